Source: an optimization exercise on an open RTL-to-GDS flow (aim: small area, a short achievable clock period and few clock cycles per item). Production flows keep margins and buffers that such runs may drop.
Where RTL was checked, it was by simulation tests only, not by an equivalence proof against the original.
The runs stand in the order in which they began. Some may have run side by side, so a run need not build on the results above it, and the first need not be the original design.
The series may have gaps, and a smaller design here may also do less where the tests do not look.
For runs 1 to 6, 30, 41 and 42, only the layout was checked, not whether the RTL still works.
The flow treats the clock pin as an ideal source, which a real chip does not have.

===== flow/config.mk =====
export PLATFORM = sky130hd
export DESIGN_NAME = Divider_Modulo
export DESIGN_NICKNAME = Divider_Modulo
export VERILOG_FILES = /design/flow/design.v
export SDC_FILE = /design/flow/constraint.sdc
export NUM_CORES = 4
export LEC_CHECK = 0
export CAP_MARGIN = 20
export CORE_MARGIN = 2
export CORE_UTILIZATION = 40
export SLEW_MARGIN = 20

===== flow/constraint.sdc =====
create_clock -name core_clock -period 25.0 [get_ports {clk}]
set_input_delay 5.0000 -clock core_clock [delete_from_list [all_inputs] [get_ports {clk}]]
set_output_delay 5.0000 -clock core_clock [all_outputs]
set_load 0.01 [all_outputs]

===== flow/design.v =====
module cas (divisor, dividend, quotient, cin, cout, remainder);
input wire divisor, dividend, quotient, cin;
output wire cout, remainder;
assign remainder = (quotient ^ divisor) ^ dividend ^ cin;
assign cout = ((quotient ^ divisor)&dividend) | ((quotient ^ divisor)&cin) | (cin&dividend);
endmodule
module Divider_row(divisor, p_in, bit_in, p_out, q_out);
input  [14:0] divisor;
input  [14:0] p_in;
input         bit_in;
output [14:0] p_out;
output        q_out;
wire [15:0] shifted = {p_in, bit_in};
wire [16:0] diff    = {1'b0, shifted} - {2'b0, divisor};
assign q_out = ~diff[16];
assign p_out = q_out ? diff[14:0] : shifted[14:0];
endmodule
module Divider_Modulo (clk , reset, mode, valid_in, divisor, dividend, result, valid_out);
input wire clk, reset, mode, valid_in;
input wire [31:0] dividend;
input wire [15:0] divisor;
output reg valid_out;
output wire [31:0] result;
localparam [16:0] CUT = 17'b0_0100_1001_0010_0100;
reg        v_in;
reg        m_in;
reg [31:0] dd_in;
reg [14:0] dv_in;
always @(posedge clk or posedge reset)
	if (reset) v_in <= 1'b0;
	else       v_in <= valid_in;
always @(posedge clk) begin
	m_in  <= mode;
	dd_in <= dividend;
	dv_in <= divisor[14:0];
end
wire [14:0] p   [0:17];
wire [16:0] s   [0:17];
wire [14:0] d   [0:17];
wire        m   [0:17];
wire        v   [0:17];
assign p[0] = dd_in[31:17];
assign s[0] = dd_in[16:0];
assign d[0] = dv_in;
assign m[0] = m_in;
assign v[0] = v_in;
genvar i;
generate for (i = 0; i < 17; i = i + 1) begin : row
	wire [14:0] p_n;
	wire        q_n;
	Divider_row r (
		.divisor (d[i]),
		.p_in    (p[i]),
		.bit_in  (s[i][16]),
		.p_out   (p_n),
		.q_out   (q_n)
	);
	if (CUT[i]) begin : cut
		reg [14:0] p_r;
		reg [16:0] s_r;
		reg [14:0] d_r;
		reg        m_r;
		reg        v_r;
		always @(posedge clk or posedge reset)
			if (reset) v_r <= 1'b0;
			else       v_r <= v[i];
		always @(posedge clk) begin
			p_r <= p_n;
			s_r <= {s[i][15:0], q_n};
			d_r <= d[i];
			m_r <= m[i];
		end
		assign p[i+1] = p_r;
		assign s[i+1] = s_r;
		assign d[i+1] = d_r;
		assign m[i+1] = m_r;
		assign v[i+1] = v_r;
	end else begin : nocut
		assign p[i+1] = p_n;
		assign s[i+1] = {s[i][15:0], q_n};
		assign d[i+1] = d[i];
		assign m[i+1] = m[i];
		assign v[i+1] = v[i];
	end
end endgenerate
reg [16:0] res_r;
always @(posedge clk or posedge reset)
	if (reset) valid_out <= 1'b0;
	else       valid_out <= v[17];
always @(posedge clk)
	res_r <= m[17] ? {2'b0, p[17]} : s[17];
assign result = {15'b0, res_r};
endmodule

===== flow/run.sh =====
#!/bin/bash
# synth_recipe.tcl (not shown) runs the flow's synth.tcl, then flattens the netlist and writes it again
# the make line also repeats each setting of config.mk as NAME=value (left out here)
make -C /OpenROAD-flow-scripts/flow DESIGN_CONFIG=/design/flow/config.mk WORK_HOME=/design/flow/orfs CLKGATE_MAP_FILE= SYNTH_SCRIPT=/design/flow/synth_recipe.tcl finish

==> results.ini, run 1 <==
[status]
status=finished clean

[clock_tree]
ctsHtreeMaxLevel=2
cts_tree=yes
post-cts-setup-buffers=0
cts_buffers=35
cts_hold_buffers=0
cts-root-buf=clkbuf_16
clk_latency_ps=550
clkTransAtPathRegs_ps=60
clock-sinks=312
clockBufferDepth=3
post_cts_resize_count=0

[logic_synthesis]
yosys.area.top_type=dfxtp_1
yosysMostFrequentCell=dfxtp_1
synthArstFlopShare_pct=2.244
synth_edf_count=0
ys_top_cells_by_count=dfxtp_1, ha_1, nor2_1
yosysWarnings=1
synth_seq_cells=312
syn_area_mm2=0.02077
synth_area_leaders=dfxtp_1, ha_1, mux2_2
avgSynthCellArea_um2=9.035
synth_top_area_share_pct=29.39
yosysUniqueCellTypes=93
yosysSeqAreaShare_pct=30.24
syn_inst=2299
synthFlopType=dfxtp_1

[finish]
fillers=4945
drive_above_1_share_pct=10.23
multi_input_area_mm2=0.01361
area_growth_syn_to_layout_pct=12.25
regArea_mm2=0.006281
num_antenna_cells=0
nets=2704

[route]
drtIter0Drc=764
totalWireLength_mm=47.75
num_vias=16340
drc=0
drt_first_pass_iters=5
ant_nets=0
wl_per_cell_um=15.48
via_per_inst=5.297

[timing]
final-setup-viol-count=0
rsz0062_at_grt=no
min_period_ps=9574
fmax_mhz=104.5
fin_worst_skew_ps=34.86
slew_headroom_pct=35.65
tightest_slew_ps=965.2
fin_setup_tns_ps=0
hold_violations=0
slew_violations=0
fin_crit_sh_pct=38.30

[global_routing]
grt_max_degree=30
grt_util_all_layers_pct=17.68
grt_pass1_wl_mm=78.10
grt_pass1_vias=15940
overflow=0
antenna_found_initial=1

[setup_path]
critPathSlowestCell=a311oi_4
ff2ff_setup_slack_ps=15430
worstPathMaxFanout=22
critPathMaxStageDelay_ps=900
worstSetupEndpointType=flip-flop
r2r_end=row[14].cut.p_r[5]
reg2reg_from=row[11].cut.d_r[0]
required_ps=25410
crit_type=reg2reg
worst_setup_path_start_kind=flip-flop
reg2reg_depth=28
worstPathArrival_ps=9980

[die]
dieArea_mm2=0.05377
fp.dieH_um=231.9
core_mm2=0.05130
ios=85
start_util_pct=40.49
dieWidth_um=231.9
rows=83

[worst_hold_path]
holdPathStages=0
holdCritPathClass=reg2reg
hp-start=row[8].cut.s_r[1]
min_to=row[11].cut.s_r[4]

[flow_run]
drv_cap=0

[placed_design]
io_buffers=68
place_congestion=0.8681
dp_hpwl_mm=38.72

## critical path, delay by kind of cell (launching register included)
kind / cells / cell delay [ps]
AO/OA/AOI/OAI: 17 / 5950
adder cells (fa/ha/maj): 4 / 1230
buffers and inverters: 3 / 850
flip-flops: 1 / 410
multiplexers: 1 / 420
AND/OR/NAND/NOR: 3 / 560
## area by class of cell
cell class,instances,area share [%]
Multi-Input combinational cell,1772,58.35
Timing Repair Buffer,79,3.273
Tap cell,680,3.649
Sequential cell,312,26.94
Inverter,180,2.908
Clock buffer,41,3.982
Clock inverter,21,0.9015
## through the flow
step / setup WS, ps / util (%) / instance area (µm²) / instances / hold WS (ps)
finish: 15430 / 45.45 / 23320 / 3085 / 323.4
floorplan: 17340 / - / 20830 / 2313 / 309.6
CTS: 15490 / 45.45 / 23320 / 3085 / 325.8
global placement: 15650 / 43.23 / 22180 / 3023 / 309.6
global route: 14560 / 45.45 / 23320 / 3085 / 327.7
detailed placement: 15590 / 43.23 / 22180 / 3023 / 312.1
## placed cells by master (no fill, tap or decap), types with 8 or more instances in the layout
cell / count
nor3_1: 54
nor2b_1: 42
a21o_1: 34
or3_1: 17
clkinv_2: 8
nor2_1: 193
nand2_1: 118
a211oi_1: 23
mux2_2: 128
a31oi_1: 13
or2_2: 12
mux2_4: 8
inv_1: 177
fa_1: 17
o21ai_0: 115
a21oi_1: 163
clkbuf_16: 35
o21a_1: 60
o2111ai_1: 9
ha_1: 255
o31ai_1: 14
xor2_1: 46
clkdlybuf4s50_1: 68
o211ai_1: 11
buf_4: 11
conb_1: 15
nor4_1: 15
a211o_1: 8
and3_1: 22
o31a_1: 15
nand2b_1: 21
dfxtp_1: 305
mux2i_1: 38
o21bai_1: 13
nand3_1: 38
xnor2_1: 121
## per-layer routing
metal | wire [µm] | track usage (%)
met1 | 22000 | 22.45
met2 | 22920 | 31.20
met3 | 1639 | 2.149
met4 | 1197 | 5.248
met5 | 0 | 0
## how the worst max path moves through the flow
stage / startpoint / end / slack [ps] / cells past startpoint
finish: row[11].cut.d_r[0] / row[14].cut.p_r[5] / 15430 / 28
global route: row[11].cut.d_r[0] / row[14].cut.p_r[5] / 14560 / 28
detailed placement: row[11].cut.d_r[0] / row[14].cut.p_r[5] / 15590 / 27
floorplan: row[2].cut.d_r[0] / row[5].cut.p_r[10] / 17340 / 31
global placement: row[11].cut.d_r[0] / row[14].cut.p_r[14] / 15650 / 27
CTS: row[11].cut.d_r[0] / row[14].cut.p_r[5] / 15490 / 27
## cell families (layout without fill, tap and decap cells)
family	count (synthesis)	after routing	synth area share (%)
simple gates	572	572	13.18
compound gates	565	565	18.17
flops	312	312	30.24
fa+ha+maj	272	272	17.00
buf+inv	229	321	4.620
mux	181	181	9.740
xor+xnor	167	167	7.041
other cells	1	15	0.01805
## sequential cells by signal, summed over array words and instances (netlist names)
signal and cells:
dd_in 32, dv_in 15, m_in 1, res_r 17
row.cut.d_r 75, row.cut.m_r 5, row.cut.p_r 75, row.cut.s_r 85
row.cut.v_r 5, v_in 1, valid_out 1
Power of run 1 is left out: the tool's default activity adds up to more than one toggle a clock period on the data nets, which glitch-free logic cannot reach.
==> run 2, diff against run 1 <==
--- a/flow/design.v
+++ b/flow/design.v
@@ -21,7 +21,7 @@
 input wire [15:0] divisor;
 output reg valid_out;
 output wire [31:0] result;
-localparam [16:0] CUT = 17'b0_0100_1001_0010_0100;
+localparam [16:0] CUT = 17'b0_1010_1010_1010_1010;
 reg        v_in;
 reg        m_in;
 reg [31:0] dd_in;
==> run 2 against run 1 <==
  * Cell count increased by 8.9%
  * Still clean on timing, DRC and antenna
  * Core utilization increased by 0.45 points
  * Critical path type is now reg2out
  * Sequential share of layout area increased by 7.8 points
  * Wire length increased by 0.80%
  * Largest cell class unchanged
  * Highest routed layer unchanged
  * Count of clock-buffer cells in the layout increased by 27
  * Fmax increased by 49%
==> results.ini, run 2 <==
[die]
fp.dieH_um=246.3
rows=88
dieArea_mm2=0.06064
dieWidth_um=246.3
start_util_pct=40.54
core_mm2=0.05792
ios=85

[timing]
setup_ws_ps=18560
rsz0062_at_grt=no
fmax_mhz=155.2
slew_violations=0
fin_worst_skew_ps=20.94
fin_setup_tns_ps=0
final-setup-viol-count=0
tightest_slew_ps=1004
min_period_ps=6445
slew_headroom_pct=33.07
hold_violations=0
fin_crit_sh_pct=25.78

[setup_path]
endpoint=result[1]
required_ps=20000
reg2reg_from=row[1].cut.d_r[6]
r2r_end=row[3].cut.p_r[2]
cp.depth=1
critPathMaxStageDelay_ps=540
worst_setup_path_start_kind=flip-flop
worstPathMaxFanout=1
startpoint=res_r[1]
ff2ff_setup_slack_ps=18580
reg2reg_depth=20
crit_type=reg2out
worstSetupEndpointType=primary output
worstPathArrival_ps=1440
timing.critical_path.buf_inv=1
critPathTopFamily=buffers and inverters
critPathSlowestCell=clkdlybuf4s50_1
crit_chain=clkdlybuf4s50_1

[finish]
drive_above_1_share_pct=9.214
num_antenna_cells=0
final_common_cell=dfxtp_1
postLayoutCellArea_mm2=0.02659
nets=2879
largest_reg_flops=136
final_cell_mix=dfxtp_1, ha_1, inv_1
reg_top3=row.cut.s_r x136, row.cut.d_r x120, row.cut.p_r x120
largest_register=row.cut.s_r
area_growth_syn_to_layout_pct=13.25

[logic_synthesis]
syn_area_mm2=0.02348
yosysUniqueCellTypes=88
synthArstFlopShare_pct=2.179
yosysSeqAreaShare_pct=39.35
ys_top_cells_by_count=dfxtp_1, ha_1, inv_1
avgSynthCellArea_um2=9.532
synth_top_area_share_pct=38.29
syn_inst=2463
synthFlopType=dfxtp_1
synth_area_leaders=dfxtp_1, ha_1, mux2_2
yosysMostFrequentCell=dfxtp_1
yosysWarnings=1
synth_seq_cells=459
synth_edf_count=0
yosys.area.top_type=dfxtp_1

[clock_tree]
post_cts_resize_count=0
ctsHtreeMaxLevel=2
clock-sinks=459
cts_buffers=50
clk_latency_ps=590
cts-root-buf=clkbuf_16
clockBufferDepth=3
clkTransAtPathRegs_ps=60
post-cts-setup-buffers=0
cts_tree=yes
cts_hold_buffers=0

[route]
drt_first_pass_iters=5
drc=0
num_vias=17180
ant_nets=0
drtIter0Drc=664
totalWireLength_mm=48.13
via_per_inst=5.115
wl_per_cell_um=14.33

[global_routing]
overflow=0
grt_pass1_vias=17320
grt_pass1_wl_mm=80.67
antenna_found_initial=0
grt_util_all_layers_pct=15.82
grt_max_degree=33

[status]
status=finished clean

[worst_hold_path]
holdCritPathClass=reg2reg

[placed_design]
place_congestion=0.8759
dp_hpwl_mm=37.85
io_buffers=68
place_ws_ps=18620
placed_cell_area_mm2=0.02492

[flow_run]
drv_cap=0

run 2: cell types whose count changed after synthesis, moves of 12 or more:
cell	before	now
nor2b_1	42	54
o21ai_0	116	147
nor4_1	15	3
mux2_2	128	111
inv_1	177	200
nand2b_1	21	34
mux2i_1	38	18
dfxtp_1	305	449
xnor2_1	121	103
nor2_1	193	178
run 2: worst min-delay path by stage:
stage / startpoint / to / cells after the start
6_report: row[7].cut.s_r[14] / row[9].cut.s_r[16] / 0
5_1_grt: row[13].cut.m_r / row[15].cut.m_r / 0
4_1_cts: row[13].cut.m_r / row[15].cut.m_r / 0
3_5_place_dp: row[9].cut.s_r[5] / row[11].cut.s_r[7] / 0
3_3_place_gp: row[13].cut.s_r[13] / row[15].cut.s_r[15] / 0
2_1_floorplan: row[9].cut.m_r / row[11].cut.m_r / 0
run 2: metrics by stage:
| step | util [%] | hold WS, ps | cells |
|---|---|---|---|
| 2_1_floorplan | - | 309.6 | 2477 |
| 5_1_grt | 45.91 | 312.5 | 3359 |
| 6_report | 45.91 | 313.7 | 3359 |
| 4_1_cts | 45.91 | 304.5 | 3359 |
| 3_3_place_gp | 43.03 | 310.5 | 3268 |
| 3_5_place_dp | 43.03 | 312.1 | 3268 |
run 2: cells by family (layout without fill, tap and decap cells):
logic type / count (synthesis) / count (layout) / share of synthesized area [%]
AOI/OAI and AO/OA: 603 / 603 / 16.59
xor gates and xnor gates: 151 / 151 / 5.633
adders and majority gates: 272 / 272 / 15.04
buffers and inverters: 251 / 368 / 4.557
DFF: 459 / 459 / 39.35
muxes: 138 / 138 / 6.539
other: 1 / 15 / 0.01597
and+or+nand+nor: 588 / 588 / 12.27
run 2: metal layers:
| metal | track usage (%) | vias up | share of wire, % |
|---|---|---|---|
| met4 | 5.138 | 0 | 2.5 |
| met3 | 2.723 | 94 | 3.7 |
| met5 | 0 | - | 0 |
| met1 | 19.20 | 7980 | 45 |
| met2 | 28.24 | 263 | 49 |
| li1 | - | 8843 | - |
run 2: final cells by class:
cell class | count | area, µm²
tap | 765 | 957.2
multi-input combinational | 1767 | 13230
timing repair buffer | 76 | 740.7
fill | 5451 | 31330
sequential | 459 | 9239
clock buffer | 68 | 1420
inverter | 201 | 754.5
clock inverter | 23 | 244.0
Power of run 2 is not shown: the default activity estimate is doubtful for this run.
==> run 3, diff against run 2 <==
--- a/flow/design.v
+++ b/flow/design.v
@@ -21,7 +21,7 @@
 input wire [15:0] divisor;
 output reg valid_out;
 output wire [31:0] result;
-localparam [16:0] CUT = 17'b0_1010_1010_1010_1010;
+localparam [16:0] CUT = 17'b0_0100_1001_0010_0100;
 reg        v_in;
 reg        m_in;
 reg [31:0] dd_in;
--- a/flow/config.mk
+++ b/flow/config.mk
@@ -5,6 +5,7 @@
 export SDC_FILE = /design/flow/constraint.sdc
 export NUM_CORES = 4
 export LEC_CHECK = 0
+export ABC_AREA = 1
 export CAP_MARGIN = 20
 export CORE_MARGIN = 2
 export CORE_UTILIZATION = 40
==> run 3 against run 2 <==
  * Fmax shrank 12%
  * Flip-flop and latch count fell by 147
  * Global-route usage rose by 4.6 points
  * Count of clock-buffer cells in the layout fell by 28
  * Die area decreased by 0.50%
  * Clock skew grew 13 ps
  * Still clean on timing, DRC and antenna
  * Via count increased by 22%
==> results.ini, run 3 <==
[clock_tree]
cts-root-buf=clkbuf_16
cts_buffers=37
clk_latency_ps=570
ctsHtreeMaxLevel=2
post_cts_resize_count=0
clock-sinks=312
post-cts-setup-buffers=0
clkTransAtPathRegs_ps=60
clockBufferDepth=3
cts_hold_buffers=0
cts_tree=yes

[die]
rows=88
start_util_pct=40.48
fp.dieH_um=245.6
dieWidth_um=245.6
dieArea_mm2=0.06034
core_mm2=0.05770
ios=85

[timing]
rsz0062_at_grt=no
fin_setup_tns_ps=0
fin_crit_sh_pct=29.22
slew_headroom_pct=40.81
min_period_ps=7306
fmax_mhz=136.9
slew_violations=0
tightest_slew_ps=887.8
hold_violations=0
fin_worst_skew_ps=34.35
final-setup-viol-count=0
setup_ws_ps=17690

[setup_path]
crit_type=reg2reg
timing.critical_path.buf_inv=3
worstPathMaxFanout=19
critPathMaxStageDelay_ps=730
r2r_end=row[5].cut.p_r[6]
critPathTopFamily=simple AND/OR/NAND/NOR gates
worstPathArrival_ps=7720
reg2reg_from=row[2].cut.d_r[0]
required_ps=25410
ff2ff_setup_slack_ps=17690
cpMostUsedCell=nand2_1
critPathSlowestCell=a21oi_2
reg2reg_depth=33
worst_setup_path_start_kind=flip-flop
worstSetupEndpointType=flip-flop

[logic_synthesis]
yosysUniqueCellTypes=49
synth_top_area_share_pct=26.14
yosysMostFrequentCell=nand2_1
ys_top_cells_by_count=nand2_1, inv_1, dfxtp_1
synth_edf_count=0
yosys.area.top_type=dfxtp_1
syn_area_mm2=0.02336
synth_area_leaders=dfxtp_1, nand2_1, ha_1
synth_seq_cells=312
synthFlopType=dfxtp_1
syn_inst=3449
yosysWarnings=1
yosysSeqAreaShare_pct=26.89
synthArstFlopShare_pct=2.244
avgSynthCellArea_um2=6.772

[finish]
regArea_mm2=0.006281
largest_reg_flops=85
multi_input_area_mm2=0.01491
fillers=6031
final_common_cell=nand2_1
post_layout_nonfiller_instances=4305
final_util_pct=44.91
final_cell_mix=nand2_1, inv_1, dfxtp_1
num_antenna_cells=0
reg_top3=row.cut.s_r x85, row.cut.d_r x75, row.cut.p_r x75
nets=3838
largest_register=row.cut.s_r
area_growth_syn_to_layout_pct=10.94
drive_above_1_share_pct=5.282

[route]
via_per_inst=4.857
totalWireLength_mm=61.72
wl_per_cell_um=14.34
drc=0
ant_nets=0
drt_first_pass_iters=5
num_vias=20910
drtIter0Drc=1217

[worst_hold_path]
hp-start=row[11].cut.s_r[6]
min_to=row[14].cut.s_r[9]
holdPathStages=0
holdCritPathClass=reg2reg

[placed_design]
place_inst=4240
dp_hpwl_mm=50.41
place_ws_ps=17830
io_buffers=68
place_congestion=0.9141

[global_routing]
grt_pass1_wl_mm=99.59
antenna_found_initial=0
grt_util_all_layers_pct=20.46
grt_max_degree=24
grt_pass1_vias=19910
overflow=0

[status]
status=finished clean

[flow_run]
drv_cap=0

[run 3: cell type report]
type / count / area share, %
timing repair buffer: 70 / 2.685
clock buffer: 40 / 3.694
tap: 765 / 3.694
sequential: 312 / 24.24
clock inverter: 25 / 1.255
multi-input combinational: 2619 / 57.55
inverter: 474 / 6.876
[run 3: kinds of logic (layout without fill, tap and decap cells)]
family,count (synthesis),count (layout),synth area share (%)
AO/OA/AOI/OAI,434,434,10.43
XOR/XNOR,152,152,5.700
adder cells (fa/ha/maj),272,272,15.12
buffers and inverters,532,609,9.482
flip-flops,312,312,26.89
other,1,15,0.01606
AND/OR/NAND/NOR,1746,1746,32.36
[run 3: worst max-delay path by stage]
stage | cells past startpoint | slack [ps] | end | start
global route | 33 | 17040 | row[5].cut.p_r[6] | row[2].cut.d_r[0]
detailed placement | 33 | 17830 | row[5].cut.p_r[6] | row[2].cut.d_r[0]
finish | 33 | 17690 | row[5].cut.p_r[6] | row[2].cut.d_r[0]
global placement | 33 | 17820 | row[5].cut.p_r[6] | row[2].cut.d_r[0]
CTS | 33 | 17780 | row[5].cut.p_r[6] | row[2].cut.d_r[0]
floorplan | 0 | 19620 | valid_out | valid_out
[run 3: worst reg2reg max path, delay by kind of cell (launching register included)]
family,cells,cell delay (ps)
AOI/OAI and AO/OA,6,1810
adders and majority gates,4,1400
buffers and inverters,3,850
and+or+nand+nor,20,2540
DFF,1,580
[run 3: stage by stage]
step,cell area [µm²],hold WS [ps]
CTS,25910,322.1
global placement,24630,310.0
global route,25910,319.4
finish,25910,313.1
detailed placement,24630,312.1
floorplan,23410,309.6
[run 3: routing by layer]
| metal | share of wire (%) | routed length (µm) | vias to the layer above | global-route usage, % |
|---|---|---|---|---|
| li1 | - | - | 11220 | - |
| met1 | 46 | 28480 | 9173 | 26.04 |
| met2 | 46 | 28540 | 392 | 35.05 |
| met3 | 3.7 | 2272 | 121 | 2.434 |
| met4 | 3.9 | 2423 | 0 | 8.271 |
| met5 | 0 | 0 | - | 0 |
Power of run 3 is left out: the tool's default activity adds up to more than one toggle a clock period on the data nets, which glitch-free logic cannot reach.
==> run 4, diff against run 3 <==
--- a/flow/design.v
+++ b/flow/design.v
@@ -21,7 +21,7 @@
 input wire [15:0] divisor;
 output reg valid_out;
 output wire [31:0] result;
-localparam [16:0] CUT = 17'b0_0100_1001_0010_0100;
+localparam [16:0] CUT = 17'b0_1010_1010_1010_1010;
 reg        v_in;
 reg        m_in;
 reg [31:0] dd_in;
==> run 4 against run 3 <==
  * Final area increased by 18%
  * Die area increased by 17%
  * Via count increased by 10%
  * Worst hold slack got worse by 9.5 ps
  * Core utilization increased by 0.58 points
  * Worst setup slack improved by 860 ps
  * Critical path depth decreased by 32
==> results.ini, run 4 <==
[route]
num_vias=23040
totalWireLength_mm=68.29
ant_nets=0
wl_per_cell_um=14.07
drt_first_pass_iters=6
drtIter0Drc=1461
drc=0
via_per_inst=4.745

[timing]
slew_headroom_pct=35.79
final-setup-viol-count=0
fin_worst_skew_ps=34.32
min_period_ps=6446
hold_violations=0
fmax_mhz=155.1
fin_setup_tns_ps=0
tightest_slew_ps=961.8
fin_crit_sh_pct=25.78
slew_violations=0
rsz0062_at_grt=no

[logic_synthesis]
synthFlopType=dfxtp_1
ys_top_cells_by_count=nand2_1, inv_1, dfxtp_1
syn_area_mm2=0.02730
yosysSeqAreaShare_pct=33.85
synthArstFlopShare_pct=2.179
synth_top_family_by_area=simple AND/OR/NAND/NOR gates
synth-simple-area-share_pct=30.67
synth_seq_cells=459
yosysUniqueCellTypes=47
yosysMostFrequentCell=nand2_1
synth_area_leaders=dfxtp_1, nand2_1, ha_1
avgSynthCellArea_um2=7.095
syn_inst=3847
yosysWarnings=1
synth_edf_count=0
synthMuxAreaShare_pct=0
yosys.area.top_type=dfxtp_1
synth_top_area_share_pct=32.93
synth_compound_area_share_pct=8.003
yosys.area_share.xor_xnor_pct=4.781
synth-adder-area-share_pct=12.94

[setup_path]
critPathSlowestCell=clkdlybuf4s50_1
worstSetupEndpointType=primary output
reg2reg_from=row[1].cut.d_r[0]
cp.depth=1
worstPathArrival_ps=1450
worst_setup_path_start_kind=flip-flop
required_ps=20000
timing.critical_path.buf_inv=1
crit_type=reg2out
worstPathMaxFanout=1
r2r_end=row[3].cut.p_r[1]
reg2reg_depth=23
critPathMaxStageDelay_ps=520
crit_chain=clkdlybuf4s50_1
critPathTopFamily=buffers and inverters
ff2ff_setup_slack_ps=20500
endpoint=result[16]
startpoint=res_r[16]

[global_routing]
grtUsageMet3_pct=2.203
grt_max_degree=25
antenna_found_initial=0
gr-usage-met1_pct=25.39
grt_use_met2_pct=33.11
grt_pass1_vias=21330
grt_pass1_wl_mm=109.7
grt_util_all_layers_pct=19.31
overflow=0
grt_busiest_layer=met2

[finish]
area_growth_syn_to_layout_pct=12.32
final_common_cell=nand2_1
nets=4263
fillers=6921
final_cell_mix=nand2_1, inv_1, dfxtp_1
postLayoutCellArea_mm2=0.03066
drive_above_1_share_pct=5.148
reg_top3=row.cut.s_r x136, row.cut.d_r x120, row.cut.p_r x120
final_util_pct=45.49
multi_input_area_mm2=0.01545
largest_reg_flops=136
regArea_mm2=0.009239
largest_register=row.cut.s_r
num_antenna_cells=0
post_layout_nonfiller_instances=4855

[status]
status=finished clean

[clock_tree]
post-cts-setup-buffers=0
cts-root-buf=clkbuf_16
cts_hold_buffers=0
cts_tree=yes
clockBufferDepth=3
post_cts_resize_count=0
clk_latency_ps=620
clkTransAtPathRegs_ps=60
ctsHtreeMaxLevel=2
cts_buffers=53
clock-sinks=459

[die]
rows=95
ios=85
core_mm2=0.06740
dieArea_mm2=0.07035
dieWidth_um=265.2
fp.dieH_um=265.2
start_util_pct=40.50

[placed_design]
place_congestion=0.9328
dp_hpwl_mm=55.61
placed_cell_area_mm2=0.02875
io_buffers=68
place_inst=4757

[worst_hold_path]
holdCritPathClass=reg2reg

[flow_run]
drv_cap=0

run 4: cell count changes after synthesis, sizes merged, moves of 8 or more:
cell,previous run,this run
buf,55,42
o21ai,142,127
or2,39,18
inv,473,603
o31ai,13,1
nor2,162,179
o21a,17,5
o21bai,9,17
nand4,41,81
nand2,1148,1335
nor3,26,15
nand3,293,254
dfxtp,305,449
run 4: worst min path at each step:
stage / start / end / depth (start not counted)
2_1_floorplan: row[9].cut.m_r / row[11].cut.m_r / 0
3_3_place_gp: row[1].cut.s_r[0] / row[3].cut.s_r[2] / 0
3_5_place_dp: row[11].cut.s_r[9] / row[13].cut.s_r[11] / 0
4_1_cts: row[11].cut.s_r[2] / row[13].cut.s_r[4] / 0
5_1_grt: row[11].cut.s_r[6] / row[13].cut.s_r[8] / 0
6_report: row[11].cut.s_r[2] / row[13].cut.s_r[4] / 0
run 4: metal layers:
metal	routed length, µm	vias up	share of wire [%]
met3	2862	112	4.2
met5	0	-	0
met4	1907	0	2.8
li1	-	12370	-
met1	31920	10120	47
met2	31600	436	46
run 4: cell type report:
class | count | area share, %
clock buffer | 68 | 4.909
clock inverter | 30 | 1.330
inverter | 607 | 7.460
multi-input combinational | 2750 | 50.38
sequential | 459 | 30.13
tap | 873 | 3.563
timing repair buffer | 68 | 2.220
run 4: kinds of logic (layout without fill, tap and decap cells):
logic type      count (synthesis)  in the layout
xor+xnor                      149            149
compound gates                393            393
other cells                     1             15
simple gates                 1921           1921
flops                         459            459
buf+inv                       652            773
fa+ha+maj                     272            272
run 4: stage by stage:
| step | setup WS [ps] | hold slack (ps) |
|---|---|---|
| detailed placement | 19170 | 312.1 |
| floorplan | 19620 | 309.6 |
| finish | 18550 | 303.6 |
| global route | 18490 | 323.8 |
| global placement | 19170 | 310.0 |
| CTS | 18500 | 317.2 |
Power of run 4 is not shown: the default activity estimate is doubtful for this run.
==> run 5, diff against run 4 <==
--- a/flow/config.mk
+++ b/flow/config.mk
@@ -5,7 +5,7 @@
 export SDC_FILE = /design/flow/constraint.sdc
 export NUM_CORES = 4
 export LEC_CHECK = 0
-export ABC_AREA = 1
+export ABC_CLOCK_PERIOD_IN_PS = 5500
 export CAP_MARGIN = 20
 export CORE_MARGIN = 2
 export CORE_UTILIZATION = 40
==> run 5 against run 4 <==
  * Sequential share of layout area grew 4.6 points
  * First-iteration DRC count fell by 55%
  * Non-clock buffer count increased by 8
  * Register-to-register slack worse by 1900 ps
  * Critical path type unchanged
  * Largest cell class unchanged
  * Highest routed layer unchanged
==> results.ini, run 5 <==
[timing]
rsz0062_at_grt=no
tightest_slew_ps=1004
fmax_mhz=155.2
slew_headroom_pct=33.07
slew_violations=0
final-setup-viol-count=0
min_period_ps=6445
fin_setup_tns_ps=0
fin_worst_skew_ps=20.94
hold_violations=0
fin_crit_sh_pct=25.78
whs_ps=313.7

[finish]
fillers=5451
postLayoutCellArea_mm2=0.02659
num_antenna_cells=0
post_layout_nonfiller_instances=3359
final_common_cell=dfxtp_1
reg_top3=row.cut.s_r x136, row.cut.d_r x120, row.cut.p_r x120
final_cell_mix=dfxtp_1, ha_1, inv_1
largest_reg_flops=136
nets=2879
largest_register=row.cut.s_r
drive_above_1_share_pct=9.214
area_growth_syn_to_layout_pct=13.25

[logic_synthesis]
syn_area_mm2=0.02348
synth_edf_count=0
synth_area_leaders=dfxtp_1, ha_1, mux2_2
syn_inst=2463
synthFlopType=dfxtp_1
synth_top_area_share_pct=38.29
yosysMostFrequentCell=dfxtp_1
yosysSeqAreaShare_pct=39.35
yosys.area.top_type=dfxtp_1
avgSynthCellArea_um2=9.532
yosysWarnings=1
synthArstFlopShare_pct=2.179
ys_top_cells_by_count=dfxtp_1, ha_1, inv_1
yosysUniqueCellTypes=88
synth_seq_cells=459

[route]
drc=0
totalWireLength_mm=48.13
drtIter0Drc=664
via_per_inst=5.115
num_vias=17180
ant_nets=0
wl_per_cell_um=14.33
drt_first_pass_iters=5

[die]
rows=88
start_util_pct=40.54
dieArea_mm2=0.06064
fp.dieH_um=246.3
ios=85
core_mm2=0.05792
dieWidth_um=246.3

[clock_tree]
post_cts_resize_count=0
post-cts-setup-buffers=0
cts_buffers=50
cts-root-buf=clkbuf_16
clock-sinks=459
cts_tree=yes
clk_latency_ps=590
clockBufferDepth=3
cts_hold_buffers=0
clkTransAtPathRegs_ps=60
ctsHtreeMaxLevel=2

[setup_path]
critPathMaxStageDelay_ps=540
crit_type=reg2out
crit_chain=clkdlybuf4s50_1
timing.critical_path.buf_inv=1
critPathTopFamily=buffers and inverters
worstPathMaxFanout=1
worstSetupEndpointType=primary output
worst_setup_path_start_kind=flip-flop
worstPathArrival_ps=1440
critPathSlowestCell=clkdlybuf4s50_1
required_ps=20000

[flow_run]
drv_cap=0

[global_routing]
grt_pass1_vias=17320
grt_util_all_layers_pct=15.82
grt_max_degree=33
grt_pass1_wl_mm=80.67
overflow=0
antenna_found_initial=0

[placed_design]
place_inst=3268
io_buffers=68
place_congestion=0.8759
dp_hpwl_mm=37.85
placed_cell_area_mm2=0.02492

[status]
status=finished clean

[worst_hold_path]
holdCritPathClass=reg2reg

[run 5: cell count changes after synthesis, sizes merged, moves of 25 or more]
| cell | previous run | this run |
|---|---|---|
| nand2 | 1335 | 129 |
| inv | 603 | 201 |
| nand3 | 254 | 42 |
| mux2 | 0 | 120 |
| nand4 | 81 | 4 |
| nor2b | 0 | 55 |
| o21a | 5 | 59 |
| a21oi | 215 | 174 |
| nor3 | 15 | 49 |
| nand2b | 1 | 34 |
| xnor2 | 77 | 103 |
| o21ai | 127 | 152 |
[run 5: area by class of cell]
type	instances	area [µm²]	share of cell area, %
clock buffer	68	1420	5.341
timing repair buffer	76	740.7	2.786
tap	765	957.2	3.600
inverter	201	754.5	2.838
multi-input combinational	1767	13230	49.77
sequential	459	9239	34.75
clock inverter	23	244.0	0.9177
[run 5: metrics by stage]
step / setup WS, ps / util (%)
after global routing: 17720 / 45.91
final: 18560 / 45.91
after CTS: 18500 / 45.91
after global placement: 18700 / 43.03
after detailed placement: 18620 / 43.03
after floorplan: 19620 / -
[run 5: logic make-up after synthesis]
| logic type | synth area share [%] |
|---|---|
| compound gates | 16.59 |
| other cells | 0.01597 |
| simple gates | 12.27 |
| buf+inv | 4.557 |
| flops | 39.35 |
| xor+xnor | 5.633 |
| mux | 6.539 |
| fa+ha+maj | 15.04 |
[run 5: worst paths after layout]
check	endpoint	slack [ps]	startpoint	cells past startpoint
worst max-delay path	result[1]	18560	res_r[1]	1
worst min-delay path	row[9].cut.s_r[16]	310	row[7].cut.s_r[14]	0
worst max register to register	row[3].cut.p_r[2]	18580	row[1].cut.d_r[6]	20
worst min register to register	row[9].cut.s_r[16]	310	row[7].cut.s_r[14]	0
max in group asynchronous	row[9].cut.v_r	20070	reset	2
min in group asynchronous	row[3].cut.v_r	4680	reset	2
[run 5: per-layer routing]
metal  GRT usage, %  up-vias  part of all wire (%)
met5              0        -                     0
li1               -     8843                     -
met2          28.24      263                    49
met4          5.138        0                   2.5
met3          2.723       94                   3.7
met1          19.20     7980                    45
Power of run 5 is not shown: the default activity estimate is doubtful for this run.
==> run 6, diff against run 5 <==
--- a/flow/design.v
+++ b/flow/design.v
@@ -21,7 +21,7 @@
 input wire [15:0] divisor;
 output reg valid_out;
 output wire [31:0] result;
-localparam [16:0] CUT = 17'b0_1010_1010_1010_1010;
+localparam [16:0] CUT = 17'b0_0100_1001_0010_0100;
 reg        v_in;
 reg        m_in;
 reg [31:0] dd_in;
==> run 6 against run 5 <==
  * Critical path type is now reg2reg
  * Final area shrank 12%
  * Fmax fell by 33%
  * Cell count down 8.2%
  * Global-route usage up 1.9 points
  * Still clean
==> results.ini, run 6 <==
[status]
status=finished clean

[timing]
hold_violations=0
rsz0062_at_grt=no
tightest_slew_ps=965.2
slew_violations=0
final-setup-viol-count=0
slew_headroom_pct=35.65
fin_setup_tns_ps=0
min_period_ps=9574
fmax_mhz=104.5
fin_crit_sh_pct=38.30
fin_worst_skew_ps=34.86

[route]
num_vias=16340
via_per_inst=5.297
drt_first_pass_iters=5
drtIter0Drc=764
drc=0
ant_nets=0
totalWireLength_mm=47.75
wl_per_cell_um=15.48

[placed_design]
dp_hpwl_mm=38.72
place_congestion=0.8681
io_buffers=68

[die]
dieWidth_um=231.9
dieArea_mm2=0.05377
core_mm2=0.05130
rows=83
ios=85
fp.dieH_um=231.9
start_util_pct=40.49

[logic_synthesis]
ys_top_cells_by_count=dfxtp_1, ha_1, nor2_1
yosysUniqueCellTypes=93
avgSynthCellArea_um2=9.035
synth_top_area_share_pct=29.39
synth_area_leaders=dfxtp_1, ha_1, mux2_2
yosys.area.top_type=dfxtp_1
yosysWarnings=1
yosysMostFrequentCell=dfxtp_1
synthArstFlopShare_pct=2.244
syn_inst=2299
yosysSeqAreaShare_pct=30.24
synth_seq_cells=312
syn_area_mm2=0.02077
synthFlopType=dfxtp_1
synth_edf_count=0

[setup_path]
required_ps=25410
ff2ff_setup_slack_ps=15430
critPathSlowestCell=a311oi_4
worst_setup_path_start_kind=flip-flop
startpoint=row[11].cut.d_r[0]
crit_type=reg2reg
worstPathArrival_ps=9980
worstSetupEndpointType=flip-flop
endpoint=row[14].cut.p_r[5]
r2r_end=row[14].cut.p_r[5]
reg2reg_depth=28
worstPathMaxFanout=22
critPathMaxStageDelay_ps=900
reg2reg_from=row[11].cut.d_r[0]

[global_routing]
overflow=0
grt_util_all_layers_pct=17.68
antenna_found_initial=1
grt_max_degree=30
grt_pass1_vias=15940
grt_pass1_wl_mm=78.10

[clock_tree]
cts_hold_buffers=0
clk_latency_ps=550
cts_buffers=35
post-cts-setup-buffers=0
clockBufferDepth=3
ctsHtreeMaxLevel=2
cts_tree=yes
post_cts_resize_count=0
cts-root-buf=clkbuf_16
clkTransAtPathRegs_ps=60
clock-sinks=312

[finish]
num_antenna_cells=0
largest_reg_flops=85
area_growth_syn_to_layout_pct=12.25
fillers=4945
nets=2704
final_common_cell=dfxtp_1
drive_above_1_share_pct=10.23
reg_top3=row.cut.s_r x85, row.cut.d_r x75, row.cut.p_r x75
largest_register=row.cut.s_r
final_cell_mix=dfxtp_1, ha_1, nor2_1

[worst_hold_path]
holdCritPathClass=reg2reg

[flow_run]
drv_cap=0

run 6: logic make-up after synthesis:
| family | after synthesis | share of synthesized area, % |
|---|---|---|
| simple gates | 572 | 13.18 |
| compound gates | 565 | 18.17 |
| flops | 312 | 30.24 |
| fa+ha+maj | 272 | 17.00 |
| buf+inv | 229 | 4.620 |
| mux | 181 | 9.740 |
| xor+xnor | 167 | 7.041 |
| other cells | 1 | 0.01805 |
run 6: routing by layer:
layer | vias to the layer above | GRT usage, % | routed length, µm
li1 | 8406 | - | -
met1 | 7603 | 22.45 | 22000
met2 | 266 | 31.20 | 22920
met3 | 65 | 2.149 | 1639
met4 | 0 | 5.248 | 1197
met5 | - | 0 | 0
run 6: cell type report:
| class | count | area [µm²] | area share [%] |
|---|---|---|---|
| multi-input combinational | 1772 | 13610 | 58.35 |
| sequential | 312 | 6281 | 26.94 |
| clock buffer | 41 | 928.4 | 3.982 |
| tap | 680 | 850.8 | 3.649 |
| timing repair buffer | 79 | 763.2 | 3.273 |
| inverter | 180 | 678.2 | 2.908 |
| clock inverter | 21 | 210.2 | 0.9015 |
run 6: through the flow:
step	util, %	worst slack [ps]	instances	hold slack [ps]	area, µm²
after floorplan	-	17340	2313	309.6	20830
after detailed placement	43.23	15590	3023	312.1	22180
after global placement	43.23	15650	3023	309.6	22180
after CTS	45.45	15490	3085	325.8	23320
after global routing	45.45	14560	3085	327.7	23320
final	45.45	15430	3085	323.4	23320
run 6: critical path, delay by kind of cell (launching register included):
family / cells / cell delay, ps
buffers and inverters: 3 / 850
flip-flops: 1 / 410
AO/OA/AOI/OAI: 17 / 5950
adder cells (fa/ha/maj): 4 / 1230
multiplexers: 1 / 420
AND/OR/NAND/NOR: 3 / 560
run 6: worst min-delay path by stage:
stage / start / endpoint / slack, ps / cells after the start
6_report: row[8].cut.s_r[1] / row[11].cut.s_r[4] / 320 / 0
2_1_floorplan: row[8].cut.m_r / row[11].cut.m_r / 310 / 0
4_1_cts: row[8].cut.s_r[1] / row[11].cut.s_r[4] / 330 / 0
5_1_grt: row[11].cut.m_r / row[14].cut.m_r / 330 / 0
3_3_place_gp: row[8].cut.m_r / row[11].cut.m_r / 310 / 0
3_5_place_dp: row[8].cut.s_r[9] / row[11].cut.s_r[12] / 310 / 0
Power of run 6 is not shown: default switching activity piles up to over one toggle a cycle in this logic, so the estimate is an artifact.
==> run 7, diff against run 6 <==
--- a/flow/design.v
+++ b/flow/design.v
@@ -5,15 +5,718 @@
 assign cout = ((quotient ^ divisor)&dividend) | ((quotient ^ divisor)&cin) | (cin&dividend);
 endmodule
 module Divider_row(divisor, p_in, bit_in, p_out, q_out);
+parameter ROWV = 7;
 input  [14:0] divisor;
 input  [14:0] p_in;
 input         bit_in;
 output [14:0] p_out;
 output        q_out;
-wire [15:0] shifted = {p_in, bit_in};
-wire [16:0] diff    = {1'b0, shifted} - {2'b0, divisor};
-assign q_out = ~diff[16];
-assign p_out = q_out ? diff[14:0] : shifted[14:0];
+wire [15:0] x = {p_in, bit_in};
+generate
+if (ROWV == 0) begin : v0
+	wire [16:0] diff = {1'b0, x} - {2'b0, divisor};
+	assign q_out = ~diff[16];
+	assign p_out = q_out ? diff[14:0] : x[14:0];
+end else if (ROWV == 1) begin : v1
+	wire [15:0] nd = ~{1'b0, divisor};
+	wire [16:0] c;
+	wire [15:0] s;
+	assign c[0] = 1'b1;
+	genvar j;
+	for (j = 0; j < 16; j = j + 1) begin : b
+		assign s[j]   = x[j] ^ nd[j] ^ c[j];
+		assign c[j+1] = (x[j] & nd[j]) | (x[j] & c[j]) | (nd[j] & c[j]);
+	end
+	assign q_out = c[16];
+	assign p_out = q_out ? s[14:0] : x[14:0];
+end else if (ROWV == 2) begin : v2
+	wire [15:0] nd = ~{1'b0, divisor};
+	wire [4:0] bc;
+	wire [15:0] s;
+	assign bc[0] = 1'b1;
+	genvar k;
+	for (k = 0; k < 4; k = k + 1) begin : blk
+		wire [4:0] s0 = {1'b0, x[4*k+3:4*k]} + {1'b0, nd[4*k+3:4*k]};
+		wire [4:0] s1 = {1'b0, x[4*k+3:4*k]} + {1'b0, nd[4*k+3:4*k]} + 5'd1;
+		assign s[4*k+3:4*k] = bc[k] ? s1[3:0] : s0[3:0];
+		assign bc[k+1] = bc[k] ? s1[4] : s0[4];
+	end
+	assign q_out = bc[4];
+	assign p_out = q_out ? s[14:0] : x[14:0];
+end else if (ROWV == 3) begin : v3
+	wire ge = x >= {1'b0, divisor};
+	wire [15:0] diff = x - {1'b0, divisor};
+	assign q_out = ge;
+	assign p_out = ge ? diff[14:0] : x[14:0];
+end else if (ROWV == 4) begin : v4
+	wire [15:0] nd = ~{1'b0, divisor};
+	wire [15:0] g0 = x & nd;
+	wire [15:0] p0 = x ^ nd;
+	wire [15:0] gg0 = {g0[15:1], g0[0] | p0[0]};
+	wire [15:0] pp0 = p0;
+	wire [15:0] gg1, pp1;
+	assign gg1[0] = gg0[0];
+	assign pp1[0] = pp0[0];
+	assign gg1[1] = gg0[1] | (pp0[1] & gg0[0]);
+	assign pp1[1] = pp0[1] & pp0[0];
+	assign gg1[2] = gg0[2];
+	assign pp1[2] = pp0[2];
+	assign gg1[3] = gg0[3] | (pp0[3] & gg0[2]);
+	assign pp1[3] = pp0[3] & pp0[2];
+	assign gg1[4] = gg0[4];
+	assign pp1[4] = pp0[4];
+	assign gg1[5] = gg0[5] | (pp0[5] & gg0[4]);
+	assign pp1[5] = pp0[5] & pp0[4];
+	assign gg1[6] = gg0[6];
+	assign pp1[6] = pp0[6];
+	assign gg1[7] = gg0[7] | (pp0[7] & gg0[6]);
+	assign pp1[7] = pp0[7] & pp0[6];
+	assign gg1[8] = gg0[8];
+	assign pp1[8] = pp0[8];
+	assign gg1[9] = gg0[9] | (pp0[9] & gg0[8]);
+	assign pp1[9] = pp0[9] & pp0[8];
+	assign gg1[10] = gg0[10];
+	assign pp1[10] = pp0[10];
+	assign gg1[11] = gg0[11] | (pp0[11] & gg0[10]);
+	assign pp1[11] = pp0[11] & pp0[10];
+	assign gg1[12] = gg0[12];
+	assign pp1[12] = pp0[12];
+	assign gg1[13] = gg0[13] | (pp0[13] & gg0[12]);
+	assign pp1[13] = pp0[13] & pp0[12];
+	assign gg1[14] = gg0[14];
+	assign pp1[14] = pp0[14];
+	assign gg1[15] = gg0[15] | (pp0[15] & gg0[14]);
+	assign pp1[15] = pp0[15] & pp0[14];
+	wire [15:0] gg2, pp2;
+	assign gg2[0] = gg1[0];
+	assign pp2[0] = pp1[0];
+	assign gg2[1] = gg1[1];
+	assign pp2[1] = pp1[1];
+	assign gg2[2] = gg1[2];
+	assign pp2[2] = pp1[2];
+	assign gg2[3] = gg1[3] | (pp1[3] & gg1[1]);
+	assign pp2[3] = pp1[3] & pp1[1];
+	assign gg2[4] = gg1[4];
+	assign pp2[4] = pp1[4];
+	assign gg2[5] = gg1[5];
+	assign pp2[5] = pp1[5];
+	assign gg2[6] = gg1[6];
+	assign pp2[6] = pp1[6];
+	assign gg2[7] = gg1[7] | (pp1[7] & gg1[5]);
+	assign pp2[7] = pp1[7] & pp1[5];
+	assign gg2[8] = gg1[8];
+	assign pp2[8] = pp1[8];
+	assign gg2[9] = gg1[9];
+	assign pp2[9] = pp1[9];
+	assign gg2[10] = gg1[10];
+	assign pp2[10] = pp1[10];
+	assign gg2[11] = gg1[11] | (pp1[11] & gg1[9]);
+	assign pp2[11] = pp1[11] & pp1[9];
+	assign gg2[12] = gg1[12];
+	assign pp2[12] = pp1[12];
+	assign gg2[13] = gg1[13];
+	assign pp2[13] = pp1[13];
+	assign gg2[14] = gg1[14];
+	assign pp2[14] = pp1[14];
+	assign gg2[15] = gg1[15] | (pp1[15] & gg1[13]);
+	assign pp2[15] = pp1[15] & pp1[13];
+	wire [15:0] gg3, pp3;
+	assign gg3[0] = gg2[0];
+	assign pp3[0] = pp2[0];
+	assign gg3[1] = gg2[1];
+	assign pp3[1] = pp2[1];
+	assign gg3[2] = gg2[2];
+	assign pp3[2] = pp2[2];
+	assign gg3[3] = gg2[3];
+	assign pp3[3] = pp2[3];
+	assign gg3[4] = gg2[4];
+	assign pp3[4] = pp2[4];
+	assign gg3[5] = gg2[5];
+	assign pp3[5] = pp2[5];
+	assign gg3[6] = gg2[6];
+	assign pp3[6] = pp2[6];
+	assign gg3[7] = gg2[7] | (pp2[7] & gg2[3]);
+	assign pp3[7] = pp2[7] & pp2[3];
+	assign gg3[8] = gg2[8];
+	assign pp3[8] = pp2[8];
+	assign gg3[9] = gg2[9];
+	assign pp3[9] = pp2[9];
+	assign gg3[10] = gg2[10];
+	assign pp3[10] = pp2[10];
+	assign gg3[11] = gg2[11];
+	assign pp3[11] = pp2[11];
+	assign gg3[12] = gg2[12];
+	assign pp3[12] = pp2[12];
+	assign gg3[13] = gg2[13];
+	assign pp3[13] = pp2[13];
+	assign gg3[14] = gg2[14];
+	assign pp3[14] = pp2[14];
+	assign gg3[15] = gg2[15] | (pp2[15] & gg2[11]);
+	assign pp3[15] = pp2[15] & pp2[11];
+	wire [15:0] gg4, pp4;
+	assign gg4[0] = gg3[0];
+	assign pp4[0] = pp3[0];
+	assign gg4[1] = gg3[1];
+	assign pp4[1] = pp3[1];
+	assign gg4[2] = gg3[2];
+	assign pp4[2] = pp3[2];
+	assign gg4[3] = gg3[3];
+	assign pp4[3] = pp3[3];
+	assign gg4[4] = gg3[4];
+	assign pp4[4] = pp3[4];
+	assign gg4[5] = gg3[5];
+	assign pp4[5] = pp3[5];
+	assign gg4[6] = gg3[6];
+	assign pp4[6] = pp3[6];
+	assign gg4[7] = gg3[7];
+	assign pp4[7] = pp3[7];
+	assign gg4[8] = gg3[8];
+	assign pp4[8] = pp3[8];
+	assign gg4[9] = gg3[9];
+	assign pp4[9] = pp3[9];
+	assign gg4[10] = gg3[10];
+	assign pp4[10] = pp3[10];
+	assign gg4[11] = gg3[11];
+	assign pp4[11] = pp3[11];
+	assign gg4[12] = gg3[12];
+	assign pp4[12] = pp3[12];
+	assign gg4[13] = gg3[13];
+	assign pp4[13] = pp3[13];
+	assign gg4[14] = gg3[14];
+	assign pp4[14] = pp3[14];
+	assign gg4[15] = gg3[15] | (pp3[15] & gg3[7]);
+	assign pp4[15] = pp3[15] & pp3[7];
+	wire [15:0] gg5, pp5;
+	assign gg5[0] = gg4[0];
+	assign pp5[0] = pp4[0];
+	assign gg5[1] = gg4[1];
+	assign pp5[1] = pp4[1];
+	assign gg5[2] = gg4[2];
+	assign pp5[2] = pp4[2];
+	assign gg5[3] = gg4[3];
+	assign pp5[3] = pp4[3];
+	assign gg5[4] = gg4[4];
+	assign pp5[4] = pp4[4];
+	assign gg5[5] = gg4[5];
+	assign pp5[5] = pp4[5];
+	assign gg5[6] = gg4[6];
+	assign pp5[6] = pp4[6];
+	assign gg5[7] = gg4[7];
+	assign pp5[7] = pp4[7];
+	assign gg5[8] = gg4[8];
+	assign pp5[8] = pp4[8];
+	assign gg5[9] = gg4[9];
+	assign pp5[9] = pp4[9];
+	assign gg5[10] = gg4[10];
+	assign pp5[10] = pp4[10];
+	assign gg5[11] = gg4[11] | (pp4[11] & gg4[7]);
+	assign pp5[11] = pp4[11] & pp4[7];
+	assign gg5[12] = gg4[12];
+	assign pp5[12] = pp4[12];
+	assign gg5[13] = gg4[13];
+	assign pp5[13] = pp4[13];
+	assign gg5[14] = gg4[14];
+	assign pp5[14] = pp4[14];
+	assign gg5[15] = gg4[15];
+	assign pp5[15] = pp4[15];
+	wire [15:0] gg6, pp6;
+	assign gg6[0] = gg5[0];
+	assign pp6[0] = pp5[0];
+	assign gg6[1] = gg5[1];
+	assign pp6[1] = pp5[1];
+	assign gg6[2] = gg5[2];
+	assign pp6[2] = pp5[2];
+	assign gg6[3] = gg5[3];
+	assign pp6[3] = pp5[3];
+	assign gg6[4] = gg5[4];
+	assign pp6[4] = pp5[4];
+	assign gg6[5] = gg5[5] | (pp5[5] & gg5[3]);
+	assign pp6[5] = pp5[5] & pp5[3];
+	assign gg6[6] = gg5[6];
+	assign pp6[6] = pp5[6];
+	assign gg6[7] = gg5[7];
+	assign pp6[7] = pp5[7];
+	assign gg6[8] = gg5[8];
+	assign pp6[8] = pp5[8];
+	assign gg6[9] = gg5[9] | (pp5[9] & gg5[7]);
+	assign pp6[9] = pp5[9] & pp5[7];
+	assign gg6[10] = gg5[10];
+	assign pp6[10] = pp5[10];
+	assign gg6[11] = gg5[11];
+	assign pp6[11] = pp5[11];
+	assign gg6[12] = gg5[12];
+	assign pp6[12] = pp5[12];
+	assign gg6[13] = gg5[13] | (pp5[13] & gg5[11]);
+	assign pp6[13] = pp5[13] & pp5[11];
+	assign gg6[14] = gg5[14];
+	assign pp6[14] = pp5[14];
+	assign gg6[15] = gg5[15];
+	assign pp6[15] = pp5[15];
+	wire [15:0] gg7, pp7;
+	assign gg7[0] = gg6[0];
+	assign pp7[0] = pp6[0];
+	assign gg7[1] = gg6[1];
+	assign pp7[1] = pp6[1];
+	assign gg7[2] = gg6[2] | (pp6[2] & gg6[1]);
+	assign pp7[2] = pp6[2] & pp6[1];
+	assign gg7[3] = gg6[3];
+	assign pp7[3] = pp6[3];
+	assign gg7[4] = gg6[4] | (pp6[4] & gg6[3]);
+	assign pp7[4] = pp6[4] & pp6[3];
+	assign gg7[5] = gg6[5];
+	assign pp7[5] = pp6[5];
+	assign gg7[6] = gg6[6] | (pp6[6] & gg6[5]);
+	assign pp7[6] = pp6[6] & pp6[5];
+	assign gg7[7] = gg6[7];
+	assign pp7[7] = pp6[7];
+	assign gg7[8] = gg6[8] | (pp6[8] & gg6[7]);
+	assign pp7[8] = pp6[8] & pp6[7];
+	assign gg7[9] = gg6[9];
+	assign pp7[9] = pp6[9];
+	assign gg7[10] = gg6[10] | (pp6[10] & gg6[9]);
+	assign pp7[10] = pp6[10] & pp6[9];
+	assign gg7[11] = gg6[11];
+	assign pp7[11] = pp6[11];
+	assign gg7[12] = gg6[12] | (pp6[12] & gg6[11]);
+	assign pp7[12] = pp6[12] & pp6[11];
+	assign gg7[13] = gg6[13];
+	assign pp7[13] = pp6[13];
+	assign gg7[14] = gg6[14] | (pp6[14] & gg6[13]);
+	assign pp7[14] = pp6[14] & pp6[13];
+	assign gg7[15] = gg6[15];
+	assign pp7[15] = pp6[15];
+	wire [16:0] c = {gg7, 1'b1};
+	wire [15:0] s = p0 ^ c[15:0];
+	assign q_out = c[16];
+	assign p_out = q_out ? s[14:0] : x[14:0];
+end else if (ROWV == 5) begin : v5
+	wire [15:0] nd = ~{1'b0, divisor};
+	wire [15:0] g0 = x & nd;
+	wire [15:0] p0 = x ^ nd;
+	wire [15:0] gg0 = {g0[15:1], g0[0] | p0[0]};
+	wire [15:0] pp0 = p0;
+	wire [15:0] gg1, pp1;
+	assign gg1[0] = gg0[0];
+	assign pp1[0] = pp0[0];
+	assign gg1[1] = gg0[1] | (pp0[1] & gg0[0]);
+	assign pp1[1] = pp0[1] & pp0[0];
+	assign gg1[2] = gg0[2];
+	assign pp1[2] = pp0[2];
+	assign gg1[3] = gg0[3] | (pp0[3] & gg0[2]);
+	assign pp1[3] = pp0[3] & pp0[2];
+	assign gg1[4] = gg0[4];
+	assign pp1[4] = pp0[4];
+	assign gg1[5] = gg0[5] | (pp0[5] & gg0[4]);
+	assign pp1[5] = pp0[5] & pp0[4];
+	assign gg1[6] = gg0[6];
+	assign pp1[6] = pp0[6];
+	assign gg1[7] = gg0[7] | (pp0[7] & gg0[6]);
+	assign pp1[7] = pp0[7] & pp0[6];
+	assign gg1[8] = gg0[8];
+	assign pp1[8] = pp0[8];
+	assign gg1[9] = gg0[9] | (pp0[9] & gg0[8]);
+	assign pp1[9] = pp0[9] & pp0[8];
+	assign gg1[10] = gg0[10];
+	assign pp1[10] = pp0[10];
+	assign gg1[11] = gg0[11] | (pp0[11] & gg0[10]);
+	assign pp1[11] = pp0[11] & pp0[10];
+	assign gg1[12] = gg0[12];
+	assign pp1[12] = pp0[12];
+	assign gg1[13] = gg0[13] | (pp0[13] & gg0[12]);
+	assign pp1[13] = pp0[13] & pp0[12];
+	assign gg1[14] = gg0[14];
+	assign pp1[14] = pp0[14];
+	assign gg1[15] = gg0[15] | (pp0[15] & gg0[14]);
+	assign pp1[15] = pp0[15] & pp0[14];
+	wire [15:0] gg2, pp2;
+	assign gg2[0] = gg1[0];
+	assign pp2[0] = pp1[0];
+	assign gg2[1] = gg1[1];
+	assign pp2[1] = pp1[1];
+	assign gg2[2] = gg1[2] | (pp1[2] & gg1[1]);
+	assign pp2[2] = pp1[2] & pp1[1];
+	assign gg2[3] = gg1[3] | (pp1[3] & gg1[1]);
+	assign pp2[3] = pp1[3] & pp1[1];
+	assign gg2[4] = gg1[4];
+	assign pp2[4] = pp1[4];
+	assign gg2[5] = gg1[5];
+	assign pp2[5] = pp1[5];
+	assign gg2[6] = gg1[6] | (pp1[6] & gg1[5]);
+	assign pp2[6] = pp1[6] & pp1[5];
+	assign gg2[7] = gg1[7] | (pp1[7] & gg1[5]);
+	assign pp2[7] = pp1[7] & pp1[5];
+	assign gg2[8] = gg1[8];
+	assign pp2[8] = pp1[8];
+	assign gg2[9] = gg1[9];
+	assign pp2[9] = pp1[9];
+	assign gg2[10] = gg1[10] | (pp1[10] & gg1[9]);
+	assign pp2[10] = pp1[10] & pp1[9];
+	assign gg2[11] = gg1[11] | (pp1[11] & gg1[9]);
+	assign pp2[11] = pp1[11] & pp1[9];
+	assign gg2[12] = gg1[12];
+	assign pp2[12] = pp1[12];
+	assign gg2[13] = gg1[13];
+	assign pp2[13] = pp1[13];
+	assign gg2[14] = gg1[14] | (pp1[14] & gg1[13]);
+	assign pp2[14] = pp1[14] & pp1[13];
+	assign gg2[15] = gg1[15] | (pp1[15] & gg1[13]);
+	assign pp2[15] = pp1[15] & pp1[13];
+	wire [15:0] gg3, pp3;
+	assign gg3[0] = gg2[0];
+	assign pp3[0] = pp2[0];
+	assign gg3[1] = gg2[1];
+	assign pp3[1] = pp2[1];
+	assign gg3[2] = gg2[2];
+	assign pp3[2] = pp2[2];
+	assign gg3[3] = gg2[3];
+	assign pp3[3] = pp2[3];
+	assign gg3[4] = gg2[4] | (pp2[4] & gg2[3]);
+	assign pp3[4] = pp2[4] & pp2[3];
+	assign gg3[5] = gg2[5] | (pp2[5] & gg2[3]);
+	assign pp3[5] = pp2[5] & pp2[3];
+	assign gg3[6] = gg2[6] | (pp2[6] & gg2[3]);
+	assign pp3[6] = pp2[6] & pp2[3];
+	assign gg3[7] = gg2[7] | (pp2[7] & gg2[3]);
+	assign pp3[7] = pp2[7] & pp2[3];
+	assign gg3[8] = gg2[8];
+	assign pp3[8] = pp2[8];
+	assign gg3[9] = gg2[9];
+	assign pp3[9] = pp2[9];
+	assign gg3[10] = gg2[10];
+	assign pp3[10] = pp2[10];
+	assign gg3[11] = gg2[11];
+	assign pp3[11] = pp2[11];
+	assign gg3[12] = gg2[12] | (pp2[12] & gg2[11]);
+	assign pp3[12] = pp2[12] & pp2[11];
+	assign gg3[13] = gg2[13] | (pp2[13] & gg2[11]);
+	assign pp3[13] = pp2[13] & pp2[11];
+	assign gg3[14] = gg2[14] | (pp2[14] & gg2[11]);
+	assign pp3[14] = pp2[14] & pp2[11];
+	assign gg3[15] = gg2[15] | (pp2[15] & gg2[11]);
+	assign pp3[15] = pp2[15] & pp2[11];
+	wire [15:0] gg4, pp4;
+	assign gg4[0] = gg3[0];
+	assign pp4[0] = pp3[0];
+	assign gg4[1] = gg3[1];
+	assign pp4[1] = pp3[1];
+	assign gg4[2] = gg3[2];
+	assign pp4[2] = pp3[2];
+	assign gg4[3] = gg3[3];
+	assign pp4[3] = pp3[3];
+	assign gg4[4] = gg3[4];
+	assign pp4[4] = pp3[4];
+	assign gg4[5] = gg3[5];
+	assign pp4[5] = pp3[5];
+	assign gg4[6] = gg3[6];
+	assign pp4[6] = pp3[6];
+	assign gg4[7] = gg3[7];
+	assign pp4[7] = pp3[7];
+	assign gg4[8] = gg3[8] | (pp3[8] & gg3[7]);
+	assign pp4[8] = pp3[8] & pp3[7];
+	assign gg4[9] = gg3[9] | (pp3[9] & gg3[7]);
+	assign pp4[9] = pp3[9] & pp3[7];
+	assign gg4[10] = gg3[10] | (pp3[10] & gg3[7]);
+	assign pp4[10] = pp3[10] & pp3[7];
+	assign gg4[11] = gg3[11] | (pp3[11] & gg3[7]);
+	assign pp4[11] = pp3[11] & pp3[7];
+	assign gg4[12] = gg3[12] | (pp3[12] & gg3[7]);
+	assign pp4[12] = pp3[12] & pp3[7];
+	assign gg4[13] = gg3[13] | (pp3[13] & gg3[7]);
+	assign pp4[13] = pp3[13] & pp3[7];
+	assign gg4[14] = gg3[14] | (pp3[14] & gg3[7]);
+	assign pp4[14] = pp3[14] & pp3[7];
+	assign gg4[15] = gg3[15] | (pp3[15] & gg3[7]);
+	assign pp4[15] = pp3[15] & pp3[7];
+	wire [16:0] c = {gg4, 1'b1};
+	wire [15:0] s = p0 ^ c[15:0];
+	assign q_out = c[16];
+	assign p_out = q_out ? s[14:0] : x[14:0];
+end else if (ROWV == 6) begin : v6
+	wire [15:0] nd = ~{1'b0, divisor};
+	wire [15:0] g0 = x & nd;
+	wire [15:0] p0 = x ^ nd;
+	wire [15:0] gg0 = {g0[15:1], g0[0] | p0[0]};
+	wire [15:0] pp0 = p0;
+	wire [15:0] gg1, pp1;
+	assign gg1[0] = gg0[0];
+	assign pp1[0] = pp0[0];
+	assign gg1[1] = gg0[1] | (pp0[1] & gg0[0]);
+	assign pp1[1] = pp0[1] & pp0[0];
+	assign gg1[2] = gg0[2] | (pp0[2] & gg0[1]);
+	assign pp1[2] = pp0[2] & pp0[1];
+	assign gg1[3] = gg0[3] | (pp0[3] & gg0[2]);
+	assign pp1[3] = pp0[3] & pp0[2];
+	assign gg1[4] = gg0[4] | (pp0[4] & gg0[3]);
+	assign pp1[4] = pp0[4] & pp0[3];
+	assign gg1[5] = gg0[5] | (pp0[5] & gg0[4]);
+	assign pp1[5] = pp0[5] & pp0[4];
+	assign gg1[6] = gg0[6] | (pp0[6] & gg0[5]);
+	assign pp1[6] = pp0[6] & pp0[5];
+	assign gg1[7] = gg0[7] | (pp0[7] & gg0[6]);
+	assign pp1[7] = pp0[7] & pp0[6];
+	assign gg1[8] = gg0[8] | (pp0[8] & gg0[7]);
+	assign pp1[8] = pp0[8] & pp0[7];
+	assign gg1[9] = gg0[9] | (pp0[9] & gg0[8]);
+	assign pp1[9] = pp0[9] & pp0[8];
+	assign gg1[10] = gg0[10] | (pp0[10] & gg0[9]);
+	assign pp1[10] = pp0[10] & pp0[9];
+	assign gg1[11] = gg0[11] | (pp0[11] & gg0[10]);
+	assign pp1[11] = pp0[11] & pp0[10];
+	assign gg1[12] = gg0[12] | (pp0[12] & gg0[11]);
+	assign pp1[12] = pp0[12] & pp0[11];
+	assign gg1[13] = gg0[13] | (pp0[13] & gg0[12]);
+	assign pp1[13] = pp0[13] & pp0[12];
+	assign gg1[14] = gg0[14] | (pp0[14] & gg0[13]);
+	assign pp1[14] = pp0[14] & pp0[13];
+	assign gg1[15] = gg0[15] | (pp0[15] & gg0[14]);
+	assign pp1[15] = pp0[15] & pp0[14];
+	wire [15:0] gg2, pp2;
+	assign gg2[0] = gg1[0];
+	assign pp2[0] = pp1[0];
+	assign gg2[1] = gg1[1];
+	assign pp2[1] = pp1[1];
+	assign gg2[2] = gg1[2] | (pp1[2] & gg1[0]);
+	assign pp2[2] = pp1[2] & pp1[0];
+	assign gg2[3] = gg1[3] | (pp1[3] & gg1[1]);
+	assign pp2[3] = pp1[3] & pp1[1];
+	assign gg2[4] = gg1[4] | (pp1[4] & gg1[2]);
+	assign pp2[4] = pp1[4] & pp1[2];
+	assign gg2[5] = gg1[5] | (pp1[5] & gg1[3]);
+	assign pp2[5] = pp1[5] & pp1[3];
+	assign gg2[6] = gg1[6] | (pp1[6] & gg1[4]);
+	assign pp2[6] = pp1[6] & pp1[4];
+	assign gg2[7] = gg1[7] | (pp1[7] & gg1[5]);
+	assign pp2[7] = pp1[7] & pp1[5];
+	assign gg2[8] = gg1[8] | (pp1[8] & gg1[6]);
+	assign pp2[8] = pp1[8] & pp1[6];
+	assign gg2[9] = gg1[9] | (pp1[9] & gg1[7]);
+	assign pp2[9] = pp1[9] & pp1[7];
+	assign gg2[10] = gg1[10] | (pp1[10] & gg1[8]);
+	assign pp2[10] = pp1[10] & pp1[8];
+	assign gg2[11] = gg1[11] | (pp1[11] & gg1[9]);
+	assign pp2[11] = pp1[11] & pp1[9];
+	assign gg2[12] = gg1[12] | (pp1[12] & gg1[10]);
+	assign pp2[12] = pp1[12] & pp1[10];
+	assign gg2[13] = gg1[13] | (pp1[13] & gg1[11]);
+	assign pp2[13] = pp1[13] & pp1[11];
+	assign gg2[14] = gg1[14] | (pp1[14] & gg1[12]);
+	assign pp2[14] = pp1[14] & pp1[12];
+	assign gg2[15] = gg1[15] | (pp1[15] & gg1[13]);
+	assign pp2[15] = pp1[15] & pp1[13];
+	wire [15:0] gg3, pp3;
+	assign gg3[0] = gg2[0];
+	assign pp3[0] = pp2[0];
+	assign gg3[1] = gg2[1];
+	assign pp3[1] = pp2[1];
+	assign gg3[2] = gg2[2];
+	assign pp3[2] = pp2[2];
+	assign gg3[3] = gg2[3];
+	assign pp3[3] = pp2[3];
+	assign gg3[4] = gg2[4] | (pp2[4] & gg2[0]);
+	assign pp3[4] = pp2[4] & pp2[0];
+	assign gg3[5] = gg2[5] | (pp2[5] & gg2[1]);
+	assign pp3[5] = pp2[5] & pp2[1];
+	assign gg3[6] = gg2[6] | (pp2[6] & gg2[2]);
+	assign pp3[6] = pp2[6] & pp2[2];
+	assign gg3[7] = gg2[7] | (pp2[7] & gg2[3]);
+	assign pp3[7] = pp2[7] & pp2[3];
+	assign gg3[8] = gg2[8] | (pp2[8] & gg2[4]);
+	assign pp3[8] = pp2[8] & pp2[4];
+	assign gg3[9] = gg2[9] | (pp2[9] & gg2[5]);
+	assign pp3[9] = pp2[9] & pp2[5];
+	assign gg3[10] = gg2[10] | (pp2[10] & gg2[6]);
+	assign pp3[10] = pp2[10] & pp2[6];
+	assign gg3[11] = gg2[11] | (pp2[11] & gg2[7]);
+	assign pp3[11] = pp2[11] & pp2[7];
+	assign gg3[12] = gg2[12] | (pp2[12] & gg2[8]);
+	assign pp3[12] = pp2[12] & pp2[8];
+	assign gg3[13] = gg2[13] | (pp2[13] & gg2[9]);
+	assign pp3[13] = pp2[13] & pp2[9];
+	assign gg3[14] = gg2[14] | (pp2[14] & gg2[10]);
+	assign pp3[14] = pp2[14] & pp2[10];
+	assign gg3[15] = gg2[15] | (pp2[15] & gg2[11]);
+	assign pp3[15] = pp2[15] & pp2[11];
+	wire [15:0] gg4, pp4;
+	assign gg4[0] = gg3[0];
+	assign pp4[0] = pp3[0];
+	assign gg4[1] = gg3[1];
+	assign pp4[1] = pp3[1];
+	assign gg4[2] = gg3[2];
+	assign pp4[2] = pp3[2];
+	assign gg4[3] = gg3[3];
+	assign pp4[3] = pp3[3];
+	assign gg4[4] = gg3[4];
+	assign pp4[4] = pp3[4];
+	assign gg4[5] = gg3[5];
+	assign pp4[5] = pp3[5];
+	assign gg4[6] = gg3[6];
+	assign pp4[6] = pp3[6];
+	assign gg4[7] = gg3[7];
+	assign pp4[7] = pp3[7];
+	assign gg4[8] = gg3[8] | (pp3[8] & gg3[0]);
+	assign pp4[8] = pp3[8] & pp3[0];
+	assign gg4[9] = gg3[9] | (pp3[9] & gg3[1]);
+	assign pp4[9] = pp3[9] & pp3[1];
+	assign gg4[10] = gg3[10] | (pp3[10] & gg3[2]);
+	assign pp4[10] = pp3[10] & pp3[2];
+	assign gg4[11] = gg3[11] | (pp3[11] & gg3[3]);
+	assign pp4[11] = pp3[11] & pp3[3];
+	assign gg4[12] = gg3[12] | (pp3[12] & gg3[4]);
+	assign pp4[12] = pp3[12] & pp3[4];
+	assign gg4[13] = gg3[13] | (pp3[13] & gg3[5]);
+	assign pp4[13] = pp3[13] & pp3[5];
+	assign gg4[14] = gg3[14] | (pp3[14] & gg3[6]);
+	assign pp4[14] = pp3[14] & pp3[6];
+	assign gg4[15] = gg3[15] | (pp3[15] & gg3[7]);
+	assign pp4[15] = pp3[15] & pp3[7];
+	wire [16:0] c = {gg4, 1'b1};
+	wire [15:0] s = p0 ^ c[15:0];
+	assign q_out = c[16];
+	assign p_out = q_out ? s[14:0] : x[14:0];
+end else if (ROWV == 7) begin : v7
+	wire [15:0] nd = {1'b1, divisor};
+	wire [15:0] g0 = x & nd;
+	wire [15:0] p0 = x ^ nd;
+	wire [15:0] gg0 = {g0[15:1], g0[0] | p0[0]};
+	wire [15:0] pp0 = p0;
+	wire [15:0] gg1, pp1;
+	assign gg1[0] = gg0[0];
+	assign pp1[0] = pp0[0];
+	assign gg1[1] = gg0[1] | (pp0[1] & gg0[0]);
+	assign pp1[1] = pp0[1] & pp0[0];
+	assign gg1[2] = gg0[2];
+	assign pp1[2] = pp0[2];
+	assign gg1[3] = gg0[3] | (pp0[3] & gg0[2]);
+	assign pp1[3] = pp0[3] & pp0[2];
+	assign gg1[4] = gg0[4];
+	assign pp1[4] = pp0[4];
+	assign gg1[5] = gg0[5] | (pp0[5] & gg0[4]);
+	assign pp1[5] = pp0[5] & pp0[4];
+	assign gg1[6] = gg0[6];
+	assign pp1[6] = pp0[6];
+	assign gg1[7] = gg0[7] | (pp0[7] & gg0[6]);
+	assign pp1[7] = pp0[7] & pp0[6];
+	assign gg1[8] = gg0[8];
+	assign pp1[8] = pp0[8];
+	assign gg1[9] = gg0[9] | (pp0[9] & gg0[8]);
+	assign pp1[9] = pp0[9] & pp0[8];
+	assign gg1[10] = gg0[10];
+	assign pp1[10] = pp0[10];
+	assign gg1[11] = gg0[11] | (pp0[11] & gg0[10]);
+	assign pp1[11] = pp0[11] & pp0[10];
+	assign gg1[12] = gg0[12];
+	assign pp1[12] = pp0[12];
+	assign gg1[13] = gg0[13] | (pp0[13] & gg0[12]);
+	assign pp1[13] = pp0[13] & pp0[12];
+	assign gg1[14] = gg0[14];
+	assign pp1[14] = pp0[14];
+	assign gg1[15] = gg0[15] | (pp0[15] & gg0[14]);
+	assign pp1[15] = pp0[15] & pp0[14];
+	wire [15:0] gg2, pp2;
+	assign gg2[0] = gg1[0];
+	assign pp2[0] = pp1[0];
+	assign gg2[1] = gg1[1];
+	assign pp2[1] = pp1[1];
+	assign gg2[2] = gg1[2] | (pp1[2] & gg1[1]);
+	assign pp2[2] = pp1[2] & pp1[1];
+	assign gg2[3] = gg1[3] | (pp1[3] & gg1[1]);
+	assign pp2[3] = pp1[3] & pp1[1];
+	assign gg2[4] = gg1[4];
+	assign pp2[4] = pp1[4];
+	assign gg2[5] = gg1[5];
+	assign pp2[5] = pp1[5];
+	assign gg2[6] = gg1[6] | (pp1[6] & gg1[5]);
+	assign pp2[6] = pp1[6] & pp1[5];
+	assign gg2[7] = gg1[7] | (pp1[7] & gg1[5]);
+	assign pp2[7] = pp1[7] & pp1[5];
+	assign gg2[8] = gg1[8];
+	assign pp2[8] = pp1[8];
+	assign gg2[9] = gg1[9];
+	assign pp2[9] = pp1[9];
+	assign gg2[10] = gg1[10] | (pp1[10] & gg1[9]);
+	assign pp2[10] = pp1[10] & pp1[9];
+	assign gg2[11] = gg1[11] | (pp1[11] & gg1[9]);
+	assign pp2[11] = pp1[11] & pp1[9];
+	assign gg2[12] = gg1[12];
+	assign pp2[12] = pp1[12];
+	assign gg2[13] = gg1[13];
+	assign pp2[13] = pp1[13];
+	assign gg2[14] = gg1[14] | (pp1[14] & gg1[13]);
+	assign pp2[14] = pp1[14] & pp1[13];
+	assign gg2[15] = gg1[15] | (pp1[15] & gg1[13]);
+	assign pp2[15] = pp1[15] & pp1[13];
+	wire [15:0] gg3, pp3;
+	assign gg3[0] = gg2[0];
+	assign pp3[0] = pp2[0];
+	assign gg3[1] = gg2[1];
+	assign pp3[1] = pp2[1];
+	assign gg3[2] = gg2[2];
+	assign pp3[2] = pp2[2];
+	assign gg3[3] = gg2[3];
+	assign pp3[3] = pp2[3];
+	assign gg3[4] = gg2[4] | (pp2[4] & gg2[3]);
+	assign pp3[4] = pp2[4] & pp2[3];
+	assign gg3[5] = gg2[5] | (pp2[5] & gg2[3]);
+	assign pp3[5] = pp2[5] & pp2[3];
+	assign gg3[6] = gg2[6] | (pp2[6] & gg2[3]);
+	assign pp3[6] = pp2[6] & pp2[3];
+	assign gg3[7] = gg2[7] | (pp2[7] & gg2[3]);
+	assign pp3[7] = pp2[7] & pp2[3];
+	assign gg3[8] = gg2[8];
+	assign pp3[8] = pp2[8];
+	assign gg3[9] = gg2[9];
+	assign pp3[9] = pp2[9];
+	assign gg3[10] = gg2[10];
+	assign pp3[10] = pp2[10];
+	assign gg3[11] = gg2[11];
+	assign pp3[11] = pp2[11];
+	assign gg3[12] = gg2[12] | (pp2[12] & gg2[11]);
+	assign pp3[12] = pp2[12] & pp2[11];
+	assign gg3[13] = gg2[13] | (pp2[13] & gg2[11]);
+	assign pp3[13] = pp2[13] & pp2[11];
+	assign gg3[14] = gg2[14] | (pp2[14] & gg2[11]);
+	assign pp3[14] = pp2[14] & pp2[11];
+	assign gg3[15] = gg2[15] | (pp2[15] & gg2[11]);
+	assign pp3[15] = pp2[15] & pp2[11];
+	wire [15:0] gg4, pp4;
+	assign gg4[0] = gg3[0];
+	assign pp4[0] = pp3[0];
+	assign gg4[1] = gg3[1];
+	assign pp4[1] = pp3[1];
+	assign gg4[2] = gg3[2];
+	assign pp4[2] = pp3[2];
+	assign gg4[3] = gg3[3];
+	assign pp4[3] = pp3[3];
+	assign gg4[4] = gg3[4];
+	assign pp4[4] = pp3[4];
+	assign gg4[5] = gg3[5];
+	assign pp4[5] = pp3[5];
+	assign gg4[6] = gg3[6];
+	assign pp4[6] = pp3[6];
+	assign gg4[7] = gg3[7];
+	assign pp4[7] = pp3[7];
+	assign gg4[8] = gg3[8] | (pp3[8] & gg3[7]);
+	assign pp4[8] = pp3[8] & pp3[7];
+	assign gg4[9] = gg3[9] | (pp3[9] & gg3[7]);
+	assign pp4[9] = pp3[9] & pp3[7];
+	assign gg4[10] = gg3[10] | (pp3[10] & gg3[7]);
+	assign pp4[10] = pp3[10] & pp3[7];
+	assign gg4[11] = gg3[11] | (pp3[11] & gg3[7]);
+	assign pp4[11] = pp3[11] & pp3[7];
+	assign gg4[12] = gg3[12] | (pp3[12] & gg3[7]);
+	assign pp4[12] = pp3[12] & pp3[7];
+	assign gg4[13] = gg3[13] | (pp3[13] & gg3[7]);
+	assign pp4[13] = pp3[13] & pp3[7];
+	assign gg4[14] = gg3[14] | (pp3[14] & gg3[7]);
+	assign pp4[14] = pp3[14] & pp3[7];
+	assign gg4[15] = gg3[15] | (pp3[15] & gg3[7]);
+	assign pp4[15] = pp3[15] & pp3[7];
+	wire [16:0] c = {gg4, 1'b1};
+	wire [15:0] s = p0 ^ c[15:0];
+	assign q_out = c[16];
+	assign p_out = q_out ? s[14:0] : x[14:0];
+end
+endgenerate
 endmodule
 module Divider_Modulo (clk , reset, mode, valid_in, divisor, dividend, result, valid_out);
 input wire clk, reset, mode, valid_in;
@@ -21,7 +724,7 @@
 input wire [15:0] divisor;
 output reg valid_out;
 output wire [31:0] result;
-localparam [16:0] CUT = 17'b0_0100_1001_0010_0100;
+localparam [16:0] CUT = 17'b0_1010_1010_1010_1010;
 reg        v_in;
 reg        m_in;
 reg [31:0] dd_in;
@@ -32,7 +735,7 @@
 always @(posedge clk) begin
 	m_in  <= mode;
 	dd_in <= dividend;
-	dv_in <= divisor[14:0];
+	dv_in <= ~divisor[14:0];
 end
 wire [14:0] p   [0:17];
 wire [16:0] s   [0:17];
--- a/flow/config.mk
+++ b/flow/config.mk
@@ -5,7 +5,6 @@
 export SDC_FILE = /design/flow/constraint.sdc
 export NUM_CORES = 4
 export LEC_CHECK = 0
-export ABC_CLOCK_PERIOD_IN_PS = 5500
 export CAP_MARGIN = 20
 export CORE_MARGIN = 2
 export CORE_UTILIZATION = 40
==> run 7 against run 6 <==
  * Wire length down 19%
  * Fmax up 48%
  * Register-to-register slack improved by 3600 ps
  * Flip-flop and latch count rose by 147
  * Die area is 5.3% higher
  * Critical path depth decreased by 27
  * Worst setup slack better by 3100 ps
  * Core utilization up 0.99 points
  * Count of clock-buffer cells in the layout is 21 higher
==> results.ini, run 7 <==
[die]
start_util_pct=40.59
fp.dieH_um=237.9
dieArea_mm2=0.05661
rows=85
dieWidth_um=237.9
ios=85
core_mm2=0.05392

[logic_synthesis]
yosys.area_share.xor_xnor_pct=5.642
synth-simple-area-share_pct=8.580
synthMuxAreaShare_pct=8.014
synth_area_leaders=dfxtp_1, ha_1, fa_1
synthFlopType=dfxtp_1
syn_inst=2050
avgSynthCellArea_um2=10.68
yosysUniqueCellTypes=76
ys_top_cells_by_count=dfxtp_1, ha_1, inv_1
synth_top_family_by_area=adder cells
yosysSeqAreaShare_pct=42.21
synth_seq_cells=459
yosysWarnings=1
synth_top_area_share_pct=41.07
synth_edf_count=0
synthArstFlopShare_pct=2.179
synth_compound_area_share_pct=11.87
yosys.area.top_type=dfxtp_1
yosysMostFrequentCell=dfxtp_1
synth-adder-area-share_pct=19.82
syn_area_mm2=0.02189

[timing]
setup_ws_ps=18540
fin_setup_tns_ps=0
fin_worst_skew_ps=21.89
min_period_ps=6459
fmax_mhz=154.8
hold_violations=0
whs_ps=305.3
slew_headroom_pct=30.04
final-setup-viol-count=0
rsz0062_at_grt=no
slew_violations=0
fin_crit_sh_pct=25.84
tightest_slew_ps=1049

[global_routing]
grt_max_degree=34
grt_util_all_layers_pct=14.19
antenna_found_initial=0
grt_pass1_vias=14660
grt_pass1_wl_mm=67.94
overflow=0

[flow_run]
drv_cap=0

[finish]
final_common_cell=dfxtp_1
area_growth_syn_to_layout_pct=14.40
largest_reg_flops=136
nets=2503
drive_above_1_share_pct=10.02
num_antenna_cells=0
largest_register=row.cut.s_r
final_cell_mix=dfxtp_1, ha_1, inv_1
reg_top3=row.cut.s_r x136, row.cut.d_r x120, row.cut.p_r x120

[placed_design]
place_ws_ps=18890
place_congestion=0.8001
dp_hpwl_mm=30.33
io_buffers=68

[clock_tree]
post_cts_resize_count=0
post-cts-setup-buffers=0
ctsHtreeMaxLevel=2
cts-root-buf=clkbuf_16
cts_tree=yes
clockBufferDepth=3
clk_latency_ps=600
clock-sinks=459
clkTransAtPathRegs_ps=60
cts_hold_buffers=0
cts_buffers=51

[route]
highest_layer=met4
drc=0
num_vias=14110
ant_nets=0
met2WireLength_mm=18.05
via_per_inst=4.898
wl_per_cell_um=13.42
drt_first_pass_iters=5
wl_met3_mm=1.284
totalWireLength_mm=38.67
met1_length_mm=18.43
drtIter0Drc=460

[setup_path]
worstPathArrival_ps=1460
critPathTopFamily=buffers and inverters
crit_type=reg2out
required_ps=20000
critPathSlowestCell=clkdlybuf4s50_1
timing.critical_path.buf_inv=1
worstSetupEndpointType=primary output
worst_setup_path_start_kind=flip-flop
critPathMaxStageDelay_ps=530
worstPathMaxFanout=1
crit_chain=clkdlybuf4s50_1

[worst_hold_path]
holdCritPathClass=reg2reg

[status]
status=finished clean

## run 7: cell types whose count changed in the layout (fill, tap and decap cells not counted), moves of 36 or more
cell     previous run  this run
o21ai_0           115        67
dfxtp_1           305       449
nor2_1            193       130
nand2_1           118        82
xnor2_1           121        73
fa_1               17        68
## run 7: per-layer routing
metal	global-route usage, %	vias to the layer above
met5	0	-
li1	-	7321
met4	4.441	0
met1	17.86	6580
met3	2.649	73
met2	24.57	138
## run 7: path summary, 6_finish.rpt
path	from	end	slack, ps	depth (start not counted)
max in group asynchronous	reset	row[7].cut.v_r	20070	2
hold reg to reg	row[13].cut.s_r[2]	row[15].cut.s_r[4]	310	0
setup reg to reg	row[13].cut.d_r[0]	row[15].cut.p_r[13]	18990	19
hold / removal	row[13].cut.s_r[2]	row[15].cut.s_r[4]	310	0
setup / recovery	valid_out	valid_out	18540	1
min in group asynchronous	reset	row[5].cut.v_r	4680	2
## run 7: metrics by stage
step                instances  utilization, %  instance area (µm²)
global route             2881           46.44                25040
finish                   2881           46.44                25040
CTS                      2881           46.44                25040
global placement         2788           43.17                23280
detailed placement       2788           43.17                23280
floorplan                2064               -                21940
## run 7: area by class of cell
class / instances / area (µm²)
multi-input combinational: 1405 / 11870
timing repair buffer: 72 / 710.7
inverter: 156 / 585.6
clock inverter: 31 / 376.6
clock buffer: 62 / 1388
fill: 4897 / 28880
sequential: 459 / 9239
tap: 696 / 870.8
## run 7: cell families after synthesis
family                     Yosys count
buffers and inverters              200
muxes                              161
and+or+nand+nor                    386
xor gates and xnor gates           141
DFF                                459
other                                1
adders and majority gates          306
AOI/OAI and AO/OA                  396
Testbench counts for the RTL of run 7, summed over its fixed seeds: cycles 16,072, items 16,000.
Power of run 7 is not shown: the default activity estimate is doubtful for this run.
==> run 8, diff against run 7 <==
--- a/flow/config.mk
+++ b/flow/config.mk
@@ -8,4 +8,6 @@
 export CAP_MARGIN = 20
 export CORE_MARGIN = 2
 export CORE_UTILIZATION = 40
+export CTS_BUF_LIST = sky130_fd_sc_hd__clkbuf_4 sky130_fd_sc_hd__clkbuf_8
+export CTS_CLUSTER_SIZE = 30
 export SLEW_MARGIN = 20
==> run 8 against run 7 <==
  * Via count is 1.4% higher
  * Count of clock-buffer cells in the layout up 58
  * Wire length increased by 1.3%
  * First-iteration DRC count fell by 2.0%
  * Global-route usage increased by 0.31 points
  * Cell count is 1.9% higher
  * Worst setup slack worse by 75 ps
  * Final area increased by 0.58%
  * Register-to-register slack got worse by 20 ps
  * Flip-flop and latch count did not move
  * Fmax fell by 1.1%
  * Critical path depth unchanged
  * Critical path type unchanged
==> results.ini, run 8 <==
[status]
status=finished clean

[route]
num_vias=14310
via_per_inst=4.875
drt_first_pass_iters=5
drc=0
totalWireLength_mm=39.17
drtIter0Drc=451
wl_per_cell_um=13.34
ant_nets=0

[logic_synthesis]
yosys.area.top_type=dfxtp_1
synth_area_leaders=dfxtp_1, ha_1, fa_1
synthFlopType=dfxtp_1
yosysWarnings=1
syn_area_mm2=0.02189
synth_edf_count=0
yosysSeqAreaShare_pct=42.21
syn_inst=2050
yosysMostFrequentCell=dfxtp_1
ys_top_cells_by_count=dfxtp_1, ha_1, inv_1
synthArstFlopShare_pct=2.179
yosysUniqueCellTypes=76
synth_seq_cells=459
avgSynthCellArea_um2=10.68
synth_top_area_share_pct=41.07

[clock_tree]
cts-root-buf=clkbuf_8
ctsHtreeMaxLevel=3
post-cts-setup-buffers=0
cts_buffers=81
cts_hold_buffers=0
clkTransAtPathRegs_ps=60
clk_latency_ps=690
clock-sinks=459
post_cts_resize_count=0
clockBufferDepth=3
cts_tree=yes

[finish]
area_growth_syn_to_layout_pct=15.06
reg_top3=row.cut.s_r x136, row.cut.d_r x120, row.cut.p_r x120
drive_above_1_share_pct=12.33
regArea_mm2=0.009239
final_cell_mix=dfxtp_1, ha_1, inv_1
largest_reg_flops=136
fillers=4934
nets=2533
multi_input_area_mm2=0.01187
final_common_cell=dfxtp_1
largest_register=row.cut.s_r

[die]
start_util_pct=40.59
ios=85
fp.dieH_um=237.9
rows=85
core_mm2=0.05392
dieArea_mm2=0.05661
dieWidth_um=237.9

[global_routing]
grt_max_degree=34
grt_pass1_wl_mm=68.67
antenna_found_initial=1
overflow=0
grt_pass1_vias=14880
grt_util_all_layers_pct=14.51

[timing]
fin_crit_sh_pct=26.14
final-setup-viol-count=0
slew_headroom_pct=29.50
min_period_ps=6534
fmax_mhz=153.0
hold_violations=0
slew_violations=0
fin_setup_tns_ps=0
fin_worst_skew_ps=56.11
rsz0062_at_grt=no
tightest_slew_ps=1058

[setup_path]
worstPathArrival_ps=1530
worstPathMaxFanout=1
critPathMaxStageDelay_ps=530
critPathTopFamily=buffers and inverters
crit_chain=clkdlybuf4s50_1
required_ps=20000
crit_type=reg2out
reg2reg_from=row[13].cut.d_r[0]
startpoint=valid_out
timing.critical_path.buf_inv=1
critPathSlowestCell=clkdlybuf4s50_1
worst_setup_path_start_kind=flip-flop
worstSetupEndpointType=primary output

[placed_design]
io_buffers=68
dp_hpwl_mm=30.33
place_congestion=0.8001

[flow_run]
drv_cap=0

[worst_hold_path]
hp-start=row[7].cut.s_r[13]
holdCritPathClass=reg2reg

-- run 8: cell counts after synthesis --
Identical to the previous run, type by type.
-- run 8: path summary, 6_finish.rpt --
kind                                            to  slack, ps  cells past startpoint
min in group asynchronous           row[7].cut.v_r       4600                      2
max in group asynchronous          row[13].cut.v_r      20130                      2
worst min-delay path            row[9].cut.s_r[15]        310                      0
worst max-delay path                     valid_out      18470                      1
worst min register to register  row[9].cut.s_r[15]        310                      0
worst max register to register  row[15].cut.p_r[2]      18970                     19
-- run 8: routing by layer --
metal	vias up	wire, µm	track usage [%]
li1	7399	-	-
met1	6650	18420	17.78
met2	185	18260	24.59
met3	80	1521	3.089
met4	0	977	6.289
met5	-	0	0
-- run 8: worst reg2reg max path: stages, from the launching register on --
cell      delay, ps
dfxtp_1         340
inv_1            70
ha_1            210
fa_1            410
nand2b_1        200
a21o_1          190
a31oi_1         400
a21bo_2         220
o21ai_0         200
nand2_1         590
mux2_2          440
fa_1            400
nor2b_1         180
o31a_1          200
o21ai_1         120
o21ai_0         390
and4_1          310
o31ai_1         110
nand2_1         540
mux2_2          420
-- run 8: cells by family after synthesis --
logic type | synth area share (%)
other | 0.01713
muxes | 8.014
adders and majority gates | 19.82
AOI/OAI and AO/OA | 11.87
xor gates and xnor gates | 5.642
buffers and inverters | 3.847
DFF | 42.21
and+or+nand+nor | 8.580
-- run 8: area by class of cell --
type                       instances  share of cell area, %
tap                              696                  3.458
antenna                            2                0.01987
inverter                         156                  2.325
clock buffer                     120                  6.061
multi-input combinational       1405                  47.13
sequential                       459                  36.68
timing repair buffer              72                  2.822
clock inverter                    26                  1.500
-- run 8: stage by stage --
step                      setup slack [ps]  util, %  instance area (µm²)  cells  hold slack [ps]
after floorplan                      19620        -                21940   2064            309.6
after global placement               18960    43.17                23280   2788            309.7
after detailed placement             18890    43.17                23280   2788            312.1
after CTS                            18380    46.70                25180   2934            297.2
after global routing                 18400    46.71                25190   2936            308.1
final                                18470    46.71                25190   2936            305.5
Power of run 8 is not shown: the default activity estimate is doubtful for this run.
==> run 9, diff against run 8 <==
--- a/flow/config.mk
+++ b/flow/config.mk
@@ -8,6 +8,6 @@
 export CAP_MARGIN = 20
 export CORE_MARGIN = 2
 export CORE_UTILIZATION = 40
-export CTS_BUF_LIST = sky130_fd_sc_hd__clkbuf_4 sky130_fd_sc_hd__clkbuf_8
-export CTS_CLUSTER_SIZE = 30
+export CTS_CLUSTER_DIAMETER = 60
+export CTS_CLUSTER_SIZE = 20
 export SLEW_MARGIN = 20
==> run 9 against run 8 <==
  * Area after synthesis did not move
  * Die area unchanged
  * Core utilization is 0.87 points lower
  * Count of clock-buffer cells in the layout fell by 69
  * Critical path type unchanged
  * Fmax increased by 1.6%
  * Critical endpoint unchanged
  * Final area is 1.9% lower
==> results.ini, run 9 <==
[finish]
final_cell_mix=dfxtp_1, ha_1, inv_1
largest_register=row.cut.s_r
final_common_cell=dfxtp_1
drive_above_1_share_pct=9.372
num_antenna_cells=0
area_growth_syn_to_layout_pct=12.91
largest_reg_flops=136
nets=2494
reg_top3=row.cut.s_r x136, row.cut.d_r x120, row.cut.p_r x120
postLayoutCellArea_mm2=0.02472

[setup_path]
crit_chain=clkdlybuf4s50_1
startpoint=valid_out
critPathTopFamily=buffers and inverters
worst_setup_path_start_kind=flip-flop
critPathSlowestCell=clkdlybuf4s50_1
worstSetupEndpointType=primary output
critPathMaxStageDelay_ps=530
required_ps=20000
worstPathArrival_ps=1430
crit_type=reg2out
timing.critical_path.buf_inv=1
worstPathMaxFanout=1
reg2reg_from=row[13].cut.d_r[0]

[logic_synthesis]
syn_area_mm2=0.02189
avgSynthCellArea_um2=10.68
synthFlopType=dfxtp_1
yosysWarnings=1
synth_seq_cells=459
syn_inst=2050
yosysUniqueCellTypes=76
synth_top_area_share_pct=41.07
synthArstFlopShare_pct=2.179
synth_edf_count=0
yosys.area.top_type=dfxtp_1
ys_top_cells_by_count=dfxtp_1, ha_1, inv_1
yosysMostFrequentCell=dfxtp_1
yosysSeqAreaShare_pct=42.21
synth_area_leaders=dfxtp_1, ha_1, fa_1

[route]
via_per_inst=4.914
drc=0
num_vias=14060
ant_nets=0
wl_per_cell_um=13.50
drtIter0Drc=474
drt_first_pass_iters=5
totalWireLength_mm=38.65

[timing]
setup_ws_ps=18570
hold_violations=0
fin_worst_skew_ps=16.63
fin_crit_sh_pct=25.72
whs_ps=310.0
min_period_ps=6431
tightest_slew_ps=1073
rsz0062_at_grt=no
fin_setup_tns_ps=0
final-setup-viol-count=0
slew_headroom_pct=28.50
slew_violations=0
fmax_mhz=155.5

[die]
start_util_pct=40.59
core_mm2=0.05392
ios=85
rows=85
dieArea_mm2=0.05661
dieWidth_um=237.9
fp.dieH_um=237.9

[placed_design]
place_ws_ps=18890
dp_hpwl_mm=30.33
place_congestion=0.8001
placed_cell_area_mm2=0.02328
io_buffers=68

[worst_hold_path]
hp-start=row[1].cut.s_r[5]
holdCritPathClass=reg2reg

[clock_tree]
post-cts-setup-buffers=0
clk_latency_ps=570
cts_buffers=42
post_cts_resize_count=0
ctsHtreeMaxLevel=2
clock-sinks=459
cts-root-buf=clkbuf_16
clockBufferDepth=3
cts_tree=yes
cts_hold_buffers=0
clkTransAtPathRegs_ps=70

[global_routing]
grt_pass1_wl_mm=67.56
overflow=0
grt_util_all_layers_pct=14.13
antenna_found_initial=0
grt_pass1_vias=14550
grt_max_degree=34

[status]
status=finished clean

[flow_run]
drv_cap=0

## run 9: area by class of cell
class                   count  area (µm²)
clock buffers              51        1199
repair buffers             72       710.7
clock inverters            23       240.2
fillers                  4947       29210
flip-flops and latches    459        9239
inverters                 156       585.6
well taps                 696       870.8
multi-input cells        1405       11870
## run 9: cells by family after synthesis
family	after synthesis	share of synthesized area, %
DFF	459	42.21
AOI/OAI and AO/OA	396	11.87
and+or+nand+nor	386	8.580
adders and majority gates	306	19.82
buffers and inverters	200	3.847
muxes	161	8.014
xor gates and xnor gates	141	5.642
other	1	0.01713
## run 9: final timing paths
kind | to | cells past startpoint | slack (ps)
setup / recovery | valid_out | 1 | 18570
hold / removal | row[3].cut.s_r[7] | 0 | 310
setup reg to reg | row[15].cut.p_r[13] | 19 | 18960
hold reg to reg | row[3].cut.s_r[7] | 0 | 310
max in group asynchronous | row[7].cut.v_r | 2 | 20040
min in group asynchronous | row[5].cut.v_r | 2 | 4700
## run 9: stage by stage
step,instances,utilization [%]
after floorplan,2064,-
after global placement,2788,43.17
after detailed placement,2788,43.17
after CTS,2862,45.84
after global routing,2862,45.84
final,2862,45.84
## run 9: routing by layer
layer  GRT usage [%]  wire, µm  vias up
li1                -         -     7284
met1           17.86     18370     6564
met2           24.40     18050      149
met3           2.233      1199       66
met4           5.051      1031        0
met5               0         0        -
Power of run 9 is not shown: the default activity estimate is doubtful for this run.
==> run 10, diff against run 9 <==
--- a/flow/config.mk
+++ b/flow/config.mk
@@ -8,6 +8,6 @@
 export CAP_MARGIN = 20
 export CORE_MARGIN = 2
 export CORE_UTILIZATION = 40
-export CTS_CLUSTER_DIAMETER = 60
-export CTS_CLUSTER_SIZE = 20
+export CTS_CLUSTER_DIAMETER = 100
+export CTS_CLUSTER_SIZE = 25
 export SLEW_MARGIN = 20
==> run 10 against run 9 <==
  * Still clean on timing, DRC and antenna
  * First-iteration DRC count shrank 10%
  * Worst hold slack gained 9.5 ps
  * Sequential share of layout area is 1.2 points higher
  * Count of clock-buffer cells in the layout decreased by 26
  * Via count fell by 1.2%
  * Final area is 3.2% lower
  * Die area unchanged
  * Clock skew is 5.2 ps lower
==> results.ini, run 10 <==
[global_routing]
antenna_found_initial=0
overflow=0
grt_pass1_vias=14340
grt_util_all_layers_pct=13.80
grt_pass1_wl_mm=66.74
grt_max_degree=34

[setup_path]
timing.critical_path.buf_inv=1
r2r_end=row[15].cut.p_r[13]
critPathSlowestCell=clkdlybuf4s50_1
crit_type=reg2out
critPathMaxStageDelay_ps=530
reg2reg_depth=19
endpoint=valid_out
worstPathMaxFanout=1
critPathTopFamily=buffers and inverters
startpoint=valid_out
reg2reg_from=row[13].cut.d_r[0]
cp.depth=1
worst_setup_path_start_kind=flip-flop
required_ps=20000
worstPathArrival_ps=1460
ff2ff_setup_slack_ps=18960
crit_chain=clkdlybuf4s50_1
worstSetupEndpointType=primary output

[finish]
nets=2475
post_layout_nonfiller_instances=2819
final_common_cell=dfxtp_1
drive_above_1_share_pct=7.489
reg_top3=row.cut.s_r x136, row.cut.d_r x120, row.cut.p_r x120
num_antenna_cells=0
fillers=5012
largest_reg_flops=136
area_growth_syn_to_layout_pct=9.283
largest_register=row.cut.s_r
final_cell_mix=dfxtp_1, ha_1, inv_1

[route]
via_per_inst=4.929
wl_per_cell_um=13.48
totalWireLength_mm=37.99
ant_nets=0
drtIter0Drc=426
drc=0
num_vias=13900
drt_first_pass_iters=5

[timing]
slew_violations=0
hold_violations=0
fin_crit_sh_pct=25.83
setup_ws_ps=18540
whs_ps=319.6
final-setup-viol-count=0
min_period_ps=6458
slew_headroom_pct=28.66
tightest_slew_ps=1070
fin_worst_skew_ps=11.47
rsz0062_at_grt=no
fmax_mhz=154.8
fin_setup_tns_ps=0

[placed_design]
dp_hpwl_mm=30.33
io_buffers=68
place_congestion=0.8001
place_inst=2788
place_ws_ps=18890

[logic_synthesis]
synthMuxAreaShare_pct=8.014
syn_area_mm2=0.02189
syn_inst=2050
yosysWarnings=1
synth_edf_count=0
yosysUniqueCellTypes=76
synth_area_leaders=dfxtp_1, ha_1, fa_1
yosysSeqAreaShare_pct=42.21
synthArstFlopShare_pct=2.179
synth-simple-area-share_pct=8.580
yosys.area.top_type=dfxtp_1
synth_compound_area_share_pct=11.87
synth_top_area_share_pct=41.07
synth_top_family_by_area=adder cells
yosysMostFrequentCell=dfxtp_1
ys_top_cells_by_count=dfxtp_1, ha_1, inv_1
avgSynthCellArea_um2=10.68
synth_seq_cells=459
yosys.area_share.xor_xnor_pct=5.642
synthFlopType=dfxtp_1
synth-adder-area-share_pct=19.82

[clock_tree]
cts_tree=yes
post-cts-setup-buffers=0
clockBufferDepth=3
ctsHtreeMaxLevel=1
clock-sinks=459
cts_hold_buffers=0
clkTransAtPathRegs_ps=90
cts_buffers=23
cts-root-buf=clkbuf_16
clk_latency_ps=570
post_cts_resize_count=0

[die]
dieArea_mm2=0.05661
ios=85
core_mm2=0.05392
fp.dieH_um=237.9
rows=85
dieWidth_um=237.9
start_util_pct=40.59

[status]
status=finished clean

[worst_hold_path]
holdCritPathClass=reg2reg

[flow_run]
drv_cap=0

run 10: cell count changes in the layout (fill, tap and decap cells not counted), moves of 2 or more:
cell / delta
bufinv_16: -2
inv_8: -2
clkinv_2: -4
clkbuf_8: -5
clkinvlp_4: -2
inv_6: -4
clkbuf_16: -22
clkinv_4: -3
run 10: cell type report:
cell class / count / area (µm²) / area share, %
repair buffers: 72 / 710.7 / 2.971
multi-input cells: 1405 / 11870 / 49.62
well taps: 696 / 870.8 / 3.641
clock inverters: 6 / 61.31 / 0.2563
flip-flops and latches: 459 / 9239 / 38.62
inverters: 156 / 585.6 / 2.448
clock buffers: 25 / 583.1 / 2.437
run 10: layer usage:
layer  up-vias  global-route usage [%]  wire, µm
met5         -                       0         0
met4         0                   3.278       563
met3        42                   1.712      1119
met2       128                   24.41     17950
met1      6508                   17.89     18360
li1       7217                       -         -
run 10: logic make-up (layout without fill, tap and decap cells):
group | Yosys count | after routing
simple gates | 386 | 386
fa+ha+maj | 306 | 306
compound gates | 396 | 396
buf+inv | 200 | 259
other cells | 1 | 15
flops | 459 | 459
xor+xnor | 141 | 141
mux | 161 | 161
run 10: worst min-delay path by stage:
stage / startpoint / end / slack [ps] / cells past startpoint
floorplan: row[9].cut.m_r / row[11].cut.m_r / 310 / 0
global route: row[13].cut.s_r[1] / row[15].cut.s_r[3] / 330 / 0
global placement: row[3].cut.m_r / row[5].cut.m_r / 310 / 0
detailed placement: row[9].cut.s_r[13] / row[11].cut.s_r[15] / 310 / 0
finish: row[11].cut.s_r[13] / row[13].cut.s_r[15] / 320 / 0
CTS: row[11].cut.s_r[13] / row[13].cut.s_r[15] / 320 / 0
run 10: per-stage QoR:
stage	cell area, µm²	utilization (%)
after global routing	23920	44.36
after floorplan	21940	-
after detailed placement	23280	43.17
final	23920	44.36
after global placement	23280	43.17
after CTS	23920	44.36
Power of run 10 is not shown: the default activity estimate is doubtful for this run.
==> run 11, diff against run 10 <==
==> flow/flow/run.sh (new file) <==
#!/bin/bash
# The standard layout (standard.sh, unchanged synthesis and steps),
# with one change: ports are buffered with a fixed buffer cell instead of
# the one buffer_ports picks by default.
set -euo pipefail
bash standard.sh "BUFFER_PORTS_ARGS=-buffer_cell sky130_fd_sc_hd__buf_2" finish > make_finish.log 2>&1
==> flow/standard.sh (new file) <==
#!/bin/bash
# synth_recipe.tcl (not shown) runs the flow's synth.tcl, then flattens the netlist and writes it again
# the make line also repeats each setting of config.mk as NAME=value (left out here)
make -C /OpenROAD-flow-scripts/flow DESIGN_CONFIG=/design/flow/config.mk WORK_HOME=/design/flow/orfs CLKGATE_MAP_FILE= SYNTH_SCRIPT=/design/flow/synth_recipe.tcl "${@:-finish}"
removed: flow/run.sh
==> run 11 against run 10 <==
  * Clock skew up 7.4 ps
  * First-iteration DRC count up 25%
  * Via count up 0.27%
  * Register-to-register slack about the same
  * Count of clock-buffer cells in the layout up 4
  * Non-clock buffer count unchanged
  * Core utilization down 0.41 points
  * Cell count up 0.21%
  * Highest routed layer unchanged
==> results.ini, run 11 <==
[logic_synthesis]
syn_area_mm2=0.02189
yosysWarnings=1
synthArstFlopShare_pct=2.179
synth_area_leaders=dfxtp_1, ha_1, fa_1
ys_top_cells_by_count=dfxtp_1, ha_1, inv_1
synth_edf_count=0
avgSynthCellArea_um2=10.68
yosysUniqueCellTypes=76
yosysSeqAreaShare_pct=42.21
yosys.area.top_type=dfxtp_1
synthFlopType=dfxtp_1
synth_seq_cells=459
synth_top_area_share_pct=41.07
yosysMostFrequentCell=dfxtp_1
syn_inst=2050

[finish]
largest_reg_flops=136
reg_top3=row.cut.s_r x136, row.cut.d_r x120, row.cut.p_r x120
num_antenna_cells=0
post_layout_nonfiller_instances=2825
area_growth_syn_to_layout_pct=8.283
nets=2477
largest_register=row.cut.s_r
drive_above_1_share_pct=10.94
final_cell_mix=dfxtp_1, ha_1, inv_1
final_common_cell=dfxtp_1

[clock_tree]
cts_hold_buffers=0
cts_buffers=25
cts-root-buf=clkbuf_16
clock-sinks=459
post_cts_resize_count=0
clockBufferDepth=3
clkTransAtPathRegs_ps=100
cts_tree=yes
post-cts-setup-buffers=0
ctsHtreeMaxLevel=1
clk_latency_ps=570

[placed_design]
place_congestion=0.8045
dp_hpwl_mm=30.06
place_inst=2788
place_ws_ps=18910
io_buffers=68

[global_routing]
grt_pass1_wl_mm=65.76
overflow=0
antenna_found_initial=0
grt_max_degree=34
grt_pass1_vias=14140
grt_util_all_layers_pct=13.59

[timing]
setup_ws_ps=18940
slew_violations=0
final-setup-viol-count=0
fin_worst_skew_ps=18.85
fin_setup_tns_ps=0
tightest_slew_ps=1071
fin_crit_sh_pct=24.23
hold_violations=0
fmax_mhz=165.1
min_period_ps=6057
rsz0062_at_grt=no
slew_headroom_pct=28.62

[die]
ios=85
core_mm2=0.05392
rows=85
fp.dieH_um=237.9
start_util_pct=40.59
dieWidth_um=237.9
dieArea_mm2=0.05661

[setup_path]
required_ps=20000
critPathSlowestCell=dfrtp_1
timing.critical_path.buf_inv=1
worstPathMaxFanout=1
critPathTopFamily=flip-flops
crit_chain=buf_2
critPathMaxStageDelay_ps=370
worstSetupEndpointType=primary output
worst_setup_path_start_kind=flip-flop
crit_type=reg2out
worstPathArrival_ps=1060

[worst_hold_path]
holdCritPathClass=reg2reg

[route]
drc=0
via_per_inst=4.932
totalWireLength_mm=37.76
num_vias=13930
wl_per_cell_um=13.37
ant_nets=0
drt_first_pass_iters=6
drtIter0Drc=534

[status]
status=finished clean

[flow_run]
drv_cap=0

==> run 11: kinds of logic (layout without fill, tap and decap cells) <==
family / count (synthesis) / in the layout / synth area share [%]
simple gates: 386 / 386 / 8.580
other cells: 1 / 15 / 0.01713
buf+inv: 200 / 265 / 3.847
fa+ha+maj: 306 / 306 / 19.82
flops: 459 / 459 / 42.21
xor+xnor: 141 / 141 / 5.642
mux: 161 / 161 / 8.014
compound gates: 396 / 396 / 11.87
==> run 11: final cells by class <==
cell class              count  area (µm²)
fillers                  4997       30220
well taps                 696       870.8
repair buffers             72       370.4
multi-input cells        1405       11870
clock inverters             8       105.1
flip-flops and latches    459        9239
inverters                 156       585.6
clock buffers              29       660.6
==> run 11: per-layer routing <==
layer  wire length (µm)  vias to the layer above  global-route usage, %
met3               1099                       43                  1.608
met4                626                        0                  3.126
met2              17560                      138                  23.73
met5                  0                        -                      0
met1              18470                     6532                  17.97
li1                   -                     7220                      -
==> run 11: final timing paths <==
| kind | to | depth (start not counted) | start | slack, ps |
|---|---|---|---|---|
| worst max register to register | row[3].cut.p_r[7] | 19 | row[1].cut.d_r[0] | 18970 |
| max in group asynchronous | row[13].cut.v_r | 2 | reset | 20320 |
| worst min-delay path | row[5].cut.s_r[15] | 0 | row[3].cut.s_r[13] | 320 |
| worst max-delay path | valid_out | 1 | valid_out | 18940 |
| worst min register to register | row[5].cut.s_r[15] | 0 | row[3].cut.s_r[13] | 320 |
| min in group asynchronous | row[15].cut.v_r | 2 | reset | 4390 |
==> run 11: metrics by stage <==
step / cell area, µm² / util (%) / hold WS [ps]
finish: 23700 / 43.96 / 318.6
global route: 23700 / 43.96 / 329.2
CTS: 23700 / 43.96 / 320.9
detailed placement: 22940 / 42.54 / 312.1
global placement: 22940 / 42.54 / 309.6
floorplan: 21940 / - / 309.6
Power of run 11 is not shown: the default activity estimate is doubtful for this run.
==> run 12, diff against run 11 <==
==> flow/flow/run.sh (replaced) <==
#!/bin/bash
# The standard layout (standard.sh, unchanged synthesis and steps),
# with one change: ports are buffered with a fixed buffer cell instead of
# the one buffer_ports picks by default.
set -euo pipefail
bash standard.sh "BUFFER_PORTS_ARGS=-buffer_cell sky130_fd_sc_hd__buf_4" finish > make_finish.log 2>&1
==> run 12 against run 11 <==
  * Flip-flop and latch count did not move
  * Worst setup slack improved by 5.8 ps
  * Still clean on timing, DRC and antenna
  * Core utilization rose by 0.081 points
  * Via count fell by 0.79%
  * Clock skew barely moved
  * Area after synthesis did not move
  * Highest routed layer unchanged
  * Global-route usage rose by 0.069 points
  * Synthesized cell count did not move
  * Critical endpoint unchanged
  * Largest cell class unchanged
  * Cell count fell by 0.28%
  * Register-to-register slack barely moved
  * Critical path depth did not move
  * Non-clock buffer count rose by 1
==> results.ini, run 12 <==
[status]
status=finished clean

[timing]
fmax_mhz=165.3
fin_worst_skew_ps=18.70
hold_violations=0
slew_headroom_pct=39.03
fin_crit_sh_pct=24.20
slew_violations=0
min_period_ps=6051
tightest_slew_ps=914.6
fin_setup_tns_ps=0
rsz0062_at_grt=no
final-setup-viol-count=0
whs_ps=326.7

[worst_hold_path]
holdPathStages=0
holdCritPathClass=reg2reg

[logic_synthesis]
synthArstFlopShare_pct=2.179
synth_compound_area_share_pct=11.87
yosysUniqueCellTypes=76
syn_area_mm2=0.02189
yosysMostFrequentCell=dfxtp_1
yosysSeqAreaShare_pct=42.21
synthMuxAreaShare_pct=8.014
yosys.area_share.xor_xnor_pct=5.642
yosys.area.top_type=dfxtp_1
ys_top_cells_by_count=dfxtp_1, ha_1, inv_1
avgSynthCellArea_um2=10.68
synth_top_area_share_pct=41.07
yosysWarnings=1
synthFlopType=dfxtp_1
synth-simple-area-share_pct=8.580
synth-adder-area-share_pct=19.82
synth_edf_count=0
synth_top_family_by_area=adder cells
synth_area_leaders=dfxtp_1, ha_1, fa_1
syn_inst=2050
synth_seq_cells=459

[die]
fp.dieH_um=237.9
start_util_pct=40.59
dieWidth_um=237.9
core_mm2=0.05392
rows=85
ios=85
dieArea_mm2=0.05661

[setup_path]
crit_type=reg2out
worstPathArrival_ps=1050
crit_chain=buf_4
required_ps=20000
reg2reg_depth=18
critPathMaxStageDelay_ps=370
worstSetupEndpointType=primary output
worst_setup_path_start_kind=flip-flop
cp.depth=1
critPathSlowestCell=dfrtp_1
timing.critical_path.buf_inv=1
worstPathMaxFanout=1
critPathTopFamily=flip-flops

[finish]
final_common_cell=dfxtp_1
largest_reg_flops=136
final_cell_mix=dfxtp_1, ha_1, inv_1
reg_top3=row.cut.s_r x136, row.cut.d_r x120, row.cut.p_r x120
area_growth_syn_to_layout_pct=8.483
num_antenna_cells=0
nets=2476
largest_register=row.cut.s_r
drive_above_1_share_pct=10.70

[global_routing]
grt_pass1_vias=13980
antenna_found_initial=0
overflow=0
grt_pass1_wl_mm=65.89
grt_max_degree=34
grt_util_all_layers_pct=13.66

[route]
ant_nets=0
drtIter0Drc=567
drc=0
num_vias=13820
wl_per_cell_um=13.60
via_per_inst=4.907
drt_first_pass_iters=5
totalWireLength_mm=38.31

[clock_tree]
post-cts-setup-buffers=0
cts-root-buf=clkbuf_16
clock-sinks=459
ctsHtreeMaxLevel=1
cts_hold_buffers=0
clkTransAtPathRegs_ps=90
post_cts_resize_count=0
clk_latency_ps=560
cts_tree=yes
cts_buffers=23
clockBufferDepth=3

[placed_design]
place_congestion=0.8103
io_buffers=68
dp_hpwl_mm=30.51

[flow_run]
drv_cap=0

## run 12: worst paths after layout
kind,startpoint,to,slack (ps)
setup / recovery,valid_out,valid_out,18950
hold / removal,row[7].cut.s_r[8],row[9].cut.s_r[10],330
setup reg to reg,row[9].cut.d_r[0],row[11].cut.p_r[5],18960
hold reg to reg,row[7].cut.s_r[8],row[9].cut.s_r[10],330
max in group asynchronous,reset,row[9].cut.v_r,20320
min in group asynchronous,reset,row[3].cut.v_r,4420
## run 12: logic make-up after synthesis
logic type,after synthesis
buffers and inverters,200
multiplexers,161
flip-flops,459
AO/OA/AOI/OAI,396
adder cells (fa/ha/maj),306
other,1
XOR/XNOR,141
AND/OR/NAND/NOR,386
## run 12: final cells by class
| cell class | instances | area [µm²] |
|---|---|---|
| sequential | 459 | 9239 |
| timing repair buffer | 73 | 551.8 |
| fill | 4976 | 30180 |
| inverter | 156 | 585.6 |
| clock inverter | 5 | 52.55 |
| clock buffer | 23 | 575.6 |
| tap | 696 | 870.8 |
| multi-input combinational | 1405 | 11870 |
## run 12: per-layer routing
metal	track usage (%)	vias up	share of wire [%]
li1	-	7217	-
met1	17.86	6455	48
met2	24.10	112	48
met3	1.643	39	2.6
met4	3.087	0	1.6
met5	0	-	0
## run 12: through the flow
step | utilization (%) | std cells | setup WS [ps] | cell area, µm²
6_report | 44.04 | 2817 | 18950 | 23750
2_1_floorplan | - | 2064 | 19620 | 21940
3_5_place_dp | 42.85 | 2788 | 18850 | 23110
3_3_place_gp | 42.85 | 2788 | 18960 | 23110
5_1_grt | 44.04 | 2817 | 18530 | 23750
4_1_cts | 44.02 | 2816 | 18850 | 23730
Power of run 12 is not shown: the default activity estimate is doubtful for this run.
==> run 13, diff against run 12 <==
==> flow/design.v (replaced) <==
module cas (divisor, dividend, quotient, cin, cout, remainder);
input wire divisor, dividend, quotient, cin;
output wire cout, remainder;
assign remainder = (quotient ^ divisor) ^ dividend ^ cin;
assign cout = ((quotient ^ divisor)&dividend) | ((quotient ^ divisor)&cin) | (cin&dividend);
endmodule
module Divider_row(ndivisor, p_in, bit_in, p_out, q_out);
input  [14:0] ndivisor;
input  [14:0] p_in;
input         bit_in;
output [14:0] p_out;
output        q_out;
wire [15:0] x  = {p_in, bit_in};
wire [15:0] nd = {1'b1, ndivisor};
wire [15:0] g0 = x & nd;
wire [15:0] p0 = x ^ nd;
wire [15:0] gl [0:4];
wire [15:0] pl [0:4];
assign gl[0] = {g0[15:1], g0[0] | p0[0]};
assign pl[0] = p0;
genvar l, i;
generate for (l = 0; l < 4; l = l + 1) begin : lvl
	for (i = 0; i < 16; i = i + 1) begin : b
		if ((i >> l) & 1) begin : comb
			localparam integer J = ((i >> (l + 1)) << (l + 1)) + (1 << l) - 1;
			assign gl[l+1][i] = gl[l][i] | (pl[l][i] & gl[l][J]);
			assign pl[l+1][i] = pl[l][i] & pl[l][J];
		end else begin : pass
			assign gl[l+1][i] = gl[l][i];
			assign pl[l+1][i] = pl[l][i];
		end
	end
end endgenerate
wire [16:0] c = {gl[4], 1'b1};
wire [15:0] s = p0 ^ c[15:0];
assign q_out = c[16];
assign p_out = q_out ? s[14:0] : x[14:0];
endmodule
module Divider_Modulo (clk , reset, mode, valid_in, divisor, dividend, result, valid_out);
input wire clk, reset, mode, valid_in;
input wire [31:0] dividend;
input wire [15:0] divisor;
output reg valid_out;
output wire [31:0] result;
localparam [16:0] CUT = 17'b0_1010_1010_1010_1010;
reg        v_in;
reg        m_in;
reg [31:0] dd_in;
reg [14:0] dv_in;    
always @(posedge clk or posedge reset)
	if (reset) v_in <= 1'b0;
	else       v_in <= valid_in;
always @(posedge clk) begin
	m_in  <= mode;
	dd_in <= dividend;
	dv_in <= ~divisor[14:0];
end
wire [14:0] p   [0:17];
wire [16:0] s   [0:17];
wire [14:0] d   [0:17];    
wire        m   [0:17];
wire        v   [0:17];
assign p[0] = dd_in[31:17];
assign s[0] = dd_in[16:0];
assign d[0] = dv_in;
assign m[0] = m_in;
assign v[0] = v_in;
genvar i;
generate for (i = 0; i < 17; i = i + 1) begin : row
	wire [14:0] p_n;
	wire        q_n;
	Divider_row r (
		.ndivisor (d[i]),
		.p_in    (p[i]),
		.bit_in  (s[i][16]),
		.p_out   (p_n),
		.q_out   (q_n)
	);
	if (CUT[i]) begin : cut
		reg [14:0] p_r;
		reg [16:0] s_r;
		reg [14:0] d_r;
		reg        m_r;
		reg        v_r;
		always @(posedge clk or posedge reset)
			if (reset) v_r <= 1'b0;
			else       v_r <= v[i];
		always @(posedge clk) begin
			p_r <= p_n;
			s_r <= {s[i][15:0], q_n};
			d_r <= d[i];
			m_r <= m[i];
		end
		assign p[i+1] = p_r;
		assign s[i+1] = s_r;
		assign d[i+1] = d_r;
		assign m[i+1] = m_r;
		assign v[i+1] = v_r;
	end else begin : nocut
		assign p[i+1] = p_n;
		assign s[i+1] = {s[i][15:0], q_n};
		assign d[i+1] = d[i];
		assign m[i+1] = m[i];
		assign v[i+1] = v[i];
	end
end endgenerate
reg [16:0] res_r;
always @(posedge clk or posedge reset)
	if (reset) valid_out <= 1'b0;
	else       valid_out <= v[17];
always @(posedge clk)
	res_r <= m[17] ? {2'b0, p[17]} : s[17];
assign result = {15'b0, res_r};
endmodule
==> flow/flow/run.sh (replaced) <==
#!/bin/bash
# The standard layout (standard.sh, unchanged synthesis and steps),
# with one change: ports are buffered with a fixed buffer cell instead of
# the one buffer_ports picks by default.
set -euo pipefail
bash standard.sh "BUFFER_PORTS_ARGS=-buffer_cell sky130_fd_sc_hd__buf_2" finish > make_finish.log 2>&1
==> run 13 against run 12 <==
  * Die area is 1.6% higher
  * Flip-flop and latch count stayed put
  * Non-clock buffer count is 6 higher
  * Highest routed layer unchanged
  * Synthesized cell count is 1.2% higher
  * Critical path depth stayed put
  * Register-to-register slack better by 70 ps
  * Area after synthesis is 1.7% higher
  * Critical endpoint unchanged
  * Core utilization is 0.15 points lower
  * Clock skew is 3.1 ps higher
  * Count of clock-buffer cells in the layout is 2 higher
  * Global-route usage is 0.60 points higher
==> results.ini, run 13 <==
[status]
status=finished clean

[setup_path]
worst_setup_path_start_kind=flip-flop
critPathTopFamily=flip-flops
reg2reg_depth=18
crit_type=reg2out
cp.depth=1
worstPathMaxFanout=1
crit_chain=buf_2
reg2reg_from=row[5].cut.d_r[0]
critPathSlowestCell=dfrtp_1
worstPathArrival_ps=1080
worstSetupEndpointType=primary output
ff2ff_setup_slack_ps=19030
timing.critical_path.buf_inv=1
critPathMaxStageDelay_ps=360
required_ps=20000
r2r_end=row[7].cut.p_r[13]

[finish]
num_antenna_cells=0
multi_input_area_mm2=0.01217
largest_register=row.cut.s_r
reg_top3=row.cut.s_r x136, row.cut.d_r x120, row.cut.p_r x120
final_common_cell=dfxtp_1
final_cell_mix=dfxtp_1, ha_1, inv_1
drive_above_1_share_pct=12.19
largest_reg_flops=136
area_growth_syn_to_layout_pct=8.659
final_util_pct=43.89
regArea_mm2=0.009239
fillers=5144
nets=2512

[global_routing]
overflow=0
antenna_found_initial=0
grt_util_all_layers_pct=14.26
grt_pass1_vias=14520
grt_max_degree=27
grt_pass1_wl_mm=68.95

[flow_run]
drv_cap=0

[die]
core_mm2=0.05509
rows=86
start_util_pct=40.39
fp.dieH_um=239.9
ios=85
dieArea_mm2=0.05754
dieWidth_um=239.9

[logic_synthesis]
synthArstFlopShare_pct=2.179
avgSynthCellArea_um2=10.72
synth_top_area_share_pct=40.39
yosysSeqAreaShare_pct=41.52
ys_top_cells_by_count=dfxtp_1, ha_1, inv_1
synth_seq_cells=459
yosysMostFrequentCell=dfxtp_1
synthFlopType=dfxtp_1
yosysUniqueCellTypes=67
synth_area_leaders=dfxtp_1, ha_1, fa_1
synth_edf_count=0
syn_inst=2075
yosys.area.top_type=dfxtp_1
yosysWarnings=2
syn_area_mm2=0.02225

[worst_hold_path]
holdCritPathClass=reg2reg
holdPathStages=0
min_to=row[15].cut.s_r[16]
hp-start=row[13].cut.s_r[14]

[clock_tree]
cts_hold_buffers=0
ctsHtreeMaxLevel=1
clkTransAtPathRegs_ps=90
cts-root-buf=clkbuf_16
clk_latency_ps=590
clock-sinks=459
post_cts_resize_count=0
post-cts-setup-buffers=0
cts_buffers=25
cts_tree=yes
clockBufferDepth=3

[route]
via_per_inst=4.905
num_vias=14290
drt_first_pass_iters=5
drtIter0Drc=500
wl_per_cell_um=13.82
drc=0
totalWireLength_mm=40.28
ant_nets=0

[placed_design]
dp_hpwl_mm=32.30
place_congestion=0.8076
io_buffers=68

[timing]
slew_violations=0
rsz0062_at_grt=no
tightest_slew_ps=1094
fmax_mhz=164.5
fin_worst_skew_ps=21.77
fin_setup_tns_ps=0
slew_headroom_pct=27.06
final-setup-viol-count=0
hold_violations=0
fin_crit_sh_pct=24.32
min_period_ps=6079

[run 13: cell count changes in the layout (fill, tap and decap cells not counted), sizes merged, moves of 17 or more]
cell   previous run  this run
mux2             99       116
xor2             68        51
nand2            82        65
inv             159       180
mux2i            62        83
nor2            130       107
[run 13: area by class of cell]
class                           instances  share of cell area, %
Inverter                              173                  2.686
Clock inverter                         14                 0.5796
Tap cell                              748                  3.871
Clock buffer                           25                  2.587
Multi-Input combinational cell       1416                  50.32
Sequential cell                       459                  38.21
Timing Repair Buffer                   79                  1.749
[run 13: logic make-up (layout without fill, tap and decap cells)]
kind of cell	count (synthesis)	in the layout	share of synthesized area, %
muxes	199	199	9.620
adders and majority gates	306	306	19.50
DFF	459	459	41.52
xor gates and xnor gates	135	135	5.313
buffers and inverters	214	291	4.060
other	1	15	0.01685
and+or+nand+nor	335	335	7.377
AOI/OAI and AO/OA	426	426	12.59
[run 13: worst max-delay path by stage]
| stage | slack (ps) | to | from |
|---|---|---|---|
| after floorplan | 19620 | valid_out | valid_out |
| after global placement | 19060 | row[7].cut.p_r[11] | row[5].cut.d_r[0] |
| after detailed placement | 19060 | row[7].cut.p_r[9] | row[5].cut.d_r[0] |
| after CTS | 18860 | valid_out | valid_out |
| after global routing | 18630 | row[7].cut.p_r[13] | row[5].cut.d_r[0] |
| final | 18920 | valid_out | valid_out |
[run 13: routing by layer]
metal	vias up	global-route usage [%]	wire length (µm)	share of wire, %
met5	-	0	0	0
li1	7395	-	-	-
met3	45	1.894	1300	3.2
met1	6690	18.75	19470	48
met4	0	3.275	649	1.6
met2	163	24.83	18860	47
[run 13: per-stage QoR]
step | cells | setup WS (ps) | hold slack [ps] | cell area [µm²]
3_5_place_dp | 2875 | 19060 | 312.1 | 23410
2_1_floorplan | 2089 | 19620 | 309.6 | 22310
5_1_grt | 2914 | 18630 | 330.0 | 24180
4_1_cts | 2914 | 18860 | 330.2 | 24180
3_3_place_gp | 2875 | 19060 | 309.7 | 23410
6_report | 2914 | 18920 | 325.2 | 24180
Testbench counts for the RTL of run 13, summed over its fixed seeds: cycles 16,072, items 16,000.
Power of run 13 is not shown: the default activity estimate is doubtful for this run.
==> run 14, diff against run 13 <==
--- a/flow/config.mk
+++ b/flow/config.mk
@@ -10,4 +10,5 @@
 export CORE_UTILIZATION = 40
 export CTS_CLUSTER_DIAMETER = 100
 export CTS_CLUSTER_SIZE = 25
+export GPL_TIMING_DRIVEN = 1
 export SLEW_MARGIN = 20
==> run 14 against run 13 <==
  * Synthesized cell count unchanged
  * Global-route usage unchanged
  * Sequential share of layout area unchanged
  * Via count unchanged
  * Core utilization is the same
  * Count of clock-buffer cells in the layout stayed put
  * Worst setup slack unchanged
  * Clock skew is the same
==> results.ini, run 14 <==
[setup_path]
required_ps=20000
critPathMaxStageDelay_ps=360
worst_setup_path_start_kind=flip-flop
crit_chain=buf_2
worstSetupEndpointType=primary output
critPathTopFamily=flip-flops
timing.critical_path.buf_inv=1
crit_type=reg2out
worstPathMaxFanout=1
critPathSlowestCell=dfrtp_1
worstPathArrival_ps=1080

[logic_synthesis]
synthMuxAreaShare_pct=9.620
avgSynthCellArea_um2=10.72
yosysMostFrequentCell=dfxtp_1
synth-simple-area-share_pct=7.377
synth_area_leaders=dfxtp_1, ha_1, fa_1
yosys.area.top_type=dfxtp_1
yosys.area_share.xor_xnor_pct=5.313
synth_edf_count=0
synthArstFlopShare_pct=2.179
synth_top_family_by_area=adder cells
yosysSeqAreaShare_pct=41.52
ys_top_cells_by_count=dfxtp_1, ha_1, inv_1
synth-adder-area-share_pct=19.50
syn_area_mm2=0.02225
synth_top_area_share_pct=40.39
synth_seq_cells=459
yosysWarnings=2
synthFlopType=dfxtp_1
yosysUniqueCellTypes=67
synth_compound_area_share_pct=12.59
syn_inst=2075

[timing]
fin_crit_sh_pct=24.32
fin_setup_tns_ps=0
fin_worst_skew_ps=21.77
fmax_mhz=164.5
slew_headroom_pct=27.06
rsz0062_at_grt=no
final-setup-viol-count=0
tightest_slew_ps=1094
min_period_ps=6079
hold_violations=0
slew_violations=0

[die]
fp.dieH_um=239.9
rows=86
ios=85
core_mm2=0.05509
dieWidth_um=239.9
dieArea_mm2=0.05754
start_util_pct=40.39

[finish]
area_growth_syn_to_layout_pct=8.659
drive_above_1_share_pct=12.19
final_cell_mix=dfxtp_1, ha_1, inv_1
largest_register=row.cut.s_r
final_common_cell=dfxtp_1
reg_top3=row.cut.s_r x136, row.cut.d_r x120, row.cut.p_r x120
largest_reg_flops=136
nets=2512
num_antenna_cells=0

[route]
num_vias=14290
totalWireLength_mm=40.28
wl_per_cell_um=13.82
via_per_inst=4.905
drt_first_pass_iters=5
drc=0
ant_nets=0
drtIter0Drc=500

[clock_tree]
clk_latency_ps=590
clockBufferDepth=3
ctsHtreeMaxLevel=1
cts_buffers=25
post_cts_resize_count=0
cts-root-buf=clkbuf_16
cts_hold_buffers=0
post-cts-setup-buffers=0
clock-sinks=459
clkTransAtPathRegs_ps=90
cts_tree=yes

[placed_design]
io_buffers=68
dp_hpwl_mm=32.30
place_congestion=0.8076

[global_routing]
overflow=0
grt_max_degree=27
grt_util_all_layers_pct=14.26
grt_pass1_wl_mm=68.95
antenna_found_initial=0
grt_pass1_vias=14520

[status]
status=finished clean

[worst_hold_path]
holdCritPathClass=reg2reg

[flow_run]
drv_cap=0

==> run 14: cell counts in the layout (fill, tap and decap cells not counted) <==
Identical to the previous run, type by type.
==> run 14: cell type report <==
class                      count  area [µm²]
fill                        5144       30910
multi-input combinational   1416       12170
sequential                   459        9239
tap                          748       935.9
inverter                     173       649.4
clock buffer                  25       625.6
timing repair buffer          79       422.9
clock inverter                14       140.1
==> run 14: kinds of logic (layout without fill, tap and decap cells) <==
group           count (synthesis)  after routing
compound gates                426            426
xor+xnor                      135            135
fa+ha+maj                     306            306
buf+inv                       214            291
flops                         459            459
mux                           199            199
other cells                     1             15
simple gates                  335            335
==> run 14: path summary, 6_finish.rpt <==
check | slack [ps] | cells past startpoint | end | startpoint
min in group asynchronous | 4360 | 2 | row[1].cut.v_r | reset
setup / recovery | 18920 | 1 | valid_out | valid_out
hold / removal | 330 | 0 | row[15].cut.s_r[16] | row[13].cut.s_r[14]
setup reg to reg | 19030 | 18 | row[7].cut.p_r[13] | row[5].cut.d_r[0]
hold reg to reg | 330 | 0 | row[15].cut.s_r[16] | row[13].cut.s_r[14]
max in group asynchronous | 20380 | 2 | row[11].cut.v_r | reset
==> run 14: metrics by stage <==
step / hold WS [ps] / utilization (%) / cell area, µm² / worst slack (ps) / cells
floorplan: 309.6 / - / 22310 / 19620 / 2089
detailed placement: 312.1 / 42.50 / 23410 / 19060 / 2875
global route: 330.0 / 43.89 / 24180 / 18630 / 2914
finish: 325.2 / 43.89 / 24180 / 18920 / 2914
CTS: 330.2 / 43.89 / 24180 / 18860 / 2914
global placement: 309.7 / 42.50 / 23410 / 19060 / 2875
==> run 14: routing by layer <==
layer  vias to the layer above  global-route usage, %  share of wire (%)
met2                       163                  24.83                 47
met4                         0                  3.275                1.6
met3                        45                  1.894                3.2
met5                         -                      0                  0
li1                       7395                      -                  -
met1                      6690                  18.75                 48
Power of run 14 is not shown: the default activity estimate is doubtful for this run.
==> run 15, diff against run 14 <==
==> flow/flow/run.sh (replaced) <==
#!/bin/bash
# The standard layout (standard.sh) with two changes:
#  - synthesis maps with flow/abc_map.script (see flow/synth_wrap.tcl);
#  - ports are buffered with a fixed buffer cell instead of the one
#    buffer_ports picks by default.
set -euo pipefail
export FLOW_SYNTH_TCL="$PWD/synth_recipe.tcl"
export MY_ABC_SCRIPT="$PWD/flow/abc_map.script"
bash standard.sh "SYNTH_SCRIPT=$PWD/flow/synth_wrap.tcl" \
  "BUFFER_PORTS_ARGS=-buffer_cell sky130_fd_sc_hd__buf_2" finish > make_finish.log 2>&1
==> flow/flow/abc_map.script (new file) <==
strash
dch -f
map -D 4500
topo
buffer -c
upsize -D 4500
dnsize -D 4500
stime -p
==> flow/flow/synth_wrap.tcl (new file) <==
# The standard synthesis (synth_recipe.tcl, sourced unchanged), with one
# change: the ABC technology-mapping call runs flow/abc_map.script instead of
# ORFS's abc_speed.script. Everything else, including register naming,
# flattening and renaming, is the standard synthesis.
proc abc {args} {
  set i [lsearch -exact $args -script]
  if {$i >= 0} { set args [lreplace $args $i [expr {$i + 1}] -script $::env(MY_ABC_SCRIPT)] }
  yosys abc {*}$args
}
source $::env(FLOW_SYNTH_TCL)
--- a/flow/config.mk
+++ b/flow/config.mk
@@ -10,5 +10,4 @@
 export CORE_UTILIZATION = 40
 export CTS_CLUSTER_DIAMETER = 100
 export CTS_CLUSTER_SIZE = 25
-export GPL_TIMING_DRIVEN = 1
 export SLEW_MARGIN = 20
==> run 15 against run 14 <==
  * Non-clock buffer count rose by 5
  * Global-route usage decreased by 0.22 points
  * Worst setup slack gained 12 ps
  * Critical path type unchanged
==> results.ini, run 15 <==
[die]
dieArea_mm2=0.05489
fp.dieH_um=234.3
start_util_pct=40.45
rows=84
ios=85
dieWidth_um=234.3
core_mm2=0.05245

[global_routing]
grt_max_degree=28
antenna_found_initial=0
grt_util_all_layers_pct=14.03
grt_pass1_vias=14470
overflow=0
grt_pass1_wl_mm=65.16

[setup_path]
critPathTopFamily=flip-flops
reg2reg_depth=24
critPathMaxStageDelay_ps=370
crit_chain=buf_2
timing.critical_path.buf_inv=1
critPathSlowestCell=dfrtp_1
worstSetupEndpointType=primary output
crit_type=reg2out
ff2ff_setup_slack_ps=19000
required_ps=20000
worstPathMaxFanout=1
worstPathArrival_ps=1070
worst_setup_path_start_kind=flip-flop
r2r_end=row[7].cut.p_r[1]
reg2reg_from=row[5].cut.d_r[0]

[status]
status=finished clean

[logic_synthesis]
yosysWarnings=2
yosysMostFrequentCell=dfxtp_1
synth_area_leaders=dfxtp_1, ha_1, fa_1
ys_top_cells_by_count=dfxtp_1, nand2_1, inv_1
synth_edf_count=0
synth_top_area_share_pct=42.37
synth_seq_cells=459
yosysSeqAreaShare_pct=43.55
synthArstFlopShare_pct=2.179
avgSynthCellArea_um2=9.117
synthFlopType=dfxtp_1
syn_inst=2327
syn_area_mm2=0.02121
yosysUniqueCellTypes=35
yosys.area.top_type=dfxtp_1

[route]
ant_nets=0
totalWireLength_mm=37.62
num_vias=14630
wl_per_cell_um=12.14
drt_first_pass_iters=5
drtIter0Drc=646
via_per_inst=4.721
drc=0

[worst_hold_path]
hp-start=row[1].cut.s_r[11]
min_to=row[3].cut.s_r[13]
holdPathStages=0
holdCritPathClass=reg2reg

[finish]
regArea_mm2=0.009239
area_growth_syn_to_layout_pct=8.835
largest_register=row.cut.s_r
nets=2758
reg_top3=row.cut.s_r x136, row.cut.d_r x120, row.cut.p_r x120
drive_above_1_share_pct=5.187
multi_input_area_mm2=0.01062
final_cell_mix=dfxtp_1, nand2_1, inv_1
largest_reg_flops=136
fillers=5016
num_antenna_cells=0
final_common_cell=dfxtp_1

[placed_design]
io_buffers=68
place_ws_ps=18960
place_congestion=0.8446
dp_hpwl_mm=30.18

[clock_tree]
clkTransAtPathRegs_ps=90
post_cts_resize_count=0
ctsHtreeMaxLevel=1
clk_latency_ps=580
clockBufferDepth=3
cts-root-buf=clkbuf_16
cts_tree=yes
cts_hold_buffers=0
cts_buffers=24
post-cts-setup-buffers=0
clock-sinks=459

[flow_run]
drv_cap=0

[timing]
slew_headroom_pct=45.74
fin_worst_skew_ps=43.85
final-setup-viol-count=0
fin_crit_sh_pct=24.27
slew_violations=0
setup_ws_ps=18930
fmax_mhz=164.8
tightest_slew_ps=805.4
min_period_ps=6067
rsz0062_at_grt=no
hold_violations=0
fin_setup_tns_ps=0

-- run 15: cell count changes after synthesis, moves of 76 or more --
cell | previous run | this run
nand2_1 | 65 | 306
o21ai_0 | 51 | 203
inv_1 | 172 | 304
mux2_2 | 115 | 2
nor2_1 | 107 | 185
xor2_1 | 51 | 127
-- run 15: logic make-up (layout without fill, tap and decap cells) --
logic type               after synthesis  in the layout  share of synthesized area [%]
AND/OR/NAND/NOR                      581            581                          11.02
AO/OA/AOI/OAI                        462            462                          11.73
flip-flops                           459            459                          43.55
buffers and inverters                360            429                          6.635
adder cells (fa/ha/maj)              306            306                          20.45
XOR/XNOR                             148            148                          6.110
multiplexers                          10             10                         0.4836
other                                  1             15                        0.01768
-- run 15: metal layers --
metal,vias up,GRT usage [%],part of all wire [%]
li1,7690,-,-
met1,6696,17.27,46
met2,176,24.91,48
met3,65,1.958,3.2
met4,0,5.110,3.4
met5,-,0,0
-- run 15: worst reg2reg max path: cells and delay by family, from the launching register on --
kind | cells | cell delay (ps)
buf+inv | 3 | 470
fa+ha+maj | 3 | 960
compound gates | 8 | 2300
mux | 1 | 370
flops | 1 | 490
simple gates | 9 | 1280
-- run 15: stage by stage --
| stage | util [%] | instances | area (µm²) | hold slack [ps] |
|---|---|---|---|---|
| floorplan | - | 2341 | 21270 | 309.6 |
| global placement | 42.60 | 3062 | 22340 | 309.6 |
| detailed placement | 42.60 | 3062 | 22340 | 312.1 |
| CTS | 44.02 | 3098 | 23090 | 295.7 |
| global route | 44.02 | 3098 | 23090 | 288.7 |
| finish | 44.02 | 3098 | 23090 | 291.4 |
-- run 15: worst max path at each step --
stage	start	endpoint	slack, ps	cells after the start
2_1_floorplan	valid_out	valid_out	19620	0
3_3_place_gp	row[5].cut.d_r[0]	row[7].cut.p_r[1]	19110	24
3_5_place_dp	row[5].cut.d_r[0]	row[7].cut.p_r[1]	18960	24
4_1_cts	row[5].cut.d_r[0]	row[7].cut.p_r[1]	18890	24
5_1_grt	row[5].cut.d_r[0]	row[7].cut.p_r[1]	18390	24
6_report	valid_out	valid_out	18930	1
-- run 15: cell type report --
class	instances	share of cell area, %
sequential	459	40.02
inverter	309	5.024
clock inverter	8	0.4877
tap	688	3.728
clock buffer	28	2.753
multi-input combinational	1522	46.00
timing repair buffer	84	1.994
Power of run 15 is not shown: the default activity estimate is doubtful for this run.
==> run 16, diff against run 15 <==
--- a/flow/design.v
+++ b/flow/design.v
@@ -42,7 +42,7 @@
 input wire [15:0] divisor;
 output reg valid_out;
 output wire [31:0] result;
-localparam [16:0] CUT = 17'b0_1010_1010_1010_1010;
+localparam [16:0] CUT = 17'b0_0100_1001_0010_0100;
 reg        v_in;
 reg        m_in;
 reg [31:0] dd_in;
==> flow/flow/run.sh (replaced) <==
#!/bin/bash
# The standard layout (standard.sh) with three changes:
#  - synthesis maps with flow/abc_map.script (see flow/synth_wrap.tcl);
#  - no full/half-adder cell extraction (ADDER_MAP_FILE empty), so ABC maps
#    the adders' logic freely;
#  - ports are buffered with a fixed buffer cell instead of the one
#    buffer_ports picks by default.
set -euo pipefail
export FLOW_SYNTH_TCL="$PWD/synth_recipe.tcl"
export MY_ABC_SCRIPT="$PWD/flow/abc_map.script"
bash standard.sh "SYNTH_SCRIPT=$PWD/flow/synth_wrap.tcl" "ADDER_MAP_FILE=" \
  "BUFFER_PORTS_ARGS=-buffer_cell sky130_fd_sc_hd__buf_2" finish > make_finish.log 2>&1
==> flow/flow/abc_map.script (replaced) <==
strash
dch -f
map -D 3500
topo
buffer -c
upsize -D 3500
dnsize -D 3500
stime -p
==> run 16 against run 15 <==
  * Still clean
  * Count of clock-buffer cells in the layout is 11 lower
  * Flip-flop and latch count down 147
  * Area after synthesis decreased by 8.5%
  * Critical path type is now reg2reg
  * Largest cell class unchanged
==> results.ini, run 16 <==
[logic_synthesis]
avgSynthCellArea_um2=6.552
syn_area_mm2=0.01942
synth-simple-area-share_pct=29.21
yosysUniqueCellTypes=76
synth_top_area_share_pct=31.44
yosysMostFrequentCell=nor2_1
synth_top_family_by_area=simple AND/OR/NAND/NOR gates
synth-adder-area-share_pct=0.1031
synthFlopType=dfxtp_1
synth_area_leaders=dfxtp_1, nor2_1, nand2_1
ys_top_cells_by_count=nor2_1, nand2_1, inv_1
synth_edf_count=0
yosysWarnings=2
yosys.area.top_type=dfxtp_1
synthMuxAreaShare_pct=0.6700
synth_seq_cells=312
synth_compound_area_share_pct=17.57
syn_inst=2964
synthArstFlopShare_pct=2.244
yosysSeqAreaShare_pct=32.34
yosys.area_share.xor_xnor_pct=10.32

[route]
ant_nets=0
met2WireLength_mm=21.97
highest_layer=met4
drt_first_pass_iters=7
totalWireLength_mm=45.18
num_vias=17830
via_per_inst=4.921
drc=0
drtIter0Drc=899
met1_length_mm=20.29
wl_per_cell_um=12.47
wl_met3_mm=1.671

[timing]
hold_violations=0
whs_ps=330.6
slew_violations=0
final-setup-viol-count=0
rsz0062_at_grt=no
fmax_mhz=139.8
fin_worst_skew_ps=32.61
fin_setup_tns_ps=0
slew_headroom_pct=37.85
tightest_slew_ps=931.6
min_period_ps=7155
setup_ws_ps=17850
fin_crit_sh_pct=28.62

[setup_path]
cpMostUsedCell=nand2_1
reg2reg_depth=28
critPathTopFamily=compound AO/OA/AOI/OAI gates
reg2reg_from=row[2].cut.d_r[0]
worstPathMaxFanout=27
r2r_end=row[5].cut.p_r[1]
critPathMaxStageDelay_ps=750
worst_setup_path_start_kind=flip-flop
critPathSlowestCell=o21ai_2
required_ps=25360
worstPathArrival_ps=7510
worstSetupEndpointType=flip-flop
ff2ff_setup_slack_ps=17850
crit_type=reg2reg
timing.critical_path.buf_inv=4

[worst_hold_path]
hp-start=row[8].cut.s_r[12]
holdPathStages=0
holdCritPathClass=reg2reg
min_to=row[11].cut.s_r[15]

[finish]
drive_above_1_share_pct=6.879
nets=3057
largest_reg_flops=85
largest_register=row.cut.s_r
post_layout_nonfiller_instances=3624
final_cell_mix=nor2_1, nand2_1, inv_1
area_growth_syn_to_layout_pct=6.339
final_common_cell=nor2_1
reg_top3=row.cut.s_r x85, row.cut.d_r x75, row.cut.p_r x75
num_antenna_cells=0
fillers=4904

[clock_tree]
cts-root-buf=clkbuf_16
clock-sinks=312
clockBufferDepth=3
clkTransAtPathRegs_ps=90
clk_latency_ps=540
post-cts-setup-buffers=0
cts_hold_buffers=0
post_cts_resize_count=0
ctsHtreeMaxLevel=1
cts_buffers=17
cts_tree=yes

[die]
rows=80
core_mm2=0.04785
dieWidth_um=224.3
fp.dieH_um=224.3
ios=85
start_util_pct=40.59
dieArea_mm2=0.05033

[placed_design]
io_buffers=68
place_ws_ps=17760
place_inst=3601
dp_hpwl_mm=36.72
place_congestion=0.8666

[global_routing]
grt_util_all_layers_pct=17.87
grt_pass1_vias=16680
grt_max_degree=32
antenna_found_initial=1
grt_pass1_wl_mm=76.40
overflow=0

[status]
status=finished clean

[flow_run]
drv_cap=0

-- run 16: final cells by class --
class                      instances  area (µm²)  area share (%)
inverter                         388        1456           7.052
tap                              615       769.5           3.726
clock inverter                     6       56.30          0.2726
sequential                       312        6281           30.41
multi-input combinational       2215       11300           54.72
clock buffer                      17       425.4           2.060
timing repair buffer              71       362.8           1.757
-- run 16: metal layers --
layer | vias up | track usage, %
met1 | 7980 | 21.88
met4 | 0 | 6.003
met3 | 76 | 1.868
met2 | 320 | 32.55
met5 | - | 0
li1 | 9456 | -
-- run 16: per-stage QoR --
step / instance area [µm²] / utilization, %
floorplan: 19470 / -
global placement: 20170 / 42.15
detailed placement: 20170 / 42.15
CTS: 20650 / 43.15
global route: 20650 / 43.16
finish: 20650 / 43.16
-- run 16: worst max-delay path by stage --
stage / end / slack (ps) / start / cells after the start
4_1_cts: row[5].cut.p_r[1] / 17700 / row[2].cut.d_r[0] / 28
6_report: row[5].cut.p_r[1] / 17850 / row[2].cut.d_r[0] / 28
3_5_place_dp: row[5].cut.p_r[1] / 17760 / row[2].cut.d_r[0] / 28
2_1_floorplan: valid_out / 19620 / valid_out / 0
5_1_grt: row[5].cut.p_r[1] / 16920 / row[2].cut.d_r[0] / 28
3_3_place_gp: row[5].cut.p_r[1] / 17970 / row[2].cut.d_r[0] / 28
-- run 16: cells by family after synthesis --
kind of cell	count (synthesis)
AO/OA/AOI/OAI	570
XOR/XNOR	228
adder cells (fa/ha/maj)	2
buffers and inverters	451
flip-flops	312
multiplexers	13
other	1
AND/OR/NAND/NOR	1387
-- run 16: worst register-to-register path: cells and delay by family, from the launching register on --
kind	cells	cell delay [ps]
flops	1	520
buf+inv	4	650
compound gates	11	3900
simple gates	13	1900
Testbench counts for the RTL of run 16, summed over its fixed seeds: cycles 16,048, items 16,000.
Power of run 16 is not shown: default switching activity piles up to over one toggle a cycle in this logic, so the estimate is an artifact.
==> run 17, diff against run 16 <==
==> flow/flow/abc_map.script (replaced) <==
strash
dch -f
map -D 4000
topo
buffer -c
upsize -D 4000
dnsize -D 4000
stime -p
--- a/flow/config.mk
+++ b/flow/config.mk
@@ -5,9 +5,9 @@
 export SDC_FILE = /design/flow/constraint.sdc
 export NUM_CORES = 4
 export LEC_CHECK = 0
-export CAP_MARGIN = 20
+export CAP_MARGIN = 60
 export CORE_MARGIN = 2
 export CORE_UTILIZATION = 40
 export CTS_CLUSTER_DIAMETER = 100
 export CTS_CLUSTER_SIZE = 25
-export SLEW_MARGIN = 20
+export SLEW_MARGIN = 60
==> run 17 against run 16 <==
  * Still clean
  * Clock skew shrank 2.0 ps
  * Count of clock-buffer cells in the layout grew 1
  * Global-route usage shrank 0.54 points
  * Die area grew 1.6%
  * Via count grew 0.27%
==> results.ini, run 17 <==
[status]
status=finished clean

[setup_path]
critPathMaxStageDelay_ps=420
ff2ff_setup_slack_ps=18650
timing.critical_path.buf_inv=7
worstSetupEndpointType=flip-flop
worstPathMaxFanout=26
reg2reg_from=row[2].cut.d_r[1]
reg2reg_depth=35
worst_setup_path_start_kind=flip-flop
r2r_end=row[5].cut.p_r[12]
cp.depth=35
crit_type=reg2reg
critPathTopFamily=simple AND/OR/NAND/NOR gates
worstPathArrival_ps=6780
required_ps=25430
critPathSlowestCell=dfxtp_1

[logic_synthesis]
yosysWarnings=2
avgSynthCellArea_um2=6.553
syn_inst=3012
synth_top_area_share_pct=30.93
ys_top_cells_by_count=nor2_1, nand2_1, inv_1
synth_seq_cells=312
synth_compound_area_share_pct=17.01
yosys.area_share.xor_xnor_pct=9.673
synthFlopType=dfxtp_1
yosys.area.top_type=dfxtp_1
synthArstFlopShare_pct=2.244
synthMuxAreaShare_pct=1.217
synth_area_leaders=dfxtp_1, nor2_1, nand2_1
syn_area_mm2=0.01974
synth_edf_count=0
synth_top_family_by_area=simple AND/OR/NAND/NOR gates
yosysSeqAreaShare_pct=31.82
yosysUniqueCellTypes=64
yosysMostFrequentCell=nor2_1
synth-simple-area-share_pct=29.13
synth-adder-area-share_pct=0

[finish]
area_growth_syn_to_layout_pct=7.100
final_common_cell=nor2_1
final_cell_mix=nor2_1, nand2_1, inv_1
drive_above_1_share_pct=8.377
nets=3115
num_antenna_cells=0
largest_reg_flops=85
reg_top3=row.cut.s_r x85, row.cut.d_r x75, row.cut.p_r x75
final_util_pct=43.28
largest_register=row.cut.s_r

[clock_tree]
ctsHtreeMaxLevel=1
cts_hold_buffers=0
post_cts_resize_count=0
cts_buffers=17
clk_latency_ps=520
clkTransAtPathRegs_ps=90
cts_tree=yes
post-cts-setup-buffers=0
clockBufferDepth=3
cts-root-buf=clkbuf_16
clock-sinks=312

[route]
totalWireLength_mm=43.78
num_vias=17880
via_per_inst=4.791
drt_first_pass_iters=6
wl_per_cell_um=11.73
drtIter0Drc=755
ant_nets=0
drc=0

[die]
fp.dieH_um=226.1
start_util_pct=40.41
ios=85
dieWidth_um=226.1
rows=81
core_mm2=0.04885
dieArea_mm2=0.05114

[timing]
min_period_ps=6351
slew_violations=0
rsz0062_at_grt=no
fin_setup_tns_ps=0
fin_worst_skew_ps=30.65
fmax_mhz=157.5
hold_violations=0
slew_headroom_pct=63.16
final-setup-viol-count=0
setup_ws_ps=18650
tightest_slew_ps=547.5
fin_crit_sh_pct=25.40

[global_routing]
grt_pass1_wl_mm=75.20
overflow=0
grt_pass1_vias=17430
antenna_found_initial=0
grt_max_degree=28
grt_util_all_layers_pct=17.33

[placed_design]
place_congestion=0.8330
place_ws_ps=18570
io_buffers=68
dp_hpwl_mm=36.14

[worst_hold_path]
min_to=row[8].cut.s_r[7]
hp-start=row[5].cut.s_r[4]
holdCritPathClass=reg2reg
holdPathStages=0

[flow_run]
drv_cap=0

[run 17: changes by cell type after synthesis, moves of 15 or more]
| cell | delta |
|---|---|
| a21oi_1 | +36 |
| and2_1 | -19 |
| inv_1 | +60 |
| nand2_1 | -88 |
| nand3_1 | +15 |
| nor2_1 | +116 |
| o21a_1 | -15 |
| o21ai_0 | -41 |
| o21ai_1 | -32 |
| o21ai_2 | +24 |
| or2_2 | -19 |
[run 17: metal layers]
metal / share of wire (%) / GRT usage (%)
met1: 43 / 18.65
met2: 52 / 35.27
met3: 2.1 / 1.652
met4: 2.5 / 4.839
met5: 0 / 0
[run 17: cells by family after synthesis]
family	Yosys count
and+or+nand+nor	1407
DFF	312
AOI/OAI and AO/OA	526
other	1
muxes	24
xor gates and xnor gates	218
buffers and inverters	524
[run 17: worst register-to-register path: cells and delay by family (launching register included)]
kind / cells / cell delay [ps]
DFF: 1 / 420
xor gates and xnor gates: 1 / 140
buffers and inverters: 7 / 940
muxes: 1 / 380
and+or+nand+nor: 18 / 2660
AOI/OAI and AO/OA: 8 / 1750
[run 17: worst max-delay path by stage]
stage                 startpoint                 end  slack (ps)
2_1_floorplan          valid_out           valid_out       19620
3_3_place_gp            dv_in[9]  row[2].cut.p_r[14]       18580
3_5_place_dp   row[2].cut.d_r[1]  row[5].cut.p_r[12]       18570
4_1_cts        row[2].cut.d_r[1]  row[5].cut.p_r[12]       18520
5_1_grt        row[5].cut.d_r[3]  row[8].cut.p_r[11]       17860
6_report       row[2].cut.d_r[1]  row[5].cut.p_r[12]       18650
[run 17: cell type report]
type,instances,area (µm²)
clock buffer,18,429.2
clock inverter,6,108.9
fill,5105,27710
inverter,466,1752
multi-input combinational,2190,11340
sequential,312,6281
tap,664,830.8
timing repair buffer,76,397.9
[run 17: through the flow]
stage                     instance area (µm²)  std cells  hold WS (ps)
after CTS                               21110       3731         327.0
final                                   21140       3732         324.0
after floorplan                         19790       3026         309.6
after global routing                    21140       3732         332.5
after detailed placement                20580       3707         312.1
after global placement                  20550       3704         310.4
Power of run 17 is left out for the same reason.
==> run 18, diff against run 17 <==
--- a/flow/config.mk
+++ b/flow/config.mk
@@ -5,9 +5,9 @@
 export SDC_FILE = /design/flow/constraint.sdc
 export NUM_CORES = 4
 export LEC_CHECK = 0
-export CAP_MARGIN = 60
+export CAP_MARGIN = 80
 export CORE_MARGIN = 2
 export CORE_UTILIZATION = 40
 export CTS_CLUSTER_DIAMETER = 100
 export CTS_CLUSTER_SIZE = 25
-export SLEW_MARGIN = 60
+export SLEW_MARGIN = 80
==> run 18 against run 17 <==
  * First-iteration DRC count decreased by 20%
  * Global-route usage up 0.20 points
  * Core utilization up 2.2 points
  * Via count is 1.5% higher
  * Register-to-register slack got worse by 1200 ps
  * Count of clock-buffer cells in the layout increased by 1
  * Area after synthesis is the same
  * Worst hold slack improved by 5.0 ps
  * Largest cell class unchanged
==> results.ini, run 18 <==
[global_routing]
grt_pass1_wl_mm=75.82
grt_max_degree=28
antenna_found_initial=1
grt_util_all_layers_pct=17.53
overflow=0
grt_pass1_vias=17640

[finish]
multi_input_area_mm2=0.01222
fillers=5030
final_util_pct=45.51
largest_register=row.cut.s_r
reg_top3=row.cut.s_r x85, row.cut.d_r x75, row.cut.p_r x75
area_growth_syn_to_layout_pct=12.63
nets=3151
regArea_mm2=0.006287
drive_above_1_share_pct=13.76
final_common_cell=nor2_1
largest_reg_flops=85
final_cell_mix=nor2_1, nand2_1, inv_1
num_antenna_cells=0

[logic_synthesis]
synthArstFlopShare_pct=2.244
yosysSeqAreaShare_pct=31.82
yosysMostFrequentCell=nor2_1
avgSynthCellArea_um2=6.553
synth_area_leaders=dfxtp_1, nor2_1, nand2_1
synthFlopType=dfxtp_1
synth_seq_cells=312
yosysWarnings=2
yosys.area.top_type=dfxtp_1
syn_area_mm2=0.01974
synth_edf_count=0
yosysUniqueCellTypes=64
synth_top_area_share_pct=30.93
ys_top_cells_by_count=nor2_1, nand2_1, inv_1
syn_inst=3012

[timing]
rsz0062_at_grt=no
fin_worst_skew_ps=28.89
min_period_ps=7518
fin_crit_sh_pct=30.07
whs_ps=329.0
hold_violations=0
fin_setup_tns_ps=0
setup_ws_ps=17480
fmax_mhz=133.0
slew_violations=0
final-setup-viol-count=0

[die]
dieWidth_um=226.1
core_mm2=0.04885
ios=85
start_util_pct=40.41
rows=81
fp.dieH_um=226.1
dieArea_mm2=0.05114

[clock_tree]
clkTransAtPathRegs_ps=90
cts_buffers=17
cts-root-buf=clkbuf_16
clk_latency_ps=540
clock-sinks=312
post-cts-setup-buffers=0
post_cts_resize_count=0
cts_hold_buffers=0
clockBufferDepth=3
cts_tree=yes
ctsHtreeMaxLevel=1

[placed_design]
dp_hpwl_mm=36.79
io_buffers=68
place_congestion=0.8330
place_ws_ps=17450

[route]
drtIter0Drc=607
num_vias=18140
wl_per_cell_um=11.90
drc=0
drt_first_pass_iters=5
ant_nets=0
totalWireLength_mm=44.83
via_per_inst=4.815

[setup_path]
crit_type=reg2reg
worst_setup_path_start_kind=flip-flop
required_ps=25460
worstSetupEndpointType=flip-flop
critPathMaxStageDelay_ps=630
worstPathArrival_ps=7970
cpMostUsedCell=nor2_1
worstPathMaxFanout=27
critPathSlowestCell=clkdlybuf4s50_1

[flow_run]
drv_cap=0

[status]
status=finished clean

[worst_hold_path]
holdCritPathClass=reg2reg

run 18: area by class of cell:
class / instances / share of cell area [%]
Tap cell: 664 / 3.737
Timing Repair Buffer: 112 / 2.797
Inverter: 466 / 7.891
Clock buffer: 19 / 1.947
Sequential cell: 312 / 28.28
Multi-Input combinational cell: 2190 / 54.99
Clock inverter: 5 / 0.3602
run 18: critical path: cells and delay by family, from the launching register on:
kind                   cells  cell delay (ps)
buffers and inverters     10             2740
AND/OR/NAND/NOR           17             2340
AO/OA/AOI/OAI              8             1530
flip-flops                 1              380
multiplexers               1              240
XOR/XNOR                   1              160
run 18: routing by layer:
metal  global-route usage, %  vias to the layer above  wire (µm)
li1                        -                     9624          -
met1                   18.58                     8305      18800
met2                   36.02                      158      24080
met5                       0                        -          0
met3                   1.769                       56       1032
met4                   4.754                        0        915
run 18: cells by family (layout without fill, tap and decap cells):
group | Yosys count | count (layout) | synth area share [%]
simple gates | 1407 | 1407 | 29.13
compound gates | 526 | 526 | 17.01
buf+inv | 524 | 602 | 11.14
flops | 312 | 312 | 31.82
xor+xnor | 218 | 218 | 9.673
mux | 24 | 24 | 1.217
other cells | 1 | 15 | 0.01900
run 18: path summary, 6_finish.rpt:
check / depth (start not counted) / slack [ps] / endpoint / start
max: 37 / 17480 / row[14].cut.p_r[0] / row[11].cut.d_r[9]
max in group asynchronous: 2 / 20500 / row[11].cut.v_r / reset
min: 0 / 330 / row[11].cut.s_r[10] / row[8].cut.s_r[7]
max reg2reg: 37 / 17480 / row[14].cut.p_r[0] / row[11].cut.d_r[9]
min reg2reg: 0 / 330 / row[11].cut.s_r[10] / row[8].cut.s_r[7]
min in group asynchronous: 2 / 4350 / row[2].cut.v_r / reset
run 18: stage by stage:
stage | instance area [µm²] | std cells
3_5_place_dp | 21250 | 3741
4_1_cts | 21760 | 3765
2_1_floorplan | 19790 | 3026
6_report | 22230 | 3768
3_3_place_gp | 20550 | 3704
5_1_grt | 22230 | 3768
Power of run 18 is left out for the same reason.
==> run 19, diff against run 18 <==
--- a/flow/config.mk
+++ b/flow/config.mk
@@ -5,9 +5,9 @@
 export SDC_FILE = /design/flow/constraint.sdc
 export NUM_CORES = 4
 export LEC_CHECK = 0
-export CAP_MARGIN = 80
+export CAP_MARGIN = 20
 export CORE_MARGIN = 2
 export CORE_UTILIZATION = 40
 export CTS_CLUSTER_DIAMETER = 100
 export CTS_CLUSTER_SIZE = 25
-export SLEW_MARGIN = 80
+export SLEW_MARGIN = 20
==> run 19 against run 18 <==
  * Count of clock-buffer cells in the layout unchanged
  * Fmax increased by 18%
  * Worst setup slack improved by 1100 ps
  * Worst hold slack improved by 1.7 ps
  * Clock skew decreased by 11 ps
  * Wire length decreased by 2.7%
  * Area after synthesis unchanged
  * Register-to-register slack improved by 1100 ps
  * Core utilization decreased by 2.4 points
  * Critical path type unchanged
  * Largest cell class unchanged
  * Highest routed layer unchanged
==> results.ini, run 19 <==
[timing]
rsz0062_at_grt=no
slew_violations=0
hold_violations=0
fin_setup_tns_ps=0
fmax_mhz=156.7
final-setup-viol-count=0
fin_worst_skew_ps=18.27
min_period_ps=6380
slew_headroom_pct=48.93
tightest_slew_ps=765.3
fin_crit_sh_pct=25.52

[logic_synthesis]
yosysMostFrequentCell=nor2_1
yosysUniqueCellTypes=64
synth_area_leaders=dfxtp_1, nor2_1, nand2_1
synth_edf_count=0
synth_seq_cells=312
ys_top_cells_by_count=nor2_1, nand2_1, inv_1
synth_top_area_share_pct=30.93
yosys.area.top_type=dfxtp_1
synthFlopType=dfxtp_1
yosysSeqAreaShare_pct=31.82
avgSynthCellArea_um2=6.553
yosysWarnings=2
syn_inst=3012
syn_area_mm2=0.01974
synthArstFlopShare_pct=2.244

[route]
drc=0
wl_per_cell_um=11.70
drtIter0Drc=690
drt_first_pass_iters=5
ant_nets=0
totalWireLength_mm=43.60
via_per_inst=4.795
num_vias=17880

[setup_path]
critPathSlowestCell=o21ai_4
reg2reg_from=row[2].cut.d_r[1]
required_ps=25450
cpMostUsedCell=nor2_1
startpoint=row[2].cut.d_r[1]
worst_setup_path_start_kind=flip-flop
worstPathMaxFanout=27
ff2ff_setup_slack_ps=18620
critPathMaxStageDelay_ps=570
crit_type=reg2reg
worstSetupEndpointType=flip-flop
worstPathArrival_ps=6830

[worst_hold_path]
holdCritPathClass=reg2reg
hp-start=row[2].cut.s_r[9]

[finish]
post_layout_nonfiller_instances=3728
nets=3111
final_cell_mix=nor2_1, nand2_1, inv_1
regArea_mm2=0.006281
reg_top3=row.cut.s_r x85, row.cut.d_r x75, row.cut.p_r x75
largest_reg_flops=85
final_common_cell=nor2_1
drive_above_1_share_pct=8.192
final_util_pct=43.08
fillers=5101
multi_input_area_mm2=0.01132
largest_register=row.cut.s_r
area_growth_syn_to_layout_pct=6.618
num_antenna_cells=0

[clock_tree]
post_cts_resize_count=0
clock-sinks=312
clkTransAtPathRegs_ps=90
cts_tree=yes
cts-root-buf=clkbuf_16
clockBufferDepth=3
post-cts-setup-buffers=0
clk_latency_ps=540
cts_buffers=17
cts_hold_buffers=0
ctsHtreeMaxLevel=1

[global_routing]
grt_pass1_wl_mm=75.18
grt_pass1_vias=17470
grt_util_all_layers_pct=17.34
grt_max_degree=30
antenna_found_initial=0
overflow=0

[die]
start_util_pct=40.41
fp.dieH_um=226.1
ios=85
dieWidth_um=226.1
core_mm2=0.04885
dieArea_mm2=0.05114
rows=81

[placed_design]
place_congestion=0.8330
io_buffers=68
place_inst=3704
dp_hpwl_mm=36.20

[flow_run]
drv_cap=0

[status]
status=finished clean

-- run 19: kinds of logic (layout without fill, tap and decap cells) --
logic type	after synthesis	in the layout	share of synthesized area, %
simple gates	1407	1407	29.13
other cells	1	15	0.01900
mux	24	24	1.217
xor+xnor	218	218	9.673
compound gates	526	526	17.01
flops	312	312	31.82
buf+inv	524	562	11.14
-- run 19: routing by layer --
layer / up-vias / GRT usage (%) / routed length [µm]
met4: 0 / 4.711 / 911
met3: 60 / 1.717 / 960
met5: - / 0 / 0
met1: 8068 / 18.55 / 18650
li1: 9556 / - / -
met2: 193 / 35.44 / 23080
-- run 19: final timing paths --
check                                      to  cells after the start
min reg2reg                row[5].cut.s_r[12]                      0
max reg2reg                row[5].cut.p_r[12]                     33
min                        row[5].cut.s_r[12]                      0
min in group asynchronous           valid_out                      2
max in group asynchronous     row[14].cut.v_r                      2
max                        row[5].cut.p_r[12]                     33
-- run 19: area by class of cell --
| cell class | count | share of cell area (%) |
|---|---|---|
| repair buffers | 72 | 1.760 |
| clock inverters | 5 | 0.2794 |
| flip-flops and latches | 312 | 29.85 |
| multi-input cells | 2190 | 53.79 |
| well taps | 664 | 3.948 |
| inverters | 466 | 8.323 |
| clock buffers | 19 | 2.057 |
-- run 19: critical path, delay by kind of cell, from the launching register on --
| kind | cells | cell delay [ps] |
|---|---|---|
| compound gates | 8 | 2180 |
| xor+xnor | 1 | 140 |
| buf+inv | 5 | 340 |
| flops | 1 | 430 |
| mux | 1 | 370 |
| simple gates | 18 | 2800 |
-- run 19: per-stage QoR --
| step | hold WS [ps] | area, µm² | setup slack (ps) |
|---|---|---|---|
| global placement | 310.4 | 20550 | 18580 |
| floorplan | 309.6 | 19790 | 19620 |
| detailed placement | 312.1 | 20550 | 18410 |
| finish | 330.7 | 21050 | 18620 |
| CTS | 330.2 | 21040 | 18370 |
| global route | 335.7 | 21050 | 17780 |
Power of run 19 is left out for the same reason.
==> run 20, diff against run 19 <==
==> flow/flow/abc_map.script (replaced) <==
strash
dch -f
map -D 4000
topo
buffer -c -N 6
upsize -D 4000
dnsize -D 4000
stime -p
==> run 20 against run 19 <==
  * Final area about the same
  * Worst hold slack got worse by 3.1 ps
  * Flip-flop and latch count unchanged
  * Synthesized cell count increased by 1.7%
  * Sequential share of layout area about the same
  * Critical endpoint is now row[14].cut.p_r[8]
  * Critical path type unchanged
  * Worst setup slack got worse by 800 ps
  * Cell count increased by 0.27%
  * Core utilization decreased by 0.056 points
  * Still clean
  * Clock skew increased by 1.8 ps
  * Non-clock buffer count increased by 5
  * Register-to-register slack got worse by 800 ps
==> results.ini, run 20 <==
[logic_synthesis]
synth_top_area_share_pct=30.82
yosysUniqueCellTypes=64
synth-adder-area-share_pct=0
synthFlopType=dfxtp_1
synthArstFlopShare_pct=2.244
yosysWarnings=2
synth_seq_cells=312
synthMuxAreaShare_pct=1.250
avgSynthCellArea_um2=6.466
syn_inst=3064
synth_top_family_by_area=simple AND/OR/NAND/NOR gates
ys_top_cells_by_count=nor2_1, nand2_1, inv_1
yosysMostFrequentCell=nor2_1
synth-simple-area-share_pct=28.94
yosys.area_share.xor_xnor_pct=9.637
synth_compound_area_share_pct=16.48
synth_edf_count=0
syn_area_mm2=0.01981
synth_area_leaders=dfxtp_1, nor2_1, nand2_1
yosysSeqAreaShare_pct=31.70
yosys.area.top_type=dfxtp_1

[timing]
fmax_mhz=139.3
fin_setup_tns_ps=0
hold_violations=0
fin_crit_sh_pct=28.72
slew_violations=0
min_period_ps=7180
fin_worst_skew_ps=20.09
final-setup-viol-count=0
rsz0062_at_grt=no
slew_headroom_pct=38.93
tightest_slew_ps=906.4

[setup_path]
critPathMaxStageDelay_ps=670
worstPathMaxFanout=24
worstSetupEndpointType=flip-flop
critPathSlowestCell=nor2_2
reg2reg_depth=35
worst_setup_path_start_kind=flip-flop
crit_type=reg2reg
required_ps=25390
cpMostUsedCell=nor2_1
worstPathArrival_ps=7570

[finish]
multi_input_area_mm2=0.01122
regArea_mm2=0.006281
final_cell_mix=nor2_1, nand2_1, inv_1
reg_top3=row.cut.s_r x85, row.cut.d_r x75, row.cut.p_r x75
area_growth_syn_to_layout_pct=6.309
nets=3117
largest_reg_flops=85
largest_register=row.cut.s_r
drive_above_1_share_pct=8.458
fillers=5061
num_antenna_cells=0
final_common_cell=nor2_1

[clock_tree]
clk_latency_ps=540
clockBufferDepth=3
ctsHtreeMaxLevel=1
post_cts_resize_count=0
post-cts-setup-buffers=0
cts_hold_buffers=0
cts_tree=yes
cts_buffers=18
clock-sinks=312
clkTransAtPathRegs_ps=90
cts-root-buf=clkbuf_16

[die]
dieArea_mm2=0.05132
ios=85
rows=81
start_util_pct=40.47
fp.dieH_um=226.6
dieWidth_um=226.6
core_mm2=0.04895

[placed_design]
dp_hpwl_mm=35.31
place_congestion=0.8784
io_buffers=68

[route]
totalWireLength_mm=43.32
drt_first_pass_iters=5
drc=0
wl_per_cell_um=11.59
num_vias=17750
via_per_inst=4.747
ant_nets=0
drtIter0Drc=802

[global_routing]
grt_util_all_layers_pct=17.02
grt_max_degree=29
grt_pass1_vias=17250
grt_pass1_wl_mm=73.97
overflow=0
antenna_found_initial=0

[status]
status=finished clean

[worst_hold_path]
holdPathStages=0
holdCritPathClass=reg2reg

[flow_run]
drv_cap=0

==> run 20: logic make-up after synthesis <==
logic type | Yosys count
buf+inv | 576
compound gates | 526
mux | 24
simple gates | 1407
other cells | 1
xor+xnor | 218
flops | 312
==> run 20: critical path: cells and delay by family (launching register included) <==
| family | cells | cell delay (ps) |
|---|---|---|
| DFF | 1 | 450 |
| AOI/OAI and AO/OA | 10 | 2100 |
| buffers and inverters | 7 | 1320 |
| and+or+nand+nor | 18 | 3130 |
==> run 20: cell type report <==
cell class,count,share of cell area (%)
multi-input combinational,2190,53.27
tap,664,3.945
timing repair buffer,77,1.937
inverter,466,8.305
clock inverter,8,0.3802
clock buffer,21,2.341
sequential,312,29.82
==> run 20: stage by stage <==
| step | hold WS, ps | instance area [µm²] | setup slack (ps) | instances | util [%] |
|---|---|---|---|---|---|
| global route | 333.7 | 21060 | 16900 | 3738 | 43.03 |
| detailed placement | 312.1 | 20490 | 17780 | 3709 | 41.86 |
| CTS | 326.9 | 21060 | 17730 | 3738 | 43.03 |
| finish | 327.6 | 21060 | 17820 | 3738 | 43.03 |
| floorplan | 309.6 | 19860 | 19620 | 3078 | - |
| global placement | 310.2 | 20490 | 17950 | 3709 | 41.86 |
==> run 20: final timing paths <==
path,from,slack (ps),to
hold reg to reg,row[11].cut.s_r[11],330,row[14].cut.s_r[14]
max in group asynchronous,reset,20440,row[11].cut.v_r
hold / removal,row[11].cut.s_r[11],330,row[14].cut.s_r[14]
min in group asynchronous,reset,4360,row[2].cut.v_r
setup reg to reg,row[11].cut.d_r[9],17820,row[14].cut.p_r[8]
setup / recovery,row[11].cut.d_r[9],17820,row[14].cut.p_r[8]
==> run 20: per-layer routing <==
metal | GRT usage, % | up-vias | part of all wire, %
met5 | 0 | - | 0
met4 | 5.242 | 0 | 2.5
met3 | 2.022 | 64 | 2.8
met2 | 34.41 | 203 | 53
met1 | 18.06 | 7901 | 42
li1 | - | 9578 | -
Power of run 20 is left out for the same reason.
==> run 21, diff against run 20 <==
==> flow/flow/run.sh (replaced) <==
#!/bin/bash
# The standard layout (standard.sh) with four changes:
#  - synthesis maps with flow/abc_map.script (see flow/synth_wrap.tcl);
#  - no full/half-adder cell extraction (ADDER_MAP_FILE empty), so ABC maps
#    the adders' logic freely;
#  - ports are buffered with a fixed buffer cell instead of the one
#    buffer_ports picks by default;
#  - after placement repair, flow/upsize.tcl upsizes the drivers of
#    high-fanout nets (before detailed placement legalizes them).
set -euo pipefail
export FLOW_SYNTH_TCL="$PWD/synth_recipe.tcl"
export MY_ABC_SCRIPT="$PWD/flow/abc_map.script"
export UPSIZE_FANOUT=8
bash standard.sh "SYNTH_SCRIPT=$PWD/flow/synth_wrap.tcl" "ADDER_MAP_FILE=" \
  "BUFFER_PORTS_ARGS=-buffer_cell sky130_fd_sc_hd__buf_2" \
  "POST_RESIZE_TCL=$PWD/flow/upsize.tcl" finish > make_finish.log 2>&1
==> flow/flow/abc_map.script (replaced) <==
strash
dch -f
map -D 4000
topo
buffer -c
upsize -D 4000
dnsize -D 4000
stime -p
==> flow/flow/upsize.tcl (new file) <==
# Upsize the drivers of high-fanout signal nets. With the design's long
# clock period the standard repair leaves these gates at minimum size, so
# the wide selects of the divider rows switch slowly. Sizing depends only on
# each net's fanout, not on any timing constraint.
set n_up 0
foreach net [get_nets *] {
  set loads [get_pins -quiet -of_objects $net -filter "direction == input"]
  set fo [llength $loads]
  if {$fo < $::env(UPSIZE_FANOUT)} { continue }
  set drv [get_pins -quiet -of_objects $net -filter "direction == output"]
  if {[llength $drv] != 1} { continue }
  set inst [get_cells -of_objects $drv]
  set cell [get_property $inst ref_name]
  if {![regexp {^(sky130_fd_sc_hd__[a-z0-9]+)_([0-9]+)$} $cell -> base size]} { continue }
  if {[regexp {df|dl|clk|conb|buf} $base]} { continue }
  set want [expr {$fo >= 2 * $::env(UPSIZE_FANOUT) ? 4 : 2}]
  if {$size >= $want} { continue }
  foreach s [list $want 2] {
    if {$s <= $size} { continue }
    set lc [get_lib_cells -quiet */${base}_$s]
    if {[llength $lc] == 1 && ![get_property $lc dont_use]} {
      replace_cell $inst $lc
      incr n_up
      break
    }
  }
}
puts "upsize.tcl: upsized $n_up drivers"
==> run 21 against run 20 <==
  * Cell count down 0.27%
  * Largest cell class unchanged
  * First-iteration DRC count down 16%
  * Final area up 0.10%
  * Area after synthesis down 0.37%
  * Worst setup slack better by 830 ps
==> results.ini, run 21 <==
[status]
status=finished clean

[die]
dieWidth_um=226.1
core_mm2=0.04885
fp.dieH_um=226.1
ios=85
rows=81
dieArea_mm2=0.05114
start_util_pct=40.41

[timing]
min_period_ps=6350
fin_crit_sh_pct=25.40
slew_violations=0
setup_ws_ps=18650
rsz0062_at_grt=no
slew_headroom_pct=51.66
whs_ps=328.8
tightest_slew_ps=722.3
fmax_mhz=157.5
hold_violations=0
fin_setup_tns_ps=0
fin_worst_skew_ps=20.42
final-setup-viol-count=0

[setup_path]
cpMostUsedCell=nor2_1
crit_type=reg2reg
startpoint=row[2].cut.d_r[0]
reg2reg_from=row[2].cut.d_r[0]
worstPathMaxFanout=27
worst_setup_path_start_kind=flip-flop
critPathMaxStageDelay_ps=580
critPathSlowestCell=o21ai_4
required_ps=25440
worstSetupEndpointType=flip-flop
worstPathArrival_ps=6790

[global_routing]
grt_busiest_layer=met2
grtUsageMet3_pct=1.861
overflow=0
grt_pass1_wl_mm=74.96
grt_max_degree=30
grt_pass1_vias=17450
gr-usage-met1_pct=18.60
grt_util_all_layers_pct=17.30
grt_use_met2_pct=35.00
antenna_found_initial=0

[clock_tree]
cts-root-buf=clkbuf_16
post_cts_resize_count=0
clock-sinks=312
post-cts-setup-buffers=0
clk_latency_ps=540
clockBufferDepth=3
clkTransAtPathRegs_ps=90
ctsHtreeMaxLevel=1
cts_tree=yes
cts_buffers=17
cts_hold_buffers=0

[route]
wl_per_cell_um=11.64
num_vias=17840
totalWireLength_mm=43.41
via_per_inst=4.785
drt_first_pass_iters=5
drc=0
ant_nets=0
drtIter0Drc=672

[finish]
reg_top3=row.cut.s_r x85, row.cut.d_r x75, row.cut.p_r x75
fillers=5106
area_growth_syn_to_layout_pct=6.808
largest_reg_flops=85
num_antenna_cells=0
nets=3111
final_common_cell=nor2_1
final_cell_mix=nor2_1, nand2_1, inv_1
final_util_pct=43.16
largest_register=row.cut.s_r
drive_above_1_share_pct=8.290

[logic_synthesis]
yosysWarnings=2
syn_area_mm2=0.01974
yosysUniqueCellTypes=64
synthArstFlopShare_pct=2.244
synthFlopType=dfxtp_1
synth_edf_count=0
yosys.area.top_type=dfxtp_1
synth_area_leaders=dfxtp_1, nor2_1, nand2_1
ys_top_cells_by_count=nor2_1, nand2_1, inv_1
avgSynthCellArea_um2=6.553
synth_top_area_share_pct=30.93
yosysSeqAreaShare_pct=31.82
synth_seq_cells=312
syn_inst=3012
yosysMostFrequentCell=nor2_1

[worst_hold_path]
holdCritPathClass=reg2reg
hp-start=row[11].cut.s_r[1]

[placed_design]
dp_hpwl_mm=36.14
place_congestion=0.8330
place_ws_ps=18650
io_buffers=68

[flow_run]
drv_cap=0

run 21: cell types whose count changed in the layout (fill, tap and decap cells not counted), moves of 5 or more:
cell	delta
inv_2	+5
a21oi_1	+5
nor2_2	-11
a21oi_2	-5
inv_1	-10
buf_4	-5
nor2_1	+9
o21ai_1	-19
nand2_2	-5
o21ai_0	+6
o21ai_2	+12
nand2_4	+7
run 21: area by class of cell:
class,instances,area (µm²),area share (%)
clock inverters,5,58.81,0.2789
clock buffers,19,432.9,2.053
multi-input cells,2190,11350,53.86
inverters,466,1754,8.320
repair buffers,72,370.4,1.757
well taps,664,830.8,3.941
flip-flops and latches,312,6281,29.79
run 21: cell families after synthesis:
| kind of cell | synth area share [%] |
|---|---|
| AOI/OAI and AO/OA | 17.01 |
| xor gates and xnor gates | 9.673 |
| buffers and inverters | 11.14 |
| DFF | 31.82 |
| muxes | 1.217 |
| other | 0.01900 |
| and+or+nand+nor | 29.13 |
run 21: routing by layer:
layer,part of all wire [%],vias to the layer above
met5,0,-
met4,2.5,0
met3,2.0,75
met2,53,161
met1,43,8054
li1,-,9550
run 21: critical path: cells and delay by family, from the launching register on:
kind                      cells  cell delay (ps)
buffers and inverters         4              270
and+or+nand+nor              18             2700
DFF                           1              470
muxes                         1              350
AOI/OAI and AO/OA             8             2280
xor gates and xnor gates      1              140
run 21: final timing paths:
kind,endpoint,slack (ps),depth (start not counted)
setup / recovery,row[5].cut.p_r[12],18650,32
hold / removal,row[14].cut.s_r[4],330,0
setup reg to reg,row[5].cut.p_r[12],18650,32
hold reg to reg,row[14].cut.s_r[4],330,0
max in group asynchronous,row[14].cut.v_r,20430,2
min in group asynchronous,row[5].cut.v_r,4380,2
run 21: stage by stage:
| step | cells | area, µm² |
|---|---|---|
| 2_1_floorplan | 3026 | 19790 |
| 3_3_place_gp | 3704 | 20550 |
| 3_5_place_dp | 3704 | 20590 |
| 4_1_cts | 3728 | 21080 |
| 5_1_grt | 3728 | 21080 |
| 6_report | 3728 | 21080 |
Power of run 21 is left out for the same reason.
==> run 22, diff against run 21 <==
--- a/flow/flow/run.sh
+++ b/flow/flow/run.sh
@@ -10,7 +10,8 @@
 set -euo pipefail
 export FLOW_SYNTH_TCL="$PWD/synth_recipe.tcl"
 export MY_ABC_SCRIPT="$PWD/flow/abc_map.script"
-export UPSIZE_FANOUT=8
+export UPSIZE_FANOUT=6
+export MAX_FANOUT=10
 bash standard.sh "SYNTH_SCRIPT=$PWD/flow/synth_wrap.tcl" "ADDER_MAP_FILE=" \
   "BUFFER_PORTS_ARGS=-buffer_cell sky130_fd_sc_hd__buf_2" \
   "POST_RESIZE_TCL=$PWD/flow/upsize.tcl" finish > make_finish.log 2>&1
--- a/flow/flow/upsize.tcl
+++ b/flow/flow/upsize.tcl
@@ -1,7 +1,10 @@
-# Upsize the drivers of high-fanout signal nets. With the design's long
-# clock period the standard repair leaves these gates at minimum size, so
-# the wide selects of the divider rows switch slowly. Sizing depends only on
-# each net's fanout, not on any timing constraint.
+# Split and strengthen high-fanout signal nets. With the design's long
+# clock period the standard repair leaves them alone, so the wide selects of
+# the divider rows switch slowly. This uses only fanout limits, not any
+# timing constraint: first buffer nets above MAX_FANOUT loads, then upsize
+# the drivers of nets with UPSIZE_FANOUT or more loads.
+set_max_fanout $::env(MAX_FANOUT) [current_design]
+repair_design
 set n_up 0
 foreach net [get_nets *] {
   set loads [get_pins -quiet -of_objects $net -filter "direction == input"]
@@ -12,7 +15,7 @@
   set inst [get_cells -of_objects $drv]
   set cell [get_property $inst ref_name]
   if {![regexp {^(sky130_fd_sc_hd__[a-z0-9]+)_([0-9]+)$} $cell -> base size]} { continue }
-  if {[regexp {df|dl|clk|conb|buf} $base]} { continue }
+  if {[regexp {df|dl|clk|conb} $base]} { continue }
   set want [expr {$fo >= 2 * $::env(UPSIZE_FANOUT) ? 4 : 2}]
   if {$size >= $want} { continue }
   foreach s [list $want 2] {
==> run 22 against run 21 <==
  * Flip-flop and latch count is the same
  * Non-clock buffer count grew 51
  * Area after synthesis unchanged
==> results.ini, run 22 <==
[status]
status=finished clean

[global_routing]
overflow=0
grt_pass1_wl_mm=77.34
grt_pass1_vias=17580
grt_util_all_layers_pct=17.99
grtUsageMet3_pct=1.913
gr-usage-met1_pct=19.46
grt_use_met2_pct=35.96
grt_max_degree=27
grt_busiest_layer=met2
antenna_found_initial=0

[die]
core_mm2=0.04885
ios=85
start_util_pct=40.41
fp.dieH_um=226.1
dieWidth_um=226.1
rows=81
dieArea_mm2=0.05114

[timing]
rsz0062_at_grt=no
slew_headroom_pct=57.36
fin_crit_sh_pct=44.30
fmax_mhz=90.30
tightest_slew_ps=632.9
fin_setup_tns_ps=0
hold_violations=0
min_period_ps=11070
setup_ws_ps=13930
slew_violations=0
final-setup-viol-count=0
fin_worst_skew_ps=21.04

[logic_synthesis]
synth_edf_count=0
synth_area_leaders=dfxtp_1, nor2_1, nand2_1
yosysSeqAreaShare_pct=31.82
synthFlopType=dfxtp_1
yosysWarnings=2
yosysUniqueCellTypes=64
syn_inst=3012
yosys.area.top_type=dfxtp_1
synthArstFlopShare_pct=2.244
synth_top_area_share_pct=30.93
ys_top_cells_by_count=nor2_1, nand2_1, inv_1
synth_seq_cells=312
yosysMostFrequentCell=nor2_1
syn_area_mm2=0.01974
avgSynthCellArea_um2=6.553

[setup_path]
worst_setup_path_start_kind=flip-flop
critPathSlowestCell=clkdlybuf4s50_1
r2r_end=row[5].cut.p_r[12]
reg2reg_from=row[2].cut.d_r[0]
crit_type=reg2reg
worstPathMaxFanout=10
reg2reg_depth=38
critPathMaxStageDelay_ps=860
worstPathArrival_ps=11500
cpMostUsedCell=clkdlybuf4s50_1
endpoint=row[5].cut.p_r[12]
worstSetupEndpointType=flip-flop
startpoint=row[2].cut.d_r[0]
required_ps=25430
ff2ff_setup_slack_ps=13930

[clock_tree]
cts_tree=yes
ctsHtreeMaxLevel=1
clk_latency_ps=520
cts_hold_buffers=0
cts-root-buf=clkbuf_16
clkTransAtPathRegs_ps=90
post-cts-setup-buffers=0
cts_buffers=17
clock-sinks=312
clockBufferDepth=3
post_cts_resize_count=0

[placed_design]
place_congestion=0.8330
place_ws_ps=13920
io_buffers=68
dp_hpwl_mm=37.86

[flow_run]
drv_cap=0

[finish]
reg_top3=row.cut.s_r x85, row.cut.d_r x75, row.cut.p_r x75
drive_above_1_share_pct=8.248
nets=3162
largest_reg_flops=85
final_cell_mix=nor2_1, nand2_1, inv_1
num_antenna_cells=0
area_growth_syn_to_layout_pct=9.179
final_common_cell=nor2_1
largest_register=row.cut.s_r

[worst_hold_path]
holdPathStages=0
holdCritPathClass=reg2reg

[route]
drt_first_pass_iters=5
via_per_inst=4.781
drtIter0Drc=655
wl_per_cell_um=11.98
ant_nets=0
drc=0
num_vias=18070
totalWireLength_mm=45.30

-- run 22: worst min-delay path by stage --
stage | from | endpoint | slack, ps
6_report | row[5].cut.m_r | row[8].cut.m_r | 320
5_1_grt | row[5].cut.s_r[0] | row[8].cut.s_r[3] | 330
4_1_cts | row[8].cut.s_r[0] | row[11].cut.s_r[3] | 330
3_5_place_dp | row[8].cut.s_r[7] | row[11].cut.s_r[10] | 310
3_3_place_gp | row[2].cut.s_r[2] | row[5].cut.s_r[5] | 310
2_1_floorplan | row[8].cut.m_r | row[11].cut.m_r | 310
-- run 22: critical path, delay by kind of cell, from the launching register on --
family          cells  cell delay, ps
compound gates      8            1900
simple gates       18            2430
flops               1             470
buf+inv            12            6140
-- run 22: logic make-up (layout without fill, tap and decap cells) --
family                 count (synthesis)  count (layout)  share of synthesized area (%)
AND/OR/NAND/NOR                     1407            1407                          29.13
AO/OA/AOI/OAI                        526             526                          17.01
buffers and inverters                524             614                          11.14
flip-flops                           312             312                          31.82
XOR/XNOR                             218             218                          9.673
multiplexers                          24              24                          1.217
other                                  1              15                        0.01900
-- run 22: stage by stage --
step | hold slack [ps] | instance area (µm²) | util (%) | instances
finish | 323.3 | 21550 | 44.12 | 3780
global route | 334.3 | 21550 | 44.12 | 3780
CTS | 325.6 | 21550 | 44.12 | 3780
detailed placement | 312.1 | 21060 | 43.10 | 3755
global placement | 310.4 | 20550 | 42.06 | 3704
floorplan | 309.6 | 19790 | - | 3026
-- run 22: cell type report --
| cell class | instances | area (µm²) |
|---|---|---|
| sequential | 312 | 6281 |
| clock buffer | 20 | 436.7 |
| tap | 664 | 830.8 |
| inverter | 466 | 1752 |
| fill | 5024 | 27300 |
| clock inverter | 5 | 57.56 |
| timing repair buffer | 123 | 880.8 |
| multi-input combinational | 2190 | 11310 |
-- run 22: metal layers --
metal  wire length (µm)  vias up
li1                   -     9663
met1              19440     8148
met2              23540      183
met3                987       79
met4               1336        0
met5                  0        -
Power of run 22 is left out for the same reason.
==> run 23, diff against run 22 <==
--- a/flow/flow/run.sh
+++ b/flow/flow/run.sh
@@ -10,8 +10,7 @@
 set -euo pipefail
 export FLOW_SYNTH_TCL="$PWD/synth_recipe.tcl"
 export MY_ABC_SCRIPT="$PWD/flow/abc_map.script"
-export UPSIZE_FANOUT=6
-export MAX_FANOUT=10
+export UPSIZE_FANOUT=8
 bash standard.sh "SYNTH_SCRIPT=$PWD/flow/synth_wrap.tcl" "ADDER_MAP_FILE=" \
   "BUFFER_PORTS_ARGS=-buffer_cell sky130_fd_sc_hd__buf_2" \
   "POST_RESIZE_TCL=$PWD/flow/upsize.tcl" finish > make_finish.log 2>&1
==> flow/flow/upsize.tcl (replaced) <==
# Upsize the drivers of high-fanout signal nets. With the design's long
# clock period the standard repair leaves these gates at minimum size, so
# the wide selects of the divider rows switch slowly. Sizing depends only on
# each net's fanout, not on any timing constraint.
set n_up 0
foreach net [get_nets *] {
  set loads [get_pins -quiet -of_objects $net -filter "direction == input"]
  set fo [llength $loads]
  if {$fo < $::env(UPSIZE_FANOUT)} { continue }
  set drv [get_pins -quiet -of_objects $net -filter "direction == output"]
  if {[llength $drv] != 1} { continue }
  set inst [get_cells -of_objects $drv]
  set cell [get_property $inst ref_name]
  if {![regexp {^(sky130_fd_sc_hd__[a-z0-9]+)_([0-9]+)$} $cell -> base size]} { continue }
  if {[regexp {df|dl|clk|conb|buf} $base]} { continue }
  set want [expr {$fo >= 2 * $::env(UPSIZE_FANOUT) ? 4 : 2}]
  if {$size >= $want} { continue }
  foreach s [list $want 2] {
    if {$s <= $size} { continue }
    set lc [get_lib_cells -quiet */${base}_$s]
    if {[llength $lc] == 1 && ![get_property $lc dont_use]} {
      replace_cell $inst $lc
      incr n_up
      break
    }
  }
}
puts "upsize.tcl: upsized $n_up drivers"
--- a/flow/config.mk
+++ b/flow/config.mk
@@ -7,7 +7,8 @@
 export LEC_CHECK = 0
 export CAP_MARGIN = 20
 export CORE_MARGIN = 2
-export CORE_UTILIZATION = 40
+export CORE_UTILIZATION = 60
 export CTS_CLUSTER_DIAMETER = 100
 export CTS_CLUSTER_SIZE = 25
+export PLACE_DENSITY = 0.7
 export SLEW_MARGIN = 20
==> run 23 against run 22 <==
  * Fmax is 71% higher
  * Critical endpoint unchanged
  * Critical path type unchanged
  * First-iteration DRC count is 39% higher
  * Highest routed layer unchanged
  * Clock skew shrank 4.2 ps
  * Via count decreased by 0.58%
  * Wire length shrank 4.0%
==> results.ini, run 23 <==
[status]
status=finished clean

[clock_tree]
cts_tree=yes
clk_latency_ps=510
cts-root-buf=clkbuf_16
ctsHtreeMaxLevel=1
clock-sinks=312
clockBufferDepth=3
cts_hold_buffers=0
cts_buffers=17
post-cts-setup-buffers=0
post_cts_resize_count=0
clkTransAtPathRegs_ps=90

[route]
drtIter0Drc=912
ant_nets=0
num_vias=17970
drc=0
via_per_inst=5.128
totalWireLength_mm=43.48
wl_per_cell_um=12.41
drt_first_pass_iters=5

[logic_synthesis]
ys_top_cells_by_count=nor2_1, nand2_1, inv_1
avgSynthCellArea_um2=6.553
synth_seq_cells=312
yosysWarnings=2
yosysMostFrequentCell=nor2_1
syn_area_mm2=0.01974
synth_area_leaders=dfxtp_1, nor2_1, nand2_1
synthArstFlopShare_pct=2.244
synth_edf_count=0
yosysSeqAreaShare_pct=31.82
yosysUniqueCellTypes=64
yosys.area.top_type=dfxtp_1
synthFlopType=dfxtp_1
synth_top_area_share_pct=30.93
syn_inst=3012

[timing]
slew_headroom_pct=51.83
fmax_mhz=154.2
rsz0062_at_grt=no
slew_violations=0
final-setup-viol-count=0
hold_violations=0
tightest_slew_ps=719.8
fin_worst_skew_ps=16.83
min_period_ps=6487
fin_setup_tns_ps=0
whs_ps=327.4
fin_crit_sh_pct=25.95

[placed_design]
dp_hpwl_mm=35.35
io_buffers=68
place_congestion=0.8832

[setup_path]
critPathSlowestCell=o21ai_4
cpMostUsedCell=nor2_1
worstPathMaxFanout=27
worst_setup_path_start_kind=flip-flop
worstPathArrival_ps=6930
worstSetupEndpointType=flip-flop
critPathMaxStageDelay_ps=590
required_ps=25440
crit_type=reg2reg

[finish]
largest_register=row.cut.s_r
nets=3109
final_common_cell=nor2_1
final_cell_mix=nor2_1, nand2_1, inv_1
drive_above_1_share_pct=8.263
num_antenna_cells=0
largest_reg_flops=85
reg_top3=row.cut.s_r x85, row.cut.d_r x75, row.cut.p_r x75
area_growth_syn_to_layout_pct=5.394

[global_routing]
grt_util_all_layers_pct=25.64
antenna_found_initial=0
grt_max_degree=30
grt_pass1_vias=17020
overflow=0
grt_pass1_wl_mm=74.25

[die]
dieArea_mm2=0.03437
rows=66
ios=85
start_util_pct=60.82
core_mm2=0.03245
fp.dieH_um=185.4
dieWidth_um=185.4

[worst_hold_path]
holdCritPathClass=reg2reg

[flow_run]
drv_cap=0

-- run 23: cell counts after synthesis --
No cell type changed its count.
-- run 23: area by class of cell --
type	instances	area [µm²]
Multi-Input combinational cell	2190	11370
Timing Repair Buffer	70	355.3
Fill cell	3069	11650
Sequential cell	312	6281
Inverter	466	1754
Tap cell	442	553.0
Clock buffer	19	432.9
Clock inverter	5	57.56
-- run 23: cells by family (layout without fill, tap and decap cells) --
kind of cell	count (synthesis)	in the layout	share of synthesized area [%]
AOI/OAI and AO/OA	526	526	17.01
DFF	312	312	31.82
xor gates and xnor gates	218	218	9.673
buffers and inverters	524	560	11.14
muxes	24	24	1.217
and+or+nand+nor	1407	1407	29.13
other	1	15	0.01900
-- run 23: routing by layer --
| metal | wire length (µm) | global-route usage (%) | up-vias |
|---|---|---|---|
| li1 | - | - | 9552 |
| met1 | 18490 | 28.89 | 8048 |
| met2 | 22420 | 49.99 | 281 |
| met3 | 1120 | 2.241 | 87 |
| met4 | 1443 | 8.730 | 0 |
| met5 | 0 | 0 | - |
-- run 23: worst paths after layout --
check | start | end | slack [ps] | depth (start not counted)
setup / recovery | row[2].cut.d_r[9] | row[5].cut.p_r[12] | 18510 | 31
hold / removal | row[11].cut.s_r[3] | row[14].cut.s_r[6] | 330 | 0
setup reg to reg | row[2].cut.d_r[9] | row[5].cut.p_r[12] | 18510 | 31
hold reg to reg | row[11].cut.s_r[3] | row[14].cut.s_r[6] | 330 | 0
max in group asynchronous | reset | valid_out | 20360 | 2
min in group asynchronous | reset | v_in | 4400 | 2
-- run 23: critical path: cells and delay by family (launching register included) --
kind | cells | cell delay, ps
AOI/OAI and AO/OA | 9 | 2450
and+or+nand+nor | 17 | 2940
buffers and inverters | 5 | 570
DFF | 1 | 430
-- run 23: per-stage QoR --
step	worst slack (ps)	std cells	util, %	instance area [µm²]
final	18510	3504	64.10	20800
after detailed placement	18580	3480	62.59	20310
after global routing	17820	3504	64.10	20800
after global placement	18600	3480	62.41	20250
after CTS	18530	3504	64.10	20800
after floorplan	19620	3026	-	19790
Power of run 23 is left out for the same reason.
==> run 24, diff against run 23 <==
==> flow/flow/run.sh (replaced) <==
#!/bin/bash
# The standard layout (standard.sh) with four changes:
#  - synthesis maps with flow/abc_map.script (see flow/synth_wrap.tcl);
#  - no full/half-adder cell extraction (ADDER_MAP_FILE empty), so ABC maps
#    the adders' logic freely;
#  - ports are buffered with a fixed buffer cell instead of the one
#    buffer_ports picks by default;
#  - after placement repair, flow/size_crit.tcl upsizes the drivers of
#    high-fanout nets (before detailed placement legalizes them).
set -euo pipefail
export FLOW_SYNTH_TCL="$PWD/synth_recipe.tcl"
export MY_ABC_SCRIPT="$PWD/flow/abc_map.script"
export SIZE_MAX_MOVES=400
bash standard.sh "SYNTH_SCRIPT=$PWD/flow/synth_wrap.tcl" "ADDER_MAP_FILE=" \
  "BUFFER_PORTS_ARGS=-buffer_cell sky130_fd_sc_hd__buf_2" \
  "POST_RESIZE_TCL=$PWD/flow/size_crit.tcl" finish > make_finish.log 2>&1
==> flow/flow/size_crit.tcl (new file) <==
# Greedy gate sizing at the design's own constraints. With the design's
# long clock period ORFS's repair_timing sees no violation and leaves every
# gate as synthesis mapped it. This loop repeatedly takes the worst path,
# tries upsizing each gate on it by one step, and keeps the single change
# that most improves the design's worst setup slack; it stops when no
# change helps or after SIZE_MAX_MOVES changes.
estimate_parasitics -placement

proc sc_parse {cell} {
  if {[regexp {^(sky130_fd_sc_hd__[a-z0-9]+)_([0-9]+)$} $cell -> base size]} {
    return [list $base $size]
  }
  return {}
}

# next larger usable size of the same cell family, or ""
proc sc_next {base size} {
  set best ""
  set best_s 1000
  foreach lc [get_lib_cells -quiet */${base}_*] {
    if {[get_property $lc dont_use]} { continue }
    set n [get_name $lc]
    if {![regexp "^${base}_(\[0-9\]+)\$" $n -> s]} { continue }
    if {$s > $size && $s < $best_s} {
      set best $lc
      set best_s $s
    }
  }
  return $best
}

set moves 0
set ws [worst_slack -max]
puts "size_crit: start worst slack $ws"
while {$moves < $::env(SIZE_MAX_MOVES)} {
  set pe [lindex [find_timing_paths -sort_by_slack -group_path_count 1] 0]
  set best_inst ""
  set best_lc ""
  set best_ws $ws
  foreach pt [get_property $pe points] {
    set pin [get_property $pt pin]
    if {[get_property $pin direction] ne "output"} { continue }
    set inst [get_cells -quiet -of_objects $pin]
    if {[llength $inst] != 1} { continue }
    set cell [get_property $inst ref_name]
    set bs [sc_parse $cell]
    if {$bs eq ""} { continue }
    lassign $bs base size
    if {[regexp {clkbuf|conb} $base]} { continue }
    set lc [sc_next $base $size]
    if {$lc eq ""} { continue }
    set old [get_lib_cells */$cell]
    replace_cell $inst $lc
    set nws [worst_slack -max]
    replace_cell $inst $old
    if {$nws > $best_ws + 0.001} {
      set best_ws $nws
      set best_inst $inst
      set best_lc $lc
    }
  }
  if {$best_inst eq ""} { break }
  replace_cell $best_inst $best_lc
  set ws [worst_slack -max]
  incr moves
}
puts "size_crit: $moves moves, worst slack $ws"
--- a/flow/config.mk
+++ b/flow/config.mk
@@ -7,8 +7,7 @@
 export LEC_CHECK = 0
 export CAP_MARGIN = 20
 export CORE_MARGIN = 2
-export CORE_UTILIZATION = 60
+export CORE_UTILIZATION = 40
 export CTS_CLUSTER_DIAMETER = 100
 export CTS_CLUSTER_SIZE = 25
-export PLACE_DENSITY = 0.7
 export SLEW_MARGIN = 20
removed: flow/flow/upsize.tcl
==> run 24 against run 23 <==
  * Still clean on timing, DRC and antenna
  * Critical path depth increased by 1
  * Global-route usage down 8.3 points
  * Non-clock buffer count rose by 2
  * Worst hold slack worse by 1.1 ps
  * Via count decreased by 0.83%
  * Count of clock-buffer cells in the layout rose by 1
  * Synthesized cell count did not move
  * Wire length grew 0.27%
  * Cell count increased by 6.4%
  * Largest cell class unchanged
  * Highest routed layer unchanged
==> results.ini, run 24 <==
[clock_tree]
clock-sinks=312
post_cts_resize_count=0
cts_buffers=17
cts_tree=yes
post-cts-setup-buffers=0
cts-root-buf=clkbuf_16
cts_hold_buffers=0
clkTransAtPathRegs_ps=90
clockBufferDepth=3
clk_latency_ps=540
ctsHtreeMaxLevel=1

[route]
via_per_inst=4.778
ant_nets=0
met1_length_mm=18.63
totalWireLength_mm=43.60
drtIter0Drc=723
highest_layer=met4
drc=0
wl_met3_um=967
drt_first_pass_iters=5
met2WireLength_mm=23.01
num_vias=17820
wl_per_cell_um=11.69

[finish]
final_cell_mix=nor2_1, nand2_1, inv_1
fillers=5084
largest_register=row.cut.s_r
final_common_cell=nor2_1
largest_reg_flops=85
num_antenna_cells=0
nets=3111
final_util_pct=43.15
drive_above_1_share_pct=8.418
area_growth_syn_to_layout_pct=6.776
reg_top3=row.cut.s_r x85, row.cut.d_r x75, row.cut.p_r x75

[setup_path]
worstSetupEndpointType=flip-flop
worstPathMaxFanout=27
r2r_end=row[5].cut.p_r[12]
reg2reg_depth=32
critPathTopFamily=simple AND/OR/NAND/NOR gates
ff2ff_setup_slack_ps=18570
crit_type=reg2reg
reg2reg_from=row[2].cut.d_r[0]
cp.depth=32
critPathSlowestCell=o21ai_4
worstPathArrival_ps=6870
timing.critical_path.buf_inv=4
worst_setup_path_start_kind=flip-flop
cpMostUsedCell=nor2_1
required_ps=25450
critPathMaxStageDelay_ps=570

[logic_synthesis]
yosysUniqueCellTypes=64
ys_top_cells_by_count=nor2_1, nand2_1, inv_1
yosysSeqAreaShare_pct=31.82
syn_area_mm2=0.01974
yosys.area.top_type=dfxtp_1
yosysWarnings=2
synth_edf_count=0
synth_area_leaders=dfxtp_1, nor2_1, nand2_1
yosysMostFrequentCell=nor2_1
syn_inst=3012
synthArstFlopShare_pct=2.244
synthFlopType=dfxtp_1
synth_top_area_share_pct=30.93
synth_seq_cells=312
avgSynthCellArea_um2=6.553

[timing]
fmax_mhz=155.6
final-setup-viol-count=0
whs_ps=326.2
hold_violations=0
fin_crit_sh_pct=25.71
rsz0062_at_grt=no
slew_headroom_pct=47.64
fin_worst_skew_ps=25.56
tightest_slew_ps=784.6
min_period_ps=6427
fin_setup_tns_ps=0
slew_violations=0

[global_routing]
grt_max_degree=30
antenna_found_initial=0
grt_pass1_vias=17380
overflow=0
grt_util_all_layers_pct=17.35
grt_pass1_wl_mm=75.14

[worst_hold_path]
holdPathStages=0
min_to=row[14].cut.s_r[15]
holdCritPathClass=reg2reg
hp-start=row[11].cut.s_r[12]

[die]
ios=85
rows=81
start_util_pct=40.41
dieWidth_um=226.1
fp.dieH_um=226.1
core_mm2=0.04885
dieArea_mm2=0.05114

[placed_design]
io_buffers=68
place_congestion=0.8330
dp_hpwl_mm=36.13

[status]
status=finished clean

[flow_run]
drv_cap=0

## run 24: per-stage QoR
step / worst slack [ps] / cell area (µm²) / instances
global placement: 18580 / 20550 / 3704
floorplan: 19620 / 19790 / 3026
detailed placement: 18540 / 20560 / 3704
CTS: 18500 / 21070 / 3729
global route: 17770 / 21080 / 3729
finish: 18570 / 21080 / 3729
## run 24: logic make-up (layout without fill, tap and decap cells)
kind of cell | after synthesis | in the layout | share of synthesized area [%]
AO/OA/AOI/OAI | 526 | 526 | 17.01
other | 1 | 15 | 0.01900
multiplexers | 24 | 24 | 1.217
AND/OR/NAND/NOR | 1407 | 1407 | 29.13
flip-flops | 312 | 312 | 31.82
buffers and inverters | 524 | 563 | 11.14
XOR/XNOR | 218 | 218 | 9.673
## run 24: worst max path at each step
stage                      startpoint            endpoint
floorplan                   valid_out           valid_out
global placement             dv_in[9]  row[2].cut.p_r[14]
detailed placement           dv_in[0]   row[2].cut.p_r[8]
CTS                 row[2].cut.d_r[0]  row[5].cut.p_r[12]
global route        row[2].cut.d_r[0]  row[5].cut.p_r[12]
finish              row[2].cut.d_r[0]  row[5].cut.p_r[12]
## run 24: layout make-up
| class | count | area [µm²] | area share, % |
|---|---|---|---|
| clock buffers | 20 | 446.7 | 2.119 |
| clock inverters | 5 | 57.56 | 0.2731 |
| inverters | 466 | 1752 | 8.311 |
| multi-input cells | 2190 | 11330 | 53.78 |
| flip-flops and latches | 312 | 6285 | 29.82 |
| well taps | 664 | 830.8 | 3.942 |
| repair buffers | 72 | 370.4 | 1.757 |
## run 24: routing by layer
layer	up-vias	GRT usage [%]
li1	9544	-
met1	8042	18.57
met2	177	35.43
met3	56	1.730
met4	0	4.711
met5	-	0
## run 24: worst register-to-register path: cells and delay by family (launching register included)
family	cells	cell delay, ps
multiplexers	1	380
buffers and inverters	4	250
flip-flops	1	480
AO/OA/AOI/OAI	8	2260
AND/OR/NAND/NOR	18	2810
XOR/XNOR	1	140
Power of run 24 is left out for the same reason.
==> run 25, diff against run 24 <==
==> flow/flow/run.sh (replaced) <==
#!/bin/bash
# The standard layout (standard.sh) with four changes:
#  - synthesis maps with flow/abc_map.script (see flow/synth_wrap.tcl);
#  - no full/half-adder cell extraction (ADDER_MAP_FILE empty), so ABC maps
#    the adders' logic freely;
#  - ports are buffered with a fixed buffer cell instead of the one
#    buffer_ports picks by default;
#  - after placement repair, flow/size_crit.tcl upsizes gates on the worst
#    register-to-register paths (before detailed placement legalizes them).
set -euo pipefail
export FLOW_SYNTH_TCL="$PWD/synth_recipe.tcl"
export MY_ABC_SCRIPT="$PWD/flow/abc_map.script"
export SIZE_MAX_MOVES=400
export SIZE_MIN_GAIN=0.003
bash standard.sh "SYNTH_SCRIPT=$PWD/flow/synth_wrap.tcl" "ADDER_MAP_FILE=" \
  "BUFFER_PORTS_ARGS=-buffer_cell sky130_fd_sc_hd__buf_2" \
  "POST_RESIZE_TCL=$PWD/flow/size_crit.tcl" finish > make_finish.log 2>&1
--- a/flow/flow/size_crit.tcl
+++ b/flow/flow/size_crit.tcl
@@ -1,9 +1,11 @@
 # Greedy gate sizing at the design's own constraints. With the design's
 # long clock period ORFS's repair_timing sees no violation and leaves every
-# gate as synthesis mapped it. This loop repeatedly takes the worst path,
-# tries upsizing each gate on it by one step, and keeps the single change
-# that most improves the design's worst setup slack; it stops when no
-# change helps or after SIZE_MAX_MOVES changes.
+# gate as synthesis mapped it. This loop repeatedly takes the worst
+# register-to-register path, tries upsizing each gate on it by one step, and
+# keeps the single change that most improves that path group's worst setup
+# slack; it stops when no change gains SIZE_MIN_GAIN ns or after
+# SIZE_MAX_MOVES changes. (Paths to and from the ports are left alone: their
+# fixed external delays and port buffers set them.)
 estimate_parasitics -placement
 
 proc sc_parse {cell} {
@@ -29,11 +31,19 @@
   return $best
 }
 
+set regs [all_registers -edge_triggered]
+proc r2r_path {} {
+  return [lindex [find_timing_paths -from $::regs -to $::regs -sort_by_slack -group_path_count 1] 0]
+}
+proc r2r_ws {} {
+  return [get_property [r2r_path] slack]
+}
+
 set moves 0
-set ws [worst_slack -max]
+set ws [r2r_ws]
 puts "size_crit: start worst slack $ws"
 while {$moves < $::env(SIZE_MAX_MOVES)} {
-  set pe [lindex [find_timing_paths -sort_by_slack -group_path_count 1] 0]
+  set pe [r2r_path]
   set best_inst ""
   set best_lc ""
   set best_ws $ws
@@ -51,9 +61,9 @@
     if {$lc eq ""} { continue }
     set old [get_lib_cells */$cell]
     replace_cell $inst $lc
-    set nws [worst_slack -max]
+    set nws [r2r_ws]
     replace_cell $inst $old
-    if {$nws > $best_ws + 0.001} {
+    if {$nws > $best_ws + $::env(SIZE_MIN_GAIN)} {
       set best_ws $nws
       set best_inst $inst
       set best_lc $lc
@@ -61,7 +71,7 @@
   }
   if {$best_inst eq ""} { break }
   replace_cell $best_inst $best_lc
-  set ws [worst_slack -max]
+  set ws [r2r_ws]
   incr moves
 }
 puts "size_crit: $moves moves, worst slack $ws"
==> run 25 against run 24 <==
  * Area after synthesis is the same
  * Synthesized cell count is the same
  * The run now fails in placement repair
==> results.ini, run 25 <==
[status]
status=stopped before the end
haltStage=placement repair
error=Error: resize.tcl, 39 can't read "::regs": no such variable

[logic_synthesis]
synthFlopType=dfxtp_1
yosys.area.top_type=dfxtp_1
synth_top_family_by_area=simple AND/OR/NAND/NOR gates
yosysWarnings=2
ys_top_cells_by_count=nor2_1, nand2_1, inv_1
synthArstFlopShare_pct=2.244
yosysSeqAreaShare_pct=31.82
synth_top_area_share_pct=30.93
yosysUniqueCellTypes=64
syn_inst=3012
synth_seq_cells=312
synth_edf_count=0
yosys.area_share.xor_xnor_pct=9.673
avgSynthCellArea_um2=6.553
yosysMostFrequentCell=nor2_1
synth-simple-area-share_pct=29.13
synth_compound_area_share_pct=17.01
synthMuxAreaShare_pct=1.217
synth-adder-area-share_pct=0
syn_area_mm2=0.01974
synth_area_leaders=dfxtp_1, nor2_1, nand2_1

[placed_design]
place_congestion=0.8330
io_buffers=68

[die]
dieWidth_um=226.1
ios=85
fp.dieH_um=226.1
start_util_pct=40.41
rows=81

run 25: cell counts after synthesis:
No cell type changed its count.
run 25: kinds of logic after synthesis:
logic type	Yosys count
AOI/OAI and AO/OA	526
xor gates and xnor gates	218
buffers and inverters	524
DFF	312
muxes	24
other	1
and+or+nand+nor	1407
run 25: how the worst max path moves through the flow:
stage                   startpoint            endpoint  slack [ps]  cells after the start
after floorplan          valid_out           valid_out       19620                      0
after global placement    dv_in[9]  row[2].cut.p_r[14]       18580                     27
run 25: stage by stage:
step	instance area (µm²)	instances	hold WS, ps	setup slack, ps
3_3_place_gp	20550	3704	310.4	18580
2_1_floorplan	19790	3026	309.6	19620
==> run 26, diff against run 25 <==
--- a/flow/flow/size_crit.tcl
+++ b/flow/flow/size_crit.tcl
@@ -31,7 +31,7 @@
   return $best
 }
 
-set regs [all_registers -edge_triggered]
+set ::regs [all_registers -edge_triggered]
 proc r2r_path {} {
   return [lindex [find_timing_paths -from $::regs -to $::regs -sort_by_slack -group_path_count 1] 0]
 }
@@ -47,11 +47,15 @@
   set best_inst ""
   set best_lc ""
   set best_ws $ws
+  # collect the path's gates first: resizing invalidates the path object
+  set insts {}
   foreach pt [get_property $pe points] {
     set pin [get_property $pt pin]
     if {[get_property $pin direction] ne "output"} { continue }
     set inst [get_cells -quiet -of_objects $pin]
-    if {[llength $inst] != 1} { continue }
+    if {[llength $inst] == 1} { lappend insts $inst }
+  }
+  foreach inst $insts {
     set cell [get_property $inst ref_name]
     set bs [sc_parse $cell]
     if {$bs eq ""} { continue }
==> run 26 against run 25 <==
  * Now clean on timing, DRC and antenna
  * Synthesized cell count unchanged
  * Area after synthesis unchanged
==> results.ini, run 26 <==
[setup_path]
reg2reg_depth=32
endpoint=row[5].cut.p_r[12]
ff2ff_setup_slack_ps=18620
worstSetupEndpointType=flip-flop
cpMostUsedCell=nor2_1
r2r_end=row[5].cut.p_r[12]
worst_setup_path_start_kind=flip-flop
reg2reg_from=row[2].cut.d_r[0]
worstPathMaxFanout=27
crit_type=reg2reg
critPathMaxStageDelay_ps=570
startpoint=row[2].cut.d_r[0]
worstPathArrival_ps=6830
critPathSlowestCell=o21ai_4
required_ps=25450

[finish]
num_antenna_cells=0
nets=3111
area_growth_syn_to_layout_pct=6.795
drive_above_1_share_pct=8.515
largest_reg_flops=85
final_common_cell=nor2_1
reg_top3=row.cut.s_r x85, row.cut.d_r x75, row.cut.p_r x75
final_cell_mix=nor2_1, nand2_1, inv_1
largest_register=row.cut.s_r
post_layout_nonfiller_instances=3729

[timing]
fin_setup_tns_ps=0
slew_headroom_pct=50.42
fin_worst_skew_ps=19.34
min_period_ps=6378
rsz0062_at_grt=no
hold_violations=0
fin_crit_sh_pct=25.51
slew_violations=0
fmax_mhz=156.8
final-setup-viol-count=0
tightest_slew_ps=742.8

[logic_synthesis]
yosysMostFrequentCell=nor2_1
syn_inst=3012
yosysUniqueCellTypes=64
synth_area_leaders=dfxtp_1, nor2_1, nand2_1
yosysWarnings=2
synthArstFlopShare_pct=2.244
synth_seq_cells=312
ys_top_cells_by_count=nor2_1, nand2_1, inv_1
synthFlopType=dfxtp_1
yosysSeqAreaShare_pct=31.82
synth_edf_count=0
avgSynthCellArea_um2=6.553
yosys.area.top_type=dfxtp_1
syn_area_mm2=0.01974
synth_top_area_share_pct=30.93

[die]
dieWidth_um=226.1
dieArea_mm2=0.05114
fp.dieH_um=226.1
start_util_pct=40.41
rows=81
ios=85
core_mm2=0.04885

[clock_tree]
cts_tree=yes
cts_buffers=17
clk_latency_ps=540
ctsHtreeMaxLevel=1
clockBufferDepth=3
cts-root-buf=clkbuf_16
clkTransAtPathRegs_ps=90
post_cts_resize_count=0
clock-sinks=312
post-cts-setup-buffers=0
cts_hold_buffers=0

[route]
totalWireLength_mm=43.48
drc=0
ant_nets=0
wl_per_cell_um=11.66
num_vias=17780
via_per_inst=4.769
drt_first_pass_iters=5
drtIter0Drc=718

[global_routing]
grt_max_degree=30
overflow=0
grt_pass1_wl_mm=75.09
antenna_found_initial=0
grt_util_all_layers_pct=17.35
grt_pass1_vias=17400

[placed_design]
place_inst=3704
io_buffers=68
dp_hpwl_mm=35.93
place_congestion=0.8330

[worst_hold_path]
holdCritPathClass=reg2reg
hp-start=row[11].cut.s_r[1]

[status]
status=finished clean

[flow_run]
drv_cap=0

-- run 26: layer usage --
layer | vias up | track usage [%] | part of all wire [%]
met2 | 175 | 35.05 | 53
met3 | 70 | 1.795 | 2.0
met4 | 0 | 5.051 | 2.4
li1 | 9547 | - | -
met1 | 7992 | 18.73 | 43
met5 | - | 0 | 0
-- run 26: cells by family (layout without fill, tap and decap cells) --
| family | after synthesis | after routing | share of synthesized area [%] |
|---|---|---|---|
| xor gates and xnor gates | 218 | 218 | 9.673 |
| DFF | 312 | 312 | 31.82 |
| and+or+nand+nor | 1407 | 1407 | 29.13 |
| buffers and inverters | 524 | 563 | 11.14 |
| AOI/OAI and AO/OA | 526 | 526 | 17.01 |
| muxes | 24 | 24 | 1.217 |
| other | 1 | 15 | 0.01900 |
-- run 26: area by class of cell --
cell class,count,area (µm²)
fillers,5106,27770
clock inverters,5,57.56
multi-input cells,2190,11350
flip-flops and latches,312,6287
clock buffers,20,436.7
well taps,664,830.8
repair buffers,72,370.4
inverters,466,1752
-- run 26: stage by stage --
step / util [%] / hold WS [ps] / setup WS, ps / instance area, µm²
2_1_floorplan: - / 309.6 / 19620 / 19790
3_3_place_gp: 42.06 / 310.4 / 18580 / 20550
3_5_place_dp: 42.14 / 312.1 / 18590 / 20590
4_1_cts: 43.15 / 330.9 / 18540 / 21080
5_1_grt: 43.15 / 339.3 / 17800 / 21080
6_report: 43.15 / 328.1 / 18620 / 21080
-- run 26: worst min-delay path by stage --
| stage | end | slack (ps) | depth (start not counted) |
|---|---|---|---|
| after detailed placement | row[11].cut.s_r[11] | 310 | 0 |
| after CTS | row[14].cut.s_r[4] | 330 | 0 |
| after floorplan | row[11].cut.m_r | 310 | 0 |
| after global routing | row[2].cut.s_r[14] | 340 | 0 |
| final | row[14].cut.s_r[4] | 330 | 0 |
| after global placement | row[5].cut.s_r[5] | 310 | 0 |
-- run 26: critical path: cells and delay by family, from the launching register on --
kind                      cells  cell delay [ps]
and+or+nand+nor              18             2730
muxes                         1              360
AOI/OAI and AO/OA             8             2280
buffers and inverters         4              270
xor gates and xnor gates      1              140
DFF                           1              470
Power of run 26 is left out for the same reason.
==> run 27, diff against run 26 <==
==> flow/flow/run.sh (replaced) <==
#!/bin/bash
# The standard layout (standard.sh) with three changes:
#  - synthesis maps with flow/abc_map.script (see flow/synth_wrap.tcl);
#  - no full/half-adder cell extraction (ADDER_MAP_FILE empty), so ABC maps
#    the adders' logic freely;
#  - ports are buffered with a fixed buffer cell instead of the one
#    buffer_ports picks by default.
set -euo pipefail
export FLOW_SYNTH_TCL="$PWD/synth_recipe.tcl"
export MY_ABC_SCRIPT="$PWD/flow/abc_map.script"
bash standard.sh "SYNTH_SCRIPT=$PWD/flow/synth_wrap.tcl" "ADDER_MAP_FILE=" \
  "BUFFER_PORTS_ARGS=-buffer_cell sky130_fd_sc_hd__buf_2" finish > make_finish.log 2>&1
--- a/flow/config.mk
+++ b/flow/config.mk
@@ -10,4 +10,5 @@
 export CORE_UTILIZATION = 40
 export CTS_CLUSTER_DIAMETER = 100
 export CTS_CLUSTER_SIZE = 25
+export GPL_TIMING_DRIVEN = 0
 export SLEW_MARGIN = 20
removed: flow/flow/size_crit.tcl
==> run 27 against run 26 <==
  * Critical path type unchanged
  * Critical path depth decreased by 2
  * Critical endpoint is now row[8].cut.p_r[8]
  * Still clean
  * Worst hold slack worse by 22 ps
  * Largest cell class unchanged
  * Via count is 2.8% higher
==> results.ini, run 27 <==
[clock_tree]
cts_hold_buffers=0
cts_tree=yes
clockBufferDepth=3
post-cts-setup-buffers=0
cts-root-buf=clkbuf_16
clk_latency_ps=540
ctsHtreeMaxLevel=1
clock-sinks=312
clkTransAtPathRegs_ps=110
post_cts_resize_count=0
cts_buffers=18

[route]
wl_per_cell_um=12.71
ant_nets=0
totalWireLength_mm=48.11
drtIter0Drc=915
drc=0
num_vias=18270
via_per_inst=4.827
drt_first_pass_iters=5

[timing]
min_period_ps=6041
slew_violations=0
final-setup-viol-count=0
rsz0062_at_grt=no
hold_violations=0
whs_ps=306.5
slew_headroom_pct=51.03
fin_crit_sh_pct=24.16
fin_setup_tns_ps=0
fmax_mhz=165.5
fin_worst_skew_ps=24.29
tightest_slew_ps=729.6

[die]
rows=81
core_mm2=0.04885
dieArea_mm2=0.05114
fp.dieH_um=226.1
ios=85
start_util_pct=40.41
dieWidth_um=226.1

[global_routing]
grt_busiest_layer=met2
overflow=0
grt_use_met2_pct=37.21
grt_util_all_layers_pct=19.04
grt_max_degree=27
grt_pass1_wl_mm=80.62
grt_pass1_vias=17650
grtUsageMet3_pct=1.900
antenna_found_initial=0
gr-usage-met1_pct=21.31

[finish]
drive_above_1_share_pct=9.641
num_antenna_cells=0
final_common_cell=nor2_1
largest_register=row.cut.s_r
reg_top3=row.cut.s_r x85, row.cut.d_r x75, row.cut.p_r x75
fillers=5086
postLayoutCellArea_mm2=0.02155
largest_reg_flops=85
nets=3166
final_cell_mix=nor2_1, nand2_1, inv_1
area_growth_syn_to_layout_pct=9.166

[setup_path]
critPathSlowestCell=dfxtp_1
worstPathMaxFanout=10
worstPathArrival_ps=6440
required_ps=25400
worstSetupEndpointType=flip-flop
worst_setup_path_start_kind=flip-flop
critPathMaxStageDelay_ps=440
cpMostUsedCell=nor2_1
crit_type=reg2reg

[logic_synthesis]
avgSynthCellArea_um2=6.553
synth_area_leaders=dfxtp_1, nor2_1, nand2_1
syn_area_mm2=0.01974
yosysUniqueCellTypes=64
synth_top_area_share_pct=30.93
yosysSeqAreaShare_pct=31.82
yosysWarnings=2
syn_inst=3012
synth_edf_count=0
yosysMostFrequentCell=nor2_1
synth_seq_cells=312
yosys.area.top_type=dfxtp_1
synthArstFlopShare_pct=2.244
ys_top_cells_by_count=nor2_1, nand2_1, inv_1
synthFlopType=dfxtp_1

[placed_design]
place_congestion=0.9144
placed_cell_area_mm2=0.02096
dp_hpwl_mm=40.14
io_buffers=68

[worst_hold_path]
holdCritPathClass=reg2reg

[status]
status=finished clean

[flow_run]
drv_cap=0

[run 27: cell type report]
cell class                      instances  area [µm²]  share of cell area, %
Buffer                                 58       446.7                  2.073
Clock inverter                          6       98.84                 0.4587
Multi-Input combinational cell       2190       11310                  52.50
Clock buffer                           22       486.7                  2.259
Tap cell                              664       830.8                  3.856
Timing Repair Buffer                   68       340.3                  1.579
Sequential cell                       312        6281                  29.15
Inverter                              466        1752                  8.129
[run 27: worst max-delay path, delay by kind of cell, from the launching register on]
kind / cells / cell delay [ps]
DFF: 1 / 440
buffers and inverters: 6 / 1140
and+or+nand+nor: 15 / 1920
AOI/OAI and AO/OA: 9 / 2370
[run 27: logic make-up after synthesis]
logic type	Yosys count	share of synthesized area, %
buf+inv	524	11.14
xor+xnor	218	9.673
compound gates	526	17.01
flops	312	31.82
other cells	1	0.01900
mux	24	1.217
simple gates	1407	29.13
[run 27: through the flow]
stage                     util, %  cells  setup WS, ps
after floorplan                 -   3026         19620
after global placement      42.91   3758         18940
after detailed placement    42.91   3758         18940
after CTS                   44.11   3786         18920
after global routing        44.11   3786         18280
final                       44.11   3786         18960
[run 27: path summary, 6_finish.rpt]
path | start | endpoint | slack [ps] | cells past startpoint
setup / recovery | row[5].cut.d_r[3] | row[8].cut.p_r[8] | 18960 | 30
hold / removal | row[2].cut.s_r[13] | row[5].cut.s_r[16] | 310 | 0
setup reg to reg | row[5].cut.d_r[3] | row[8].cut.p_r[8] | 18960 | 30
hold reg to reg | row[2].cut.s_r[13] | row[5].cut.s_r[16] | 310 | 0
max in group asynchronous | reset | row[11].cut.v_r | 20400 | 2
min in group asynchronous | reset | valid_out | 4380 | 2
[run 27: routing by layer]
metal | vias to the layer above | share of wire (%)
met3 | 78 | 2.5
met1 | 8297 | 43
met4 | 0 | 2.9
met5 | - | 0
li1 | 9668 | -
met2 | 231 | 52
Power of run 27 is left out for the same reason.
==> run 28, diff against run 27 <==
==> flow/flow/run.sh (replaced) <==
#!/bin/bash
# The standard layout (standard.sh) with four changes:
#  - synthesis maps with flow/abc_map.script (see flow/synth_wrap.tcl);
#  - no full/half-adder cell extraction (ADDER_MAP_FILE empty), so ABC maps
#    the adders' logic freely;
#  - ports are buffered with a fixed buffer cell instead of the one
#    buffer_ports picks by default;
#  - after placement repair, flow/upsize.tcl upsizes the drivers of
#    high-fanout nets (before detailed placement legalizes them).
set -euo pipefail
export FLOW_SYNTH_TCL="$PWD/synth_recipe.tcl"
export MY_ABC_SCRIPT="$PWD/flow/abc_map.script"
export UPSIZE_FANOUT=8
bash standard.sh "SYNTH_SCRIPT=$PWD/flow/synth_wrap.tcl" "ADDER_MAP_FILE=" \
  "BUFFER_PORTS_ARGS=-buffer_cell sky130_fd_sc_hd__buf_2" \
  "POST_RESIZE_TCL=$PWD/flow/upsize.tcl" finish > make_finish.log 2>&1
==> flow/flow/upsize.tcl (new file) <==
# Upsize the drivers of high-fanout signal nets. With the design's long
# clock period the standard repair leaves these gates at minimum size, so
# the wide selects of the divider rows switch slowly. Sizing depends only on
# each net's fanout, not on any timing constraint.
set n_up 0
foreach net [get_nets *] {
  set loads [get_pins -quiet -of_objects $net -filter "direction == input"]
  set fo [llength $loads]
  if {$fo < $::env(UPSIZE_FANOUT)} { continue }
  set drv [get_pins -quiet -of_objects $net -filter "direction == output"]
  if {[llength $drv] != 1} { continue }
  set inst [get_cells -of_objects $drv]
  set cell [get_property $inst ref_name]
  if {![regexp {^(sky130_fd_sc_hd__[a-z0-9]+)_([0-9]+)$} $cell -> base size]} { continue }
  if {[regexp {df|dl|clk|conb|buf} $base]} { continue }
  set want [expr {$fo >= 2 * $::env(UPSIZE_FANOUT) ? 4 : 2}]
  if {$size >= $want} { continue }
  foreach s [list $want 2] {
    if {$s <= $size} { continue }
    set lc [get_lib_cells -quiet */${base}_$s]
    if {[llength $lc] == 1 && ![get_property $lc dont_use]} {
      replace_cell $inst $lc
      incr n_up
      break
    }
  }
}
puts "upsize.tcl: upsized $n_up drivers"
==> run 28 against run 27 <==
  * Still clean
  * Worst setup slack better by 34 ps
  * Cell count about the same
  * Synthesized cell count unchanged
  * Register-to-register slack better by 70 ps
  * First-iteration DRC count down 1.9%
  * Die area unchanged
  * Critical endpoint is now valid_out
  * Highest routed layer unchanged
==> results.ini, run 28 <==
[logic_synthesis]
syn_area_mm2=0.01974
synthFlopType=dfxtp_1
synth_edf_count=0
syn_inst=3012
yosysWarnings=2
yosys.area.top_type=dfxtp_1
yosysMostFrequentCell=nor2_1
avgSynthCellArea_um2=6.553
synth_seq_cells=312
synth_area_leaders=dfxtp_1, nor2_1, nand2_1
synthArstFlopShare_pct=2.244
yosysSeqAreaShare_pct=31.82
synth_top_area_share_pct=30.93
ys_top_cells_by_count=nor2_1, nand2_1, inv_1
yosysUniqueCellTypes=64

[clock_tree]
clockBufferDepth=3
post-cts-setup-buffers=0
cts-root-buf=clkbuf_16
cts_tree=yes
clock-sinks=312
post_cts_resize_count=0
cts_buffers=18
cts_hold_buffers=0
clk_latency_ps=530
ctsHtreeMaxLevel=1
clkTransAtPathRegs_ps=100

[finish]
nets=3166
largest_register=row.cut.s_r
reg_top3=row.cut.s_r x85, row.cut.d_r x75, row.cut.p_r x75
final_cell_mix=nor2_1, nand2_1, inv_1
drive_above_1_share_pct=9.708
num_antenna_cells=0
final_common_cell=nor2_1
post_layout_nonfiller_instances=3785
postLayoutCellArea_mm2=0.02155
largest_reg_flops=85
area_growth_syn_to_layout_pct=9.179

[global_routing]
grt_util_all_layers_pct=18.97
overflow=0
grt_max_degree=27
grt_pass1_wl_mm=80.31
grt_pass1_vias=17600
antenna_found_initial=0

[setup_path]
worstPathArrival_ps=1010
ff2ff_setup_slack_ps=19030
critPathSlowestCell=dfrtp_1
worst_setup_path_start_kind=flip-flop
worstPathMaxFanout=1
crit_type=reg2out
worstSetupEndpointType=primary output
crit_chain=buf_2
required_ps=20000
timing.critical_path.buf_inv=1
critPathTopFamily=flip-flops
critPathMaxStageDelay_ps=360
startpoint=valid_out
reg2reg_from=row[5].cut.d_r[3]

[timing]
hold_violations=0
slew_headroom_pct=56.13
setup_ws_ps=18990
slew_violations=0
rsz0062_at_grt=no
tightest_slew_ps=651.2
fin_setup_tns_ps=0
fmax_mhz=166.5
fin_crit_sh_pct=24.03
min_period_ps=6008
fin_worst_skew_ps=18.55
final-setup-viol-count=0

[route]
drt_first_pass_iters=5
wl_per_cell_um=12.71
totalWireLength_mm=48.11
via_per_inst=4.808
ant_nets=0
drtIter0Drc=898
num_vias=18200
drc=0

[die]
fp.dieH_um=226.1
dieWidth_um=226.1
ios=85
rows=81
start_util_pct=40.41
dieArea_mm2=0.05114
core_mm2=0.04885

[placed_design]
place_ws_ps=18950
dp_hpwl_mm=40.09
place_inst=3758
io_buffers=68
placed_cell_area_mm2=0.02097
place_congestion=0.9144

[flow_run]
drv_cap=0

[status]
status=finished clean

[worst_hold_path]
holdCritPathClass=reg2reg
hp-start=row[2].cut.s_r[13]

==> run 28: cell types whose count changed in the layout (fill, tap and decap cells not counted) <==
| cell | delta |
|---|---|
| inv_6 | +1 |
| nand2_2 | +1 |
| o21ai_2 | +1 |
| clkbuf_1 | -1 |
| clkinv_4 | -1 |
| o21ai_1 | -1 |
| nand2_1 | -1 |
==> run 28: per-layer routing <==
layer / part of all wire (%) / vias up / track usage [%]
li1: - / 9659 / -
met1: 43 / 8233 / 21.17
met2: 52 / 234 / 37.52
met3: 2.6 / 74 / 1.821
met4: 2.8 / 0 / 5.645
met5: 0 / - / 0
==> run 28: area by class of cell <==
type	count	area (µm²)
Fill cell	5081	27300
Multi-Input combinational cell	2190	11320
Sequential cell	312	6281
Inverter	466	1752
Tap cell	664	830.8
Clock buffer	21	483.0
Buffer	58	446.7
Timing Repair Buffer	68	340.3
Clock inverter	6	98.84
==> run 28: worst paths after layout <==
kind,endpoint,cells past startpoint
worst max-delay path,valid_out,1
worst min-delay path,row[5].cut.s_r[16],0
worst max register to register,row[8].cut.p_r[8],30
worst min register to register,row[5].cut.s_r[16],0
max in group asynchronous,row[11].cut.v_r,2
min in group asynchronous,v_in,2
==> run 28: cells by family (layout without fill, tap and decap cells) <==
| kind of cell | count (synthesis) | count (layout) | synth area share [%] |
|---|---|---|---|
| simple gates | 1407 | 1407 | 29.13 |
| other cells | 1 | 15 | 0.01900 |
| buf+inv | 524 | 619 | 11.14 |
| xor+xnor | 218 | 218 | 9.673 |
| flops | 312 | 312 | 31.82 |
| compound gates | 526 | 526 | 17.01 |
| mux | 24 | 24 | 1.217 |
==> run 28: metrics by stage <==
| step | util, % | hold slack (ps) |
|---|---|---|
| floorplan | - | 309.6 |
| global placement | 42.91 | 310.0 |
| CTS | 44.12 | 321.0 |
| global route | 44.12 | 325.4 |
| finish | 44.12 | 314.9 |
| detailed placement | 42.93 | 312.1 |
Power of run 28 is left out for the same reason.
==> run 29, diff against run 28 <==
==> flow/flow/run.sh (replaced) <==
#!/bin/bash
# The standard layout (standard.sh) with four changes:
#  - synthesis maps with flow/abc_map.script (see flow/synth_wrap.tcl);
#  - no full/half-adder cell extraction (ADDER_MAP_FILE empty), so ABC maps
#    the adders' logic freely;
#  - ports are buffered with a fixed buffer cell instead of the one
#    buffer_ports picks by default;
#  - after placement repair, flow/size_crit.tcl upsizes gates on the worst
#    register-to-register paths (before detailed placement legalizes them).
set -euo pipefail
export FLOW_SYNTH_TCL="$PWD/synth_recipe.tcl"
export MY_ABC_SCRIPT="$PWD/flow/abc_map.script"
export SIZE_MAX_MOVES=400
export SIZE_MIN_GAIN=0.003
bash standard.sh "SYNTH_SCRIPT=$PWD/flow/synth_wrap.tcl" "ADDER_MAP_FILE=" \
  "BUFFER_PORTS_ARGS=-buffer_cell sky130_fd_sc_hd__buf_2" \
  "POST_RESIZE_TCL=$PWD/flow/size_crit.tcl" finish > make_finish.log 2>&1
==> flow/flow/size_crit.tcl: back to that of run 26 <==
removed: flow/flow/upsize.tcl
==> run 29 against run 28 <==
  * Still clean
  * Wire length rose by 0.14%
  * Fmax down 1.0%
  * Register-to-register slack got worse by 99 ps
  * Worst hold slack worse by 0.57 ps
  * Global-route usage decreased by 0.082 points
  * Count of clock-buffer cells in the layout did not move
  * Via count barely moved
  * Die area unchanged
  * Synthesized cell count unchanged
  * Clock skew increased by 2.6 ps
  * Non-clock buffer count stayed put
==> results.ini, run 29 <==
[route]
num_vias=18190
drc=0
ant_nets=0
drtIter0Drc=815
wl_per_cell_um=12.73
via_per_inst=4.806
drt_first_pass_iters=5
totalWireLength_mm=48.17

[global_routing]
grtUsageMet3_pct=2.017
grt_pass1_vias=17260
grt_max_degree=27
overflow=0
grt_pass1_wl_mm=79.92
grt_util_all_layers_pct=18.89
antenna_found_initial=0
grt_busiest_layer=met2
gr-usage-met1_pct=21.29
grt_use_met2_pct=36.82

[setup_path]
worstPathArrival_ps=6470
ff2ff_setup_slack_ps=18930
reg2reg_from=row[5].cut.d_r[3]
r2r_end=row[8].cut.p_r[8]
worstSetupEndpointType=flip-flop
worst_setup_path_start_kind=flip-flop
worstPathMaxFanout=10
critPathMaxStageDelay_ps=450
crit_type=reg2reg
reg2reg_depth=30
cpMostUsedCell=nor2_1
required_ps=25400
critPathSlowestCell=dfxtp_1
endpoint=row[8].cut.p_r[8]
startpoint=row[5].cut.d_r[3]

[timing]
fin_setup_tns_ps=0
fin_worst_skew_ps=21.11
fin_crit_sh_pct=24.28
slew_headroom_pct=50.31
hold_violations=0
setup_ws_ps=18930
final-setup-viol-count=0
rsz0062_at_grt=no
slew_violations=0
fmax_mhz=164.8
tightest_slew_ps=740.4
min_period_ps=6069

[die]
ios=85
dieArea_mm2=0.05114
core_mm2=0.04885
rows=81
start_util_pct=40.41
dieWidth_um=226.1
fp.dieH_um=226.1

[clock_tree]
clock-sinks=312
post_cts_resize_count=0
post-cts-setup-buffers=0
cts_tree=yes
clockBufferDepth=3
clkTransAtPathRegs_ps=100
cts_hold_buffers=0
cts_buffers=18
ctsHtreeMaxLevel=1
cts-root-buf=clkbuf_16
clk_latency_ps=530

[placed_design]
place_ws_ps=18860
io_buffers=68
place_congestion=0.9144
dp_hpwl_mm=40.07
placed_cell_area_mm2=0.02101

[finish]
nets=3166
area_growth_syn_to_layout_pct=9.394
final_common_cell=nor2_1
drive_above_1_share_pct=10.16
multi_input_area_mm2=0.01134
regArea_mm2=0.006292
largest_reg_flops=85
num_antenna_cells=0
largest_register=row.cut.s_r
postLayoutCellArea_mm2=0.02159
reg_top3=row.cut.s_r x85, row.cut.d_r x75, row.cut.p_r x75
final_cell_mix=nor2_1, nand2_1, inv_1
fillers=5094

[logic_synthesis]
synthArstFlopShare_pct=2.244
yosys.area.top_type=dfxtp_1
avgSynthCellArea_um2=6.553
synth_area_leaders=dfxtp_1, nor2_1, nand2_1
syn_area_mm2=0.01974
synth_edf_count=0
synth_top_area_share_pct=30.93
synthFlopType=dfxtp_1
yosysWarnings=2
yosysUniqueCellTypes=64
yosysMostFrequentCell=nor2_1
yosysSeqAreaShare_pct=31.82
ys_top_cells_by_count=nor2_1, nand2_1, inv_1
synth_seq_cells=312
syn_inst=3012

[flow_run]
drv_cap=0

[worst_hold_path]
holdCritPathClass=reg2reg

[status]
status=finished clean

==> run 29: cell counts after synthesis <==
No cell type changed its count.
==> run 29: cell families (layout without fill, tap and decap cells) <==
group                  after synthesis  in the layout  share of synthesized area, %
AO/OA/AOI/OAI                      526            526                         17.01
XOR/XNOR                           218            218                         9.673
buffers and inverters              524            619                         11.14
flip-flops                         312            312                         31.82
multiplexers                        24             24                         1.217
other                                1             15                       0.01900
AND/OR/NAND/NOR                   1407           1407                         29.13
==> run 29: layout make-up <==
type,count,share of cell area (%)
clock buffer,21,2.237
sequential,312,29.14
clock inverter,6,0.4578
tap,664,3.847
inverter,466,8.124
buffer,58,2.080
multi-input combinational,2190,52.54
timing repair buffer,68,1.576
==> run 29: metal layers <==
layer	part of all wire [%]	vias to the layer above	routed length (µm)
met2	52	245	24940
met4	2.9	0	1389
met1	42	8205	20470
met3	2.9	75	1374
met5	0	-	0
li1	-	9667	-
==> run 29: metrics by stage <==
stage	hold slack, ps	utilization (%)	cells
after floorplan	309.6	-	3026
after global placement	310.0	42.91	3758
after detailed placement	312.1	43.01	3758
after CTS	323.8	44.20	3785
after global routing	327.6	44.20	3785
final	314.3	44.20	3785
==> run 29: how the worst min path moves through the flow <==
stage / startpoint / end / cells after the start
floorplan: row[8].cut.m_r / row[11].cut.m_r / 0
global placement: row[8].cut.s_r[9] / row[11].cut.s_r[12] / 0
detailed placement: row[8].cut.s_r[7] / row[11].cut.s_r[10] / 0
CTS: row[5].cut.s_r[12] / row[8].cut.s_r[15] / 0
global route: dd_in[9] / row[2].cut.s_r[12] / 0
finish: row[2].cut.s_r[13] / row[5].cut.s_r[16] / 0
==> run 29: critical path, delay by kind of cell, from the launching register on <==
kind                   cells  cell delay, ps
buffers and inverters      6            1130
AOI/OAI and AO/OA          9            2420
DFF                        1             450
and+or+nand+nor           15            1930
Power of run 29 is left out for the same reason.
==> run 30, diff against run 29 <==
--- a/flow/design.v
+++ b/flow/design.v
@@ -10,31 +10,100 @@
 input         bit_in;
 output [14:0] p_out;
 output        q_out;
-wire [15:0] x  = {p_in, bit_in};
-wire [15:0] nd = {1'b1, ndivisor};
-wire [15:0] g0 = x & nd;
-wire [15:0] p0 = x ^ nd;
-wire [15:0] gl [0:4];
-wire [15:0] pl [0:4];
-assign gl[0] = {g0[15:1], g0[0] | p0[0]};
-assign pl[0] = p0;
-genvar l, i;
-generate for (l = 0; l < 4; l = l + 1) begin : lvl
-	for (i = 0; i < 16; i = i + 1) begin : b
-		if ((i >> l) & 1) begin : comb
-			localparam integer J = ((i >> (l + 1)) << (l + 1)) + (1 << l) - 1;
-			assign gl[l+1][i] = gl[l][i] | (pl[l][i] & gl[l][J]);
-			assign pl[l+1][i] = pl[l][i] & pl[l][J];
-		end else begin : pass
-			assign gl[l+1][i] = gl[l][i];
-			assign pl[l+1][i] = pl[l][i];
-		end
-	end
-end endgenerate
-wire [16:0] c = {gl[4], 1'b1};
-wire [15:0] s = p0 ^ c[15:0];
-assign q_out = c[16];
-assign p_out = q_out ? s[14:0] : x[14:0];
+wire [15:0] x = {p_in, bit_in};
+	wire [15:0] nd = {1'b1, ndivisor};
+	wire [15:0] g0 = x & nd;
+	wire [15:0] p0 = x ^ nd;
+	wire [16:0] c;
+	assign c[0] = 1'b1;
+	wire [7:0] GG, GP;
+	assign GG[0] = (g0[1] | (p0[1] & (g0[0] | p0[0])));
+	assign GP[0] = (p0[1] & p0[0]);
+	assign GG[1] = (g0[3] | (p0[3] & g0[2]));
+	assign GP[1] = (p0[3] & p0[2]);
+	assign GG[2] = (g0[5] | (p0[5] & g0[4]));
+	assign GP[2] = (p0[5] & p0[4]);
+	assign GG[3] = (g0[7] | (p0[7] & g0[6]));
+	assign GP[3] = (p0[7] & p0[6]);
+	assign GG[4] = (g0[9] | (p0[9] & g0[8]));
+	assign GP[4] = (p0[9] & p0[8]);
+	assign GG[5] = (g0[11] | (p0[11] & g0[10]));
+	assign GP[5] = (p0[11] & p0[10]);
+	assign GG[6] = (g0[13] | (p0[13] & g0[12]));
+	assign GP[6] = (p0[13] & p0[12]);
+	assign GG[7] = (g0[15] | (p0[15] & g0[14]));
+	assign GP[7] = (p0[15] & p0[14]);
+	wire [7:0] G0 = GG, P0 = GP;
+	wire [7:0] G1, P1;
+	assign G1[0] = G0[0];
+	assign P1[0] = P0[0];
+	assign G1[1] = G0[1] | (P0[1] & G0[0]);
+	assign P1[1] = P0[1] & P0[0];
+	assign G1[2] = G0[2];
+	assign P1[2] = P0[2];
+	assign G1[3] = G0[3] | (P0[3] & G0[2]);
+	assign P1[3] = P0[3] & P0[2];
+	assign G1[4] = G0[4];
+	assign P1[4] = P0[4];
+	assign G1[5] = G0[5] | (P0[5] & G0[4]);
+	assign P1[5] = P0[5] & P0[4];
+	assign G1[6] = G0[6];
+	assign P1[6] = P0[6];
+	assign G1[7] = G0[7] | (P0[7] & G0[6]);
+	assign P1[7] = P0[7] & P0[6];
+	wire [7:0] G2, P2;
+	assign G2[0] = G1[0];
+	assign P2[0] = P1[0];
+	assign G2[1] = G1[1];
+	assign P2[1] = P1[1];
+	assign G2[2] = G1[2] | (P1[2] & G1[1]);
+	assign P2[2] = P1[2] & P1[1];
+	assign G2[3] = G1[3] | (P1[3] & G1[1]);
+	assign P2[3] = P1[3] & P1[1];
+	assign G2[4] = G1[4];
+	assign P2[4] = P1[4];
+	assign G2[5] = G1[5];
+	assign P2[5] = P1[5];
+	assign G2[6] = G1[6] | (P1[6] & G1[5]);
+	assign P2[6] = P1[6] & P1[5];
+	assign G2[7] = G1[7] | (P1[7] & G1[5]);
+	assign P2[7] = P1[7] & P1[5];
+	wire [7:0] G3, P3;
+	assign G3[0] = G2[0];
+	assign P3[0] = P2[0];
+	assign G3[1] = G2[1];
+	assign P3[1] = P2[1];
+	assign G3[2] = G2[2];
+	assign P3[2] = P2[2];
+	assign G3[3] = G2[3];
+	assign P3[3] = P2[3];
+	assign G3[4] = G2[4] | (P2[4] & G2[3]);
+	assign P3[4] = P2[4] & P2[3];
+	assign G3[5] = G2[5] | (P2[5] & G2[3]);
+	assign P3[5] = P2[5] & P2[3];
+	assign G3[6] = G2[6] | (P2[6] & G2[3]);
+	assign P3[6] = P2[6] & P2[3];
+	assign G3[7] = G2[7] | (P2[7] & G2[3]);
+	assign P3[7] = P2[7] & P2[3];
+	assign c[1] = g0[0] | (p0[0] & c[0]);
+	assign c[2] = G3[0];
+	assign c[3] = g0[2] | (p0[2] & c[2]);
+	assign c[4] = G3[1];
+	assign c[5] = g0[4] | (p0[4] & c[4]);
+	assign c[6] = G3[2];
+	assign c[7] = g0[6] | (p0[6] & c[6]);
+	assign c[8] = G3[3];
+	assign c[9] = g0[8] | (p0[8] & c[8]);
+	assign c[10] = G3[4];
+	assign c[11] = g0[10] | (p0[10] & c[10]);
+	assign c[12] = G3[5];
+	assign c[13] = g0[12] | (p0[12] & c[12]);
+	assign c[14] = G3[6];
+	assign c[15] = g0[14] | (p0[14] & c[14]);
+	assign c[16] = G3[7];
+	wire [15:0] s = p0 ^ c[15:0];
+	assign q_out = c[16];
+	assign p_out = q_out ? s[14:0] : x[14:0];
 endmodule
 module Divider_Modulo (clk , reset, mode, valid_in, divisor, dividend, result, valid_out);
 input wire clk, reset, mode, valid_in;
==> flow/flow/run.sh (replaced) <==
#!/bin/bash
# The standard layout (standard.sh) with four changes:
#  - synthesis maps with flow/abc_map.script (see flow/synth_wrap.tcl);
#  - no full/half-adder cell extraction (ADDER_MAP_FILE empty), so ABC maps
#    the adders' logic freely;
#  - ports are buffered with a fixed buffer cell instead of the one
#    buffer_ports picks by default;
#  - after placement repair, flow/upsize.tcl upsizes the drivers of
#    high-fanout nets (before detailed placement legalizes them).
set -euo pipefail
export FLOW_SYNTH_TCL="$PWD/synth_recipe.tcl"
export MY_ABC_SCRIPT="$PWD/flow/abc_map.script"
export UPSIZE_FANOUT=8
bash standard.sh "SYNTH_SCRIPT=$PWD/flow/synth_wrap.tcl" "ADDER_MAP_FILE=" \
  "BUFFER_PORTS_ARGS=-buffer_cell sky130_fd_sc_hd__buf_2" \
  "POST_RESIZE_TCL=$PWD/flow/upsize.tcl" finish > make_finish.log 2>&1
==> flow/flow/upsize.tcl (new file) <==
# Upsize the drivers of high-fanout signal nets. With the design's long
# clock period the standard repair leaves these gates at minimum size, so
# the wide selects of the divider rows switch slowly. Sizing depends only on
# each net's fanout, not on any timing constraint.
set n_up 0
foreach net [get_nets *] {
  set loads [get_pins -quiet -of_objects $net -filter "direction == input"]
  set fo [llength $loads]
  if {$fo < $::env(UPSIZE_FANOUT)} { continue }
  set drv [get_pins -quiet -of_objects $net -filter "direction == output"]
  if {[llength $drv] != 1} { continue }
  set inst [get_cells -of_objects $drv]
  set cell [get_property $inst ref_name]
  if {![regexp {^(sky130_fd_sc_hd__[a-z0-9]+)_([0-9]+)$} $cell -> base size]} { continue }
  if {[regexp {df|dl|clk|conb|buf} $base]} { continue }
  set want [expr {$fo >= 2 * $::env(UPSIZE_FANOUT) ? 4 : 2}]
  if {$size >= $want} { continue }
  foreach s [list $want 2] {
    if {$s <= $size} { continue }
    set lc [get_lib_cells -quiet */${base}_$s]
    if {[llength $lc] == 1 && ![get_property $lc dont_use]} {
      replace_cell $inst $lc
      incr n_up
      break
    }
  }
}
puts "upsize.tcl: upsized $n_up drivers"
removed: flow/flow/size_crit.tcl
==> run 30 against run 29 <==
  * Still clean
  * Via count decreased by 2.0%
  * Sequential share of layout area rose by 1.1 points
  * Fmax decreased by 3.3%
  * Final area is 3.8% lower
  * Worst setup slack got worse by 210 ps
  * Critical path type unchanged
  * Largest cell class unchanged
==> results.ini, run 30 <==
[finish]
final_cell_mix=nor2_1, nand2_1, inv_1
num_antenna_cells=0
drive_above_1_share_pct=8.426
final_common_cell=nor2_1
reg_top3=row.cut.s_r x85, row.cut.d_r x75, row.cut.p_r x75
area_growth_syn_to_layout_pct=8.932
nets=3095
largest_reg_flops=85
largest_register=row.cut.s_r

[die]
fp.dieH_um=222.3
start_util_pct=40.27
ios=85
dieArea_mm2=0.04943
core_mm2=0.04735
dieWidth_um=222.3
rows=80

[global_routing]
grt_pass1_wl_mm=77.34
grt_pass1_vias=16950
overflow=0
grt_util_all_layers_pct=18.56
grt_max_degree=27
antenna_found_initial=0

[flow_run]
drv_cap=0

[setup_path]
reg2reg_depth=36
critPathSlowestCell=dfxtp_1
cp.depth=36
worst_setup_path_start_kind=flip-flop
worstPathArrival_ps=6690
critPathTopFamily=simple AND/OR/NAND/NOR gates
timing.critical_path.buf_inv=9
ff2ff_setup_slack_ps=18720
critPathMaxStageDelay_ps=490
worstPathMaxFanout=10
required_ps=25410
crit_type=reg2reg
worstSetupEndpointType=flip-flop

[route]
via_per_inst=4.866
highest_layer=met4
drt_first_pass_iters=5
wl_per_cell_um=12.70
wl_met3_mm=1.372
met2WireLength_mm=24.36
totalWireLength_mm=46.56
drtIter0Drc=928
ant_nets=0
num_vias=17840
drc=0
met1_length_mm=19.23

[timing]
fmax_mhz=159.3
hold_violations=0
fin_worst_skew_ps=13.29
final-setup-viol-count=0
setup_ws_ps=18720
fin_setup_tns_ps=0
fin_crit_sh_pct=25.12
tightest_slew_ps=619.2
slew_headroom_pct=58.18
slew_violations=0
min_period_ps=6279
rsz0062_at_grt=no

[clock_tree]
post_cts_resize_count=0
clk_latency_ps=530
post-cts-setup-buffers=0
clock-sinks=312
cts-root-buf=clkbuf_16
clkTransAtPathRegs_ps=100
clockBufferDepth=3
cts_tree=yes
ctsHtreeMaxLevel=1
cts_hold_buffers=0
cts_buffers=17

[placed_design]
place_congestion=0.8787
io_buffers=68
place_ws_ps=18740
dp_hpwl_mm=38.75

[logic_synthesis]
synth_edf_count=0
syn_inst=2942
synth_area_leaders=dfxtp_1, nor2_1, nand2_1
yosysMostFrequentCell=nor2_1
yosys.area.top_type=dfxtp_1
synth_top_area_share_pct=32.03
synthArstFlopShare_pct=2.244
yosysSeqAreaShare_pct=32.94
avgSynthCellArea_um2=6.481
yosysWarnings=1
synthFlopType=dfxtp_1
ys_top_cells_by_count=nor2_1, nand2_1, inv_1
synth_seq_cells=312
syn_area_mm2=0.01907
yosysUniqueCellTypes=73

[worst_hold_path]
holdCritPathClass=reg2reg
holdPathStages=0

[status]
status=finished clean

-- run 30: metal layers --
layer | GRT usage [%] | vias up
met5 | 0 | -
met4 | 6.364 | 0
met3 | 1.666 | 82
met2 | 37.22 | 270
met1 | 20.05 | 8046
li1 | - | 9437
-- run 30: worst paths after layout --
| kind | startpoint | end |
|---|---|---|
| worst max-delay path | dv_in[7] | row[2].cut.p_r[13] |
| worst min-delay path | row[11].cut.s_r[13] | row[14].cut.s_r[16] |
| worst min register to register | row[11].cut.s_r[13] | row[14].cut.s_r[16] |
| min in group asynchronous | reset | row[11].cut.v_r |
| worst max register to register | dv_in[7] | row[2].cut.p_r[13] |
| max in group asynchronous | reset | v_in |
-- run 30: stage by stage --
stage	instances	utilization (%)	hold WS (ps)	instance area, µm²
5_1_grt	3665	43.87	338.3	20770
3_5_place_dp	3639	42.73	312.1	20230
3_3_place_gp	3639	42.72	309.6	20230
6_report	3665	43.87	325.9	20770
2_1_floorplan	2956	-	309.6	19120
4_1_cts	3665	43.87	325.7	20770
-- run 30: layout make-up --
type | instances | area (µm²)
multi-input cells | 2154 | 10820
repair buffers | 68 | 340.3
fillers | 4934 | 26580
plain buffers | 60 | 409.1
clock buffers | 21 | 460.4
flip-flops and latches | 312 | 6281
inverters | 430 | 1614
well taps | 615 | 769.5
clock inverters | 5 | 77.57
-- run 30: worst reg2reg max path: cells and delay by family (launching register included) --
kind	cells	cell delay, ps
DFF	1	490
and+or+nand+nor	19	2570
AOI/OAI and AO/OA	8	1650
buffers and inverters	9	1450
-- run 30: cells by family after synthesis --
logic type	count (synthesis)	synth area share [%]
AO/OA/AOI/OAI	536	17.17
XOR/XNOR	198	9.096
buffers and inverters	490	10.61
flip-flops	312	32.94
multiplexers	7	0.3872
other	1	0.01967
AND/OR/NAND/NOR	1398	29.77
Power of run 30 is left out for the same reason.
==> run 31, diff against run 30 <==
==> flow/design.v: back to that of run 16 <==
==> flow/flow/run.sh (replaced) <==
#!/bin/bash
# The standard layout (standard.sh, with flow/config.mk's settings)
# with these changes:
#  - no full/half-adder cell extraction (ADDER_MAP_FILE empty), so ABC maps
#    the adders' logic freely;
#  - ports are buffered with buf_2 instead of the buffer buffer_ports picks;
#  - after placement repair, flow/size_crit.tcl upsizes gates on the worst
#    register-to-register path (before detailed placement legalizes them).
# Each step's full log is under orfs/logs/; make's own output goes to
# make_finish.log.
set -euo pipefail
export FLOW_SYNTH_TCL="$PWD/synth_recipe.tcl"
export MY_ABC_SCRIPT="$PWD/flow/abc_map.script"
export SIZE_MAX_MOVES=80
export SIZE_MIN_GAIN=0.005
export SIZE_WINDOW=0.3
export SIZE_PATHS=3
export SIZE_ENDPOINTS=300
bash standard.sh "SYNTH_SCRIPT=$PWD/flow/synth_wrap.tcl" "ADDER_MAP_FILE=" \
  "BUFFER_PORTS_ARGS=-buffer_cell sky130_fd_sc_hd__buf_2" \
  "POST_RESIZE_TCL=$PWD/flow/size_crit.tcl" finish > make_finish.log 2>&1
==> flow/flow/size_crit.tcl (new file) <==
source $::env(PLATFORM_DIR)/setRC.tcl

proc sc_parse {cell} {
  if {[regexp {^(sky130_fd_sc_hd__[a-z0-9]+)_([0-9]+)$} $cell -> base size]} {
    return [list $base $size]
  }
  return {}
}

# next larger usable size of the same cell family, or ""
proc sc_next {base size} {
  set best ""
  set best_s 1000
  foreach lc [get_lib_cells -quiet */${base}_*] {
    if {[get_property $lc dont_use]} { continue }
    set n [get_name $lc]
    if {![regexp "^${base}_(\[0-9\]+)\$" $n -> s]} { continue }
    if {$s > $size && $s < $best_s} {
      set best $lc
      set best_s $s
    }
  }
  return $best
}

set ::regs [all_registers -edge_triggered]

proc r2r_paths {n} {
  return [find_timing_paths -from $::regs -to $::regs -sort_by_slack \
    -group_path_count $n -endpoint_path_count 1]
}

# summed shortfall below target t of the register endpoints (a resized
# gate's nets lose their estimated parasitics, so estimate again first)
proc shortfall {t} {
  estimate_parasitics -placement
  set sum 0.0
  foreach pe [r2r_paths $::env(SIZE_ENDPOINTS)] {
    set s [get_property $pe slack]
    if {$s >= $t} { break }
    set sum [expr {$sum + $t - $s}]
  }
  return $sum
}

set moves 0
estimate_parasitics -placement
puts "size_crit: start worst slack [get_property [lindex [r2r_paths 1] 0] slack]"
while {$moves < $::env(SIZE_MAX_MOVES)} {
  estimate_parasitics -placement
  set worst [r2r_paths $::env(SIZE_PATHS)]
  set t [expr {[get_property [lindex $worst 0] slack] + $::env(SIZE_WINDOW)}]
  # collect the gates first: resizing invalidates the path objects
  set insts {}
  foreach pe $worst {
    foreach pt [get_property $pe points] {
      set pin [get_property $pt pin]
      if {[get_property $pin direction] ne "output"} { continue }
      set inst [get_cells -quiet -of_objects $pin]
      if {[llength $inst] == 1 && [lsearch -exact $insts $inst] < 0} { lappend insts $inst }
    }
  }
  set base_cost [shortfall $t]
  set best_cost [expr {$base_cost - $::env(SIZE_MIN_GAIN)}]
  set best_inst ""
  set best_lc ""
  foreach inst $insts {
    set cell [get_property $inst ref_name]
    set bs [sc_parse $cell]
    if {$bs eq ""} { continue }
    lassign $bs base size
    if {[regexp {clkbuf|conb} $base]} { continue }
    set lc [sc_next $base $size]
    if {$lc eq ""} { continue }
    set old [get_lib_cells */$cell]
    replace_cell $inst $lc
    set cost [shortfall $t]
    replace_cell $inst $old
    if {$cost < $best_cost} {
      set best_cost $cost
      set best_inst $inst
      set best_lc $lc
    }
  }
  if {$best_inst eq ""} { break }
  replace_cell $best_inst $best_lc
  incr moves
}
estimate_parasitics -placement
puts "size_crit: $moves moves, worst slack [get_property [lindex [r2r_paths 1] 0] slack]"
removed: flow/flow/upsize.tcl
==> run 31 against run 30 <==
  * Via count is 2.5% higher
  * Sequential share of layout area down 1.2 points
  * Flip-flop and latch count stayed put
  * First-iteration DRC count fell by 5.7%
  * Non-clock buffer count fell by 2
  * Largest cell class unchanged
==> results.ini, run 31 <==
[clock_tree]
clkTransAtPathRegs_ps=100
post-cts-setup-buffers=0
clock-sinks=312
clockBufferDepth=3
cts_tree=yes
ctsHtreeMaxLevel=1
clk_latency_ps=530
cts_buffers=17
cts_hold_buffers=0
cts-root-buf=clkbuf_16
post_cts_resize_count=0

[timing]
slew_violations=0
fmax_mhz=166.0
min_period_ps=6023
fin_setup_tns_ps=0
hold_violations=0
tightest_slew_ps=627.1
fin_worst_skew_ps=16.91
slew_headroom_pct=58.20
rsz0062_at_grt=no
final-setup-viol-count=0
fin_crit_sh_pct=24.09

[finish]
drive_above_1_share_pct=11.38
final_util_pct=44.44
area_growth_syn_to_layout_pct=9.971
nets=3165
largest_register=row.cut.s_r
largest_reg_flops=85
fillers=5085
reg_top3=row.cut.s_r x85, row.cut.d_r x75, row.cut.p_r x75
final_cell_mix=nor2_1, nand2_1, inv_1
final_common_cell=nor2_1
num_antenna_cells=0

[die]
start_util_pct=40.41
ios=85
fp.dieH_um=226.1
dieArea_mm2=0.05114
rows=81
dieWidth_um=226.1
core_mm2=0.04885

[setup_path]
required_ps=20000
crit_type=reg2out
worstSetupEndpointType=primary output
reg2reg_from=dv_in[10]
worstPathArrival_ps=1020
timing.critical_path.buf_inv=1
critPathSlowestCell=dfrtp_1
critPathMaxStageDelay_ps=370
cp.depth=1
critPathTopFamily=flip-flops
worstPathMaxFanout=1
crit_chain=buf_2
startpoint=valid_out
worst_setup_path_start_kind=flip-flop
reg2reg_depth=31

[logic_synthesis]
yosysMostFrequentCell=nor2_1
synthFlopType=dfxtp_1
avgSynthCellArea_um2=6.553
syn_area_mm2=0.01974
ys_top_cells_by_count=nor2_1, nand2_1, inv_1
yosysWarnings=2
synth_area_leaders=dfxtp_1, nor2_1, nand2_1
yosysSeqAreaShare_pct=31.82
yosysUniqueCellTypes=64
syn_inst=3012
yosys.area.top_type=dfxtp_1
synth_seq_cells=312
synthArstFlopShare_pct=2.244
synth_top_area_share_pct=30.93
synth_edf_count=0

[placed_design]
place_congestion=0.9144
io_buffers=68
dp_hpwl_mm=40.16

[global_routing]
overflow=0
grt_pass1_vias=17520
grt_max_degree=27
antenna_found_initial=0
grt_pass1_wl_mm=80.79
grt_util_all_layers_pct=19.01

[route]
totalWireLength_mm=48.35
drt_first_pass_iters=6
ant_nets=0
num_vias=18280
drtIter0Drc=875
via_per_inst=4.833
wl_per_cell_um=12.78
drc=0

[flow_run]
drv_cap=0

[worst_hold_path]
hp-start=row[5].cut.s_r[12]
holdCritPathClass=reg2reg
holdPathStages=0

[status]
status=finished clean

## run 31: changes by cell type in the layout (fill, tap and decap cells not counted), moves of 14 or more
cell     previous run  this run
a21oi_1           149       183
mux2i_1             6        24
inv_2              16        40
xnor2_1            62        89
o21ai_2             6        38
or2_2              22         8
o21ai_0           184       131
nor2_1            716       770
buf_2              88        74
nand2_1           488       428
nor2_2              8        24
## run 31: per-stage QoR
stage	worst slack, ps	cell area (µm²)	hold WS [ps]	instances
2_1_floorplan	19620	19790	309.6	3026
3_3_place_gp	18940	20960	310.0	3758
3_5_place_dp	19450	21210	312.1	3758
4_1_cts	18940	21710	323.0	3783
5_1_grt	18770	21710	325.3	3783
6_report	18980	21710	322.2	3783
## run 31: layout make-up
| cell class | count | area [µm²] | area share, % |
|---|---|---|---|
| buffer | 58 | 471.7 | 2.173 |
| sequential | 312 | 6295 | 29.00 |
| clock buffer | 20 | 446.7 | 2.058 |
| tap | 664 | 830.8 | 3.827 |
| multi-input combinational | 2190 | 11510 | 53.05 |
| inverter | 466 | 1757 | 8.093 |
| timing repair buffer | 68 | 340.3 | 1.568 |
| clock inverter | 5 | 51.30 | 0.2363 |
## run 31: cells by family (layout without fill, tap and decap cells)
logic type | count (synthesis) | in the layout | synth area share [%]
compound gates | 526 | 526 | 17.01
flops | 312 | 312 | 31.82
mux | 24 | 24 | 1.217
simple gates | 1407 | 1407 | 29.13
other cells | 1 | 15 | 0.01900
xor+xnor | 218 | 218 | 9.673
buf+inv | 524 | 617 | 11.14
## run 31: per-layer routing
layer / vias to the layer above / track usage, % / wire [µm]
li1: 9673 / - / -
met1: 8260 / 21.37 / 20560
met2: 271 / 37.21 / 24850
met3: 80 / 1.782 / 1423
met4: 0 / 6.091 / 1504
met5: - / 0 / 0
## run 31: final timing paths
kind / end / slack (ps)
max in group asynchronous: row[11].cut.v_r / 20410
setup reg to reg: row[2].cut.p_r[13] / 19380
hold reg to reg: row[8].cut.s_r[15] / 320
min in group asynchronous: valid_out / 4370
hold / removal: row[8].cut.s_r[15] / 320
setup / recovery: valid_out / 18980
Testbench counts for the RTL of run 31, summed over its fixed seeds: cycles 16,048, items 16,000.
Power of run 31 is left out for the same reason.
==> run 32, diff against run 31 <==
==> flow/flow/abc_map.script (replaced) <==
strash
dch -f
amap
topo
buffer -c
upsize -D 4000
dnsize -D 4000
stime -p
==> run 32 against run 31 <==
  * Critical path type is now reg2reg
  * Clock skew fell by 2.7 ps
  * Wire length fell by 6.2%
  * Via count fell by 5.2%
  * Synthesized cell count fell by 16%
  * Area after synthesis fell by 11%
  * Fmax fell by 10%
  * Still clean
  * Final area fell by 9.3%
==> results.ini, run 32 <==
[status]
status=finished clean

[timing]
rsz0062_at_grt=no
slew_violations=0
fmax_mhz=149.3
hold_violations=0
min_period_ps=6700
slew_headroom_pct=54.55
fin_worst_skew_ps=14.26
fin_crit_sh_pct=26.80
fin_setup_tns_ps=0
final-setup-viol-count=0
tightest_slew_ps=676.7

[logic_synthesis]
synth_seq_cells=312
synth-simple-area-share_pct=19.88
synth_compound_area_share_pct=35.89
yosys.area.top_type=dfxtp_1
yosys.area_share.xor_xnor_pct=0
synth-adder-area-share_pct=0
synth_area_leaders=dfxtp_1, nor2_1, a21oi_1
yosysSeqAreaShare_pct=35.58
syn_inst=2523
yosysWarnings=2
synth_top_area_share_pct=34.59
synthMuxAreaShare_pct=0
yosysMostFrequentCell=nor2_1
yosysUniqueCellTypes=63
avgSynthCellArea_um2=6.997
ys_top_cells_by_count=nor2_1, dfxtp_1, nand2_1
synthArstFlopShare_pct=2.244
synth_edf_count=0
synth_top_family_by_area=compound AO/OA/AOI/OAI gates
synthFlopType=dfxtp_1
syn_area_mm2=0.01765

[worst_hold_path]
hp-start=row[2].cut.s_r[11]
holdCritPathClass=reg2reg
holdPathStages=0
min_to=row[5].cut.s_r[14]

[finish]
fillers=4391
largest_register=row.cut.s_r
final_common_cell=nor2_1
area_growth_syn_to_layout_pct=11.57
final_cell_mix=nor2_1, dfxtp_1, nand2_1
postLayoutCellArea_mm2=0.01970
reg_top3=row.cut.s_r x85, row.cut.d_r x75, row.cut.p_r x75
multi_input_area_mm2=0.01017
drive_above_1_share_pct=11.36
regArea_mm2=0.006297
largest_reg_flops=85
nets=2677

[route]
wl_per_cell_um=14.09
drt_first_pass_iters=5
drc=0
ant_nets=0
num_vias=17330
totalWireLength_mm=45.37
drtIter0Drc=874
via_per_inst=5.384

[setup_path]
worstPathMaxFanout=10
worst_setup_path_start_kind=flip-flop
ff2ff_setup_slack_ps=18300
r2r_end=row[14].cut.p_r[9]
worstSetupEndpointType=flip-flop
critPathMaxStageDelay_ps=390
reg2reg_depth=36
critPathSlowestCell=a31oi_4
crit_type=reg2reg
required_ps=25430
worstPathArrival_ps=7130
reg2reg_from=row[11].cut.d_r[1]

[clock_tree]
post_cts_resize_count=0
clock-sinks=312
cts_hold_buffers=0
cts_buffers=18
cts-root-buf=clkbuf_16
post-cts-setup-buffers=0
clk_latency_ps=540
clockBufferDepth=3
clkTransAtPathRegs_ps=90
ctsHtreeMaxLevel=1
cts_tree=yes

[global_routing]
overflow=0
grt_pass1_wl_mm=75.62
antenna_found_initial=1
grt_pass1_vias=16020
grt_max_degree=27
grt_util_all_layers_pct=19.31

[die]
rows=76
dieArea_mm2=0.04583
ios=85
dieWidth_um=214.1
start_util_pct=40.71
core_mm2=0.04336
fp.dieH_um=214.1

[placed_design]
placed_cell_area_mm2=0.01911
place_congestion=0.8685
io_buffers=68
dp_hpwl_mm=36.73

[flow_run]
drv_cap=0

[run 32: cell types whose count changed after synthesis, sizes merged, moves of 50 or more]
cell   previous run  this run
nor2            799       432
a21oi           193       258
inv             463       319
nand3            57         7
o22ai             2       168
xor2            129         0
nand2           448       290
xnor2            89         0
[run 32: how the worst max path moves through the flow]
stage	startpoint	end	cells past startpoint
6_report	row[11].cut.d_r[1]	row[14].cut.p_r[9]	36
5_1_grt	row[14].cut.p_r[0]	res_r[14]	32
4_1_cts	row[11].cut.d_r[1]	row[14].cut.p_r[9]	36
3_5_place_dp	row[11].cut.d_r[1]	row[14].cut.p_r[9]	36
3_3_place_gp	row[2].cut.d_r[1]	row[5].cut.p_r[0]	37
2_1_floorplan	row[11].cut.d_r[0]	row[14].cut.p_r[11]	36
[run 32: worst max-delay path: cells and delay by family, from the launching register on]
family | cells | cell delay, ps
compound gates | 16 | 3580
simple gates | 12 | 1450
buf+inv | 8 | 1160
flops | 1 | 360
[run 32: cell families after synthesis]
family	count (synthesis)
flip-flops	312
other	1
AO/OA/AOI/OAI	991
buffers and inverters	376
AND/OR/NAND/NOR	843
[run 32: area by class of cell]
type / count / area share, %
clock buffer: 20 / 2.376
timing repair buffer: 68 / 1.728
antenna: 1 / 0.01270
buffer: 54 / 1.741
multi-input combinational: 1849 / 51.63
clock inverter: 8 / 0.6098
tap: 585 / 3.716
inverter: 322 / 6.213
sequential: 312 / 31.97
[run 32: layer usage]
metal	up-vias	global-route usage (%)	share of wire [%]
li1	9088	-	-
met3	86	2.085	3.6
met5	-	0	0
met1	7821	24.46	46
met4	0	5.903	2.9
met2	335	34.42	48
[run 32: through the flow]
step / worst slack (ps) / std cells / hold slack [ps] / utilization (%)
floorplan: 19490 / 2537 / 309.6 / -
global placement: 17990 / 3190 / 310.0 / 43.31
detailed placement: 18390 / 3190 / 312.1 / 44.06
CTS: 18350 / 3218 / 324.4 / 45.42
global route: 17190 / 3218 / 329.3 / 45.42
finish: 18300 / 3219 / 319.2 / 45.42
Power of run 32 is left out for the same reason.
==> run 33, diff against run 32 <==
--- a/flow/flow/run.sh
+++ b/flow/flow/run.sh
@@ -11,11 +11,11 @@
 set -euo pipefail
 export FLOW_SYNTH_TCL="$PWD/synth_recipe.tcl"
 export MY_ABC_SCRIPT="$PWD/flow/abc_map.script"
-export SIZE_MAX_MOVES=80
+export SIZE_MAX_MOVES=150
 export SIZE_MIN_GAIN=0.005
 export SIZE_WINDOW=0.3
 export SIZE_PATHS=3
 export SIZE_ENDPOINTS=300
 bash standard.sh "SYNTH_SCRIPT=$PWD/flow/synth_wrap.tcl" "ADDER_MAP_FILE=" \
   "BUFFER_PORTS_ARGS=-buffer_cell sky130_fd_sc_hd__buf_2" \
-  "POST_RESIZE_TCL=$PWD/flow/size_crit.tcl" finish > make_finish.log 2>&1
+  "POST_CTS_TCL=$PWD/flow/size_cts.tcl" finish > make_finish.log 2>&1
==> flow/flow/abc_map.script (replaced) <==
strash
dch -f
map -D 4000
topo
buffer -c
upsize -D 4000
dnsize -D 4000
stime -p
==> flow/flow/size_cts.tcl (new file) <==
source $::env(PLATFORM_DIR)/setRC.tcl
set_propagated_clock [all_clocks]

proc sc_parse {cell} {
  if {[regexp {^(sky130_fd_sc_hd__[a-z0-9]+)_([0-9]+)$} $cell -> base size]} {
    return [list $base $size]
  }
  return {}
}

# next larger usable size of the same cell family, or ""
proc sc_next {base size} {
  set best ""
  set best_s 1000
  foreach lc [get_lib_cells -quiet */${base}_*] {
    if {[get_property $lc dont_use]} { continue }
    set n [get_name $lc]
    if {![regexp "^${base}_(\[0-9\]+)\$" $n -> s]} { continue }
    if {$s > $size && $s < $best_s} {
      set best $lc
      set best_s $s
    }
  }
  return $best
}

proc worst_paths {n} {
  return [find_timing_paths -path_delay max -sort_by_slack \
    -group_path_count $n -endpoint_path_count 1]
}

# summed shortfall below target t of the endpoints (a resized gate's nets
# lose their estimated parasitics, so estimate again first)
proc shortfall {t} {
  estimate_parasitics -placement
  set sum 0.0
  foreach pe [worst_paths $::env(SIZE_ENDPOINTS)] {
    set s [get_property $pe slack]
    if {$s >= $t} { break }
    set sum [expr {$sum + $t - $s}]
  }
  return $sum
}

set moves 0
estimate_parasitics -placement
puts "size_cts: start worst slack [get_property [lindex [worst_paths 1] 0] slack]"
while {$moves < $::env(SIZE_MAX_MOVES)} {
  estimate_parasitics -placement
  set worst [worst_paths $::env(SIZE_PATHS)]
  set t [expr {[get_property [lindex $worst 0] slack] + $::env(SIZE_WINDOW)}]
  # collect the gates first: resizing invalidates the path objects
  set insts {}
  foreach pe $worst {
    foreach pt [get_property $pe points] {
      set pin [get_property $pt pin]
      if {[get_property $pin direction] ne "output"} { continue }
      set inst [get_cells -quiet -of_objects $pin]
      if {[llength $inst] == 1 && [lsearch -exact $insts $inst] < 0} { lappend insts $inst }
    }
  }
  set base_cost [shortfall $t]
  set best_cost [expr {$base_cost - $::env(SIZE_MIN_GAIN)}]
  set best_inst ""
  set best_lc ""
  foreach inst $insts {
    set cell [get_property $inst ref_name]
    set bs [sc_parse $cell]
    if {$bs eq ""} { continue }
    lassign $bs base size
    if {[regexp {clkbuf|clkinv|conb} $base]} { continue }
    set lc [sc_next $base $size]
    if {$lc eq ""} { continue }
    set old [get_lib_cells */$cell]
    replace_cell $inst $lc
    set cost [shortfall $t]
    replace_cell $inst $old
    if {$cost < $best_cost} {
      set best_cost $cost
      set best_inst $inst
      set best_lc $lc
    }
  }
  if {$best_inst eq ""} { break }
  replace_cell $best_inst $best_lc
  incr moves
}
estimate_parasitics -placement
puts "size_cts: $moves moves, worst slack [get_property [lindex [worst_paths 1] 0] slack]"

# legalize the resized cells
detailed_placement
check_placement -verbose
estimate_parasitics -placement
puts "size_cts: after legalization, worst slack [get_property [lindex [worst_paths 1] 0] slack]"
removed: flow/flow/size_crit.tcl
==> run 33 against run 32 <==
  * Highest routed layer unchanged
  * Sequential share of layout area shrank 2.8 points
  * Global-route usage shrank 0.27 points
  * Synthesized cell count grew 19%
  * Flip-flop and latch count is the same
  * Cell count grew 18%
  * Critical path depth shrank 35
  * Core utilization shrank 1.3 points
  * Largest cell class unchanged
==> results.ini, run 33 <==
[timing]
setup_ws_ps=18980
hold_violations=0
rsz0062_at_grt=no
min_period_ps=6024
fin_crit_sh_pct=24.10
tightest_slew_ps=729.6
fmax_mhz=166.0
slew_violations=0
slew_headroom_pct=51.03
fin_setup_tns_ps=0
fin_worst_skew_ps=24.15
final-setup-viol-count=0

[die]
core_mm2=0.04885
fp.dieH_um=226.1
start_util_pct=40.41
dieArea_mm2=0.05114
dieWidth_um=226.1
ios=85
rows=81

[finish]
reg_top3=row.cut.s_r x85, row.cut.d_r x75, row.cut.p_r x75
final_cell_mix=nor2_1, nand2_1, inv_1
multi_input_area_mm2=0.01132
largest_register=row.cut.s_r
final_common_cell=nor2_1
drive_above_1_share_pct=9.673
fillers=5085
area_growth_syn_to_layout_pct=9.210
largest_reg_flops=85
postLayoutCellArea_mm2=0.02156
num_antenna_cells=0
regArea_mm2=0.006282
nets=3166

[global_routing]
grt_pass1_wl_mm=80.62
grt_max_degree=27
antenna_found_initial=0
overflow=0
grt_util_all_layers_pct=19.04
grt_pass1_vias=17650

[logic_synthesis]
synthArstFlopShare_pct=2.244
avgSynthCellArea_um2=6.553
synth_top_area_share_pct=30.93
syn_area_mm2=0.01974
yosysWarnings=2
synth_edf_count=0
synth_seq_cells=312
syn_inst=3012
yosys.area.top_type=dfxtp_1
synthFlopType=dfxtp_1
synth_area_leaders=dfxtp_1, nor2_1, nand2_1
yosysUniqueCellTypes=64
ys_top_cells_by_count=nor2_1, nand2_1, inv_1
yosysMostFrequentCell=nor2_1
yosysSeqAreaShare_pct=31.82

[route]
num_vias=18280
via_per_inst=4.827
wl_per_cell_um=12.71
drtIter0Drc=911
drt_first_pass_iters=5
totalWireLength_mm=48.11
ant_nets=0
drc=0

[placed_design]
dp_hpwl_mm=40.14
place_congestion=0.9144
place_ws_ps=18940
placed_cell_area_mm2=0.02096
io_buffers=68

[setup_path]
worst_setup_path_start_kind=flip-flop
crit_type=reg2out
worstSetupEndpointType=primary output
critPathMaxStageDelay_ps=370
timing.critical_path.buf_inv=1
crit_chain=buf_2
worstPathArrival_ps=1020
worstPathMaxFanout=1
required_ps=20000
critPathTopFamily=flip-flops
critPathSlowestCell=dfrtp_1

[flow_run]
drv_cap=0

[clock_tree]
clkTransAtPathRegs_ps=110
clock-sinks=312
clk_latency_ps=540
cts_tree=yes

[status]
status=finished clean

[worst_hold_path]
holdCritPathClass=reg2reg

## run 33: cell types whose count changed after synthesis, sizes merged, moves of 35 or more
cell   before  now
a21oi     258  193
a22oi      37    0
a31oi      53   18
inv       319  463
nand2     290  448
nand3       7   57
nor2      432  799
o21ai     281  233
o22a       48    0
o22ai     168    2
xnor2       0   89
xor2        0  129
## run 33: cells by family after synthesis
group	share of synthesized area (%)
AOI/OAI and AO/OA	17.01
xor gates and xnor gates	9.673
and+or+nand+nor	29.13
other	0.01900
muxes	1.217
buffers and inverters	11.14
DFF	31.82
## run 33: worst paths after layout
path                               startpoint                  to  slack (ps)  depth (start not counted)
max                                 valid_out           valid_out       18980                          1
min                        row[2].cut.s_r[13]  row[5].cut.s_r[16]         310                          0
max reg2reg                 row[5].cut.d_r[3]   row[8].cut.p_r[8]       19050                         30
min reg2reg                row[2].cut.s_r[13]  row[5].cut.s_r[16]         310                          0
max in group asynchronous               reset     row[11].cut.v_r       20400                          2
min in group asynchronous               reset           valid_out        4380                          2
## run 33: routing by layer
metal / vias to the layer above / wire, µm / GRT usage (%)
li1: 9667 / - / -
met1: 8289 / 20440 / 21.31
met2: 244 / 24950 / 37.21
met3: 76 / 1315 / 1.900
met4: 0 / 1404 / 6.261
met5: - / 0 / 0
## run 33: final cells by class
type                            instances  area share [%]
Multi-Input combinational cell       2190           52.51
Sequential cell                       312           29.14
Inverter                              466           8.126
Tap cell                              664           3.854
Clock buffer                           22           2.258
Buffer                                 58           2.072
Timing Repair Buffer                   68           1.579
Clock inverter                          6          0.4585
## run 33: stage by stage
stage               utilization, %  hold WS (ps)  cells
floorplan                        -         309.6   3026
global placement             42.91         310.0   3758
detailed placement           42.91         312.1   3758
global route                 44.13         317.5   3786
finish                       44.13         306.5   3786
Power of run 33 is left out for the same reason.
==> run 34, diff against run 33 <==
==> flow/flow/abc_map.script (replaced) <==
strash
dch -f
amap
topo
buffer -c
upsize -D 4000
dnsize -D 4000
stime -p
==> run 34 against run 33 <==
  * Still clean on timing, DRC and antenna
  * Clock skew shrank 6.5 ps
  * Cell count shrank 15%
  * Final area shrank 8.9%
  * Core utilization grew 1.2 points
  * Area after synthesis shrank 11%
  * Fmax shrank 10%
  * Worst hold slack gained 13 ps
  * Non-clock buffer count shrank 4
  * Register-to-register slack lost 770 ps
  * Largest cell class unchanged
==> results.ini, run 34 <==
[finish]
fillers=4430
post_layout_nonfiller_instances=3218
drive_above_1_share_pct=10.98
reg_top3=row.cut.s_r x85, row.cut.d_r x75, row.cut.p_r x75
final_common_cell=nor2_1
nets=2677
largest_reg_flops=85
area_growth_syn_to_layout_pct=11.29
largest_register=row.cut.s_r
num_antenna_cells=0
final_cell_mix=nor2_1, dfxtp_1, nand2_1

[global_routing]
grt_pass1_wl_mm=76.29
grt_pass1_vias=16090
grt_max_degree=27
antenna_found_initial=0
overflow=0
grt_util_all_layers_pct=19.49

[timing]
setup_ws_ps=18280
slew_headroom_pct=52.84
fmax_mhz=148.7
slew_violations=0
rsz0062_at_grt=no
fin_worst_skew_ps=17.62
fin_crit_sh_pct=26.90
tightest_slew_ps=702.1
fin_setup_tns_ps=0
hold_violations=0
final-setup-viol-count=0
min_period_ps=6724

[logic_synthesis]
synth_area_leaders=dfxtp_1, nor2_1, a21oi_1
ys_top_cells_by_count=nor2_1, dfxtp_1, nand2_1
yosysMostFrequentCell=nor2_1
yosysWarnings=2
syn_inst=2523
yosysSeqAreaShare_pct=35.58
synthArstFlopShare_pct=2.244
yosys.area.top_type=dfxtp_1
syn_area_mm2=0.01765
avgSynthCellArea_um2=6.997
synth_edf_count=0
synthFlopType=dfxtp_1
synth_top_area_share_pct=34.59
yosysUniqueCellTypes=63
synth_seq_cells=312

[worst_hold_path]
holdCritPathClass=reg2reg
holdPathStages=0
hp-start=dd_in[13]
min_to=row[2].cut.s_r[16]

[route]
drc=0
totalWireLength_mm=45.57
via_per_inst=5.373
wl_per_cell_um=14.16
drt_first_pass_iters=7
num_vias=17290
ant_nets=0
drtIter0Drc=961

[placed_design]
place_ws_ps=17900
place_congestion=0.8685
place_inst=3190
io_buffers=68
dp_hpwl_mm=36.55

[setup_path]
crit_type=reg2reg
critPathMaxStageDelay_ps=500
worstPathMaxFanout=10
r2r_end=row[11].cut.p_r[1]
ff2ff_setup_slack_ps=18280
reg2reg_depth=32
reg2reg_from=row[8].cut.d_r[11]
worstSetupEndpointType=flip-flop
required_ps=25430
worst_setup_path_start_kind=flip-flop
worstPathArrival_ps=7160
cpMostUsedCell=a21oi_1
critPathSlowestCell=nor4_4

[flow_run]
drv_cap=0

[die]
start_util_pct=40.71
rows=76
dieWidth_um=214.1
fp.dieH_um=214.1
dieArea_mm2=0.04583
core_mm2=0.04336
ios=85

[clock_tree]
clkTransAtPathRegs_ps=110
cts_tree=yes
clk_latency_ps=550
clock-sinks=312

[status]
status=finished clean

[run 34: changes by cell type after synthesis, sizes merged, moves of 31 or more]
cell,before,now
a21oi,193,258
a22oi,0,37
a31oi,18,53
inv,463,319
nand2,448,290
nand3,57,7
nor2,799,432
o21ai,233,281
o22a,0,48
o22ai,2,168
o32ai,0,31
xnor2,89,0
xor2,129,0
[run 34: routing by layer]
metal | GRT usage [%] | routed length (µm) | vias to the layer above | share of wire, %
met1 | 24.65 | 20900 | 7822 | 46
met2 | 35.25 | 21970 | 313 | 48
met4 | 5.023 | 1027 | 0 | 2.3
li1 | - | - | 9085 | -
met3 | 2.085 | 1675 | 71 | 3.7
met5 | 0 | 0 | - | 0
[run 34: how the worst max path moves through the flow]
stage | start | endpoint | slack (ps)
3_3_place_gp | row[2].cut.d_r[1] | row[5].cut.p_r[0] | 17990
6_report | row[8].cut.d_r[11] | row[11].cut.p_r[1] | 18280
3_5_place_dp | row[2].cut.d_r[3] | row[5].cut.p_r[0] | 17900
5_1_grt | row[14].cut.p_r[0] | res_r[14] | 17300
2_1_floorplan | row[11].cut.d_r[0] | row[14].cut.p_r[11] | 19490
[run 34: layout make-up]
type | instances | area [µm²] | area share (%)
flip-flops and latches | 312 | 6285 | 31.99
clock buffers | 19 | 454.2 | 2.312
repair buffers | 68 | 340.3 | 1.732
clock inverters | 9 | 120.1 | 0.6113
well taps | 585 | 732.0 | 3.725
plain buffers | 54 | 332.8 | 1.694
inverters | 322 | 1219 | 6.203
multi-input cells | 1849 | 10160 | 51.74
[run 34: stage by stage]
stage,utilization [%],cell area (µm²),hold WS (ps)
2_1_floorplan,-,17710,309.6
3_3_place_gp,43.31,18780,310.0
3_5_place_dp,43.31,18780,312.1
5_1_grt,45.31,19650,332.1
6_report,45.31,19650,319.3
[run 34: critical path: cells and delay by family (launching register included)]
kind            cells  cell delay (ps)
compound gates     14             3320
buf+inv             8             1550
simple gates       10             1320
flops               1              410
[run 34: cell families (layout without fill, tap and decap cells)]
logic type,after synthesis,after routing,share of synthesized area [%]
flip-flops,312,312,35.58
other,1,15,0.02124
AO/OA/AOI/OAI,991,991,35.89
AND/OR/NAND/NOR,843,843,19.88
buffers and inverters,376,472,8.632
Power of run 34 is left out for the same reason.
==> run 35, diff against run 34 <==
==> flow/flow/run.sh (replaced) <==
#!/bin/bash
# The standard layout (standard.sh, with flow/config.mk's settings)
# with these changes:
#  - no full/half-adder cell extraction (ADDER_MAP_FILE empty), so ABC maps
#    the adders' logic freely;
#  - ports are buffered by flow/buffer_ports.tcl (buf_1 on inputs, buf_2 on
#    outputs) instead of with the buffer buffer_ports picks;
#  - after placement repair, flow/size_crit.tcl upsizes gates on the worst
#    register-to-register paths (before detailed placement legalizes them).
# Each step's full log is under orfs/logs/; make's own output goes to
# make_finish.log.
set -euo pipefail
export FLOW_SYNTH_TCL="$PWD/synth_recipe.tcl"
export MY_ABC_SCRIPT="$PWD/flow/abc_map.script"
export SIZE_MAX_MOVES=80
export SIZE_MIN_GAIN=0.005
export SIZE_WINDOW=0.3
export SIZE_PATHS=3
export SIZE_ENDPOINTS=300
export SIZE_TARGET_SLACK=19.05
bash standard.sh "SYNTH_SCRIPT=$PWD/flow/synth_wrap.tcl" "ADDER_MAP_FILE=" \
  "DONT_BUFFER_PORTS=1" "PRE_GLOBAL_PLACE_TCL=$PWD/flow/buffer_ports.tcl" \
  "POST_RESIZE_TCL=$PWD/flow/size_crit.tcl" finish > make_finish.log 2>&1
==> flow/flow/abc_map.script (replaced) <==
strash
dch -f
map -D 4000
topo
buffer -c
upsize -D 4000
dnsize -D 4000
stime -p
==> flow/flow/buffer_ports.tcl (new file) <==
# Buffer every port, as the standard flow's buffer_ports does, with fixed
# cells: buf_1 on the inputs (their paths have slack to spare) and buf_2 on
# the outputs (whose paths set the period).
buffer_ports -inputs -buffer_cell sky130_fd_sc_hd__buf_1
buffer_ports -outputs -buffer_cell sky130_fd_sc_hd__buf_2
==> flow/flow/size_crit.tcl (new file) <==
source $::env(PLATFORM_DIR)/setRC.tcl

proc sc_parse {cell} {
  if {[regexp {^(sky130_fd_sc_hd__[a-z0-9]+)_([0-9]+)$} $cell -> base size]} {
    return [list $base $size]
  }
  return {}
}

# next larger usable size of the same cell family, or ""
proc sc_next {base size} {
  set best ""
  set best_s 1000
  foreach lc [get_lib_cells -quiet */${base}_*] {
    if {[get_property $lc dont_use]} { continue }
    set n [get_name $lc]
    if {![regexp "^${base}_(\[0-9\]+)\$" $n -> s]} { continue }
    if {$s > $size && $s < $best_s} {
      set best $lc
      set best_s $s
    }
  }
  return $best
}

set ::regs [all_registers -edge_triggered]

proc r2r_paths {n} {
  return [find_timing_paths -from $::regs -to $::regs -sort_by_slack \
    -group_path_count $n -endpoint_path_count 1]
}

# summed shortfall below target t of the register endpoints (a resized
# gate's nets lose their estimated parasitics, so estimate again first)
proc shortfall {t} {
  estimate_parasitics -placement
  set sum 0.0
  foreach pe [r2r_paths $::env(SIZE_ENDPOINTS)] {
    set s [get_property $pe slack]
    if {$s >= $t} { break }
    set sum [expr {$sum + $t - $s}]
  }
  return $sum
}

set moves 0
estimate_parasitics -placement
puts "size_crit: start worst slack [get_property [lindex [r2r_paths 1] 0] slack]"
while {$moves < $::env(SIZE_MAX_MOVES)} {
  estimate_parasitics -placement
  set worst [r2r_paths $::env(SIZE_PATHS)]
  if {[get_property [lindex $worst 0] slack] >= $::env(SIZE_TARGET_SLACK)} { break }
  set t [expr {[get_property [lindex $worst 0] slack] + $::env(SIZE_WINDOW)}]
  # collect the gates first: resizing invalidates the path objects
  set insts {}
  foreach pe $worst {
    foreach pt [get_property $pe points] {
      set pin [get_property $pt pin]
      if {[get_property $pin direction] ne "output"} { continue }
      set inst [get_cells -quiet -of_objects $pin]
      if {[llength $inst] == 1 && [lsearch -exact $insts $inst] < 0} { lappend insts $inst }
    }
  }
  set base_cost [shortfall $t]
  set best_cost [expr {$base_cost - $::env(SIZE_MIN_GAIN)}]
  set best_inst ""
  set best_lc ""
  foreach inst $insts {
    set cell [get_property $inst ref_name]
    set bs [sc_parse $cell]
    if {$bs eq ""} { continue }
    lassign $bs base size
    if {[regexp {clkbuf|conb} $base]} { continue }
    set lc [sc_next $base $size]
    if {$lc eq ""} { continue }
    set old [get_lib_cells */$cell]
    replace_cell $inst $lc
    set cost [shortfall $t]
    replace_cell $inst $old
    if {$cost < $best_cost} {
      set best_cost $cost
      set best_inst $inst
      set best_lc $lc
    }
  }
  if {$best_inst eq ""} { break }
  replace_cell $best_inst $best_lc
  incr moves
}
estimate_parasitics -placement
puts "size_crit: $moves moves, worst slack [get_property [lindex [r2r_paths 1] 0] slack]"
removed: flow/flow/size_cts.tcl
==> run 35 against run 34 <==
  * Core utilization shrank 1.5 points
  * Still clean on timing, DRC and antenna
  * Fmax grew 12%
  * Global-route usage shrank 0.75 points
  * Flip-flop and latch count is the same
  * Wire length grew 3.6%
  * Worst hold slack lost 9.4 ps
  * First-iteration DRC count shrank 16%
  * Area after synthesis grew 12%
  * Clock skew grew 15 ps
  * Critical endpoint is now valid_out
  * Final area grew 8.9%
==> results.ini, run 35 <==
[status]
status=finished clean

[logic_synthesis]
synth_edf_count=0
syn_inst=3012
syn_area_mm2=0.01974
ys_top_cells_by_count=nor2_1, nand2_1, inv_1
synth_seq_cells=312
yosysUniqueCellTypes=64
synth_top_area_share_pct=30.93
yosys.area.top_type=dfxtp_1
yosysSeqAreaShare_pct=31.82
synth-adder-area-share_pct=0
yosysWarnings=2
synthMuxAreaShare_pct=1.217
synth_compound_area_share_pct=17.01
yosys.area_share.xor_xnor_pct=9.673
synth_area_leaders=dfxtp_1, nor2_1, nand2_1
yosysMostFrequentCell=nor2_1
synthArstFlopShare_pct=2.244
synth-simple-area-share_pct=29.13
avgSynthCellArea_um2=6.553
synth_top_family_by_area=simple AND/OR/NAND/NOR gates
synthFlopType=dfxtp_1

[global_routing]
grt_pass1_wl_mm=79.72
antenna_found_initial=1
grt_pass1_vias=17520
overflow=0
grt_max_degree=27
grt_util_all_layers_pct=18.74

[timing]
rsz0062_at_grt=no
slew_violations=0
hold_violations=0
min_period_ps=6025
tightest_slew_ps=751.3
fin_worst_skew_ps=32.87
slew_headroom_pct=49.57
final-setup-viol-count=0
fin_crit_sh_pct=24.10
fin_setup_tns_ps=0
fmax_mhz=166.0

[die]
dieWidth_um=226.1
core_mm2=0.04885
fp.dieH_um=226.1
start_util_pct=40.41
dieArea_mm2=0.05114
rows=81
ios=85

[clock_tree]
clockBufferDepth=3
cts_buffers=17
cts-root-buf=clkbuf_16
cts_hold_buffers=0
clkTransAtPathRegs_ps=90
post_cts_resize_count=0
ctsHtreeMaxLevel=1
post-cts-setup-buffers=0
cts_tree=yes
clk_latency_ps=540
clock-sinks=312

[flow_run]
drv_cap=0

[finish]
final_common_cell=nor2_1
largest_reg_flops=85
largest_register=row.cut.s_r
final_cell_mix=nor2_1, nand2_1, inv_1
drive_above_1_share_pct=7.949
nets=3165
area_growth_syn_to_layout_pct=8.418
reg_top3=row.cut.s_r x85, row.cut.d_r x75, row.cut.p_r x75

[setup_path]
worstPathMaxFanout=1
critPathMaxStageDelay_ps=370
worstPathArrival_ps=1030
critPathSlowestCell=dfrtp_1
ff2ff_setup_slack_ps=19040
crit_chain=buf_2
reg2reg_depth=35
critPathTopFamily=flip-flops
timing.critical_path.buf_inv=1
reg2reg_from=row[5].cut.d_r[0]
worst_setup_path_start_kind=flip-flop
r2r_end=row[8].cut.p_r[7]
required_ps=20000
worstSetupEndpointType=primary output
crit_type=reg2out

[worst_hold_path]
hp-start=dd_in[3]
holdCritPathClass=reg2reg
min_to=row[2].cut.s_r[6]
holdPathStages=0

[route]
num_vias=18200
drtIter0Drc=811
totalWireLength_mm=47.20
via_per_inst=4.808
drc=0
drt_first_pass_iters=5
ant_nets=0
wl_per_cell_um=12.47

[placed_design]
io_buffers=68
place_congestion=0.9220
dp_hpwl_mm=39.55

## run 35: cell families after synthesis
group	Yosys count
other	1
buffers and inverters	524
flip-flops	312
multiplexers	24
AO/OA/AOI/OAI	526
XOR/XNOR	218
AND/OR/NAND/NOR	1407
## run 35: worst reg2reg max path, delay by kind of cell, from the launching register on
| kind | cells | cell delay, ps |
|---|---|---|
| flops | 1 | 320 |
| simple gates | 17 | 2310 |
| mux | 1 | 210 |
| buf+inv | 9 | 1380 |
| compound gates | 8 | 1690 |
## run 35: cell type report
| type | count | area [µm²] |
|---|---|---|
| antenna | 1 | 2.502 |
| buffer | 58 | 446.7 |
| clock buffer | 21 | 440.4 |
| clock inverter | 5 | 57.56 |
| fill | 5048 | 27450 |
| inverter | 466 | 1752 |
| multi-input combinational | 2190 | 11310 |
| sequential | 312 | 6281 |
| tap | 664 | 830.8 |
| timing repair buffer | 68 | 277.8 |
## run 35: layer usage
metal  up-vias  global-route usage, %  routed length (µm)
met5         -                      0                   0
met4         0                  5.645                1242
met3        68                  1.821                1146
met2       228                  37.29               24630
met1      8243                  20.67               20180
li1       9661                      -                   -
## run 35: through the flow
stage                     hold WS, ps  setup WS, ps  cell area, µm²  instances  util, %
final                           309.9         18970           21400       3785    43.81
after floorplan                 309.6         19620           19790       3026        -
after global routing            323.7         18340           21400       3784    43.80
after CTS                       308.8         18940           21400       3784    43.80
after detailed placement        312.1         19050           20900       3758    42.78
after global placement          310.7         19160           20900       3758    42.78
## run 35: worst max path at each step
stage                     cells after the start  slack [ps]               start                  end
after floorplan                               0       19620           valid_out            valid_out
after global placement                       31       19160  row[11].cut.d_r[0]  row[14].cut.p_r[14]
after detailed placement                     32       19050   row[5].cut.d_r[0]    row[8].cut.p_r[7]
after CTS                                     1       18940           valid_out            valid_out
after global routing                         35       18340   row[5].cut.d_r[3]    row[8].cut.p_r[7]
final                                         1       18970           valid_out            valid_out
Power of run 35 is left out for the same reason.
==> run 36, diff against run 35 <==
--- a/flow/flow/run.sh
+++ b/flow/flow/run.sh
@@ -17,7 +17,7 @@
 export SIZE_WINDOW=0.3
 export SIZE_PATHS=3
 export SIZE_ENDPOINTS=300
-export SIZE_TARGET_SLACK=19.05
+export SIZE_TARGET_SLACK=19.3
 bash standard.sh "SYNTH_SCRIPT=$PWD/flow/synth_wrap.tcl" "ADDER_MAP_FILE=" \
   "DONT_BUFFER_PORTS=1" "PRE_GLOBAL_PLACE_TCL=$PWD/flow/buffer_ports.tcl" \
   "POST_RESIZE_TCL=$PWD/flow/size_crit.tcl" finish > make_finish.log 2>&1
==> run 36 against run 35 <==
  * Register-to-register slack improved by 150 ps
  * Worst setup slack improved by 1.0 ps
  * Count of clock-buffer cells in the layout rose by 1
  * Fmax barely moved
==> results.ini, run 36 <==
[status]
status=finished clean

[global_routing]
antenna_found_initial=0
overflow=0
grt_pass1_vias=17560
grt_pass1_wl_mm=80.18
grt_util_all_layers_pct=18.91
grt_max_degree=27

[route]
ant_nets=0
via_per_inst=4.852
num_vias=18370
wl_per_cell_um=12.67
drtIter0Drc=748
totalWireLength_mm=47.95
drc=0
drt_first_pass_iters=7

[finish]
postLayoutCellArea_mm2=0.02143
fillers=5032
largest_register=row.cut.s_r
largest_reg_flops=85
final_cell_mix=nor2_1, nand2_1, inv_1
final_common_cell=nor2_1
drive_above_1_share_pct=7.978
reg_top3=row.cut.s_r x85, row.cut.d_r x75, row.cut.p_r x75
regArea_mm2=0.006281
area_growth_syn_to_layout_pct=8.576
nets=3165
multi_input_area_mm2=0.01134
num_antenna_cells=0

[logic_synthesis]
avgSynthCellArea_um2=6.553
synthMuxAreaShare_pct=1.217
synth_top_family_by_area=simple AND/OR/NAND/NOR gates
synth_area_leaders=dfxtp_1, nor2_1, nand2_1
yosysMostFrequentCell=nor2_1
ys_top_cells_by_count=nor2_1, nand2_1, inv_1
synth-adder-area-share_pct=0
syn_inst=3012
yosysWarnings=2
synth_seq_cells=312
yosys.area_share.xor_xnor_pct=9.673
syn_area_mm2=0.01974
yosysUniqueCellTypes=64
synth-simple-area-share_pct=29.13
yosys.area.top_type=dfxtp_1
yosysSeqAreaShare_pct=31.82
synthArstFlopShare_pct=2.244
synth_edf_count=0
synth_compound_area_share_pct=17.01
synth_top_area_share_pct=30.93
synthFlopType=dfxtp_1

[die]
ios=85
fp.dieH_um=226.1
rows=81
dieWidth_um=226.1
core_mm2=0.04885
start_util_pct=40.41
dieArea_mm2=0.05114

[clock_tree]
post_cts_resize_count=0
cts_hold_buffers=0
clkTransAtPathRegs_ps=90
clk_latency_ps=530
post-cts-setup-buffers=0
clock-sinks=312
cts_buffers=17
cts_tree=yes
ctsHtreeMaxLevel=1
clockBufferDepth=3
cts-root-buf=clkbuf_16

[worst_hold_path]
holdCritPathClass=reg2reg

[timing]
min_period_ps=6024
fmax_mhz=166.0
fin_worst_skew_ps=30.51
rsz0062_at_grt=no
setup_ws_ps=18980
fin_crit_sh_pct=24.10
fin_setup_tns_ps=0
hold_violations=0
tightest_slew_ps=678.5
final-setup-viol-count=0
whs_ps=315.0
slew_headroom_pct=54.29
slew_violations=0

[setup_path]
worstPathArrival_ps=1020
crit_chain=buf_2
critPathTopFamily=flip-flops
crit_type=reg2out
critPathMaxStageDelay_ps=370
worstSetupEndpointType=primary output
timing.critical_path.buf_inv=1
worst_setup_path_start_kind=flip-flop
required_ps=20000
worstPathMaxFanout=1
critPathSlowestCell=dfrtp_1

[placed_design]
place_congestion=0.9220
placed_cell_area_mm2=0.02093
io_buffers=68
dp_hpwl_mm=39.76
place_ws_ps=19180

[flow_run]
drv_cap=0

run 36: cell families (layout without fill, tap and decap cells):
kind of cell           count (synthesis)  count (layout)
multiplexers                          24              24
buffers and inverters                524             619
flip-flops                           312             312
other                                  1              15
XOR/XNOR                             218             218
AND/OR/NAND/NOR                     1407            1407
AO/OA/AOI/OAI                        526             526
run 36: final cells by class:
type / count / area share, %
Clock inverter: 5 / 0.2686
Multi-Input combinational cell: 2190 / 52.91
Timing Repair Buffer: 68 / 1.296
Clock buffer: 22 / 2.073
Inverter: 466 / 8.173
Sequential cell: 312 / 29.31
Tap cell: 664 / 3.876
Buffer: 58 / 2.096
run 36: per-stage QoR:
stage,instances,util [%]
floorplan,3026,-
global route,3785,43.87
global placement,3758,42.78
CTS,3785,43.87
detailed placement,3758,42.85
finish,3785,43.87
run 36: path summary, 6_finish.rpt:
path | start | to | slack, ps | cells after the start
max reg2reg | row[5].cut.d_r[10] | row[8].cut.p_r[7] | 19190 | 32
max in group asynchronous | reset | row[2].cut.v_r | 20430 | 2
max | valid_out | valid_out | 18980 | 1
min reg2reg | dd_in[3] | row[2].cut.s_r[6] | 320 | 0
min in group asynchronous | reset | valid_out | 4350 | 2
min | dd_in[3] | row[2].cut.s_r[6] | 320 | 0
run 36: routing by layer:
layer | track usage (%) | routed length [µm]
met1 | 20.94 | 20580
met2 | 37.72 | 25090
met3 | 1.808 | 1181
met4 | 5.348 | 1102
met5 | 0 | 0
Power of run 36 is left out for the same reason.
==> run 37, diff against run 36 <==
--- a/flow/flow/run.sh
+++ b/flow/flow/run.sh
@@ -12,7 +12,7 @@
 set -euo pipefail
 export FLOW_SYNTH_TCL="$PWD/synth_recipe.tcl"
 export MY_ABC_SCRIPT="$PWD/flow/abc_map.script"
-export SIZE_MAX_MOVES=80
+export SIZE_MAX_MOVES=200
 export SIZE_MIN_GAIN=0.005
 export SIZE_WINDOW=0.3
 export SIZE_PATHS=3
==> flow/flow/abc_map.script (replaced) <==
strash
dch -f
map -D 4500
topo
buffer -c
upsize -D 4500
dnsize -D 4500
stime -p
==> run 37 against run 36 <==
  * Still clean
  * Register-to-register slack got worse by 180 ps
  * First-iteration DRC count increased by 16%
  * Cell count shrank 0.95%
  * Via count shrank 0.30%
  * Die area down 2.5%
  * Flip-flop and latch count stayed put
  * Non-clock buffer count increased by 2
  * Wire length shrank 2.1%
  * Critical path type unchanged
  * Highest routed layer unchanged
==> results.ini, run 37 <==
[status]
status=finished clean

[setup_path]
required_ps=20000
cp.depth=1
worstPathArrival_ps=1040
reg2reg_depth=34
worst_setup_path_start_kind=flip-flop
crit_chain=buf_2
timing.critical_path.buf_inv=1
critPathTopFamily=flip-flops
worstPathMaxFanout=1
crit_type=reg2out
critPathSlowestCell=dfrtp_1
critPathMaxStageDelay_ps=380
worstSetupEndpointType=primary output

[placed_design]
io_buffers=68
place_inst=3725
place_congestion=0.8991
place_ws_ps=19110
dp_hpwl_mm=38.78

[timing]
fmax_mhz=165.5
tightest_slew_ps=666.2
fin_crit_sh_pct=24.18
fin_setup_tns_ps=0
fin_worst_skew_ps=27.81
setup_ws_ps=18960
slew_violations=0
min_period_ps=6044
slew_headroom_pct=55.12
rsz0062_at_grt=no
final-setup-viol-count=0
hold_violations=0

[clock_tree]
clockBufferDepth=3
clkTransAtPathRegs_ps=100
ctsHtreeMaxLevel=1
cts_hold_buffers=0
cts_tree=yes
cts-root-buf=clkbuf_16
post_cts_resize_count=0
cts_buffers=17
clk_latency_ps=540
post-cts-setup-buffers=0
clock-sinks=312

[logic_synthesis]
yosysWarnings=2
synth_top_family_by_area=simple AND/OR/NAND/NOR gates
yosys.area.top_type=dfxtp_1
yosysUniqueCellTypes=58
yosys.area_share.xor_xnor_pct=9.748
ys_top_cells_by_count=nor2_1, inv_1, nand2_1
synth_area_leaders=dfxtp_1, nor2_1, inv_1
synth-adder-area-share_pct=0
synth_edf_count=0
yosysSeqAreaShare_pct=32.67
synth_compound_area_share_pct=16.14
avgSynthCellArea_um2=6.350
synth_seq_cells=312
yosysMostFrequentCell=nor2_1
synth-simple-area-share_pct=29.67
synth_top_area_share_pct=31.75
synthFlopType=dfxtp_1
syn_area_mm2=0.01923
synthMuxAreaShare_pct=0.6767
syn_inst=3028
synthArstFlopShare_pct=2.244

[global_routing]
overflow=0
grt_pass1_vias=17090
antenna_found_initial=1
grt_max_degree=27
grt_pass1_wl_mm=78.40
grt_util_all_layers_pct=18.71

[route]
drtIter0Drc=864
num_vias=18310
drt_first_pass_iters=7
via_per_inst=4.884
ant_nets=0
totalWireLength_mm=46.93
wl_per_cell_um=12.52
drc=0

[finish]
final_cell_mix=nor2_1, inv_1, nand2_1
largest_reg_flops=85
nets=3181
final_common_cell=nor2_1
area_growth_syn_to_layout_pct=9.845
num_antenna_cells=0
largest_register=row.cut.s_r
drive_above_1_share_pct=6.222
post_layout_nonfiller_instances=3749
reg_top3=row.cut.s_r x85, row.cut.d_r x75, row.cut.p_r x75

[die]
rows=80
ios=85
dieWidth_um=223.3
dieArea_mm2=0.04984
fp.dieH_um=223.3
core_mm2=0.04755
start_util_pct=40.44

[flow_run]
drv_cap=0

[worst_hold_path]
holdCritPathClass=reg2reg
holdPathStages=0

-- run 37: changes by cell type after synthesis, moves of 26 or more --
| cell | delta |
|---|---|
| nand2_1 | -26 |
| inv_2 | -33 |
| nor2_1 | +75 |
| o21ai_1 | -28 |
| inv_1 | +36 |
| o21ai_0 | +63 |
-- run 37: final cells by class --
type / instances / area (µm²)
inverters: 466 / 1749
clock buffers: 20 / 446.7
plain buffers: 60 / 410.4
well taps: 615 / 769.5
fillers: 4852 / 26420
flip-flops and latches: 312 / 6299
multi-input cells: 2204 / 11120
clock inverters: 4 / 46.29
repair buffers: 68 / 277.8
-- run 37: per-layer routing --
metal	part of all wire, %	vias up	wire length (µm)	global-route usage (%)
met5	0	-	0	0
met4	2.3	0	1101	5.376
met3	3.4	74	1601	1.699
met1	46	8290	21530	23.38
met2	48	278	22700	34.17
li1	-	9668	-	-
-- run 37: final timing paths --
kind	endpoint	slack, ps	start
setup / recovery	valid_out	18960	valid_out
hold / removal	row[5].cut.s_r[8]	320	row[2].cut.s_r[5]
setup reg to reg	row[8].cut.p_r[5]	19010	row[5].cut.d_r[3]
hold reg to reg	row[5].cut.s_r[8]	320	row[2].cut.s_r[5]
max in group asynchronous	row[5].cut.v_r	20470	reset
min in group asynchronous	row[11].cut.v_r	4340	reset
-- run 37: cells by family (layout without fill, tap and decap cells) --
| family | Yosys count | in the layout |
|---|---|---|
| xor+xnor | 214 | 214 |
| simple gates | 1432 | 1432 |
| compound gates | 530 | 530 |
| other cells | 1 | 15 |
| buf+inv | 526 | 618 |
| flops | 312 | 312 |
| mux | 13 | 13 |
-- run 37: through the flow --
stage               cell area [µm²]  hold WS, ps  utilization (%)
floorplan                     19280        309.6                -
global placement              20330        310.3            42.76
detailed placement            20630        312.1            43.39
CTS                           21120        330.5            44.42
global route                  21120        333.1            44.42
finish                        21120        317.1            44.42
Power of run 37 is left out for the same reason.
==> run 38, diff against run 37 <==
--- a/flow/flow/run.sh
+++ b/flow/flow/run.sh
@@ -12,7 +12,7 @@
 set -euo pipefail
 export FLOW_SYNTH_TCL="$PWD/synth_recipe.tcl"
 export MY_ABC_SCRIPT="$PWD/flow/abc_map.script"
-export SIZE_MAX_MOVES=200
+export SIZE_MAX_MOVES=80
 export SIZE_MIN_GAIN=0.005
 export SIZE_WINDOW=0.3
 export SIZE_PATHS=3
==> flow/flow/abc_map.script (replaced) <==
strash
dch -f
map -D 4000
topo
buffer -c
upsize -D 4000
dnsize -D 4000
stime -p
--- a/flow/config.mk
+++ b/flow/config.mk
@@ -8,7 +8,7 @@
 export CAP_MARGIN = 20
 export CORE_MARGIN = 2
 export CORE_UTILIZATION = 40
-export CTS_CLUSTER_DIAMETER = 100
-export CTS_CLUSTER_SIZE = 25
+export CTS_CLUSTER_DIAMETER = 60
+export CTS_CLUSTER_SIZE = 40
 export GPL_TIMING_DRIVEN = 0
 export SLEW_MARGIN = 20
==> run 38 against run 37 <==
  * Clock skew rose by 1.9 ps
  * Cell count grew 1.5%
  * Die area is 2.6% higher
  * Wire length is 2.1% higher
  * Worst hold slack got worse by 20 ps
  * Critical path depth stayed put
==> results.ini, run 38 <==
[setup_path]
worstPathArrival_ps=1070
crit_type=reg2out
timing.critical_path.buf_inv=1
crit_chain=buf_2
worstSetupEndpointType=primary output
worst_setup_path_start_kind=flip-flop
worstPathMaxFanout=1
required_ps=20000
critPathSlowestCell=dfrtp_1
critPathMaxStageDelay_ps=360
critPathTopFamily=flip-flops

[placed_design]
io_buffers=68
place_congestion=0.9220
dp_hpwl_mm=39.76

[clock_tree]
cts-root-buf=clkbuf_16
cts_tree=yes
clk_latency_ps=580
clkTransAtPathRegs_ps=100
ctsHtreeMaxLevel=1
clockBufferDepth=3
clock-sinks=312
cts_buffers=26
cts_hold_buffers=0
post_cts_resize_count=0
post-cts-setup-buffers=0

[logic_synthesis]
synth_seq_cells=312
synth_area_leaders=dfxtp_1, nor2_1, nand2_1
synth_top_area_share_pct=30.93
syn_area_mm2=0.01974
synth_edf_count=0
yosysUniqueCellTypes=64
ys_top_cells_by_count=nor2_1, nand2_1, inv_1
yosysWarnings=2
avgSynthCellArea_um2=6.553
synthArstFlopShare_pct=2.244
yosysSeqAreaShare_pct=31.82
yosys.area.top_type=dfxtp_1
syn_inst=3012
synthFlopType=dfxtp_1
yosysMostFrequentCell=nor2_1

[finish]
final_cell_mix=nor2_1, nand2_1, inv_1
num_antenna_cells=0
largest_reg_flops=85
reg_top3=row.cut.s_r x85, row.cut.d_r x75, row.cut.p_r x75
nets=3174
area_growth_syn_to_layout_pct=11.55
final_common_cell=nor2_1
drive_above_1_share_pct=8.721
largest_register=row.cut.s_r

[route]
drc=0
wl_per_cell_um=12.59
num_vias=18370
drtIter0Drc=768
totalWireLength_mm=47.91
via_per_inst=4.826
drt_first_pass_iters=7
ant_nets=0

[flow_run]
drv_cap=0

[timing]
fin_worst_skew_ps=29.73
tightest_slew_ps=676.3
fin_crit_sh_pct=24.27
rsz0062_at_grt=no
min_period_ps=6068
fin_setup_tns_ps=0
slew_headroom_pct=54.44
hold_violations=0
final-setup-viol-count=0
slew_violations=0
fmax_mhz=164.8

[die]
dieWidth_um=226.1
dieArea_mm2=0.05114
rows=81
fp.dieH_um=226.1
core_mm2=0.04885
ios=85
start_util_pct=40.41

[worst_hold_path]
holdCritPathClass=reg2reg

[global_routing]
antenna_found_initial=0
grt_pass1_wl_mm=80.15
grt_util_all_layers_pct=18.87
overflow=0
grt_pass1_vias=17640
grt_max_degree=32

[status]
status=finished clean

[run 38: per-stage QoR]
step | std cells | worst slack (ps) | hold WS (ps) | util, % | instance area, µm²
global placement | 3758 | 19160 | 310.7 | 42.78 | 20900
floorplan | 3026 | 19620 | 309.6 | - | 19790
CTS | 3806 | 18900 | 302.6 | 45.07 | 22020
global route | 3806 | 18410 | 306.9 | 45.07 | 22020
finish | 3806 | 18930 | 297.3 | 45.07 | 22020
detailed placement | 3758 | 19180 | 312.1 | 42.85 | 20930
[run 38: logic make-up after synthesis]
family / Yosys count / synth area share (%)
AOI/OAI and AO/OA: 526 / 17.01
xor gates and xnor gates: 218 / 9.673
buffers and inverters: 524 / 11.14
DFF: 312 / 31.82
muxes: 24 / 1.217
other: 1 / 0.01900
and+or+nand+nor: 1407 / 29.13
[run 38: path summary, 6_finish.rpt]
check,startpoint,end,slack [ps],depth (start not counted)
worst min register to register,dd_in[9],row[2].cut.s_r[12],300,0
worst min-delay path,dd_in[9],row[2].cut.s_r[12],300,0
min in group asynchronous,reset,v_in,4300,2
max in group asynchronous,reset,row[14].cut.v_r,20490,2
worst max-delay path,valid_out,valid_out,18930,1
worst max register to register,row[5].cut.d_r[11],row[8].cut.p_r[7],19190,32
[run 38: routing by layer]
layer,routed length (µm),GRT usage [%]
met1,20460,20.65
met3,1225,2.082
met2,24940,37.53
met5,0,0
met4,1279,5.794
[run 38: final cells by class]
| type | count | area [µm²] |
|---|---|---|
| buffer | 58 | 449.2 |
| fill | 4977 | 26830 |
| inverter | 466 | 1752 |
| multi-input combinational | 2190 | 11340 |
| tap | 664 | 830.8 |
| timing repair buffer | 68 | 277.8 |
| clock buffer | 28 | 679.4 |
| clock inverter | 20 | 409.1 |
| sequential | 312 | 6281 |
Power of run 38 is left out for the same reason.
==> run 39, diff against run 38 <==
--- a/flow/config.mk
+++ b/flow/config.mk
@@ -7,8 +7,8 @@
 export LEC_CHECK = 0
 export CAP_MARGIN = 20
 export CORE_MARGIN = 2
-export CORE_UTILIZATION = 40
-export CTS_CLUSTER_DIAMETER = 60
-export CTS_CLUSTER_SIZE = 40
+export CORE_UTILIZATION = 50
+export CTS_CLUSTER_DIAMETER = 100
+export CTS_CLUSTER_SIZE = 25
 export GPL_TIMING_DRIVEN = 0
 export SLEW_MARGIN = 20
==> run 39 against run 38 <==
  * Final area down 3.2%
  * Worst setup slack better by 46 ps
  * Global-route usage up 4.5 points
  * Core utilization up 9.8 points
  * Area after synthesis unchanged
  * Flip-flop and latch count unchanged
  * Clock skew down 9.7 ps
  * Via count down 0.71%
  * Count of clock-buffer cells in the layout down 5
  * Die area down 20%
  * Sequential share of layout area up 0.95 points
  * Critical endpoint unchanged
  * Highest routed layer unchanged
==> results.ini, run 39 <==
[status]
status=finished clean

[clock_tree]
cts_tree=yes
cts-root-buf=clkbuf_16
clkTransAtPathRegs_ps=90
cts_buffers=18
cts_hold_buffers=0
post-cts-setup-buffers=0
ctsHtreeMaxLevel=1
clk_latency_ps=530
clock-sinks=312
clockBufferDepth=3
post_cts_resize_count=0

[worst_hold_path]
holdPathStages=0
min_to=row[8].cut.m_r
hp-start=row[5].cut.m_r
holdCritPathClass=reg2reg

[timing]
final-setup-viol-count=0
slew_violations=0
fmax_mhz=166.0
fin_crit_sh_pct=24.09
rsz0062_at_grt=no
fin_setup_tns_ps=0
slew_headroom_pct=53.25
min_period_ps=6022
hold_violations=0
whs_ps=328.2
fin_worst_skew_ps=20.07
setup_ws_ps=18980
tightest_slew_ps=696.6

[setup_path]
reg2reg_depth=28
crit_type=reg2out
worstPathMaxFanout=1
crit_chain=buf_2
reg2reg_from=row[5].cut.d_r[10]
worstSetupEndpointType=primary output
worst_setup_path_start_kind=flip-flop
critPathTopFamily=flip-flops
timing.critical_path.buf_inv=1
critPathMaxStageDelay_ps=360
required_ps=20000
cp.depth=1
critPathSlowestCell=dfrtp_1
ff2ff_setup_slack_ps=19180
worstPathArrival_ps=1020
r2r_end=row[8].cut.p_r[10]

[route]
drc=0
totalWireLength_mm=47.85
wl_met3_mm=1.554
drt_first_pass_iters=5
met1_length_mm=20.99
highest_layer=met4
met2WireLength_mm=23.61
num_vias=18240
wl_per_cell_um=13.14
drtIter0Drc=783
ant_nets=0
via_per_inst=5.009

[logic_synthesis]
synth_top_area_share_pct=30.93
yosysUniqueCellTypes=64
synthFlopType=dfxtp_1
avgSynthCellArea_um2=6.553
syn_inst=3012
yosysMostFrequentCell=nor2_1
ys_top_cells_by_count=nor2_1, nand2_1, inv_1
yosys.area.top_type=dfxtp_1
synthArstFlopShare_pct=2.244
synth_seq_cells=312
syn_area_mm2=0.01974
synth_area_leaders=dfxtp_1, nor2_1, nand2_1
synth_edf_count=0
yosysWarnings=2
yosysSeqAreaShare_pct=31.82

[die]
fp.dieH_um=202.7
rows=72
core_mm2=0.03883
ios=85
dieWidth_um=202.7
dieArea_mm2=0.04108
start_util_pct=50.84

[finish]
fillers=3819
nets=3166
postLayoutCellArea_mm2=0.02131
num_antenna_cells=0
regArea_mm2=0.006281
largest_reg_flops=85
largest_register=row.cut.s_r
reg_top3=row.cut.s_r x85, row.cut.d_r x75, row.cut.p_r x75
multi_input_area_mm2=0.01134
drive_above_1_share_pct=8.101
final_common_cell=nor2_1
final_cell_mix=nor2_1, nand2_1, inv_1
area_growth_syn_to_layout_pct=7.936

[global_routing]
grt_pass1_wl_mm=79.97
grt_pass1_vias=17370
antenna_found_initial=0
grt_max_degree=27
overflow=0
grt_util_all_layers_pct=23.35

[placed_design]
place_ws_ps=19190
place_congestion=0.9197
placed_cell_area_mm2=0.02075
io_buffers=68
dp_hpwl_mm=39.70

[flow_run]
drv_cap=0

==> run 39: cell counts after synthesis <==
Identical to the previous run, type by type.
==> run 39: worst max path at each step <==
| stage | from | to |
|---|---|---|
| 2_1_floorplan | valid_out | valid_out |
| 3_3_place_gp | row[5].cut.d_r[3] | row[8].cut.p_r[8] |
| 3_5_place_dp | row[5].cut.d_r[10] | row[8].cut.p_r[10] |
| 4_1_cts | valid_out | valid_out |
| 5_1_grt | row[5].cut.d_r[10] | row[8].cut.p_r[10] |
| 6_report | valid_out | valid_out |
==> run 39: final cells by class <==
| class | count | area share (%) |
|---|---|---|
| multi-input cells | 2190 | 53.24 |
| flip-flops and latches | 312 | 29.48 |
| inverters | 466 | 8.222 |
| well taps | 518 | 3.042 |
| clock buffers | 23 | 2.249 |
| plain buffers | 58 | 2.120 |
| repair buffers | 68 | 1.304 |
| clock inverters | 6 | 0.3465 |
==> run 39: through the flow <==
step	util, %	std cells
after CTS	54.87	3641
after floorplan	-	3026
final	54.87	3641
after global placement	53.36	3612
after detailed placement	53.45	3612
after global routing	54.87	3641
==> run 39: per-layer routing <==
metal  vias up  GRT usage (%)
met5         -              0
met4         0          8.916
met3        95          2.103
met2       298          43.71
met1      8169          27.46
li1       9675              -
==> run 39: logic make-up after synthesis <==
kind of cell	Yosys count	share of synthesized area, %
XOR/XNOR	218	9.673
flip-flops	312	31.82
buffers and inverters	524	11.14
AND/OR/NAND/NOR	1407	29.13
AO/OA/AOI/OAI	526	17.01
multiplexers	24	1.217
other	1	0.01900
Power of run 39 is left out for the same reason.
==> run 40, diff against run 39 <==
--- a/flow/design.v
+++ b/flow/design.v
@@ -14,24 +14,38 @@
 wire [15:0] nd = {1'b1, ndivisor};
 wire [15:0] g0 = x & nd;
 wire [15:0] p0 = x ^ nd;
-wire [15:0] gl [0:4];
-wire [15:0] pl [0:4];
-assign gl[0] = {g0[15:1], g0[0] | p0[0]};
-assign pl[0] = p0;
-genvar l, i;
-generate for (l = 0; l < 4; l = l + 1) begin : lvl
-	for (i = 0; i < 16; i = i + 1) begin : b
-		if ((i >> l) & 1) begin : comb
-			localparam integer J = ((i >> (l + 1)) << (l + 1)) + (1 << l) - 1;
-			assign gl[l+1][i] = gl[l][i] | (pl[l][i] & gl[l][J]);
-			assign pl[l+1][i] = pl[l][i] & pl[l][J];
+wire [16:0] c;
+assign c[0] = 1'b1;
+wire [7:0] gl [0:3];
+wire [7:0] pl [0:3];
+genvar k, l;
+generate for (k = 0; k < 8; k = k + 1) begin : grp
+	if (k == 0) begin : first
+		assign gl[0][k] = g0[1] | (p0[1] & (g0[0] | p0[0]));
+	end else begin : other
+		assign gl[0][k] = g0[2*k+1] | (p0[2*k+1] & g0[2*k]);
+	end
+	assign pl[0][k] = p0[2*k+1] & p0[2*k];
+end endgenerate
+generate for (l = 0; l < 3; l = l + 1) begin : lvl
+	for (k = 0; k < 8; k = k + 1) begin : b
+		if ((k >> l) & 1) begin : comb
+			localparam integer J = ((k >> (l + 1)) << (l + 1)) + (1 << l) - 1;
+			assign gl[l+1][k] = gl[l][k] | (pl[l][k] & gl[l][J]);
+			assign pl[l+1][k] = pl[l][k] & pl[l][J];
 		end else begin : pass
-			assign gl[l+1][i] = gl[l][i];
-			assign pl[l+1][i] = pl[l][i];
+			assign gl[l+1][k] = gl[l][k];
+			assign pl[l+1][k] = pl[l][k];
 		end
 	end
 end endgenerate
-wire [16:0] c = {gl[4], 1'b1};
+generate for (k = 0; k < 8; k = k + 1) begin : cin
+	if (k > 0) begin : grp_in
+		assign c[2*k] = gl[3][k-1];
+	end
+	assign c[2*k+1] = g0[2*k] | (p0[2*k] & c[2*k]);
+end endgenerate
+assign c[16] = gl[3][7];
 wire [15:0] s = p0 ^ c[15:0];
 assign q_out = c[16];
 assign p_out = q_out ? s[14:0] : x[14:0];
--- a/flow/flow/run.sh
+++ b/flow/flow/run.sh
@@ -12,7 +12,7 @@
 set -euo pipefail
 export FLOW_SYNTH_TCL="$PWD/synth_recipe.tcl"
 export MY_ABC_SCRIPT="$PWD/flow/abc_map.script"
-export SIZE_MAX_MOVES=80
+export SIZE_MAX_MOVES=200
 export SIZE_MIN_GAIN=0.005
 export SIZE_WINDOW=0.3
 export SIZE_PATHS=3
--- a/flow/config.mk
+++ b/flow/config.mk
@@ -7,7 +7,7 @@
 export LEC_CHECK = 0
 export CAP_MARGIN = 20
 export CORE_MARGIN = 2
-export CORE_UTILIZATION = 50
+export CORE_UTILIZATION = 40
 export CTS_CLUSTER_DIAMETER = 100
 export CTS_CLUSTER_SIZE = 25
 export GPL_TIMING_DRIVEN = 0
==> run 40 against run 39 <==
  * Cell count up 0.66%
  * Die area up 20%
  * Register-to-register slack worse by 60 ps
  * Sequential share of layout area increased by 0.70 points
  * First-iteration DRC count grew 3.6%
  * Critical path depth did not move
  * Final area shrank 2.3%
  * Worst setup slack gained 5.2 ps
  * Fmax barely moved
  * Count of clock-buffer cells in the layout down 2
  * Highest routed layer unchanged
  * Synthesized cell count shrank 2.3%
  * Flip-flop and latch count stayed put
==> results.ini, run 40 <==
[flow_run]
drv_cap=0

[placed_design]
dp_hpwl_mm=38.51
io_buffers=68
place_congestion=0.8998

[clock_tree]
cts_tree=yes
clkTransAtPathRegs_ps=90
clock-sinks=312
post-cts-setup-buffers=0
clk_latency_ps=530
post_cts_resize_count=0
cts_buffers=17
cts-root-buf=clkbuf_16
cts_hold_buffers=0
clockBufferDepth=3
ctsHtreeMaxLevel=1

[logic_synthesis]
yosys.area.top_type=dfxtp_1
syn_area_mm2=0.01907
synth_area_leaders=dfxtp_1, nor2_1, nand2_1
synth_top_area_share_pct=32.03
syn_inst=2942
yosysUniqueCellTypes=73
ys_top_cells_by_count=nor2_1, nand2_1, inv_1
synth_edf_count=0
synthFlopType=dfxtp_1
yosysSeqAreaShare_pct=32.94
synthArstFlopShare_pct=2.244
synth_seq_cells=312
yosysWarnings=2
avgSynthCellArea_um2=6.481
yosysMostFrequentCell=nor2_1

[finish]
largest_reg_flops=85
final_cell_mix=nor2_1, nand2_1, inv_1
largest_register=row.cut.s_r
nets=3095
reg_top3=row.cut.s_r x85, row.cut.d_r x75, row.cut.p_r x75
drive_above_1_share_pct=7.410
area_growth_syn_to_layout_pct=9.194
final_util_pct=43.97
num_antenna_cells=0
final_common_cell=nor2_1
fillers=4874

[route]
num_vias=17880
via_per_inst=4.879
drc=0
wl_per_cell_um=12.63
totalWireLength_mm=46.30
drtIter0Drc=811
drt_first_pass_iters=5
ant_nets=0

[setup_path]
cp.depth=1
crit_type=reg2out
worstPathArrival_ps=1020
critPathSlowestCell=dfrtp_1
reg2reg_depth=37
critPathMaxStageDelay_ps=370
worstSetupEndpointType=primary output
timing.critical_path.buf_inv=1
worstPathMaxFanout=1
worst_setup_path_start_kind=flip-flop
critPathTopFamily=flip-flops
required_ps=20000
crit_chain=buf_2

[worst_hold_path]
holdPathStages=0
holdCritPathClass=reg2reg

[timing]
rsz0062_at_grt=no
slew_violations=0
fin_setup_tns_ps=0
slew_headroom_pct=58.39
tightest_slew_ps=616.1
fmax_mhz=166.2
min_period_ps=6017
fin_worst_skew_ps=16.28
fin_crit_sh_pct=24.07
final-setup-viol-count=0
hold_violations=0

[status]
status=finished clean

[die]
ios=85
rows=80
fp.dieH_um=222.3
core_mm2=0.04735
dieWidth_um=222.3
start_util_pct=40.27
dieArea_mm2=0.04943

[global_routing]
grt_pass1_vias=17160
overflow=0
antenna_found_initial=0
grt_pass1_wl_mm=77.43
grt_max_degree=27
grt_util_all_layers_pct=18.49

-- run 40: changes by cell type after synthesis, moves of 27 or more --
cell / before / now
nand2_1: 437 / 489
nor2_1: 780 / 716
a21oi_1: 187 / 149
xnor2_1: 89 / 62
o21ai_0: 137 / 184
o21ai_2: 34 / 6
-- run 40: kinds of logic after synthesis --
logic type | count (synthesis) | share of synthesized area, %
other cells | 1 | 0.01967
simple gates | 1398 | 29.77
flops | 312 | 32.94
compound gates | 536 | 17.17
buf+inv | 490 | 10.61
mux | 7 | 0.3872
xor+xnor | 198 | 9.096
-- run 40: final timing paths --
check / startpoint / end / slack (ps)
worst max register to register: dv_in[0] / row[2].cut.p_r[13] / 19120
worst max-delay path: valid_out / valid_out / 18980
max in group asynchronous: reset / valid_out / 20410
worst min-delay path: row[8].cut.s_r[9] / row[11].cut.s_r[12] / 330
min in group asynchronous: reset / v_in / 4370
worst min register to register: row[8].cut.s_r[9] / row[11].cut.s_r[12] / 330
-- run 40: per-layer routing --
metal / wire length [µm] / global-route usage, % / part of all wire, % / vias to the layer above
met4: 1666 / 7.258 / 3.6 / 0
met5: 0 / 0 / 0 / -
met3: 1390 / 1.851 / 3.0 / 90
met2: 24060 / 36.71 / 52 / 266
li1: - / - / - / 9448
met1: 19180 / 19.80 / 41 / 8079
-- run 40: cell type report --
cell class | count | area (µm²) | share of cell area [%]
Multi-Input combinational cell | 2154 | 10950 | 52.61
Sequential cell | 312 | 6284 | 30.18
Inverter | 430 | 1619 | 7.777
Tap cell | 615 | 769.5 | 3.696
Clock buffer | 21 | 440.4 | 2.116
Buffer | 60 | 417.9 | 2.007
Timing Repair Buffer | 68 | 277.8 | 1.334
Clock inverter | 5 | 57.56 | 0.2765
-- run 40: worst register-to-register path: cells and delay by family, from the launching register on --
| family | cells | cell delay, ps |
|---|---|---|
| AOI/OAI and AO/OA | 8 | 1970 |
| DFF | 1 | 360 |
| and+or+nand+nor | 21 | 2480 |
| buffers and inverters | 8 | 980 |
-- run 40: through the flow --
stage,cell area [µm²],cells,hold WS (ps),setup slack [ps]
4_1_cts,20820,3665,327.5,18940
5_1_grt,20820,3665,337.2,18320
3_5_place_dp,20320,3639,312.1,19170
3_3_place_gp,20170,3639,309.5,18890
2_1_floorplan,19120,2956,309.6,19620
6_report,20820,3665,325.4,18980
Testbench counts for the RTL of run 40, summed over its fixed seeds: cycles 16,048, items 16,000.
Power of run 40 is left out for the same reason.
==> run 41, diff against run 40 <==
--- a/flow/design.v
+++ b/flow/design.v
@@ -16,36 +16,49 @@
 wire [15:0] p0 = x ^ nd;
 wire [16:0] c;
 assign c[0] = 1'b1;
-wire [7:0] gl [0:3];
-wire [7:0] pl [0:3];
-genvar k, l;
-generate for (k = 0; k < 8; k = k + 1) begin : grp
-	if (k == 0) begin : first
-		assign gl[0][k] = g0[1] | (p0[1] & (g0[0] | p0[0]));
-	end else begin : other
-		assign gl[0][k] = g0[2*k+1] | (p0[2*k+1] & g0[2*k]);
-	end
-	assign pl[0][k] = p0[2*k+1] & p0[2*k];
-end endgenerate
-generate for (l = 0; l < 3; l = l + 1) begin : lvl
-	for (k = 0; k < 8; k = k + 1) begin : b
-		if ((k >> l) & 1) begin : comb
-			localparam integer J = ((k >> (l + 1)) << (l + 1)) + (1 << l) - 1;
-			assign gl[l+1][k] = gl[l][k] | (pl[l][k] & gl[l][J]);
-			assign pl[l+1][k] = pl[l][k] & pl[l][J];
-		end else begin : pass
-			assign gl[l+1][k] = gl[l][k];
-			assign pl[l+1][k] = pl[l][k];
-		end
-	end
-end endgenerate
-generate for (k = 0; k < 8; k = k + 1) begin : cin
-	if (k > 0) begin : grp_in
-		assign c[2*k] = gl[3][k-1];
-	end
-	assign c[2*k+1] = g0[2*k] | (p0[2*k] & c[2*k]);
-end endgenerate
-assign c[16] = gl[3][7];
+wire [3:0] G0, P0;
+assign G0[0] = (g0[3] | (p0[3] & (g0[2] | (p0[2] & (g0[1] | (p0[1] & (g0[0] | p0[0])))))));
+assign P0[0] = (p0[3] & (p0[2] & (p0[1] & p0[0])));
+assign G0[1] = (g0[7] | (p0[7] & (g0[6] | (p0[6] & (g0[5] | (p0[5] & g0[4]))))));
+assign P0[1] = (p0[7] & (p0[6] & (p0[5] & p0[4])));
+assign G0[2] = (g0[11] | (p0[11] & (g0[10] | (p0[10] & (g0[9] | (p0[9] & g0[8]))))));
+assign P0[2] = (p0[11] & (p0[10] & (p0[9] & p0[8])));
+assign G0[3] = (g0[15] | (p0[15] & (g0[14] | (p0[14] & (g0[13] | (p0[13] & g0[12]))))));
+assign P0[3] = (p0[15] & (p0[14] & (p0[13] & p0[12])));
+wire [3:0] G1, P1;
+assign G1[0] = G0[0];
+assign P1[0] = P0[0];
+assign G1[1] = G0[1] | (P0[1] & G0[0]);
+assign P1[1] = P0[1] & P0[0];
+assign G1[2] = G0[2];
+assign P1[2] = P0[2];
+assign G1[3] = G0[3] | (P0[3] & G0[2]);
+assign P1[3] = P0[3] & P0[2];
+wire [3:0] G2, P2;
+assign G2[0] = G1[0];
+assign P2[0] = P1[0];
+assign G2[1] = G1[1];
+assign P2[1] = P1[1];
+assign G2[2] = G1[2] | (P1[2] & G1[1]);
+assign P2[2] = P1[2] & P1[1];
+assign G2[3] = G1[3] | (P1[3] & G1[1]);
+assign P2[3] = P1[3] & P1[1];
+assign c[1] = g0[0] | (p0[0] & c[0]);
+assign c[2] = g0[1] | (p0[1] & c[1]);
+assign c[3] = g0[2] | (p0[2] & c[2]);
+assign c[4] = G2[0];
+assign c[5] = g0[4] | (p0[4] & c[4]);
+assign c[6] = g0[5] | (p0[5] & c[5]);
+assign c[7] = g0[6] | (p0[6] & c[6]);
+assign c[8] = G2[1];
+assign c[9] = g0[8] | (p0[8] & c[8]);
+assign c[10] = g0[9] | (p0[9] & c[9]);
+assign c[11] = g0[10] | (p0[10] & c[10]);
+assign c[12] = G2[2];
+assign c[13] = g0[12] | (p0[12] & c[12]);
+assign c[14] = g0[13] | (p0[13] & c[13]);
+assign c[15] = g0[14] | (p0[14] & c[14]);
+assign c[16] = G2[3];
 wire [15:0] s = p0 ^ c[15:0];
 assign q_out = c[16];
 assign p_out = q_out ? s[14:0] : x[14:0];
==> run 41 against run 40 <==
  * Count of clock-buffer cells in the layout rose by 1
  * Global-route usage is 0.12 points lower
  * First-iteration DRC count fell by 0.99%
  * Die area is 2.0% lower
  * Synthesized cell count shrank 5.5%
  * Via count shrank 5.0%
  * Non-clock buffer count increased by 1
  * Wire length decreased by 5.3%
  * Flip-flop and latch count did not move
  * Critical path type is now reg2reg
==> results.ini, run 41 <==
[status]
status=finished clean

[setup_path]
worstSetupEndpointType=flip-flop
timing.critical_path.buf_inv=5
worstPathMaxFanout=10
required_ps=25390
critPathSlowestCell=dfxtp_1
cpMostUsedCell=nor2_1
worst_setup_path_start_kind=flip-flop
critPathTopFamily=simple AND/OR/NAND/NOR gates
worstPathArrival_ps=6430
crit_type=reg2reg
critPathMaxStageDelay_ps=490

[worst_hold_path]
holdCritPathClass=reg2reg

[clock_tree]
clkTransAtPathRegs_ps=90
post_cts_resize_count=0
clockBufferDepth=3
cts_buffers=18
ctsHtreeMaxLevel=1
cts_hold_buffers=0
cts_tree=yes
post-cts-setup-buffers=0
cts-root-buf=clkbuf_16
clk_latency_ps=540
clock-sinks=312

[finish]
largest_register=row.cut.s_r
largest_reg_flops=85
final_cell_mix=nor2_1, nand2_1, inv_1
drive_above_1_share_pct=9.305
regArea_mm2=0.006295
nets=2933
fillers=4683
num_antenna_cells=0
area_growth_syn_to_layout_pct=11.29
multi_input_area_mm2=0.01095
reg_top3=row.cut.s_r x85, row.cut.d_r x75, row.cut.p_r x75
final_util_pct=44.84
final_common_cell=nor2_1

[global_routing]
grt_max_degree=27
overflow=0
grt_util_all_layers_pct=18.36
grt_pass1_wl_mm=73.88
antenna_found_initial=0
grt_pass1_vias=16700

[logic_synthesis]
ys_top_cells_by_count=nor2_1, nand2_1, inv_1
yosys.area_share.xor_xnor_pct=10.82
synth_area_leaders=dfxtp_1, nor2_1, nand2_1
synth-simple-area-share_pct=27.34
synth_top_family_by_area=simple AND/OR/NAND/NOR gates
yosysWarnings=1
yosysUniqueCellTypes=71
syn_inst=2779
synthMuxAreaShare_pct=0.5894
synth_compound_area_share_pct=17.21
synth_seq_cells=312
synth-adder-area-share_pct=0.3818
yosys.area.top_type=dfxtp_1
synthArstFlopShare_pct=2.244
yosysSeqAreaShare_pct=33.62
synth_top_area_share_pct=32.69
synthFlopType=dfxtp_1
syn_area_mm2=0.01868
synth_edf_count=0
avgSynthCellArea_um2=6.722
yosysMostFrequentCell=nor2_1

[placed_design]
place_ws_ps=19080
io_buffers=68
place_congestion=0.8847
dp_hpwl_mm=36.07

[route]
ant_nets=0
drtIter0Drc=803
via_per_inst=4.858
drc=0
drt_first_pass_iters=6
totalWireLength_mm=43.86
wl_per_cell_um=12.54
num_vias=16990

[die]
core_mm2=0.04636
start_util_pct=40.30
ios=85
dieArea_mm2=0.04845
fp.dieH_um=220.1
dieWidth_um=220.1
rows=79

[timing]
whs_ps=312.8
slew_violations=0
tightest_slew_ps=584.9
min_period_ps=6042
final-setup-viol-count=0
setup_ws_ps=18960
fin_setup_tns_ps=0
rsz0062_at_grt=no
fin_worst_skew_ps=20.80
fin_crit_sh_pct=24.17
hold_violations=0
fmax_mhz=165.5
slew_headroom_pct=60.00

[flow_run]
drv_cap=0

[run 41: cell types whose count changed after synthesis, moves of 10 or more]
cell | before | now
inv_1 | 414 | 383
nor2_1 | 716 | 518
xnor2_1 | 62 | 76
xor2_1 | 136 | 153
o211ai_1 | 0 | 10
o21ai_0 | 184 | 231
a21oi_1 | 149 | 124
nand2_1 | 489 | 502
or2_2 | 22 | 35
o21ai_1 | 68 | 30
o21ai_2 | 6 | 16
inv_2 | 16 | 5
[run 41: worst paths after layout]
| path | end | slack (ps) | cells past startpoint | start |
|---|---|---|---|---|
| worst max-delay path | row[5].cut.p_r[0] | 18960 | 30 | row[2].cut.d_r[10] |
| worst min-delay path | row[11].cut.s_r[9] | 310 | 0 | row[8].cut.s_r[6] |
| worst max register to register | row[5].cut.p_r[0] | 18960 | 30 | row[2].cut.d_r[10] |
| worst min register to register | row[11].cut.s_r[9] | 310 | 0 | row[8].cut.s_r[6] |
| max in group asynchronous | v_in | 20440 | 2 | reset |
| min in group asynchronous | row[8].cut.v_r | 4350 | 2 | reset |
[run 41: logic make-up (layout without fill, tap and decap cells)]
| family | count (synthesis) | in the layout |
|---|---|---|
| buf+inv | 450 | 548 |
| simple gates | 1237 | 1237 |
| compound gates | 531 | 531 |
| fa+ha+maj | 7 | 7 |
| mux | 11 | 11 |
| other cells | 1 | 15 |
| xor+xnor | 230 | 230 |
| flops | 312 | 312 |
[run 41: layout make-up]
cell class	count	share of cell area, %
sequential	312	30.28
tap	607	3.653
clock buffer	22	2.341
clock inverter	8	0.5056
inverter	389	7.036
multi-input combinational	2031	52.69
timing repair buffer	68	1.336
buffer	61	2.155
[run 41: per-stage QoR]
step | instance area, µm² | std cells
detailed placement | 20200 | 3468
finish | 20790 | 3498
CTS | 20790 | 3498
global placement | 19770 | 3468
floorplan | 18730 | 2793
global route | 20790 | 3498
[run 41: metal layers]
layer  share of wire, %  global-route usage (%)  wire (µm)
met1                 40                   18.64      17620
met2                 52                   36.76      22750
met3                2.7                   2.043       1205
met4                5.2                   8.881       2284
met5                  0                       0          0
Power of run 41 is left out for the same reason.
==> run 42, diff against run 41 <==
--- a/flow/design.v
+++ b/flow/design.v
@@ -32,8 +32,8 @@
 assign P1[1] = P0[1] & P0[0];
 assign G1[2] = G0[2];
 assign P1[2] = P0[2];
-assign G1[3] = G0[3] | (P0[3] & G0[2]);
-assign P1[3] = P0[3] & P0[2];
+assign G1[3] = G0[3];
+assign P1[3] = P0[3];
 wire [3:0] G2, P2;
 assign G2[0] = G1[0];
 assign P2[0] = P1[0];
@@ -41,24 +41,33 @@
 assign P2[1] = P1[1];
 assign G2[2] = G1[2] | (P1[2] & G1[1]);
 assign P2[2] = P1[2] & P1[1];
-assign G2[3] = G1[3] | (P1[3] & G1[1]);
-assign P2[3] = P1[3] & P1[1];
+assign G2[3] = G1[3];
+assign P2[3] = P1[3];
+wire [3:0] G3, P3;
+assign G3[0] = G2[0];
+assign P3[0] = P2[0];
+assign G3[1] = G2[1];
+assign P3[1] = P2[1];
+assign G3[2] = G2[2];
+assign P3[2] = P2[2];
+assign G3[3] = G2[3] | (P2[3] & G2[2]);
+assign P3[3] = P2[3] & P2[2];
 assign c[1] = g0[0] | (p0[0] & c[0]);
 assign c[2] = g0[1] | (p0[1] & c[1]);
 assign c[3] = g0[2] | (p0[2] & c[2]);
-assign c[4] = G2[0];
+assign c[4] = G3[0];
 assign c[5] = g0[4] | (p0[4] & c[4]);
 assign c[6] = g0[5] | (p0[5] & c[5]);
 assign c[7] = g0[6] | (p0[6] & c[6]);
-assign c[8] = G2[1];
+assign c[8] = G3[1];
 assign c[9] = g0[8] | (p0[8] & c[8]);
 assign c[10] = g0[9] | (p0[9] & c[9]);
 assign c[11] = g0[10] | (p0[10] & c[10]);
-assign c[12] = G2[2];
+assign c[12] = G3[2];
 assign c[13] = g0[12] | (p0[12] & c[12]);
 assign c[14] = g0[13] | (p0[13] & c[13]);
 assign c[15] = g0[14] | (p0[14] & c[14]);
-assign c[16] = G2[3];
+assign c[16] = G3[3];
 wire [15:0] s = p0 ^ c[15:0];
 assign q_out = c[16];
 assign p_out = q_out ? s[14:0] : x[14:0];
==> run 42 against run 41 <==
  * Clock skew shrank 7.2 ps
  * Highest routed layer unchanged
  * Count of clock-buffer cells in the layout shrank 2
  * Via count is essentially flat
  * Wire length grew 0.34%
  * Still clean
  * Global-route usage shrank 0.38 points
  * Worst hold slack gained 17 ps
  * Register-to-register slack gained 120 ps
  * Core utilization shrank 0.42 points
  * Sequential share of layout area grew 0.24 points
  * Critical endpoint is now valid_out
==> results.ini, run 42 <==
[status]
status=finished clean

[global_routing]
grt_max_degree=26
antenna_found_initial=0
overflow=0
grt_util_all_layers_pct=17.98
gr-usage-met1_pct=20.94
grt_busiest_layer=met2
grt_pass1_wl_mm=72.43
grt_pass1_vias=15900
grtUsageMet3_pct=1.966
grt_use_met2_pct=34.05

[timing]
rsz0062_at_grt=no
slew_violations=0
final-setup-viol-count=0
setup_ws_ps=18960
fin_setup_tns_ps=0
fmax_mhz=165.6
hold_violations=0
min_period_ps=6038
fin_worst_skew_ps=13.63
fin_crit_sh_pct=24.15
slew_headroom_pct=61.62
tightest_slew_ps=575.8

[logic_synthesis]
synth_top_family_by_area=simple AND/OR/NAND/NOR gates
synth_seq_cells=312
yosysMostFrequentCell=nor2_1
synth_area_leaders=dfxtp_1, nor2_1, nand2_1
synthMuxAreaShare_pct=0.3741
synth_edf_count=0
yosys.area_share.xor_xnor_pct=9.585
syn_area_mm2=0.01873
avgSynthCellArea_um2=6.714
synth-simple-area-share_pct=27.53
syn_inst=2790
yosysUniqueCellTypes=76
synth-adder-area-share_pct=0
synth_top_area_share_pct=32.60
ys_top_cells_by_count=nor2_1, nand2_1, inv_1
yosysSeqAreaShare_pct=33.53
synthArstFlopShare_pct=2.244
synthFlopType=dfxtp_1
yosysWarnings=1
synth_compound_area_share_pct=18.96
yosys.area.top_type=dfxtp_1

[clock_tree]
clock-sinks=312
cts_hold_buffers=0
cts_tree=yes
cts_buffers=18
clk_latency_ps=530
cts-root-buf=clkbuf_16
post_cts_resize_count=0
post-cts-setup-buffers=0
clockBufferDepth=3
clkTransAtPathRegs_ps=90
ctsHtreeMaxLevel=1

[die]
core_mm2=0.04636
fp.dieH_um=220.4
dieWidth_um=220.4
ios=85
start_util_pct=40.41
rows=79
dieArea_mm2=0.04858

[finish]
area_growth_syn_to_layout_pct=9.953
final_common_cell=nor2_1
reg_top3=row.cut.s_r x85, row.cut.d_r x75, row.cut.p_r x75
largest_register=row.cut.s_r
drive_above_1_share_pct=8.385
largest_reg_flops=85
num_antenna_cells=0
final_cell_mix=nor2_1, nand2_1, inv_1
nets=2944

[setup_path]
critPathMaxStageDelay_ps=380
ff2ff_setup_slack_ps=19080
worstSetupEndpointType=primary output
worstPathArrival_ps=1040
worst_setup_path_start_kind=flip-flop
timing.critical_path.buf_inv=1
critPathTopFamily=flip-flops
required_ps=20000
crit_chain=buf_2
critPathSlowestCell=dfrtp_1
worstPathMaxFanout=1
crit_type=reg2out

[route]
drt_first_pass_iters=5
totalWireLength_mm=44.01
num_vias=16990
via_per_inst=4.846
drc=0
wl_per_cell_um=12.56
ant_nets=0
drtIter0Drc=866

[flow_run]
drv_cap=0

[placed_design]
place_congestion=0.9178
dp_hpwl_mm=36.33
place_ws_ps=19130
io_buffers=68

[worst_hold_path]
holdCritPathClass=reg2reg

[run 42: cell families after synthesis]
logic type | Yosys count
multiplexers | 7
buffers and inverters | 461
AO/OA/AOI/OAI | 566
XOR/XNOR | 205
other | 1
AND/OR/NAND/NOR | 1238
flip-flops | 312
[run 42: metrics by stage]
step / instance area [µm²] / hold slack, ps / cells / util [%]
2_1_floorplan: 18780 / 309.6 / 2804 / -
3_3_place_gp: 19820 / 310.6 / 3479 / 42.76
3_5_place_dp: 20040 / 312.1 / 3479 / 43.22
4_1_cts: 20600 / 333.0 / 3505 / 44.43
5_1_grt: 20600 / 328.2 / 3505 / 44.43
6_report: 20600 / 329.4 / 3505 / 44.43
[run 42: final timing paths]
check | to | start | cells after the start
setup reg to reg | row[14].cut.p_r[12] | row[11].cut.d_r[1] | 31
setup / recovery | valid_out | valid_out | 1
hold / removal | row[11].cut.s_r[5] | row[8].cut.s_r[2] | 0
hold reg to reg | row[11].cut.s_r[5] | row[8].cut.s_r[2] | 0
max in group asynchronous | valid_out | reset | 2
min in group asynchronous | v_in | reset | 2
[run 42: area by class of cell]
cell class                 count  area, µm²
fill                        4716      25760
multi-input combinational   2031      10800
sequential                   312       6286
inverter                     409       1538
tap                          607      759.5
clock buffer                  20      479.2
buffer                        52      374.1
timing repair buffer          68      277.8
clock inverter                 6      81.33
[run 42: per-layer routing]
layer / vias up / wire, µm
met2: 235 / 21960
met1: 7616 / 19420
met3: 83 / 1297
met4: 0 / 1328
met5: - / 0
li1: 9052 / -
Power of run 42 is left out for the same reason.
==> run 43, diff against run 42 <==
--- a/flow/design.v
+++ b/flow/design.v
@@ -16,58 +16,24 @@
 wire [15:0] p0 = x ^ nd;
 wire [16:0] c;
 assign c[0] = 1'b1;
-wire [3:0] G0, P0;
-assign G0[0] = (g0[3] | (p0[3] & (g0[2] | (p0[2] & (g0[1] | (p0[1] & (g0[0] | p0[0])))))));
-assign P0[0] = (p0[3] & (p0[2] & (p0[1] & p0[0])));
-assign G0[1] = (g0[7] | (p0[7] & (g0[6] | (p0[6] & (g0[5] | (p0[5] & g0[4]))))));
-assign P0[1] = (p0[7] & (p0[6] & (p0[5] & p0[4])));
-assign G0[2] = (g0[11] | (p0[11] & (g0[10] | (p0[10] & (g0[9] | (p0[9] & g0[8]))))));
-assign P0[2] = (p0[11] & (p0[10] & (p0[9] & p0[8])));
-assign G0[3] = (g0[15] | (p0[15] & (g0[14] | (p0[14] & (g0[13] | (p0[13] & g0[12]))))));
-assign P0[3] = (p0[15] & (p0[14] & (p0[13] & p0[12])));
-wire [3:0] G1, P1;
-assign G1[0] = G0[0];
-assign P1[0] = P0[0];
-assign G1[1] = G0[1] | (P0[1] & G0[0]);
-assign P1[1] = P0[1] & P0[0];
-assign G1[2] = G0[2];
-assign P1[2] = P0[2];
-assign G1[3] = G0[3];
-assign P1[3] = P0[3];
-wire [3:0] G2, P2;
-assign G2[0] = G1[0];
-assign P2[0] = P1[0];
-assign G2[1] = G1[1];
-assign P2[1] = P1[1];
-assign G2[2] = G1[2] | (P1[2] & G1[1]);
-assign P2[2] = P1[2] & P1[1];
-assign G2[3] = G1[3];
-assign P2[3] = P1[3];
-wire [3:0] G3, P3;
-assign G3[0] = G2[0];
-assign P3[0] = P2[0];
-assign G3[1] = G2[1];
-assign P3[1] = P2[1];
-assign G3[2] = G2[2];
-assign P3[2] = P2[2];
-assign G3[3] = G2[3] | (P2[3] & G2[2]);
-assign P3[3] = P2[3] & P2[2];
-assign c[1] = g0[0] | (p0[0] & c[0]);
-assign c[2] = g0[1] | (p0[1] & c[1]);
-assign c[3] = g0[2] | (p0[2] & c[2]);
-assign c[4] = G3[0];
-assign c[5] = g0[4] | (p0[4] & c[4]);
-assign c[6] = g0[5] | (p0[5] & c[5]);
-assign c[7] = g0[6] | (p0[6] & c[6]);
-assign c[8] = G3[1];
-assign c[9] = g0[8] | (p0[8] & c[8]);
-assign c[10] = g0[9] | (p0[9] & c[9]);
-assign c[11] = g0[10] | (p0[10] & c[10]);
-assign c[12] = G3[2];
-assign c[13] = g0[12] | (p0[12] & c[12]);
-assign c[14] = g0[13] | (p0[13] & c[13]);
-assign c[15] = g0[14] | (p0[14] & c[14]);
-assign c[16] = G3[3];
+genvar k, j;
+generate for (k = 0; k < 4; k = k + 1) begin : grp
+	wire [3:0] gg, gp;
+	assign gg[0] = (k == 0) ? (g0[0] | p0[0]) : g0[4*k];
+	assign gp[0] = p0[4*k];
+	for (j = 1; j < 4; j = j + 1) begin : b
+		assign gg[j] = g0[4*k+j] | (p0[4*k+j] & gg[j-1]);
+		assign gp[j] = p0[4*k+j] & gp[j-1];
+	end
+	if (k == 0) begin : first
+		assign c[4] = gg[3];
+	end else begin : other
+		assign c[4*k+4] = gg[3] | (gp[3] & c[4*k]);
+	end
+	for (j = 1; j < 4; j = j + 1) begin : in
+		assign c[4*k+j] = g0[4*k+j-1] | (p0[4*k+j-1] & c[4*k+j-1]);
+	end
+end endgenerate
 wire [15:0] s = p0 ^ c[15:0];
 assign q_out = c[16];
 assign p_out = q_out ? s[14:0] : x[14:0];
==> run 43 against run 42 <==
  * Core utilization did not move
  * Global-route usage did not move
  * Synthesized cell count did not move
  * Sequential share of layout area did not move
  * Die area did not move
  * Clock skew did not move
  * Via count did not move
  * Area after synthesis did not move
  * Count of clock-buffer cells in the layout did not move
  * First-iteration DRC count did not move
  * Critical endpoint unchanged
  * Final area did not move
  * Cell count did not move
==> results.ini, run 43 <==
[finish]
largest_reg_flops=85
fillers=4716
multi_input_area_mm2=0.01080
final_cell_mix=nor2_1, nand2_1, inv_1
largest_register=row.cut.s_r
nets=2944
area_growth_syn_to_layout_pct=9.953
final_common_cell=nor2_1
regArea_mm2=0.006286
num_antenna_cells=0
drive_above_1_share_pct=8.385
reg_top3=row.cut.s_r x85, row.cut.d_r x75, row.cut.p_r x75

[setup_path]
worstPathMaxFanout=1
critPathMaxStageDelay_ps=380
critPathTopFamily=flip-flops
crit_chain=buf_2
worstSetupEndpointType=primary output
worst_setup_path_start_kind=flip-flop
critPathSlowestCell=dfrtp_1
required_ps=20000
crit_type=reg2out
timing.critical_path.buf_inv=1
ff2ff_setup_slack_ps=19080
worstPathArrival_ps=1040

[timing]
final-setup-viol-count=0
fmax_mhz=165.6
slew_headroom_pct=61.62
fin_worst_skew_ps=13.63
fin_setup_tns_ps=0
fin_crit_sh_pct=24.15
hold_violations=0
min_period_ps=6038
rsz0062_at_grt=no
tightest_slew_ps=575.8
slew_violations=0
setup_ws_ps=18960

[die]
fp.dieH_um=220.4
rows=79
dieArea_mm2=0.04858
core_mm2=0.04636
dieWidth_um=220.4
ios=85
start_util_pct=40.41

[route]
drt_first_pass_iters=5
drtIter0Drc=866
num_vias=16990
drc=0
totalWireLength_mm=44.01
ant_nets=0
wl_per_cell_um=12.56
via_per_inst=4.846

[global_routing]
grtUsageMet3_pct=1.966
overflow=0
grt_pass1_wl_mm=72.43
grt_use_met2_pct=34.05
antenna_found_initial=0
grt_util_all_layers_pct=17.98
gr-usage-met1_pct=20.94
grt_max_degree=26
grt_pass1_vias=15900
grt_busiest_layer=met2

[status]
status=finished clean

[logic_synthesis]
synth_top_area_share_pct=32.60
yosysSeqAreaShare_pct=33.53
syn_area_mm2=0.01873
ys_top_cells_by_count=nor2_1, nand2_1, inv_1
synth_seq_cells=312
synthFlopType=dfxtp_1
synth_edf_count=0
yosysMostFrequentCell=nor2_1
syn_inst=2790
synthArstFlopShare_pct=2.244
yosys.area.top_type=dfxtp_1
yosysUniqueCellTypes=76
yosysWarnings=1
synth_area_leaders=dfxtp_1, nor2_1, nand2_1
avgSynthCellArea_um2=6.714

[placed_design]
place_congestion=0.9178
place_ws_ps=19130
dp_hpwl_mm=36.33
io_buffers=68

[clock_tree]
cts-root-buf=clkbuf_16
clkTransAtPathRegs_ps=90
clk_latency_ps=530
clockBufferDepth=3
cts_tree=yes
ctsHtreeMaxLevel=1
cts_hold_buffers=0
cts_buffers=18
post_cts_resize_count=0
clock-sinks=312
post-cts-setup-buffers=0

[worst_hold_path]
holdCritPathClass=reg2reg

[flow_run]
drv_cap=0

==> run 43: cell counts after synthesis <==
Identical to the previous run, type by type.
==> run 43: worst paths after layout <==
path | depth (start not counted) | start | to
worst max-delay path | 1 | valid_out | valid_out
worst min-delay path | 0 | row[8].cut.s_r[2] | row[11].cut.s_r[5]
worst max register to register | 31 | row[11].cut.d_r[1] | row[14].cut.p_r[12]
worst min register to register | 0 | row[8].cut.s_r[2] | row[11].cut.s_r[5]
max in group asynchronous | 2 | reset | valid_out
min in group asynchronous | 2 | reset | v_in
==> run 43: kinds of logic (layout without fill, tap and decap cells) <==
family	Yosys count	in the layout	share of synthesized area [%]
AO/OA/AOI/OAI	566	566	18.96
XOR/XNOR	205	205	9.585
buffers and inverters	461	555	9.999
flip-flops	312	312	33.53
multiplexers	7	7	0.3741
other	1	15	0.02002
AND/OR/NAND/NOR	1238	1238	27.53
==> run 43: cell type report <==
| class | count | area share [%] |
|---|---|---|
| Clock buffer | 20 | 2.327 |
| Buffer | 52 | 1.816 |
| Clock inverter | 6 | 0.3949 |
| Inverter | 409 | 7.466 |
| Sequential cell | 312 | 30.52 |
| Timing Repair Buffer | 68 | 1.349 |
| Tap cell | 607 | 3.688 |
| Multi-Input combinational cell | 2031 | 52.44 |
==> run 43: layer usage <==
metal	vias to the layer above	wire [µm]	share of wire, %
met4	0	1328	3.0
met1	7616	19420	44
li1	9052	-	-
met3	83	1297	2.9
met2	235	21960	50
met5	-	0	0
==> run 43: per-stage QoR <==
stage          instances  hold slack, ps  instance area [µm²]  util [%]
6_report            3505           329.4                20600     44.43
5_1_grt             3505           328.2                20600     44.43
4_1_cts             3505           333.0                20600     44.43
3_5_place_dp        3479           312.1                20040     43.22
3_3_place_gp        3479           310.6                19820     42.76
2_1_floorplan       2804           309.6                18780         -
Testbench counts for the RTL of run 43, summed over its fixed seeds: cycles 16,048, items 16,000.
Power of run 43 is left out for the same reason.
==> run 44, diff against run 43 <==
==> flow/flow/abc_map.script (replaced) <==
strash
dch -f
map -D 3500
topo
buffer -c
upsize -D 3500
dnsize -D 3500
stime -p
==> run 44 against run 43 <==
  * Core utilization down 0.19 points
  * Sequential share of layout area fell by 0.14 points
  * Register-to-register slack gained 120 ps
  * Critical path type unchanged
  * Critical endpoint unchanged
  * Highest routed layer unchanged
==> results.ini, run 44 <==
[setup_path]
crit_type=reg2out
startpoint=valid_out
crit_chain=buf_2
critPathTopFamily=flip-flops
timing.critical_path.buf_inv=1
required_ps=20000
endpoint=valid_out
cp.depth=1
ff2ff_setup_slack_ps=19200
worstSetupEndpointType=primary output
reg2reg_depth=33
reg2reg_from=row[2].cut.d_r[0]
worstPathMaxFanout=1
critPathSlowestCell=dfrtp_1
critPathMaxStageDelay_ps=380
r2r_end=row[5].cut.p_r[8]
worstPathArrival_ps=1050
worst_setup_path_start_kind=flip-flop

[logic_synthesis]
yosysUniqueCellTypes=81
yosysWarnings=1
synth_top_area_share_pct=32.12
yosysMostFrequentCell=nand2_1
synthArstFlopShare_pct=2.244
ys_top_cells_by_count=nand2_1, nor2_1, inv_1
syn_inst=2849
synthFlopType=dfxtp_1
synth_area_leaders=dfxtp_1, nand2_1, nor2_1
synth_seq_cells=312
avgSynthCellArea_um2=6.672
yosys.area.top_type=dfxtp_1
synth_edf_count=0
syn_area_mm2=0.01901
yosysSeqAreaShare_pct=33.04

[timing]
tightest_slew_ps=610.0
fmax_mhz=165.3
fin_setup_tns_ps=0
slew_violations=0
fin_worst_skew_ps=17.52
final-setup-viol-count=0
rsz0062_at_grt=no
whs_ps=331.4
slew_headroom_pct=58.69
hold_violations=0
min_period_ps=6050
fin_crit_sh_pct=24.20

[global_routing]
overflow=0
antenna_found_initial=0
grt_pass1_wl_mm=75.58
grt_util_all_layers_pct=18.26
grt_pass1_vias=16150
grt_max_degree=27

[route]
wl_per_cell_um=12.85
highest_layer=met4
ant_nets=0
drtIter0Drc=949
wl_met3_mm=1.331
num_vias=17430
met1_length_mm=21.02
drc=0
drt_first_pass_iters=6
met2WireLength_mm=21.92
totalWireLength_mm=45.80
via_per_inst=4.891

[status]
status=finished clean

[flow_run]
drv_cap=0

[finish]
largest_reg_flops=85
multi_input_area_mm2=0.01081
final_cell_mix=nand2_1, nor2_1, inv_1
reg_top3=row.cut.s_r x85, row.cut.d_r x75, row.cut.p_r x75
largest_register=row.cut.s_r
drive_above_1_share_pct=8.285
area_growth_syn_to_layout_pct=8.801
final_common_cell=nand2_1
num_antenna_cells=0
nets=3003
regArea_mm2=0.006282
fillers=4759

[die]
start_util_pct=40.66
core_mm2=0.04675
dieWidth_um=222.0
rows=79
ios=85
dieArea_mm2=0.04928
fp.dieH_um=222.0

[clock_tree]
cts_buffers=18
cts-root-buf=clkbuf_16
cts_hold_buffers=0
clock-sinks=312
cts_tree=yes
ctsHtreeMaxLevel=1
clockBufferDepth=3
clkTransAtPathRegs_ps=100
clk_latency_ps=540
post_cts_resize_count=0
post-cts-setup-buffers=0

[worst_hold_path]
holdCritPathClass=reg2reg

[placed_design]
place_congestion=0.8982
dp_hpwl_mm=37.79
io_buffers=68

[run 44: changes by cell type in the layout (fill, tap and decap cells not counted), moves of 12 or more]
cell and change:
nand3_1 +12, a31oi_1 +23, nand2_1 +61, nor2_1 -42
o21ai_1 +21, o21ai_2 +17, xnor2_1 -14, o21ai_0 -18
[run 44: layer usage]
layer  track usage [%]  vias to the layer above
li1                  -                     9286
met1             22.44                     7821
met2             33.15                      244
met3             1.842                       80
met4             6.234                        0
met5                 0                        -
[run 44: worst min path at each step]
| stage | startpoint | endpoint | slack, ps | depth (start not counted) |
|---|---|---|---|---|
| after floorplan | row[8].cut.m_r | row[11].cut.m_r | 310 | 0 |
| after global placement | row[2].cut.s_r[0] | row[5].cut.s_r[3] | 310 | 0 |
| after detailed placement | row[8].cut.s_r[6] | row[11].cut.s_r[9] | 310 | 0 |
| after CTS | dd_in[7] | row[2].cut.s_r[10] | 330 | 0 |
| after global routing | row[5].cut.s_r[2] | row[8].cut.s_r[5] | 340 | 0 |
| final | dd_in[12] | row[2].cut.s_r[15] | 330 | 0 |
[run 44: through the flow]
step | cell area [µm²] | setup slack (ps) | instances | util [%]
finish | 20680 | 18950 | 3564 | 44.23
global route | 20680 | 18600 | 3564 | 44.23
CTS | 20680 | 18910 | 3564 | 44.23
detailed placement | 20100 | 19220 | 3538 | 42.99
global placement | 20100 | 19270 | 3538 | 42.99
floorplan | 19060 | 19620 | 2863 | -
[run 44: final cells by class]
cell class / count / area share (%)
Timing Repair Buffer: 68 / 1.343
Tap cell: 607 / 3.672
Multi-Input combinational cell: 2086 / 52.29
Inverter: 407 / 7.387
Buffer: 58 / 2.117
Sequential cell: 312 / 30.38
Clock buffer: 20 / 2.317
Clock inverter: 6 / 0.4961
[run 44: logic make-up (layout without fill, tap and decap cells)]
family	count (synthesis)	in the layout	synth area share, %
other	1	15	0.01973
AOI/OAI and AO/OA	605	605	19.69
DFF	312	312	33.04
xor gates and xnor gates	182	182	8.386
buffers and inverters	465	559	10.34
adders and majority gates	4	4	0.2172
and+or+nand+nor	1276	1276	28.09
muxes	4	4	0.2106
Power of run 44 is left out for the same reason.
==> run 45, diff against run 44 <==
==> flow/flow/abc_map.script (replaced) <==
strash
dch -f
map -D 4000
topo
buffer -c
upsize -D 4000
dnsize -D 4000
stime -p
--- a/flow/config.mk
+++ b/flow/config.mk
@@ -9,6 +9,6 @@
 export CORE_MARGIN = 2
 export CORE_UTILIZATION = 40
 export CTS_CLUSTER_DIAMETER = 100
-export CTS_CLUSTER_SIZE = 25
+export CTS_CLUSTER_SIZE = 32
 export GPL_TIMING_DRIVEN = 0
 export SLEW_MARGIN = 20
==> run 45 against run 44 <==
  * Still clean
  * Flip-flop and latch count unchanged
  * Core utilization increased by 0.25 points
  * Count of clock-buffer cells in the layout decreased by 3
  * Die area decreased by 1.4%
  * Critical path depth unchanged
  * Final area decreased by 0.28%
  * Cell count decreased by 1.6%
  * Worst hold slack improved by 5.6 ps
  * Global-route usage decreased by 0.34 points
  * Critical endpoint unchanged
==> results.ini, run 45 <==
[die]
fp.dieH_um=220.4
ios=85
dieArea_mm2=0.04858
core_mm2=0.04636
start_util_pct=40.41
rows=79
dieWidth_um=220.4

[finish]
largest_reg_flops=85
area_growth_syn_to_layout_pct=10.09
reg_top3=row.cut.s_r x85, row.cut.d_r x75, row.cut.p_r x75
largest_register=row.cut.s_r
nets=2943
fillers=4725
post_layout_nonfiller_instances=3507
postLayoutCellArea_mm2=0.02062
drive_above_1_share_pct=8.483
num_antenna_cells=0
multi_input_area_mm2=0.01080
final_common_cell=nor2_1
final_cell_mix=nor2_1, nand2_1, inv_1
regArea_mm2=0.006286

[setup_path]
worstPathMaxFanout=1
worstPathArrival_ps=1040
reg2reg_depth=31
crit_chain=buf_2
required_ps=20000
critPathTopFamily=flip-flops
worstSetupEndpointType=primary output
reg2reg_from=row[11].cut.d_r[1]
ff2ff_setup_slack_ps=19080
worst_setup_path_start_kind=flip-flop
critPathSlowestCell=dfrtp_1
critPathMaxStageDelay_ps=380
r2r_end=row[14].cut.p_r[13]
timing.critical_path.buf_inv=1
crit_type=reg2out

[global_routing]
grt_pass1_wl_mm=72.21
grt_util_all_layers_pct=17.92
grt_pass1_vias=15890
overflow=0
antenna_found_initial=0
grt_max_degree=33

[clock_tree]
cts-root-buf=clkbuf_16
ctsHtreeMaxLevel=1
clockBufferDepth=3
post_cts_resize_count=0
clk_latency_ps=540
cts_hold_buffers=0
cts_tree=yes
clkTransAtPathRegs_ps=110
cts_buffers=17
post-cts-setup-buffers=0
clock-sinks=312

[timing]
final-setup-viol-count=0
slew_violations=0
hold_violations=0
fin_setup_tns_ps=0
fin_worst_skew_ps=30.52
slew_headroom_pct=61.15
setup_ws_ps=18960
fmax_mhz=165.5
rsz0062_at_grt=no
min_period_ps=6041
fin_crit_sh_pct=24.16
tightest_slew_ps=582.8

[logic_synthesis]
synth_area_leaders=dfxtp_1, nor2_1, nand2_1
yosysWarnings=1
yosysUniqueCellTypes=76
avgSynthCellArea_um2=6.714
yosys.area.top_type=dfxtp_1
synth_top_area_share_pct=32.60
synthFlopType=dfxtp_1
ys_top_cells_by_count=nor2_1, nand2_1, inv_1
syn_inst=2790
syn_area_mm2=0.01873
synth_seq_cells=312
yosysMostFrequentCell=nor2_1
yosysSeqAreaShare_pct=33.53
synthArstFlopShare_pct=2.244
synth_edf_count=0

[flow_run]
drv_cap=0

[worst_hold_path]
holdPathStages=0
min_to=row[14].cut.m_r
holdCritPathClass=reg2reg
hp-start=row[11].cut.m_r

[placed_design]
place_ws_ps=19130
placed_cell_area_mm2=0.02004
place_inst=3479
place_congestion=0.9178
io_buffers=68
dp_hpwl_mm=36.33

[route]
num_vias=16970
wl_per_cell_um=12.49
via_per_inst=4.837
drt_first_pass_iters=5
totalWireLength_mm=43.80
drtIter0Drc=846
drc=0
ant_nets=0

[status]
status=finished clean

[run 45: cell count changes after synthesis, moves of 19 or more]
cell / before / now
o21ai_2: 32 / 13
nand2_1: 558 / 502
a31oi_1: 38 / 17
o21ai_0: 201 / 223
o21ai_1: 66 / 43
nor2_1: 477 / 524
[run 45: cell type report]
cell class              instances  area share (%)
clock buffers                  17           2.063
well taps                     607           3.683
inverters                     409           7.457
flip-flops and latches        312           30.48
multi-input cells            2031           52.37
clock inverters                11          0.7827
plain buffers                  52           1.814
repair buffers                 68           1.347
[run 45: worst max path at each step]
| stage | start | to | depth (start not counted) |
|---|---|---|---|
| after floorplan | valid_out | valid_out | 0 |
| after global placement | row[11].cut.d_r[0] | row[14].cut.p_r[12] | 29 |
| after detailed placement | dv_in[0] | row[2].cut.p_r[4] | 30 |
| after CTS | valid_out | valid_out | 1 |
| after global routing | row[14].cut.d_r[1] | res_r[7] | 38 |
| final | valid_out | valid_out | 1 |
[run 45: through the flow]
step,util [%],hold WS (ps)
after detailed placement,43.22,312.1
after CTS,44.48,337.3
final,44.48,337.0
after global routing,44.48,342.9
after global placement,42.76,310.6
after floorplan,-,309.6
[run 45: logic make-up after synthesis]
group,share of synthesized area (%)
flip-flops,33.53
AND/OR/NAND/NOR,27.53
other,0.02002
XOR/XNOR,9.585
multiplexers,0.3741
buffers and inverters,9.999
AO/OA/AOI/OAI,18.96
[run 45: routing by layer]
layer | vias up | share of wire [%] | GRT usage, %
li1 | 9059 | - | -
met1 | 7602 | 45 | 20.91
met2 | 229 | 50 | 33.91
met3 | 75 | 2.7 | 2.062
met4 | 0 | 2.9 | 5.593
met5 | - | 0 | 0
Power of run 45 is left out for the same reason.
==> run 46, diff against run 45 <==
--- a/flow/config.mk
+++ b/flow/config.mk
@@ -8,7 +8,8 @@
 export CAP_MARGIN = 20
 export CORE_MARGIN = 2
 export CORE_UTILIZATION = 40
-export CTS_CLUSTER_DIAMETER = 100
-export CTS_CLUSTER_SIZE = 32
+export CTS_BUF_LIST = sky130_fd_sc_hd__clkbuf_8
+export CTS_CLUSTER_DIAMETER = 60
+export CTS_CLUSTER_SIZE = 16
 export GPL_TIMING_DRIVEN = 0
 export SLEW_MARGIN = 20
==> run 46 against run 45 <==
  * Largest cell class unchanged
  * Final area increased by 0.53%
  * Area after synthesis unchanged
  * Clock skew decreased by 8.4 ps
  * Die area stayed put
==> results.ini, run 46 <==
[status]
status=finished clean

[route]
drtIter0Drc=858
wl_met3_mm=1.346
via_per_inst=4.830
ant_nets=0
highest_layer=met4
drt_first_pass_iters=5
totalWireLength_mm=44.27
drc=0
met1_length_mm=19.63
num_vias=17060
met2WireLength_mm=22.03
wl_per_cell_um=12.54

[logic_synthesis]
yosysMostFrequentCell=nor2_1
syn_inst=2790
synth_seq_cells=312
synth_top_area_share_pct=32.60
syn_area_mm2=0.01873
yosysSeqAreaShare_pct=33.53
synthArstFlopShare_pct=2.244
ys_top_cells_by_count=nor2_1, nand2_1, inv_1
yosys.area.top_type=dfxtp_1
synth_area_leaders=dfxtp_1, nor2_1, nand2_1
avgSynthCellArea_um2=6.714
yosysUniqueCellTypes=76
yosysWarnings=1
synth_edf_count=0
synthFlopType=dfxtp_1

[clock_tree]
cts_tree=yes
ctsHtreeMaxLevel=1
clkTransAtPathRegs_ps=90
cts_hold_buffers=0
clock-sinks=312
clk_latency_ps=650
clockBufferDepth=3
cts-root-buf=clkbuf_8
post-cts-setup-buffers=0
cts_buffers=31
post_cts_resize_count=0

[timing]
slew_violations=0
tightest_slew_ps=549.5
fin_worst_skew_ps=22.08
final-setup-viol-count=0
fin_setup_tns_ps=0
min_period_ps=6150
rsz0062_at_grt=no
fin_crit_sh_pct=24.60
fmax_mhz=162.6
hold_violations=0
slew_headroom_pct=62.79

[setup_path]
critPathMaxStageDelay_ps=370
crit_chain=buf_2
reg2reg_from=row[11].cut.d_r[4]
worstPathArrival_ps=1150
critPathTopFamily=flip-flops
startpoint=valid_out
worstSetupEndpointType=primary output
crit_type=reg2out
critPathSlowestCell=dfrtp_1
timing.critical_path.buf_inv=1
worst_setup_path_start_kind=flip-flop
required_ps=20000
worstPathMaxFanout=1

[die]
core_mm2=0.04636
dieWidth_um=220.4
dieArea_mm2=0.04858
start_util_pct=40.41
rows=79
fp.dieH_um=220.4
ios=85

[placed_design]
dp_hpwl_mm=36.33
io_buffers=68
place_congestion=0.9178

[global_routing]
antenna_found_initial=0
grt_max_degree=17
grt_util_all_layers_pct=18.08
grt_pass1_wl_mm=73.08
overflow=0
grt_pass1_vias=16030

[finish]
final_cell_mix=nor2_1, nand2_1, inv_1
nets=2957
num_antenna_cells=0
reg_top3=row.cut.s_r x85, row.cut.d_r x75, row.cut.p_r x75
area_growth_syn_to_layout_pct=10.67
largest_reg_flops=85
largest_register=row.cut.s_r
final_common_cell=nor2_1
drive_above_1_share_pct=9.166

[worst_hold_path]
hp-start=dd_in[10]
holdCritPathClass=reg2reg

[flow_run]
drv_cap=0

[run 46: cell types whose count changed in the layout (fill, tap and decap cells not counted), moves of 2 or more]
cell,previous run,this run
clkbuf_8,0,32
clkbuf_16,17,0
inv_8,0,5
bufinv_16,0,3
clkinv_16,2,0
clkinv_4,0,2
inv_1,397,399
[run 46: cell type report]
cell class              instances  area [µm²]
plain buffers                  52       374.1
clock inverters                20       255.2
well taps                     607       759.5
multi-input cells            2031       10800
fillers                      4735       25630
clock buffers                  32       440.4
flip-flops and latches        312        6286
repair buffers                 68       277.8
inverters                     409        1538
[run 46: through the flow]
step                worst slack, ps  cells  hold WS [ps]  cell area [µm²]  util, %
finish                        18850   3531         323.6            20730    44.72
floorplan                     19620   2804         309.6            18780        -
detailed placement            19130   3479         312.1            20040    43.22
global placement              18790   3479         310.6            19820    42.76
global route                  18440   3531         331.4            20730    44.72
CTS                           18770   3531         326.3            20730    44.72
[run 46: routing by layer]
layer / GRT usage, % / up-vias
met3: 2.172 / 80
met4: 5.638 / 0
met1: 21.10 / 7645
li1: - / 9086
met2: 34.16 / 245
met5: 0 / -
[run 46: final timing paths]
check                                       to  slack, ps  cells after the start
max                                  valid_out      18850                      1
min                         row[2].cut.s_r[13]        320                      0
max reg2reg                row[14].cut.p_r[12]      19090                     31
min reg2reg                 row[2].cut.s_r[13]        320                      0
max in group asynchronous            valid_out      20570                      2
min in group asynchronous                 v_in       4230                      2
[run 46: kinds of logic (layout without fill, tap and decap cells)]
| kind of cell | Yosys count | after routing | synth area share (%) |
|---|---|---|---|
| AO/OA/AOI/OAI | 566 | 566 | 18.96 |
| flip-flops | 312 | 312 | 33.53 |
| AND/OR/NAND/NOR | 1238 | 1238 | 27.53 |
| XOR/XNOR | 205 | 205 | 9.585 |
| buffers and inverters | 461 | 581 | 9.999 |
| other | 1 | 15 | 0.02002 |
| multiplexers | 7 | 7 | 0.3741 |
Power of run 46 is left out for the same reason.
==> run 47, diff against run 46 <==
--- a/flow/config.mk
+++ b/flow/config.mk
@@ -8,8 +8,8 @@
 export CAP_MARGIN = 20
 export CORE_MARGIN = 2
 export CORE_UTILIZATION = 40
-export CTS_BUF_LIST = sky130_fd_sc_hd__clkbuf_8
-export CTS_CLUSTER_DIAMETER = 60
-export CTS_CLUSTER_SIZE = 16
+export CTS_BUF_LIST = sky130_fd_sc_hd__clkbuf_8 sky130_fd_sc_hd__clkbuf_16
+export CTS_CLUSTER_DIAMETER = 80
+export CTS_CLUSTER_SIZE = 20
 export GPL_TIMING_DRIVEN = 0
 export SLEW_MARGIN = 20
==> run 47 against run 46 <==
  * Flip-flop and latch count did not move
  * Via count is 0.19% lower
  * Count of clock-buffer cells in the layout fell by 4
  * Wire length up 0.35%
==> results.ini, run 47 <==
[status]
status=finished clean

[logic_synthesis]
yosysMostFrequentCell=nor2_1
yosys.area.top_type=dfxtp_1
synth_top_area_share_pct=32.60
syn_area_mm2=0.01873
ys_top_cells_by_count=nor2_1, nand2_1, inv_1
yosysSeqAreaShare_pct=33.53
synth_edf_count=0
syn_inst=2790
synth_seq_cells=312
synthArstFlopShare_pct=2.244
yosysWarnings=1
synth_area_leaders=dfxtp_1, nor2_1, nand2_1
synthFlopType=dfxtp_1
yosysUniqueCellTypes=76
avgSynthCellArea_um2=6.714

[timing]
whs_ps=324.5
fin_setup_tns_ps=0
min_period_ps=6085
fin_worst_skew_ps=26.49
tightest_slew_ps=608.9
fmax_mhz=164.3
slew_headroom_pct=59.41
final-setup-viol-count=0
slew_violations=0
hold_violations=0
rsz0062_at_grt=no
fin_crit_sh_pct=24.34

[finish]
nets=2953
area_growth_syn_to_layout_pct=11.82
final_common_cell=nor2_1
largest_register=row.cut.s_r
largest_reg_flops=85
reg_top3=row.cut.s_r x85, row.cut.d_r x75, row.cut.p_r x75
drive_above_1_share_pct=9.016
num_antenna_cells=0
final_cell_mix=nor2_1, nand2_1, inv_1

[placed_design]
place_congestion=0.9178
dp_hpwl_mm=36.33
io_buffers=68

[route]
wl_per_cell_um=12.61
drt_first_pass_iters=5
totalWireLength_mm=44.42
via_per_inst=4.831
drc=0
drtIter0Drc=819
ant_nets=0
num_vias=17020

[global_routing]
grt_max_degree=21
grt_pass1_vias=16040
grt_pass1_wl_mm=73.42
overflow=0
grt_util_all_layers_pct=18.21
antenna_found_initial=0

[setup_path]
critPathSlowestCell=dfrtp_1
required_ps=20000
crit_chain=buf_2
worstPathMaxFanout=1
worstPathArrival_ps=1080
ff2ff_setup_slack_ps=19080
worst_setup_path_start_kind=flip-flop
worstSetupEndpointType=primary output
timing.critical_path.buf_inv=1
critPathTopFamily=flip-flops
critPathMaxStageDelay_ps=370
crit_type=reg2out

[die]
ios=85
start_util_pct=40.41
core_mm2=0.04636
fp.dieH_um=220.4
dieArea_mm2=0.04858
rows=79
dieWidth_um=220.4

[clock_tree]
cts_tree=yes
clk_latency_ps=590
clkTransAtPathRegs_ps=80
post_cts_resize_count=0
cts-root-buf=clkbuf_16
clockBufferDepth=3
clock-sinks=312
ctsHtreeMaxLevel=1
cts_hold_buffers=0
cts_buffers=27
post-cts-setup-buffers=0

[flow_run]
drv_cap=0

[worst_hold_path]
holdCritPathClass=reg2reg

run 47: final cells by class:
class / count / area [µm²]
flip-flops and latches: 312 / 6286
repair buffers: 68 / 277.8
inverters: 409 / 1538
well taps: 607 / 759.5
clock inverters: 17 / 209.0
clock buffers: 28 / 700.7
fillers: 4691 / 25410
plain buffers: 52 / 374.1
multi-input cells: 2031 / 10800
run 47: routing by layer:
layer | track usage (%) | share of wire [%] | vias to the layer above
li1 | - | - | 9084
met1 | 21.31 | 44 | 7610
met2 | 34.37 | 50 | 255
met3 | 1.966 | 3.2 | 75
met4 | 5.928 | 2.7 | 0
met5 | 0 | 0 | -
run 47: final timing paths:
| check | cells after the start | startpoint | endpoint |
|---|---|---|---|
| min in group asynchronous | 2 | reset | v_in |
| worst min-delay path | 0 | dd_in[7] | row[2].cut.s_r[10] |
| worst max-delay path | 1 | valid_out | valid_out |
| worst max register to register | 31 | row[11].cut.d_r[1] | row[14].cut.p_r[12] |
| max in group asynchronous | 2 | reset | valid_out |
| worst min register to register | 0 | dd_in[7] | row[2].cut.s_r[10] |
run 47: cell families after synthesis:
kind of cell | Yosys count | share of synthesized area (%)
and+or+nand+nor | 1238 | 27.53
AOI/OAI and AO/OA | 566 | 18.96
buffers and inverters | 461 | 9.999
DFF | 312 | 33.53
xor gates and xnor gates | 205 | 9.585
muxes | 7 | 0.3741
other | 1 | 0.02002
run 47: through the flow:
step / utilization [%] / std cells / worst slack (ps) / instance area [µm²]
final: 45.18 / 3524 / 18920 / 20950
after global routing: 45.18 / 3524 / 18450 / 20950
after CTS: 45.18 / 3524 / 18860 / 20950
after detailed placement: 43.22 / 3479 / 19130 / 20040
after global placement: 42.76 / 3479 / 18790 / 19820
after floorplan: - / 2804 / 19620 / 18780
Power of run 47 is left out for the same reason.

[re-timing with driven ports]
Ports are ideal in the flow. The routed layouts listed here were re-timed in OpenROAD. Step 1 sets driving cells, clkbuf_16 on the clock port and buf_2 on the other inputs (assumed; they add their load-dependent delay and slew). Step 2 adds t to the input delays and takes it off the output delays; t is the mean of the earliest and latest rising clock arrival at the registers after step 1. Input paths then give back, and output paths get back, about the clock's delay inside the block. Three values: ideal ports, drivers, drivers and shift; two values: the first two.
run	shift t [ns]	slack for setup (ns)	worst setup path after step 2	slew at the worst register clock pin (ns)
run 1	0.582	15.426 / 15.426 / 15.426	register to register	0.06 / 0.06
run 2	0.643	18.555 / 18.495 / 18.583	register to register	0.06 / 0.06
run 3	0.610	17.694 / 17.694 / 17.694	register to register	0.07 / 0.07
run 4	0.668	18.554 / 18.493 / 19.161	register to output	0.06 / 0.06
run 5	0.643	18.555 / 18.495 / 18.583	register to register	0.06 / 0.06
run 6	0.582	15.426 / 15.426 / 15.426	register to register	0.06 / 0.06
run 7	0.645	18.540 / 18.484 / 18.987	register to register	0.06 / 0.06
run 8	0.714	18.466 / 18.412 / 18.973	register to register	0.06 / 0.06
run 9	0.617	18.569 / 18.513 / 18.958	register to register	0.08 / 0.08
run 10	0.619	18.542 / 18.488 / 18.963	register to register	0.10 / 0.10
run 11	0.617	18.943 / 18.887 / 18.966	register to register	0.10 / 0.10
run 12	0.606	18.949 / 18.895 / 18.957	register to register	0.10 / 0.10
run 13	0.638	18.921 / 18.864 / 19.030	register to register	0.10 / 0.10
run 14	0.638	18.921 / 18.864 / 19.030	register to register	0.10 / 0.10
run 15	0.614	18.933 / 18.878 / 18.996	register to register	0.10 / 0.10
run 16	0.583	17.845 / 17.845 / 17.845	register to register	0.10 / 0.10
run 17	0.569	18.649 / 18.649 / 18.649	register to register	0.10 / 0.10
run 18	0.590	17.482 / 17.482 / 17.482	register to register	0.11 / 0.11
run 19	0.581	18.620 / 18.620 / 18.620	register to register	0.10 / 0.10
run 20	0.584	17.820 / 17.820 / 17.820	register to register	0.10 / 0.10
run 21	0.583	18.650 / 18.650 / 18.650	register to register	0.10 / 0.10
run 22	0.572	13.926 / 13.926 / 13.926	register to register	0.10 / 0.10
run 23	0.558	18.513 / 18.513 / 18.513	register to register	0.10 / 0.10
run 24	0.583	18.574 / 18.574 / 18.574	register to register	0.11 / 0.11
run 26	0.587	18.622 / 18.622 / 18.622	register to register	0.10 / 0.10
run 27	0.586	18.959 / 18.914 / 18.959	register to register	0.11 / 0.11
run 28	0.579	18.993 / 18.933 / 19.029	register to register	0.10 / 0.10
run 29	0.580	18.931 / 18.916 / 18.931	register to register	0.10 / 0.10
run 30	0.577	18.721 / 18.721 / 18.721	register to register	0.10 / 0.10
run 31	0.573	18.977 / 18.920 / 19.378	register to register	0.10 / 0.10
run 32	0.586	18.300 / 18.300 / 18.300	register to register	0.10 / 0.10
run 33	0.586	18.976 / 18.914 / 19.046	register to register	0.11 / 0.11
run 34	0.587	18.276 / 18.276 / 18.276	register to register	0.11 / 0.11
run 35	0.576	18.975 / 18.917 / 19.043	register to register	0.11 / 0.11
run 36	0.576	18.976 / 18.918 / 19.192	register to register	0.11 / 0.11
run 37	0.579	18.956 / 18.898 / 19.014	register to register	0.10 / 0.10
run 38	0.628	18.932 / 18.874 / 19.191	register to register	0.10 / 0.10
run 39	0.579	18.978 / 18.923 / 19.179	register to register	0.10 / 0.10
run 40	0.577	18.983 / 18.925 / 19.124	register to register	0.10 / 0.10
run 41	0.587	18.958 / 18.919 / 18.958	register to register	0.10 / 0.10
run 42	0.579	18.962 / 18.909 / 19.082	register to register	0.09 / 0.09
run 43	0.579	18.962 / 18.909 / 19.082	register to register	0.09 / 0.09
run 44	0.590	18.950 / 18.892 / 19.203	register to register	0.10 / 0.10
run 45	0.576	18.959 / 18.906 / 19.082	register to register	0.11 / 0.11
run 46	0.693	18.850 / 18.797 / 19.091	register to register	0.10 / 0.10
run 47	0.635	18.915 / 18.860 / 19.082	register to register	0.08 / 0.08
After both steps every run listed still meets setup and hold.
